Source: an optimization exercise on an open RTL-to-GDS flow (aim: small area and a short achievable clock period). Production flows keep margins and buffers that such runs may drop.
RTL that was checked went through simulation tests only; none was proved equivalent to the original.
Runs are listed by start time; runs that overlapped did not see each other's results, and the first one shown may already differ from the original design.
Not every run is shown, and edits may drop behaviour that the tests do not exercise.
Only the layout flow was run in runs 2 to 9, 12 to 18, 32, 36, 40, 42 and 43; the RTL was not checked for function there.
Power is estimated from default activity; no workload was simulated.

**design/flow/design.v**
```verilog
`timescale 1ns / 1ps
module full_adder(
    input a,
    input b,
    input cin,
    output s,
    output cout
    );
	 wire ab;
	 wire bc;
	 wire ca;
	 wire axb;
	 xor T0(axb, a, b);
	 xor T1(s, axb, cin);
	 and T2(ab, a, b);
	 and T3(bc, b, cin);
	 and T4(ca, cin, a);
	 or T5(cout, ab, bc, ca);
endmodule
`timescale 1ns / 1ps
module multibit_adder(
    input [7:0] a,
    input [7:0] b,
    output [7:0] out
    );
	 wire [7:0] cin;
	 full_adder T1(a[0], b[0], 1'b0, out[0], cin[0]);
	 full_adder T2(a[1], b[1], cin[0], out[1], cin[1]);
	 full_adder T3(a[2], b[2], cin[1], out[2], cin[2]);
	 full_adder T4(a[3], b[3], cin[2], out[3], cin[3]);
	 full_adder T5(a[4], b[4], cin[3], out[4], cin[4]);
	 full_adder T6(a[5], b[5], cin[4], out[5], cin[5]);
	 full_adder T7(a[6], b[6], cin[5], out[6], cin[6]);
	 full_adder T8(a[7], b[7], cin[6], out[7], cin[7]);
endmodule
`timescale 1ns / 1ps
module ALU(
    input [7:0] a,
    input [7:0] b,
    input m,
    output [7:0] out
    );
	 wire [7:0] add;
	 multibit_adder T1(a, b, add);
	 assign out = add;
endmodule
`timescale 1ns / 1ps
module BCDto7(
    input [3:0] BCD,
    output reg[6:0] seg
    );
	always@(BCD) begin
		case(BCD)
			4'd0: seg = 7'b0111111;
			4'd1: seg = 7'b0000110;
			4'd2: seg = 7'b1011011;
			4'd3: seg = 7'b1001111;
			4'd4: seg = 7'b1100110;
			4'd5: seg = 7'b1101101;
			4'd6: seg = 7'b1111101;
			4'd7: seg = 7'b0000111;
			4'd8: seg = 7'b1111111;
			4'd9: seg = 7'b1101111;
			4'd10: seg = 7'b1110111;
			4'd11: seg = 7'b1011110;
			4'd12: seg = 7'b0111001;
			4'd13: seg = 7'b1001110;
			4'd14: seg = 7'b1111001;
			4'd15: seg = 7'b1110001;
			default: seg = 7'd0;
		endcase
	end
endmodule
`timescale 1ns / 1ps
module Control(
    input [1:0] op,
    output reg Branch,
    output reg MemtoReg,
    output reg MemRead,
    output reg MemWrite,
    output reg ALUOp,
    output reg ALUSrc,
    output reg RegWrite,
    output reg RegDst
    );
	 always @* begin
		if(op == 2'b00) begin
			RegDst = 1'b1;
			RegWrite = 1'b1;
			ALUSrc = 1'b0;
			Branch = 1'b0;
			MemRead = 1'b0;
			MemWrite = 1'b0;
			MemtoReg = 1'b0;
			ALUOp = 1'b1;
		end
		else if(op == 2'b01) begin
			RegDst = 1'b0;
			RegWrite = 1'b1;
			ALUSrc = 1'b1;
			Branch = 1'b0;
			MemRead = 1'b1;
			MemWrite = 1'b0;
			MemtoReg = 1'b1;
			ALUOp = 1'b0;
		end
		else if(op == 2'b10) begin
			RegDst = 1'b1;
			RegWrite = 1'b0;
			ALUSrc = 1'b1;
			Branch = 1'b0;
			MemRead = 1'b0;
			MemWrite = 1'b1;
			MemtoReg = 1'b0;
			ALUOp = 1'b0;
		end
		else begin
			RegDst = 1'b1;
			RegWrite = 1'b0;
			ALUSrc = 1'b0;
			Branch = 1'b1;
			MemRead = 1'b0;
			MemWrite = 1'b0;
			MemtoReg = 1'b0;
			ALUOp = 1'b0;
		end
	 end
endmodule
`timescale 1ns / 1ps
module DataMemory(
    input [7:0] Address,
    input [7:0] WriteData,
    input MemRead,
    input MemWrite,
	 input reset,
	 input clk,
    output [7:0] ReadData,
	 output led
    );
	 assign led = reset;
	 reg [7:0] data [31:0];
	always @(posedge reset or posedge clk) begin
		if(reset==1) begin
			data[0] = 8'd0;
			data[1] = 8'd1;
			data[2] = 8'd2;
			data[3] = 8'd3;
			data[4] = 8'd4;
			data[5] = 8'd5;
			data[6] = 8'd6;
			data[7] = 8'd7;
			data[8] = 8'd8;
			data[9] = 8'd9;
			data[10] = 8'd10;
			data[11] = 8'd11;
			data[12] = 8'd12;
			data[13] = 8'd13;
			data[14] = 8'd14;
			data[15] = 8'd15;
			data[16] = 8'd0;
			data[17] = 8'b11111111;
			data[18] = 8'b11111110;
			data[19] = 8'b11111101;
			data[20] = 8'b11111100;
			data[21] = 8'b11111011;
			data[22] = 8'b11111010;
			data[23] = 8'b11111001;
			data[24] = 8'b11111000;
			data[25] = 8'b11110111;
			data[26] = 8'b11110110;
			data[27] = 8'b11110101;
			data[28] = 8'b11110100;
			data[29] = 8'b11110011;
			data[30] = 8'b11110010;
			data[31] = 8'b11110001;
		end
		else if(MemWrite==1) begin
			data[Address[4:0]] = WriteData;
		end
	end
	assign ReadData = data[Address[4:0]];
endmodule
`timescale 1ns / 1ps
module Mux(
    input [7:0] a,
    input [7:0] b,
    input s,
    output [7:0] out
    );
	 assign out = (s==1'b0) ? a : b;
endmodule
`timescale 1ns / 1ps
module Mux2(
    input[1:0] a,
    input[1:0] b,
    input s,
    output[1:0] out
    );
	 assign out = (s==1'b0) ? a : b;
endmodule
`timescale 1ns / 1ps
module PC(
	 input[7:0] in,
    input clk,
	 input reset,
    output reg [7:0] out
    );
	 always @(posedge clk, posedge reset) begin
		if(reset) begin
			out <= 8'd0;
		end else begin
			out <= in;
		end
	 end
endmodule
`timescale 1ns / 1ps
module Register(
    input [1:0] ReadReg1,
    input [1:0] ReadReg2,
    input [1:0] WriteReg,
    input [7:0] WriteData,
	 input RegWrite,
	 input clk,
	 input reset,
    output [7:0] ReadData1,
    output [7:0] ReadData2,
    output [3:0] BCD_ten,
    output [3:0] BCD_one
    );
	 reg [7:0] register [3:0];
	 assign BCD_ten = WriteData[7:4];
	 assign BCD_one = WriteData[3:0];
	 assign ReadData1[7:0] = register[ReadReg1];
	 assign ReadData2[7:0] = register[ReadReg2];
	 always @(posedge clk, posedge reset) begin
	   if(reset) begin
			register[0] = 8'd0;
			register[1] = 8'd0;
			register[2] = 8'd0;
			register[3] = 8'd0;
		end else begin
		if(RegWrite==1'b1) begin
			register[WriteReg] = WriteData;
		end	
		end
	 end
endmodule
`timescale 1ns / 1ps
module SignExtend(
    input [1:0] in,
    output [7:0] extended
    );
	 assign extended = {in[1], in[1], in[1], in[1], in[1], in[1], in[1], in[0]};
endmodule
`timescale 1ns / 1ps
module Main(
    input clk,
    input [7:0] instruction,
	 input reset,
    output [7:0] ReadAddress,
	 output [6:0] seg_ten,
	 output [6:0] seg_one,
	 output led
    );
	 wire Branch;
	 wire MemtoReg;
	 wire MemRead;
	 wire MemWrite;
	 wire ALUOp;
	 wire ALUSrc;
	 wire RegWrite;
	 wire RegDst;
	 wire[7:0] extended;
	 wire[1:0] WriteReg;
	 wire[7:0] RegWriteData;
	 wire[7:0] ReadData1;
	 wire[7:0] ReadData2;
	 wire[3:0] BCD_ten;
	 wire[3:0] BCD_one;
	 wire[7:0] ALUin;
	 wire[7:0] Address;
	 wire[7:0] ReadDataMem;
	 wire[7:0] PC_in;
	 wire[7:0] PC_out;
	 wire[7:0] nextPC;
	 wire[7:0] AddtoMux;
	 assign ReadAddress = PC_out;
	 Control T1(instruction[7:6], Branch, MemtoReg, MemRead, MemWrite, ALUOp, ALUSrc, RegWrite, RegDst);
	 SignExtend T2(instruction[1:0], extended);
	 Mux2 T3(instruction[3:2], instruction[1:0], RegDst, WriteReg);
	 Register T4(instruction[5:4], instruction[3:2], WriteReg, RegWriteData, RegWrite, clk, reset, ReadData1, ReadData2, BCD_ten, BCD_one);
	 Mux T5(ReadData2, extended, ALUSrc, ALUin);
	 ALU T6(ReadData1, ALUin, ALUOp, Address);
	 DataMemory T7(Address, ReadData2, MemRead, MemWrite, reset, clk, ReadDataMem, led);
	 Mux T8(Address, ReadDataMem, MemtoReg, RegWriteData);
	 PC T9(PC_in, clk, reset, PC_out);
	 multibit_adder T10(PC_out, 8'd1, nextPC);
	 multibit_adder T11(nextPC, extended, AddtoMux);
	 Mux T12(nextPC, AddtoMux, Branch, PC_in);
	 BCDto7 T13(BCD_ten, seg_ten);
	 BCDto7 T14(BCD_one, seg_one);
endmodule
```
**design/flow/config.mk**
```make
export PLATFORM = sky130hd
export DESIGN_NAME = Main
export DESIGN_NICKNAME = Main
export VERILOG_FILES = /design/flow/design.v
export SDC_FILE = /design/flow/constraint.sdc
export NUM_CORES = 4
export LEC_CHECK = 0
export CAP_MARGIN = 20
export CORE_MARGIN = 2
export CORE_UTILIZATION = 40
export SLEW_MARGIN = 20
```
**design/flow/constraint.sdc**
```tcl
create_clock -name core_clock -period 9.0 [get_ports {clk}]
set_input_delay 1.8000 -clock core_clock [delete_from_list [all_inputs] [get_ports {clk}]]
set_output_delay 1.8000 -clock core_clock [all_outputs]
set_load 0.01 [all_outputs]
```
**design/flow/run.sh**
```bash
#!/bin/bash
# synth_recipe.tcl (not shown) runs the flow's synth.tcl, then flattens the netlist and writes it again
# the make line also repeats each setting of config.mk as NAME=value (left out here)
make -C /OpenROAD-flow-scripts/flow DESIGN_CONFIG=/design/flow/config.mk WORK_HOME=/design/flow/orfs CLKGATE_MAP_FILE= SYNTH_SCRIPT=/design/flow/synth_recipe.tcl finish
```
==> run notes, run 1 <==
- Pre-antenna DRT Iters: 6
- Hold Startpoint: T7.data[18][1]
- IO Count: 33
- Reg clk slew, reported paths: 0.05 ns
- Number of synthesized flops with an enable pin: 0
- Max-cap violations: 0
- Most common cell in the netlist: nand2_1
- Die X: 199 um
- Synth Area in XOR/XNOR: 0.344%
- CTS tree: done
- GR Overflow Total: 0
- Worst skew pair latency: 0.55 ns
- Drc violations: 0
- Post-route cell area: 0.0186 mm2
- Crit path time final: 8.77 ns
- Antenna violations before repair: 2
- Startpoint types: primary input
- First-pass GRT wire length: 79,300 um
- Initial DRC Count: 1,202
- Distinct cell type count after synthesis: 76
- Clk root buf: clkbuf_16
- Clock Tree Buf Depth: 3
- Worst EP required: 7.20 ns
- YS warnings: 7
- Compound-Gate Fraction of Synth Area: 13.5%
- Area contributors post-synth: dfrtp_1, dfstp_2, mux2_2
- Share of cells above drive strength 1: 38.2%
- Final setup viols: 0
- Initial core utilization: 40.6%
- Buffers on Ports: 32
- Post-synthesis simple-gate area fraction: 12.0%
- Mapped Cells: 1,407
- Post-synthesis adder-cell area fraction: 3.62%
- Slew margin rel.: 22.1%
- Number of cells on the worst reg-to-reg path: 23
- Fmax: 114 MHz
- Crit path max-delay family: adder cells
- Chip Height: 199 um
- Cell taking the most area after synthesis: dfrtp_1
- Vias in the first global route: 12,200
- H-tree depth: 2
- Largest net degree at the start of global routing: 175
- Period utilization: 97.4%
- Critical R2R Launch: T4.register[2][0]
- Min-Delay Path Depth: 2
- CP peak stage delay: 0.58 ns
- Least-Margin Pin Slew: 1.16 ns
- Nets: 1,611
- Critical path's slowest cell: fa_2
- Top FF cell, synth: dfrtp_1
- Die footprint: 0.0398 mm2
- GPL Wtd Cong: 0.974
- Syn Area/Cell: 10.9 um2
- CP Launch Point: instruction[6]
- Top-area cell type share of the netlist area: 28.2%
- Final ANT Viol Nets: 0
- HP Class: reg -> reg
- #FFs+latches synth: 296
- Mux contribution to synthesized area: 16.7%
- Number of CTS-inserted buffers: 34
- Critical-path maximum fanout: 10
- Total wire length: 52,600 um
- Top post-synthesis cells by count: nand2_1, dfrtp_1, mux2_2
- Via count: 12,200
- Cell mode on critical path: fa_2
- Diodes inserted: 0
- Async SR Flop Fraction: 100%
- Crit path buf inv count: 10
- CP Depth: 26
- Largest family of logic cells by synthesized area: multiplexers
- Mapped Nets: 1,454
- Final setup TNS: 0 ns
- Sequential area share after synthesis: 49.5%
- Core area: 0.0377 mm2
- Hold Vio Cnt, Final: 0
- Netlist Area Pre-Place: 0.0153 mm2
- Critical Path Sink Type: output pin
- Overall Global Routing Usage: 27.3%
- DP HPWL: 36,900 um
- Setup Skew: 0.0332 ns
- Final count of pins violating max slew: 0
- Avg WL per Cell: 25.1 um
- Area Growth Syn to Fin: 21.8%
- Status: no timing/DRC/antenna violations
- Placed Area: 0.0172 mm2
- Core Rows: 71
- WS Path Type: in -> out
- Clk sinks: 296
- RSZ-0062 raised after global routing: false
- Crit path arrival time: 6.97 ns
- Via-per-instance ratio: 5.83
## kinds of logic (layout without fill, tap and decap cells)
kind of cell,Yosys count,in the layout
xor gates and xnor gates,6,6
DFF,296,296
adders and majority gates,37,37
AOI/OAI and AO/OA,316,316
and+or+nand+nor,388,388
muxes,223,223
buffers and inverters,141,322
## repair_timing
action	4_1_cts	5_1_grt
buffers inserted	10	0
pin swaps	13	10
setup endpoints to repair	14	14
gates resized for setup	60	19
hold buffers	0	0
## tightest hold or removal path: stages (launching register included)
cell and delay (ns):
dfstp_2 0.36, nand2_1 0.04, o21ai_0 0.07
## registers in the layout, indices dropped and copies added, names as in the netlist
name	count
T7.data	256
T4.register	32
T9.out	8
## cells in the final DEF, fill, tap and decap left out, drive strengths merged, types with 8 or more instances in the layout
| master | instances |
|---|---|
| clkbuf | 54 |
| nand3b | 8 |
| buf | 196 |
| mux4 | 9 |
| nor2b | 10 |
| mux2 | 171 |
| nand4 | 11 |
| a22o | 8 |
| nor2 | 54 |
| nor3 | 16 |
| nor3b | 11 |
| inv | 35 |
| a31oi | 12 |
| o21ai | 156 |
| mux2i | 43 |
| nor4 | 8 |
| dlygate4sd2 | 9 |
| a22oi | 26 |
| o22ai | 8 |
| a21oi | 20 |
| dfrtp | 172 |
| clkdlybuf4s50 | 12 |
| dfstp | 124 |
| o21a | 12 |
| nand2 | 186 |
| nand3 | 35 |
| ha | 25 |
| a32oi | 16 |
| fa | 12 |
| and3 | 18 |
## routing by layer
layer  part of all wire, %  global-route usage, %  vias up
li1                      -                      -     5379
met1                    44                   38.1     6220
met2                    45                   41.5      522
met3                   7.4                   5.01      126
met4                   4.2                   11.6        0
met5                     0                      0        -
## stage by stage
stage / std cells / setup slack [ns] / utilization [%] / hold slack, ns
after floorplan: 1407 / 0.0401 / - / 0.442
after detailed placement: 2030 / -0.965 / 45.7 / 0.469
after global routing: 2099 / 0.00841 / 49.4 / 0.495
after global placement: 2029 / -0.974 / 45.6 / 0.458
after CTS: 2099 / 0.0176 / 49.3 / 0.481
final: 2099 / 0.233 / 49.4 / 0.480
## path summary, 6_finish.rpt
kind | end | slack [ns]
min reg2reg | T7.data[18][1] | 0.48
max reg2reg | T4.register[0][2] | 3.84
max | seg_one[6] | 0.23
min | T7.data[18][1] | 0.48
min in group asynchronous | T9.out[4] | 1.72
max in group asynchronous | T7.data[1][5] | 5.41
## layout make-up
| type | instances | area [um2] |
|---|---|---|
| inverter | 35 | 135 |
| clock inverter | 9 | 126 |
| fill | 3450 | 19100 |
| clock buffer | 51 | 997 |
| timing repair buffer | 227 | 1880 |
| multi-input combinational | 970 | 7270 |
| tap | 511 | 639 |
| sequential | 296 | 7560 |
Power of run 1 is not shown: the default activity estimate is doubtful for this run.
==> inputs of run 2 (changes only) <==
==> design/flow/design.v (replaced) <==
`timescale 1ns / 1ps
module Main(
    input clk,
    input [7:0] instruction,
    input reset,
    output [7:0] ReadAddress,
    output [6:0] seg_ten,
    output [6:0] seg_one,
    output led
    );
  wire [1:0] op = instruction[7:6];
  wire [1:0] rs = instruction[5:4];
  wire [1:0] rt = instruction[3:2];
  wire [1:0] x  = instruction[1:0];
  wire [7:0] imm = {{7{x[1]}}, x[0]};
  wire is_add  = (op == 2'b00);
  wire is_lw   = (op == 2'b01);
  wire is_sw   = (op == 2'b10);
  wire is_jump = (op == 2'b11);
  reg [7:0] R [0:3];
  wire [7:0] A = R[rs];
  wire [7:0] B = R[rt];
  wire [7:0] sum  = A + ((is_lw | is_sw) ? imm : B);
  wire [4:0] addr = sum[4:0];
  reg [7:0] M [0:31];
  wire [7:0] rd = M[addr];
  wire [7:0] W = is_lw ? rd : sum;
  integer i;
  always @(posedge clk or posedge reset) begin
    if (reset) begin
      for (i = 0; i < 4; i = i + 1) R[i] <= 8'd0;
    end else if (is_add) begin
      R[x] <= W;
    end else if (is_lw) begin
      R[rt] <= W;
    end
  end
  always @(posedge clk or posedge reset) begin
    if (reset) begin
      for (i = 0; i < 32; i = i + 1) M[i] <= (i <= 16) ? (i % 16) : (272 - i);
    end else if (is_sw) begin
      M[addr] <= B;
    end
  end
  reg [7:0] PC;
  always @(posedge clk or posedge reset) begin
    if (reset) PC <= 8'd0;
    else PC <= PC + 8'd1 + (is_jump ? imm : 8'd0);
  end
  assign ReadAddress = PC;
  assign led = reset;
  function [6:0] seg7(input [3:0] v);
    case (v)
      4'h0: seg7 = 7'b0111111;
      4'h1: seg7 = 7'b0000110;
      4'h2: seg7 = 7'b1011011;
      4'h3: seg7 = 7'b1001111;
      4'h4: seg7 = 7'b1100110;
      4'h5: seg7 = 7'b1101101;
      4'h6: seg7 = 7'b1111101;
      4'h7: seg7 = 7'b0000111;
      4'h8: seg7 = 7'b1111111;
      4'h9: seg7 = 7'b1101111;
      4'hA: seg7 = 7'b1110111;
      4'hB: seg7 = 7'b1011110;
      4'hC: seg7 = 7'b0111001;
      4'hD: seg7 = 7'b1001110;
      4'hE: seg7 = 7'b1111001;
      default: seg7 = 7'b1110001;
    endcase
  endfunction
  assign seg_ten = seg7(W[7:4]);
  assign seg_one = seg7(W[3:0]);
endmodule
==> run 2 against run 1 <==
  * Sequential share of layout area increased by 0.92 points
  * First-iteration DRC count is 14% lower
  * Clock-buffer cell count fell by 2
  * Critical endpoint unchanged
  * Largest cell class unchanged
  * Highest routed layer unchanged
==> run notes, run 2 <==
- Post-route cell area: 0.0182 mm2
- Via count: 12,000
- Crit path time final: 8.80 ns
- Area Growth Syn to Fin: 20.8%
- Clk root buf: clkbuf_16
- Core area: 0.0374 mm2
- Cts hold-fix bufs: 0
- Slew margin rel.: 19.9%
- IO Count: 33
- Max reg flops: 256
- DP HPWL: 34,800 um
- Status: no timing/DRC/antenna violations
- First-pass GRT wire length: 76,200 um
- Core Rows: 71
- Critical-path maximum fanout: 13
- HP Class: reg -> reg
- Async SR Flop Fraction: 100%
- Initial DRC Count: 1,038
- Max layer used: met4
- Setup Skew: 0.0149 ns
- M1 WL: 21,200 um
- Most common cell in the netlist: nand2_1
- Total wire length: 49,500 um
- Fmax: 114 MHz
- Final setup viols: 0
- #FFs+latches synth: 296
- Overall Global Routing Usage: 26.0%
- H-tree depth: 2
- CTS tree: done
- Max-cap violations: 0
- Cell taking the most area after synthesis: dfrtp_1
- Syn Area/Cell: 10.4 um2
- Clk sinks: 296
- Placed Area: 0.0168 mm2
- Chip Height: 198 um
- Met2 routed WL: 22,600 um
- Buffers on Ports: 32
- Most frequent cells in the layout: nand2_1, o21ai_0, dfrtp_1
- Worst EP required: 7.20 ns
- Number of CTS-inserted buffers: 35
- GR Overflow Total: 0
- Final ANT Viol Nets: 0
- Via-per-instance ratio: 5.73
- Mapped Nets: 1,486
- Antenna violations before repair: 1
- Least-Margin Pin Slew: 1.20 ns
- Period utilization: 97.8%
- Crit path arrival time: 7.00 ns
- Critical Path Sink Type: output pin
- YS warnings: 3
- Die X: 198 um
- RSZ-0062 raised after global routing: true
- Die footprint: 0.0392 mm2
- Hold Vio Cnt, Final: 0
- Startpoint types: primary input
- Worst skew pair latency: 0.53 ns
- Commonest non-fill, non-tap cell in the layout: nand2_1
- Avg WL per Cell: 23.7 um
- Number of synthesized flops with an enable pin: 0
- Share of cells above drive strength 1: 33.6%
- Top-area cell type share of the netlist area: 28.6%
- Final count of pins violating max slew: 0
- Top post-synthesis cells by count: nand2_1, o21ai_0, dfrtp_1
- GPL Wtd Cong: 0.934
- Initial core utilization: 40.3%
- Top FF cell, synth: dfrtp_1
- Hold Slack: 0.479 ns
- Area contributors post-synth: dfrtp_1, dfstp_2, mux2_2
- Netlist Area Pre-Place: 0.0151 mm2
- Vias in the first global route: 12,100
- Largest net degree at the start of global routing: 173
- Distinct cell type count after synthesis: 75
- Mapped Cells: 1,442
- Sequential area share after synthesis: 50.2%
- Drc violations: 0
- Pre-antenna DRT Iters: 7
- Clock Tree Buf Depth: 3
- Met3 wire len: 3610 um
- WS Path Type: in -> out
- Reg clk slew, reported paths: 0.06 ns
- Nets: 1,597
run 2: cell count changes after synthesis, sizes merged, moves of 15 or more:
cell	change
o21ai	+40
inv	-15
mux2	-19
nand2	+62
clkbuf	+15
a21oi	+18
run 2: area by class of cell:
class,instances,area [um2]
clock buffer,49,1030
inverter,21,86.3
antenna,1,2.50
sequential,296,7560
multi-input combinational,1017,7130
fill,3425,19200
tap,511,639
timing repair buffer,182,1570
clock inverter,14,180
run 2: kinds of logic after synthesis:
family,count (synthesis),share of synthesized area [%]
compound gates,362,14.8
xor+xnor,19,1.25
fa+ha+maj,34,2.92
buf+inv,129,3.54
flops,296,50.2
mux,215,16.4
simple gates,387,10.9
run 2: timing repair:
action                                  4_1_cts  5_1_grt
pin swaps                                     2        5
gates resized for setup                       0       34
hold endpoints to repair                      0        0
gates cloned                                  0        0
buffers inserted                              5        6
endpoints found under the setup margin        5       14
run 2: path summary, 6_finish.rpt:
kind | start | cells after the start | endpoint | slack [ns]
min | M[25][2] | 2 | M[25][2] | 0.48
max in group asynchronous | reset | 4 | M[12][5] | 5.73
max | instruction[2] | 22 | seg_one[6] | 0.20
min reg2reg | M[25][2] | 2 | M[25][2] | 0.48
min in group asynchronous | reset | 3 | M[11][2] | 1.87
max reg2reg | R[0][0] | 21 | R[2][4] | 4.61
run 2: through the flow:
step	instances	setup WS [ns]	TNS [ns]	util [%]
after floorplan	1442	0.546	0	-
after global placement	2016	-0.0311	-0.0311	44.9
after detailed placement	2016	-0.0564	-0.117	44.9
after CTS	2084	0.0000959	0	48.2
after global routing	2090	-0.0614	-0.125	48.7
final	2091	0.197	0	48.7
run 2: critical path, cell delays in order:
cell and delay [ns]:
clkdlybuf4s50_1 0.53, buf_4 0.17, buf_6 0.18, mux2_2 0.36, o21ai_1 0.17, o21ai_0 0.11, ha_2 0.41, nor2_1 0.09
a21oi_4 0.26, xnor2_4 0.19, buf_4 0.19, buf_12 0.14, nor2_1 0.07, a22o_1 0.22, a2111oi_1 0.38, a31oi_1 0.26
buf_4 0.23, ha_1 0.24, mux2_2 0.27, nand2_1 0.06, o31a_1 0.12, clkdlybuf4s50_1 0.53
run 2: metal layers:
metal	track usage, %	vias to the layer above
met5	0	-
met3	4.34	127
met4	11.1	0
li1	-	5349
met1	35.6	6014
met2	40.8	482
Power of run 2 is not shown: the default activity estimate is doubtful for this run.
==> inputs of run 3 (changes only) <==
--- a/design/flow/design.v
+++ b/design/flow/design.v
@@ -20,25 +20,62 @@
   reg [7:0] R [0:3];
-  wire [7:0] A = R[rs];
-  wire [7:0] B = R[rt];
-  wire [7:0] sum  = A + ((is_lw | is_sw) ? imm : B);
-  wire [4:0] addr = sum[4:0];
+  reg [3:0] RV;                  
+  wire [3:0] selA, selB;
+  genvar j;
+  generate
+    for (j = 0; j < 4; j = j + 1) begin : rsel
+      assign selA[j] = (rs == j) & RV[j];
+      assign selB[j] = (rt == j) & RV[j];
+    end
+  endgenerate
+  wire [7:0] A = ({8{selA[0]}} & R[0]) | ({8{selA[1]}} & R[1]) |
+                 ({8{selA[2]}} & R[2]) | ({8{selA[3]}} & R[3]);
+  wire [7:0] B = ({8{selB[0]}} & R[0]) | ({8{selB[1]}} & R[1]) |
+                 ({8{selB[2]}} & R[2]) | ({8{selB[3]}} & R[3]);
+  wire [7:0] sum_ab = A + B;      
+  wire [7:0] sum_ai = A + imm;    
+  wire [4:0] addr = sum_ai[4:0];
   reg [7:0] M [0:31];
-  wire [7:0] rd = M[addr];
-  wire [7:0] W = is_lw ? rd : sum;
-  integer i;
+  reg [31:0] MV;                 
+  wire [31:0] dec;
+  genvar i;
+  generate
+    for (i = 0; i < 32; i = i + 1) begin : mdec
+      assign dec[i] = (addr == i);
+    end
+  endgenerate
+  wire [31:0] msel = dec & MV;
+  reg [7:0] rdm;
+  integer k;
+  always @* begin
+    rdm = 8'd0;
+    for (k = 0; k < 32; k = k + 1)
+      rdm = rdm | ({8{msel[k]}} & M[k]);
+  end
+  wire written = |msel;
+  wire [7:0] init = {{4{addr[4] & (addr[3:0] != 4'd0)}},
+                     addr[4] ? (4'd0 - addr[3:0]) : addr[3:0]};
+  wire [7:0] rd = rdm | ({8{~written}} & init);
+  wire [7:0] W = is_lw ? rd : (is_sw ? sum_ai : sum_ab);
+  wire [3:0] rwe;
+  generate
+    for (j = 0; j < 4; j = j + 1) begin : rw
+      assign rwe[j] = (is_add & (x == j)) | (is_lw & (rt == j));
+      always @(posedge clk)
+        if (rwe[j]) R[j] <= W;
+    end
+  endgenerate
   always @(posedge clk or posedge reset) begin
-    if (reset) begin
-      for (i = 0; i < 4; i = i + 1) R[i] <= 8'd0;
-    end else if (is_add) begin
-      R[x] <= W;
-    end else if (is_lw) begin
-      R[rt] <= W;
+    if (reset) RV <= 4'd0;
+    else RV <= RV | rwe;
+  end
+  wire [31:0] mwe = {32{is_sw}} & dec;
+  generate
+    for (i = 0; i < 32; i = i + 1) begin : mw
+      always @(posedge clk)
+        if (mwe[i]) M[i] <= B;
     end
-  end
+  endgenerate
   always @(posedge clk or posedge reset) begin
-    if (reset) begin
-      for (i = 0; i < 32; i = i + 1) M[i] <= (i <= 16) ? (i % 16) : (272 - i);
-    end else if (is_sw) begin
-      M[addr] <= B;
-    end
+    if (reset) MV <= 32'd0;
+    else MV <= MV | mwe;
   end
==> run 3 against run 2 <==
  * Still clean
  * Global-route usage shrank 1.4 points
  * Worst setup slack gained 0.053 ns
  * Critical path depth shrank 1
  * Core utilization grew 0.79 points
  * Sequential share of layout area grew 11 points
  * Final cell count shrank 11%
  * Synthesized area grew 0.24%
  * Via count shrank 8.0%
  * Sequential cell count grew 36
  * Hold slack lost 0.024 ns
  * Cell area grew 1.6%
  * Die area grew 0.23%
  * Critical path type unchanged
  * Critical endpoint is now seg_one[3]
==> run notes, run 3 <==
- GPL Wtd Cong: 1.03
- DP HPWL: 33,000 um
- Post-route cell area: 0.0185 mm2
- Max-cap violations: 0
- Fmax: 114 MHz
- Largest net degree at the start of global routing: 45
- Critical Path Sink Type: output pin
- Setup slack after layout: 0.249 ns
- Final count of pins violating max slew: 0
- VDD IR-drop max: 112 uV
- Hold Startpoint: MV[14]
- Lkg Pwr: 6.72 nW
- Buffers on Ports: 32
- #FFs+latches synth: 332
- Nets: 1,367
- Hold Slack: 0.455 ns
- Clk root buf: clkbuf_16
- Worst EP required: 7.20 ns
- Commonest non-fill, non-tap cell in the layout: edfxtp_1
- # fillers: 3,216
- Worst r2r dst: R[2][3]
- Top-area cell type share of the netlist area: 57.3%
- Antenna violations before repair: 1
- Vias in the first global route: 10,800
- CTS tree: done
- RSZ-0062 raised after global routing: false
- Diodes inserted: 0
- Netlist Area Pre-Place: 0.0151 mm2
- YS warnings: 3
- Clock Tree Buf Depth: 3
- Distinct cell type count after synthesis: 83
- Clk sinks: 332
- Die footprint: 0.0393 mm2
- Syn Area/Cell: 13.3 um2
- Mapped Nets: 1,187
- Reg clk slew, reported paths: 0.05 ns
- GR Overflow Total: 0
- Number of CTS-inserted buffers: 36
- Mapped Cells: 1,139
- Core area: 0.0374 mm2
- Via count: 11,000
- Status: no timing/DRC/antenna violations
- Sequential area share after synthesis: 64.5%
- Avg WL per Cell: 25.8 um
- Drc violations: 0
- Pre-antenna DRT Iters: 6
- Top post-synthesis cells by count: edfxtp_1, nand2_1, nor2_1
- Cell taking the most area after synthesis: edfxtp_1
- Via-per-instance ratio: 5.93
- Crit path arrival time: 6.95 ns
- Top FF cell, synth: edfxtp_1
- Chip Height: 198 um
- Most common cell in the netlist: edfxtp_1
- Most frequent cells in the layout: edfxtp_1, buf_4, nand2_1
- Hold Path Sink: MV[14]
- Die X: 198 um
- Startpoint types: primary input
- Initial DRC Count: 1,399
- Total wire length: 47,900 um
- Initial core utilization: 40.4%
- Setup Skew: 0.0158 ns
- Period utilization: 97.2%
- Number of cells on the worst reg-to-reg path: 18
- Reg-to-reg slack, setup: 4.19 ns
- Area contributors post-synth: edfxtp_1, dfrtp_1, ha_1
- Critical R2R Launch: RV[1]
- WS Path Type: in -> out
- IO Count: 33
- Final setup TNS: 0 ns
- Least-Margin Pin Slew: 1.15 ns
- Placed Area: 0.0171 mm2
- Core Rows: 71
- DP Cell Count: 1,789
- First-pass GRT wire length: 70,400 um
- Critical-path maximum fanout: 7
- Hold Vio Cnt, Final: 0
- Async SR Flop Fraction: 13.3%
- Overall Global Routing Usage: 24.6%
- H-tree depth: 2
- Final setup viols: 0
- Share of cells above drive strength 1: 24.7%
- Slew margin rel.: 22.9%
- Min-Delay Path Depth: 1
- Area Growth Syn to Fin: 22.5%
- Setup WS pre-CTS: -0.463 ns
- Number of synthesized flops with an enable pin: 288
- Final ANT Viol Nets: 0
- Worst skew pair latency: 0.54 ns
- Pwr dens: 273 mW/mm2
- Finished Layout Cells: 1,857
- Max reg flops: 256
- Crit path time final: 8.75 ns
- HP Class: reg -> reg
-- run 3: logic make-up (layout without fill, tap and decap cells) --
kind of cell | Yosys count | count (layout) | share of synthesized area [%]
adders and majority gates | 38 | 38 | 3.30
buffers and inverters | 97 | 304 | 2.68
muxes | 10 | 10 | 0.779
DFF | 332 | 332 | 64.5
AOI/OAI and AO/OA | 298 | 298 | 15.5
and+or+nand+nor | 340 | 340 | 11.8
xor gates and xnor gates | 24 | 24 | 1.44
-- run 3: metrics by stage --
step | power, mW | utilization, %
floorplan | 2.78 | -
global placement | 3.54 | 45.7
detailed placement | 3.55 | 45.7
CTS | 5.01 | 49.1
global route | 5.25 | 49.5
finish | 5.05 | 49.5
-- run 3: routing by layer --
metal / track usage (%) / vias to the layer above / share of wire [%]
met5: 0 / - / 0.019
met4: 12.0 / 2 / 4.6
met3: 5.28 / 138 / 8.9
met2: 36.3 / 586 / 44
met1: 34.6 / 5478 / 42
li1: - / 4809 / -
-- run 3: worst max-delay path, cell delays in order --
cell             delay (ns)
clkdlybuf4s50_1        0.46
and3b_1                0.21
a22oi_1                0.17
o21ai_1                0.12
ha_2                   0.21
fa_2                   0.65
inv_1                  0.10
ha_2                   0.25
buf_4                  0.19
and2_1                 0.27
nor4_2                 0.35
o21ai_2                0.13
o311ai_1               0.15
and4_4                 0.34
and2_0                 0.17
a211o_1                0.22
inv_1                  0.11
ha_1                   0.28
inv_1                  0.05
mux4_2                 0.43
dlygate4sd2_1          0.30
-- run 3: worst max-delay path by stage --
stage / startpoint / to / slack, ns / cells past startpoint
after floorplan: instruction[5] / seg_one[3] / 0.68 / 22
after global placement: instruction[5] / seg_one[3] / -0.44 / 22
after detailed placement: instruction[5] / seg_one[5] / -0.46 / 23
after CTS: instruction[5] / seg_ten[6] / 0.009 / 22
after global routing: instruction[4] / seg_ten[3] / 0.007 / 23
final: instruction[4] / seg_one[3] / 0.25 / 21
-- run 3: layout make-up --
class / count / area (um2) / share of cell area, %
Inverter: 29 / 110 / 0.595
Clock buffer: 49 / 1020 / 5.51
Sequential cell: 332 / 9750 / 52.7
Clock inverter: 16 / 149 / 0.805
Timing Repair Buffer: 210 / 1690 / 9.12
Multi-Input combinational cell: 710 / 5140 / 27.8
Tap cell: 511 / 639 / 3.46
-- run 3: repair_timing --
item / 4_1_cts / 5_1_grt
hold buffers: 0 / 0
setup endpoints to repair: 14 / 14
resized for setup: 28 / 34
pin swaps: 12 / 12
buffers inserted: 0 / 3
-- run 3: power by group --
| group | switching, mW | internal [mW] | total (mW) |
|---|---|---|---|
| Clock | 0.600 | 0.855 | 1.46 |
| Sequential | 0.0740 | 1.84 | 1.92 |
| Combinational | 0.971 | 0.708 | 1.68 |
==> inputs of run 4 (changes only) <==
--- a/design/flow/config.mk
+++ b/design/flow/config.mk
@@ -10,2 +10,3 @@
 export CORE_UTILIZATION = 40
+export GPL_TIMING_DRIVEN = 0
 export SLEW_MARGIN = 20
==> run 4 against run 3 <==
  * Final cell count fell by 5.7%
  * Register-to-register slack improved by 0.03 ns
  * Clock power grew 8%
  * Sequential share of layout area is 0.84 points higher
  * Synthesized area did not move
  * Combinational power down 5%
  * Wire length fell by 3.1%
  * Critical path type unchanged
  * Critical endpoint unchanged
==> run notes, run 4 <==
- Most frequent cells in the layout: edfxtp_1, nand2_1, nor2_1
- YS warnings: 3
- Critical-path maximum fanout: 10
- DP HPWL: 31,200 um
- Nets: 1,259
- Drc violations: 0
- Cts hold-fix bufs: 0
- Seq. cell area: 0.00975 mm2
- Reg clk slew, reported paths: 0.06 ns
- Number of CTS-inserted buffers: 38
- Top-area cell type share of the netlist area: 57.3%
- GPL Wtd Cong: 0.939
- Pre-antenna DRT Iters: 6
- Critical Path Sink Type: output pin
- CP peak stage delay: 0.44 ns
- Final ANT Viol Nets: 0
- Hold Slack: 0.455 ns
- Worst skew pair latency: 0.53 ns
- Core Rows: 71
- Mapped Cells: 1,139
- Area contributors post-synth: edfxtp_1, dfrtp_1, ha_1
- Vias in the first global route: 10,200
- Fmax: 114 MHz
- Overall Power: 5.07 mW
- Share of cells above drive strength 1: 21.9%
- Multi-input logic area: 0.00549 mm2
- Top FF cell, synth: edfxtp_1
- Period utilization: 97.3%
- Die X: 198 um
- Core area: 0.0374 mm2
- Startpoint types: primary input
- Largest net degree at the start of global routing: 34
- Antenna violations before repair: 0
- DP Cell Count: 1,688
- Setup Skew: 0.0116 ns
- WS Path Type: in -> out
- IO Count: 33
- Cell mode on critical path: inv_1
- Setup slack after layout: 0.245 ns
- Syn Area/Cell: 13.3 um2
- # fillers: 3,234
- Final count of pins violating max slew: 0
- Clk root buf: clkbuf_16
- Commonest non-fill, non-tap cell in the layout: edfxtp_1
- Setup WS pre-CTS: -2.19 ns
- Netlist Area Pre-Place: 0.0151 mm2
- Most common cell in the netlist: edfxtp_1
- Hold Vio Cnt, Final: 0
- Initial DRC Count: 1,301
- Slew margin rel.: 15.3%
- Avg WL per Cell: 26.5 um
- Crit path cell chain: clkbuf_1 > and3_2 > a22o_1 > a221o_1 > ha_1 > o21ai_1 > or2_0 > clkbuf_2 > nand2_1 > clkbuf_4 > buf_4 > nand3_1 > a32oi_2 > a31oi_1 > a211o_4 > inv_1 > ha_2 > inv_1 > mux4_2 > dlygate4sd2_1
- Via count: 10,500
- Critical path's slowest cell: ha_1
- VDD IR-drop max: 113 uV
- Overall Global Routing Usage: 23.9%
- Via-per-instance ratio: 6.00
- Diodes inserted: 0
- Crit path max-delay family: compound AO/OA/AOI/OAI gates
- Total wire length: 46,400 um
- Cell taking the most area after synthesis: edfxtp_1
- Finished Layout Cells: 1,752
- Crit path buf inv count: 7
- Max-cap violations: 0
- Clock Tree Buf Depth: 3
- Crit path arrival time: 6.96 ns
- Area Growth Syn to Fin: 20.5%
- Initial core utilization: 40.4%
- Async SR Flop Fraction: 13.3%
- Lkg Pwr: 6.24 nW
- HP Class: reg -> reg
- Die footprint: 0.0393 mm2
- Crit path time final: 8.76 ns
- H-tree depth: 2
- #FFs+latches synth: 332
- Status: no timing/DRC/antenna violations
- Clk sinks: 332
- First-pass GRT wire length: 68,000 um
- Pwr dens: 279 mW/mm2
- CTS tree: done
- Sequential area share after synthesis: 64.5%
- Buffers on Ports: 31
- Mapped Nets: 1,187
- GR Overflow Total: 0
- Distinct cell type count after synthesis: 83
- Worst EP required: 7.20 ns
- Top post-synthesis cells by count: edfxtp_1, nand2_1, nor2_1
- Number of synthesized flops with an enable pin: 288
- Least-Margin Pin Slew: 1.27 ns
- Chip Height: 198 um
- Max reg flops: 256
- RSZ-0062 raised after global routing: false
- Final setup viols: 0
## run 4: cell types whose count changed in the layout (fill, tap and decap cells not counted), moves of 4 or more
| cell | change |
|---|---|
| a221oi_1 | -4 |
| and2_1 | -19 |
| and2_2 | +10 |
| and2_4 | +9 |
| buf_12 | +5 |
| buf_2 | +7 |
| buf_4 | -150 |
| clkbuf_1 | +14 |
| clkbuf_16 | +5 |
| clkbuf_2 | +5 |
| dlygate4sd2_1 | +6 |
| dlymetal6s2s_1 | -7 |
| nand2_1 | -8 |
| nand2_2 | +7 |
## run 4: power by group
part	total, mW	switching, mW	internal [mW]
sequential	1.90	0.0592	1.84
combinational	1.60	0.979	0.616
clock	1.57	0.622	0.950
total	5.07	1.66	3.41
## run 4: cells by family after synthesis
kind of cell / synth area share, %
and+or+nand+nor: 11.8
muxes: 0.779
xor gates and xnor gates: 1.44
AOI/OAI and AO/OA: 15.5
buffers and inverters: 2.68
adders and majority gates: 3.30
DFF: 64.5
## run 4: path summary, 6_finish.rpt
check                                from    endpoint  slack, ns  depth (start not counted)
min                                MV[14]      MV[14]       0.45                          1
max in group asynchronous           reset      MV[13]       6.86                          3
min reg2reg                        MV[14]      MV[14]       0.45                          1
min in group asynchronous           reset      MV[26]       1.63                          2
max reg2reg                         RV[0]      MV[23]       4.22                         15
max                        instruction[4]  seg_one[3]       0.24                         20
## run 4: cell type report
type / count / share of cell area, %
Buffer: 40 / 1.54
Clock inverter: 19 / 1.21
Timing Repair Buffer: 60 / 3.61
Clock buffer: 51 / 5.83
Tap cell: 511 / 3.51
Sequential cell: 332 / 53.6
Inverter: 29 / 0.619
Multi-Input combinational cell: 710 / 30.1
## run 4: metrics by stage
stage,TNS (ns),util (%),cell area [um2]
3_3_place_gp,-28.30,42.9,16100
6_report,0,48.7,18200
3_5_place_dp,-28.60,43.4,16200
4_1_cts,-0.0395,48.5,18100
2_1_floorplan,0,-,15100
5_1_grt,0,48.7,18200
## run 4: per-layer routing
layer  wire length, um  vias to the layer above  global-route usage (%)
met1             19500                     5301                    32.9
met5                 0                        -                       0
li1                  -                     4608                       -
met2             21400                      495                    37.6
met3              3890                      106                    4.79
met4              1620                        0                    8.33
## run 4: what timing repair did
action / CTS / global route
endpoints found under the setup margin: 14 / 14
pin swaps: 26 / 8
resized for setup: 146 / 20
hold endpoints to repair: 0 / 0
buffers inserted: 19 / 2
==> inputs of run 5 (changes only) <==
--- a/design/flow/config.mk
+++ b/design/flow/config.mk
@@ -10,3 +10,3 @@
 export CORE_UTILIZATION = 40
-export GPL_TIMING_DRIVEN = 0
+export SETUP_SLACK_MARGIN = 3.0
 export SLEW_MARGIN = 20
==> run 5 against run 4 <==
  * Synthesized cell count unchanged
  * Core utilization increased by 2.9 points
  * Critical path type unchanged
  * Total power increased by 5.4%
  * Worst setup slack improved by 0.72 ns
  * Clock-buffer cell count increased by 6
  * Global-route usage increased by 0.96 points
  * Critical path depth increased by 1
  * Non-clock buffer count increased by 114
  * Clock power decreased by 9.6%
  * Synthesized area unchanged
  * Sequential share of layout area decreased by 3.0 points
  * First-iteration DRC count increased by 2.6%
  * Still clean
==> run notes, run 5 <==
- Hold Vio Cnt, Final: 0
- GPL Wtd Cong: 0.929
- Number of CTS-inserted buffers: 37
- Worst skew pair latency: 0.55 ns
- Cell mode on critical path: buf_6
- GR Overflow Total: 0
- Setup Skew: 0.0281 ns
- Reg-to-reg slack, setup: 4.41 ns
- Netlist Area Pre-Place: 0.0151 mm2
- Clock Tree Buf Depth: 3
- Final setup viols: 0
- YS warnings: 3
- Area contributors post-synth: edfxtp_1, dfrtp_1, ha_1
- Max reg flops: 256
- IO Count: 33
- Crit path cell chain: buf_6 > and3b_2 > a22oi_2 > o21ai_2 > ha_2 > fa_2 > ha_4 > buf_6 > a222oi_1 > mux2_4 > a311oi_2 > buf_4 > o21ai_4 > and4_4 > and2_4 > a211o_1 > inv_2 > ha_4 > inv_1 > mux4_2 > buf_6
- Lkg Pwr: 6.86 nW
- CP Depth: 21
- Overall Power: 5.34 mW
- H-tree depth: 2
- Chip Height: 198 um
- Period utilization: 89.3%
- Buffers on Ports: 32
- CP Launch Point: instruction[4]
- Crit path time final: 8.04 ns
- Core Rows: 71
- Number of cells on the worst reg-to-reg path: 18
- Via count: 11,000
- Nets: 1,372
- Critical Path Sink Type: output pin
- Fmax: 124 MHz
- Clk root buf: clkbuf_16
- Sequential area share after synthesis: 64.5%
- First-pass GRT wire length: 71,200 um
- # fillers: 3,149
- Total wire length: 48,200 um
- Pre-antenna DRT Iters: 6
- Antenna violations before repair: 2
- CP peak stage delay: 0.71 ns
- Drc violations: 0
- Max-cap violations: 0
- Initial DRC Count: 1,335
- Distinct cell type count after synthesis: 83
- Cts hold-fix bufs: 0
- Largest net degree at the start of global routing: 45
- Area Growth Syn to Fin: 27.8%
- Hold Startpoint: MV[31]
- VDD IR-drop max: 133 uV
- Syn Area/Cell: 13.3 um2
- Via-per-instance ratio: 5.90
- Critical R2R Launch: RV[1]
- Final ANT Viol Nets: 0
- Top post-synthesis cells by count: edfxtp_1, nand2_1, nor2_1
- Reg clk slew, reported paths: 0.06 ns
- Die footprint: 0.0393 mm2
- CP endpoint: seg_one[3]
- Share of cells above drive strength 1: 32.8%
- Top-area cell type share of the netlist area: 57.3%
- Commonest non-fill, non-tap cell in the layout: edfxtp_1
- Crit path arrival time: 6.24 ns
- Core area: 0.0374 mm2
- Vias in the first global route: 10,900
- Avg WL per Cell: 25.9 um
- Critical path's slowest cell: fa_2
- Slew margin rel.: 22.7%
- Most common cell in the netlist: edfxtp_1
- Startpoint types: primary input
- Pwr dens: 277 mW/mm2
- Async SR Flop Fraction: 13.3%
- Crit path max-delay family: adder cells
- Crit path buf inv count: 6
- DP HPWL: 32,200 um
- RSZ-0062 raised after global routing: true
- WS Path Type: in -> out
- Die X: 198 um
- Final count of pins violating max slew: 0
- CTS tree: done
- Cell taking the most area after synthesis: edfxtp_1
- Diodes inserted: 0
- Overall Global Routing Usage: 24.8%
- Most frequent cells in the layout: edfxtp_1, buf_4, nand2_1
- Final Core Density: 51.6%
- Top FF cell, synth: edfxtp_1
- Status: no timing/DRC/antenna violations
- HP Class: reg -> reg
- Number of synthesized flops with an enable pin: 288
- Initial core utilization: 40.4%
- Mapped Nets: 1,187
- Least-Margin Pin Slew: 1.16 ns
- Critical-path maximum fanout: 5
- #FFs+latches synth: 332
- Worst EP required: 7.20 ns
- Mapped Cells: 1,139
- Clk sinks: 332
- Worst r2r dst: R[3][3]
==> run 5: cell counts after synthesis <==
No cell type changed its count.
==> run 5: metal layers <==
metal | track usage (%) | part of all wire [%] | routed length (um) | vias up
li1 | - | - | - | 4818
met3 | 5.23 | 9.2 | 4420 | 100
met1 | 34.2 | 41 | 19900 | 5542
met2 | 38.9 | 46 | 22200 | 526
met4 | 8.80 | 3.6 | 1750 | 0
met5 | 0 | 0 | 0 | -
==> run 5: area by class of cell <==
type / instances / area (um2) / area share [%]
clock buffers: 57 / 1040 / 5.40
clock inverters: 10 / 81.3 / 0.421
inverters: 29 / 119 / 0.616
multi-input cells: 710 / 5820 / 30.1
flip-flops and latches: 332 / 9750 / 50.5
well taps: 511 / 639 / 3.31
repair buffers: 214 / 1850 / 9.59
==> run 5: how the worst min path moves through the flow <==
| stage | endpoint | slack [ns] | cells after the start |
|---|---|---|---|
| after floorplan | MV[10] | 0.43 | 1 |
| after global placement | MV[0] | 0.44 | 1 |
| after detailed placement | MV[30] | 0.45 | 1 |
| after CTS | MV[30] | 0.46 | 1 |
| after global routing | MV[11] | 0.48 | 1 |
| final | MV[31] | 0.46 | 1 |
==> run 5: cells by family (layout without fill, tap and decap cells) <==
family,after synthesis,after routing,share of synthesized area [%]
AOI/OAI and AO/OA,298,298,15.5
muxes,10,10,0.779
and+or+nand+nor,340,340,11.8
buffers and inverters,97,310,2.68
xor gates and xnor gates,24,24,1.44
adders and majority gates,38,38,3.30
DFF,332,332,64.5
==> run 5: per-stage QoR <==
stage / hold slack (ns) / area [um2] / TNS (ns) / worst slack [ns] / instances
after floorplan: 0.430 / 15500 / 0 / 1.34 / 1139
after global placement: 0.441 / 17200 / -0.0539 / -0.0339 / 1758
after detailed placement: 0.445 / 17200 / -0.0702 / -0.0520 / 1758
after CTS: 0.460 / 18900 / 0 / 0.971 / 1853
after global routing: 0.476 / 19300 / 0 / 0.829 / 1863
final: 0.460 / 19300 / 0 / 0.960 / 1863
==> run 5: where the power goes <==
group / internal [mW] / switching, mW / leakage (nW)
clock network: 0.805 / 0.611 / 0.548
registers: 1.84 / 0.0665 / 3.14
logic: 0.904 / 1.11 / 3.17
==> run 5: timing repair <==
action / in CTS / in global routing
setup buffers: 28 / 10
hold endpoints to repair: 0 / 0
resized for setup: 173 / 59
pin swaps: 46 / 36
endpoints found under the setup margin: 30 / 14
==> inputs of run 6 (changes only) <==
--- a/design/flow/config.mk
+++ b/design/flow/config.mk
@@ -10,3 +10,4 @@
 export CORE_UTILIZATION = 40
-export SETUP_SLACK_MARGIN = 3.0
+export CTS_BUF_LIST = sky130_fd_sc_hd__clkbuf_4 sky130_fd_sc_hd__clkbuf_8
+export GPL_TIMING_DRIVEN = 0
 export SLEW_MARGIN = 20
==> run 6 against run 5 <==
  * Core utilization decreased by 3.3 points
  * Sequential power about the same
  * Final cell count decreased by 4.2%
  * Wire length decreased by 3.0%
  * Sequential cell count unchanged
  * Synthesized area unchanged
  * Non-clock buffer count decreased by 114
  * Cell area decreased by 6.3%
  * Global-route usage decreased by 0.64 points
  * Die area unchanged
  * Register-to-register slack got worse by 0.10 ns
==> run notes, run 6 <==
- Period utilization: 97.5%
- Max-cap violations: 0
- Crit path time final: 8.77 ns
- CTS tree: done
- Final setup viols: 0
- Status: no timing/DRC/antenna violations
- IO Count: 33
- Largest net degree at the start of global routing: 34
- Total wire length: 46,800 um
- Commonest non-fill, non-tap cell in the layout: edfxtp_1
- Clock network power share: 28.5%
- Critical Path Sink Type: output pin
- YS warnings: 3
- Final count of pins violating max slew: 0
- Cell taking the most area after synthesis: edfxtp_1
- Core area: 0.0374 mm2
- Initial DRC Count: 1,337
- Switching portion of total power: 34.0%
- Die footprint: 0.0393 mm2
- HP Class: reg -> reg
- DP HPWL: 31,200 um
- Final Core Density: 48.3%
- Max reg flops: 256
- Sequential area share after synthesis: 64.5%
- H-tree depth: 2
- Netlist Area Pre-Place: 0.0151 mm2
- RSZ-0062 raised after global routing: false
- Combinational Power Share: 32.7%
- #FFs+latches synth: 332
- Vias in the first global route: 10,300
- Die X: 198 um
- Fmax: 114 MHz
- Top FF cell, synth: edfxtp_1
- Via-per-instance ratio: 5.98
- Nets: 1,276
- Area Growth Syn to Fin: 19.7%
- Psw: 1.67 mW
- Mapped Cells: 1,139
- GPL Wtd Cong: 0.939
- VDD IR-drop max: 105 uV
- Startpoint types: primary input
- Via count: 10,700
- Slew margin rel.: 14.2%
- Top-area cell type share of the netlist area: 57.3%
- Final ANT Viol Nets: 0
- Mapped Nets: 1,187
- Setup Skew: 0.0322 ns
- Worst EP required: 7.20 ns
- Number of synthesized flops with an enable pin: 288
- Async SR Flop Fraction: 13.3%
- Syn Area/Cell: 13.3 um2
- WS Path Type: in -> out
- Initial core utilization: 40.4%
- First-pass GRT wire length: 68,600 um
- Top post-synthesis cells by count: edfxtp_1, nand2_1, nor2_1
- Most frequent cells in the layout: edfxtp_1, clkbuf_8, nand2_1
- Hold Slack: 0.455 ns
- DP Cell Count: 1,688
- Worst skew pair latency: 0.66 ns
- Overall Global Routing Usage: 24.2%
- Clk sinks: 332
- Avg WL per Cell: 26.2 um
- GR Overflow Total: 0
- Area contributors post-synth: edfxtp_1, dfrtp_1, ha_1
- Most common cell in the netlist: edfxtp_1
- Chip Height: 198 um
- Internal: 3.23 mW
- Drc violations: 0
- Hold Vio Cnt, Final: 0
- Reg clk slew, reported paths: 0.06 ns
- Least-Margin Pin Slew: 1.29 ns
- Cts hold-fix bufs: 0
- Finished Layout Cells: 1,785
- Crit path arrival time: 6.97 ns
- Share of cells above drive strength 1: 24.7%
- Number of CTS-inserted buffers: 55
- Critical-path maximum fanout: 10
- Flop pwr share: 38.8%
- Clk root buf: clkbuf_8
- Lkg Pwr: 6.25 nW
- Buffers on Ports: 31
- Distinct cell type count after synthesis: 83
- Pwr dens: 271 mW/mm2
- Pre-antenna DRT Iters: 6
- Clock Tree Buf Depth: 3
- Antenna violations before repair: 0
- Core Rows: 71
==> run 6: changes by cell type in the layout (fill, tap and decap cells not counted), sizes merged <==
cell / previous run / this run
bufinv: 0 / 1
clkdlybuf4s15: 0 / 1
clkinv: 9 / 12
buf: 198 / 47
dlymetal6s2s: 0 / 1
clkdlybuf4s50: 16 / 19
clkinvlp: 0 / 1
clkbuf: 57 / 109
diode: 0 / 1
dlygate4sd2: 0 / 10
==> run 6: final cells by class <==
type / instances / area, um2
plain buffers: 40 / 280
clock inverters: 15 / 120
fillers: 3258 / 19300
well taps: 511 / 639
flip-flops and latches: 332 / 9750
inverters: 29 / 113
repair buffers: 60 / 642
multi-input cells: 710 / 5500
clock buffers: 87 / 1040
diodes: 1 / 2.50
==> run 6: through the flow <==
stage / worst slack, ns / instance area [um2] / setup TNS [ns] / total power, mW
after detailed placement: -2.19 / 16200 / -28.60 / 3.35
after CTS: -0.0220 / 18000 / -0.0220 / 4.87
after floorplan: 0.676 / 15100 / 0 / 2.78
final: 0.228 / 18100 / 0 / 4.90
after global routing: 0.0310 / 18100 / 0 / 5.10
after global placement: -2.21 / 16100 / -28.30 / 3.32
==> run 6: logic make-up (layout without fill, tap and decap cells) <==
logic type	Yosys count	count (layout)	synth area share, %
AO/OA/AOI/OAI	298	298	15.5
XOR/XNOR	24	24	1.44
adder cells (fa/ha/maj)	38	38	3.30
buffers and inverters	97	231	2.68
flip-flops	332	332	64.5
multiplexers	10	10	0.779
other	0	1	0
AND/OR/NAND/NOR	340	340	11.8
==> run 6: repair_timing <==
item                       in CTS  in global routing
pin swaps                      28                  8
resized for setup             143                 21
setup buffers                  21                  1
setup endpoints to repair      14                 14
==> run 6: worst paths after layout <==
check	slack, ns	depth (start not counted)	startpoint	endpoint
worst min register to register	0.46	1	MV[14]	MV[14]
worst max-delay path	0.23	20	instruction[4]	seg_one[3]
worst min-delay path	0.46	1	MV[14]	MV[14]
min in group asynchronous	1.51	2	reset	MV[21]
worst max register to register	4.31	14	RV[0]	MV[23]
max in group asynchronous	6.97	3	reset	MV[13]
==> run 6: critical path, stage by stage <==
cell and delay, ns:
clkbuf_1 0.20, and3_2 0.37, a22o_1 0.26, a221o_1 0.33
ha_1 0.44, o21ai_1 0.19, or2_0 0.23, clkbuf_2 0.25
nand2_1 0.22, clkbuf_4 0.27, buf_4 0.27, nand3_1 0.20
a32oi_2 0.32, a31oi_1 0.14, a211o_4 0.36, inv_1 0.13
ha_2 0.21, inv_1 0.05, mux4_2 0.43, dlygate4sd2_1 0.29
==> run 6: metal layers <==
layer / vias up / part of all wire (%) / GRT usage [%]
met5: - / 0 / 0
met4: 0 / 3.6 / 9.91
met3: 95 / 8.8 / 5.23
li1: 4637 / - / -
met1: 5401 / 42 / 33.1
met2: 534 / 46 / 37.4
==> run 6: power groups by stage <==
stage	Clock (mW)	Combinational, mW	Sequential (mW)
3_3_place_gp	0	1.38	1.94
3_5_place_dp	0	1.42	1.93
6_report	1.39	1.60	1.90
4_1_cts	1.41	1.56	1.90
5_1_grt	1.48	1.70	1.92
2_1_floorplan	0	0.850	1.93
==> inputs of run 7 (changes only) <==
==> design/flow/design.v (replaced) <==
`timescale 1ns / 1ps
module Main(
    input clk,
    input [7:0] instruction,
    input reset,
    output [7:0] ReadAddress,
    output [6:0] seg_ten,
    output [6:0] seg_one,
    output led
    );
  wire [1:0] op = instruction[7:6];
  wire [1:0] rs = instruction[5:4];
  wire [1:0] rt = instruction[3:2];
  wire [1:0] x  = instruction[1:0];
  wire [7:0] imm = {{7{x[1]}}, x[0]};
  wire is_add  = (op == 2'b00);
  wire is_lw   = (op == 2'b01);
  wire is_sw   = (op == 2'b10);
  wire is_jump = (op == 2'b11);
  wire [3:0] rsd = {rs == 2'd3, rs == 2'd2, rs == 2'd1, rs == 2'd0};
  wire [3:0] rtd = {rt == 2'd3, rt == 2'd2, rt == 2'd1, rt == 2'd0};
  reg [7:0] R0, R1, R2, R3;
  wire [7:0] A, B, HA;
  wire [3:0] LA;
  genvar b;
  generate
    for (b = 0; b < 8; b = b + 1) begin : rdport
      cpu_ao4 ua (.s(rsd), .d({R3[b], R2[b], R1[b], R0[b]}), .y(A[b]));
      cpu_ao4 ub (.s(rtd), .d({R3[b], R2[b], R1[b], R0[b]}), .y(B[b]));
      cpu_ao4 uh (.s(rsd), .d({R3[4:2] == b, R2[4:2] == b, R1[4:2] == b, R0[4:2] == b}), .y(HA[b]));
    end
    for (b = 0; b < 4; b = b + 1) begin : rdlo
      cpu_ao4 ul (.s(rsd), .d({R3[1:0] == b, R2[1:0] == b, R1[1:0] == b, R0[1:0] == b}), .y(LA[b]));
    end
  endgenerate
  wire [7:0] sum_ab, sum_ai;
  cpu_add8 u_addab (.a(A), .b(B), .s(sum_ab));      
  cpu_add8 u_addai (.a(A), .b(imm), .s(sum_ai));    
  wire [3:0] lo;
  wire c2;
  cpu_lo u_lo (.la(LA), .x(x), .lo(lo), .c2(c2));
  wire [7:0] hi;
  cpu_hi u_hi (.ha(HA), .c2(c2), .x1(x[1]), .hi(hi));
  wire [31:0] dec;
  cpu_dec u_dec (.hi(hi), .lo(lo), .dec(dec));
  reg [7:0] M [0:31];
  reg [31:0] MV;                 
  wire [7:0] rdm;
  wire written;
  genvar i;
  generate
    for (b = 0; b < 8; b = b + 1) begin : rdmem
      wire [31:0] col;
      for (i = 0; i < 32; i = i + 1) begin : c
        assign col[i] = M[i][b];
      end
      cpu_ao32 u (.s(dec), .d(col), .y(rdm[b]));
    end
  endgenerate
  cpu_ao32 u_wr (.s(dec), .d(MV), .y(written));
  wire [4:0] addr = sum_ai[4:0];
  wire [7:0] init = {{4{addr[4] & (addr[3:0] != 4'd0)}},
                     addr[4] ? (4'd0 - addr[3:0]) : addr[3:0]};
  wire [7:0] W;
  cpu_wmux u_w (.rdm(rdm), .written(written), .init(init),
                .sum_ai(sum_ai), .sum_ab(sum_ab), .is_lw(is_lw), .is_sw(is_sw), .w(W));
  wire [3:0] rwe;
  assign rwe[0] = (is_add & (x == 2'd0)) | (is_lw & (rt == 2'd0));
  assign rwe[1] = (is_add & (x == 2'd1)) | (is_lw & (rt == 2'd1));
  assign rwe[2] = (is_add & (x == 2'd2)) | (is_lw & (rt == 2'd2));
  assign rwe[3] = (is_add & (x == 2'd3)) | (is_lw & (rt == 2'd3));
  always @(posedge clk or posedge reset) begin
    if (reset) begin
      R0 <= 8'd0; R1 <= 8'd0; R2 <= 8'd0; R3 <= 8'd0;
    end else begin
      if (rwe[0]) R0 <= W;
      if (rwe[1]) R1 <= W;
      if (rwe[2]) R2 <= W;
      if (rwe[3]) R3 <= W;
    end
  end
  wire [31:0] mwe = {32{is_sw}} & dec;
  generate
    for (i = 0; i < 32; i = i + 1) begin : mw
      always @(posedge clk)
        if (mwe[i]) M[i] <= B;
    end
  endgenerate
  always @(posedge clk or posedge reset) begin
    if (reset) MV <= 32'd0;
    else MV <= MV | mwe;
  end
  reg [7:0] PC;
  always @(posedge clk or posedge reset) begin
    if (reset) PC <= 8'd0;
    else PC <= PC + 8'd1 + (is_jump ? imm : 8'd0);
  end
  assign ReadAddress = PC;
  assign led = reset;
  cpu_seg7 u_ten (.v(W[7:4]), .seg(seg_ten));
  cpu_seg7 u_one (.v(W[3:0]), .seg(seg_one));
endmodule
module cpu_ao4(input [3:0] s, input [3:0] d, output y);
  assign y = |(s & d);
endmodule
module cpu_ao32(input [31:0] s, input [31:0] d, output y);
  assign y = |(s & d);
endmodule
module cpu_add8(input [7:0] a, input [7:0] b, output [7:0] s);
  assign s = a + b;
endmodule
module cpu_lo(input [3:0] la, input [1:0] x, output [3:0] lo, output c2);
  assign lo = (x == 2'd0) ? la :
              (x == 2'd1) ? {la[2:0], la[3]} :
              (x == 2'd2) ? {la[1:0], la[3:2]} :
                            {la[0], la[3:1]};
  assign c2 = (x == 2'd0) ? 1'b0 :
              (x == 2'd1) ? la[3] :
              (x == 2'd2) ? (la[2] | la[3]) :
                            (la[1] | la[2] | la[3]);
endmodule
module cpu_hi(input [7:0] ha, input c2, input x1, output [7:0] hi);
  wire [7:0] up   = {ha[6:0], ha[7]};
  wire [7:0] down = {ha[0], ha[7:1]};
  assign hi = x1 ? (c2 ? ha : down) : (c2 ? up : ha);
endmodule
module cpu_dec(input [7:0] hi, input [3:0] lo, output [31:0] dec);
  genvar i;
  generate
    for (i = 0; i < 32; i = i + 1) begin : d
      assign dec[i] = hi[i / 4] & lo[i % 4];
    end
  endgenerate
endmodule
module cpu_wmux(input [7:0] rdm, input written, input [7:0] init,
                input [7:0] sum_ai, input [7:0] sum_ab,
                input is_lw, input is_sw, output [7:0] w);
  wire [7:0] rd = written ? rdm : init;
  assign w = is_lw ? rd : (is_sw ? sum_ai : sum_ab);
endmodule
module cpu_seg7(input [3:0] v, output reg [6:0] seg);
  always @* begin
    case (v)
      4'h0: seg = 7'b0111111;
      4'h1: seg = 7'b0000110;
      4'h2: seg = 7'b1011011;
      4'h3: seg = 7'b1001111;
      4'h4: seg = 7'b1100110;
      4'h5: seg = 7'b1101101;
      4'h6: seg = 7'b1111101;
      4'h7: seg = 7'b0000111;
      4'h8: seg = 7'b1111111;
      4'h9: seg = 7'b1101111;
      4'hA: seg = 7'b1110111;
      4'hB: seg = 7'b1011110;
      4'hC: seg = 7'b0111001;
      4'hD: seg = 7'b1001110;
      4'hE: seg = 7'b1111001;
      default: seg = 7'b1110001;
    endcase
  end
endmodule
--- a/design/flow/config.mk
+++ b/design/flow/config.mk
@@ -12,2 +12,4 @@
 export GPL_TIMING_DRIVEN = 0
+export SETUP_SLACK_MARGIN = 2.5
 export SLEW_MARGIN = 20
+export SYNTH_HIERARCHICAL = 1
==> run 7 against run 6 <==
  * Still clean on timing, DRC and antenna
  * Sequential share of layout area is 3.1 points lower
  * Sequential cell count is 4 lower
  * Critical path depth is 1 higher
==> run notes, run 7 <==
- Avg WL per Cell: 21.7 um
- Final ANT Viol Nets: 0
- Syn Area/Cell: 13.9 um2
- Reg clk slew, reported paths: 0.06 ns
- Netlist Area Pre-Place: 0.0151 mm2
- Top post-synthesis cells by count: edfxtp_1, a22oi_1, dfrtp_1
- Antenna violations before repair: 1
- Number of cells on the worst reg-to-reg path: 17
- WS Path Type: in -> out
- Critical-path maximum fanout: 8
- Area contributors post-synth: edfxtp_1, dfrtp_1, a22oi_1
- Drc violations: 0
- Min-Delay Path Depth: 1
- Setup slack after layout: 1.24 ns
- Max reg flops: 256
- Clk root buf: clkbuf_8
- Critical R2R Launch: R0[4]
- Multi-input logic area: 0.00615 mm2
- Clk sinks: 328
- Top FF cell, synth: edfxtp_1
- Cell taking the most area after synthesis: edfxtp_1
- Core area: 0.0374 mm2
- Largest net degree at the start of global routing: 53
- Critical Path Sink Type: output pin
- Die X: 198 um
- Overall Global Routing Usage: 20.2%
- Via count: 10,000
- Startpoint types: primary input
- CTS tree: done
- Final setup viols: 0
- Most common cell in the netlist: edfxtp_1
- Most frequent cells in the layout: edfxtp_1, a22oi_1, dfrtp_1
- Worst skew pair latency: 0.61 ns
- CP Launch Point: instruction[5]
- Core Rows: 71
- Number of CTS-inserted buffers: 54
- Least-Margin Pin Slew: 0.801 ns
- Initial DRC Count: 830
- Setup Skew: 0.0455 ns
- Share of cells above drive strength 1: 34.2%
- Worst EP required: 7.20 ns
- Number of synthesized flops with an enable pin: 256
- IO Count: 33
- Seq. cell area: 0.00949 mm2
- GR Overflow Total: 0
- Crit path arrival time: 5.96 ns
- RSZ-0062 raised after global routing: true
- Hold Startpoint: PC[7]
- Commonest non-fill, non-tap cell in the layout: edfxtp_1
- #FFs+latches synth: 328
- Mapped Nets: 1,132
- Final count of pins violating max slew: 0
- Mapped Cells: 1,089
- Diodes inserted: 0
- Max-cap violations: 0
- YS warnings: 9
- Total wire length: 39,200 um
- Clock Tree Buf Depth: 3
- H-tree depth: 2
- Cts hold-fix bufs: 0
- Crit path time final: 7.76 ns
- Hold Vio Cnt, Final: 0
- HP Class: reg -> reg
- Period utilization: 86.2%
- # fillers: 3,193
- First-pass GRT wire length: 59,600 um
- Slew margin rel.: 46.4%
- Chip Height: 198 um
- Nets: 1,290
- Fmax: 129 MHz
- Distinct cell type count after synthesis: 61
- Setup WS pre-CTS: -0.681 ns
- Async SR Flop Fraction: 22.0%
- Buffers on Ports: 31
- Pre-antenna DRT Iters: 5
- Initial core utilization: 40.3%
- Die footprint: 0.0393 mm2
- Status: no timing/DRC/antenna violations
- GPL Wtd Cong: 0.868
- Top-area cell type share of the netlist area: 50.9%
- Vias in the first global route: 10,100
- Sequential area share after synthesis: 62.9%
- Via-per-instance ratio: 5.56
- DP HPWL: 24,400 um
- Area Growth Syn to Fin: 23.7%
run 7: changes by cell type after synthesis, sizes merged, moves of 17 or more:
cell	delta
a22o	-29
nor2	-33
nand3	-33
and2	+30
a31oi	-21
dfrtp	+28
nand4	+25
mux2	+28
clkbuf	-32
mux2i	+34
edfxtp	-32
a22oi	+147
nand2	-17
run 7: worst paths after layout:
check	endpoint	slack, ns
max	seg_one[6]	1.24
min	PC[7]	0.47
max reg2reg	R1[6]	4.57
min reg2reg	PC[7]	0.47
max in group asynchronous	PC[1]	6.77
min in group asynchronous	MV[17]	1.57
run 7: logic make-up after synthesis:
| kind of cell | Yosys count | synth area share [%] |
|---|---|---|
| compound gates | 273 | 13.6 |
| xor+xnor | 18 | 1.04 |
| fa+ha+maj | 33 | 2.84 |
| buf+inv | 54 | 1.88 |
| flops | 328 | 62.9 |
| mux | 75 | 5.72 |
| simple gates | 308 | 12.1 |
run 7: area by class of cell:
cell class | count | area share (%)
plain buffers | 27 | 1.03
well taps | 511 | 3.42
multi-input cells | 712 | 33.0
inverters | 27 | 0.623
flip-flops and latches | 328 | 50.8
clock buffers | 85 | 5.49
clock inverters | 16 | 0.911
repair buffers | 97 | 4.76
run 7: through the flow:
stage          hold WS (ns)  instances  TNS [ns]  utilization [%]  cell area (um2)
6_report              0.469       1803         0             49.9            18700
5_1_grt               0.487       1803         0             49.9            18700
4_1_cts               0.469       1785         0             49.0            18300
3_5_place_dp          0.451       1632     -7.87             43.4            16200
3_3_place_gp          0.448       1631     -7.03             43.3            16200
2_1_floorplan         0.434       1089         0                -            15200
run 7: per-module statistics from Yosys, one instance, submodules excluded:
| module | flops+latches | cells inside | copies in the design | cell area [um2] |
|---|---|---|---|---|
| Main | 328 | 567 | 1 | 11200 |
| cpu_add8 | 0 | 41 | 2 | 310 |
| cpu_ao32 | 0 | 21 | 9 | 158 |
| cpu_ao4 | 0 | 3 | 28 | 18.8 |
| cpu_dec | 0 | 32 | 1 | 200 |
| cpu_hi | 0 | 24 | 1 | 219 |
| cpu_lo | 0 | 8 | 1 | 124 |
| cpu_seg7 | 0 | 38 | 2 | 273 |
| cpu_wmux | 0 | 27 | 1 | 268 |
run 7: per-layer routing:
metal | global-route usage (%) | vias up | part of all wire [%]
met1 | 26.8 | 5077 | 43
met2 | 33.5 | 261 | 49
met3 | 3.51 | 67 | 5.7
li1 | - | 4624 | -
met4 | 7.07 | 0 | 3.2
met5 | 0 | - | 0
run 7: worst max-delay path, stage by stage:
cell and delay, ns:
buf_12 0.12, and2_4 0.18, a22oi_2 0.14, nand2_2 0.13
buf_6 0.13, mux4_2 0.59, and2_4 0.25, a22oi_2 0.22
nand4_1 0.26, or4_4 0.62, buf_12 0.17, buf_4 0.13
buf_6 0.11, mux2i_4 0.18, mux2i_4 0.17, buf_12 0.15
buf_8 0.11, nand2b_4 0.12, nand2_2 0.06, a22oi_2 0.14
buf_2 0.15
run 7: timing repair:
item,in CTS,in global routing
gates resized for setup,218,53
endpoints found under the setup margin,14,14
pin swaps,34,43
gates cloned,6,1
buffers inserted,46,17
Power of run 7 is not shown: the default activity estimate is doubtful for this run.
==> inputs of run 8 (changes only) <==
--- a/design/flow/design.v
+++ b/design/flow/design.v
@@ -37,25 +37,49 @@
   cpu_add8 u_addab (.a(A), .b(B), .s(sum_ab));      
-  cpu_add8 u_addai (.a(A), .b(imm), .s(sum_ai));    
+  cpu_addimm u_addai (.a(A), .x(x), .s(sum_ai));    
+  wire [3:0] xd = {x == 2'd3, x == 2'd2, x == 2'd1, x == 2'd0};
   wire [3:0] lo;
+  cpu_ao4 u_lo0 (.s(xd), .d({LA[1], LA[2], LA[3], LA[0]}), .y(lo[0]));
+  cpu_ao4 u_lo1 (.s(xd), .d({LA[2], LA[3], LA[0], LA[1]}), .y(lo[1]));
+  cpu_ao4 u_lo2 (.s(xd), .d({LA[3], LA[0], LA[1], LA[2]}), .y(lo[2]));
+  cpu_ao4 u_lo3 (.s(xd), .d({LA[0], LA[1], LA[2], LA[3]}), .y(lo[3]));
   wire c2;
-  cpu_lo u_lo (.la(LA), .x(x), .lo(lo), .c2(c2));
+  cpu_ao3 u_c2 (.s({x == 2'd3, x[1], x != 2'd0}), .d({LA[1], LA[2], LA[3]}), .y(c2));
+  wire [7:0] hc0 = x[1] ? {HA[0], HA[7:1]} : HA;
+  wire [7:0] hc1 = x[1] ? HA : {HA[6:0], HA[7]};
   wire [7:0] hi;
-  cpu_hi u_hi (.ha(HA), .c2(c2), .x1(x[1]), .hi(hi));
-  wire [31:0] dec;
-  cpu_dec u_dec (.hi(hi), .lo(lo), .dec(dec));
+  generate
+    for (b = 0; b < 8; b = b + 1) begin : hsel
+      cpu_mux2 u (.s(c2), .a(hc0[b]), .b(hc1[b]), .y(hi[b]));
+    end
+  endgenerate
+  wire [3:0] lo_sw = lo & {4{is_sw}};
+  wire [31:0] mwe;
+  genvar i, g;
+  generate
+    for (i = 0; i < 32; i = i + 1) begin : we
+      assign mwe[i] = hi[i / 4] & lo_sw[i % 4];
+    end
+  endgenerate
   reg [7:0] M [0:31];
   reg [31:0] MV;                 
+  wire [3:0] lo_lw = lo & {4{is_lw}};
   wire [7:0] rdm;
-  wire written;
-  genvar i;
+  wire written_lw;               
   generate
-    for (b = 0; b < 8; b = b + 1) begin : rdmem
-      wire [31:0] col;
-      for (i = 0; i < 32; i = i + 1) begin : c
-        assign col[i] = M[i][b];
+    for (b = 0; b < 9; b = b + 1) begin : rdmem
+      wire [7:0] grp;
+      for (g = 0; g < 8; g = g + 1) begin : gr
+        if (b < 8) begin : d
+          cpu_ao4 u (.s(lo), .d({M[4*g+3][b], M[4*g+2][b], M[4*g+1][b], M[4*g][b]}), .y(grp[g]));
+        end else begin : v
+          cpu_ao4 u (.s(lo_lw), .d(MV[4*g+3:4*g]), .y(grp[g]));
+        end
       end
-      cpu_ao32 u (.s(dec), .d(col), .y(rdm[b]));
+      if (b < 8) begin : o
+        cpu_ao8 u (.s(hi), .d(grp), .y(rdm[b]));
+      end else begin : ov
+        cpu_ao8 u (.s(hi), .d(grp), .y(written_lw));
+      end
     end
   endgenerate
-  cpu_ao32 u_wr (.s(dec), .d(MV), .y(written));
   wire [4:0] addr = sum_ai[4:0];
@@ -63,5 +87,5 @@
                      addr[4] ? (4'd0 - addr[3:0]) : addr[3:0]};
+  wire [7:0] other = is_lw ? init : (is_sw ? sum_ai : sum_ab);
   wire [7:0] W;
-  cpu_wmux u_w (.rdm(rdm), .written(written), .init(init),
-                .sum_ai(sum_ai), .sum_ab(sum_ab), .is_lw(is_lw), .is_sw(is_sw), .w(W));
+  cpu_wmux u_w (.rdm(rdm), .sel(written_lw), .other(other), .w(W));
   wire [3:0] rwe;
@@ -81,3 +105,2 @@
   end
-  wire [31:0] mwe = {32{is_sw}} & dec;
   generate
@@ -105,3 +128,3 @@
 endmodule
-module cpu_ao32(input [31:0] s, input [31:0] d, output y);
+module cpu_ao8(input [7:0] s, input [7:0] d, output y);
   assign y = |(s & d);
@@ -111,30 +134,13 @@
 endmodule
-module cpu_lo(input [3:0] la, input [1:0] x, output [3:0] lo, output c2);
-  assign lo = (x == 2'd0) ? la :
-              (x == 2'd1) ? {la[2:0], la[3]} :
-              (x == 2'd2) ? {la[1:0], la[3:2]} :
-                            {la[0], la[3:1]};
-  assign c2 = (x == 2'd0) ? 1'b0 :
-              (x == 2'd1) ? la[3] :
-              (x == 2'd2) ? (la[2] | la[3]) :
-                            (la[1] | la[2] | la[3]);
+module cpu_addimm(input [7:0] a, input [1:0] x, output [7:0] s);
+  assign s = a + {{7{x[1]}}, x[0]};
 endmodule
-module cpu_hi(input [7:0] ha, input c2, input x1, output [7:0] hi);
-  wire [7:0] up   = {ha[6:0], ha[7]};
-  wire [7:0] down = {ha[0], ha[7:1]};
-  assign hi = x1 ? (c2 ? ha : down) : (c2 ? up : ha);
+module cpu_ao3(input [2:0] s, input [2:0] d, output y);
+  assign y = |(s & d);
 endmodule
-module cpu_dec(input [7:0] hi, input [3:0] lo, output [31:0] dec);
-  genvar i;
-  generate
-    for (i = 0; i < 32; i = i + 1) begin : d
-      assign dec[i] = hi[i / 4] & lo[i % 4];
-    end
-  endgenerate
+module cpu_mux2(input s, input a, input b, output y);
+  assign y = s ? b : a;
 endmodule
-module cpu_wmux(input [7:0] rdm, input written, input [7:0] init,
-                input [7:0] sum_ai, input [7:0] sum_ab,
-                input is_lw, input is_sw, output [7:0] w);
-  wire [7:0] rd = written ? rdm : init;
-  assign w = is_lw ? rd : (is_sw ? sum_ai : sum_ab);
+module cpu_wmux(input [7:0] rdm, input sel, input [7:0] other, output [7:0] w);
+  assign w = sel ? rdm : other;
 endmodule
--- a/design/flow/config.mk
+++ b/design/flow/config.mk
@@ -10,5 +10,2 @@
 export CORE_UTILIZATION = 40
-export CTS_BUF_LIST = sky130_fd_sc_hd__clkbuf_4 sky130_fd_sc_hd__clkbuf_8
-export GPL_TIMING_DRIVEN = 0
-export SETUP_SLACK_MARGIN = 2.5
 export SLEW_MARGIN = 20
==> run 8 against run 7 <==
  * Wire length is 1.7% lower
  * Sequential cell count stayed put
  * Critical path depth shrank 5
  * Global-route usage is 0.58 points lower
==> run notes, run 8 <==
- Mapped Cells: 1,132
- WS Path Type: in -> out
- DP HPWL: 24,100 um
- Cell taking the most area after synthesis: edfxtp_1
- Diodes inserted: 0
- Largest net degree at the start of global routing: 73
- Async SR Flop Fraction: 22.0%
- Number of synthesized flops with an enable pin: 256
- Die footprint: 0.0400 mm2
- Total wire length: 38,500 um
- Clk root buf: clkbuf_16
- Number of CTS-inserted buffers: 35
- Top post-synthesis cells by count: edfxtp_1, a22oi_1, nand2_1
- Sequential area share after synthesis: 61.7%
- Final setup TNS: 0 ns
- Syn Area/Cell: 13.6 um2
- Pwr dens: 355 mW/mm2
- #FFs+latches synth: 328
- Placed Area: 0.0164 mm2
- Final count of pins violating max slew: 0
- Psw: 2.34 mW
- Core area: 0.0378 mm2
- Internal: 3.91 mW
- Fmax: 119 MHz
- Area Growth Syn to Fin: 14.5%
- Lkg Pwr: 6.73 nW
- Setup WS pre-CTS: 0.646 ns
- YS warnings: 9
- Period utilization: 93.7%
- Vias in the first global route: 9,627
- IO Count: 33
- Slew margin rel.: 45.0%
- Antenna violations before repair: 0
- Critical Path Sink Type: output pin
- Most common cell in the netlist: edfxtp_1
- Cts hold-fix bufs: 0
- Reg clk slew, reported paths: 0.06 ns
- Setup Skew: 0.0192 ns
- HP Class: reg -> reg
- VDD IR-drop max: 144 uV
- RSZ-0062 raised after global routing: false
- Avg WL per Cell: 22.0 um
- Die X: 200 um
- Top-area cell type share of the netlist area: 50.0%
- Critical-path maximum fanout: 20
- Via-per-instance ratio: 5.71
- Final ANT Viol Nets: 0
- Nets: 1,256
- Status: no timing/DRC/antenna violations
- Clock network power share: 23.7%
- Drc violations: 0
- Setup Fix Bufs, Post-CTS: 0
- Commonest non-fill, non-tap cell in the layout: edfxtp_1
- H-tree depth: 2
- Crit path arrival time: 6.64 ns
- Top FF cell, synth: edfxtp_1
- Startpoint types: primary input
- Chip Height: 200 um
- Buffers on Ports: 32
- Initial core utilization: 40.7%
- Post-CTS Resized: 0
- Clk sinks: 328
- Initial DRC Count: 930
- Min-Delay Path Depth: 1
- Most frequent cells in the layout: edfxtp_1, a22oi_1, nand2_1
- Max-cap violations: 0
- Crit path time final: 8.44 ns
- Max reg flops: 256
- Overall Global Routing Usage: 19.6%
- Setup slack after layout: 0.565 ns
- Post-route cell area: 0.0176 mm2
- Area contributors post-synth: edfxtp_1, a22oi_1, dfrtp_1
- Worst skew pair latency: 0.54 ns
- Share of cells above drive strength 1: 14.4%
- Via count: 9,989
- Netlist Area Pre-Place: 0.0154 mm2
- Combinational Power Share: 41.6%
- Mapped Nets: 1,175
- Final setup viols: 0
- CTS tree: done
- Core Rows: 71
- Number of cells on the worst reg-to-reg path: 10
- Worst EP required: 7.20 ns
- Overall Power: 6.25 mW
- Hold Vio Cnt, Final: 0
- Clock Tree Buf Depth: 3
- Distinct cell type count after synthesis: 62
- GPL Wtd Cong: 0.877
- Pre-antenna DRT Iters: 6
- Least-Margin Pin Slew: 0.824 ns
- Flop pwr share: 34.7%
- First-pass GRT wire length: 59,100 um
- Switching portion of total power: 37.4%
- GR Overflow Total: 0
run 8: final timing paths:
check                               start  slack (ns)         end
setup / recovery           instruction[4]        0.56  seg_ten[0]
hold / removal                     MV[13]        0.47      MV[13]
setup reg to reg                    R0[0]        5.07       R0[2]
hold reg to reg                    MV[13]        0.47      MV[13]
max in group asynchronous           reset        6.69       PC[7]
min in group asynchronous           reset        1.82       R3[2]
run 8: critical path, stage by stage:
cell and delay (ns):
clkdlybuf4s50_1 0.45, and2_1 0.44, a22oi_1 0.27, nand2_1 0.16, a222oi_1 0.49, inv_1 0.33
mux2_4 0.46, a22oi_1 0.37, nand4_1 0.27, mux2_4 0.39, inv_1 0.17, ha_1 0.26
nand2_1 0.10, a21oi_1 0.17, a21oi_2 0.04, clkdlybuf4s50_1 0.47
run 8: cell type report:
class                           instances  area, um2
Fill cell                            3319      20200
Sequential cell                       328       9490
Multi-Input combinational cell        763       5650
Clock buffer                           41        928
Tap cell                              511        639
Timing Repair Buffer                   59        539
Clock inverter                         22        256
Inverter                               26       98.8
run 8: kinds of logic (layout without fill, tap and decap cells):
logic type,Yosys count,after routing,synth area share [%]
buffers and inverters,41,148,1.61
DFF,328,328,61.7
adders and majority gates,33,33,2.78
and+or+nand+nor,326,326,11.5
xor gates and xnor gates,17,17,0.969
AOI/OAI and AO/OA,320,320,15.3
muxes,67,67,6.08
run 8: stage by stage:
step	cells	util (%)	hold slack (ns)
5_1_grt	1750	46.6	0.482
2_1_floorplan	1132	-	0.434
6_report	1750	46.6	0.469
3_3_place_gp	1687	43.5	0.448
4_1_cts	1750	46.6	0.471
3_5_place_dp	1687	43.5	0.454
run 8: power groups by stage:
stage	sequential [mW]	clock (mW)	combinational, mW
after global placement	2.19	0	2.54
final	2.17	1.48	2.60
after CTS	2.17	1.51	2.60
after detailed placement	2.20	0	2.58
after floorplan	2.14	0	1.70
after global routing	2.20	1.57	2.84
run 8: per-layer routing:
layer	part of all wire (%)	up-vias	GRT usage (%)
li1	-	4638	-
met1	46	4998	27.9
met2	46	295	31.2
met3	5.3	58	2.60
met4	2.8	0	6.42
met5	0	-	0
run 8: per-module statistics from Yosys, one instance, submodules excluded, excerpt:
module / cells inside / flops+latches / times used
Main: 598 / 328 / 1
cpu_add8: 41 / 0 / 1
cpu_addimm: 41 / 0 / 1
cpu_ao3: 2 / 0 / 1
cpu_ao4: 3 / 0 / 104
cpu_ao8: 5 / 0 / 9
cpu_mux2: 1 / 0 / 8
cpu_seg7: 38 / 0 / 2
==> inputs of run 9 (changes only) <==
--- a/design/flow/config.mk
+++ b/design/flow/config.mk
@@ -10,2 +10,3 @@
 export CORE_UTILIZATION = 40
+export SETUP_SLACK_MARGIN = 3.0
 export SLEW_MARGIN = 20
==> run 9 against run 8 <==
  * Via count increased by 11%
  * Critical endpoint is now seg_one[4]
  * Register-to-register slack got worse by 0.25 ns
  * Clock power decreased by 5%
  * Still clean
  * Cell area increased by 9.8%
  * Highest routed layer unchanged
  * Largest cell class unchanged
  * Core utilization increased by 4.6 points
==> run notes, run 9 <==
- Final setup TNS: 0 ns
- Crit path cell chain: buf_12 > and2_4 > a22oi_2 > nand2_2 > a222oi_1 > inv_2 > buf_8 > mux2_4 > buf_4 > a22oi_2 > nand4_1 > mux2_4 > buf_6 > ha_1 > a211oi_2 > a21oi_1 > buf_2
- Worst r2r dst: R0[7]
- Final count of pins violating max slew: 0
- Drc violations: 0
- Chip Height: 200 um
- Buffers on Ports: 32
- Top FF cell, synth: edfxtp_1
- Via-per-instance ratio: 5.92
- Avg WL per Cell: 25.3 um
- Pwr dens: 369 mW/mm2
- IO Count: 33
- Worst EP required: 7.20 ns
- YS warnings: 9
- Initial core utilization: 40.7%
- Area Growth Syn to Fin: 25.7%
- Startpoint types: primary input
- Vias in the first global route: 10,600
- Largest net degree at the start of global routing: 73
- Final ANT Viol Nets: 0
- Die X: 200 um
- Diodes inserted: 0
- Hold Slack: 0.467 ns
- Clk sinks: 328
- Sequential area share after synthesis: 61.7%
- CTS tree: done
- Share of cells above drive strength 1: 31.5%
- Commonest non-fill, non-tap cell in the layout: edfxtp_1
- Syn Area/Cell: 13.6 um2
- WS Path Type: in -> out
- Crit path buf inv count: 6
- Die footprint: 0.0400 mm2
- Initial DRC Count: 1,081
- Number of synthesized flops with an enable pin: 256
- Layer with the highest usage: met2
- Least-Margin Pin Slew: 0.583 ns
- Fmax: 141 MHz
- CP Launch Point: instruction[4]
- Setup Skew: 0.0237 ns
- Number of cells on the worst reg-to-reg path: 16
- Antenna violations before repair: 0
- Final setup viols: 0
- Status: no timing/DRC/antenna violations
- Slew margin rel.: 61.2%
- Most common cell in the netlist: edfxtp_1
- Lkg Pwr: 7.46 nW
- H-tree depth: 2
- Clk root buf: clkbuf_16
- Overall Global Routing Usage: 23.8%
- Nets: 1,375
- Top post-synthesis cells by count: edfxtp_1, a22oi_1, nand2_1
- Max reg flops: 256
- Mapped Nets: 1,175
- First-pass GRT wire length: 69,900 um
- HP Class: reg -> reg
- Max-cap violations: 0
- Critical-path maximum fanout: 8
- Total wire length: 47,300 um
- Hold Vio Cnt, Final: 0
- VDD IR-drop max: 139 uV
- Crit path arrival time: 5.29 ns
- Met2 Usage GRT: 38.4%
- Critical R2R Launch: R2[0]
- Reg-to-reg slack, setup: 4.82 ns
- Overall Power: 7.12 mW
- Worst skew pair latency: 0.53 ns
- Mapped Cells: 1,132
- Netlist Area Pre-Place: 0.0154 mm2
- Crit path max-delay family: compound AO/OA/AOI/OAI gates
- DP HPWL: 24,800 um
- Min-Delay Path Depth: 1
- #FFs+latches synth: 328
- Cell taking the most area after synthesis: edfxtp_1
- Period utilization: 78.8%
- Core Rows: 71
- M3 GR Usage: 4.40%
- Critical path's slowest cell: a222oi_1
- Hold Path Sink: MV[27]
- Hold Startpoint: MV[27]
- GR Overflow Total: 0
- Pre-antenna DRT Iters: 6
- Met1 Usage GRT: 32.3%
- Number of CTS-inserted buffers: 36
- Top-area cell type share of the netlist area: 50.0%
- Clock Tree Buf Depth: 3
- Crit path time final: 7.09 ns
- RSZ-0062 raised after global routing: true
- Area contributors post-synth: edfxtp_1, a22oi_1, dfrtp_1
- Via count: 11,100
- Reg clk slew, reported paths: 0.06 ns
- Cts hold-fix bufs: 0
- Final Core Density: 51.2%
- GPL Wtd Cong: 0.886
- Core area: 0.0378 mm2
- CP peak stage delay: 0.57 ns
- Async SR Flop Fraction: 22.0%
- Critical Path Sink Type: output pin
- Distinct cell type count after synthesis: 62
- Most frequent cells in the layout: edfxtp_1, a22oi_1, nand2_1
## run 9: cell counts after synthesis
No cell type changed its count.
## run 9: cell type report
cell class	count	area (um2)
Clock buffer	44	951
Clock inverter	19	168
Fill cell	3166	18400
Inverter	26	124
Multi-Input combinational cell	780	6530
Sequential cell	328	9490
Tap cell	511	639
Timing Repair Buffer	160	1430
## run 9: metrics by stage
step / cell area, um2 / setup WS [ns] / cells
6_report: 19300 / 1.91 / 1868
5_1_grt: 19300 / 1.81 / 1868
4_1_cts: 19100 / 2.07 / 1861
3_5_place_dp: 16700 / 0.746 / 1676
3_3_place_gp: 16700 / 0.774 / 1676
2_1_floorplan: 15700 / 2.52 / 1132
## run 9: worst max-delay path by stage
stage	slack, ns	endpoint	depth (start not counted)
floorplan	2.52	seg_ten[1]	15
global placement	0.77	seg_one[5]	16
detailed placement	0.75	seg_one[5]	16
CTS	2.07	seg_ten[3]	19
global route	1.81	seg_one[4]	19
finish	1.91	seg_one[4]	17
## run 9: logic make-up (layout without fill, tap and decap cells)
| kind of cell | Yosys count | count (layout) | share of synthesized area (%) |
|---|---|---|---|
| AO/OA/AOI/OAI | 320 | 320 | 15.3 |
| XOR/XNOR | 17 | 17 | 0.969 |
| adder cells (fa/ha/maj) | 33 | 33 | 2.78 |
| buffers and inverters | 41 | 249 | 1.61 |
| flip-flops | 328 | 328 | 61.7 |
| multiplexers | 67 | 70 | 6.08 |
| AND/OR/NAND/NOR | 326 | 340 | 11.5 |
## run 9: metal layers
layer / up-vias / part of all wire [%]
met5: - / 0
met4: 0 / 3.6
met3: 103 / 6.9
met2: 448 / 47
met1: 5621 / 43
li1: 4881 / -
## run 9: where the power goes
part	leakage, nW	switching, mW	internal [mW]	total, mW
sequential	3.23	0.216	1.96	2.18
combinational	3.68	2.03	1.50	3.54
clock	0.547	0.596	0.813	1.41
## run 9: modules after synthesis, one instance, submodules excluded
module	cells inside	copies in the design	flip-flops and latches
cpu_ao4	3	104	0
cpu_ao3	2	1	0
cpu_mux2	1	8	0
cpu_ao8	5	9	0
cpu_addimm	41	1	0
cpu_seg7	38	2	0
cpu_add8	41	1	0
cpu_wmux	9	1	0
Main	598	1	328
## run 9: what timing repair did
item                       in CTS  in global routing
pin swaps                      60                 32
cloned                         19                  0
buffers inserted              103                  6
resized for setup             173                 23
setup endpoints to repair      14                 14
==> inputs of run 10 (changes only) <==
--- a/design/flow/design.v
+++ b/design/flow/design.v
@@ -45,3 +45,6 @@
   wire c2;
-  cpu_ao3 u_c2 (.s({x == 2'd3, x[1], x != 2'd0}), .d({LA[1], LA[2], LA[3]}), .y(c2));
+  wire c2_a, c2_b;
+  cpu_aoi22 u_c2a (.a1(x == 2'd3), .a2(LA[1]), .b1(x[1]), .b2(LA[2]), .y(c2_a));
+  cpu_nand2 u_c2b (.a(x != 2'd0), .b(LA[3]), .y(c2_b));
+  cpu_nand2 u_c2 (.a(c2_a), .b(c2_b), .y(c2));
   wire [7:0] hc0 = x[1] ? {HA[0], HA[7:1]} : HA;
@@ -137,4 +140,7 @@
 endmodule
-module cpu_ao3(input [2:0] s, input [2:0] d, output y);
-  assign y = |(s & d);
+module cpu_aoi22(input a1, input a2, input b1, input b2, output y);
+  assign y = ~((a1 & a2) | (b1 & b2));
+endmodule
+module cpu_nand2(input a, input b, output y);
+  assign y = ~(a & b);
 endmodule
--- a/design/flow/config.mk
+++ b/design/flow/config.mk
@@ -9,4 +9,5 @@
 export CORE_MARGIN = 2
-export CORE_UTILIZATION = 40
-export SETUP_SLACK_MARGIN = 3.0
+export CORE_UTILIZATION = 55
+export CTS_CLUSTER_SIZE = 50
+export SETUP_SLACK_MARGIN = 2.5
 export SLEW_MARGIN = 20
==> run 10 against run 9 <==
  * Final cell count shrank 7.0%
  * Register-to-register slack gained 0.33 ns
  * Combinational power is essentially flat
  * Die area shrank 27%
  * Worst setup slack gained 0.18 ns
  * Still clean
  * Global-route usage grew 8.5 points
==> run notes, run 10 <==
- Final setup TNS: 0 ns
- # fillers: 1,943
- Slew margin rel.: 64.4%
- Overall Global Routing Usage: 32.3%
- HP Class: reg -> reg
- IO Count: 33
- Mux contribution to synthesized area: 6.08%
- Nets: 1,379
- YS warnings: 9
- Most common cell in the netlist: edfxtp_1
- RSZ-0062 raised after global routing: true
- Setup Skew: 0.0144 ns
- Mapped Cells: 1,133
- Compound-Gate Fraction of Synth Area: 15.3%
- Hold Path Sink: MV[2]
- Post-synthesis adder-cell area fraction: 2.78%
- Initial core utilization: 55.7%
- Initial DRC Count: 1,076
- Sequential area share after synthesis: 61.7%
- Final count of pins violating max slew: 0
- Distinct cell type count after synthesis: 61
- Max reg flops: 256
- Period utilization: 76.9%
- Post-synthesis simple-gate area fraction: 11.6%
- H-tree depth: 2
- Core Rows: 61
- Worst EP required: 7.20 ns
- Clock Tree Buf Depth: 3
- Final setup viols: 0
- Largest family of logic cells by synthesized area: compound AO/OA/AOI/OAI gates
- #FFs+latches synth: 328
- Top post-synthesis cells by count: edfxtp_1, a22oi_1, nand2_1
- Buffers on Ports: 32
- Core area: 0.0276 mm2
- Area contributors post-synth: edfxtp_1, a22oi_1, dfrtp_1
- Crit path time final: 6.92 ns
- Lkg Pwr: 7.44 nW
- Cts hold-fix bufs: 0
- Area Growth Syn to Fin: 25.5%
- Worst skew pair latency: 0.52 ns
- Clk sinks: 328
- Avg WL per Cell: 26.7 um
- Number of synthesized flops with an enable pin: 256
- Most frequent cells in the layout: edfxtp_1, a22oi_1, buf_4
- Pre-antenna DRT Iters: 5
- Netlist Area Pre-Place: 0.0154 mm2
- CTS tree: done
- Final ANT Viol Nets: 0
- Largest net degree at the start of global routing: 73
- First-pass GRT wire length: 69,200 um
- Crit path arrival time: 5.12 ns
- Mapped Nets: 1,176
- Min-Delay Path Depth: 1
- Total wire length: 46,300 um
- Clk root buf: clkbuf_16
- Top FF cell, synth: edfxtp_1
- DP Cell Count: 1,547
- DP HPWL: 24,400 um
- Worst r2r dst: R0[6]
- Max-cap violations: 0
- Least-Margin Pin Slew: 0.534 ns
- Reg-to-reg slack, setup: 5.15 ns
- Antenna violations before repair: 0
- Die footprint: 0.0293 mm2
- Startpoint types: primary input
- Hold Startpoint: MV[2]
- WS Path Type: in -> out
- Via count: 11,100
- Status: no timing/DRC/antenna violations
- Cell taking the most area after synthesis: edfxtp_1
- GPL Wtd Cong: 0.897
- Hold Slack: 0.468 ns
- Critical R2R Launch: R0[0]
- Reg clk slew, reported paths: 0.06 ns
- Top-area cell type share of the netlist area: 50.0%
- Via-per-instance ratio: 6.41
- Chip Height: 171 um
- Pwr dens: 369 mW/mm2
- VDD IR-drop max: 188 uV
- Critical Path Sink Type: output pin
- Critical-path maximum fanout: 8
- Commonest non-fill, non-tap cell in the layout: edfxtp_1
- Drc violations: 0
- Syn Area/Cell: 13.6 um2
- Share of cells above drive strength 1: 32.7%
- Number of cells on the worst reg-to-reg path: 15
- Synth Area in XOR/XNOR: 0.968%
- Vias in the first global route: 10,700
- Final Core Density: 69.8%
- Hold Vio Cnt, Final: 0
- Die X: 171 um
- Number of CTS-inserted buffers: 36
- Diodes inserted: 0
- Async SR Flop Fraction: 22.0%
- Fmax: 145 MHz
- GR Overflow Total: 0
- Finished Layout Cells: 1,738
## run 10: cell types whose count changed in the layout (fill, tap and decap cells not counted), sizes merged, moves of 2 or more
cell    before  now
buf        146  148
nand2      139  142
clkbuf      44   48
clkinv      14    9
## run 10: what timing repair did
action | 4_1_cts | 5_1_grt
gates resized for setup | 200 | 31
buffers inserted | 104 | 6
endpoints found under the setup margin | 14 | 14
gates cloned | 18 | 0
pin swaps | 68 | 27
## run 10: worst max-delay path by stage
stage	from	to	slack, ns	cells past startpoint
floorplan	instruction[4]	seg_one[1]	2.50	15
global placement	instruction[4]	seg_one[3]	0.88	17
detailed placement	instruction[5]	seg_one[0]	0.83	17
CTS	instruction[5]	seg_ten[6]	2.17	20
global route	instruction[5]	seg_ten[0]	1.93	21
finish	instruction[5]	seg_ten[0]	2.08	20
## run 10: per-layer routing
| metal | track usage, % | part of all wire (%) | wire (um) |
|---|---|---|---|
| met5 | 0 | 0 | 0 |
| met4 | 12.7 | 4.0 | 1870 |
| met1 | 46.3 | 42 | 19400 |
| met3 | 4.86 | 7.6 | 3500 |
| met2 | 50.2 | 47 | 21600 |
## run 10: where the power goes
group | switching (mW) | internal, mW
sequential | 0.222 | 1.96
combinational | 2.02 | 1.49
clock | 0.578 | 0.853
## run 10: per-module statistics from Yosys (local to each module, per instance)
module / times used / cells
cpu_add8: 1 / 41
cpu_ao4: 104 / 3
cpu_addimm: 1 / 41
cpu_mux2: 8 / 1
cpu_nand2: 2 / 1
cpu_ao8: 9 / 5
cpu_wmux: 1 / 9
cpu_seg7: 2 / 38
Main: 1 / 598
cpu_aoi22: 1 / 1
## run 10: critical path, stage by stage
cell     delay [ns]
buf_12         0.12
and2_4         0.19
a22oi_2        0.14
nand2_2        0.14
buf_6          0.14
a22oi_2        0.30
nand2_8        0.15
buf_12         0.17
buf_6          0.13
a22oi_1        0.17
nand2_1        0.12
a22oi_1        0.28
nand4_1        0.19
mux2_4         0.37
inv_6          0.11
ha_4           0.17
nand2_2        0.07
a21oi_2        0.15
a21oi_2        0.03
buf_2          0.13
## run 10: final cells by class
class                           instances  area [um2]  area share (%)
Clock inverter                         14         161           0.836
Timing Repair Buffer                  164        1410            7.31
Clock buffer                           48         977            5.06
Sequential cell                       328        9490            49.2
Inverter                               25         120           0.622
Tap cell                              378         473            2.45
Multi-Input combinational cell        781        6670            34.5
## run 10: kinds of logic (layout without fill, tap and decap cells)
group,after synthesis,count (layout)
fa+ha+maj,33,33
xor+xnor,17,17
flops,328,328
simple gates,328,342
mux,67,69
compound gates,320,320
buf+inv,40,251
## run 10: through the flow
stage	setup WS [ns]	total power [mW]	area [um2]
5_1_grt	1.93	7.44	19300
4_1_cts	2.17	6.93	19000
6_report	2.08	7.13	19300
3_3_place_gp	0.877	4.81	16400
2_1_floorplan	2.50	3.90	15600
3_5_place_dp	0.827	4.85	16400
==> inputs of run 11 (changes only) <==
--- a/design/flow/config.mk
+++ b/design/flow/config.mk
@@ -10,4 +10,3 @@
 export CORE_UTILIZATION = 55
-export CTS_CLUSTER_SIZE = 50
-export SETUP_SLACK_MARGIN = 2.5
+export SETUP_SLACK_MARGIN = 2.0
 export SLEW_MARGIN = 20
==> run 11 against run 10 <==
  * Highest routed layer unchanged
  * Sequential power about the same
  * Still clean
  * Cell area down 2.0%
  * Sequential cell count unchanged
  * Largest power group unchanged
  * Maximum frequency down 1.3%
==> run notes, run 11 <==
- Number of CTS-inserted buffers: 36
- Commonest non-fill, non-tap cell in the layout: edfxtp_1
- Clk sinks: 328
- Crit path time final: 7.01 ns
- IO Count: 33
- Initial DRC Count: 1,090
- Vias in the first global route: 10,200
- Reg clk slew, reported paths: 0.06 ns
- Final Core Density: 68.4%
- Via count: 10,700
- Top FF cell, synth: edfxtp_1
- YS warnings: 9
- Pre-antenna DRT Iters: 5
- GPL Wtd Cong: 0.894
- Die footprint: 0.0293 mm2
- Cts hold-fix bufs: 0
- RSZ-0062 raised after global routing: true
- Synth Area in XOR/XNOR: 0.968%
- Pwr dens: 366 mW/mm2
- Compound-Gate Fraction of Synth Area: 15.3%
- Final ANT Viol Nets: 0
- Status: no timing/DRC/antenna violations
- Max-cap violations: 0
- Final count of pins violating max slew: 0
- Largest family of logic cells by synthesized area: compound AO/OA/AOI/OAI gates
- Final setup viols: 0
- Area Growth Syn to Fin: 22.9%
- Mapped Nets: 1,176
- Syn Area/Cell: 13.6 um2
- Clock Tree Buf Depth: 3
- Largest net degree at the start of global routing: 73
- Cell taking the most area after synthesis: edfxtp_1
- Avg WL per Cell: 24.9 um
- Chip Height: 171 um
- Seq. cell area: 0.00949 mm2
- Worst EP required: 7.20 ns
- VDD IR-drop max: 171 uV
- Buffers on Ports: 32
- Critical Path Sink Type: output pin
- Setup Skew: 0.0132 ns
- Most frequent cells in the layout: edfxtp_1, a22oi_1, nand2_1
- Max reg flops: 256
- Fmax: 143 MHz
- #FFs+latches synth: 328
- Worst skew pair latency: 0.53 ns
- Diodes inserted: 0
- Initial core utilization: 55.7%
- Core area: 0.0276 mm2
- Die X: 171 um
- Netlist Area Pre-Place: 0.0154 mm2
- Drc violations: 0
- Post-synthesis adder-cell area fraction: 2.78%
- # fillers: 1,973
- Startpoint types: primary input
- HP Class: reg -> reg
- Nets: 1,351
- Critical path's slowest cell: mux2_4
- Crit path max-delay family: buffers and inverters
- Total wire length: 42,700 um
- Hold Slack: 0.468 ns
- Lkg Pwr: 7.28 nW
- Period utilization: 77.9%
- Crit path cell chain: clkdlybuf4s18_2 > or2_2 > inv_1 > a22oi_2 > nand2_4 > buf_12 > buf_12 > buf_4 > a22oi_1 > nand2_1 > a22oi_2 > nand4_1 > mux2_4 > inv_6 > buf_4 > ha_1 > a211oi_1 > a21oi_1 > buf_2
- Hold Vio Cnt, Final: 0
- Crit path buf inv count: 8
- WS Path Type: in -> out
- Slew margin rel.: 49.5%
- Crit path arrival time: 5.21 ns
- Clk root buf: clkbuf_16
- Critical-path maximum fanout: 8
- CP peak stage delay: 0.42 ns
- Overall Global Routing Usage: 29.3%
- Area contributors post-synth: edfxtp_1, a22oi_1, dfrtp_1
- Sequential area share after synthesis: 61.7%
- Distinct cell type count after synthesis: 61
- Core Rows: 61
- Share of cells above drive strength 1: 30.0%
- Top post-synthesis cells by count: edfxtp_1, a22oi_1, nand2_1
- Number of synthesized flops with an enable pin: 256
- Antenna violations before repair: 1
- DP HPWL: 25,000 um
- GR Overflow Total: 0
- Final setup TNS: 0 ns
- H-tree depth: 2
- Mapped Cells: 1,133
- Most common cell in the netlist: edfxtp_1
- Least-Margin Pin Slew: 0.758 ns
- Multi-input logic area: 0.00636 mm2
- Mux contribution to synthesized area: 6.08%
- First-pass GRT wire length: 63,700 um
- Post-synthesis simple-gate area fraction: 11.6%
- CTS tree: done
- Top-area cell type share of the netlist area: 50.0%
- Async SR Flop Fraction: 22.0%
- Via-per-instance ratio: 6.27
[run 11: cell counts after synthesis]
Identical to the previous run, type by type.
[run 11: metrics by stage]
step | instance area (um2) | instances | power, mW | setup slack, ns
after global routing | 18900 | 1714 | 7.23 | 1.90
after CTS | 18500 | 1693 | 6.66 | 2.00
after global placement | 16300 | 1562 | 4.78 | 0.805
after floorplan | 15400 | 1133 | 3.84 | 2.01
after detailed placement | 16300 | 1562 | 4.80 | 0.789
final | 18900 | 1714 | 6.91 | 1.99
[run 11: worst paths after layout]
check / slack [ns] / cells after the start / end / from
hold / removal: 0.47 / 1 / MV[21] / MV[21]
min in group asynchronous: 1.81 / 3 / MV[10] / reset
setup / recovery: 1.99 / 19 / seg_ten[4] / instruction[0]
hold reg to reg: 0.47 / 1 / MV[21] / MV[21]
setup reg to reg: 5.15 / 16 / R0[6] / R2[0]
max in group asynchronous: 6.65 / 3 / PC[1] / reset
[run 11: cell families after synthesis]
logic type / after synthesis
AND/OR/NAND/NOR: 328
flip-flops: 328
AO/OA/AOI/OAI: 320
multiplexers: 67
buffers and inverters: 40
adder cells (fa/ha/maj): 33
XOR/XNOR: 17
[run 11: power breakdown]
part	internal, mW	switching, mW	total [mW]
combinational	1.41	1.82	3.23
clock	0.877	0.607	1.48
sequential	1.96	0.235	2.20
[run 11: cell type report]
cell class | count | area share, %
clock inverters | 14 | 0.966
multi-input cells | 772 | 33.7
well taps | 378 | 2.50
repair buffers | 145 | 6.77
inverters | 25 | 0.556
flip-flops and latches | 328 | 50.2
clock buffers | 52 | 5.35
[run 11: per-module statistics from Yosys (local to each module, per instance), excerpt]
module | cell area [um2] | times used | cells inside
cpu_add8 | 310 | 1 | 41
cpu_ao8 | 36.3 | 9 | 5
Main | 11700 | 1 | 598
cpu_ao4 | 18.8 | 104 | 3
cpu_seg7 | 273 | 2 | 38
cpu_mux2 | 15.0 | 8 | 1
[run 11: repair_timing]
| item | 4_1_cts | 5_1_grt |
|---|---|---|
| setup endpoints to repair | 14 | 14 |
| cloned | 7 | 1 |
| pin swaps | 35 | 49 |
| setup buffers | 58 | 20 |
| gates resized for setup | 149 | 81 |
[run 11: metal layers]
layer | track usage (%) | vias up | part of all wire, %
met5 | 0 | - | 0
met4 | 8.00 | 0 | 2.6
met3 | 4.03 | 87 | 5.9
met2 | 45.9 | 411 | 46
met1 | 43.4 | 5412 | 45
li1 | - | 4836 | -
==> inputs of run 12 (changes only) <==
--- a/design/flow/design.v
+++ b/design/flow/design.v
@@ -68,4 +68,4 @@
   wire [3:0] lo_lw = lo & {4{is_lw}};
-  wire [7:0] rdm;
-  wire written_lw;               
+  wire [7:0] r0, r1;
+  wire w0, w1;                   
   generate
@@ -81,5 +81,7 @@
       if (b < 8) begin : o
-        cpu_ao8 u (.s(hi), .d(grp), .y(rdm[b]));
+        cpu_ao8 u0 (.s(hc0), .d(grp), .y(r0[b]));
+        cpu_ao8 u1 (.s(hc1), .d(grp), .y(r1[b]));
       end else begin : ov
-        cpu_ao8 u (.s(hi), .d(grp), .y(written_lw));
+        cpu_ao8 u0 (.s(hc0), .d(grp), .y(w0));
+        cpu_ao8 u1 (.s(hc1), .d(grp), .y(w1));
       end
@@ -92,3 +94,10 @@
   wire [7:0] W;
-  cpu_wmux u_w (.rdm(rdm), .sel(written_lw), .other(other), .w(W));
+  wire [7:0] y0, y1;
+  generate
+    for (b = 0; b < 8; b = b + 1) begin : wsel
+      cpu_mux2 u0 (.s(w0), .a(other[b]), .b(r0[b]), .y(y0[b]));
+      cpu_mux2 u1 (.s(w1), .a(other[b]), .b(r1[b]), .y(y1[b]));
+      cpu_mux2 u (.s(c2), .a(y0[b]), .b(y1[b]), .y(W[b]));
+    end
+  endgenerate
   wire [3:0] rwe;
@@ -149,5 +158,2 @@
 endmodule
-module cpu_wmux(input [7:0] rdm, input sel, input [7:0] other, output [7:0] w);
-  assign w = sel ? rdm : other;
-endmodule
 module cpu_seg7(input [3:0] v, output reg [6:0] seg);
==> run 12 against run 11 <==
  * Clock skew increased by 0.0053 ns
  * Die area increased by 3.5%
  * Still clean on timing, DRC and antenna
  * Highest routed layer unchanged
  * Largest cell class unchanged
  * Clock power down 5%
==> run notes, run 12 <==
- Distinct cell type count after synthesis: 61
- Setup Skew: 0.0185 ns
- # fillers: 2,072
- Crit path time final: 7.21 ns
- Worst skew pair latency: 0.53 ns
- Mapped Nets: 1,236
- Mapped Cells: 1,193
- GPL Wtd Cong: 0.918
- Initial core utilization: 55.7%
- Commonest non-fill, non-tap cell in the layout: edfxtp_1
- Area contributors post-synth: edfxtp_1, a22oi_1, dfrtp_1
- Psw: 2.96 mW
- Seq. cell area: 0.00949 mm2
- Share of cells above drive strength 1: 29.3%
- Syn Area/Cell: 13.4 um2
- Via-per-instance ratio: 6.54
- Buffers on Ports: 32
- Area Growth Syn to Fin: 21.0%
- Clock Tree Buf Depth: 3
- WS Path Type: in -> out
- Nets: 1,373
- Cell taking the most area after synthesis: edfxtp_1
- HP Class: reg -> reg
- IO Count: 33
- Vias in the first global route: 11,100
- Most common cell in the netlist: a22oi_1
- RSZ-0062 raised after global routing: true
- Lkg Pwr: 7.28 nW
- Final count of pins violating max slew: 0
- Top post-synthesis cells by count: a22oi_1, edfxtp_1, nand2_1
- Sequential area share after synthesis: 59.6%
- Diodes inserted: 0
- Status: no timing/DRC/antenna violations
- Largest net degree at the start of global routing: 73
- Pwr dens: 378 mW/mm2
- Top FF cell, synth: edfxtp_1
- Period utilization: 80.1%
- Netlist Area Pre-Place: 0.0159 mm2
- Reg clk slew, reported paths: 0.06 ns
- Hold Vio Cnt, Final: 0
- First-pass GRT wire length: 68,800 um
- CP peak stage delay: 0.37 ns
- Final setup TNS: 0 ns
- Internal: 4.34 mW
- Final Core Density: 67.4%
- Final setup viols: 0
- Core area: 0.0286 mm2
- Clock network power share: 19.3%
- Switching portion of total power: 40.6%
- Async SR Flop Fraction: 22.0%
- Total wire length: 45,400 um
- Multi-input logic area: 0.00709 mm2
- Combinational Power Share: 50.8%
- Drc violations: 0
- Crit path arrival time: 5.41 ns
- Clk sinks: 328
- Clk root buf: clkbuf_16
- Avg WL per Cell: 26.1 um
- Worst EP required: 7.20 ns
- Slew margin rel.: 33.5%
- Antenna violations before repair: 0
- Critical Path Sink Type: output pin
- Overall Global Routing Usage: 29.9%
- Flop pwr share: 29.9%
- Critical-path maximum fanout: 8
- Setup slack after layout: 1.79 ns
- Max-cap violations: 0
- Critical path's slowest cell: mux2_4
- Die footprint: 0.0303 mm2
- Number of synthesized flops with an enable pin: 256
- Cts hold-fix bufs: 0
- Pre-antenna DRT Iters: 5
- Top-area cell type share of the netlist area: 48.2%
- Max reg flops: 256
- Crit path cell chain: buf_12 > nor2b_4 > buf_6 > a22oi_2 > nand2_2 > a22oi_2 > nand2_8 > and2_4 > a22oi_2 > nand2_2 > a22oi_2 > nand4_1 > buf_6 > buf_4 > mux2_4 > mux2_4 > mux2i_1 > nor2_2 > a21oi_2 > buf_2
- DP HPWL: 27,100 um
- Most frequent cells in the layout: edfxtp_1, a22oi_1, nand2_1
- Least-Margin Pin Slew: 0.997 ns
- Die X: 174 um
- Fmax: 139 MHz
- GR Overflow Total: 0
- Initial DRC Count: 1,200
- #FFs+latches synth: 328
- Final ANT Viol Nets: 0
- Setup WS pre-CTS: 0.384 ns
- H-tree depth: 2
- Core Rows: 62
- Chip Height: 174 um
- VDD IR-drop max: 205 uV
- Number of CTS-inserted buffers: 35
- Overall Power: 7.30 mW
- CTS tree: done
- Cell mode on critical path: a22oi_2
- YS warnings: 9
- Startpoint types: primary input
- Via count: 11,400
-- run 12: final cells by class --
class	instances	share of cell area, %
Inverter	25	0.623
Multi-Input combinational cell	833	36.8
Clock inverter	17	0.915
Sequential cell	328	49.2
Timing Repair Buffer	107	4.98
Clock buffer	47	4.99
Tap cell	384	2.49
-- run 12: worst paths after layout --
| kind | slack, ns | start | cells after the start | end |
|---|---|---|---|---|
| min | 0.46 | MV[15] | 1 | MV[15] |
| max reg2reg | 4.90 | R0[1] | 17 | R0[6] |
| min in group asynchronous | 1.94 | reset | 3 | R3[2] |
| min reg2reg | 0.46 | MV[15] | 1 | MV[15] |
| max in group asynchronous | 6.41 | reset | 3 | MV[10] |
| max | 1.79 | instruction[5] | 20 | seg_ten[3] |
-- run 12: kinds of logic (layout without fill, tap and decap cells) --
logic type / Yosys count / in the layout / synth area share [%]
adders and majority gates: 33 / 33 / 2.69
xor gates and xnor gates: 17 / 17 / 0.934
AOI/OAI and AO/OA: 356 / 356 / 16.5
muxes: 83 / 84 / 7.37
DFF: 328 / 328 / 59.6
and+or+nand+nor: 337 / 343 / 11.5
buffers and inverters: 39 / 196 / 1.46
-- run 12: worst max-delay path: cells and delay by family --
family	cells	cell delay, ns
AO/OA/AOI/OAI	5	1.05
AND/OR/NAND/NOR	7	0.94
buffers and inverters	5	0.68
multiplexers	3	0.91
-- run 12: layer usage --
metal	up-vias	wire length, um	track usage, %
li1	5056	-	-
met2	432	21300	47.9
met3	123	2880	5.14
met5	-	0	0
met1	5777	19300	41.2
met4	0	1920	11.1
-- run 12: power by group through the flow --
stage               clock [mW]  sequential [mW]  combinational (mW)
finish                    1.41             2.18                3.70
global route              1.49             2.21                3.94
CTS                       1.42             2.17                3.51
detailed placement           0             2.20                3.15
global placement             0             2.19                3.11
floorplan                    0             2.13                2.11
-- run 12: timing repair --
action	CTS	global route
endpoints found under the setup margin	14	14
pin swaps	48	23
cloned	8	0
hold endpoints to repair	0	0
resized for setup	186	42
setup buffers	44	8
-- run 12: Yosys stat by module, one instance, submodules excluded --
| module | cells inside | flip-flops and latches |
|---|---|---|
| cpu_addimm | 41 | 0 |
| cpu_aoi22 | 1 | 0 |
| cpu_ao8 | 5 | 0 |
| cpu_ao4 | 3 | 0 |
| cpu_nand2 | 1 | 0 |
| cpu_mux2 | 1 | 0 |
| Main | 598 | 328 |
| cpu_seg7 | 38 | 0 |
| cpu_add8 | 41 | 0 |
-- run 12: per-stage QoR --
step                      cells  hold slack [ns]  instance area (um2)
after floorplan            1193            0.434                16200
after global placement     1617            0.448                17000
after detailed placement   1617            0.451                17000
after CTS                  1733            0.468                19000
after global routing       1741            0.481                19300
final                      1741            0.465                19300
==> inputs of run 13 (changes only) <==
--- a/design/flow/design.v
+++ b/design/flow/design.v
@@ -21,2 +21,5 @@
   wire [3:0] rtd = {rt == 2'd3, rt == 2'd2, rt == 2'd1, rt == 2'd0};
+  wire [3:0] xd  = {x == 2'd3, x == 2'd2, x == 2'd1, x == 2'd0};
+  wire [3:0] xd_lw = xd & {4{is_lw}};
+  wire [3:0] xd_sw = xd & {4{is_sw}};
   reg [7:0] R0, R1, R2, R3;
@@ -24,3 +27,3 @@
   wire [3:0] LA;
-  genvar b;
+  genvar b, i, g;
   generate
@@ -36,12 +39,12 @@
   wire [7:0] sum_ab, sum_ai;
-  cpu_add8 u_addab (.a(A), .b(B), .s(sum_ab));      
-  cpu_addimm u_addai (.a(A), .x(x), .s(sum_ai));    
-  wire [3:0] xd = {x == 2'd3, x == 2'd2, x == 2'd1, x == 2'd0};
-  wire [3:0] lo;
-  cpu_ao4 u_lo0 (.s(xd), .d({LA[1], LA[2], LA[3], LA[0]}), .y(lo[0]));
-  cpu_ao4 u_lo1 (.s(xd), .d({LA[2], LA[3], LA[0], LA[1]}), .y(lo[1]));
-  cpu_ao4 u_lo2 (.s(xd), .d({LA[3], LA[0], LA[1], LA[2]}), .y(lo[2]));
-  cpu_ao4 u_lo3 (.s(xd), .d({LA[0], LA[1], LA[2], LA[3]}), .y(lo[3]));
-  wire c2;
-  wire c2_a, c2_b;
+  cpu_add8 u_addab (.a(A), .b(B), .s(sum_ab));        
+  cpu_addimm u_addai (.a(A), .x(x), .s(sum_ai));      
+  wire [3:0] lo_rd, lo_wr;
+  generate
+    for (b = 0; b < 4; b = b + 1) begin : lsel
+      cpu_ao4 ur (.s(xd_lw), .d({LA[(b + 1) % 4], LA[(b + 2) % 4], LA[(b + 3) % 4], LA[b]}), .y(lo_rd[b]));
+      cpu_ao4 uw (.s(xd_sw), .d({LA[(b + 1) % 4], LA[(b + 2) % 4], LA[(b + 3) % 4], LA[b]}), .y(lo_wr[b]));
+    end
+  endgenerate
+  wire c2, c2_a, c2_b;
   cpu_aoi22 u_c2a (.a1(x == 2'd3), .a2(LA[1]), .b1(x[1]), .b2(LA[2]), .y(c2_a));
@@ -57,45 +60,13 @@
   endgenerate
-  wire [3:0] lo_sw = lo & {4{is_sw}};
-  wire [31:0] mwe;
-  genvar i, g;
+  reg [7:0] M [0:31];
+  wire [7:0] alu = is_sw ? sum_ai : sum_ab;
+  wire [7:0] alu_nlw = alu & {8{~is_lw}};
+  wire [7:0] W;
   generate
-    for (i = 0; i < 32; i = i + 1) begin : we
-      assign mwe[i] = hi[i / 4] & lo_sw[i % 4];
-    end
-  endgenerate
-  reg [7:0] M [0:31];
-  reg [31:0] MV;                 
-  wire [3:0] lo_lw = lo & {4{is_lw}};
-  wire [7:0] r0, r1;
-  wire w0, w1;                   
-  generate
-    for (b = 0; b < 9; b = b + 1) begin : rdmem
+    for (b = 0; b < 8; b = b + 1) begin : rdmem
       wire [7:0] grp;
       for (g = 0; g < 8; g = g + 1) begin : gr
-        if (b < 8) begin : d
-          cpu_ao4 u (.s(lo), .d({M[4*g+3][b], M[4*g+2][b], M[4*g+1][b], M[4*g][b]}), .y(grp[g]));
-        end else begin : v
-          cpu_ao4 u (.s(lo_lw), .d(MV[4*g+3:4*g]), .y(grp[g]));
-        end
+        cpu_ao4 u (.s(lo_rd), .d({M[4*g+3][b], M[4*g+2][b], M[4*g+1][b], M[4*g][b]}), .y(grp[g]));
       end
-      if (b < 8) begin : o
-        cpu_ao8 u0 (.s(hc0), .d(grp), .y(r0[b]));
-        cpu_ao8 u1 (.s(hc1), .d(grp), .y(r1[b]));
-      end else begin : ov
-        cpu_ao8 u0 (.s(hc0), .d(grp), .y(w0));
-        cpu_ao8 u1 (.s(hc1), .d(grp), .y(w1));
-      end
-    end
-  endgenerate
-  wire [4:0] addr = sum_ai[4:0];
-  wire [7:0] init = {{4{addr[4] & (addr[3:0] != 4'd0)}},
-                     addr[4] ? (4'd0 - addr[3:0]) : addr[3:0]};
-  wire [7:0] other = is_lw ? init : (is_sw ? sum_ai : sum_ab);
-  wire [7:0] W;
-  wire [7:0] y0, y1;
-  generate
-    for (b = 0; b < 8; b = b + 1) begin : wsel
-      cpu_mux2 u0 (.s(w0), .a(other[b]), .b(r0[b]), .y(y0[b]));
-      cpu_mux2 u1 (.s(w1), .a(other[b]), .b(r1[b]), .y(y1[b]));
-      cpu_mux2 u (.s(c2), .a(y0[b]), .b(y1[b]), .y(W[b]));
+      cpu_ao8p1 u (.s(hi), .d(grp), .e(alu_nlw[b]), .y(W[b]));
     end
@@ -119,10 +90,7 @@
     for (i = 0; i < 32; i = i + 1) begin : mw
-      always @(posedge clk)
-        if (mwe[i]) M[i] <= B;
+      always @(posedge clk or posedge reset)
+        if (reset) M[i] <= (i <= 16) ? (i % 16) : (272 - i);
+        else if (hi[i / 4] & lo_wr[i % 4]) M[i] <= B;
     end
   endgenerate
-  always @(posedge clk or posedge reset) begin
-    if (reset) MV <= 32'd0;
-    else MV <= MV | mwe;
-  end
   reg [7:0] PC;
@@ -140,4 +108,4 @@
 endmodule
-module cpu_ao8(input [7:0] s, input [7:0] d, output y);
-  assign y = |(s & d);
+module cpu_ao8p1(input [7:0] s, input [7:0] d, input e, output y);
+  assign y = |(s & d) | e;
 endmodule
==> run 13 against run 12 <==
  * Critical endpoint is now seg_ten[4]
  * Critical path depth fell by 1
  * Global-route usage fell by 0.92 points
  * Largest cell class is now multi-input combinational cells
  * Core utilization rose by 2.6 points
  * Hold slack improved by 0.0081 ns
  * Critical path type unchanged
  * First-iteration DRC count fell by 18%
  * Die area fell by 1.4%
  * Final cell count rose by 8.6%
  * Maximum frequency rose by 3.0%
  * Still clean on timing, DRC and antenna
==> run notes, run 13 <==
- Status: no timing/DRC/antenna violations
- Async SR Flop Fraction: 100%
- Setup Skew: 0.0134 ns
- Setup slack after layout: 2.00 ns
- CP peak stage delay: 0.53 ns
- Most frequent cells in the layout: mux2_2, dfrtp_1, a22oi_1
- Via-per-instance ratio: 6.26
- Worst skew pair latency: 0.57 ns
- Compound-Gate Fraction of Synth Area: 14.9%
- Nets: 1,529
- Die X: 173 um
- Largest net degree at the start of global routing: 184
- Distinct cell type count after synthesis: 58
- Critical Path Sink Type: output pin
- Clock Tree Buf Depth: 3
- Crit path time final: 7.00 ns
- Lkg Pwr: 8.81 nW
- DP HPWL: 27,000 um
- Startpoint types: primary input
- H-tree depth: 1
- Area Growth Syn to Fin: 24.5%
- Core area: 0.0279 mm2
- CP Launch Point: instruction[4]
- Via count: 11,800
- Critical-path maximum fanout: 7
- Least-Margin Pin Slew: 0.965 ns
- Cell mode on critical path: buf_6
- Pre-antenna DRT Iters: 6
- Worst r2r dst: R2[5]
- Number of cells on the worst reg-to-reg path: 16
- Hold Path Sink: PC[7]
- Hold Vio Cnt, Final: 0
- Vias in the first global route: 11,700
- First-pass GRT wire length: 68,900 um
- GR Overflow Total: 0
- Overall Global Routing Usage: 29.0%
- Drc violations: 0
- Top FF cell, synth: dfrtp_1
- Fmax: 143 MHz
- Clk sinks: 296
- Min-Delay Path Depth: 1
- Post-synthesis simple-gate area fraction: 8.72%
- Top post-synthesis cells by count: mux2_2, a22oi_1, dfrtp_1
- Number of synthesized flops with an enable pin: 0
- Reg clk slew, reported paths: 0.06 ns
- Pwr dens: 332 mW/mm2
- Diodes inserted: 0
- Post-synthesis adder-cell area fraction: 2.64%
- Mux contribution to synthesized area: 22.7%
- RSZ-0062 raised after global routing: true
- Clk root buf: clkbuf_16
- Slew margin rel.: 35.5%
- Crit path cell chain: buf_12 > nor2b_4 > buf_6 > a22oi_2 > nand2_2 > a22oi_2 > buf_6 > nand2_8 > buf_4 > a22oi_1 > nand2_1 > a222oi_1 > nand3_2 > buf_6 > buf_6 > ha_4 > a211oi_2 > a21oi_1 > buf_2
- Buffers on Ports: 32
- Core Rows: 61
- Synth Area in XOR/XNOR: 0.781%
- Hold Startpoint: PC[7]
- YS warnings: 9
- Setup WS pre-CTS: 0.465 ns
- Initial DRC Count: 987
- Critical path's slowest cell: a222oi_1
- CTS tree: done
- Antenna violations before repair: 0
- Cts hold-fix bufs: 0
- WS Path Type: in -> out
- Chip Height: 173 um
- Largest family of logic cells by synthesized area: multiplexers
- Critical R2R Launch: R2[1]
- Cell taking the most area after synthesis: dfrtp_1
- Final count of pins violating max slew: 0
- Die footprint: 0.0299 mm2
- Total wire length: 44,800 um
- Sequential area share after synthesis: 48.2%
- Top-area cell type share of the netlist area: 27.4%
- Max-cap violations: 0
- Max reg flops: 256
- Crit path buf inv count: 7
- Period utilization: 77.8%
- Mapped Nets: 1,365
- DP Cell Count: 1,730
- Finished Layout Cells: 1,890
- Mapped Cells: 1,323
- GPL Wtd Cong: 0.863
- Final setup TNS: 0 ns
- VDD IR-drop max: 195 uV
- IO Count: 33
- Worst EP required: 7.20 ns
- Final setup viols: 0
- Initial core utilization: 56.2%
- Most common cell in the netlist: mux2_2
- Crit path max-delay family: compound AO/OA/AOI/OAI gates
- Area contributors post-synth: dfrtp_1, mux2_2, dfstp_2
- Share of cells above drive strength 1: 54.2%
- Final ANT Viol Nets: 0
- Netlist Area Pre-Place: 0.0157 mm2
- HP Class: reg -> reg
- Number of CTS-inserted buffers: 31
- Avg WL per Cell: 23.7 um
- Commonest non-fill, non-tap cell in the layout: mux2_2
- Crit path arrival time: 5.20 ns
- Syn Area/Cell: 11.9 um2
- Reg-to-reg slack, setup: 5.17 ns
- #FFs+latches synth: 296
run 13: changes by cell type after synthesis, moves of 48 or more:
cell,delta
dfstp_2,+124
dfrtp_1,+100
mux2_2,+289
mux2_4,-48
edfxtp_1,-256
a22oi_1,-83
run 13: where the power goes:
part	total, mW	internal [mW]	leakage, nW	switching (mW)
logic	2.92	1.43	4.71	1.49
clock network	1.27	0.735	0.507	0.534
registers	2.30	1.94	3.59	0.364
run 13: worst max-delay path by stage:
stage	to	cells past startpoint
2_1_floorplan	seg_ten[1]	16
3_3_place_gp	seg_one[5]	15
4_1_cts	seg_one[5]	18
3_5_place_dp	seg_one[3]	15
5_1_grt	seg_ten[3]	17
6_report	seg_ten[4]	19
run 13: per-layer routing:
| metal | wire, um | track usage (%) | up-vias | share of wire [%] |
|---|---|---|---|---|
| met3 | 2660 | 4.20 | 75 | 5.9 |
| met2 | 21000 | 46.6 | 365 | 47 |
| li1 | - | - | 5313 | - |
| met4 | 990 | 6.11 | 0 | 2.2 |
| met5 | 0 | 0 | - | 0 |
| met1 | 20200 | 42.0 | 6080 | 45 |
run 13: worst reg2reg max path, stage by stage (launching register included):
cell	delay, ns
dfrtp_1	0.45
and2_1	0.19
a22oi_1	0.26
nand2_4	0.13
a22oi_2	0.24
nand2_4	0.17
buf_12	0.18
buf_4	0.15
a22oi_2	0.18
nand2_1	0.08
a222oi_1	0.58
nand3_2	0.26
buf_6	0.19
buf_6	0.12
buf_4	0.13
buf_4	0.12
mux2_1	0.29
run 13: per-module statistics from Yosys, one instance, submodules excluded:
module	flops+latches	times used	cell area [um2]	cells inside
Main	296	1	12200	814
cpu_add8	0	1	310	41
cpu_addimm	0	1	310	41
cpu_ao4	0	100	18.8	3
cpu_ao8p1	0	8	43.8	5
cpu_aoi22	0	1	12.5	1
cpu_mux2	0	8	15.0	1
cpu_nand2	0	2	3.75	1
cpu_seg7	0	2	273	38
run 13: per-stage QoR:
stage                     utilization, %  area (um2)  total power, mW  hold slack [ns]
after global routing                70.0       19500             6.85            0.509
after floorplan                        -       15700             3.79            0.480
after CTS                           66.8       18700             6.15            0.480
after global placement              59.6       16600             4.49            0.461
final                               70.0       19500             6.50            0.473
after detailed placement            59.6       16600             4.55            0.466
run 13: logic make-up (layout without fill, tap and decap cells):
family,after synthesis,in the layout
AOI/OAI and AO/OA,307,307
and+or+nand+nor,285,289
adders and majority gates,32,32
muxes,314,314
xor gates and xnor gates,14,14
DFF,296,296
buffers and inverters,75,260
run 13: final cells by class:
class / instances / area, um2
sequential: 296 / 7560
fill: 2060 / 8390
multi-input combinational: 956 / 8720
tap: 378 / 473
clock inverter: 10 / 80.1
inverter: 23 / 97.6
clock buffer: 48 / 930
timing repair buffer: 179 / 1680
run 13: repair_timing:
item / 4_1_cts / 5_1_grt
pin swaps: 26 / 75
setup buffers: 59 / 33
setup endpoints to repair: 14 / 14
resized for setup: 159 / 143
cloned: 5 / 4
endpoints found under the hold margin: 0 / 0
==> inputs of run 14 (changes only) <==
--- a/design/flow/config.mk
+++ b/design/flow/config.mk
@@ -10,2 +10,5 @@
 export CORE_UTILIZATION = 55
+export CTS_BUF_LIST = sky130_fd_sc_hd__clkbuf_8
+export CTS_CLUSTER_DIAMETER = 100
+export CTS_CLUSTER_SIZE = 16
 export SETUP_SLACK_MARGIN = 2.0
==> run 14 against run 13 <==
  * Maximum frequency decreased by 0.15%
  * Final cell count fell by 0.79%
  * Sequential cell count did not move
  * Largest power group unchanged
  * Synthesized area is the same
  * Critical path depth down 2
  * Still clean
  * Largest cell class unchanged
  * Highest routed layer unchanged
  * Sequential power about the same
==> run notes, run 14 <==
- GR Overflow Total: 0
- Core Rows: 61
- Top post-synthesis cells by count: mux2_2, a22oi_1, dfrtp_1
- Crit path arrival time: 5.21 ns
- Period utilization: 77.9%
- Largest net degree at the start of global routing: 184
- H-tree depth: 1
- Chip Height: 173 um
- Crit path time final: 7.01 ns
- Via count: 11,800
- Worst EP required: 7.20 ns
- Antenna violations before repair: 0
- Mapped Cells: 1,323
- Die X: 173 um
- GPL Wtd Cong: 0.863
- Number of synthesized flops with an enable pin: 0
- CTS tree: done
- Clock Tree Buf Depth: 3
- Cell taking the most area after synthesis: dfrtp_1
- Status: no timing/DRC/antenna violations
- WS Path Type: in -> out
- Initial core utilization: 56.2%
- Startpoint types: primary input
- Mapped Nets: 1,365
- Clk root buf: clkbuf_8
- Fmax: 143 MHz
- Hold Slack: 0.480 ns
- Final ANT Viol Nets: 0
- RSZ-0062 raised after global routing: true
- Via-per-instance ratio: 6.28
- Least-Margin Pin Slew: 1.01 ns
- Initial DRC Count: 1,151
- Setup Skew: 0.0249 ns
- Syn Area/Cell: 11.9 um2
- Buffers on Ports: 32
- VDD IR-drop max: 187 uV
- Pwr dens: 312 mW/mm2
- Async SR Flop Fraction: 100%
- Top FF cell, synth: dfrtp_1
- Top-area cell type share of the netlist area: 27.4%
- Vias in the first global route: 11,600
- Netlist Area Pre-Place: 0.0157 mm2
- Clk sinks: 296
- Diodes inserted: 0
- Drc violations: 0
- Area contributors post-synth: dfrtp_1, mux2_2, dfstp_2
- Area Growth Syn to Fin: 20.9%
- #FFs+latches synth: 296
- Worst skew pair latency: 0.59 ns
- Setup WS pre-CTS: 0.465 ns
- Most frequent cells in the layout: mux2_2, dfrtp_1, a22oi_1
- Total wire length: 44,600 um
- DP HPWL: 27,000 um
- HP Class: reg -> reg
- IO Count: 33
- Lkg Pwr: 8.57 nW
- Die footprint: 0.0299 mm2
- Hold Vio Cnt, Final: 0
- Number of CTS-inserted buffers: 22
- Post-route cell area: 0.0190 mm2
- Max reg flops: 256
- Commonest non-fill, non-tap cell in the layout: mux2_2
- Overall Global Routing Usage: 28.9%
- Distinct cell type count after synthesis: 58
- Avg WL per Cell: 23.8 um
- Share of cells above drive strength 1: 53.6%
- Most common cell in the netlist: mux2_2
- Nets: 1,523
- Reg-to-reg slack, setup: 5.18 ns
- Max-cap violations: 0
- Cts hold-fix bufs: 0
- First-pass GRT wire length: 68,500 um
- # fillers: 2,112
- YS warnings: 9
- Sequential area share after synthesis: 48.2%
- Final count of pins violating max slew: 0
- Critical Path Sink Type: output pin
- Placed Area: 0.0166 mm2
- Slew margin rel.: 32.6%
- Critical-path maximum fanout: 7
- Reg clk slew, reported paths: 0.11 ns
- Core area: 0.0279 mm2
- Pre-antenna DRT Iters: 6
- Final setup viols: 0
- Setup slack after layout: 1.99 ns
- Final setup TNS: 0 ns
==> run 14: cell count changes in the layout (fill, tap and decap cells not counted), moves of 4 or more <==
| cell | before | now |
|---|---|---|
| clkbuf_16 | 34 | 3 |
| a21oi_2 | 15 | 10 |
| clkbuf_1 | 8 | 0 |
| buf_4 | 104 | 110 |
| a21oi_1 | 16 | 20 |
| clkinv_2 | 7 | 0 |
| a22oi_1 | 163 | 157 |
| inv_1 | 15 | 32 |
| a22oi_2 | 41 | 47 |
| clkbuf_8 | 9 | 22 |
==> run 14: final timing paths <==
path / start / to / cells past startpoint
worst max register to register: R0[0] / R2[5] / 16
max in group asynchronous: reset / M[2][0] / 5
worst min register to register: PC[7] / PC[7] / 1
worst min-delay path: PC[7] / PC[7] / 1
min in group asynchronous: reset / M[10][4] / 2
worst max-delay path: instruction[4] / seg_one[4] / 17
==> run 14: logic make-up after synthesis <==
group | after synthesis | synth area share, %
adders and majority gates | 32 | 2.65
DFF | 296 | 48.2
AOI/OAI and AO/OA | 307 | 14.9
buffers and inverters | 75 | 2.13
muxes | 314 | 22.7
and+or+nand+nor | 285 | 8.72
xor gates and xnor gates | 14 | 0.781
==> run 14: worst max-delay path, cell delays in order <==
cell,delay [ns]
buf_6,0.11
nor2b_4,0.15
buf_8,0.14
buf_4,0.13
buf_4,0.15
a22oi_2,0.14
nand2_2,0.09
mux2_4,0.30
mux2_4,0.33
a222oi_1,0.75
nand3_4,0.24
buf_6,0.19
buf_6,0.12
ha_4,0.15
a211oi_2,0.20
a21oi_1,0.06
buf_2,0.14
==> run 14: stage by stage <==
step / std cells / power (mW) / util, %
after floorplan: 1323 / 3.79 / -
after global placement: 1730 / 4.49 / 59.6
after detailed placement: 1730 / 4.55 / 59.6
after CTS: 1834 / 5.58 / 64.9
after global routing: 1875 / 6.27 / 68.0
final: 1875 / 5.92 / 68.0
==> run 14: power breakdown <==
part / total, mW / internal, mW / leakage (nW) / switching (mW)
Combinational: 2.94 / 1.45 / 4.72 / 1.50
Sequential: 2.30 / 1.93 / 3.59 / 0.362
Clock: 0.681 / 0.235 / 0.255 / 0.446
Total: 5.92 / 3.61 / 8.57 / 2.31
==> run 14: modules after synthesis (local to each module, per instance), excerpt <==
module	flip-flops and latches	cell area [um2]	cells
cpu_seg7	0	273	38
cpu_mux2	0	15.0	1
Main	296	12200	814
cpu_ao8p1	0	43.8	5
cpu_aoi22	0	12.5	1
cpu_addimm	0	310	41
cpu_add8	0	310	41
cpu_nand2	0	3.75	1
==> run 14: what timing repair did <==
action | CTS | global route
cloned | 4 | 3
endpoints found under the setup margin | 14 | 14
setup buffers | 60 | 37
resized for setup | 164 | 143
pin swaps | 29 | 63
==> run 14: per-layer routing <==
metal / global-route usage (%) / share of wire [%]
met1: 41.6 / 45
met5: 0 / 0
met4: 7.77 / 2.6
met2: 46.2 / 47
met3: 4.05 / 5.4
==> run 14: cell type report <==
cell class              count  area, um2  share of cell area [%]
repair buffers            183       1700                    8.93
inverters                  23        103                   0.540
flip-flops and latches    296       7560                    39.8
clock inverters            18       85.1                   0.448
well taps                 378        473                    2.49
clock buffers              22        303                    1.59
multi-input cells         955       8770                    46.2
==> inputs of run 15 (changes only) <==
--- a/design/flow/design.v
+++ b/design/flow/design.v
@@ -21,2 +21,3 @@
   wire [3:0] rtd = {rt == 2'd3, rt == 2'd2, rt == 2'd1, rt == 2'd0};
+  wire [3:0] rtd_nsw = rtd & {4{~is_sw}};
   wire [3:0] xd  = {x == 2'd3, x == 2'd2, x == 2'd1, x == 2'd0};
@@ -25,3 +26,3 @@
   reg [7:0] R0, R1, R2, R3;
-  wire [7:0] A, B, HA;
+  wire [7:0] A, B, BI, HA;
   wire [3:0] LA;
@@ -32,2 +33,3 @@
       cpu_ao4 ub (.s(rtd), .d({R3[b], R2[b], R1[b], R0[b]}), .y(B[b]));
+      cpu_ao4p1 ubi (.s(rtd_nsw), .d({R3[b], R2[b], R1[b], R0[b]}), .e(is_sw & imm[b]), .y(BI[b]));
       cpu_ao4 uh (.s(rsd), .d({R3[4:2] == b, R2[4:2] == b, R1[4:2] == b, R0[4:2] == b}), .y(HA[b]));
@@ -38,5 +40,4 @@
   endgenerate
-  wire [7:0] sum_ab, sum_ai;
-  cpu_add8 u_addab (.a(A), .b(B), .s(sum_ab));        
-  cpu_addimm u_addai (.a(A), .x(x), .s(sum_ai));      
+  wire [7:0] sum;
+  cpu_add8 u_add (.a(A), .b(BI), .s(sum));
   wire [3:0] lo_rd, lo_wr;
@@ -61,5 +62,4 @@
   reg [7:0] M [0:31];
-  wire [7:0] alu = is_sw ? sum_ai : sum_ab;
-  wire [7:0] alu_nlw = alu & {8{~is_lw}};
-  wire [7:0] W;
+  wire [7:0] alu_nlw = sum & {8{~is_lw}};
+  wire [7:0] W, Wr;
   generate
@@ -70,3 +70,9 @@
       end
-      cpu_ao8p1 u (.s(hi), .d(grp), .e(alu_nlw[b]), .y(W[b]));
+      wire [3:0] t;
+      cpu_aoi22 u0 (.a1(hi[0]), .a2(grp[0]), .b1(hi[1]), .b2(grp[1]), .y(t[0]));
+      cpu_aoi22 u1 (.a1(hi[2]), .a2(grp[2]), .b1(hi[3]), .b2(grp[3]), .y(t[1]));
+      cpu_aoi22 u2 (.a1(hi[4]), .a2(grp[4]), .b1(hi[5]), .b2(grp[5]), .y(t[2]));
+      cpu_aoi221 u3 (.a1(hi[6]), .a2(grp[6]), .b1(hi[7]), .b2(grp[7]), .c(alu_nlw[b]), .y(t[3]));
+      cpu_nand4 us (.a(t[0]), .b(t[1]), .c(t[2]), .d(t[3]), .y(W[b]));
+      cpu_nand4r ur (.a(t[0]), .b(t[1]), .c(t[2]), .d(t[3]), .y(Wr[b]));
     end
@@ -82,6 +88,6 @@
     end else begin
-      if (rwe[0]) R0 <= W;
-      if (rwe[1]) R1 <= W;
-      if (rwe[2]) R2 <= W;
-      if (rwe[3]) R3 <= W;
+      if (rwe[0]) R0 <= Wr;
+      if (rwe[1]) R1 <= Wr;
+      if (rwe[2]) R2 <= Wr;
+      if (rwe[3]) R3 <= Wr;
     end
@@ -108,4 +114,7 @@
 endmodule
-module cpu_ao8p1(input [7:0] s, input [7:0] d, input e, output y);
-  assign y = |(s & d) | e;
+module cpu_ao4p1(input [3:0] s, input [3:0] d, input e, output y);
+  wire t0, t1;
+  cpu_aoi22 u0 (.a1(s[0]), .a2(d[0]), .b1(s[1]), .b2(d[1]), .y(t0));
+  cpu_aoi221 u1 (.a1(s[2]), .a2(d[2]), .b1(s[3]), .b2(d[3]), .c(e), .y(t1));
+  cpu_nand2 u2 (.a(t0), .b(t1), .y(y));
 endmodule
@@ -114,4 +123,10 @@
 endmodule
-module cpu_addimm(input [7:0] a, input [1:0] x, output [7:0] s);
-  assign s = a + {{7{x[1]}}, x[0]};
+module cpu_aoi221(input a1, input a2, input b1, input b2, input c, output y);
+  assign y = ~((a1 & a2) | (b1 & b2) | c);
+endmodule
+module cpu_nand4(input a, input b, input c, input d, output y);
+  assign y = ~(a & b & c & d);
+endmodule
+module cpu_nand4r(input a, input b, input c, input d, output y);
+  assign y = ~(a & b & c & d);
 endmodule
==> design/flow/flow/run.sh (new file) <==
#!/bin/bash
# The standard layout, with two changes made through ORFS's own variables:
# the input and output ports get buf_4 buffers (the standard port buffering
# picks a delay cell), and after global routing the gates with slack to spare
# are downsized (ORFS's power recovery step).
set -uo pipefail
export BUFFER_PORTS_ARGS="-buffer_cell sky130_fd_sc_hd__buf_4"
export RECOVER_POWER=100
bash standard.sh finish > standard.log 2>&1
==> design/flow/standard.sh (new file) <==
#!/bin/bash
# synth_recipe.tcl (not shown) runs the flow's synth.tcl, then flattens the netlist and writes it again
# the make line also repeats each setting of config.mk as NAME=value (left out here)
make -C /OpenROAD-flow-scripts/flow DESIGN_CONFIG=/design/flow/config.mk WORK_HOME=/design/flow/orfs CLKGATE_MAP_FILE= SYNTH_SCRIPT=/design/flow/synth_recipe.tcl "${@:-finish}"
--- a/design/flow/config.mk
+++ b/design/flow/config.mk
@@ -10,5 +10,2 @@
 export CORE_UTILIZATION = 55
-export CTS_BUF_LIST = sky130_fd_sc_hd__clkbuf_8
-export CTS_CLUSTER_DIAMETER = 100
-export CTS_CLUSTER_SIZE = 16
 export SETUP_SLACK_MARGIN = 2.0
removed: design/flow/run.sh
==> run 15 against run 14 <==
  * The layout now fails its checks (capacitance limit, slew limit)
  * Clock power rose by 100%
  * Synthesized cell count fell by 2.1%
  * Non-clock buffer count fell by 68
  * Total power rose by 0.36%
  * Hold slack got worse by 0.0073 ns
  * Final cell count fell by 3.3%
  * Via count fell by 2.3%
  * Sequential cell count did not move
  * Largest cell class unchanged
  * Highest routed layer unchanged
==> run notes, run 15 <==
- Most frequent cells in the layout: mux2_2, a22oi_1, dfrtp_1
- Clock Tree Buf Depth: 3
- Overall Global Routing Usage: 29.0%
- Netlist Area Pre-Place: 0.0157 mm2
- Most common cell in the netlist: mux2_2
- Mapped Nets: 1,329
- Die footprint: 0.0298 mm2
- Final count of pins violating max slew: 137
- Async SR Flop Fraction: 100%
- Final setup TNS: 0 ns
- Least-Margin Pin Slew: 3.24 ns
- Met2 Usage GRT: 45.4%
- Overall Power: 5.94 mW
- Layer with the highest usage: met2
- Final ANT Viol Nets: 0
- Slew margin rel.: -116%
- M3 GR Usage: 4.18%
- Initial DRC Count: 1,023
- Largest net degree at the start of global routing: 163
- Top-area cell type share of the netlist area: 27.5%
- HP Class: reg -> reg
- DP HPWL: 26,700 um
- YS warnings: 9
- Via-per-instance ratio: 6.34
- Antenna violations before repair: 0
- Worst EP required: 7.20 ns
- IO Count: 33
- Via count: 11,500
- Reg clk slew, reported paths: 0.05 ns
- #FFs+latches synth: 296
- Cell taking the most area after synthesis: dfrtp_1
- Share of cells above drive strength 1: 47.8%
- Sequential area share after synthesis: 48.3%
- Crit path arrival time: 6.00 ns
- Die X: 173 um
- Commonest non-fill, non-tap cell in the layout: mux2_2
- WS Path Type: in -> out
- Cell mode on critical path: buf_4
- Pwr dens: 327 mW/mm2
- VDD IR-drop max: 236 uV
- Startpoint types: primary input
- First-pass GRT wire length: 67,800 um
- Number of CTS-inserted buffers: 34
- Area contributors post-synth: dfrtp_1, mux2_2, dfstp_2
- RSZ-0062 raised after global routing: false
- Mapped Cells: 1,295
- Area Growth Syn to Fin: 16.2%
- Number of synthesized flops with an enable pin: 0
- Syn Area/Cell: 12.1 um2
- Setup Skew: 0.0147 ns
- Nets: 1,444
- Crit path buf inv count: 6
- Lkg Pwr: 8.18 nW
- Max reg flops: 256
- Vias in the first global route: 11,300
- SO Faults: capacitance limit, slew limit
- Critical path's slowest cell: a221oi_1
- Distinct cell type count after synthesis: 54
- Initial core utilization: 56.1%
- Drc violations: 0
- Final setup viols: 0
- Diodes inserted: 0
- Status: finished with violations
- Period utilization: 86.7%
- Crit path cell chain: clkbuf_1 > and2_1 > buf_4 > a22oi_1 > nand2_1 > clkbuf_4 > a22oi_1 > nand2_1 > mux2_1 > a221oi_1 > nand4_1 > buf_4 > buf_4 > ha_1 > mux2i_1 > nor2_1 > a21oi_1 > clkbuf_1
- Fmax: 128 MHz
- Critical Path Sink Type: output pin
- H-tree depth: 2
- GPL Wtd Cong: 0.920
- Avg WL per Cell: 24.3 um
- Clk root buf: clkbuf_16
- Cts hold-fix bufs: 0
- Crit path max-delay family: buffers and inverters
- Pre-antenna DRT Iters: 5
- Clk sinks: 296
- Core area: 0.0279 mm2
- GR Overflow Total: 0
- Chip Height: 173 um
- Total wire length: 44,100 um
- Max-cap violations: 2
- Core Rows: 61
- Critical-path maximum fanout: 20
- Top post-synthesis cells by count: mux2_2, a22oi_1, dfrtp_1
- Met1 Usage GRT: 41.4%
- Hold Vio Cnt, Final: 0
- CP peak stage delay: 0.74 ns
- Worst skew pair latency: 0.52 ns
- Buffers on Ports: 32
- CTS tree: done
- Top FF cell, synth: dfrtp_1
- Crit path time final: 7.80 ns
[run 15: cell types whose count changed in the layout (fill, tap and decap cells not counted), moves of 11 or more]
cell	before	now
mux2_4	12	0
ha_1	7	19
buf_2	11	0
ha_4	20	3
a22oi_1	157	179
clkbuf_1	0	35
nand2_1	135	150
a22o_1	14	0
buf_6	25	6
clkbuf_16	3	35
clkbuf_8	22	6
nand4_1	1	17
buf_4	110	77
inv_1	32	14
[run 15: metrics by stage]
step / hold slack (ns) / instance area [um2] / worst slack, ns / std cells / util, %
6_report: 0.472 / 18200 / 1.20 / 1814 / 65.1
5_1_grt: 0.487 / 18200 / 1.02 / 1814 / 65.1
4_1_cts: 0.482 / 17800 / 2.01 / 1777 / 63.9
3_5_place_dp: 0.472 / 16400 / 1.23 / 1683 / 58.5
3_3_place_gp: 0.462 / 16400 / 1.32 / 1683 / 58.5
2_1_floorplan: 0.480 / 15700 / 2.18 / 1295 / -
[run 15: per-module statistics from Yosys, one instance, submodules excluded, excerpt]
module	flops+latches	cell area (um2)	cells	times used
cpu_aoi221	0	15.0	1	16
Main	296	12000	795	1
cpu_nand4r	0	6.26	1	8
cpu_ao4	0	18.8	3	100
cpu_nand4	0	6.26	1	8
cpu_aoi22	0	12.5	1	33
[run 15: path summary, 6_finish.rpt]
| path | to | slack, ns | start | cells after the start |
|---|---|---|---|---|
| min reg2reg | PC[7] | 0.47 | PC[7] | 1 |
| min | PC[7] | 0.47 | PC[7] | 1 |
| max in group asynchronous | M[1][5] | 3.30 | reset | 4 |
| max reg2reg | R3[2] | 4.95 | R2[1] | 11 |
| max | seg_one[3] | 1.20 | instruction[4] | 18 |
| min in group asynchronous | M[10][0] | 2.56 | reset | 3 |
[run 15: area by class of cell]
| type | instances | area [um2] |
|---|---|---|
| clock inverters | 10 | 97.6 |
| flip-flops and latches | 296 | 7560 |
| fillers | 2238 | 9740 |
| inverters | 18 | 71.3 |
| well taps | 378 | 473 |
| clock buffers | 52 | 1000 |
| multi-input cells | 945 | 8140 |
| repair buffers | 115 | 851 |
[run 15: what timing repair did]
action,in CTS,in global routing
setup endpoints to repair,14,14
cloned,3,2
buffers inserted,29,35
resized for setup,40,60
pin swaps,16,31
[run 15: logic make-up after synthesis]
group | after synthesis | share of synthesized area [%]
mux | 306 | 22.2
simple gates | 300 | 9.29
flops | 296 | 48.3
xor+xnor | 11 | 0.615
buf+inv | 59 | 1.69
compound gates | 299 | 16.0
fa+ha+maj | 24 | 1.97
[run 15: metal layers]
metal / part of all wire [%] / vias up / routed length [um]
met1: 44 / 5876 / 19500
met2: 46 / 395 / 20300
li1: - / 5152 / -
met5: 0 / - / 0
met4: 3.2 / 0 / 1390
met3: 6.5 / 83 / 2870
[run 15: power breakdown]
group / leakage, nW / internal [mW] / total [mW] / switching (mW)
Clock: 0.543 / 0.802 / 1.36 / 0.554
Combinational: 4.05 / 0.998 / 2.26 / 1.27
Sequential: 3.59 / 1.93 / 2.32 / 0.388
Total: 8.18 / 3.73 / 5.94 / 2.21
==> inputs of run 16 (changes only) <==
==> design/flow/run.sh (new file) <==
#!/bin/bash
# synth_recipe.tcl (not shown) runs the flow's synth.tcl, then flattens the netlist and writes it again
# the make line also repeats each setting of config.mk as NAME=value (left out here)
make -C /OpenROAD-flow-scripts/flow DESIGN_CONFIG=/design/flow/config.mk WORK_HOME=/design/flow/orfs CLKGATE_MAP_FILE= SYNTH_SCRIPT=/design/flow/synth_recipe.tcl finish
removed: design/flow/flow/run.sh
removed: design/flow/standard.sh
==> run 16 against run 15 <==
  * Now clean on timing, DRC and antenna
  * Final cell count is 2.1% higher
  * Sequential share of layout area is 1.8 points lower
  * Register-to-register slack better by 0.55 ns
  * First-iteration DRC count is 6.0% higher
  * Maximum frequency is 12% higher
  * Critical path depth is 3 higher
  * Synthesized cell count stayed put
  * Non-clock buffer count is 44 higher
  * Sequential power hardly changed
  * Largest cell class unchanged
  * Largest power group is now combinational cells
  * Highest routed layer unchanged
==> run notes, run 16 <==
- Clock network power share: 21.4%
- Syn Area/Cell: 12.1 um2
- Top FF cell, synth: dfrtp_1
- Final setup TNS: 0 ns
- Worst skew pair latency: 0.53 ns
- H-tree depth: 2
- Mapped Nets: 1,329
- Number of CTS-inserted buffers: 34
- Setup WS pre-CTS: 0.625 ns
- Final setup viols: 0
- Min-Delay Path Depth: 1
- Nets: 1,484
- #FFs+latches synth: 296
- Top-area cell type share of the netlist area: 27.5%
- Crit path time final: 6.98 ns
- Number of synthesized flops with an enable pin: 0
- Largest net degree at the start of global routing: 123
- Overall Power: 6.27 mW
- Final Core Density: 68.1%
- Drc violations: 0
- Async SR Flop Fraction: 100%
- Area Growth Syn to Fin: 21.5%
- Die footprint: 0.0298 mm2
- Period utilization: 77.6%
- Die X: 173 um
- Top post-synthesis cells by count: mux2_2, a22oi_1, dfrtp_1
- IO Count: 33
- Number of cells on the worst reg-to-reg path: 13
- Fmax: 143 MHz
- Least-Margin Pin Slew: 1.03 ns
- Diodes inserted: 0
- Setup Skew: 0.0373 ns
- YS warnings: 9
- Netlist Area Pre-Place: 0.0157 mm2
- Status: no timing/DRC/antenna violations
- Cts hold-fix bufs: 0
- Final ANT Viol Nets: 0
- Chip Height: 173 um
- Core Rows: 61
- Distinct cell type count after synthesis: 54
- Pwr dens: 329 mW/mm2
- Clk sinks: 296
- Reg clk slew, reported paths: 0.05 ns
- Initial DRC Count: 1,084
- Worst EP required: 7.20 ns
- Most common cell in the netlist: mux2_2
- Commonest non-fill, non-tap cell in the layout: mux2_2
- Most frequent cells in the layout: mux2_2, a22oi_1, dfrtp_1
- Area contributors post-synth: dfrtp_1, mux2_2, dfstp_2
- Combinational Power Share: 41.6%
- Cell taking the most area after synthesis: dfrtp_1
- Pre-antenna DRT Iters: 6
- Critical-path maximum fanout: 9
- First-pass GRT wire length: 68,600 um
- Sequential area share after synthesis: 48.3%
- Startpoint types: primary input
- Total wire length: 44,900 um
- Flop pwr share: 37.0%
- Hold Vio Cnt, Final: 0
- Switching portion of total power: 37.0%
- CTS tree: done
- Critical Path Sink Type: output pin
- Mapped Cells: 1,295
- Share of cells above drive strength 1: 53.2%
- GR Overflow Total: 0
- Max-cap violations: 0
- Buffers on Ports: 32
- Avg WL per Cell: 24.2 um
- RSZ-0062 raised after global routing: true
- Lkg Pwr: 8.51 nW
- Internal: 3.95 mW
- Vias in the first global route: 11,600
- Overall Global Routing Usage: 29.3%
- Psw: 2.32 mW
- GPL Wtd Cong: 0.953
- VDD IR-drop max: 200 uV
- Initial core utilization: 56.1%
- Final count of pins violating max slew: 0
- HP Class: reg -> reg
- Via-per-instance ratio: 6.33
- Setup slack after layout: 2.02 ns
- Clock Tree Buf Depth: 3
- Max reg flops: 256
- Via count: 11,700
- DP HPWL: 27,400 um
- Crit path arrival time: 5.18 ns
- WS Path Type: in -> out
- Antenna violations before repair: 0
- Clk root buf: clkbuf_16
- Slew margin rel.: 31.4%
- Core area: 0.0279 mm2
==> run 16: changes by cell type in the layout (fill, tap and decap cells not counted), sizes merged, moves of 4 or more <==
cell,change
buf,+53
clkbuf,-14
clkdlybuf4s50,+10
clkinv,-6
nand2,-4
==> run 16: logic make-up (layout without fill, tap and decap cells) <==
| logic type | count (synthesis) | count (layout) | synth area share (%) |
|---|---|---|---|
| compound gates | 299 | 299 | 16.0 |
| xor+xnor | 11 | 11 | 0.615 |
| fa+ha+maj | 24 | 24 | 1.97 |
| buf+inv | 59 | 238 | 1.69 |
| flops | 296 | 296 | 48.3 |
| mux | 306 | 306 | 22.2 |
| simple gates | 300 | 301 | 9.29 |
==> run 16: stage by stage <==
step,hold slack [ns],cell area [um2],std cells
4_1_cts,0.469,18500,1827
6_report,0.468,19000,1853
3_3_place_gp,0.457,16600,1706
3_5_place_dp,0.458,16600,1706
2_1_floorplan,0.480,15700,1295
5_1_grt,0.483,19000,1853
==> run 16: layer usage <==
| metal | vias to the layer above | GRT usage (%) | part of all wire, % |
|---|---|---|---|
| met5 | - | 0 | 0 |
| met4 | 0 | 10.2 | 3.6 |
| met3 | 102 | 4.57 | 5.9 |
| met2 | 367 | 46.1 | 46 |
| met1 | 6037 | 41.6 | 44 |
| li1 | 5231 | - | - |
==> run 16: cell type report <==
| class | count | area [um2] |
|---|---|---|
| inverter | 18 | 75.1 |
| fill | 2086 | 8900 |
| multi-input combinational | 941 | 8400 |
| clock inverter | 3 | 47.5 |
| clock buffer | 58 | 1040 |
| sequential | 296 | 7560 |
| timing repair buffer | 159 | 1430 |
| tap | 378 | 473 |
==> run 16: path summary, 6_finish.rpt <==
check                          startpoint    endpoint  slack (ns)
setup reg to reg                    R2[1]       R2[3]        5.50
min in group asynchronous           reset     M[9][7]        1.76
hold reg to reg                     PC[7]       PC[7]        0.47
setup / recovery           instruction[7]  seg_ten[4]        2.02
max in group asynchronous           reset    M[16][6]        5.88
hold / removal                      PC[7]       PC[7]        0.47
==> run 16: timing repair <==
item,4_1_cts,5_1_grt
setup buffers,58,25
pin swaps,34,43
setup endpoints to repair,14,14
endpoints found under the hold margin,0,0
gates resized for setup,146,89
gates cloned,2,1
==> run 16: power by group through the flow <==
| stage | Combinational, mW | Clock (mW) | Sequential [mW] |
|---|---|---|---|
| final | 2.61 | 1.34 | 2.32 |
| after global routing | 2.80 | 1.42 | 2.39 |
| after CTS | 2.44 | 1.36 | 2.31 |
| after detailed placement | 2.21 | 0 | 2.32 |
| after global placement | 2.18 | 0 | 2.31 |
| after floorplan | 1.54 | 0 | 2.21 |
==> run 16: modules after synthesis (local to each module, per instance), excerpt <==
module	cell area [um2]	flops+latches
Main	12000	296
cpu_add8	310	0
cpu_ao4	18.8	0
cpu_aoi22	12.5	0
cpu_aoi221	15.0	0
cpu_mux2	15.0	0
cpu_nand2	3.75	0
cpu_nand4	6.26	0
cpu_nand4r	6.26	0
cpu_seg7	273	0
==> run 16: worst max-delay path, cell delays in order <==
cell        delay, ns
buf_6            0.12
nor2b_4          0.14
nor3_4           0.30
buf_6            0.15
a22oi_2          0.07
nand2_2          0.12
buf_4            0.12
inv_1            0.05
fa_2             0.39
nor2b_4          0.13
o31a_1           0.17
a21oi_1          0.06
and2_1           0.18
a221oi_4         0.26
nand4_1          0.13
buf_4            0.20
clkinvlp_4       0.15
ha_1             0.21
a211oi_1         0.08
a21oi_1          0.15
clkbuf_2         0.16
==> inputs of run 17 (changes only) <==
--- a/design/flow/config.mk
+++ b/design/flow/config.mk
@@ -10,3 +10,3 @@
 export CORE_UTILIZATION = 55
-export SETUP_SLACK_MARGIN = 2.0
+export SETUP_SLACK_MARGIN = 3.0
 export SLEW_MARGIN = 20
==> run 17 against run 16 <==
  * Still clean
  * Synthesized area did not move
  * Cell area rose by 1.5%
  * Clock power barely moved
  * Sequential share of layout area fell by 0.58 points
  * Non-clock buffer count rose by 12
  * Sequential cell count did not move
  * Highest routed layer unchanged
==> run notes, run 17 <==
- Chip Height: 173 um
- Commonest non-fill, non-tap cell in the layout: mux2_2
- Max-cap violations: 0
- H-tree depth: 2
- Setup slack after layout: 2.03 ns
- IO Count: 33
- #FFs+latches synth: 296
- Flop pwr share: 35.8%
- Most frequent cells in the layout: mux2_2, a22oi_1, dfrtp_1
- Initial DRC Count: 1,030
- Slew margin rel.: 30.0%
- Crit path time final: 6.97 ns
- Pre-antenna DRT Iters: 6
- Buffers on Ports: 32
- Max reg flops: 256
- Clock Tree Buf Depth: 3
- Crit path arrival time: 5.17 ns
- Worst EP required: 7.20 ns
- Final setup TNS: 0 ns
- Async SR Flop Fraction: 100%
- Pwr dens: 334 mW/mm2
- Hold Path Sink: PC[7]
- Switching portion of total power: 37.3%
- Most common cell in the netlist: mux2_2
- Worst r2r dst: R3[2]
- Number of cells on the worst reg-to-reg path: 14
- Fmax: 143 MHz
- Area Growth Syn to Fin: 23.3%
- Placed Area: 0.0168 mm2
- Status: no timing/DRC/antenna violations
- Overall Global Routing Usage: 31.1%
- Critical R2R Launch: R2[0]
- Period utilization: 77.4%
- Reg-to-reg slack, setup: 5.34 ns
- Critical-path maximum fanout: 6
- Final setup viols: 0
- Psw: 2.40 mW
- Least-Margin Pin Slew: 1.05 ns
- Largest net degree at the start of global routing: 188
- Syn Area/Cell: 12.1 um2
- Final count of pins violating max slew: 0
- DP HPWL: 26,900 um
- VDD IR-drop max: 201 uV
- Distinct cell type count after synthesis: 54
- Avg WL per Cell: 25.3 um
- Seq. cell area: 0.00756 mm2
- Die footprint: 0.0298 mm2
- Diodes inserted: 0
- Top post-synthesis cells by count: mux2_2, a22oi_1, dfrtp_1
- CTS tree: done
- Post-route cell area: 0.0193 mm2
- First-pass GRT wire length: 71,400 um
- Share of cells above drive strength 1: 54.8%
- Mapped Cells: 1,295
- Startpoint types: primary input
- Mapped Nets: 1,329
- Nets: 1,503
- # fillers: 2,030
- Reg clk slew, reported paths: 0.05 ns
- Core area: 0.0279 mm2
- WS Path Type: in -> out
- Die X: 173 um
- Lkg Pwr: 8.68 nW
- Critical Path Sink Type: output pin
- Hold Slack: 0.463 ns
- Antenna violations before repair: 0
- Hold Startpoint: PC[7]
- GR Overflow Total: 0
- Sequential area share after synthesis: 48.3%
- RSZ-0062 raised after global routing: true
- Core Rows: 61
- Internal: 4.04 mW
- Via-per-instance ratio: 6.41
- Area contributors post-synth: dfrtp_1, mux2_2, dfstp_2
- Clk root buf: clkbuf_16
- Hold Vio Cnt, Final: 0
- YS warnings: 9
- Multi-input logic area: 0.00857 mm2
- Combinational Power Share: 43.2%
- Top-area cell type share of the netlist area: 27.5%
- Final ANT Viol Nets: 0
- Number of CTS-inserted buffers: 34
- CP Launch Point: instruction[6]
- Netlist Area Pre-Place: 0.0157 mm2
- Clk sinks: 296
- GPL Wtd Cong: 0.875
- Setup WS pre-CTS: 0.692 ns
- Initial core utilization: 56.1%
- HP Class: reg -> reg
- Cell taking the most area after synthesis: dfrtp_1
- Worst skew pair latency: 0.53 ns
- Drc violations: 0
- Setup Skew: 0.0148 ns
- Number of synthesized flops with an enable pin: 0
- Clock network power share: 21.0%
- Via count: 12,000
- Min-Delay Path Depth: 1
- Total wire length: 47,400 um
- Top FF cell, synth: dfrtp_1
- Vias in the first global route: 11,700
[run 17: metal layers]
metal / GRT usage (%) / routed length (um) / vias to the layer above
met5: 0 / 0 / -
met4: 10.9 / 1620 / 0
met3: 6.40 / 3530 / 100
met2: 49.6 / 22300 / 431
met1: 42.5 / 20000 / 6193
li1: - / - / 5284
[run 17: layout make-up]
cell class                 instances  share of cell area [%]
clock buffer                      51                    5.15
clock inverter                    10                   0.564
sequential                       296                    39.2
timing repair buffer             171                    7.83
tap                              378                    2.45
inverter                          18                   0.460
multi-input combinational        948                    44.4
[run 17: timing repair]
action / in CTS / in global routing
endpoints found under the setup margin: 14 / 14
hold buffers: 0 / 0
setup buffers: 82 / 28
cloned: 8 / 2
resized for setup: 168 / 33
pin swaps: 58 / 31
[run 17: power groups by stage]
stage                     Clock [mW]  Combinational [mW]  Sequential [mW]
after floorplan                    0                1.65             2.21
after global placement             0                2.29             2.30
after detailed placement           0                2.32             2.32
after CTS                       1.38                2.59             2.30
after global routing            1.43                2.96             2.38
final                           1.36                2.78             2.31
[run 17: stage by stage]
| step | instances | power, mW | util (%) |
|---|---|---|---|
| 2_1_floorplan | 1295 | 3.86 | - |
| 3_3_place_gp | 1691 | 4.59 | 60.1 |
| 3_5_place_dp | 1691 | 4.64 | 60.1 |
| 4_1_cts | 1842 | 6.26 | 67.7 |
| 5_1_grt | 1872 | 6.77 | 69.1 |
| 6_report | 1872 | 6.45 | 69.1 |
[run 17: kinds of logic (layout without fill, tap and decap cells)]
| kind of cell | count (synthesis) | count (layout) | synth area share [%] |
|---|---|---|---|
| muxes | 306 | 307 | 22.2 |
| xor gates and xnor gates | 11 | 11 | 0.615 |
| and+or+nand+nor | 300 | 307 | 9.29 |
| buffers and inverters | 59 | 250 | 1.69 |
| AOI/OAI and AO/OA | 299 | 299 | 16.0 |
| DFF | 296 | 296 | 48.3 |
| adders and majority gates | 24 | 24 | 1.97 |
[run 17: worst max-delay path by stage]
stage,to,slack (ns),cells after the start
CTS,seg_ten[5],2.02,21
floorplan,seg_ten[1],2.53,17
finish,seg_ten[0],2.03,21
detailed placement,seg_ten[4],0.69,19
global placement,seg_ten[4],0.70,19
global route,seg_ten[4],1.84,20
[run 17: Yosys stat by module, one instance, submodules excluded, a selection]
module / cell area [um2] / flops+latches / cells
cpu_nand4r: 6.26 / 0 / 1
cpu_add8: 310 / 0 / 41
cpu_ao4: 18.8 / 0 / 3
cpu_mux2: 15.0 / 0 / 1
cpu_aoi221: 15.0 / 0 / 1
cpu_aoi22: 12.5 / 0 / 1
Main: 12000 / 296 / 795
cpu_seg7: 273 / 0 / 38
cpu_nand2: 3.75 / 0 / 1
cpu_nand4: 6.26 / 0 / 1
[run 17: worst max-delay path: stages]
cell      delay (ns)
buf_6           0.09
buf_6           0.11
nand2b_4        0.15
and2_4          0.20
a221oi_2        0.29
nand2_1         0.15
ha_4            0.24
a211oi_2        0.22
o21bai_1        0.11
a21oi_1         0.17
xnor2_1         0.08
and2_1          0.17
a221oi_2        0.27
nand4_1         0.23
buf_4           0.21
ha_4            0.16
buf_6           0.11
nand2_4         0.08
o21ai_2         0.06
a21oi_2         0.11
buf_2           0.13
==> inputs of run 18 (changes only) <==
--- a/design/flow/config.mk
+++ b/design/flow/config.mk
@@ -10,3 +10,6 @@
 export CORE_UTILIZATION = 55
-export SETUP_SLACK_MARGIN = 3.0
+export CTS_BUF_LIST = sky130_fd_sc_hd__clkbuf_8
+export CTS_CLUSTER_DIAMETER = 100
+export CTS_CLUSTER_SIZE = 12
+export SETUP_SLACK_MARGIN = 3.6
 export SLEW_MARGIN = 20
==> run 18 against run 17 <==
  * First-iteration DRC count rose by 6.6%
  * Sequential cell count unchanged
  * Maximum frequency increased by 2.1%
  * Core utilization up 0.96 points
  * Critical path type unchanged
  * Critical endpoint is now seg_ten[3]
  * Largest cell class unchanged
==> run notes, run 18 <==
- Initial core utilization: 56.1%
- Core area: 0.0279 mm2
- Async SR Flop Fraction: 100%
- Max layer used: met4
- Buffers on Ports: 32
- Final ANT Viol Nets: 0
- RSZ-0062 raised after global routing: true
- Via count: 12,300
- Mapped Nets: 1,329
- Overall Power: 6.08 mW
- CP peak stage delay: 0.30 ns
- Critical Path Sink Type: output pin
- GPL Wtd Cong: 0.877
- Pre-antenna DRT Iters: 5
- Crit path max-delay family: compound AO/OA/AOI/OAI gates
- Drc violations: 0
- Mapped Cells: 1,295
- First-pass GRT wire length: 72,400 um
- Netlist Area Pre-Place: 0.0157 mm2
- Initial DRC Count: 1,098
- #FFs+latches synth: 296
- Met3 wire len: 3720 um
- Worst skew pair latency: 0.62 ns
- Area Growth Syn to Fin: 25.1%
- Vias in the first global route: 11,800
- Top-area cell type share of the netlist area: 27.5%
- Setup Skew: 0.0328 ns
- Period utilization: 75.8%
- Least-Margin Pin Slew: 1.13 ns
- Clock Tree Buf Depth: 3
- Status: no timing/DRC/antenna violations
- Max-cap violations: 0
- Crit path arrival time: 5.03 ns
- Lkg Pwr: 8.84 nW
- DP HPWL: 27,100 um
- # fillers: 2,063
- Antenna violations before repair: 0
- Largest net degree at the start of global routing: 180
- Worst EP required: 7.20 ns
- Sequential area share after synthesis: 48.3%
- Final setup TNS: 0 ns
- Top FF cell, synth: dfrtp_1
- Clk sinks: 296
- HP Class: reg -> reg
- WS Path Type: in -> out
- Via-per-instance ratio: 6.40
- Total wire length: 49,100 um
- Hold Vio Cnt, Final: 0
- Met2 routed WL: 23,000 um
- Crit path buf inv count: 5
- Top post-synthesis cells by count: mux2_2, a22oi_1, dfrtp_1
- YS warnings: 9
- Crit path cell chain: buf_8 > buf_6 > nand2b_4 > and2_4 > buf_4 > a221oi_2 > nand2_1 > ha_4 > a21oi_1 > o21ai_1 > a41oi_2 > xnor2_1 > and2_4 > a221oi_4 > nand4_1 > buf_6 > mux2i_1 > nor2_2 > a21oi_2 > buf_2
- Cell taking the most area after synthesis: dfrtp_1
- Overall Global Routing Usage: 31.3%
- Critical-path maximum fanout: 8
- Final setup viols: 0
- Max reg flops: 256
- Share of cells above drive strength 1: 57.2%
- Reg clk slew, reported paths: 0.08 ns
- Most common cell in the netlist: mux2_2
- Crit path time final: 6.83 ns
- Die X: 173 um
- Avg WL per Cell: 25.6 um
- Area contributors post-synth: dfrtp_1, mux2_2, dfstp_2
- Critical path's slowest cell: a221oi_4
- Syn Area/Cell: 12.1 um2
- Chip Height: 173 um
- Diodes inserted: 0
- GR Overflow Total: 0
- Pwr dens: 311 mW/mm2
- Fmax: 147 MHz
- Final count of pins violating max slew: 0
- Distinct cell type count after synthesis: 54
- VDD IR-drop max: 204 uV
- M1 WL: 20,600 um
- IO Count: 33
- Nets: 1,552
- Core Rows: 61
- Slew margin rel.: 24.7%
- Startpoint types: primary input
- CTS tree: done
- Commonest non-fill, non-tap cell in the layout: mux2_2
- Die footprint: 0.0298 mm2
- Multi-input logic area: 0.00889 mm2
- Clk root buf: clkbuf_8
- Number of CTS-inserted buffers: 28
- Most frequent cells in the layout: mux2_2, dfrtp_1, a22oi_1
- Number of synthesized flops with an enable pin: 0
- H-tree depth: 1
- Seq. cell area: 0.00756 mm2
-- run 18: cell counts after synthesis --
No cell type changed its count.
-- run 18: cell families after synthesis --
family,after synthesis,synth area share (%)
adder cells (fa/ha/maj),24,1.97
AO/OA/AOI/OAI,299,16.0
AND/OR/NAND/NOR,300,9.29
multiplexers,306,22.2
buffers and inverters,59,1.69
flip-flops,296,48.3
XOR/XNOR,11,0.615
-- run 18: area by class of cell --
class | instances | area share, %
flip-flops and latches | 296 | 38.6
inverters | 18 | 0.518
repair buffers | 221 | 10.5
well taps | 378 | 2.42
clock inverters | 24 | 0.530
multi-input cells | 953 | 45.4
clock buffers | 28 | 1.97
-- run 18: worst paths after layout --
check / end / cells past startpoint / startpoint / slack (ns)
worst max register to register: R3[4] / 15 / R2[0] / 5.26
worst min register to register: PC[7] / 1 / PC[7] / 0.47
min in group asynchronous: M[8][0] / 3 / reset / 1.77
worst max-delay path: seg_ten[3] / 20 / instruction[6] / 2.17
worst min-delay path: PC[7] / 1 / PC[7] / 0.47
max in group asynchronous: M[30][3] / 4 / reset / 5.81
-- run 18: worst reg2reg max path: stages, from the launching register on --
cell and delay (ns):
dfrtp_1 0.50, and2_1 0.23, a22oi_2 0.22, nand2_2 0.15, buf_6 0.15, a22oi_2 0.19, buf_6 0.20, nand2_8 0.13
buf_4 0.17, a22oi_1 0.26, nand2_2 0.11, a221oi_4 0.35, buf_4 0.17, buf_4 0.10, nand4_1 0.30, mux2_2 0.40
-- run 18: what timing repair did --
| item | in CTS | in global routing |
|---|---|---|
| pin swaps | 75 | 63 |
| hold buffers | 0 | 0 |
| endpoints found under the setup margin | 14 | 14 |
| gates resized for setup | 216 | 73 |
| gates cloned | 11 | 6 |
| buffers inserted | 106 | 52 |
-- run 18: metrics by stage --
step	instance area [um2]	setup slack (ns)	utilization [%]	std cells	hold WS [ns]
floorplan	16000	2.52	-	1295	0.480
global placement	16800	0.718	60.0	1691	0.457
detailed placement	16800	0.607	60.0	1691	0.460
CTS	18700	2.23	67.0	1860	0.476
global route	19600	2.05	70.1	1918	0.497
finish	19600	2.17	70.1	1918	0.471
-- run 18: where the power goes --
part | internal [mW] | switching (mW) | total [mW]
clock network | 0.293 | 0.466 | 0.759
registers | 1.93 | 0.393 | 2.32
logic | 1.44 | 1.56 | 3.00
-- run 18: routing by layer --
| layer | GRT usage [%] | vias to the layer above |
|---|---|---|
| met5 | 0 | - |
| met4 | 10.7 | 0 |
| met3 | 5.01 | 118 |
| met2 | 50.3 | 532 |
| met1 | 43.7 | 6267 |
| li1 | - | 5363 |
-- run 18: per-module statistics from Yosys (local to each module, per instance), a selection --
module	copies in the design	area, um2
cpu_nand4r	8	6.26
cpu_nand2	10	3.75
cpu_ao4	100	18.8
cpu_aoi22	33	12.5
cpu_seg7	2	273
cpu_aoi221	16	15.0
==> inputs of run 19 (changes only) <==
--- a/design/flow/design.v
+++ b/design/flow/design.v
@@ -21,3 +21,4 @@
   wire [3:0] rtd = {rt == 2'd3, rt == 2'd2, rt == 2'd1, rt == 2'd0};
-  wire [3:0] rtd_nsw = rtd & {4{~is_sw}};
+  wire [3:0] rsd_alu = rsd & {4{~is_lw}};
+  wire [3:0] rtd_alu = rtd & {4{is_add | is_jump}};
   wire [3:0] xd  = {x == 2'd3, x == 2'd2, x == 2'd1, x == 2'd0};
@@ -31,5 +32,5 @@
     for (b = 0; b < 8; b = b + 1) begin : rdport
-      cpu_ao4 ua (.s(rsd), .d({R3[b], R2[b], R1[b], R0[b]}), .y(A[b]));
+      cpu_ao4 ua (.s(rsd_alu), .d({R3[b], R2[b], R1[b], R0[b]}), .y(A[b]));
       cpu_ao4 ub (.s(rtd), .d({R3[b], R2[b], R1[b], R0[b]}), .y(B[b]));
-      cpu_ao4p1 ubi (.s(rtd_nsw), .d({R3[b], R2[b], R1[b], R0[b]}), .e(is_sw & imm[b]), .y(BI[b]));
+      cpu_ao4p1 ubi (.s(rtd_alu), .d({R3[b], R2[b], R1[b], R0[b]}), .e(is_sw & imm[b]), .y(BI[b]));
       cpu_ao4 uh (.s(rsd), .d({R3[4:2] == b, R2[4:2] == b, R1[4:2] == b, R0[4:2] == b}), .y(HA[b]));
@@ -62,3 +63,3 @@
   reg [7:0] M [0:31];
-  wire [7:0] alu_nlw = sum & {8{~is_lw}};
+  wire [7:0] alu_nlw = sum;
   wire [7:0] W, Wr;
--- a/design/flow/config.mk
+++ b/design/flow/config.mk
@@ -7,3 +7,3 @@
 export LEC_CHECK = 0
-export CAP_MARGIN = 20
+export CAP_MARGIN = 10
 export CORE_MARGIN = 2
@@ -13,4 +13,6 @@
 export CTS_CLUSTER_SIZE = 12
-export SETUP_SLACK_MARGIN = 3.6
-export SLEW_MARGIN = 20
+export GPL_TIMING_DRIVEN = 0
+export SETUP_SLACK_MARGIN = 3.0
+export SLEW_MARGIN = 10
 export SYNTH_HIERARCHICAL = 1
+export TNS_END_PERCENT = 0
==> run 19 against run 18 <==
  * Critical path depth fell by 2
  * Worst setup slack lost 0.16 ns
  * Still clean
  * Global-route usage decreased by 0.12 points
==> run notes, run 19 <==
- Core Rows: 61
- Status: no timing/DRC/antenna violations
- Max reg flops: 256
- Top FF cell, synth: dfrtp_1
- Period utilization: 77.7%
- Switching portion of total power: 40.0%
- Buffers on Ports: 32
- H-tree depth: 1
- Cell taking the most area after synthesis: dfrtp_1
- Top-area cell type share of the netlist area: 27.4%
- GR Overflow Total: 0
- Avg WL per Cell: 25.5 um
- Share of cells above drive strength 1: 50.1%
- Hold Path Sink: PC[7]
- Combinational Power Share: 46.3%
- First-pass GRT wire length: 72,100 um
- Pwr dens: 311 mW/mm2
- Max-cap violations: 0
- Area Growth Syn to Fin: 19.1%
- Clk root buf: clkbuf_8
- Chip Height: 173 um
- RSZ-0062 raised after global routing: true
- Min-Delay Path Depth: 1
- Mapped Nets: 1,327
- Most frequent cells in the layout: mux2_2, a22oi_1, dfrtp_1
- Sequential area share after synthesis: 48.1%
- Fmax: 143 MHz
- Lkg Pwr: 8.47 nW
- Drc violations: 0
- Final count of pins violating max slew: 0
- Core area: 0.0279 mm2
- Critical R2R Launch: R2[1]
- Total wire length: 47,700 um
- Syn Area/Cell: 12.2 um2
- Final Core Density: 67.0%
- CTS tree: done
- HP Class: reg -> reg
- Setup Skew: 0.0187 ns
- Reg-to-reg slack, setup: 5.40 ns
- Number of CTS-inserted buffers: 28
- Hold Vio Cnt, Final: 0
- Layer with the highest usage: met2
- Met1 Usage GRT: 45.6%
- Startpoint types: primary input
- Hold Slack: 0.471 ns
- Worst skew pair latency: 0.61 ns
- Distinct cell type count after synthesis: 55
- Hold Startpoint: PC[7]
- Vias in the first global route: 11,700
- Clk sinks: 296
- Finished Layout Cells: 1,868
- Number of synthesized flops with an enable pin: 0
- Crit path arrival time: 5.19 ns
- Via count: 11,900
- Initial DRC Count: 1,094
- Via-per-instance ratio: 6.39
- Crit path cell chain: clkbuf_4 > and2_4 > a22oi_2 > nand2_2 > buf_4 > a22oi_2 > nand2_4 > buf_12 > a22oi_2 > nand2_2 > a221oi_4 > nand4_1 > inv_2 > buf_4 > ha_1 > o21ai_2 > a21oi_1 > clkdlybuf4s15_2
- M3 GR Usage: 4.09%
- GPL Wtd Cong: 0.892
- Async SR Flop Fraction: 100%
- Worst r2r dst: R1[6]
- Psw: 2.32 mW
- Largest net degree at the start of global routing: 41
- Least-Margin Pin Slew: 1.01 ns
- Overall Global Routing Usage: 31.2%
- Initial core utilization: 56.3%
- Nets: 1,507
- Critical-path maximum fanout: 36
- Cts hold-fix bufs: 0
- Slew margin rel.: 32.9%
- Netlist Area Pre-Place: 0.0157 mm2
- DP Cell Count: 1,712
- Clock network power share: 13.4%
- #FFs+latches synth: 296
- Worst EP required: 7.20 ns
- IO Count: 33
- Die X: 173 um
- Number of cells on the worst reg-to-reg path: 14
- Reg clk slew, reported paths: 0.08 ns
- Flop pwr share: 40.3%
- DP HPWL: 29,300 um
- Clock Tree Buf Depth: 3
- Mapped Cells: 1,289
- Final setup viols: 0
- Final ANT Viol Nets: 0
- Antenna violations before repair: 0
- Critical Path Sink Type: output pin
- Top post-synthesis cells by count: mux2_2, a22oi_1, dfrtp_1
- VDD IR-drop max: 156 uV
- Die footprint: 0.0299 mm2
- Crit path time final: 6.99 ns
- Met2 Usage GRT: 49.4%
- Area contributors post-synth: dfrtp_1, dfstp_2, mux2_2
- Pre-antenna DRT Iters: 5
- Commonest non-fill, non-tap cell in the layout: mux2_2
- WS Path Type: in -> out
- Most common cell in the netlist: mux2_2
- YS warnings: 9
- Cell mode on critical path: a22oi_2
- Diodes inserted: 0
- Critical path's slowest cell: a221oi_4
- CP peak stage delay: 0.41 ns
- Internal: 3.49 mW
==> run 19: cell count changes after synthesis, sizes merged, moves of 4 or more <==
| cell | previous run | this run |
|---|---|---|
| and2 | 19 | 12 |
| nor2 | 30 | 26 |
| a21oi | 19 | 15 |
| ha | 23 | 27 |
| nand2b | 8 | 4 |
| nand2 | 161 | 165 |
| inv | 18 | 22 |
==> run 19: cell type report <==
type	instances	area, um2
flip-flops and latches	296	7560
multi-input cells	933	8400
inverters	22	103
plain buffers	42	240
well taps	378	473
fillers	2170	9230
clock buffers	30	413
clock inverters	21	83.8
repair buffers	146	1430
==> run 19: per-layer routing <==
metal	vias to the layer above	share of wire, %
met4	0	2.8
li1	5270	-
met2	491	46
met5	-	0
met1	6072	44
met3	96	7.1
==> run 19: power groups by stage <==
stage	sequential [mW]	clock, mW	combinational (mW)
floorplan	2.25	0	1.58
global placement	2.33	0	2.31
finish	2.34	0.777	2.69
CTS	2.33	0.796	2.60
detailed placement	2.35	0	2.38
global route	2.41	0.848	2.87
==> run 19: timing repair <==
action	CTS	global route
gates cloned	8	1
buffers inserted	85	11
pin swaps	49	29
endpoints found under the setup margin	22	14
resized for setup	176	36
==> run 19: kinds of logic (layout without fill, tap and decap cells) <==
kind of cell             after synthesis  after routing  share of synthesized area (%)
adder cells (fa/ha/maj)               28             28                           2.28
multiplexers                         308            308                           22.6
buffers and inverters                 64            261                           1.92
AND/OR/NAND/NOR                      286            290                           8.62
XOR/XNOR                              11             11                          0.613
AO/OA/AOI/OAI                        296            296                           15.8
flip-flops                           296            296                           48.1
==> run 19: how the worst max path moves through the flow <==
stage                        start    endpoint
floorplan           instruction[6]  seg_ten[1]
global placement    instruction[5]  seg_one[3]
detailed placement  instruction[3]  seg_ten[1]
CTS                 instruction[6]  seg_ten[4]
global route        instruction[4]  seg_one[3]
finish              instruction[4]  seg_one[3]
==> run 19: metrics by stage <==
stage               setup slack, ns  instance area [um2]  power [mW]  TNS, ns
finish                         2.01                18700        5.81        0
global route                   1.90                18700        6.13        0
CTS                            2.09                18500        5.73        0
detailed placement           -0.158                16800        4.73   -0.693
global placement             -0.887                16500        4.65   -11.21
floorplan                      1.94                15700        3.83        0
==> run 19: modules after synthesis, one instance, submodules excluded, a selection <==
module | flops+latches | cell area, um2
cpu_nand4 | 0 | 6.26
Main | 296 | 12100
cpu_seg7 | 0 | 273
cpu_ao4 | 0 | 18.8
cpu_nand2 | 0 | 3.75
cpu_aoi22 | 0 | 12.5
cpu_mux2 | 0 | 15.0
cpu_add8 | 0 | 310
cpu_aoi221 | 0 | 15.0
cpu_nand4r | 0 | 6.26
==> run 19: worst max-delay path, delay by kind of cell <==
kind	cells	cell delay, ns
and+or+nand+nor	5	0.83
AOI/OAI and AO/OA	6	1.22
adders and majority gates	1	0.25
buffers and inverters	6	1.03
==> inputs of run 20 (changes only) <==
--- a/design/flow/config.mk
+++ b/design/flow/config.mk
@@ -7,3 +7,3 @@
 export LEC_CHECK = 0
-export CAP_MARGIN = 10
+export CAP_MARGIN = 20
 export CORE_MARGIN = 2
@@ -13,6 +13,4 @@
 export CTS_CLUSTER_SIZE = 12
-export GPL_TIMING_DRIVEN = 0
-export SETUP_SLACK_MARGIN = 3.0
-export SLEW_MARGIN = 10
+export SETUP_SLACK_MARGIN = 2.5
+export SLEW_MARGIN = 20
 export SYNTH_HIERARCHICAL = 1
-export TNS_END_PERCENT = 0
==> run 20 against run 19 <==
  * Register-to-register slack worse by 0.09 ns
  * Hold slack gained 0.0040 ns
  * Sequential power grew 2%
  * Critical path type unchanged
  * Critical endpoint is now seg_ten[3]
  * Largest cell class unchanged
==> run notes, run 20 <==
- Clock Tree Buf Depth: 3
- Area contributors post-synth: dfrtp_1, dfstp_2, mux2_2
- Initial core utilization: 56.3%
- Slew margin rel.: 31.2%
- Least-Margin Pin Slew: 1.03 ns
- Largest net degree at the start of global routing: 179
- Core area: 0.0279 mm2
- Period utilization: 75.4%
- Buffers on Ports: 32
- CP peak stage delay: 0.37 ns
- Critical path's slowest cell: fa_2
- Mapped Cells: 1,289
- YS warnings: 9
- Number of CTS-inserted buffers: 28
- Met1 Usage GRT: 44.7%
- Status: no timing/DRC/antenna violations
- Critical Path Sink Type: output pin
- Initial DRC Count: 1,374
- Final setup TNS: 0 ns
- M3 GR Usage: 7.12%
- Final count of pins violating max slew: 0
- Via count: 12,100
- Met2 Usage GRT: 46.7%
- Placed Area: 0.0167 mm2
- Hold Vio Cnt, Final: 0
- Max reg flops: 256
- Fmax: 147 MHz
- HP Class: reg -> reg
- Startpoint types: primary input
- Total wire length: 48,900 um
- Layer with the highest usage: met2
- Cell taking the most area after synthesis: dfrtp_1
- GR Overflow Total: 0
- Setup slack after layout: 2.21 ns
- First-pass GRT wire length: 71,800 um
- Worst EP required: 7.20 ns
- Syn Area/Cell: 12.2 um2
- Mapped Nets: 1,327
- GPL Wtd Cong: 0.874
- Clk sinks: 296
- Die footprint: 0.0299 mm2
- RSZ-0062 raised after global routing: true
- Nets: 1,504
- Setup WS pre-CTS: 0.416 ns
- H-tree depth: 1
- DP Cell Count: 1,686
- Top post-synthesis cells by count: mux2_2, a22oi_1, dfrtp_1
- Final ANT Viol Nets: 0
- Most common cell in the netlist: mux2_2
- IO Count: 33
- Setup Skew: 0.0230 ns
- Post-route cell area: 0.0191 mm2
- WS Path Type: in -> out
- Core Rows: 61
- Top-area cell type share of the netlist area: 27.4%
- Die X: 173 um
- Share of cells above drive strength 1: 55.7%
- Crit path time final: 6.79 ns
- Drc violations: 0
- Diodes inserted: 0
- Number of synthesized flops with an enable pin: 0
- #FFs+latches synth: 296
- Avg WL per Cell: 26.2 um
- Overall Global Routing Usage: 31.0%
- Reg clk slew, reported paths: 0.08 ns
- Area Growth Syn to Fin: 21.7%
- Max-cap violations: 0
- Pwr dens: 314 mW/mm2
- Critical-path maximum fanout: 5
- Via-per-instance ratio: 6.49
- Crit path arrival time: 4.99 ns
- Antenna violations before repair: 0
- Async SR Flop Fraction: 100%
- Final setup viols: 0
- Distinct cell type count after synthesis: 55
- Lkg Pwr: 8.61 nW
- DP HPWL: 27,200 um
- Finished Layout Cells: 1,864
- Clk root buf: clkbuf_8
- Vias in the first global route: 11,600
- Sequential area share after synthesis: 48.1%
- # fillers: 2,079
- Top FF cell, synth: dfrtp_1
- CTS tree: done
- Pre-antenna DRT Iters: 6
- Most frequent cells in the layout: mux2_2, dfrtp_1, a22oi_1
- Worst skew pair latency: 0.61 ns
- Commonest non-fill, non-tap cell in the layout: mux2_2
- VDD IR-drop max: 151 uV
- Crit path cell chain: buf_8 > inv_6 > ha_4 > buf_12 > nor3_4 > buf_6 > a22oi_2 > nand2_1 > ha_2 > inv_2 > fa_2 > nor2b_4 > o31a_1 > a21oi_2 > a221oi_2 > nand4_1 > buf_6 > ha_4 > mux2i_1 > nor2_1 > a21oi_1 > buf_2
- Chip Height: 173 um
- Netlist Area Pre-Place: 0.0157 mm2
-- run 20: metal layers --
layer / wire length [um] / vias to the layer above / part of all wire [%]
li1: - / 5245 / -
met1: 21300 / 6132 / 44
met2: 21400 / 571 / 44
met3: 4190 / 155 / 8.6
met4: 1990 / 0 / 4.1
met5: 0 / - / 0
-- run 20: area by class of cell --
| type | count | area (um2) | area share (%) |
|---|---|---|---|
| multi-input cells | 937 | 8830 | 46.2 |
| flip-flops and latches | 296 | 7560 | 39.5 |
| repair buffers | 181 | 1630 | 8.53 |
| well taps | 378 | 473 | 2.47 |
| clock buffers | 28 | 385 | 2.02 |
| inverters | 22 | 125 | 0.654 |
| clock inverters | 22 | 114 | 0.595 |
-- run 20: timing repair --
item                                    4_1_cts  5_1_grt
gates cloned                                  8        3
gates resized for setup                     191      124
endpoints found under the hold margin         0        0
buffers inserted                             86       31
hold buffers                                  0        0
endpoints found under the setup margin       14       14
pin swaps                                    64       72
-- run 20: metrics by stage --
step           power [mW]  utilization, %  hold slack (ns)
2_1_floorplan        3.83               -            0.480
3_3_place_gp         4.59            59.6            0.452
3_5_place_dp         4.64            59.6            0.463
4_1_cts              5.73            65.9            0.477
5_1_grt              6.32            68.5            0.515
6_report             6.01            68.5            0.475
-- run 20: worst paths after layout --
path,from,slack (ns),cells after the start,end
hold reg to reg,PC[7],0.47,1,PC[7]
setup reg to reg,R0[0],5.31,13,R1[2]
max in group asynchronous,reset,5.81,3,PC[7]
hold / removal,PC[7],0.47,1,PC[7]
min in group asynchronous,reset,1.74,2,R3[3]
setup / recovery,instruction[7],2.21,22,seg_ten[3]
-- run 20: report_power, final --
group | switching (mW) | internal [mW] | total, mW | leakage [nW]
Sequential | 0.425 | 1.96 | 2.39 | 3.57
Clock | 0.462 | 0.319 | 0.782 | 0.327
Combinational | 1.54 | 1.31 | 2.85 | 4.71
Total | 2.42 | 3.59 | 6.01 | 8.61
-- run 20: Yosys stat by module (local to each module, per instance), a selection --
module,cells inside,flip-flops and latches,cell area (um2)
Main,789,296,12100
cpu_add8,41,0,310
cpu_ao4,3,0,18.8
cpu_mux2,1,0,15.0
cpu_nand2,1,0,3.75
cpu_seg7,38,0,273
-- run 20: logic make-up (layout without fill, tap and decap cells) --
| family | count (synthesis) | count (layout) | synth area share (%) |
|---|---|---|---|
| compound gates | 296 | 296 | 15.8 |
| simple gates | 286 | 294 | 8.62 |
| mux | 308 | 308 | 22.6 |
| buf+inv | 64 | 253 | 1.92 |
| xor+xnor | 11 | 11 | 0.613 |
| flops | 296 | 296 | 48.1 |
| fa+ha+maj | 28 | 28 | 2.28 |
-- run 20: worst max-delay path, delay by kind of cell --
kind            cells  cell delay (ns)
simple gates        5             0.61
compound gates      5             0.74
mux                 1             0.14
fa+ha+maj           4             0.89
buf+inv             7             0.80
==> inputs of run 21 (changes only) <==
--- a/design/flow/config.mk
+++ b/design/flow/config.mk
@@ -9,3 +9,3 @@
 export CORE_MARGIN = 2
-export CORE_UTILIZATION = 55
+export CORE_UTILIZATION = 70
 export CTS_BUF_LIST = sky130_fd_sc_hd__clkbuf_8
==> run 21 against run 20 <==
  * Clock power increased by 3.8%
  * Maximum frequency decreased by 4.4%
  * Via count increased by 11%
  * Synthesized area unchanged
  * Synthesized cell count unchanged
  * Critical path type unchanged
  * Highest routed layer unchanged
==> run notes, run 21 <==
- Status: no timing/DRC/antenna violations
- CP peak stage delay: 0.35 ns
- GR Overflow Total: 0
- Placed Area: 0.0164 mm2
- Crit path time final: 7.10 ns
- Syn Area/Cell: 12.2 um2
- Number of synthesized flops with an enable pin: 0
- Cell taking the most area after synthesis: dfrtp_1
- Die X: 154 um
- #FFs+latches synth: 296
- Lkg Pwr: 8.73 nW
- Overall Global Routing Usage: 44.1%
- H-tree depth: 1
- RSZ-0062 raised after global routing: true
- Mapped Nets: 1,327
- Mapped Cells: 1,289
- Worst skew pair latency: 0.64 ns
- Max reg flops: 256
- Core area: 0.0220 mm2
- Crit path arrival time: 5.30 ns
- Share of cells above drive strength 1: 56.4%
- Post-route cell area: 0.0192 mm2
- CP Launch Point: instruction[7]
- Number of cells on the worst reg-to-reg path: 33
- Die footprint: 0.0237 mm2
- Drc violations: 0
- Via-per-instance ratio: 7.57
- Hold Slack: 0.470 ns
- Period utilization: 78.9%
- Buffers on Ports: 32
- Crit path buf inv count: 8
- Fmax: 141 MHz
- First-pass GRT wire length: 78,900 um
- Worst r2r dst: R1[4]
- Final count of pins violating max slew: 0
- Clk root buf: clkbuf_8
- Total wire length: 56,400 um
- Critical Path Sink Type: output pin
- Netlist Area Pre-Place: 0.0157 mm2
- GPL Wtd Cong: 0.913
- Core Rows: 54
- Largest net degree at the start of global routing: 173
- Crit path cell chain: buf_8 > inv_6 > ha_4 > nor3_4 > buf_4 > buf_4 > a22oi_1 > nand2_1 > ha_4 > o21a_1 > o31a_1 > or4_4 > nand3_2 > a221oi_2 > nand4_1 > buf_6 > buf_6 > inv_4 > a211oi_2 > a21oi_1 > buf_2
- Critical path's slowest cell: ha_4
- Setup Skew: 0.0300 ns
- Pwr dens: 334 mW/mm2
- Reg clk slew, reported paths: 0.09 ns
- Pre-antenna DRT Iters: 7
- CP endpoint: seg_ten[4]
- Cts hold-fix bufs: 0
- Max-cap violations: 0
- Crit path max-delay family: compound AO/OA/AOI/OAI gates
- CP Depth: 21
- Top post-synthesis cells by count: mux2_2, a22oi_1, dfrtp_1
- Final setup viols: 0
- Initial core utilization: 71.6%
- Most common cell in the netlist: mux2_2
- IO Count: 33
- Top FF cell, synth: dfrtp_1
- Diodes inserted: 0
- Clk sinks: 296
- Clock Tree Buf Depth: 3
- WS Path Type: in -> out
- YS warnings: 9
- Most frequent cells in the layout: mux2_2, dfrtp_1, a22oi_1
- Nets: 1,516
- Area Growth Syn to Fin: 22.1%
- Antenna violations before repair: 0
- Reg-to-reg slack, setup: 2.98 ns
- Final setup TNS: 0 ns
- DP HPWL: 26,400 um
- Hold Vio Cnt, Final: 0
- HP Class: reg -> reg
- CTS tree: done
- Least-Margin Pin Slew: 1.08 ns
- Slew margin rel.: 28.0%
- Async SR Flop Fraction: 100%
- Final Core Density: 87.4%
- Final ANT Viol Nets: 0
- Chip Height: 154 um
- Number of CTS-inserted buffers: 28
- Distinct cell type count after synthesis: 55
- Initial DRC Count: 1,842
- Avg WL per Cell: 31.7 um
- Finished Layout Cells: 1,780
- Vias in the first global route: 13,300
- Worst EP required: 7.20 ns
- Sequential area share after synthesis: 48.1%
- Startpoint types: primary input
- Area contributors post-synth: dfrtp_1, dfstp_2, mux2_2
- Commonest non-fill, non-tap cell in the layout: mux2_2
- Via count: 13,500
- DP Cell Count: 1,576
- Critical-path maximum fanout: 6
- Critical R2R Launch: R3[1]
- Top-area cell type share of the netlist area: 27.4%
- VDD IR-drop max: 249 uV
-- run 21: cell counts after synthesis --
No cell type changed its count.
-- run 21: routing by layer --
metal / wire length, um / GRT usage, % / share of wire [%]
met5: 0 / 0 / 0
met2: 24800 / 68.4 / 44
met3: 7470 / 11.5 / 13
met1: 18800 / 55.6 / 33
met4: 5290 / 27.9 / 9.4
-- run 21: layout make-up --
cell class,instances,area (um2)
clock buffers,28,385
clock inverters,24,121
fillers,1017,2770
inverters,22,115
multi-input cells,941,8920
flip-flops and latches,296,7560
well taps,280,350
repair buffers,189,1730
-- run 21: how the worst min path moves through the flow --
stage | startpoint | to | slack [ns] | depth (start not counted)
2_1_floorplan | M[0][0] | M[0][0] | 0.48 | 1
3_3_place_gp | PC[7] | PC[7] | 0.46 | 1
3_5_place_dp | PC[7] | PC[7] | 0.46 | 1
4_1_cts | PC[7] | PC[7] | 0.48 | 1
5_1_grt | PC[7] | PC[7] | 0.49 | 1
6_report | PC[7] | PC[7] | 0.47 | 1
-- run 21: Yosys stat by module (local to each module, per instance), a selection --
| module | flops+latches | cells inside |
|---|---|---|
| cpu_mux2 | 0 | 1 |
| cpu_seg7 | 0 | 38 |
| cpu_add8 | 0 | 41 |
| cpu_nand2 | 0 | 1 |
| cpu_aoi22 | 0 | 1 |
| cpu_aoi221 | 0 | 1 |
| Main | 296 | 789 |
| cpu_nand4 | 0 | 1 |
| cpu_nand4r | 0 | 1 |
| cpu_ao4 | 0 | 3 |
-- run 21: cell families after synthesis --
family | synth area share, %
flops | 48.1
compound gates | 15.8
mux | 22.6
fa+ha+maj | 2.28
xor+xnor | 0.613
buf+inv | 1.92
simple gates | 8.62
-- run 21: timing repair --
action	4_1_cts	5_1_grt
buffers inserted	121	18
gates cloned	13	0
setup endpoints to repair	14	14
gates resized for setup	239	73
pin swaps	72	74
-- run 21: where the power goes --
| part | switching (mW) | leakage (nW) | internal, mW |
|---|---|---|---|
| registers | 0.479 | 3.57 | 1.96 |
| logic | 1.72 | 4.82 | 1.43 |
| clock network | 0.491 | 0.337 | 0.321 |
-- run 21: through the flow --
step | power (mW) | setup WS (ns)
2_1_floorplan | 3.83 | 2.50
3_3_place_gp | 4.49 | 0.739
3_5_place_dp | 4.59 | 0.694
4_1_cts | 5.82 | 2.33
5_1_grt | 6.59 | 1.87
6_report | 6.41 | 1.90
==> inputs of run 22 (changes only) <==
--- a/design/flow/design.v
+++ b/design/flow/design.v
@@ -22,3 +22,3 @@
   wire [3:0] rsd_alu = rsd & {4{~is_lw}};
-  wire [3:0] rtd_alu = rtd & {4{is_add | is_jump}};
+  wire b_en = is_add | is_jump;
   wire [3:0] xd  = {x == 2'd3, x == 2'd2, x == 2'd1, x == 2'd0};
@@ -27,3 +27,3 @@
   reg [7:0] R0, R1, R2, R3;
-  wire [7:0] A, B, BI, HA;
+  wire [7:0] A, B, B2, BI, HA;
   wire [3:0] LA;
@@ -34,3 +34,4 @@
       cpu_ao4 ub (.s(rtd), .d({R3[b], R2[b], R1[b], R0[b]}), .y(B[b]));
-      cpu_ao4p1 ubi (.s(rtd_alu), .d({R3[b], R2[b], R1[b], R0[b]}), .e(is_sw & imm[b]), .y(BI[b]));
+      cpu_ao4 ub2 (.s(rtd), .d({R3[b], R2[b], R1[b], R0[b]}), .y(B2[b]));
+      cpu_a21o ubi (.a1(B2[b]), .a2(b_en), .b1(is_sw & imm[b]), .x(BI[b]));
       cpu_ao4 uh (.s(rsd), .d({R3[4:2] == b, R2[4:2] == b, R1[4:2] == b, R0[4:2] == b}), .y(HA[b]));
@@ -43,6 +44,9 @@
   cpu_add8 u_add (.a(A), .b(BI), .s(sum));
-  wire [3:0] lo_rd, lo_wr;
+  wire [3:0] lo_rd [0:3];
+  wire [3:0] lo_wr;
   generate
     for (b = 0; b < 4; b = b + 1) begin : lsel
-      cpu_ao4 ur (.s(xd_lw), .d({LA[(b + 1) % 4], LA[(b + 2) % 4], LA[(b + 3) % 4], LA[b]}), .y(lo_rd[b]));
+      for (g = 0; g < 4; g = g + 1) begin : cp
+        cpu_ao4 ur (.s(xd_lw), .d({LA[(b + 1) % 4], LA[(b + 2) % 4], LA[(b + 3) % 4], LA[b]}), .y(lo_rd[g][b]));
+      end
       cpu_ao4 uw (.s(xd_sw), .d({LA[(b + 1) % 4], LA[(b + 2) % 4], LA[(b + 3) % 4], LA[b]}), .y(lo_wr[b]));
@@ -69,3 +73,3 @@
       for (g = 0; g < 8; g = g + 1) begin : gr
-        cpu_ao4 u (.s(lo_rd), .d({M[4*g+3][b], M[4*g+2][b], M[4*g+1][b], M[4*g][b]}), .y(grp[g]));
+        cpu_ao4 u (.s(lo_rd[b / 2]), .d({M[4*g+3][b], M[4*g+2][b], M[4*g+1][b], M[4*g][b]}), .y(grp[g]));
       end
@@ -124,2 +128,5 @@
 endmodule
+module cpu_a21o(input a1, input a2, input b1, output x);
+  assign x = (a1 & a2) | b1;
+endmodule
 module cpu_aoi221(input a1, input a2, input b1, input b2, input c, output y);
--- a/design/flow/config.mk
+++ b/design/flow/config.mk
@@ -9,3 +9,3 @@
 export CORE_MARGIN = 2
-export CORE_UTILIZATION = 70
+export CORE_UTILIZATION = 55
 export CTS_BUF_LIST = sky130_fd_sc_hd__clkbuf_8
==> run 22 against run 21 <==
  * Maximum frequency rose by 5.3%
  * Critical path type unchanged
  * Combinational power fell by 6%
  * Wire length fell by 14%
  * Via count fell by 7.8%
  * Critical endpoint is now seg_ten[5]
  * First-iteration DRC count fell by 41%
  * Hold slack barely moved
  * Cell area rose by 2.0%
  * Synthesized area rose by 1.1%
  * Clock-buffer cell count did not move
  * Non-clock buffer count rose by 10
  * Sequential cell count did not move
==> run notes, run 22 <==
- Status: no timing/DRC/antenna violations
- Via count: 12,400
- Crit path time final: 6.74 ns
- Cell mode on critical path: buf_4
- #FFs+latches synth: 296
- Top FF cell, synth: dfrtp_1
- Die X: 174 um
- Switching portion of total power: 39.7%
- CP peak stage delay: 0.28 ns
- Crit path arrival time: 4.94 ns
- Critical path's slowest cell: and3b_2
- Final count of pins violating max slew: 0
- Vias in the first global route: 12,400
- Setup Skew: 0.0511 ns
- Hold Slack: 0.470 ns
- Distinct cell type count after synthesis: 52
- Min-Delay Path Depth: 1
- Reg clk slew, reported paths: 0.08 ns
- Area contributors post-synth: dfrtp_1, dfstp_2, mux2_2
- Drc violations: 0
- Mapped Nets: 1,374
- Final setup TNS: 0 ns
- Flop pwr share: 38.4%
- Initial core utilization: 55.6%
- Final ANT Viol Nets: 0
- Clk sinks: 296
- Critical-path maximum fanout: 6
- Sequential area share after synthesis: 47.6%
- Combinational Power Share: 48.5%
- Number of CTS-inserted buffers: 28
- HP Class: reg -> reg
- First-pass GRT wire length: 75,200 um
- Worst EP required: 7.20 ns
- Overall Global Routing Usage: 32.2%
- Top-area cell type share of the netlist area: 27.1%
- Crit path cell chain: buf_8 > clkinv_4 > ha_4 > and3b_2 > a22oi_1 > nand2_1 > ha_4 > buf_4 > a211oi_4 > nor2_2 > a41oi_2 > xnor2_2 > a221oi_4 > nand4_1 > buf_4 > buf_4 > nand2b_4 > nand3_1 > o21ai_1 > buf_2
- Hold Startpoint: PC[7]
- RSZ-0062 raised after global routing: true
- Hold Path Sink: PC[7]
- Final setup viols: 0
- Syn Area/Cell: 11.9 um2
- Area Growth Syn to Fin: 23.2%
- Startpoint types: primary input
- Largest family of logic cells by synthesized area: multiplexers
- Worst skew pair latency: 0.64 ns
- Most common cell in the netlist: mux2_2
- Number of synthesized flops with an enable pin: 0
- Reg-to-reg slack, setup: 5.48 ns
- Most frequent cells in the layout: mux2_2, a22oi_1, dfrtp_1
- Netlist Area Pre-Place: 0.0159 mm2
- Post-synthesis adder-cell area fraction: 2.25%
- Hold Vio Cnt, Final: 0
- H-tree depth: 1
- Async SR Flop Fraction: 100%
- IO Count: 33
- Core area: 0.0285 mm2
- Chip Height: 174 um
- Core Rows: 62
- Via-per-instance ratio: 6.43
- Share of cells above drive strength 1: 55.5%
- GPL Wtd Cong: 0.898
- Compound-Gate Fraction of Synth Area: 16.6%
- Clock network power share: 13.0%
- Commonest non-fill, non-tap cell in the layout: mux2_2
- Least-Margin Pin Slew: 0.890 ns
- DP HPWL: 30,700 um
- Avg WL per Cell: 25.2 um
- Largest net degree at the start of global routing: 161
- WS Path Type: in -> out
- Fmax: 148 MHz
- Synth Area in XOR/XNOR: 0.606%
- Critical R2R Launch: R2[0]
- Lkg Pwr: 8.79 nW
- Mapped Cells: 1,336
- Mux contribution to synthesized area: 22.1%
- Initial DRC Count: 1,079
- Max-cap violations: 0
- Max reg flops: 256
- Cell taking the most area after synthesis: dfrtp_1
- Psw: 2.43 mW
- CTS tree: done
- Clk root buf: clkbuf_8
- GR Overflow Total: 0
- Die footprint: 0.0303 mm2
- Total wire length: 48,700 um
- Top post-synthesis cells by count: mux2_2, a22oi_1, nand2_1
- Pre-antenna DRT Iters: 6
- Number of cells on the worst reg-to-reg path: 14
- Antenna violations before repair: 0
- Slew margin rel.: 40.7%
- Internal: 3.68 mW
- Worst r2r dst: R1[7]
- Buffers on Ports: 32
- Period utilization: 74.9%
- Clock Tree Buf Depth: 3
- Post-synthesis simple-gate area fraction: 8.94%
- Diodes inserted: 0
- VDD IR-drop max: 205 uV
- Critical Path Sink Type: output pin
- YS warnings: 10
- Pwr dens: 312 mW/mm2
- Nets: 1,564
-- run 22: worst max-delay path by stage --
stage	start	end	slack (ns)	depth (start not counted)
detailed placement	instruction[5]	seg_ten[5]	0.60	15
global placement	instruction[7]	seg_ten[1]	0.65	17
floorplan	instruction[7]	seg_ten[1]	2.50	16
global route	instruction[7]	seg_ten[2]	2.09	21
finish	instruction[7]	seg_ten[5]	2.26	20
CTS	instruction[7]	seg_ten[2]	2.27	21
-- run 22: critical path: cells and delay by family --
| kind | cells | cell delay (ns) |
|---|---|---|
| fa+ha+maj | 2 | 0.39 |
| xor+xnor | 1 | 0.14 |
| compound gates | 5 | 0.98 |
| buf+inv | 6 | 0.77 |
| simple gates | 6 | 0.86 |
-- run 22: layout make-up --
cell class              count  area (um2)
clock buffers              28         385
clock inverters            23         125
fillers                  2152        8980
inverters                  21         103
multi-input cells         980        9010
flip-flops and latches    296        7560
well taps                 384         480
repair buffers            199        1910
-- run 22: cells by family after synthesis --
logic type / Yosys count
flip-flops: 296
adder cells (fa/ha/maj): 28
buffers and inverters: 65
XOR/XNOR: 11
AND/OR/NAND/NOR: 299
AO/OA/AOI/OAI: 330
multiplexers: 307
-- run 22: modules after synthesis, one instance, submodules excluded, a selection --
| module | copies in the design | area, um2 | flops+latches | cells |
|---|---|---|---|---|
| Main | 1 | 12100 | 296 | 792 |
| cpu_add8 | 1 | 310 | 0 | 41 |
| cpu_seg7 | 2 | 273 | 0 | 38 |
| cpu_ao4 | 120 | 18.8 | 0 | 3 |
| cpu_mux2 | 8 | 15.0 | 0 | 1 |
| cpu_aoi221 | 8 | 15.0 | 0 | 1 |
| cpu_aoi22 | 25 | 12.5 | 0 | 1 |
| cpu_a21o | 8 | 7.51 | 0 | 1 |
| cpu_nand4r | 8 | 6.26 | 0 | 1 |
| cpu_nand2 | 2 | 3.75 | 0 | 1 |
-- run 22: stage by stage --
step	instance area [um2]	utilization (%)	cells	power (mW)	setup WS [ns]
after global placement	16800	58.9	1746	4.55	0.654
final	19600	68.5	1931	6.11	2.26
after detailed placement	16800	58.9	1746	4.61	0.596
after floorplan	15900	-	1336	3.81	2.50
after CTS	19100	66.9	1911	5.90	2.27
after global routing	19600	68.5	1931	6.45	2.09
-- run 22: layer usage --
layer  part of all wire [%]  vias to the layer above  global-route usage [%]
met5                      0                        -                       0
met4                    5.2                        0                    13.9
met3                    5.4                      128                    4.55
met2                     46                      462                    51.2
met1                     43                     6360                    44.3
li1                       -                     5467                       -
-- run 22: what timing repair did --
action / 4_1_cts / 5_1_grt
buffers inserted: 104 / 20
hold buffers: 0 / 0
resized for setup: 297 / 67
pin swaps: 98 / 65
gates cloned: 10 / 0
setup endpoints to repair: 14 / 14
-- run 22: power by group through the flow --
stage	combinational [mW]	sequential (mW)	clock (mW)
4_1_cts	2.75	2.33	0.817
2_1_floorplan	1.59	2.22	0
5_1_grt	3.16	2.42	0.868
6_report	2.97	2.35	0.797
3_5_place_dp	2.26	2.35	0
3_3_place_gp	2.22	2.33	0
==> inputs of run 23 (changes only) <==
--- a/design/flow/design.v
+++ b/design/flow/design.v
@@ -22,3 +22,3 @@
   wire [3:0] rsd_alu = rsd & {4{~is_lw}};
-  wire b_en = is_add | is_jump;
+  wire [3:0] rtd_alu = rtd & {4{is_add | is_jump}};
   wire [3:0] xd  = {x == 2'd3, x == 2'd2, x == 2'd1, x == 2'd0};
@@ -27,3 +27,3 @@
   reg [7:0] R0, R1, R2, R3;
-  wire [7:0] A, B, B2, BI, HA;
+  wire [7:0] A, B, BI, HA;
   wire [3:0] LA;
@@ -34,4 +34,3 @@
       cpu_ao4 ub (.s(rtd), .d({R3[b], R2[b], R1[b], R0[b]}), .y(B[b]));
-      cpu_ao4 ub2 (.s(rtd), .d({R3[b], R2[b], R1[b], R0[b]}), .y(B2[b]));
-      cpu_a21o ubi (.a1(B2[b]), .a2(b_en), .b1(is_sw & imm[b]), .x(BI[b]));
+      cpu_ao4p1 ubi (.s(rtd_alu), .d({R3[b], R2[b], R1[b], R0[b]}), .e(is_sw & imm[b]), .y(BI[b]));
       cpu_ao4 uh (.s(rsd), .d({R3[4:2] == b, R2[4:2] == b, R1[4:2] == b, R0[4:2] == b}), .y(HA[b]));
@@ -44,9 +43,6 @@
   cpu_add8 u_add (.a(A), .b(BI), .s(sum));
-  wire [3:0] lo_rd [0:3];
-  wire [3:0] lo_wr;
+  wire [3:0] lo_rd, lo_wr;
   generate
     for (b = 0; b < 4; b = b + 1) begin : lsel
-      for (g = 0; g < 4; g = g + 1) begin : cp
-        cpu_ao4 ur (.s(xd_lw), .d({LA[(b + 1) % 4], LA[(b + 2) % 4], LA[(b + 3) % 4], LA[b]}), .y(lo_rd[g][b]));
-      end
+      cpu_ao4 ur (.s(xd_lw), .d({LA[(b + 1) % 4], LA[(b + 2) % 4], LA[(b + 3) % 4], LA[b]}), .y(lo_rd[b]));
       cpu_ao4 uw (.s(xd_sw), .d({LA[(b + 1) % 4], LA[(b + 2) % 4], LA[(b + 3) % 4], LA[b]}), .y(lo_wr[b]));
@@ -73,3 +69,3 @@
       for (g = 0; g < 8; g = g + 1) begin : gr
-        cpu_ao4 u (.s(lo_rd[b / 2]), .d({M[4*g+3][b], M[4*g+2][b], M[4*g+1][b], M[4*g][b]}), .y(grp[g]));
+        cpu_ao4 u (.s(lo_rd), .d({M[4*g+3][b], M[4*g+2][b], M[4*g+1][b], M[4*g][b]}), .y(grp[g]));
       end
@@ -128,5 +124,2 @@
 endmodule
-module cpu_a21o(input a1, input a2, input b1, output x);
-  assign x = (a1 & a2) | b1;
-endmodule
 module cpu_aoi221(input a1, input a2, input b1, input b2, input c, output y);
--- a/design/flow/config.mk
+++ b/design/flow/config.mk
@@ -13,2 +13,3 @@
 export CTS_CLUSTER_SIZE = 12
+export GPL_TIMING_DRIVEN = 0
 export SETUP_SLACK_MARGIN = 2.5
==> run 23 against run 22 <==
  * Sequential power about the same
  * Final cell count down 0.10%
  * First-iteration DRC count up 6.7%
  * Worst setup slack worse by 0.16 ns
  * Via count up 2.0%
  * Clock power about the same
  * Register-to-register slack worse by 0.15 ns
  * Cell area up 1.2%
  * Clock-buffer cell count up 2
  * Largest cell class unchanged
  * Highest routed layer unchanged
==> run notes, run 23 <==
- Status: no timing/DRC/antenna violations
- Clk sinks: 296
- Core area: 0.0279 mm2
- Vias in the first global route: 12,700
- Least-Margin Pin Slew: 0.884 ns
- Mapped Nets: 1,327
- Largest net degree at the start of global routing: 35
- Mapped Cells: 1,289
- Setup Skew: 0.0270 ns
- Critical-path maximum fanout: 6
- DP HPWL: 28,900 um
- First-pass GRT wire length: 80,000 um
- Diodes inserted: 0
- Syn Area/Cell: 12.2 um2
- Via count: 12,700
- #FFs+latches synth: 296
- Netlist Area Pre-Place: 0.0157 mm2
- Final count of pins violating max slew: 0
- H-tree depth: 1
- Share of cells above drive strength 1: 56.0%
- HP Class: reg -> reg
- IO Count: 33
- Most frequent cells in the layout: mux2_2, dfrtp_1, a22oi_1
- Via-per-instance ratio: 6.57
- Initial core utilization: 56.3%
- Startpoint types: primary input
- Overall Global Routing Usage: 35.4%
- Worst skew pair latency: 0.63 ns
- WS Path Type: in -> out
- Final setup viols: 0
- Pwr dens: 317 mW/mm2
- Hold Slack: 0.475 ns
- Pre-antenna DRT Iters: 5
- Period utilization: 76.7%
- Area contributors post-synth: dfrtp_1, dfstp_2, mux2_2
- Reg clk slew, reported paths: 0.08 ns
- GR Overflow Total: 0
- Clk root buf: clkbuf_8
- Core Rows: 61
- Multi-input logic area: 0.00908 mm2
- Hold Vio Cnt, Final: 0
- Distinct cell type count after synthesis: 55
- Total wire length: 54,400 um
- GPL Wtd Cong: 0.842
- Crit path time final: 6.91 ns
- Worst EP required: 7.20 ns
- Lkg Pwr: 8.92 nW
- Crit path arrival time: 5.11 ns
- Number of synthesized flops with an enable pin: 0
- Final ANT Viol Nets: 0
- YS warnings: 9
- Avg WL per Cell: 28.2 um
- Area Growth Syn to Fin: 26.0%
- CTS tree: done
- Async SR Flop Fraction: 100%
- Critical Path Sink Type: output pin
- Max-cap violations: 0
- Cell taking the most area after synthesis: dfrtp_1
- Max reg flops: 256
- Top-area cell type share of the netlist area: 27.4%
- Drc violations: 0
- Top FF cell, synth: dfrtp_1
- Buffers on Ports: 32
- # fillers: 2,015
- Final setup TNS: 0 ns
- Initial DRC Count: 1,151
- Chip Height: 173 um
- Post-route cell area: 0.0198 mm2
- Commonest non-fill, non-tap cell in the layout: mux2_2
- Slew margin rel.: 41.0%
- Number of CTS-inserted buffers: 28
- Placed Area: 0.0168 mm2
- Antenna violations before repair: 0
- Nets: 1,567
- Die footprint: 0.0299 mm2
- Fmax: 145 MHz
- Seq. cell area: 0.00756 mm2
- RSZ-0062 raised after global routing: true
- Top post-synthesis cells by count: mux2_2, a22oi_1, dfrtp_1
- Die X: 173 um
- Clock Tree Buf Depth: 3
- Sequential area share after synthesis: 48.1%
- Most common cell in the netlist: mux2_2
- VDD IR-drop max: 147 uV
run 23: cell families after synthesis:
family,synth area share [%]
compound gates,15.8
buf+inv,1.92
fa+ha+maj,2.28
xor+xnor,0.613
mux,22.6
flops,48.1
simple gates,8.62
run 23: per-stage QoR:
stage | setup slack (ns) | cells | utilization [%] | power [mW]
after floorplan | 2.50 | 1289 | - | 3.83
after global placement | 0.409 | 1699 | 59.5 | 4.65
after detailed placement | 0.320 | 1708 | 60.2 | 4.72
after CTS | 2.15 | 1902 | 68.6 | 5.90
after global routing | 1.99 | 1929 | 70.9 | 6.57
final | 2.09 | 1929 | 70.9 | 6.27
run 23: repair_timing:
action | in CTS | in global routing
gates cloned | 16 | 3
setup buffers | 126 | 24
hold buffers | 0 | 0
setup endpoints to repair | 14 | 14
pin swaps | 75 | 68
resized for setup | 249 | 95
run 23: layout make-up:
class                           instances  area share (%)
Buffer                                 42            1.30
Clock buffer                           30            2.09
Clock inverter                         22           0.442
Inverter                               22           0.645
Multi-Input combinational cell        947            45.9
Sequential cell                       296            38.2
Tap cell                              378            2.39
Timing Repair Buffer                  192            9.08
run 23: final timing paths:
check                                     from    endpoint  slack, ns  cells past startpoint
min in group asynchronous                reset    M[30][0]       1.55                      2
worst min register to register           PC[7]       PC[7]       0.47                      1
max in group asynchronous                reset    M[18][3]       6.14                      6
worst max-delay path            instruction[7]  seg_ten[3]       2.09                     21
worst min-delay path                     PC[7]       PC[7]       0.47                      1
worst max register to register           R2[1]       R1[6]       5.33                     15
run 23: modules after synthesis, one instance, submodules excluded, a selection:
module	copies in the design	cells inside	cell area, um2	flip-flops and latches
cpu_add8	1	41	310	0
cpu_nand4	8	1	6.26	0
cpu_aoi221	16	1	15.0	0
cpu_aoi22	33	1	12.5	0
cpu_nand4r	8	1	6.26	0
cpu_mux2	8	1	15.0	0
Main	1	789	12100	296
cpu_ao4	100	3	18.8	0
cpu_seg7	2	38	273	0
cpu_nand2	10	1	3.75	0
run 23: worst max-delay path, stage by stage:
cell and delay (ns):
buf_8 0.09, inv_6 0.04, ha_4 0.17, clkbuf_16 0.16, nor3b_4 0.28, buf_6 0.16
a22oi_2 0.05, nand2_2 0.13, inv_2 0.06, fa_2 0.42, nor2b_4 0.12, o31a_1 0.18
or4_1 0.15, nand3_2 0.09, a221oi_4 0.31, nand4_1 0.27, buf_6 0.24, buf_6 0.14
nor2_4 0.08, a21oi_2 0.04, buf_2 0.14
run 23: power by group:
| part | total (mW) | internal (mW) | switching (mW) |
|---|---|---|---|
| clock network | 0.797 | 0.309 | 0.488 |
| registers | 2.36 | 1.96 | 0.403 |
| logic | 3.11 | 1.40 | 1.71 |
run 23: routing by layer:
metal	vias up	track usage [%]	share of wire, %
met5	-	0	0
met2	609	54.2	45
li1	5395	-	-
met4	0	16.1	5.0
met3	153	6.90	8.7
met1	6509	48.9	42
==> inputs of run 24 (changes only) <==
--- a/design/flow/config.mk
+++ b/design/flow/config.mk
@@ -13,3 +13,2 @@
 export CTS_CLUSTER_SIZE = 12
-export GPL_TIMING_DRIVEN = 0
 export SETUP_SLACK_MARGIN = 2.5
@@ -17 +16,2 @@
 export SYNTH_HIERARCHICAL = 1
+export TNS_END_PERCENT = 0
==> run 24 against run 23 <==
  * Die area unchanged
  * Critical path depth fell by 2
  * Global-route usage shrank 5.6 points
  * Sequential share of layout area rose by 3.4 points
  * Clock power decreased by 3.0%
  * Critical path type unchanged
  * Sequential power is essentially flat
  * Largest power group unchanged
  * Clock skew is 0.0033 ns lower
  * Total power is 9.1% lower
  * Register-to-register slack better by 0.11 ns
  * First-iteration DRC count fell by 31%
==> run notes, run 24 <==
- Status: no timing/DRC/antenna violations
- Most common cell in the netlist: mux2_2
- Overall Global Routing Usage: 29.8%
- Final count of pins violating max slew: 0
- YS warnings: 9
- Number of cells on the worst reg-to-reg path: 12
- Reg-to-reg slack, setup: 5.44 ns
- RSZ-0062 raised after global routing: true
- Vias in the first global route: 11,600
- Top post-synthesis cells by count: mux2_2, a22oi_1, dfrtp_1
- CTS tree: done
- Number of CTS-inserted buffers: 28
- Sequential area share after synthesis: 48.1%
- Area contributors post-synth: dfrtp_1, dfstp_2, mux2_2
- Diodes inserted: 0
- Via-per-instance ratio: 6.33
- Critical path's slowest cell: a221oi_2
- CP endpoint: seg_ten[3]
- Clock Tree Buf Depth: 3
- Die footprint: 0.0299 mm2
- Clk sinks: 296
- GR Overflow Total: 0
- Most frequent cells in the layout: mux2_2, a22oi_1, dfrtp_1
- Mapped Cells: 1,289
- Least-Margin Pin Slew: 1.05 ns
- Antenna violations before repair: 0
- Crit path cell chain: buf_2 > nor2_4 > a22oi_1 > nand2_2 > buf_4 > a22oi_2 > nand2_4 > buf_4 > buf_4 > a22oi_1 > nand2_1 > a221oi_2 > nand4_1 > buf_4 > ha_1 > mux2i_1 > nor2_1 > a21oi_2 > buf_2
- Overall Power: 5.70 mW
- VDD IR-drop max: 146 uV
- Avg WL per Cell: 24.5 um
- Top FF cell, synth: dfrtp_1
- Clk root buf: clkbuf_8
- Drc violations: 0
- Max layer used: met4
- Critical Path Sink Type: output pin
- Initial DRC Count: 789
- Cell mode on critical path: buf_4
- Compound-Gate Fraction of Synth Area: 15.8%
- Worst skew pair latency: 0.60 ns
- Max reg flops: 256
- Met2 routed WL: 20,300 um
- Share of cells above drive strength 1: 50.0%
- Final setup TNS: 0 ns
- Commonest non-fill, non-tap cell in the layout: mux2_2
- CP Launch Point: instruction[4]
- Pwr dens: 314 mW/mm2
- Mux contribution to synthesized area: 22.6%
- Netlist Area Pre-Place: 0.0157 mm2
- #FFs+latches synth: 296
- Critical-path maximum fanout: 12
- Buffers on Ports: 32
- CP peak stage delay: 0.30 ns
- IO Count: 33
- Worst r2r dst: R1[3]
- GPL Wtd Cong: 0.903
- H-tree depth: 1
- Slew margin rel.: 29.8%
- Setup Skew: 0.0237 ns
- Synth Area in XOR/XNOR: 0.613%
- Hold Vio Cnt, Final: 0
- HP Class: reg -> reg
- Area Growth Syn to Fin: 15.7%
- Nets: 1,465
- Lkg Pwr: 8.28 nW
- DP HPWL: 28,000 um
- Max-cap violations: 0
- Crit path time final: 6.93 ns
- Cell taking the most area after synthesis: dfrtp_1
- Largest family of logic cells by synthesized area: multiplexers
- Chip Height: 173 um
- WS Path Type: in -> out
- Initial core utilization: 56.3%
- Crit path arrival time: 5.13 ns
- Distinct cell type count after synthesis: 55
- Syn Area/Cell: 12.2 um2
- First-pass GRT wire length: 69,400 um
- Die X: 173 um
- Startpoint types: primary input
- Total wire length: 44,700 um
- Final setup viols: 0
- Worst EP required: 7.20 ns
- Met3 wire len: 3090 um
- Post-synthesis adder-cell area fraction: 2.28%
- Critical R2R Launch: R2[1]
- Fmax: 144 MHz
- Core area: 0.0279 mm2
- Number of synthesized flops with an enable pin: 0
- Final ANT Viol Nets: 0
- M1 WL: 19,800 um
- Reg clk slew, reported paths: 0.08 ns
- Top-area cell type share of the netlist area: 27.4%
- Period utilization: 76.9%
- Core Rows: 61
- Pre-antenna DRT Iters: 7
- Largest net degree at the start of global routing: 155
- Async SR Flop Fraction: 100%
- Post-synthesis simple-gate area fraction: 8.62%
- Via count: 11,600
- Mapped Nets: 1,327
- # fillers: 2,264
## run 24: power breakdown
group | switching (mW) | total, mW | internal (mW)
combinational | 1.37 | 2.56 | 1.20
clock | 0.454 | 0.773 | 0.319
sequential | 0.402 | 2.36 | 1.96
## run 24: cells by family after synthesis
kind of cell | count (synthesis)
compound gates | 296
xor+xnor | 11
fa+ha+maj | 28
buf+inv | 64
flops | 296
mux | 308
simple gates | 286
## run 24: worst max-delay path: cells and delay by family
kind,cells,cell delay (ns)
compound gates,5,1.00
fa+ha+maj,1,0.18
buf+inv,6,1.09
mux,1,0.14
simple gates,6,0.90
## run 24: cell type report
type | count | area, um2 | area share (%)
Multi-Input combinational cell | 933 | 8290 | 45.6
Sequential cell | 296 | 7560 | 41.6
Timing Repair Buffer | 146 | 1250 | 6.88
Tap cell | 378 | 473 | 2.60
Clock buffer | 28 | 385 | 2.12
Clock inverter | 22 | 114 | 0.626
Inverter | 22 | 103 | 0.565
## run 24: how the worst min path moves through the flow
stage,startpoint,to,slack (ns),depth (start not counted)
floorplan,M[0][0],M[0][0],0.48,1
finish,PC[7],PC[7],0.47,1
detailed placement,PC[7],PC[7],0.46,1
global placement,PC[7],PC[7],0.45,1
CTS,PC[7],PC[7],0.47,1
global route,PC[7],PC[7],0.51,1
## run 24: what timing repair did
action                                 CTS  global route
hold buffers                             0             0
pin swaps                               49             9
gates cloned                             5             0
buffers inserted                        71             5
endpoints found under the hold margin    0             0
setup endpoints to repair               14            14
resized for setup                      175             9
## run 24: per-stage QoR
step | setup WS [ns] | area (um2) | hold slack [ns] | instances | utilization (%)
2_1_floorplan | 1.94 | 15700 | 0.480 | 1289 | -
3_3_place_gp | 0.613 | 16600 | 0.454 | 1694 | 59.6
6_report | 2.07 | 18200 | 0.470 | 1825 | 65.1
3_5_place_dp | 0.550 | 16600 | 0.460 | 1694 | 59.6
4_1_cts | 2.19 | 18100 | 0.474 | 1820 | 64.8
5_1_grt | 1.95 | 18200 | 0.506 | 1825 | 65.1
## run 24: Yosys stat by module (local to each module, per instance), excerpt
module      cell area (um2)  flops+latches  times used
cpu_nand2              3.75              0          10
Main                  12100            296           1
cpu_mux2               15.0              0           8
cpu_ao4                18.8              0         100
cpu_nand4r             6.26              0           8
cpu_aoi221             15.0              0          16
cpu_nand4              6.26              0           8
cpu_aoi22              12.5              0          33
cpu_add8                310              0           1
cpu_seg7                273              0           2
## run 24: metal layers
metal  global-route usage, %  vias to the layer above
met2                    46.8                      397
met3                    5.83                       93
met4                    9.43                        0
li1                        -                     5160
met1                    41.7                     5903
met5                       0                        -
==> inputs of run 25 (changes only) <==
--- a/design/flow/config.mk
+++ b/design/flow/config.mk
@@ -13,3 +13,3 @@
 export CTS_CLUSTER_SIZE = 12
-export SETUP_SLACK_MARGIN = 2.5
+export SETUP_SLACK_MARGIN = 3.0
 export SLEW_MARGIN = 20
==> run 25 against run 24 <==
  * Sequential power is essentially flat
  * Wire length unchanged
  * Hold slack unchanged
  * Critical endpoint unchanged
  * Die area unchanged
  * Combinational power barely moved
  * Highest routed layer unchanged
  * Sequential share of layout area did not move
  * Total power did not move
  * First-iteration DRC count unchanged
  * Critical path depth is the same
  * Largest cell class unchanged
  * Worst setup slack is the same
  * Maximum frequency is the same
  * Critical path type unchanged
==> run notes, run 25 <==
- Status: no timing/DRC/antenna violations
- Crit path time final: 6.93 ns
- Area Growth Syn to Fin: 15.7%
- Setup Skew: 0.0237 ns
- Startpoint types: primary input
- Mapped Nets: 1,327
- Placed Area: 0.0166 mm2
- Final setup viols: 0
- Top FF cell, synth: dfrtp_1
- Diodes inserted: 0
- Nets: 1,465
- Most frequent cells in the layout: mux2_2, a22oi_1, dfrtp_1
- Via count: 11,600
- Overall Power: 5.70 mW
- #FFs+latches synth: 296
- Sequential area share after synthesis: 48.1%
- Share of cells above drive strength 1: 50.0%
- Fmax: 144 MHz
- VDD IR-drop max: 146 uV
- Initial DRC Count: 789
- Number of CTS-inserted buffers: 28
- Vias in the first global route: 11,600
- Reg clk slew, reported paths: 0.08 ns
- Max reg flops: 256
- Clk sinks: 296
- Worst r2r dst: R1[3]
- Period utilization: 76.9%
- H-tree depth: 1
- Slew margin rel.: 29.8%
- Async SR Flop Fraction: 100%
- IO Count: 33
- Clk root buf: clkbuf_8
- Commonest non-fill, non-tap cell in the layout: mux2_2
- Core area: 0.0279 mm2
- HP Class: reg -> reg
- Pwr dens: 314 mW/mm2
- Pre-antenna DRT Iters: 7
- Chip Height: 173 um
- Hold Startpoint: PC[7]
- RSZ-0062 raised after global routing: true
- Buffers on Ports: 32
- Die footprint: 0.0299 mm2
- GPL Wtd Cong: 0.903
- DP HPWL: 28,000 um
- Worst EP required: 7.20 ns
- Cell taking the most area after synthesis: dfrtp_1
- Top post-synthesis cells by count: mux2_2, a22oi_1, dfrtp_1
- # fillers: 2,264
- Core Rows: 61
- Crit path arrival time: 5.13 ns
- Clock Tree Buf Depth: 3
- Area contributors post-synth: dfrtp_1, dfstp_2, mux2_2
- Antenna violations before repair: 0
- Final Core Density: 65.1%
- Mapped Cells: 1,289
- Final setup TNS: 0 ns
- Setup slack after layout: 2.07 ns
- Final ANT Viol Nets: 0
- Worst skew pair latency: 0.60 ns
- First-pass GRT wire length: 69,400 um
- Critical R2R Launch: R2[1]
- Critical-path maximum fanout: 12
- Final count of pins violating max slew: 0
- Largest net degree at the start of global routing: 155
- Hold Path Sink: PC[7]
- Reg-to-reg slack, setup: 5.44 ns
- Setup WS pre-CTS: 0.550 ns
- Top-area cell type share of the netlist area: 27.4%
- Overall Global Routing Usage: 29.8%
- Initial core utilization: 56.3%
- Max-cap violations: 0
- Syn Area/Cell: 12.2 um2
- YS warnings: 9
- Die X: 173 um
- Number of cells on the worst reg-to-reg path: 12
- Number of synthesized flops with an enable pin: 0
- Avg WL per Cell: 24.5 um
- Post-route cell area: 0.0182 mm2
- Lkg Pwr: 8.28 nW
- Hold Vio Cnt, Final: 0
- Total wire length: 44,700 um
- Critical Path Sink Type: output pin
- GR Overflow Total: 0
- CTS tree: done
- Most common cell in the netlist: mux2_2
- Least-Margin Pin Slew: 1.05 ns
- Min-Delay Path Depth: 1
- Via-per-instance ratio: 6.33
- Distinct cell type count after synthesis: 55
- Drc violations: 0
- WS Path Type: in -> out
- Netlist Area Pre-Place: 0.0157 mm2
-- run 25: logic make-up (layout without fill, tap and decap cells) --
logic type / Yosys count / after routing / share of synthesized area, %
and+or+nand+nor: 286 / 290 / 8.62
DFF: 296 / 296 / 48.1
adders and majority gates: 28 / 28 / 2.28
xor gates and xnor gates: 11 / 11 / 0.613
AOI/OAI and AO/OA: 296 / 296 / 15.8
buffers and inverters: 64 / 218 / 1.92
muxes: 308 / 308 / 22.6
-- run 25: cell type report --
type	count	area [um2]	area share (%)
Multi-Input combinational cell	933	8290	45.6
Sequential cell	296	7560	41.6
Timing Repair Buffer	146	1250	6.88
Tap cell	378	473	2.60
Clock buffer	28	385	2.12
Clock inverter	22	114	0.626
Inverter	22	103	0.565
-- run 25: critical path: stages --
cell      delay, ns
buf_2          0.18
nor2_4         0.10
a22oi_1        0.23
nand2_2        0.17
buf_4          0.17
a22oi_2        0.20
nand2_4        0.15
buf_4          0.21
buf_4          0.15
a22oi_1        0.16
nand2_1        0.12
a221oi_2       0.30
nand4_1        0.28
buf_4          0.23
ha_1           0.18
mux2i_1        0.14
nor2_1         0.08
a21oi_2        0.11
buf_2          0.15
-- run 25: metrics by stage --
stage,instances,hold WS [ns]
after global routing,1825,0.506
after floorplan,1289,0.480
after global placement,1694,0.454
after detailed placement,1694,0.460
final,1825,0.470
after CTS,1820,0.474
-- run 25: worst max-delay path by stage --
stage | startpoint | end | slack (ns) | cells past startpoint
after global placement | instruction[5] | seg_one[5] | 0.61 | 13
after global routing | instruction[4] | seg_one[3] | 1.95 | 18
after CTS | instruction[7] | seg_ten[3] | 2.19 | 22
final | instruction[4] | seg_ten[3] | 2.07 | 19
after detailed placement | instruction[5] | seg_one[3] | 0.55 | 13
after floorplan | instruction[6] | seg_ten[1] | 1.94 | 16
-- run 25: metal layers --
metal / routed length (um) / up-vias / track usage (%)
li1: - / 5160 / -
met5: 0 / - / 0
met1: 19800 / 5903 / 41.7
met3: 3090 / 93 / 5.83
met4: 1530 / 0 / 9.43
met2: 20300 / 397 / 46.8
-- run 25: modules after synthesis, one instance, submodules excluded, a selection --
module / cells / cell area [um2] / flops+latches / times used
Main: 789 / 12100 / 296 / 1
cpu_add8: 41 / 310 / 0 / 1
cpu_seg7: 38 / 273 / 0 / 2
cpu_ao4: 3 / 18.8 / 0 / 100
cpu_aoi221: 1 / 15.0 / 0 / 16
cpu_mux2: 1 / 15.0 / 0 / 8
cpu_aoi22: 1 / 12.5 / 0 / 33
cpu_nand4: 1 / 6.26 / 0 / 8
cpu_nand4r: 1 / 6.26 / 0 / 8
cpu_nand2: 1 / 3.75 / 0 / 10
-- run 25: what timing repair did --
action                                  4_1_cts  5_1_grt
gates cloned                                  5        0
endpoints found under the setup margin       14       14
hold buffers                                  0        0
gates resized for setup                     175        9
pin swaps                                    49        9
setup buffers                                71        5
-- run 25: power by group --
group | total (mW) | internal, mW | switching [mW]
Clock | 0.773 | 0.319 | 0.454
Sequential | 2.36 | 1.96 | 0.402
Combinational | 2.56 | 1.20 | 1.37
Total | 5.70 | 3.47 | 2.22
==> inputs of run 26 (changes only) <==
--- a/design/flow/config.mk
+++ b/design/flow/config.mk
@@ -13,3 +13,3 @@
 export CTS_CLUSTER_SIZE = 12
-export SETUP_SLACK_MARGIN = 3.0
+export SETUP_SLACK_MARGIN = 2.3
 export SLEW_MARGIN = 20
==> run 26 against run 25 <==
  * Still clean on timing, DRC and antenna
  * Combinational power is essentially flat
  * Cell area is the same
  * Clock-buffer cell count is the same
  * Non-clock buffer count is the same
  * Critical path depth is the same
  * Sequential cell count is the same
  * Clock skew is the same
  * Critical endpoint unchanged
  * Highest routed layer unchanged
==> run notes, run 26 <==
- Diodes inserted: 0
- Die X: 173 um
- Avg WL per Cell: 24.5 um
- Pwr dens: 314 mW/mm2
- Clk sinks: 296
- Antenna violations before repair: 0
- Slew margin rel.: 29.8%
- Startpoint types: primary input
- Max reg flops: 256
- Distinct cell type count after synthesis: 55
- Chip Height: 173 um
- Hold Startpoint: PC[7]
- Top FF cell, synth: dfrtp_1
- Initial core utilization: 56.3%
- Cts hold-fix bufs: 0
- Number of CTS-inserted buffers: 28
- Switching portion of total power: 39.0%
- Die footprint: 0.0299 mm2
- Most frequent cells in the layout: mux2_2, a22oi_1, dfrtp_1
- Largest net degree at the start of global routing: 155
- Period utilization: 76.9%
- Max layer used: met4
- HP Class: reg -> reg
- Core area: 0.0279 mm2
- Worst skew pair latency: 0.60 ns
- Core Rows: 61
- Nets: 1,465
- Lkg Pwr: 8.28 nW
- Least-Margin Pin Slew: 1.05 ns
- Critical Path Sink Type: output pin
- Top post-synthesis cells by count: mux2_2, a22oi_1, dfrtp_1
- Netlist Area Pre-Place: 0.0157 mm2
- Finished Layout Cells: 1,825
- # fillers: 2,264
- Crit path time final: 6.93 ns
- Final setup TNS: 0 ns
- IO Count: 33
- Final setup viols: 0
- Flop pwr share: 41.4%
- Total wire length: 44,700 um
- First-pass GRT wire length: 69,400 um
- DP HPWL: 28,000 um
- Max-cap violations: 0
- YS warnings: 9
- Async SR Flop Fraction: 100%
- Vias in the first global route: 11,600
- Overall Power: 5.70 mW
- Placed Area: 0.0166 mm2
- Final ANT Viol Nets: 0
- Reg-to-reg slack, setup: 5.44 ns
- Crit path arrival time: 5.13 ns
- Critical-path maximum fanout: 12
- Met3 wire len: 3090 um
- Met2 routed WL: 20,300 um
- Via-per-instance ratio: 6.33
- VDD IR-drop max: 146 uV
- Overall Global Routing Usage: 29.8%
- Drc violations: 0
- Clock network power share: 13.6%
- DP Cell Count: 1,694
- Mapped Cells: 1,289
- Sequential area share after synthesis: 48.1%
- Final count of pins violating max slew: 0
- #FFs+latches synth: 296
- Internal: 3.47 mW
- Clock Tree Buf Depth: 3
- Top-area cell type share of the netlist area: 27.4%
- CP Launch Point: instruction[4]
- Initial DRC Count: 789
- Hold Vio Cnt, Final: 0
- RSZ-0062 raised after global routing: true
- Share of cells above drive strength 1: 50.0%
- H-tree depth: 1
- CTS tree: done
- Reg clk slew, reported paths: 0.08 ns
- Post-route cell area: 0.0182 mm2
- M1 WL: 19,800 um
- GPL Wtd Cong: 0.903
- Number of synthesized flops with an enable pin: 0
- Clk root buf: clkbuf_8
- Cell taking the most area after synthesis: dfrtp_1
- WS Path Type: in -> out
- Buffers on Ports: 32
- Pre-antenna DRT Iters: 7
- Worst EP required: 7.20 ns
- Setup Skew: 0.0237 ns
- Commonest non-fill, non-tap cell in the layout: mux2_2
- GR Overflow Total: 0
- Critical R2R Launch: R2[1]
- Via count: 11,600
- Area contributors post-synth: dfrtp_1, dfstp_2, mux2_2
- Status: no timing/DRC/antenna violations
- Most common cell in the netlist: mux2_2
- Psw: 2.22 mW
- Mapped Nets: 1,327
- Combinational Power Share: 45.0%
- Syn Area/Cell: 12.2 um2
- Fmax: 144 MHz
- Area Growth Syn to Fin: 15.7%
## run 26: logic make-up (layout without fill, tap and decap cells)
| group | count (synthesis) | in the layout | synth area share (%) |
|---|---|---|---|
| mux | 308 | 308 | 22.6 |
| compound gates | 296 | 296 | 15.8 |
| flops | 296 | 296 | 48.1 |
| simple gates | 286 | 290 | 8.62 |
| buf+inv | 64 | 218 | 1.92 |
| fa+ha+maj | 28 | 28 | 2.28 |
| xor+xnor | 11 | 11 | 0.613 |
## run 26: timing repair
action	CTS	global route
pin swaps	49	9
setup buffers	71	5
cloned	5	0
gates resized for setup	175	9
endpoints found under the setup margin	14	14
## run 26: cell type report
class	instances	area (um2)	share of cell area [%]
well taps	378	473	2.60
repair buffers	146	1250	6.88
flip-flops and latches	296	7560	41.6
clock buffers	28	385	2.12
multi-input cells	933	8290	45.6
clock inverters	22	114	0.626
inverters	22	103	0.565
## run 26: power groups by stage
stage	clock network (mW)	registers, mW	logic [mW]
CTS	0.799	2.35	2.48
global placement	0	2.36	2.23
detailed placement	0	2.38	2.26
finish	0.773	2.36	2.56
global route	0.853	2.43	2.75
floorplan	0	2.25	1.58
## run 26: path summary, 6_finish.rpt
| check | cells after the start | end |
|---|---|---|
| setup / recovery | 19 | seg_ten[3] |
| hold / removal | 1 | PC[7] |
| setup reg to reg | 12 | R1[3] |
| hold reg to reg | 1 | PC[7] |
| max in group asynchronous | 4 | M[28][0] |
| min in group asynchronous | 3 | M[7][7] |
## run 26: per-module statistics from Yosys (local to each module, per instance), a selection
module,area (um2),cells inside,copies in the design,flops+latches
cpu_nand4,6.26,1,8,0
Main,12100,789,1,296
cpu_ao4,18.8,3,100,0
cpu_seg7,273,38,2,0
cpu_nand2,3.75,1,10,0
cpu_aoi22,12.5,1,33,0
cpu_mux2,15.0,1,8,0
cpu_nand4r,6.26,1,8,0
cpu_add8,310,41,1,0
## run 26: worst max-delay path, cell delays in order
cell,delay (ns)
buf_2,0.18
nor2_4,0.10
a22oi_1,0.23
nand2_2,0.17
buf_4,0.17
a22oi_2,0.20
nand2_4,0.15
buf_4,0.21
buf_4,0.15
a22oi_1,0.16
nand2_1,0.12
a221oi_2,0.30
nand4_1,0.28
buf_4,0.23
ha_1,0.18
mux2i_1,0.14
nor2_1,0.08
a21oi_2,0.11
buf_2,0.15
## run 26: through the flow
| stage | setup WS (ns) | hold slack [ns] | utilization [%] |
|---|---|---|---|
| after floorplan | 1.94 | 0.480 | - |
| after global placement | 0.613 | 0.454 | 59.6 |
| after detailed placement | 0.550 | 0.460 | 59.6 |
| after CTS | 2.19 | 0.474 | 64.8 |
| after global routing | 1.95 | 0.506 | 65.1 |
| final | 2.07 | 0.470 | 65.1 |
## run 26: per-layer routing
layer | GRT usage, % | up-vias
met5 | 0 | -
met4 | 9.43 | 0
met3 | 5.83 | 93
met2 | 46.8 | 397
met1 | 41.7 | 5903
li1 | - | 5160
==> inputs of run 27 (changes only) <==
--- a/design/flow/config.mk
+++ b/design/flow/config.mk
@@ -13,5 +13,5 @@
 export CTS_CLUSTER_SIZE = 12
-export SETUP_SLACK_MARGIN = 2.3
+export SETUP_SLACK_MARGIN = 2.5
 export SLEW_MARGIN = 20
 export SYNTH_HIERARCHICAL = 1
-export TNS_END_PERCENT = 0
+export TNS_END_PERCENT = 20
==> run 27 against run 26 <==
  * Combinational power about the same
  * Largest power group unchanged
  * Largest cell class unchanged
  * Sequential cell count unchanged
  * Clock skew increased by 0.0039 ns
  * Sequential power about the same
  * Still clean on timing, DRC and antenna
  * Critical endpoint unchanged
==> run notes, run 27 <==
- Status: no timing/DRC/antenna violations
- Min-Delay Path Depth: 1
- GR Overflow Total: 0
- Number of CTS-inserted buffers: 28
- Number of cells on the worst reg-to-reg path: 12
- Least-Margin Pin Slew: 1.00 ns
- Hold Slack: 0.470 ns
- Antenna violations before repair: 0
- Worst r2r dst: R1[3]
- Syn Area/Cell: 12.2 um2
- Buffers on Ports: 32
- Commonest non-fill, non-tap cell in the layout: mux2_2
- Top FF cell, synth: dfrtp_1
- Overall Global Routing Usage: 29.8%
- Distinct cell type count after synthesis: 55
- Most frequent cells in the layout: mux2_2, a22oi_1, dfrtp_1
- DP HPWL: 28,000 um
- Crit path arrival time: 5.15 ns
- Reg-to-reg slack, setup: 5.43 ns
- Final setup viols: 0
- # fillers: 2,250
- Finished Layout Cells: 1,826
- Core Rows: 61
- Number of synthesized flops with an enable pin: 0
- Top-area cell type share of the netlist area: 27.4%
- #FFs+latches synth: 296
- Final ANT Viol Nets: 0
- Final setup TNS: 0 ns
- RSZ-0062 raised after global routing: true
- Setup WS pre-CTS: 0.550 ns
- Max reg flops: 256
- Nets: 1,466
- Setup Skew: 0.0276 ns
- CTS tree: done
- Die footprint: 0.0299 mm2
- Mapped Cells: 1,289
- Mapped Nets: 1,327
- Vias in the first global route: 11,700
- IO Count: 33
- HP Class: reg -> reg
- VDD IR-drop max: 152 uV
- Critical-path maximum fanout: 6
- Clk sinks: 296
- Sequential area share after synthesis: 48.1%
- GPL Wtd Cong: 0.903
- Lkg Pwr: 8.30 nW
- Period utilization: 77.2%
- Hold Vio Cnt, Final: 0
- Clock Tree Buf Depth: 3
- Top post-synthesis cells by count: mux2_2, a22oi_1, dfrtp_1
- First-pass GRT wire length: 70,200 um
- Diodes inserted: 0
- Cell taking the most area after synthesis: dfrtp_1
- Via count: 11,600
- Critical Path Sink Type: output pin
- Via-per-instance ratio: 6.38
- Total wire length: 44,700 um
- Initial core utilization: 56.3%
- Largest net degree at the start of global routing: 155
- Hold Path Sink: PC[7]
- Worst skew pair latency: 0.60 ns
- Area contributors post-synth: dfrtp_1, dfstp_2, mux2_2
- Crit path time final: 6.95 ns
- WS Path Type: in -> out
- Netlist Area Pre-Place: 0.0157 mm2
- Chip Height: 173 um
- Async SR Flop Fraction: 100%
- Hold Startpoint: PC[7]
- Critical R2R Launch: R2[1]
- Fmax: 144 MHz
- Core area: 0.0279 mm2
- Share of cells above drive strength 1: 50.6%
- Pwr dens: 314 mW/mm2
- Max-cap violations: 0
- Die X: 173 um
- DP Cell Count: 1,694
- Slew margin rel.: 32.8%
- Avg WL per Cell: 24.5 um
- Most common cell in the netlist: mux2_2
- Worst EP required: 7.20 ns
- Final count of pins violating max slew: 0
- Setup slack after layout: 2.05 ns
- Area Growth Syn to Fin: 16.1%
- Clk root buf: clkbuf_8
- Drc violations: 0
- Pre-antenna DRT Iters: 6
- Startpoint types: primary input
- Initial DRC Count: 766
- YS warnings: 9
- Reg clk slew, reported paths: 0.08 ns
- H-tree depth: 1
run 27: cell counts after synthesis:
Identical to the previous run, type by type.
run 27: cell families (layout without fill, tap and decap cells):
kind of cell	Yosys count	in the layout	synth area share (%)
flip-flops	296	296	48.1
XOR/XNOR	11	11	0.613
buffers and inverters	64	219	1.92
AO/OA/AOI/OAI	296	296	15.8
AND/OR/NAND/NOR	286	290	8.62
adder cells (fa/ha/maj)	28	28	2.28
multiplexers	308	308	22.6
run 27: final cells by class:
class / instances / area (um2) / area share [%]
timing repair buffer: 147 / 1280 / 7.04
clock inverter: 22 / 114 / 0.624
sequential: 296 / 7560 / 41.5
tap: 378 / 473 / 2.59
clock buffer: 28 / 385 / 2.11
multi-input combinational: 933 / 8320 / 45.6
inverter: 22 / 108 / 0.590
run 27: layer usage:
metal,global-route usage (%),wire (um),up-vias
met3,4.20,2930,83
met1,42.9,19900,6000
met4,8.12,1280,0
li1,-,-,5161
met5,0,0,-
met2,47.6,20600,399
run 27: worst max-delay path by stage:
| stage | from | to | cells past startpoint |
|---|---|---|---|
| global route | instruction[4] | seg_ten[6] | 20 |
| finish | instruction[4] | seg_ten[3] | 21 |
| CTS | instruction[7] | seg_ten[3] | 22 |
| detailed placement | instruction[5] | seg_one[3] | 13 |
| global placement | instruction[5] | seg_one[5] | 13 |
| floorplan | instruction[6] | seg_ten[1] | 16 |
run 27: worst max-delay path, cell delays in order:
cell	delay, ns
buf_2	0.16
nor2b_4	0.22
nor2b_1	0.20
buf_4	0.16
a22oi_1	0.09
nand2_1	0.14
ha_4	0.18
inv_2	0.04
fa_2	0.36
nor2b_4	0.13
o31a_1	0.17
a21oi_2	0.06
a221oi_2	0.30
nand4_1	0.22
buf_4	0.20
ha_4	0.17
buf_6	0.11
mux2i_1	0.12
nor2_1	0.08
a21oi_2	0.10
buf_2	0.15
run 27: metrics by stage:
step,utilization (%),instance area [um2],power (mW)
after floorplan,-,15700,3.83
after global placement,59.6,16600,4.59
after detailed placement,59.6,16600,4.64
after CTS,64.9,18100,5.64
after global routing,65.3,18200,6.06
final,65.3,18200,5.72
run 27: where the power goes:
| part | switching [mW] | total, mW | internal, mW | leakage, nW |
|---|---|---|---|---|
| sequential | 0.403 | 2.36 | 1.96 | 3.57 |
| clock | 0.453 | 0.772 | 0.319 | 0.327 |
| combinational | 1.38 | 2.59 | 1.21 | 4.40 |
| total | 2.24 | 5.72 | 3.49 | 8.30 |
run 27: Yosys stat by module (local to each module, per instance), a selection:
module,copies in the design,flops+latches
Main,1,296
cpu_add8,1,0
cpu_ao4,100,0
cpu_aoi22,33,0
cpu_aoi221,16,0
cpu_mux2,8,0
cpu_nand2,10,0
cpu_nand4,8,0
cpu_nand4r,8,0
cpu_seg7,2,0
run 27: what timing repair did:
| item | CTS | global route |
|---|---|---|
| buffers inserted | 72 | 5 |
| pin swaps | 53 | 14 |
| hold endpoints to repair | 0 | 0 |
| resized for setup | 187 | 20 |
| gates cloned | 5 | 0 |
| hold buffers | 0 | 0 |
| endpoints found under the setup margin | 14 | 14 |
==> inputs of run 28 (changes only) <==
--- a/design/flow/design.v
+++ b/design/flow/design.v
@@ -22,3 +22,3 @@
   wire [3:0] rsd_alu = rsd & {4{~is_lw}};
-  wire [3:0] rtd_alu = rtd & {4{is_add | is_jump}};
+  wire b_en = is_add | is_jump;
   wire [3:0] xd  = {x == 2'd3, x == 2'd2, x == 2'd1, x == 2'd0};
@@ -27,3 +27,3 @@
   reg [7:0] R0, R1, R2, R3;
-  wire [7:0] A, B, BI, HA;
+  wire [7:0] A, B, B2, BI, HA;
   wire [3:0] LA;
@@ -34,3 +34,4 @@
       cpu_ao4 ub (.s(rtd), .d({R3[b], R2[b], R1[b], R0[b]}), .y(B[b]));
-      cpu_ao4p1 ubi (.s(rtd_alu), .d({R3[b], R2[b], R1[b], R0[b]}), .e(is_sw & imm[b]), .y(BI[b]));
+      cpu_ao4 ub2 (.s(rtd), .d({R3[b], R2[b], R1[b], R0[b]}), .y(B2[b]));
+      cpu_a21o ubi (.a1(B2[b]), .a2(b_en), .b1(is_sw & imm[b]), .x(BI[b]));
       cpu_ao4 uh (.s(rsd), .d({R3[4:2] == b, R2[4:2] == b, R1[4:2] == b, R0[4:2] == b}), .y(HA[b]));
@@ -43,6 +44,9 @@
   cpu_add8 u_add (.a(A), .b(BI), .s(sum));
-  wire [3:0] lo_rd, lo_wr;
+  wire [3:0] lo_rd [0:3];
+  wire [3:0] lo_wr;
   generate
     for (b = 0; b < 4; b = b + 1) begin : lsel
-      cpu_ao4 ur (.s(xd_lw), .d({LA[(b + 1) % 4], LA[(b + 2) % 4], LA[(b + 3) % 4], LA[b]}), .y(lo_rd[b]));
+      for (g = 0; g < 4; g = g + 1) begin : cp
+        cpu_ao4 ur (.s(xd_lw), .d({LA[(b + 1) % 4], LA[(b + 2) % 4], LA[(b + 3) % 4], LA[b]}), .y(lo_rd[g][b]));
+      end
       cpu_ao4 uw (.s(xd_sw), .d({LA[(b + 1) % 4], LA[(b + 2) % 4], LA[(b + 3) % 4], LA[b]}), .y(lo_wr[b]));
@@ -69,3 +73,3 @@
       for (g = 0; g < 8; g = g + 1) begin : gr
-        cpu_ao4 u (.s(lo_rd), .d({M[4*g+3][b], M[4*g+2][b], M[4*g+1][b], M[4*g][b]}), .y(grp[g]));
+        cpu_ao4 u (.s(lo_rd[b / 2]), .d({M[4*g+3][b], M[4*g+2][b], M[4*g+1][b], M[4*g][b]}), .y(grp[g]));
       end
@@ -124,2 +128,5 @@
 endmodule
+module cpu_a21o(input a1, input a2, input b1, output x);
+  assign x = (a1 & a2) | b1;
+endmodule
 module cpu_aoi221(input a1, input a2, input b1, input b2, input c, output y);
--- a/design/flow/config.mk
+++ b/design/flow/config.mk
@@ -8,2 +8,4 @@
 export CAP_MARGIN = 20
+export CELL_PAD_IN_SITES_DETAIL_PLACEMENT = 0
+export CELL_PAD_IN_SITES_GLOBAL_PLACEMENT = 0
 export CORE_MARGIN = 2
@@ -13,5 +15,5 @@
 export CTS_CLUSTER_SIZE = 12
-export SETUP_SLACK_MARGIN = 2.5
+export SETUP_SLACK_MARGIN = 2.3
 export SLEW_MARGIN = 20
 export SYNTH_HIERARCHICAL = 1
-export TNS_END_PERCENT = 20
+export TNS_END_PERCENT = 0
==> run 28 against run 27 <==
  * Combinational power up 2%
  * Maximum frequency is 2.7% higher
  * Clock-buffer cell count is the same
  * Synthesized cell count increased by 3.6%
  * Clock power shrank 2%
  * Critical endpoint is now seg_ten[5]
  * Largest cell class unchanged
  * Largest power group unchanged
==> run notes, run 28 <==
- Status: no timing/DRC/antenna violations
- Nets: 1,502
- YS warnings: 10
- Clk sinks: 296
- Most frequent cells in the layout: mux2_2, a22oi_1, dfrtp_1
- Cell taking the most area after synthesis: dfrtp_1
- Netlist Area Pre-Place: 0.0159 mm2
- Area Growth Syn to Fin: 16.5%
- Worst EP required: 7.20 ns
- Final count of pins violating max slew: 0
- Initial core utilization: 55.6%
- CTS tree: done
- Commonest non-fill, non-tap cell in the layout: mux2_2
- HP Class: reg -> reg
- Period utilization: 75.1%
- Mapped Nets: 1,374
- DP HPWL: 29,700 um
- Sequential area share after synthesis: 47.6%
- Top-area cell type share of the netlist area: 27.1%
- Most common cell in the netlist: mux2_2
- Max-cap violations: 0
- Distinct cell type count after synthesis: 52
- Core Rows: 62
- Buffers on Ports: 32
- Final ANT Viol Nets: 0
- Crit path time final: 6.76 ns
- Final setup TNS: 0 ns
- Setup Skew: 0.0589 ns
- Area contributors post-synth: dfrtp_1, dfstp_2, mux2_2
- H-tree depth: 1
- Overall Power: 5.74 mW
- Async SR Flop Fraction: 100%
- Antenna violations before repair: 0
- Fmax: 148 MHz
- #FFs+latches synth: 296
- Initial DRC Count: 915
- Worst skew pair latency: 0.63 ns
- Critical Path Sink Type: output pin
- WS Path Type: in -> out
- Number of CTS-inserted buffers: 28
- Drc violations: 0
- Least-Margin Pin Slew: 0.999 ns
- # fillers: 2,304
- Max reg flops: 256
- Pwr dens: 310 mW/mm2
- GR Overflow Total: 0
- Vias in the first global route: 11,600
- Hold Vio Cnt, Final: 0
- RSZ-0062 raised after global routing: true
- Total wire length: 46,100 um
- Avg WL per Cell: 24.6 um
- Number of synthesized flops with an enable pin: 0
- Mapped Cells: 1,336
- Clock Tree Buf Depth: 3
- Clk root buf: clkbuf_8
- Pre-antenna DRT Iters: 5
- Finished Layout Cells: 1,870
- Core area: 0.0285 mm2
- Share of cells above drive strength 1: 50.0%
- Startpoint types: primary input
- VDD IR-drop max: 181 uV
- DP Cell Count: 1,746
- Largest net degree at the start of global routing: 79
- Top post-synthesis cells by count: mux2_2, a22oi_1, nand2_1
- Critical-path maximum fanout: 12
- Die X: 174 um
- Lkg Pwr: 8.37 nW
- Reg clk slew, reported paths: 0.08 ns
- Overall Global Routing Usage: 30.2%
- Top FF cell, synth: dfrtp_1
- Crit path arrival time: 4.96 ns
- Die footprint: 0.0303 mm2
- IO Count: 33
- Syn Area/Cell: 11.9 um2
- GPL Wtd Cong: 0.885
- Via count: 12,000
- Via-per-instance ratio: 6.39
- Slew margin rel.: 33.4%
- Diodes inserted: 0
- First-pass GRT wire length: 70,100 um
- Final setup viols: 0
- Chip Height: 174 um
-- run 28: cell types whose count changed after synthesis, moves of 9 or more --
cell	delta
nand2_1	+12
a22oi_1	+40
a22oi_2	-9
mux2_2	+16
-- run 28: layout make-up --
| type | instances | area [um2] | share of cell area (%) |
|---|---|---|---|
| Timing Repair Buffer | 137 | 1160 | 6.26 |
| Tap cell | 384 | 480 | 2.60 |
| Multi-Input combinational cell | 980 | 8710 | 47.1 |
| Sequential cell | 296 | 7560 | 40.9 |
| Clock inverter | 24 | 96.3 | 0.521 |
| Inverter | 21 | 105 | 0.568 |
| Clock buffer | 28 | 385 | 2.08 |
-- run 28: routing by layer --
| metal | routed length (um) | global-route usage, % |
|---|---|---|
| met3 | 3490 | 5.69 |
| met5 | 0 | 0 |
| met1 | 20200 | 43.5 |
| met4 | 1840 | 10.3 |
| met2 | 20500 | 46.0 |
-- run 28: where the power goes --
group / internal [mW] / total (mW) / switching, mW
logic: 1.21 / 2.65 / 1.44
clock network: 0.291 / 0.754 / 0.462
registers: 1.96 / 2.34 / 0.381
total: 3.46 / 5.74 / 2.28
-- run 28: logic make-up after synthesis --
kind of cell | synth area share (%)
DFF | 47.6
muxes | 22.1
and+or+nand+nor | 8.94
adders and majority gates | 2.25
buffers and inverters | 1.91
xor gates and xnor gates | 0.606
AOI/OAI and AO/OA | 16.6
-- run 28: modules after synthesis, one instance, submodules excluded --
module      flip-flops and latches  cell area, um2  times used  cells inside
cpu_aoi22                        0            12.5          25             1
cpu_ao4                          0            18.8         120             3
cpu_nand4r                       0            6.26           8             1
cpu_add8                         0             310           1            41
cpu_aoi221                       0            15.0           8             1
cpu_a21o                         0            7.51           8             1
cpu_nand4                        0            6.26           8             1
cpu_mux2                         0            15.0           8             1
Main                           296           12100           1           792
cpu_nand2                        0            3.75           2             1
cpu_seg7                         0             273           2            38
-- run 28: final timing paths --
kind | from | end | slack, ns | cells after the start
min in group asynchronous | reset | M[23][2] | 1.70 | 2
worst max-delay path | instruction[4] | seg_ten[5] | 2.24 | 18
max in group asynchronous | reset | M[7][3] | 5.92 | 3
worst max register to register | R0[0] | R1[6] | 5.51 | 12
worst min-delay path | M[15][5] | M[15][5] | 0.51 | 1
worst min register to register | M[15][5] | M[15][5] | 0.51 | 1
-- run 28: timing repair --
| item | 4_1_cts | 5_1_grt |
|---|---|---|
| pin swaps | 42 | 52 |
| setup buffers | 46 | 19 |
| gates cloned | 5 | 2 |
| hold buffers | 0 | 0 |
| hold endpoints to repair | 0 | 0 |
| gates resized for setup | 189 | 61 |
| endpoints found under the setup margin | 14 | 14 |
-- run 28: critical path, stage by stage --
cell       delay [ns]
buf_4            0.16
and2_4           0.20
a22oi_2          0.19
nand2_2          0.14
clkbuf_16        0.19
a22oi_1          0.27
nand2_4          0.25
buf_4            0.22
a22oi_1          0.15
nand2_1          0.15
a22oi_2          0.30
nand4_1          0.18
buf_6            0.18
buf_6            0.14
nand2b_4         0.14
nand3_1          0.09
o21ai_2          0.05
buf_2            0.13
-- run 28: stage by stage --
stage	hold slack, ns	setup WS [ns]	utilization (%)	area (um2)
after floorplan	0.480	2.18	-	15900
after global placement	0.466	0.584	58.7	16800
after detailed placement	0.493	0.535	58.7	16800
after CTS	0.512	2.29	63.4	18100
after global routing	0.522	2.15	64.8	18500
final	0.510	2.24	64.8	18500
==> inputs of run 29 (changes only) <==
==> design/flow/flow/run.sh (new file) <==
#!/bin/bash
set -uo pipefail
export CTS_ARGS="-sink_clustering_enable -repair_clock_nets -sink_clustering_size 12 -sink_clustering_max_diameter 100 -buf_list sky130_fd_sc_hd__clkbuf_8 -dont_use_dummy_load"
export BUFFER_PORTS_ARGS="-buffer_cell sky130_fd_sc_hd__buf_2"
bash standard.sh finish > standard.log 2>&1
==> design/flow/standard.sh (new file) <==
#!/bin/bash
# synth_recipe.tcl (not shown) runs the flow's synth.tcl, then flattens the netlist and writes it again
# the make line also repeats each setting of config.mk as NAME=value (left out here)
make -C /OpenROAD-flow-scripts/flow DESIGN_CONFIG=/design/flow/config.mk WORK_HOME=/design/flow/orfs CLKGATE_MAP_FILE= SYNTH_SCRIPT=/design/flow/synth_recipe.tcl "${@:-finish}"
--- a/design/flow/config.mk
+++ b/design/flow/config.mk
@@ -8,4 +8,2 @@
 export CAP_MARGIN = 20
-export CELL_PAD_IN_SITES_DETAIL_PLACEMENT = 0
-export CELL_PAD_IN_SITES_GLOBAL_PLACEMENT = 0
 export CORE_MARGIN = 2
removed: design/flow/run.sh
==> run 29 against run 28 <==
  * Still clean
  * Final cell count down 1.3%
  * Maximum frequency down 0.10%
  * Worst setup slack worse by 0.0069 ns
  * Die area unchanged
  * Critical path type unchanged
  * Highest routed layer unchanged
==> run notes, run 29 <==
- Area Growth Syn to Fin: 16.6%
- M3 GR Usage: 4.68%
- Final setup TNS: 0 ns
- DP HPWL: 29,300 um
- Number of synthesized flops with an enable pin: 0
- RSZ-0062 raised after global routing: true
- Max-cap violations: 0
- # fillers: 2,242
- Antenna violations before repair: 0
- Overall Global Routing Usage: 31.1%
- Period utilization: 75.2%
- Final ANT Viol Nets: 0
- Critical-path maximum fanout: 13
- Die footprint: 0.0303 mm2
- Critical path's slowest cell: a221oi_4
- Vias in the first global route: 11,600
- GR Overflow Total: 0
- VDD IR-drop max: 142 uV
- Via count: 12,000
- Buffers on Ports: 32
- Total wire length: 47,000 um
- HP Class: reg -> reg
- Async SR Flop Fraction: 100%
- Pwr dens: 310 mW/mm2
- Cts hold-fix bufs: 0
- Top-area cell type share of the netlist area: 27.1%
- Cell taking the most area after synthesis: dfrtp_1
- Top post-synthesis cells by count: mux2_2, a22oi_1, nand2_1
- Status: no timing/DRC/antenna violations
- Setup Skew: 0.120 ns
- IO Count: 33
- Critical Path Sink Type: output pin
- Mapped Nets: 1,374
- Top FF cell, synth: dfrtp_1
- Startpoint types: primary input
- CTS tree: done
- YS warnings: 10
- Cell mode on critical path: buf_4
- Clk root buf: clkbuf_8
- WS Path Type: in -> out
- Crit path cell chain: buf_4 > nor2b_4 > a22oi_2 > buf_4 > nand2_4 > a22oi_1 > nand2_2 > buf_4 > a22oi_1 > nand2_2 > a221oi_4 > nand4_1 > buf_6 > nand2b_1 > a21oi_1 > a21oi_2 > buf_2
- Drc violations: 0
- Worst EP required: 7.20 ns
- Fmax: 148 MHz
- Hold Vio Cnt, Final: 0
- Post-route cell area: 0.0185 mm2
- Clock Tree Buf Depth: 3
- Die X: 174 um
- Via-per-instance ratio: 6.48
- Slew margin rel.: 34.9%
- Most frequent cells in the layout: mux2_2, a22oi_1, dfrtp_1
- First-pass GRT wire length: 72,400 um
- Worst skew pair latency: 0.64 ns
- Nets: 1,501
- Seq. cell area: 0.00756 mm2
- Crit path time final: 6.77 ns
- Met1 Usage GRT: 45.2%
- Max reg flops: 256
- Least-Margin Pin Slew: 0.977 ns
- Setup WS pre-CTS: 1.03 ns
- Netlist Area Pre-Place: 0.0159 mm2
- Commonest non-fill, non-tap cell in the layout: mux2_2
- Mapped Cells: 1,336
- Final setup viols: 0
- Initial DRC Count: 1,149
- Diodes inserted: 0
- Pre-antenna DRT Iters: 6
- Reg clk slew, reported paths: 0.09 ns
- Final count of pins violating max slew: 0
- Area contributors post-synth: dfrtp_1, dfstp_2, mux2_2
- CP peak stage delay: 0.36 ns
- Number of CTS-inserted buffers: 28
- Layer with the highest usage: met2
- Met2 Usage GRT: 48.8%
- Chip Height: 174 um
- #FFs+latches synth: 296
- Clk sinks: 296
- H-tree depth: 1
- Multi-input logic area: 0.00886 mm2
- Largest net degree at the start of global routing: 170
- Crit path arrival time: 4.97 ns
- Core Rows: 62
- Sequential area share after synthesis: 47.6%
- Syn Area/Cell: 11.9 um2
- Placed Area: 0.0165 mm2
- GPL Wtd Cong: 0.855
- Core area: 0.0285 mm2
- Lkg Pwr: 8.28 nW
- Initial core utilization: 55.6%
- Setup slack after layout: 2.23 ns
- Distinct cell type count after synthesis: 52
- Avg WL per Cell: 25.5 um
- Most common cell in the netlist: mux2_2
- Share of cells above drive strength 1: 52.5%
run 29: cell counts after synthesis:
No cell type changed its count.
run 29: final cells by class:
cell class	count	share of cell area, %
clock buffer	28	2.08
tap	384	2.59
inverter	21	0.554
multi-input combinational	980	47.8
sequential	296	40.8
timing repair buffer	136	6.16
run 29: worst max-delay path: cells and delay by family:
| family | cells | cell delay, ns |
|---|---|---|
| AO/OA/AOI/OAI | 6 | 1.24 |
| AND/OR/NAND/NOR | 6 | 0.95 |
| buffers and inverters | 5 | 0.94 |
run 29: logic make-up after synthesis:
logic type | count (synthesis) | share of synthesized area, %
and+or+nand+nor | 299 | 8.94
xor gates and xnor gates | 11 | 0.606
adders and majority gates | 28 | 2.25
AOI/OAI and AO/OA | 330 | 16.6
muxes | 307 | 22.1
DFF | 296 | 47.6
buffers and inverters | 65 | 1.91
run 29: path summary, 6_finish.rpt:
check | from | endpoint | slack, ns | depth (start not counted)
max in group asynchronous | reset | M[16][4] | 5.85 | 4
hold / removal | PC[7] | PC[7] | 0.48 | 1
hold reg to reg | PC[7] | PC[7] | 0.48 | 1
setup reg to reg | R0[1] | R1[2] | 5.54 | 11
setup / recovery | instruction[4] | seg_one[0] | 2.23 | 17
min in group asynchronous | reset | M[24][1] | 1.27 | 2
run 29: timing repair:
action / CTS / global route
pin swaps: 51 / 51
cloned: 5 / 1
endpoints found under the setup margin: 14 / 14
buffers inserted: 59 / 18
resized for setup: 128 / 83
run 29: power breakdown:
group          internal [mW]  switching [mW]
Sequential              1.96           0.376
Clock                  0.276           0.435
Combinational           1.22            1.47
Total                   3.45            2.28
run 29: per-module statistics from Yosys, one instance, submodules excluded:
module / cell area (um2) / cells / flops+latches
Main: 12100 / 792 / 296
cpu_add8: 310 / 41 / 0
cpu_seg7: 273 / 38 / 0
cpu_ao4: 18.8 / 3 / 0
cpu_aoi221: 15.0 / 1 / 0
cpu_mux2: 15.0 / 1 / 0
cpu_aoi22: 12.5 / 1 / 0
cpu_a21o: 7.51 / 1 / 0
cpu_nand4: 6.26 / 1 / 0
cpu_nand4r: 6.26 / 1 / 0
cpu_nand2: 3.75 / 1 / 0
run 29: per-layer routing:
metal  up-vias  share of wire [%]
met5         -                  0
met4         0                2.9
met3        84                5.7
met2       392                 46
met1      6168                 45
li1       5317                  -
run 29: stage by stage:
stage | hold WS (ns) | cells | util (%) | power (mW)
after floorplan | 0.480 | 1336 | - | 3.81
after global placement | 0.458 | 1734 | 57.8 | 4.44
after detailed placement | 0.467 | 1734 | 57.8 | 4.49
after CTS | 0.484 | 1826 | 63.0 | 5.48
after global routing | 0.509 | 1845 | 64.9 | 6.07
final | 0.476 | 1845 | 64.9 | 5.74
==> inputs of run 30 (changes only) <==
==> design/flow/run.sh (new file) <==
#!/bin/bash
# synth_recipe.tcl (not shown) runs the flow's synth.tcl, then flattens the netlist and writes it again
# the make line also repeats each setting of config.mk as NAME=value (left out here)
make -C /OpenROAD-flow-scripts/flow DESIGN_CONFIG=/design/flow/config.mk WORK_HOME=/design/flow/orfs CLKGATE_MAP_FILE= SYNTH_SCRIPT=/design/flow/synth_recipe.tcl finish
removed: design/flow/flow/run.sh
removed: design/flow/standard.sh
==> run 30 against run 29 <==
  * Still clean on timing, DRC and antenna
  * Core utilization down 0.092 points
  * Total power about the same
  * Maximum frequency grew 0.10%
  * Die area unchanged
  * Register-to-register slack got worse by 0.03 ns
  * Critical path depth is 1 higher
  * Wire length shrank 1.9%
  * Via count about the same
  * Largest power group unchanged
==> run notes, run 30 <==
- Initial DRC Count: 915
- Total wire length: 46,100 um
- Least-Margin Pin Slew: 0.999 ns
- Area contributors post-synth: dfrtp_1, dfstp_2, mux2_2
- Vias in the first global route: 11,600
- RSZ-0062 raised after global routing: true
- Via-per-instance ratio: 6.39
- Via count: 12,000
- Post-route cell area: 0.0185 mm2
- Cell taking the most area after synthesis: dfrtp_1
- Most frequent cells in the layout: mux2_2, a22oi_1, dfrtp_1
- Largest net degree at the start of global routing: 79
- Most common cell in the netlist: mux2_2
- Startpoint types: primary input
- DP HPWL: 29,700 um
- Netlist Area Pre-Place: 0.0159 mm2
- Number of CTS-inserted buffers: 28
- Syn Area/Cell: 11.9 um2
- Final ANT Viol Nets: 0
- Hold Vio Cnt, Final: 0
- H-tree depth: 1
- Clk sinks: 296
- Initial core utilization: 55.6%
- Worst EP required: 7.20 ns
- Crit path max-delay family: simple AND/OR/NAND/NOR gates
- Avg WL per Cell: 24.6 um
- First-pass GRT wire length: 70,100 um
- GR Overflow Total: 0
- Slew margin rel.: 33.4%
- Top post-synthesis cells by count: mux2_2, a22oi_1, nand2_1
- Mapped Nets: 1,374
- YS warnings: 10
- Die footprint: 0.0303 mm2
- GPL Wtd Cong: 0.885
- Min-Delay Path Depth: 1
- Chip Height: 174 um
- Hold Slack: 0.510 ns
- Cts hold-fix bufs: 0
- Number of synthesized flops with an enable pin: 0
- Status: no timing/DRC/antenna violations
- Pre-antenna DRT Iters: 5
- Setup Skew: 0.0589 ns
- WS Path Type: in -> out
- Critical path's slowest cell: a22oi_2
- DP Cell Count: 1,746
- Fmax: 148 MHz
- Diodes inserted: 0
- VDD IR-drop max: 181 uV
- Buffers on Ports: 32
- Crit path buf inv count: 6
- Number of cells on the worst reg-to-reg path: 12
- Finished Layout Cells: 1,870
- Crit path cell chain: buf_4 > and2_4 > a22oi_2 > nand2_2 > clkbuf_16 > a22oi_1 > nand2_4 > buf_4 > a22oi_1 > nand2_1 > a22oi_2 > nand4_1 > buf_6 > buf_6 > nand2b_4 > nand3_1 > o21ai_2 > buf_2
- Async SR Flop Fraction: 100%
- Top FF cell, synth: dfrtp_1
- Overall Global Routing Usage: 30.2%
- Top-area cell type share of the netlist area: 27.1%
- Max-cap violations: 0
- Area Growth Syn to Fin: 16.5%
- Crit path time final: 6.76 ns
- Critical Path Sink Type: output pin
- HP Class: reg -> reg
- Critical-path maximum fanout: 12
- Nets: 1,502
- Reg-to-reg slack, setup: 5.51 ns
- Distinct cell type count after synthesis: 52
- Drc violations: 0
- Core area: 0.0285 mm2
- Sequential area share after synthesis: 47.6%
- Pwr dens: 310 mW/mm2
- Core Rows: 62
- Clk root buf: clkbuf_8
- IO Count: 33
- CP Depth: 18
- Final setup viols: 0
- Antenna violations before repair: 0
- Commonest non-fill, non-tap cell in the layout: mux2_2
- Lkg Pwr: 8.37 nW
- Final count of pins violating max slew: 0
- Clock Tree Buf Depth: 3
- CP peak stage delay: 0.30 ns
- Share of cells above drive strength 1: 50.0%
- Crit path arrival time: 4.96 ns
- Reg clk slew, reported paths: 0.08 ns
- CTS tree: done
- Placed Area: 0.0168 mm2
- Die X: 174 um
- Max reg flops: 256
- Final setup TNS: 0 ns
- #FFs+latches synth: 296
- Mapped Cells: 1,336
- Period utilization: 75.1%
- Worst skew pair latency: 0.63 ns
## run 30: cell counts after synthesis
Identical to the previous run, type by type.
## run 30: final cells by class
| type | instances | area, um2 |
|---|---|---|
| clock buffer | 28 | 385 |
| clock inverter | 24 | 96.3 |
| fill | 2304 | 10000 |
| inverter | 21 | 105 |
| multi-input combinational | 980 | 8710 |
| sequential | 296 | 7560 |
| tap | 384 | 480 |
| timing repair buffer | 137 | 1160 |
## run 30: per-module statistics from Yosys, one instance, submodules excluded, a selection
module / cell area [um2] / copies in the design
cpu_aoi221: 15.0 / 8
cpu_seg7: 273 / 2
cpu_aoi22: 12.5 / 25
cpu_ao4: 18.8 / 120
cpu_a21o: 7.51 / 8
cpu_nand2: 3.75 / 2
cpu_nand4r: 6.26 / 8
cpu_nand4: 6.26 / 8
cpu_mux2: 15.0 / 8
## run 30: layer usage
layer  GRT usage [%]  wire length, um  vias up
li1                -                -     5327
met1            43.5            20200     6096
met2            46.0            20500      431
met3            5.69             3490      104
met4            10.3             1840        0
met5               0                0        -
## run 30: path summary, 6_finish.rpt
check,to,from
worst min-delay path,M[15][5],M[15][5]
worst max register to register,R1[6],R0[0]
worst min register to register,M[15][5],M[15][5]
max in group asynchronous,M[7][3],reset
min in group asynchronous,M[23][2],reset
worst max-delay path,seg_ten[5],instruction[4]
## run 30: repair_timing
action	CTS	global route
setup buffers	46	19
pin swaps	42	52
gates resized for setup	189	61
cloned	5	2
setup endpoints to repair	14	14
## run 30: power by group
part           switching (mW)  total [mW]  internal [mW]
registers               0.381        2.34           1.96
clock network           0.462       0.754          0.291
logic                    1.44        2.65           1.21
## run 30: cells by family after synthesis
family / Yosys count / share of synthesized area, %
adders and majority gates: 28 / 2.25
and+or+nand+nor: 299 / 8.94
xor gates and xnor gates: 11 / 0.606
muxes: 307 / 22.1
buffers and inverters: 65 / 1.91
DFF: 296 / 47.6
AOI/OAI and AO/OA: 330 / 16.6
## run 30: metrics by stage
| stage | total power, mW | util, % | setup slack [ns] |
|---|---|---|---|
| after floorplan | 3.81 | - | 2.18 |
| after global placement | 4.56 | 58.7 | 0.584 |
| after detailed placement | 4.61 | 58.7 | 0.535 |
| after CTS | 5.58 | 63.4 | 2.29 |
| after global routing | 6.08 | 64.8 | 2.15 |
| final | 5.74 | 64.8 | 2.24 |
==> inputs of run 31 (changes only) <==
--- a/design/flow/config.mk
+++ b/design/flow/config.mk
@@ -13,2 +13,3 @@
 export CTS_CLUSTER_SIZE = 12
+export PLACE_DENSITY = 0.75
 export SETUP_SLACK_MARGIN = 2.3
==> run 31 against run 30 <==
  * Still clean on timing, DRC and antenna
  * Synthesized cell count unchanged
  * Clock-buffer cell count unchanged
  * Total power increased by 2.1%
  * Combinational power grew 4%
  * Clock power increased by 0.5%
  * Wire length is 1.3% higher
  * Hold slack got worse by 0.022 ns
  * Sequential share of layout area fell by 0.20 points
  * Maximum frequency is 1.1% lower
  * Final cell count is 1.3% higher
  * Sequential power barely moved
  * Core utilization rose by 0.32 points
  * Largest cell class unchanged
  * Highest routed layer unchanged
==> run notes, run 31 <==
- #FFs+latches synth: 296
- Top-area cell type share of the netlist area: 27.1%
- Diodes inserted: 0
- Cts hold-fix bufs: 0
- CTS tree: done
- DP Cell Count: 1,736
- Nets: 1,527
- Worst r2r dst: R2[7]
- Netlist Area Pre-Place: 0.0159 mm2
- Via count: 12,500
- Clk root buf: clkbuf_8
- Setup WS pre-CTS: 0.463 ns
- Final setup viols: 0
- Drc violations: 0
- GR Overflow Total: 0
- Post-route cell area: 0.0186 mm2
- Slew margin rel.: 33.3%
- Die footprint: 0.0303 mm2
- Initial DRC Count: 1,327
- Most frequent cells in the layout: mux2_2, a22oi_1, dfrtp_1
- Vias in the first global route: 12,400
- Finished Layout Cells: 1,894
- Clock Tree Buf Depth: 3
- Buffers on Ports: 32
- IO Count: 33
- Syn Area/Cell: 11.9 um2
- Number of CTS-inserted buffers: 28
- # fillers: 2,174
- Reg clk slew, reported paths: 0.09 ns
- Pwr dens: 315 mW/mm2
- H-tree depth: 1
- Initial core utilization: 55.6%
- Cell taking the most area after synthesis: dfrtp_1
- Final ANT Viol Nets: 0
- Fmax: 146 MHz
- Clk sinks: 296
- Antenna violations before repair: 0
- Number of cells on the worst reg-to-reg path: 27
- First-pass GRT wire length: 71,900 um
- RSZ-0062 raised after global routing: true
- Mapped Cells: 1,336
- Largest net degree at the start of global routing: 189
- Sequential area share after synthesis: 47.6%
- Setup slack after layout: 2.16 ns
- Placed Area: 0.0167 mm2
- CP Launch Point: instruction[7]
- Chip Height: 174 um
- Top post-synthesis cells by count: mux2_2, a22oi_1, nand2_1
- Crit path time final: 6.84 ns
- Worst skew pair latency: 0.64 ns
- Distinct cell type count after synthesis: 52
- Core Rows: 62
- Pre-antenna DRT Iters: 6
- Number of synthesized flops with an enable pin: 0
- Startpoint types: primary input
- Critical R2R Launch: R0[1]
- DP HPWL: 28,900 um
- Mapped Nets: 1,374
- Final setup TNS: 0 ns
- Avg WL per Cell: 24.6 um
- Commonest non-fill, non-tap cell in the layout: mux2_2
- Async SR Flop Fraction: 100%
- Worst EP required: 7.20 ns
- Final count of pins violating max slew: 0
- Area Growth Syn to Fin: 17.1%
- Crit path arrival time: 5.04 ns
- Share of cells above drive strength 1: 50.3%
- Hold Startpoint: PC[7]
- Max-cap violations: 0
- Seq. cell area: 0.00756 mm2
- Overall Global Routing Usage: 30.2%
- CP endpoint: seg_ten[3]
- Critical-path maximum fanout: 8
- Die X: 174 um
- VDD IR-drop max: 144 uV
- Period utilization: 76.0%
- Multi-input logic area: 0.00861 mm2
- Core area: 0.0285 mm2
- Critical Path Sink Type: output pin
- Setup Skew: 0.0532 ns
- HP Class: reg -> reg
- GPL Wtd Cong: 0.945
- YS warnings: 10
- WS Path Type: in -> out
- Reg-to-reg slack, setup: 4.14 ns
- Area contributors post-synth: dfrtp_1, dfstp_2, mux2_2
- Top FF cell, synth: dfrtp_1
- Status: no timing/DRC/antenna violations
- Via-per-instance ratio: 6.60
- Max reg flops: 256
- Lkg Pwr: 8.47 nW
- Total wire length: 46,700 um
- Most common cell in the netlist: mux2_2
- Hold Vio Cnt, Final: 0
- Overall Power: 5.86 mW
- Least-Margin Pin Slew: 1.00 ns
-- run 31: cell count changes in the layout (fill, tap and decap cells not counted), moves of 4 or more --
cell | previous run | this run
a22oi_1 | 212 | 216
buf_2 | 12 | 8
buf_6 | 14 | 8
ha_4 | 14 | 8
inv_2 | 3 | 8
ha_2 | 1 | 5
nand2_2 | 20 | 14
nand2_4 | 10 | 19
buf_4 | 88 | 116
a22oi_2 | 55 | 51
-- run 31: Yosys stat by module, one instance, submodules excluded, a selection --
module,cells,times used
cpu_seg7,38,2
cpu_nand4r,1,8
cpu_nand2,1,2
cpu_nand4,1,8
cpu_ao4,3,120
cpu_add8,41,1
cpu_aoi221,1,8
Main,792,1
cpu_aoi22,1,25
cpu_a21o,1,8
-- run 31: through the flow --
step / utilization (%) / hold WS (ns)
floorplan: - / 0.480
global placement: 58.5 / 0.471
detailed placement: 58.5 / 0.478
CTS: 64.3 / 0.496
global route: 65.1 / 0.516
finish: 65.1 / 0.488
-- run 31: cell families after synthesis --
kind of cell | after synthesis | share of synthesized area [%]
AOI/OAI and AO/OA | 330 | 16.6
muxes | 307 | 22.1
and+or+nand+nor | 299 | 8.94
DFF | 296 | 47.6
buffers and inverters | 65 | 1.91
adders and majority gates | 28 | 2.25
xor gates and xnor gates | 11 | 0.606
-- run 31: critical path: stages --
cell	delay, ns
buf_6	0.09
inv_4	0.04
buf_4	0.12
ha_1	0.28
inv_2	0.14
a21o_1	0.20
ha_4	0.22
a211oi_4	0.27
o21bai_1	0.13
a21oi_2	0.19
xnor2_2	0.14
a221oi_2	0.24
nand4_1	0.30
buf_4	0.25
ha_2	0.17
mux2i_1	0.14
nor2_1	0.06
a21oi_1	0.10
buf_2	0.14
-- run 31: worst min path at each step --
stage / end / depth (start not counted)
6_report: PC[7] / 1
5_1_grt: PC[7] / 1
4_1_cts: PC[7] / 1
3_5_place_dp: PC[7] / 1
3_3_place_gp: PC[7] / 1
2_1_floorplan: M[0][0] / 1
-- run 31: final cells by class --
type / count / share of cell area, %
clock buffer: 28 / 2.07
clock inverter: 23 / 0.538
inverter: 21 / 0.458
multi-input combinational: 980 / 46.3
sequential: 296 / 40.7
tap: 384 / 2.58
timing repair buffer: 162 / 7.35
-- run 31: report_power, final --
group          internal, mW  total [mW]  switching (mW)
sequential             1.96        2.35           0.391
clock                 0.293       0.758           0.464
combinational          1.30        2.75            1.45
total                  3.55        5.86            2.30
-- run 31: routing by layer --
layer | wire length (um) | vias up | global-route usage (%)
li1 | - | 5364 | -
met1 | 19000 | 6277 | 41.6
met2 | 20700 | 672 | 46.0
met3 | 4340 | 183 | 6.34
met4 | 2700 | 0 | 14.4
met5 | 0 | - | 0
-- run 31: what timing repair did --
| action | 4_1_cts | 5_1_grt |
|---|---|---|
| resized for setup | 202 | 15 |
| pin swaps | 56 | 23 |
| setup buffers | 84 | 18 |
| setup endpoints to repair | 14 | 14 |
| endpoints found under the hold margin | 0 | 0 |
| gates cloned | 3 | 2 |
==> inputs of run 32 (changes only) <==
--- a/design/flow/design.v
+++ b/design/flow/design.v
@@ -28,3 +28,3 @@
   wire [7:0] A, B, B2, BI, HA;
-  wire [3:0] LA;
+  wire [3:0] LA, LB;             
   genvar b, i, g;
@@ -40,2 +40,3 @@
       cpu_ao4 ul (.s(rsd), .d({R3[1:0] == b, R2[1:0] == b, R1[1:0] == b, R0[1:0] == b}), .y(LA[b]));
+      cpu_ao4 ul2 (.s(rsd), .d({R3[1:0] == b, R2[1:0] == b, R1[1:0] == b, R0[1:0] == b}), .y(LB[b]));
     end
@@ -49,5 +50,9 @@
       for (g = 0; g < 4; g = g + 1) begin : cp
-        cpu_ao4 ur (.s(xd_lw), .d({LA[(b + 1) % 4], LA[(b + 2) % 4], LA[(b + 3) % 4], LA[b]}), .y(lo_rd[g][b]));
+        if (g < 2) begin : ca
+          cpu_ao4 ur (.s(xd_lw), .d({LA[(b + 1) % 4], LA[(b + 2) % 4], LA[(b + 3) % 4], LA[b]}), .y(lo_rd[g][b]));
+        end else begin : cb
+          cpu_ao4 ur (.s(xd_lw), .d({LB[(b + 1) % 4], LB[(b + 2) % 4], LB[(b + 3) % 4], LB[b]}), .y(lo_rd[g][b]));
+        end
       end
-      cpu_ao4 uw (.s(xd_sw), .d({LA[(b + 1) % 4], LA[(b + 2) % 4], LA[(b + 3) % 4], LA[b]}), .y(lo_wr[b]));
+      cpu_ao4 uw (.s(xd_sw), .d({LB[(b + 1) % 4], LB[(b + 2) % 4], LB[(b + 3) % 4], LB[b]}), .y(lo_wr[b]));
     end
@@ -68,3 +73,3 @@
   wire [7:0] alu_nlw = sum;
-  wire [7:0] W, Wr;
+  wire [7:0] W, W2, Wr;          
   generate
@@ -81,2 +86,3 @@
       cpu_nand4 us (.a(t[0]), .b(t[1]), .c(t[2]), .d(t[3]), .y(W[b]));
+      cpu_nand4 us2 (.a(t[0]), .b(t[1]), .c(t[2]), .d(t[3]), .y(W2[b]));
       cpu_nand4r ur (.a(t[0]), .b(t[1]), .c(t[2]), .d(t[3]), .y(Wr[b]));
@@ -113,4 +119,6 @@
   assign led = reset;
-  cpu_seg7 u_ten (.v(W[7:4]), .seg(seg_ten));
-  cpu_seg7 u_one (.v(W[3:0]), .seg(seg_one));
+  cpu_seg7a u_ten_a (.v(W[7:4]), .seg(seg_ten[3:0]));
+  cpu_seg7b u_ten_b (.v(W2[7:4]), .seg(seg_ten[6:4]));
+  cpu_seg7a u_one_a (.v(W[3:0]), .seg(seg_one[3:0]));
+  cpu_seg7b u_one_b (.v(W2[3:0]), .seg(seg_one[6:4]));
 endmodule
@@ -149,23 +157,49 @@
 endmodule
-module cpu_seg7(input [3:0] v, output reg [6:0] seg);
+module cpu_seg7a(input [3:0] v, output [3:0] seg);
+  reg [6:0] p;
   always @* begin
     case (v)
-      4'h0: seg = 7'b0111111;
-      4'h1: seg = 7'b0000110;
-      4'h2: seg = 7'b1011011;
-      4'h3: seg = 7'b1001111;
-      4'h4: seg = 7'b1100110;
-      4'h5: seg = 7'b1101101;
-      4'h6: seg = 7'b1111101;
-      4'h7: seg = 7'b0000111;
-      4'h8: seg = 7'b1111111;
-      4'h9: seg = 7'b1101111;
-      4'hA: seg = 7'b1110111;
-      4'hB: seg = 7'b1011110;
-      4'hC: seg = 7'b0111001;
-      4'hD: seg = 7'b1001110;
-      4'hE: seg = 7'b1111001;
-      default: seg = 7'b1110001;
+      4'h0: p = 7'b0111111;
+      4'h1: p = 7'b0000110;
+      4'h2: p = 7'b1011011;
+      4'h3: p = 7'b1001111;
+      4'h4: p = 7'b1100110;
+      4'h5: p = 7'b1101101;
+      4'h6: p = 7'b1111101;
+      4'h7: p = 7'b0000111;
+      4'h8: p = 7'b1111111;
+      4'h9: p = 7'b1101111;
+      4'hA: p = 7'b1110111;
+      4'hB: p = 7'b1011110;
+      4'hC: p = 7'b0111001;
+      4'hD: p = 7'b1001110;
+      4'hE: p = 7'b1111001;
+      default: p = 7'b1110001;
     endcase
   end
-endmodule
+  assign seg = p[3:0];
+endmodule
+module cpu_seg7b(input [3:0] v, output [2:0] seg);
+  reg [6:0] p;
+  always @* begin
+    case (v)
+      4'h0: p = 7'b0111111;
+      4'h1: p = 7'b0000110;
+      4'h2: p = 7'b1011011;
+      4'h3: p = 7'b1001111;
+      4'h4: p = 7'b1100110;
+      4'h5: p = 7'b1101101;
+      4'h6: p = 7'b1111101;
+      4'h7: p = 7'b0000111;
+      4'h8: p = 7'b1111111;
+      4'h9: p = 7'b1101111;
+      4'hA: p = 7'b1110111;
+      4'hB: p = 7'b1011110;
+      4'hC: p = 7'b0111001;
+      4'hD: p = 7'b1001110;
+      4'hE: p = 7'b1111001;
+      default: p = 7'b1110001;
+    endcase
+  end
+  assign seg = p[6:4];
+endmodule
--- a/design/flow/config.mk
+++ b/design/flow/config.mk
@@ -13,3 +13,2 @@
 export CTS_CLUSTER_SIZE = 12
-export PLACE_DENSITY = 0.75
 export SETUP_SLACK_MARGIN = 2.3
==> run 32 against run 31 <==
  * Total power decreased by 1.1%
  * Cell area increased by 1.9%
  * Clock-buffer cell count rose by 1
  * First-iteration DRC count rose by 3.3%
  * Global-route usage increased by 1.4 points
  * Final cell count up 1.3%
  * Sequential power fell by 2%
  * Register-to-register slack better by 1.3 ns
  * Synthesized cell count is 0.82% higher
  * Critical path depth shrank 2
  * Hold slack worse by 0.012 ns
  * Wire length grew 3.1%
  * Largest cell class unchanged
==> run notes, run 32 <==
- Top-area cell type share of the netlist area: 27.0%
- CTS tree: done
- Met1 Usage GRT: 46.1%
- First-pass GRT wire length: 74,000 um
- Least-Margin Pin Slew: 0.896 ns
- Vias in the first global route: 11,900
- GR Overflow Total: 0
- Die footprint: 0.0304 mm2
- Final setup TNS: 0 ns
- Layer with the highest usage: met2
- Avg WL per Cell: 25.1 um
- YS warnings: 11
- Clk sinks: 296
- Max-cap violations: 0
- Max reg flops: 256
- Antenna violations before repair: 0
- Share of cells above drive strength 1: 49.8%
- Setup WS pre-CTS: 0.429 ns
- Nets: 1,547
- #FFs+latches synth: 296
- Core area: 0.0286 mm2
- Buffers on Ports: 32
- Final ANT Viol Nets: 0
- Final count of pins violating max slew: 0
- Syn Area/Cell: 11.8 um2
- Worst EP required: 7.20 ns
- Most common cell in the netlist: mux2_2
- Setup slack after layout: 2.05 ns
- WS Path Type: in -> out
- Top FF cell, synth: dfrtp_1
- Number of CTS-inserted buffers: 29
- Initial DRC Count: 1,371
- Area Growth Syn to Fin: 18.8%
- Hold Startpoint: PC[7]
- # fillers: 2,222
- Via-per-instance ratio: 6.44
- M3 GR Usage: 5.10%
- Met2 Usage GRT: 48.9%
- Top post-synthesis cells by count: mux2_2, a22oi_1, nand2_1
- Mapped Cells: 1,347
- GPL Wtd Cong: 0.873
- H-tree depth: 1
- Crit path time final: 6.95 ns
- Lkg Pwr: 8.65 nW
- Largest net degree at the start of global routing: 108
- Slew margin rel.: 40.2%
- Most frequent cells in the layout: mux2_2, a22oi_1, dfrtp_1
- Critical Path Sink Type: output pin
- Pre-antenna DRT Iters: 6
- Clk root buf: clkbuf_8
- Commonest non-fill, non-tap cell in the layout: mux2_2
- Period utilization: 77.2%
- Area contributors post-synth: dfrtp_1, mux2_2, dfstp_2
- RSZ-0062 raised after global routing: true
- Critical R2R Launch: R2[0]
- Pwr dens: 306 mW/mm2
- CP Launch Point: instruction[7]
- HP Class: reg -> reg
- Mapped Nets: 1,381
- IO Count: 33
- Diodes inserted: 0
- Reg clk slew, reported paths: 0.09 ns
- Netlist Area Pre-Place: 0.0159 mm2
- Number of synthesized flops with an enable pin: 0
- DP HPWL: 31,200 um
- Initial core utilization: 55.7%
- Final setup viols: 0
- Setup Skew: 0.0347 ns
- Via count: 12,400
- Hold Vio Cnt, Final: 0
- Clock Tree Buf Depth: 3
- Overall Global Routing Usage: 31.6%
- Total wire length: 48,100 um
- VDD IR-drop max: 194 uV
- Async SR Flop Fraction: 100%
- Sequential area share after synthesis: 47.4%
- Worst skew pair latency: 0.64 ns
- Fmax: 144 MHz
- Distinct cell type count after synthesis: 56
- Status: no timing/DRC/antenna violations
- Startpoint types: primary input
- Drc violations: 0
- Chip Height: 174 um
- Cts hold-fix bufs: 0
- Critical-path maximum fanout: 7
- Core Rows: 62
- Die X: 174 um
- Crit path arrival time: 5.15 ns
- Cell taking the most area after synthesis: dfrtp_1
[run 32: cell types whose count changed after synthesis, moves of 4 or more]
cell      previous run  this run
a21oi_1             16         9
nand4_1             16        26
buf_6                7         2
xor2_1               1         7
mux2_2             288       295
mux2_4              16         8
a22oi_1            240       250
clkbuf_1            34        39
o21ai_1              4         0
xnor2_1             10         5
ha_1                27        23
[run 32: cells by family after synthesis]
logic type	Yosys count	share of synthesized area, %
AO/OA/AOI/OAI	329	16.5
buffers and inverters	67	1.74
XOR/XNOR	12	0.659
flip-flops	296	47.4
multiplexers	312	22.3
adder cells (fa/ha/maj)	24	1.93
AND/OR/NAND/NOR	307	9.35
[run 32: worst paths after layout]
check                                  end  slack (ns)  depth (start not counted)
min in group asynchronous          M[1][1]        1.58                          2
worst min-delay path                 PC[7]        0.48                          1
worst max-delay path            seg_ten[3]        2.05                         17
worst max register to register       R2[3]        5.43                         11
max in group asynchronous         M[14][7]        5.67                          4
worst min register to register       PC[7]        0.48                          1
[run 32: area by class of cell]
| type | count | area, um2 | share of cell area (%) |
|---|---|---|---|
| clock buffer | 29 | 399 | 2.11 |
| clock inverter | 23 | 151 | 0.799 |
| inverter | 21 | 87.6 | 0.462 |
| multi-input combinational | 992 | 8700 | 45.9 |
| sequential | 296 | 7560 | 39.9 |
| tap | 384 | 480 | 2.54 |
| timing repair buffer | 173 | 1560 | 8.25 |
[run 32: metal layers]
metal / part of all wire, % / vias to the layer above
li1: - / 5489
met2: 45 / 495
met5: 0 / -
met4: 3.0 / 0
met3: 7.4 / 100
met1: 44 / 6273
[run 32: power by group]
| part | internal (mW) | switching, mW | leakage, nW |
|---|---|---|---|
| combinational | 1.26 | 1.39 | 4.72 |
| clock | 0.361 | 0.482 | 0.349 |
| sequential | 1.93 | 0.370 | 3.58 |
| total | 3.55 | 2.24 | 8.65 |
[run 32: per-stage QoR]
step                cell area, um2  power (mW)  util [%]  std cells  hold WS (ns)
floorplan                    15900        3.75         -       1347         0.480
global route                 18900        6.12      66.2       1918         0.506
finish                       18900        5.79      66.2       1918         0.475
detailed placement           16800        4.52      58.8       1753         0.461
CTS                          18600        5.65      65.0       1897         0.475
global placement             16800        4.47      58.8       1753         0.456
[run 32: repair_timing]
| item | 4_1_cts | 5_1_grt |
|---|---|---|
| setup endpoints to repair | 14 | 14 |
| pin swaps | 60 | 32 |
| gates resized for setup | 167 | 39 |
| gates cloned | 7 | 3 |
| buffers inserted | 85 | 18 |
[run 32: modules after synthesis (local to each module, per instance), a selection]
module,cells inside,area (um2)
Main,796,12000
cpu_add8,38,309
cpu_seg7a,20,174
cpu_seg7b,13,88.8
cpu_mux2,1,15.0
cpu_aoi221,1,15.0
cpu_a21o,1,7.51
cpu_nand4,1,6.26
cpu_nand4r,1,6.26
cpu_nand2,1,3.75
[run 32: worst max-delay path, stage by stage]
cell	delay, ns
buf_8	0.10
inv_6	0.05
ha_4	0.16
and3b_2	0.28
a22oi_2	0.19
nand2_2	0.10
ha_4	0.18
fa_2	0.35
a21o_2	0.20
a21oi_2	0.17
xnor2_2	0.09
a221oi_2	0.25
nand4_1	0.23
inv_2	0.17
ha_4	0.22
mux4_2	0.47
buf_6	0.14
==> inputs of run 33 (changes only) <==
==> design/flow/design.v: back to that of run 22 <==
--- a/design/flow/config.mk
+++ b/design/flow/config.mk
@@ -13,3 +13,3 @@
 export CTS_CLUSTER_SIZE = 12
-export SETUP_SLACK_MARGIN = 2.3
+export SETUP_SLACK_MARGIN = 1.6
 export SLEW_MARGIN = 20
==> run 33 against run 32 <==
  * Total power decreased by 6.5%
  * Non-clock buffer count is 85 lower
  * Core utilization down 4.7 points
  * Largest power group is now sequential cells
  * Critical endpoint is now seg_one[4]
==> run notes, run 33 <==
- Via count: 11,600
- Overall Global Routing Usage: 29.3%
- Die X: 174 um
- Area Growth Syn to Fin: 10.4%
- Largest net degree at the start of global routing: 79
- Most common cell in the netlist: mux2_2
- Cell mode on critical path: buf_4
- Crit path cell chain: dlygate4sd2_1 > inv_2 > ha_4 > buf_4 > and3b_2 > a22oi_1 > nand2_2 > buf_4 > a22oi_1 > nand2_1 > a221oi_2 > nand4_1 > buf_4 > inv_2 > a211oi_1 > a21oi_1 > clkdlybuf4s50_1
- First-pass GRT wire length: 68,200 um
- Die footprint: 0.0303 mm2
- Mapped Cells: 1,336
- Async SR Flop Fraction: 100%
- H-tree depth: 1
- Crit path buf inv count: 7
- Total wire length: 44,200 um
- Overall Power: 5.42 mW
- Chip Height: 174 um
- Drc violations: 0
- Number of synthesized flops with an enable pin: 0
- Sequential area share after synthesis: 47.6%
- Clk sinks: 296
- Reg clk slew, reported paths: 0.08 ns
- VDD IR-drop max: 180 uV
- Netlist Area Pre-Place: 0.0159 mm2
- Crit path arrival time: 5.62 ns
- Max reg flops: 256
- Clock network power share: 13.9%
- Psw: 2.11 mW
- Final setup viols: 0
- Nets: 1,448
- Hold Slack: 0.511 ns
- Syn Area/Cell: 11.9 um2
- Final count of pins violating max slew: 0
- IO Count: 33
- Critical path's slowest cell: clkdlybuf4s50_1
- Core Rows: 62
- Top post-synthesis cells by count: mux2_2, a22oi_1, nand2_1
- Internal: 3.30 mW
- Least-Margin Pin Slew: 0.992 ns
- Buffers on Ports: 32
- HP Class: reg -> reg
- Final setup TNS: 0 ns
- Pre-antenna DRT Iters: 6
- Setup WS pre-CTS: 0.535 ns
- YS warnings: 10
- Fmax: 135 MHz
- Setup Skew: 0.0498 ns
- Startpoint types: primary input
- Post-route cell area: 0.0175 mm2
- Period utilization: 82.4%
- Area contributors post-synth: dfrtp_1, dfstp_2, mux2_2
- Share of cells above drive strength 1: 42.2%
- Worst EP required: 7.20 ns
- Top FF cell, synth: dfrtp_1
- Max-cap violations: 0
- Cell taking the most area after synthesis: dfrtp_1
- GPL Wtd Cong: 0.885
- Clock Tree Buf Depth: 3
- Initial DRC Count: 911
- Setup slack after layout: 1.58 ns
- DP HPWL: 29,700 um
- Antenna violations before repair: 0
- GR Overflow Total: 0
- Placed Area: 0.0168 mm2
- Commonest non-fill, non-tap cell in the layout: mux2_2
- Top-area cell type share of the netlist area: 27.1%
- CP peak stage delay: 0.55 ns
- Critical-path maximum fanout: 16
- Most frequent cells in the layout: mux2_2, a22oi_1, dfrtp_1
- Multi-input logic area: 0.00820 mm2
- Via-per-instance ratio: 6.37
- CTS tree: done
- Worst skew pair latency: 0.62 ns
- Pwr dens: 309 mW/mm2
- Core area: 0.0285 mm2
- Hold Vio Cnt, Final: 0
- Diodes inserted: 0
- #FFs+latches synth: 296
- Crit path time final: 7.42 ns
- Final ANT Viol Nets: 0
- Combinational Power Share: 43.1%
- Lkg Pwr: 8.04 nW
- Slew margin rel.: 33.9%
- Number of CTS-inserted buffers: 28
- RSZ-0062 raised after global routing: true
- Status: no timing/DRC/antenna violations
- Flop pwr share: 43.0%
- Vias in the first global route: 11,200
- # fillers: 2,426
- WS Path Type: in -> out
- Mapped Nets: 1,374
- Crit path max-delay family: buffers and inverters
- Initial core utilization: 55.6%
- Switching portion of total power: 39.0%
- Avg WL per Cell: 24.3 um
- Distinct cell type count after synthesis: 52
- Critical Path Sink Type: output pin
- Seq. cell area: 0.00756 mm2
- Clk root buf: clkbuf_8
-- run 33: cell types whose count changed in the layout (fill, tap and decap cells not counted), moves of 10 or more --
| cell | before | now |
|---|---|---|
| buf_4 | 118 | 55 |
| a22oi_2 | 60 | 31 |
| a22oi_1 | 215 | 236 |
| ha_1 | 12 | 25 |
| buf_6 | 11 | 0 |
| clkdlybuf4s50_1 | 10 | 21 |
| nand2_2 | 19 | 8 |
| a21oi_1 | 6 | 16 |
| nand4_1 | 26 | 16 |
-- run 33: power groups by stage --
stage | clock [mW] | sequential [mW] | combinational [mW]
5_1_grt | 0.819 | 2.41 | 2.53
3_5_place_dp | 0 | 2.35 | 2.26
4_1_cts | 0.772 | 2.32 | 2.32
3_3_place_gp | 0 | 2.33 | 2.23
2_1_floorplan | 0 | 2.22 | 1.58
6_report | 0.750 | 2.33 | 2.33
-- run 33: final timing paths --
kind	endpoint	start	depth (start not counted)	slack, ns
max in group asynchronous	M[0][5]	reset	3	5.95
worst max-delay path	seg_one[4]	instruction[7]	17	1.58
worst min-delay path	M[15][5]	M[15][5]	1	0.51
min in group asynchronous	M[23][2]	reset	2	1.70
worst min register to register	M[15][5]	M[15][5]	1	0.51
worst max register to register	R1[6]	R0[1]	11	5.38
-- run 33: cell type report --
type | count | share of cell area, %
Clock buffer | 28 | 2.20
Timing Repair Buffer | 88 | 4.21
Tap cell | 384 | 2.74
Multi-Input combinational cell | 975 | 46.7
Inverter | 21 | 0.471
Sequential cell | 296 | 43.1
Clock inverter | 24 | 0.549
-- run 33: what timing repair did --
item	CTS	global route
buffers inserted	18	0
pin swaps	6	2
cloned	0	0
hold buffers	0	0
resized for setup	53	15
endpoints found under the setup margin	14	13
-- run 33: cells by family after synthesis --
| kind of cell | count (synthesis) | synth area share (%) |
|---|---|---|
| buffers and inverters | 65 | 1.91 |
| xor gates and xnor gates | 11 | 0.606 |
| AOI/OAI and AO/OA | 330 | 16.6 |
| and+or+nand+nor | 299 | 8.94 |
| DFF | 296 | 47.6 |
| muxes | 307 | 22.1 |
| adders and majority gates | 28 | 2.25 |
-- run 33: per-module statistics from Yosys, one instance, submodules excluded, excerpt --
module | flip-flops and latches | cells inside | cell area [um2]
cpu_ao4 | 0 | 3 | 18.8
cpu_aoi221 | 0 | 1 | 15.0
cpu_nand4r | 0 | 1 | 6.26
cpu_nand2 | 0 | 1 | 3.75
cpu_mux2 | 0 | 1 | 15.0
cpu_seg7 | 0 | 38 | 273
-- run 33: through the flow --
step           std cells  utilization [%]
6_report            1816             61.5
5_1_grt             1816             61.5
4_1_cts             1816             61.3
3_5_place_dp        1746             58.7
3_3_place_gp        1746             58.7
2_1_floorplan       1336                -
-- run 33: routing by layer --
layer	GRT usage (%)	part of all wire [%]	routed length, um
met3	4.51	6.9	3060
met1	43.4	45	20100
met2	44.8	44	19600
met5	0	0	0
met4	8.75	3.2	1410
==> inputs of run 34 (changes only) <==
--- a/design/flow/config.mk
+++ b/design/flow/config.mk
@@ -13,3 +13,4 @@
 export CTS_CLUSTER_SIZE = 12
-export SETUP_SLACK_MARGIN = 1.6
+export GPL_ROUTABILITY_DRIVEN = 0
+export SETUP_SLACK_MARGIN = 2.3
 export SLEW_MARGIN = 20
==> run 34 against run 33 <==
  * Still clean on timing, DRC and antenna
  * Total power grew 5.9%
  * Clock skew increased by 0.0091 ns
  * Non-clock buffer count increased by 49
  * Cell area is 5.5% higher
  * Register-to-register slack better by 0.13 ns
  * Core utilization rose by 3.4 points
  * Hold slack worse by 0.00092 ns
  * Critical endpoint is now seg_ten[5]
  * Highest routed layer unchanged
==> run notes, run 34 <==
- Total wire length: 46,100 um
- Most common cell in the netlist: mux2_2
- Via count: 12,000
- Pre-antenna DRT Iters: 5
- #FFs+latches synth: 296
- Clk root buf: clkbuf_8
- RSZ-0062 raised after global routing: true
- Mapped Cells: 1,336
- Distinct cell type count after synthesis: 52
- Crit path arrival time: 4.96 ns
- VDD IR-drop max: 181 uV
- Setup Skew: 0.0589 ns
- Slew margin rel.: 33.4%
- Async SR Flop Fraction: 100%
- Largest net degree at the start of global routing: 79
- Placed Area: 0.0168 mm2
- DP Cell Count: 1,746
- Top-area cell type share of the netlist area: 27.1%
- Status: no timing/DRC/antenna violations
- Vias in the first global route: 11,600
- Least-Margin Pin Slew: 0.999 ns
- Number of synthesized flops with an enable pin: 0
- Chip Height: 174 um
- Internal: 3.46 mW
- Core area: 0.0285 mm2
- Final count of pins violating max slew: 0
- Buffers on Ports: 32
- Drc violations: 0
- Commonest non-fill, non-tap cell in the layout: mux2_2
- Area Growth Syn to Fin: 16.5%
- Die X: 174 um
- Clock Tree Buf Depth: 3
- Netlist Area Pre-Place: 0.0159 mm2
- Max-cap violations: 0
- YS warnings: 10
- Antenna violations before repair: 0
- Critical Path Sink Type: output pin
- CP Launch Point: instruction[4]
- Final ANT Viol Nets: 0
- Reg clk slew, reported paths: 0.08 ns
- Startpoint types: primary input
- Hold Vio Cnt, Final: 0
- Combinational Power Share: 46.2%
- Critical-path maximum fanout: 12
- Diodes inserted: 0
- Initial DRC Count: 915
- WS Path Type: in -> out
- Period utilization: 75.1%
- Flop pwr share: 40.7%
- Critical R2R Launch: R0[0]
- Max reg flops: 256
- Psw: 2.28 mW
- Area contributors post-synth: dfrtp_1, dfstp_2, mux2_2
- Most frequent cells in the layout: mux2_2, a22oi_1, dfrtp_1
- First-pass GRT wire length: 70,100 um
- Lkg Pwr: 8.37 nW
- Nets: 1,502
- Via-per-instance ratio: 6.39
- IO Count: 33
- Cell taking the most area after synthesis: dfrtp_1
- CTS tree: done
- Avg WL per Cell: 24.6 um
- Worst skew pair latency: 0.63 ns
- Clock network power share: 13.1%
- Overall Global Routing Usage: 30.2%
- Finished Layout Cells: 1,870
- Top post-synthesis cells by count: mux2_2, a22oi_1, nand2_1
- Switching portion of total power: 39.7%
- Mapped Nets: 1,374
- Sequential area share after synthesis: 47.6%
- HP Class: reg -> reg
- Clk sinks: 296
- Initial core utilization: 55.6%
- Pwr dens: 310 mW/mm2
- Core Rows: 62
- Final setup TNS: 0 ns
- DP HPWL: 29,700 um
- H-tree depth: 1
- Fmax: 148 MHz
- Final setup viols: 0
- Number of CTS-inserted buffers: 28
- Syn Area/Cell: 11.9 um2
- Hold Startpoint: M[15][5]
- Top FF cell, synth: dfrtp_1
- Share of cells above drive strength 1: 50.0%
- Die footprint: 0.0303 mm2
- GR Overflow Total: 0
- Crit path time final: 6.76 ns
- Post-route cell area: 0.0185 mm2
- Worst EP required: 7.20 ns
run 34: cell count changes in the layout (fill, tap and decap cells not counted), moves of 5 or more:
cell             delta
clkdlybuf4s50_1    -11
inv_1               -5
ha_1               -13
nand2_1            -12
ha_4               +13
nand2_2            +12
a22oi_1            -24
buf_6              +14
buf_4              +33
buf_2              +12
a22oi_2            +24
run 34: power by group through the flow:
stage / Combinational, mW / Sequential, mW / Clock [mW]
final: 2.65 / 2.34 / 0.754
after global routing: 2.85 / 2.41 / 0.819
after CTS: 2.49 / 2.33 / 0.772
after detailed placement: 2.26 / 2.35 / 0
after global placement: 2.23 / 2.33 / 0
after floorplan: 1.58 / 2.22 / 0
run 34: metrics by stage:
stage	hold WS, ns	worst slack, ns	total power, mW	util [%]
final	0.510	2.24	5.74	64.8
after global routing	0.522	2.15	6.08	64.8
after CTS	0.512	2.29	5.58	63.4
after detailed placement	0.493	0.535	4.61	58.7
after global placement	0.466	0.584	4.56	58.7
after floorplan	0.480	2.18	3.81	-
run 34: layer usage:
metal / up-vias / GRT usage [%] / part of all wire, %
met5: - / 0 / 0
met4: 0 / 10.3 / 4.0
met3: 104 / 5.69 / 7.6
met2: 431 / 46.0 / 44
met1: 6096 / 43.5 / 44
li1: 5327 / - / -
run 34: worst paths after layout:
kind | end | slack [ns] | cells after the start
max | seg_ten[5] | 2.24 | 18
min | M[15][5] | 0.51 | 1
max in group asynchronous | M[7][3] | 5.92 | 3
min reg2reg | M[15][5] | 0.51 | 1
max reg2reg | R1[6] | 5.51 | 12
min in group asynchronous | M[23][2] | 1.70 | 2
run 34: critical path: stages:
cell and delay (ns):
buf_4 0.16, and2_4 0.20, a22oi_2 0.19, nand2_2 0.14
clkbuf_16 0.19, a22oi_1 0.27, nand2_4 0.25, buf_4 0.22
a22oi_1 0.15, nand2_1 0.15, a22oi_2 0.30, nand4_1 0.18
buf_6 0.18, buf_6 0.14, nand2b_4 0.14, nand3_1 0.09
o21ai_2 0.05, buf_2 0.13
run 34: timing repair:
action                                  in CTS  in global routing
pin swaps                                   42                 52
endpoints found under the setup margin      14                 14
gates resized for setup                    189                 61
cloned                                       5                  2
buffers inserted                            46                 19
hold buffers                                 0                  0
run 34: logic make-up (layout without fill, tap and decap cells):
kind of cell	after synthesis	count (layout)	share of synthesized area, %
buf+inv	65	210	1.91
simple gates	299	303	8.94
xor+xnor	11	11	0.606
fa+ha+maj	28	28	2.25
mux	307	308	22.1
compound gates	330	330	16.6
flops	296	296	47.6
run 34: layout make-up:
class                           count  area, um2
Clock buffer                       28        385
Clock inverter                     24       96.3
Fill cell                        2304      10000
Inverter                           21        105
Multi-Input combinational cell    980       8710
Sequential cell                   296       7560
Tap cell                          384        480
Timing Repair Buffer              137       1160
run 34: Yosys stat by module, one instance, submodules excluded, excerpt:
module,cells,area (um2)
cpu_add8,41,310
cpu_seg7,38,273
cpu_ao4,3,18.8
cpu_aoi221,1,15.0
cpu_mux2,1,15.0
cpu_aoi22,1,12.5
cpu_a21o,1,7.51
cpu_nand2,1,3.75
==> inputs of run 35 (changes only) <==
--- a/design/flow/config.mk
+++ b/design/flow/config.mk
@@ -7,3 +7,3 @@
 export LEC_CHECK = 0
-export CAP_MARGIN = 20
+export CAP_MARGIN = 0
 export CORE_MARGIN = 2
@@ -13,5 +13,4 @@
 export CTS_CLUSTER_SIZE = 12
-export GPL_ROUTABILITY_DRIVEN = 0
 export SETUP_SLACK_MARGIN = 2.3
-export SLEW_MARGIN = 20
+export SLEW_MARGIN = 0
 export SYNTH_HIERARCHICAL = 1
==> run 35 against run 34 <==
  * Synthesized area unchanged
  * Total power down 1.3%
  * Sequential share of layout area up 0.10 points
  * Sequential power about the same
  * Clock power down 0.8%
  * Clock skew down 0.0079 ns
  * Synthesized cell count unchanged
  * Core utilization down 0.16 points
  * Final cell count about the same
  * Wire length down 0.22%
==> run notes, run 35 <==
- Status: no timing/DRC/antenna violations
- Top post-synthesis cells by count: mux2_2, a22oi_1, nand2_1
- Buffers on Ports: 32
- Most common cell in the netlist: mux2_2
- Psw: 2.25 mW
- Total wire length: 46,000 um
- Combinational Power Share: 45.6%
- Startpoint types: primary input
- Critical-path maximum fanout: 8
- Worst skew pair latency: 0.62 ns
- Sequential area share after synthesis: 47.6%
- Final count of pins violating max slew: 0
- Reg clk slew, reported paths: 0.08 ns
- Number of CTS-inserted buffers: 28
- Mapped Cells: 1,336
- Cell mode on critical path: buf_4
- Compound-Gate Fraction of Synth Area: 16.6%
- Final Core Density: 64.6%
- Crit path arrival time: 4.90 ns
- Switching portion of total power: 39.8%
- Critical Path Sink Type: output pin
- YS warnings: 10
- Fmax: 149 MHz
- #FFs+latches synth: 296
- Crit path cell chain: buf_4 > nor2b_4 > a22oi_2 > buf_4 > nand2_4 > a22oi_2 > nand2_1 > buf_6 > mux2_4 > buf_4 > a221oi_2 > buf_4 > nand4_1 > buf_6 > inv_6 > ha_4 > o21ai_2 > a21oi_1 > buf_2
- Nets: 1,501
- Post-synthesis adder-cell area fraction: 2.25%
- Antenna violations before repair: 0
- Least-Margin Pin Slew: 1.22 ns
- Largest net degree at the start of global routing: 79
- Max reg flops: 256
- Die footprint: 0.0303 mm2
- Seq. cell area: 0.00756 mm2
- Distinct cell type count after synthesis: 52
- Post-synthesis simple-gate area fraction: 8.94%
- Worst EP required: 7.20 ns
- RSZ-0062 raised after global routing: true
- Most frequent cells in the layout: mux2_2, a22oi_1, dfrtp_1
- Core Rows: 62
- Cts hold-fix bufs: 0
- Initial core utilization: 55.6%
- Pwr dens: 307 mW/mm2
- Critical path's slowest cell: mux2_4
- Drc violations: 0
- Area contributors post-synth: dfrtp_1, dfstp_2, mux2_2
- IO Count: 33
- Vias in the first global route: 11,500
- Multi-input logic area: 0.00871 mm2
- Commonest non-fill, non-tap cell in the layout: mux2_2
- Internal: 3.41 mW
- Flop pwr share: 41.2%
- Lkg Pwr: 8.36 nW
- HP Class: reg -> reg
- Syn Area/Cell: 11.9 um2
- CP peak stage delay: 0.36 ns
- Final ANT Viol Nets: 0
- Chip Height: 174 um
- Pre-antenna DRT Iters: 6
- Area Growth Syn to Fin: 16.2%
- Core area: 0.0285 mm2
- Die X: 174 um
- H-tree depth: 1
- DP Cell Count: 1,746
- Via count: 11,900
- Period utilization: 74.5%
- Async SR Flop Fraction: 100%
- Mapped Nets: 1,374
- Number of synthesized flops with an enable pin: 0
- # fillers: 2,306
- VDD IR-drop max: 172 uV
- Clock network power share: 13.2%
- Clk sinks: 296
- GR Overflow Total: 0
- Setup Skew: 0.0510 ns
- GPL Wtd Cong: 0.885
- Avg WL per Cell: 24.6 um
- Top-area cell type share of the netlist area: 27.1%
- WS Path Type: in -> out
- Cell taking the most area after synthesis: dfrtp_1
- Crit path max-delay family: buffers and inverters
- Initial DRC Count: 1,045
- Final setup viols: 0
- Top FF cell, synth: dfrtp_1
- Clock Tree Buf Depth: 3
- Crit path buf inv count: 8
- Largest family of logic cells by synthesized area: multiplexers
- CTS tree: done
- Diodes inserted: 0
- Clk root buf: clkbuf_8
- First-pass GRT wire length: 70,400 um
- Slew margin rel.: 18.2%
- Netlist Area Pre-Place: 0.0159 mm2
- Crit path time final: 6.70 ns
- Mux contribution to synthesized area: 22.1%
- DP HPWL: 29,700 um
- Max-cap violations: 0
- Synth Area in XOR/XNOR: 0.606%
- Final setup TNS: 0 ns
- Overall Global Routing Usage: 30.2%
- Via-per-instance ratio: 6.38
- Finished Layout Cells: 1,869
- Share of cells above drive strength 1: 49.2%
- Hold Vio Cnt, Final: 0
[run 35: worst paths after layout]
kind,start,to,slack (ns),cells past startpoint
worst min-delay path,M[24][1],M[24][1],0.51,1
max in group asynchronous,reset,M[8][4],5.95,3
worst max-delay path,instruction[4],seg_ten[3],2.30,19
min in group asynchronous,reset,M[23][2],1.68,2
worst max register to register,R0[1],R1[6],5.53,12
worst min register to register,M[24][1],M[24][1],0.51,1
[run 35: logic make-up after synthesis]
kind of cell               count (synthesis)
AOI/OAI and AO/OA                        330
xor gates and xnor gates                  11
adders and majority gates                 28
buffers and inverters                     65
DFF                                      296
muxes                                    307
and+or+nand+nor                          299
[run 35: layout make-up]
| class | count | area share, % |
|---|---|---|
| Inverter | 21 | 0.556 |
| Clock buffer | 28 | 2.09 |
| Tap cell | 384 | 2.60 |
| Sequential cell | 296 | 41.0 |
| Clock inverter | 24 | 0.522 |
| Multi-Input combinational cell | 984 | 47.2 |
| Timing Repair Buffer | 132 | 6.07 |
[run 35: metrics by stage]
stage | total power [mW] | cell area (um2) | setup WS, ns | hold WS [ns]
3_5_place_dp | 4.61 | 16800 | 0.539 | 0.493
3_3_place_gp | 4.56 | 16800 | 0.584 | 0.466
5_1_grt | 6.00 | 18500 | 2.16 | 0.523
2_1_floorplan | 3.81 | 15900 | 2.18 | 0.480
4_1_cts | 5.56 | 18100 | 2.29 | 0.512
6_report | 5.66 | 18500 | 2.30 | 0.511
[run 35: worst reg2reg max path, delay by kind of cell (launching register included)]
| family | cells | cell delay, ns |
|---|---|---|
| buffers and inverters | 2 | 0.41 |
| AOI/OAI and AO/OA | 4 | 0.98 |
| DFF | 1 | 0.49 |
| and+or+nand+nor | 5 | 1.06 |
| muxes | 1 | 0.39 |
[run 35: power groups by stage]
stage          Sequential (mW)  Combinational, mW  Clock [mW]
3_5_place_dp              2.35               2.26           0
3_3_place_gp              2.33               2.23           0
6_report                  2.33               2.58       0.748
2_1_floorplan             2.22               1.58           0
4_1_cts                   2.32               2.47       0.770
5_1_grt                   2.41               2.77       0.817
[run 35: layer usage]
layer,wire (um),up-vias,track usage (%)
met5,0,-,0
met4,1700,0,9.70
met3,3290,106,5.42
met2,20500,423,46.3
met1,20400,6049,43.8
li1,-,5347,-
[run 35: per-module statistics from Yosys, one instance, submodules excluded, excerpt]
module	times used	area, um2
Main	1	12100
cpu_a21o	8	7.51
cpu_ao4	120	18.8
cpu_mux2	8	15.0
cpu_nand2	2	3.75
cpu_nand4	8	6.26
cpu_nand4r	8	6.26
[run 35: repair_timing]
action | in CTS | in global routing
cloned | 8 | 2
setup buffers | 42 | 19
resized for setup | 200 | 49
pin swaps | 43 | 42
endpoints found under the setup margin | 14 | 14
==> inputs of run 36 (changes only) <==
==> design/flow/design.v: back to that of run 32 <==
--- a/design/flow/config.mk
+++ b/design/flow/config.mk
@@ -7,3 +7,3 @@
 export LEC_CHECK = 0
-export CAP_MARGIN = 0
+export CAP_MARGIN = 5
 export CORE_MARGIN = 2
@@ -14,3 +14,3 @@
 export SETUP_SLACK_MARGIN = 2.3
-export SLEW_MARGIN = 0
+export SLEW_MARGIN = 5
 export SYNTH_HIERARCHICAL = 1
==> run 36 against run 35 <==
  * Clock power grew 6.4%
  * Via count up 3.7%
  * Wire length grew 3.6%
  * Sequential power about the same
  * Critical path type unchanged
==> run notes, run 36 <==
- DP Cell Count: 1,753
- Nets: 1,548
- WS Path Type: in -> out
- Critical Path Sink Type: output pin
- Cts hold-fix bufs: 0
- Via-per-instance ratio: 6.44
- Mapped Nets: 1,381
- Share of cells above drive strength 1: 50.6%
- Clock Tree Buf Depth: 3
- Startpoint types: primary input
- Most common cell in the netlist: mux2_2
- # fillers: 2,208
- Hold Path Sink: PC[7]
- Final Core Density: 65.9%
- Hold Startpoint: PC[7]
- Final count of pins violating max slew: 0
- Buffers on Ports: 32
- CTS tree: done
- Via count: 12,400
- Crit path arrival time: 5.14 ns
- Clk root buf: clkbuf_8
- Combinational Power Share: 46.3%
- Final setup TNS: 0 ns
- Critical R2R Launch: R0[1]
- Initial core utilization: 55.7%
- Flop pwr share: 39.9%
- Distinct cell type count after synthesis: 56
- Worst r2r dst: R2[2]
- Number of CTS-inserted buffers: 28
- Drc violations: 0
- Total wire length: 47,600 um
- DP HPWL: 31,200 um
- Multi-input logic area: 0.00875 mm2
- Area contributors post-synth: dfrtp_1, mux2_2, dfstp_2
- Sequential area share after synthesis: 47.4%
- Async SR Flop Fraction: 100%
- Setup Skew: 0.0428 ns
- Internal: 3.52 mW
- Pwr dens: 305 mW/mm2
- Period utilization: 77.2%
- Placed Area: 0.0168 mm2
- Clk sinks: 296
- Top-area cell type share of the netlist area: 27.0%
- Clock network power share: 13.8%
- Core Rows: 62
- Chip Height: 174 um
- Worst skew pair latency: 0.63 ns
- Max-cap violations: 0
- Seq. cell area: 0.00756 mm2
- GR Overflow Total: 0
- Avg WL per Cell: 24.8 um
- YS warnings: 11
- Lkg Pwr: 8.62 nW
- Mapped Cells: 1,347
- Status: no timing/DRC/antenna violations
- IO Count: 33
- Initial DRC Count: 1,027
- Number of synthesized flops with an enable pin: 0
- Critical-path maximum fanout: 10
- Hold Vio Cnt, Final: 0
- Crit path time final: 6.94 ns
- Switching portion of total power: 38.9%
- Slew margin rel.: 22.7%
- Die X: 174 um
- Max reg flops: 256
- Psw: 2.24 mW
- Final setup viols: 0
- Overall Global Routing Usage: 31.1%
- Netlist Area Pre-Place: 0.0159 mm2
- Syn Area/Cell: 11.8 um2
- Die footprint: 0.0304 mm2
- Reg clk slew, reported paths: 0.09 ns
- Antenna violations before repair: 0
- Area Growth Syn to Fin: 18.4%
- Diodes inserted: 0
- Number of cells on the worst reg-to-reg path: 13
- Vias in the first global route: 11,800
- First-pass GRT wire length: 73,200 um
- Worst EP required: 7.20 ns
- Reg-to-reg slack, setup: 5.44 ns
- GPL Wtd Cong: 0.873
- Pre-antenna DRT Iters: 5
- Top post-synthesis cells by count: mux2_2, a22oi_1, nand2_1
- Final ANT Viol Nets: 0
- Fmax: 144 MHz
- HP Class: reg -> reg
- Cell taking the most area after synthesis: dfrtp_1
- Largest net degree at the start of global routing: 108
- H-tree depth: 1
- Top FF cell, synth: dfrtp_1
- Min-Delay Path Depth: 1
- VDD IR-drop max: 194 uV
- Finished Layout Cells: 1,919
- RSZ-0062 raised after global routing: true
- Core area: 0.0286 mm2
- Most frequent cells in the layout: mux2_2, a22oi_1, dfrtp_1
- Hold Slack: 0.474 ns
- Post-route cell area: 0.0189 mm2
- Least-Margin Pin Slew: 1.16 ns
- #FFs+latches synth: 296
- Commonest non-fill, non-tap cell in the layout: mux2_2
## run 36: power groups by stage
stage / clock [mW] / sequential (mW) / combinational, mW
after floorplan: 0 / 2.18 / 1.57
after global placement: 0 / 2.29 / 2.17
after detailed placement: 0 / 2.31 / 2.21
after CTS: 0.810 / 2.29 / 2.47
after global routing: 0.864 / 2.37 / 2.86
final: 0.796 / 2.30 / 2.67
## run 36: per-layer routing
metal,wire (um),up-vias,track usage (%),part of all wire [%]
met5,0,-,0,0
met4,1490,0,8.58,3.1
met3,3040,89,4.42,6.4
met2,21300,462,47.4,45
met1,21800,6323,46.8,46
li1,-,5493,-,-
## run 36: through the flow
stage                     setup slack [ns]  total power, mW
after floorplan                       2.01             3.75
after global placement               0.575             4.47
after detailed placement             0.457             4.52
after CTS                             2.18             5.56
after global routing                  1.99             6.09
final                                 2.06             5.77
## run 36: how the worst max path moves through the flow
stage	start	endpoint	slack, ns	depth (start not counted)
6_report	instruction[5]	seg_one[3]	2.06	16
5_1_grt	instruction[5]	seg_one[3]	1.99	17
4_1_cts	instruction[5]	seg_ten[3]	2.18	17
3_5_place_dp	instruction[5]	seg_one[3]	0.46	13
3_3_place_gp	instruction[5]	seg_one[3]	0.57	13
2_1_floorplan	instruction[7]	seg_ten[3]	2.01	15
## run 36: kinds of logic (layout without fill, tap and decap cells)
| kind of cell | after synthesis | in the layout | share of synthesized area, % |
|---|---|---|---|
| xor gates and xnor gates | 12 | 12 | 0.659 |
| DFF | 296 | 296 | 47.4 |
| muxes | 312 | 312 | 22.3 |
| and+or+nand+nor | 307 | 314 | 9.35 |
| AOI/OAI and AO/OA | 329 | 329 | 16.5 |
| buffers and inverters | 67 | 248 | 1.74 |
| adders and majority gates | 24 | 24 | 1.93 |
## run 36: per-module statistics from Yosys, one instance, submodules excluded, excerpt
module | cell area, um2 | copies in the design
cpu_add8 | 309 | 1
cpu_mux2 | 15.0 | 8
cpu_a21o | 7.51 | 8
cpu_aoi22 | 12.5 | 25
Main | 12000 | 1
cpu_ao4 | 18.8 | 124
## run 36: timing repair
action / CTS / global route
setup buffers: 88 / 20
gates cloned: 3 / 4
resized for setup: 161 / 70
setup endpoints to repair: 14 / 14
pin swaps: 51 / 50
## run 36: layout make-up
type	instances	area share (%)
Inverter	21	0.464
Tap cell	384	2.55
Multi-Input combinational cell	991	46.3
Timing Repair Buffer	176	7.88
Clock inverter	23	0.663
Sequential cell	296	40.1
Clock buffer	28	2.04
## run 36: critical path: stages
cell and delay [ns]:
buf_4 0.15, nor2b_4 0.16, buf_4 0.16, a22oi_2 0.23
nand2_2 0.18, a22oi_2 0.21, nand2_2 0.13, buf_6 0.18
a22oi_1 0.21, nand2_1 0.13, a221oi_4 0.36, nand4_1 0.21
inv_2 0.11, ha_1 0.24, mux4_2 0.50, buf_6 0.14
==> inputs of run 37 (changes only) <==
==> design/flow/design.v: back to that of run 22 <==
==> run 37 against run 36 <==
  * Non-clock buffer count fell by 44
  * Wire length decreased by 3.5%
  * Global-route usage is 0.91 points lower
  * Sequential share of layout area increased by 0.91 points
  * Cell area shrank 2.2%
  * Combinational power fell by 3%
  * Synthesized area fell by 0.35%
  * Synthesized cell count shrank 0.82%
  * Clock power shrank 6.0%
==> run notes, run 37 <==
- Max reg flops: 256
- Critical Path Sink Type: output pin
- Final setup TNS: 0 ns
- Met2 Usage GRT: 46.3%
- Period utilization: 74.5%
- Share of cells above drive strength 1: 49.2%
- Antenna violations before repair: 0
- DP HPWL: 29,700 um
- GPL Wtd Cong: 0.885
- Cts hold-fix bufs: 0
- Clk sinks: 296
- Most frequent cells in the layout: mux2_2, a22oi_1, dfrtp_1
- Core Rows: 62
- Nets: 1,501
- Worst EP required: 7.20 ns
- Number of synthesized flops with an enable pin: 0
- Area Growth Syn to Fin: 16.2%
- Area contributors post-synth: dfrtp_1, dfstp_2, mux2_2
- #FFs+latches synth: 296
- Drc violations: 0
- Final ANT Viol Nets: 0
- Die X: 174 um
- M3 GR Usage: 5.42%
- Least-Margin Pin Slew: 1.22 ns
- Syn Area/Cell: 11.9 um2
- Sequential area share after synthesis: 47.6%
- Via count: 11,900
- RSZ-0062 raised after global routing: true
- Async SR Flop Fraction: 100%
- YS warnings: 10
- Mapped Nets: 1,374
- Critical-path maximum fanout: 8
- Most common cell in the netlist: mux2_2
- Post-route cell area: 0.0185 mm2
- Fmax: 149 MHz
- Commonest non-fill, non-tap cell in the layout: mux2_2
- First-pass GRT wire length: 70,400 um
- Overall Global Routing Usage: 30.2%
- Worst skew pair latency: 0.62 ns
- HP Class: reg -> reg
- Setup Skew: 0.0510 ns
- H-tree depth: 1
- Initial DRC Count: 1,045
- Largest net degree at the start of global routing: 79
- Pre-antenna DRT Iters: 6
- Total wire length: 46,000 um
- Met1 Usage GRT: 43.8%
- Final setup viols: 0
- VDD IR-drop max: 172 uV
- Die footprint: 0.0303 mm2
- Pwr dens: 307 mW/mm2
- Top-area cell type share of the netlist area: 27.1%
- GR Overflow Total: 0
- IO Count: 33
- # fillers: 2,306
- Top post-synthesis cells by count: mux2_2, a22oi_1, nand2_1
- Crit path arrival time: 4.90 ns
- Crit path time final: 6.70 ns
- Final Core Density: 64.6%
- Top FF cell, synth: dfrtp_1
- Reg clk slew, reported paths: 0.08 ns
- Lkg Pwr: 8.36 nW
- Clk root buf: clkbuf_8
- Buffers on Ports: 32
- Max-cap violations: 0
- WS Path Type: in -> out
- Vias in the first global route: 11,500
- Startpoint types: primary input
- CTS tree: done
- Distinct cell type count after synthesis: 52
- Diodes inserted: 0
- Placed Area: 0.0168 mm2
- Final count of pins violating max slew: 0
- Avg WL per Cell: 24.6 um
- Mapped Cells: 1,336
- Via-per-instance ratio: 6.38
- Netlist Area Pre-Place: 0.0159 mm2
- Initial core utilization: 55.6%
- Hold Vio Cnt, Final: 0
- Clock Tree Buf Depth: 3
- Cell taking the most area after synthesis: dfrtp_1
- Layer with the highest usage: met2
- Slew margin rel.: 18.2%
- Chip Height: 174 um
- Core area: 0.0285 mm2
- Number of CTS-inserted buffers: 28
- Status: no timing/DRC/antenna violations
[run 37: cell types whose count changed in the layout (fill, tap and decap cells not counted), moves of 5 or more]
cell,before,now
buf_4,123,79
a22oi_2,68,53
nand2_2,24,13
nand4_1,26,16
nand2_4,4,12
a22oi_1,207,214
buf_2,4,11
mux2_4,9,16
a21oi_1,6,12
dlygate4sd2_1,9,3
xor2_1,6,1
[run 37: routing by layer]
layer  routed length (um)  share of wire, %
met1                20400                44
met2                20500                45
met3                 3290               7.2
met4                 1700               3.7
met5                    0                 0
[run 37: worst max-delay path: stages]
cell and delay (ns):
buf_4 0.16, nor2b_4 0.16, a22oi_2 0.27, buf_4 0.18
nand2_4 0.09, a22oi_2 0.13, nand2_1 0.11, buf_6 0.15
mux2_4 0.36, buf_4 0.15, a221oi_2 0.26, buf_4 0.17
nand4_1 0.10, buf_6 0.17, inv_6 0.09, ha_4 0.21
o21ai_2 0.12, a21oi_1 0.07, buf_2 0.13
[run 37: area by class of cell]
type,count,area (um2),share of cell area [%]
clock inverter,24,96.3,0.522
multi-input combinational,984,8710,47.2
sequential,296,7560,41.0
timing repair buffer,132,1120,6.07
tap,384,480,2.60
inverter,21,103,0.556
clock buffer,28,385,2.09
[run 37: through the flow]
step	instances	power (mW)	hold WS, ns	setup WS [ns]
3_3_place_gp	1746	4.56	0.466	0.584
3_5_place_dp	1746	4.61	0.493	0.539
6_report	1869	5.66	0.511	2.30
4_1_cts	1848	5.56	0.512	2.29
5_1_grt	1869	6.00	0.523	2.16
2_1_floorplan	1336	3.81	0.480	2.18
[run 37: cell families after synthesis]
kind of cell	Yosys count	share of synthesized area, %
simple gates	299	8.94
buf+inv	65	1.91
xor+xnor	11	0.606
compound gates	330	16.6
fa+ha+maj	28	2.25
flops	296	47.6
mux	307	22.1
[run 37: path summary, 6_finish.rpt]
| check | startpoint | cells after the start | slack (ns) | endpoint |
|---|---|---|---|---|
| worst min-delay path | M[24][1] | 1 | 0.51 | M[24][1] |
| worst min register to register | M[24][1] | 1 | 0.51 | M[24][1] |
| worst max-delay path | instruction[4] | 19 | 2.30 | seg_ten[3] |
| max in group asynchronous | reset | 3 | 5.95 | M[8][4] |
| worst max register to register | R0[1] | 12 | 5.53 | R1[6] |
| min in group asynchronous | reset | 2 | 1.68 | M[23][2] |
[run 37: power breakdown]
part           internal (mW)  total, mW  leakage (nW)  switching (mW)
Clock                  0.292      0.748         0.327           0.457
Sequential              1.96       2.33          3.58           0.379
Combinational           1.16       2.58          4.46            1.42
Total                   3.41       5.66          8.36            2.25
[run 37: repair_timing]
action	in CTS	in global routing
endpoints found under the hold margin	0	0
cloned	8	2
gates resized for setup	200	49
endpoints found under the setup margin	14	14
pin swaps	43	42
buffers inserted	42	19
[run 37: Yosys stat by module (local to each module, per instance)]
module,cell area (um2),flip-flops and latches,times used,cells inside
cpu_nand2,3.75,0,2,1
cpu_add8,310,0,1,41
cpu_a21o,7.51,0,8,1
cpu_nand4r,6.26,0,8,1
Main,12100,296,1,792
cpu_seg7,273,0,2,38
cpu_aoi221,15.0,0,8,1
cpu_mux2,15.0,0,8,1
cpu_aoi22,12.5,0,25,1
cpu_nand4,6.26,0,8,1
cpu_ao4,18.8,0,120,3
==> inputs of run 38 (changes only) <==
--- a/design/flow/config.mk
+++ b/design/flow/config.mk
@@ -9,3 +9,3 @@
 export CORE_MARGIN = 2
-export CORE_UTILIZATION = 55
+export CORE_UTILIZATION = 60
 export CTS_BUF_LIST = sky130_fd_sc_hd__clkbuf_8
==> run 38 against run 37 <==
  * Combinational power increased by 5%
  * Largest cell class unchanged
  * Clock power increased by 3.5%
  * First-iteration DRC count increased by 26%
  * Critical path type unchanged
==> run notes, run 38 <==
- Least-Margin Pin Slew: 1.21 ns
- Commonest non-fill, non-tap cell in the layout: mux2_2
- Worst EP required: 7.20 ns
- Die X: 167 um
- Worst skew pair latency: 0.61 ns
- Slew margin rel.: 18.8%
- Max-cap violations: 0
- Most common cell in the netlist: mux2_2
- Clk sinks: 296
- Via-per-instance ratio: 6.58
- Area Growth Syn to Fin: 17.6%
- Critical Path Sink Type: output pin
- Crit path arrival time: 4.98 ns
- DP HPWL: 28,500 um
- Reg clk slew, reported paths: 0.08 ns
- Top post-synthesis cells by count: mux2_2, a22oi_1, nand2_1
- Number of synthesized flops with an enable pin: 0
- Clk root buf: clkbuf_8
- HP Class: reg -> reg
- CTS tree: done
- Nets: 1,514
- Setup slack after layout: 2.22 ns
- Core area: 0.0261 mm2
- Max reg flops: 256
- Antenna violations before repair: 0
- GR Overflow Total: 0
- Vias in the first global route: 12,100
- Mapped Nets: 1,374
- Pwr dens: 312 mW/mm2
- YS warnings: 10
- Post-route cell area: 0.0187 mm2
- Startpoint types: primary input
- Period utilization: 75.3%
- Top FF cell, synth: dfrtp_1
- RSZ-0062 raised after global routing: true
- Fmax: 148 MHz
- Mapped Cells: 1,336
- Pre-antenna DRT Iters: 6
- Distinct cell type count after synthesis: 52
- IO Count: 33
- WS Path Type: in -> out
- Area contributors post-synth: dfrtp_1, dfstp_2, mux2_2
- Overall Global Routing Usage: 32.1%
- Netlist Area Pre-Place: 0.0159 mm2
- Total wire length: 45,800 um
- Cell taking the most area after synthesis: dfrtp_1
- Placed Area: 0.0166 mm2
- H-tree depth: 1
- Lkg Pwr: 8.47 nW
- Die footprint: 0.0278 mm2
- Sequential area share after synthesis: 47.6%
- Final ANT Viol Nets: 0
- Largest net degree at the start of global routing: 182
- Cts hold-fix bufs: 0
- Buffers on Ports: 32
- Critical-path maximum fanout: 10
- Final setup TNS: 0 ns
- Critical path's slowest cell: bufbuf_16
- Drc violations: 0
- Initial DRC Count: 1,321
- Crit path time final: 6.78 ns
- Final count of pins violating max slew: 0
- CP peak stage delay: 0.31 ns
- Top-area cell type share of the netlist area: 27.1%
- Most frequent cells in the layout: mux2_2, a22oi_1, dfrtp_1
- Final setup viols: 0
- Chip Height: 167 um
- Async SR Flop Fraction: 100%
- Status: no timing/DRC/antenna violations
- VDD IR-drop max: 256 uV
- First-pass GRT wire length: 70,300 um
- Setup Skew: 0.0464 ns
- Hold Vio Cnt, Final: 0
- Clock Tree Buf Depth: 3
- Number of CTS-inserted buffers: 28
- Diodes inserted: 0
- #FFs+latches synth: 296
- Via count: 12,100
- Crit path cell chain: buf_4 > and2_4 > a22oi_2 > nand2_2 > bufbuf_16 > a22oi_1 > nand2_4 > buf_12 > a22oi_1 > nand2_1 > a22oi_2 > nand4_1 > buf_6 > inv_4 > ha_4 > o21ai_2 > a21oi_1 > buf_2
- Setup WS pre-CTS: 0.620 ns
- Share of cells above drive strength 1: 51.3%
- Initial core utilization: 61.0%
- GPL Wtd Cong: 0.897
- Avg WL per Cell: 25.0 um
- Syn Area/Cell: 11.9 um2
- Core Rows: 59
## run 38: cell counts after synthesis
Identical to the previous run, type by type.
## run 38: per-stage QoR
stage | power, mW | std cells | hold WS (ns) | utilization, %
floorplan | 3.81 | 1336 | 0.480 | -
global placement | 4.52 | 1688 | 0.460 | 63.8
detailed placement | 4.59 | 1688 | 0.467 | 63.8
CTS | 5.63 | 1807 | 0.479 | 69.9
global route | 6.15 | 1833 | 0.504 | 71.7
finish | 5.84 | 1833 | 0.474 | 71.7
## run 38: modules after synthesis, one instance, submodules excluded
module,flip-flops and latches,copies in the design
cpu_ao4,0,120
Main,296,1
cpu_nand4r,0,8
cpu_aoi221,0,8
cpu_add8,0,1
cpu_seg7,0,2
cpu_mux2,0,8
cpu_nand2,0,2
cpu_aoi22,0,25
cpu_a21o,0,8
cpu_nand4,0,8
## run 38: area by class of cell
| type | count | area, um2 |
|---|---|---|
| clock inverters | 24 | 121 |
| inverters | 21 | 100 |
| well taps | 335 | 419 |
| flip-flops and latches | 296 | 7560 |
| repair buffers | 150 | 1360 |
| clock buffers | 28 | 385 |
| fillers | 1839 | 7370 |
| multi-input cells | 979 | 8740 |
## run 38: final timing paths
check	slack [ns]	endpoint	startpoint	cells after the start
max in group asynchronous	5.86	M[3][4]	reset	3
setup reg to reg	5.28	R0[6]	R2[0]	13
setup / recovery	2.22	seg_ten[3]	instruction[5]	18
hold / removal	0.47	PC[7]	PC[7]	1
min in group asynchronous	1.72	M[2][6]	reset	2
hold reg to reg	0.47	PC[7]	PC[7]	1
## run 38: timing repair
item,in CTS,in global routing
gates cloned,7,3
setup endpoints to repair,14,14
setup buffers,60,23
pin swaps,57,49
resized for setup,215,63
endpoints found under the hold margin,0,0
## run 38: routing by layer
layer  GRT usage [%]  share of wire, %
met2            50.6                46
met1            44.6                44
met4            13.2               4.4
met5               0                 0
met3            5.13               5.9
## run 38: kinds of logic (layout without fill, tap and decap cells)
logic type | after synthesis | after routing | share of synthesized area [%]
buf+inv | 65 | 223 | 1.91
mux | 307 | 307 | 22.1
xor+xnor | 11 | 11 | 0.606
simple gates | 299 | 303 | 8.94
compound gates | 330 | 330 | 16.6
fa+ha+maj | 28 | 28 | 2.25
flops | 296 | 296 | 47.6
## run 38: worst max-delay path, delay by kind of cell
family | cells | cell delay, ns
and+or+nand+nor | 5 | 0.75
adders and majority gates | 1 | 0.22
AOI/OAI and AO/OA | 6 | 1.10
buffers and inverters | 6 | 1.06
## run 38: power by group
| group | total [mW] | switching [mW] | internal (mW) |
|---|---|---|---|
| clock | 0.774 | 0.454 | 0.320 |
| combinational | 2.72 | 1.46 | 1.26 |
| sequential | 2.34 | 0.388 | 1.96 |
==> inputs of run 39 (changes only) <==
--- a/design/flow/config.mk
+++ b/design/flow/config.mk
@@ -9,3 +9,3 @@
 export CORE_MARGIN = 2
-export CORE_UTILIZATION = 60
+export CORE_UTILIZATION = 50
 export CTS_BUF_LIST = sky130_fd_sc_hd__clkbuf_8
==> run 39 against run 38 <==
  * Sequential cell count is the same
  * Synthesized cell count is the same
  * Clock skew down 0.013 ns
  * Core utilization fell by 11 points
  * Synthesized area is the same
  * Maximum frequency shrank 0.85%
  * Global-route usage down 3.6 points
  * Combinational power rose by 6%
  * Critical path depth increased by 2
  * Cell area rose by 2.0%
  * Via count rose by 1.8%
==> run notes, run 39 <==
- Status: no timing/DRC/antenna violations
- Clock Tree Buf Depth: 3
- Pre-antenna DRT Iters: 5
- CP Depth: 20
- WS Path Type: in -> out
- Period utilization: 76.0%
- Chip Height: 182 um
- Commonest non-fill, non-tap cell in the layout: mux2_2
- Final ANT Viol Nets: 0
- Reg-to-reg slack, setup: 4.49 ns
- Syn Area/Cell: 11.9 um2
- CP endpoint: seg_ten[0]
- Distinct cell type count after synthesis: 52
- IO Count: 33
- Final setup viols: 0
- Vias in the first global route: 12,100
- RSZ-0062 raised after global routing: true
- Crit path time final: 6.84 ns
- Clk sinks: 296
- Critical path's slowest cell: a221oi_2
- Cell mode on critical path: buf_4
- Max-cap violations: 0
- Die footprint: 0.0332 mm2
- CTS tree: done
- Final Core Density: 60.7%
- Max reg flops: 256
- Nets: 1,571
- #FFs+latches synth: 296
- Crit path buf inv count: 7
- # fillers: 2,542
- Reg clk slew, reported paths: 0.08 ns
- H-tree depth: 1
- YS warnings: 10
- Number of synthesized flops with an enable pin: 0
- Overall Global Routing Usage: 28.5%
- Crit path max-delay family: compound AO/OA/AOI/OAI gates
- Number of CTS-inserted buffers: 28
- Via-per-instance ratio: 6.28
- Number of cells on the worst reg-to-reg path: 22
- Drc violations: 0
- Psw: 2.36 mW
- Cell taking the most area after synthesis: dfrtp_1
- Worst r2r dst: R2[6]
- Top-area cell type share of the netlist area: 27.1%
- Internal: 3.63 mW
- Setup Skew: 0.0329 ns
- Lkg Pwr: 8.72 nW
- Total wire length: 47,900 um
- Hold Vio Cnt, Final: 0
- Initial core utilization: 50.6%
- Async SR Flop Fraction: 100%
- Initial DRC Count: 930
- Critical-path maximum fanout: 8
- Share of cells above drive strength 1: 53.4%
- Sequential area share after synthesis: 47.6%
- Mapped Cells: 1,336
- Final count of pins violating max slew: 0
- CP Launch Point: instruction[5]
- Antenna violations before repair: 0
- Netlist Area Pre-Place: 0.0159 mm2
- Combinational Power Share: 48.0%
- Diodes inserted: 0
- Crit path arrival time: 5.04 ns
- Critical Path Sink Type: output pin
- Top FF cell, synth: dfrtp_1
- Largest net degree at the start of global routing: 171
- Most common cell in the netlist: mux2_2
- DP HPWL: 30,200 um
- Via count: 12,300
- Area contributors post-synth: dfrtp_1, dfstp_2, mux2_2
- Core area: 0.0314 mm2
- Buffers on Ports: 32
- First-pass GRT wire length: 73,200 um
- GPL Wtd Cong: 0.892
- VDD IR-drop max: 154 uV
- Core Rows: 65
- Pwr dens: 314 mW/mm2
- Least-Margin Pin Slew: 0.978 ns
- Final setup TNS: 0 ns
- Most frequent cells in the layout: mux2_2, a22oi_1, dfrtp_1
- Top post-synthesis cells by count: mux2_2, a22oi_1, nand2_1
- Critical R2R Launch: R0[0]
- Flop pwr share: 39.2%
- Fmax: 146 MHz
- Die X: 182 um
- GR Overflow Total: 0
- Startpoint types: primary input
- Clk root buf: clkbuf_8
- Mapped Nets: 1,374
- Worst skew pair latency: 0.63 ns
- Avg WL per Cell: 24.5 um
- Clock network power share: 12.8%
- Crit path cell chain: buf_4 > nor2b_4 > a22oi_2 > nand2_2 > buf_4 > buf_4 > a22oi_2 > nand2_4 > buf_4 > a22oi_1 > nand2_1 > a221oi_2 > nand4_1 > buf_4 > inv_2 > ha_2 > nand2_1 > a21oi_2 > a21oi_2 > buf_2
- HP Class: reg -> reg
- CP peak stage delay: 0.33 ns
- Min-Delay Path Depth: 1
- Area Growth Syn to Fin: 20.0%
- Worst EP required: 7.20 ns
- Switching portion of total power: 39.4%
- Slew margin rel.: 34.8%
## run 39: cell count changes in the layout (fill, tap and decap cells not counted), moves of 4 or more
cell      change
a22oi_1       -5
a22oi_2       +5
buf_4        +60
clkbuf_2      -4
ha_4          -6
nand2_2       +4
## run 39: worst min path at each step
stage / start / to / slack, ns
3_5_place_dp: PC[7] / PC[7] / 0.47
3_3_place_gp: PC[7] / PC[7] / 0.47
5_1_grt: M[1][7] / M[1][7] / 0.52
2_1_floorplan: M[0][0] / M[0][0] / 0.48
6_report: PC[7] / PC[7] / 0.47
4_1_cts: PC[7] / PC[7] / 0.48
## run 39: logic make-up (layout without fill, tap and decap cells)
| logic type | Yosys count | after routing | share of synthesized area (%) |
|---|---|---|---|
| DFF | 296 | 296 | 47.6 |
| and+or+nand+nor | 299 | 304 | 8.94 |
| xor gates and xnor gates | 11 | 11 | 0.606 |
| adders and majority gates | 28 | 28 | 2.25 |
| buffers and inverters | 65 | 279 | 1.91 |
| muxes | 307 | 307 | 22.1 |
| AOI/OAI and AO/OA | 330 | 330 | 16.6 |
## run 39: metal layers
metal / GRT usage (%) / vias up / wire length, um
met5: 0 / - / 0
met4: 10.8 / 0 / 2100
met3: 4.17 / 116 / 3130
met2: 44.0 / 474 / 21200
met1: 40.9 / 6242 / 21400
li1: - / 5459 / -
## run 39: modules after synthesis (local to each module, per instance)
module	copies in the design	cells	area, um2
Main	1	792	12100
cpu_add8	1	41	310
cpu_seg7	2	38	273
cpu_ao4	120	3	18.8
cpu_aoi221	8	1	15.0
cpu_mux2	8	1	15.0
cpu_aoi22	25	1	12.5
cpu_a21o	8	1	7.51
cpu_nand4	8	1	6.26
cpu_nand4r	8	1	6.26
cpu_nand2	2	1	3.75
## run 39: final cells by class
type,count,area [um2],area share [%]
Tap cell,402,503,2.64
Sequential cell,296,7560,39.7
Clock inverter,24,104,0.545
Inverter,21,87.6,0.459
Multi-Input combinational cell,980,8730,45.8
Timing Repair Buffer,206,1700,8.91
Clock buffer,28,385,2.02
## run 39: timing repair
item	4_1_cts	5_1_grt
setup endpoints to repair	14	14
gates cloned	6	2
hold buffers	0	0
pin swaps	68	39
buffers inserted	117	20
resized for setup	220	43
## run 39: through the flow
step                std cells  hold WS, ns  area, um2  total power, mW  worst slack (ns)
floorplan                1336        0.480      15900             3.81              2.18
global placement         1760        0.467      16800             4.56             0.582
detailed placement       1760        0.466      16800             4.61             0.488
CTS                      1935        0.479      18800             5.82              2.21
global route             1957        0.517      19100             6.33              2.05
finish                   1957        0.472      19100             5.99              2.16
## run 39: power groups by stage
stage	Combinational [mW]	Clock [mW]	Sequential, mW
after floorplan	1.58	0	2.22
after global placement	2.22	0	2.34
after detailed placement	2.26	0	2.35
after CTS	2.69	0.791	2.34
after global routing	3.07	0.843	2.42
final	2.87	0.768	2.35
==> inputs of run 40 (changes only) <==
--- a/design/flow/design.v
+++ b/design/flow/design.v
@@ -34,8 +34,8 @@
       cpu_ao4 ub (.s(rtd), .d({R3[b], R2[b], R1[b], R0[b]}), .y(B[b]));
-      cpu_ao4 ub2 (.s(rtd), .d({R3[b], R2[b], R1[b], R0[b]}), .y(B2[b]));
+      cpu_mux4 ub2 (.s(rt), .d({R3[b], R2[b], R1[b], R0[b]}), .y(B2[b]));
       cpu_a21o ubi (.a1(B2[b]), .a2(b_en), .b1(is_sw & imm[b]), .x(BI[b]));
-      cpu_ao4 uh (.s(rsd), .d({R3[4:2] == b, R2[4:2] == b, R1[4:2] == b, R0[4:2] == b}), .y(HA[b]));
+      cpu_mux4 uh (.s(rs), .d({R3[4:2] == b, R2[4:2] == b, R1[4:2] == b, R0[4:2] == b}), .y(HA[b]));
     end
     for (b = 0; b < 4; b = b + 1) begin : rdlo
-      cpu_ao4 ul (.s(rsd), .d({R3[1:0] == b, R2[1:0] == b, R1[1:0] == b, R0[1:0] == b}), .y(LA[b]));
+      cpu_mux4 ul (.s(rs), .d({R3[1:0] == b, R2[1:0] == b, R1[1:0] == b, R0[1:0] == b}), .y(LA[b]));
     end
@@ -116,2 +116,5 @@
 endmodule
+module cpu_mux4(input [1:0] s, input [3:0] d, output y);
+  assign y = d[s];
+endmodule
 module cpu_ao4(input [3:0] s, input [3:0] d, output y);
--- a/design/flow/config.mk
+++ b/design/flow/config.mk
@@ -9,3 +9,3 @@
 export CORE_MARGIN = 2
-export CORE_UTILIZATION = 50
+export CORE_UTILIZATION = 55
 export CTS_BUF_LIST = sky130_fd_sc_hd__clkbuf_8
==> run 40 against run 39 <==
  * Cell area fell by 3.3%
  * Global-route usage increased by 2.6 points
  * Critical path type unchanged
  * Critical endpoint is now seg_ten[4]
  * Synthesized area hardly changed
  * Still clean
  * Via count shrank 3.0%
  * Largest power group unchanged
  * Sequential share of layout area increased by 1.4 points
  * Hold slack better by 0.0044 ns
==> run notes, run 40 <==
- Syn Area/Cell: 12.4 um2
- Initial DRC Count: 1,277
- Vias in the first global route: 11,700
- WS Path Type: in -> out
- IO Count: 33
- Least-Margin Pin Slew: 1.20 ns
- Worst skew pair latency: 0.64 ns
- Final ANT Viol Nets: 0
- Critical Path Sink Type: output pin
- DP Cell Count: 1,696
- Core area: 0.0285 mm2
- Period utilization: 76.7%
- Fmax: 145 MHz
- DP HPWL: 29,600 um
- Final setup viols: 0
- Hold Vio Cnt, Final: 0
- Buffers on Ports: 32
- GPL Wtd Cong: 0.876
- Reg-to-reg slack, setup: 5.09 ns
- H-tree depth: 1
- Largest family of logic cells by synthesized area: multiplexers
- Worst EP required: 7.20 ns
- Startpoint types: primary input
- Lkg Pwr: 8.28 nW
- Max reg flops: 256
- Via-per-instance ratio: 6.57
- Reg clk slew, reported paths: 0.09 ns
- Core Rows: 62
- Compound-Gate Fraction of Synth Area: 14.8%
- Async SR Flop Fraction: 100%
- Pre-antenna DRT Iters: 9
- Drc violations: 0
- Share of cells above drive strength 1: 50.0%
- HP Class: reg -> reg
- CTS tree: done
- Die footprint: 0.0303 mm2
- Hold Slack: 0.476 ns
- Commonest non-fill, non-tap cell in the layout: mux2_2
- Largest net degree at the start of global routing: 158
- Finished Layout Cells: 1,815
- Via count: 11,900
- Overall Global Routing Usage: 31.1%
- Worst r2r dst: R1[6]
- Hold Path Sink: PC[7]
- Initial core utilization: 55.6%
- Top-area cell type share of the netlist area: 27.1%
- Mapped Nets: 1,322
- Critical R2R Launch: R3[1]
- Min-Delay Path Depth: 1
- Number of CTS-inserted buffers: 28
- Avg WL per Cell: 26.0 um
- Number of cells on the worst reg-to-reg path: 9
- Post-synthesis adder-cell area fraction: 2.25%
- Hold Startpoint: PC[7]
- Top FF cell, synth: dfrtp_1
- Final setup TNS: 0 ns
- Nets: 1,448
- Synth Area in XOR/XNOR: 0.662%
- Mux contribution to synthesized area: 24.7%
- Sequential area share after synthesis: 47.6%
- Total wire length: 47,200 um
- Die X: 174 um
- Most frequent cells in the layout: mux2_2, a22oi_1, dfrtp_1
- Final count of pins violating max slew: 0
- Most common cell in the netlist: mux2_2
- Area contributors post-synth: dfrtp_1, dfstp_2, mux2_2
- Status: no timing/DRC/antenna violations
- Antenna violations before repair: 0
- # fillers: 2,286
- Final Core Density: 64.6%
- Slew margin rel.: 19.9%
- #FFs+latches synth: 296
- Top post-synthesis cells by count: mux2_2, a22oi_1, dfrtp_1
- Chip Height: 174 um
- YS warnings: 10
- Cell taking the most area after synthesis: dfrtp_1
- Clk sinks: 296
- Netlist Area Pre-Place: 0.0159 mm2
- Clock Tree Buf Depth: 3
- Mapped Cells: 1,284
- GR Overflow Total: 0
- Number of synthesized flops with an enable pin: 0
- Clk root buf: clkbuf_8
- Post-synthesis simple-gate area fraction: 8.40%
- Cts hold-fix bufs: 0
- VDD IR-drop max: 175 uV
- RSZ-0062 raised after global routing: true
- Area Growth Syn to Fin: 16.0%
- First-pass GRT wire length: 72,500 um
- Distinct cell type count after synthesis: 57
- Crit path time final: 6.91 ns
- Max-cap violations: 0
- Diodes inserted: 0
- Critical-path maximum fanout: 6
- Crit path arrival time: 5.11 ns
- Setup Skew: 0.0509 ns
- Pwr dens: 309 mW/mm2
run 40: cell count changes after synthesis, sizes merged, moves of 4 or more:
cell | previous run | this run
mux4 | 0 | 20
a22oi | 267 | 227
xnor2 | 10 | 5
nor2 | 25 | 18
nand2 | 178 | 158
nor2b | 16 | 12
xor2 | 1 | 7
run 40: cells by family (layout without fill, tap and decap cells):
kind of cell / count (synthesis) / in the layout
mux: 326 / 332
flops: 296 / 296
compound gates: 290 / 290
simple gates: 274 / 276
buf+inv: 58 / 197
fa+ha+maj: 28 / 28
xor+xnor: 12 / 12
run 40: power by group:
part,internal (mW),switching (mW)
combinational,1.19,1.48
clock,0.322,0.468
sequential,1.86,0.368
run 40: Yosys stat by module (local to each module, per instance), a selection:
module / cells inside / times used / flops+latches / cell area, um2
cpu_nand4r: 1 / 8 / 0 / 6.26
cpu_aoi221: 1 / 8 / 0 / 15.0
cpu_nand4: 1 / 8 / 0 / 6.26
cpu_ao4: 3 / 100 / 0 / 18.8
cpu_mux2: 1 / 8 / 0 / 15.0
cpu_seg7: 38 / 2 / 0 / 273
cpu_aoi22: 1 / 25 / 0 / 12.5
cpu_a21o: 1 / 8 / 0 / 7.51
cpu_mux4: 1 / 20 / 0 / 22.5
run 40: area by class of cell:
class,count,area (um2),area share [%]
Timing Repair Buffer,127,1160,6.28
Sequential cell,296,7560,41.0
Tap cell,384,480,2.61
Multi-Input combinational cell,938,8640,46.9
Inverter,19,85.1,0.462
Clock inverter,23,125,0.679
Clock buffer,28,385,2.09
run 40: per-layer routing:
metal | wire [um] | global-route usage (%) | share of wire [%] | up-vias
met5 | 0 | 0 | 0 | -
li1 | - | - | - | 5176
met4 | 1930 | 10.3 | 4.1 | 0
met3 | 3470 | 5.64 | 7.4 | 115
met2 | 21200 | 48.1 | 45 | 494
met1 | 20700 | 44.7 | 44 | 6136
run 40: what timing repair did:
action | in CTS | in global routing
pin swaps | 35 | 33
gates resized for setup | 135 | 64
gates cloned | 7 | 3
setup buffers | 33 | 25
endpoints found under the hold margin | 0 | 0
setup endpoints to repair | 14 | 14
run 40: critical path: stages:
cell and delay (ns):
buf_8 0.11, inv_6 0.05, ha_4 0.18, nor3b_4 0.07, buf_4 0.16, a22oi_2 0.18
nand2_2 0.09, ha_4 0.17, fa_2 0.36, a211oi_2 0.27, nor3_1 0.10, or3b_4 0.39
a221oi_4 0.33, nand4_1 0.23, buf_6 0.20, inv_4 0.07, a211oi_2 0.05, a21oi_1 0.13
buf_2 0.15
run 40: how the worst max path moves through the flow:
| stage | start | end | slack (ns) | cells past startpoint |
|---|---|---|---|---|
| 3_3_place_gp | instruction[7] | seg_ten[1] | 0.72 | 17 |
| 3_5_place_dp | instruction[7] | seg_ten[0] | 0.56 | 19 |
| 5_1_grt | instruction[7] | seg_ten[4] | 1.94 | 19 |
| 4_1_cts | instruction[6] | seg_ten[4] | 2.08 | 17 |
| 2_1_floorplan | instruction[7] | seg_ten[1] | 2.19 | 15 |
| 6_report | instruction[7] | seg_ten[4] | 2.09 | 19 |
run 40: per-stage QoR:
| stage | total power [mW] | setup WS [ns] | instance area [um2] |
|---|---|---|---|
| after floorplan | 3.73 | 2.19 | 15900 |
| after global placement | 4.55 | 0.721 | 16800 |
| after detailed placement | 4.60 | 0.559 | 16800 |
| after CTS | 5.52 | 2.08 | 17900 |
| after global routing | 6.02 | 1.94 | 18400 |
| final | 5.69 | 2.09 | 18400 |
==> inputs of run 41 (changes only) <==
--- a/design/flow/design.v
+++ b/design/flow/design.v
@@ -34,8 +34,8 @@
       cpu_ao4 ub (.s(rtd), .d({R3[b], R2[b], R1[b], R0[b]}), .y(B[b]));
-      cpu_mux4 ub2 (.s(rt), .d({R3[b], R2[b], R1[b], R0[b]}), .y(B2[b]));
+      cpu_ao4 ub2 (.s(rtd), .d({R3[b], R2[b], R1[b], R0[b]}), .y(B2[b]));
       cpu_a21o ubi (.a1(B2[b]), .a2(b_en), .b1(is_sw & imm[b]), .x(BI[b]));
-      cpu_mux4 uh (.s(rs), .d({R3[4:2] == b, R2[4:2] == b, R1[4:2] == b, R0[4:2] == b}), .y(HA[b]));
+      cpu_ao4 uh (.s(rsd), .d({R3[4:2] == b, R2[4:2] == b, R1[4:2] == b, R0[4:2] == b}), .y(HA[b]));
     end
     for (b = 0; b < 4; b = b + 1) begin : rdlo
-      cpu_mux4 ul (.s(rs), .d({R3[1:0] == b, R2[1:0] == b, R1[1:0] == b, R0[1:0] == b}), .y(LA[b]));
+      cpu_ao4 ul (.s(rsd), .d({R3[1:0] == b, R2[1:0] == b, R1[1:0] == b, R0[1:0] == b}), .y(LA[b]));
     end
@@ -116,5 +116,2 @@
 endmodule
-module cpu_mux4(input [1:0] s, input [3:0] d, output y);
-  assign y = d[s];
-endmodule
 module cpu_ao4(input [3:0] s, input [3:0] d, output y);
==> design/flow/flow/run.sh (new file) <==
#!/bin/bash
# The standard layout (standard.sh), with one step added between the
# standard synthesis and the floorplan: every combinational cell of the
# synthesized netlist is set to drive strength 1 (flow/downsize.py), so that
# the layout's timing repair sizes up only the cells on the critical paths.
# Registers and their cell types are those of the standard synthesis.
# Each step's full output goes to a log file in this folder.
set -euo pipefail
RES=$PWD/orfs/results/$FLOW_PLATFORM/Main/base
bash standard.sh "$RES/1_2_yosys.v" > synth.log 2>&1
python3 flow/downsize.py "$FLOW_HOME/platforms/sky130hd/lib/sky130_fd_sc_hd__tt_025C_1v80.lib" "$RES/1_2_yosys.v" > downsize.log 2>&1
bash standard.sh finish > standard.log 2>&1
==> design/flow/flow/downsize.py (new file) <==
"""Set every combinational cell of a synthesized netlist to drive strength 1
(when the library has that size), so that the layout's timing repair sizes up
only the cells that need it. Flip-flops and the function of every cell are
left as they are. Usage: downsize.py LIBERTY NETLIST"""
import re
import sys

lib, net = sys.argv[1], sys.argv[2]
cells = set(re.findall(r'cell\s*\(\s*"?(sky130_fd_sc_hd__\w+)"?\s*\)', open(lib).read()))
text = open(net).read()


def smaller(m):
    name = m.group(1)
    base, size = m.group(2), m.group(3)
    if re.match(r'(e|s|se)?df|dl|conb|tap|fill|decap', base):
        return m.group(0)
    one = 'sky130_fd_sc_hd__%s_1' % base
    if int(size) > 1 and one in cells:
        return m.group(0).replace(name, one, 1)
    return m.group(0)


text, n = re.subn(r'^\s*((?:sky130_fd_sc_hd__)(\w+?)_(\d+))\s', smaller, text, flags=re.M)
open(net, 'w').write(text)
==> design/flow/standard.sh (new file) <==
#!/bin/bash
# synth_recipe.tcl (not shown) runs the flow's synth.tcl, then flattens the netlist and writes it again
# the make line also repeats each setting of config.mk as NAME=value (left out here)
make -C /OpenROAD-flow-scripts/flow DESIGN_CONFIG=/design/flow/config.mk WORK_HOME=/design/flow/orfs CLKGATE_MAP_FILE= SYNTH_SCRIPT=/design/flow/synth_recipe.tcl "${@:-finish}"
removed: design/flow/run.sh
==> run 41 against run 40 <==
  * Critical path depth rose by 1
  * Via count is 0.50% higher
  * Global-route usage increased by 0.16 points
  * Die area decreased by 2.2%
  * Core utilization increased by 1.5 points
  * Clock power increased by 0.9%
  * Synthesized area is 2.2% lower
  * Register-to-register slack improved by 0.37 ns
  * Sequential power up 5%
  * Critical path type unchanged
  * Largest power group unchanged
==> run notes, run 41 <==
- Psw: 2.25 mW
- Internal: 3.34 mW
- Vias in the first global route: 11,400
- Area Growth Syn to Fin: 18.3%
- HP Class: reg -> reg
- Clock Tree Buf Depth: 3
- Max-cap violations: 0
- Min-Delay Path Depth: 1
- Final setup viols: 0
- Diodes inserted: 0
- Commonest non-fill, non-tap cell in the layout: mux2_1
- Clk root buf: clkbuf_8
- Chip Height: 172 um
- Seq. cell area: 0.00756 mm2
- Mapped Cells: 1,336
- Clk sinks: 296
- CP peak stage delay: 0.50 ns
- Number of cells on the worst reg-to-reg path: 13
- Worst r2r dst: R1[7]
- Combinational Power Share: 43.6%
- Clock network power share: 14.3%
- Via-per-instance ratio: 6.49
- DP HPWL: 29,800 um
- # fillers: 2,206
- Critical Path Sink Type: output pin
- Drc violations: 0
- Total wire length: 46,100 um
- Mapped Nets: 1,374
- Core Rows: 61
- Final setup TNS: 0 ns
- Switching portion of total power: 40.3%
- Hold Startpoint: PC[7]
- Share of cells above drive strength 1: 28.8%
- Period utilization: 74.8%
- Crit path time final: 6.73 ns
- Slew margin rel.: 15.4%
- GR Overflow Total: 0
- Nets: 1,487
- Reg clk slew, reported paths: 0.09 ns
- Initial core utilization: 55.9%
- Crit path max-delay family: simple AND/OR/NAND/NOR gates
- Critical R2R Launch: R2[1]
- Buffers on Ports: 32
- Syn Area/Cell: 11.6 um2
- Pre-antenna DRT Iters: 6
- IO Count: 33
- Hold Path Sink: PC[7]
- Startpoint types: primary input
- Largest net degree at the start of global routing: 119
- VDD IR-drop max: 166 uV
- Overall Global Routing Usage: 31.3%
- Lkg Pwr: 8.44 nW
- Via count: 12,000
- Least-Margin Pin Slew: 1.27 ns
- Crit path arrival time: 4.93 ns
- Multi-input logic area: 0.00860 mm2
- CTS tree: done
- Netlist Area Pre-Place: 0.0155 mm2
- Crit path cell chain: buf_6 > inv_4 > ha_4 > and3b_2 > a22oi_2 > nand2_2 > ha_4 > inv_2 > fa_2 > nor2b_2 > o31a_1 > or4_4 > nand3_4 > a221oi_4 > nand4_1 > buf_6 > inv_2 > a211oi_2 > a21oi_1 > buf_2
- Most frequent cells in the layout: mux2_1, a22oi_1, dfrtp_1
- Worst skew pair latency: 0.64 ns
- Initial DRC Count: 1,173
- Final ANT Viol Nets: 0
- Die X: 172 um
- GPL Wtd Cong: 0.876
- Status: no timing/DRC/antenna violations
- Setup Skew: 0.0445 ns
- Critical-path maximum fanout: 6
- Hold Vio Cnt, Final: 0
- RSZ-0062 raised after global routing: true
- Avg WL per Cell: 24.9 um
- Max reg flops: 256
- H-tree depth: 1
- First-pass GRT wire length: 70,500 um
- Antenna violations before repair: 0
- Worst EP required: 7.20 ns
- Final Core Density: 66.1%
- Number of CTS-inserted buffers: 28
- Crit path buf inv count: 6
- Flop pwr share: 42.1%
- Core area: 0.0278 mm2
- Die footprint: 0.0296 mm2
- Critical path's slowest cell: or4_4
- Final count of pins violating max slew: 0
- Cts hold-fix bufs: 0
- Pwr dens: 304 mW/mm2
- Reg-to-reg slack, setup: 5.46 ns
- YS warnings: 10
- Fmax: 149 MHz
- WS Path Type: in -> out
## run 41: cell types whose count changed in the layout (fill, tap and decap cells not counted), moves of 8 or more
cell	delta
nand2_1	+15
mux4_2	-24
ha_4	+8
a21oi_1	+8
buf_4	-15
buf_6	+12
mux2_1	+288
a22oi_2	+10
mux2_2	-282
a22oi_1	+30
## run 41: area by class of cell
type,instances,area share (%)
clock buffer,28,2.10
timing repair buffer,124,6.18
inverter,21,0.518
multi-input combinational,978,46.8
clock inverter,22,0.661
tap,378,2.57
sequential,296,41.2
## run 41: what timing repair did
| item | in CTS | in global routing |
|---|---|---|
| setup buffers | 43 | 5 |
| gates cloned | 2 | 4 |
| pin swaps | 51 | 52 |
| endpoints found under the setup margin | 14 | 14 |
| resized for setup | 227 | 92 |
## run 41: power by group through the flow
| stage | logic (mW) | registers (mW) | clock network (mW) |
|---|---|---|---|
| after global routing | 2.63 | 2.42 | 0.863 |
| after global placement | 1.99 | 2.34 | 0 |
| after floorplan | 1.31 | 2.23 | 0 |
| after CTS | 2.26 | 2.34 | 0.813 |
| after detailed placement | 2.02 | 2.36 | 0 |
| final | 2.44 | 2.35 | 0.797 |
## run 41: worst max path at each step
| stage | startpoint | to | slack (ns) | cells past startpoint |
|---|---|---|---|---|
| after global routing | instruction[5] | seg_one[1] | 2.15 | 17 |
| after floorplan | instruction[7] | seg_ten[1] | 2.10 | 17 |
| after global placement | instruction[7] | seg_ten[4] | 0.60 | 19 |
| after detailed placement | instruction[7] | seg_ten[4] | 0.50 | 19 |
| after CTS | instruction[7] | seg_ten[3] | 2.26 | 19 |
| final | instruction[7] | seg_ten[4] | 2.27 | 20 |
## run 41: through the flow
stage	instances	worst slack [ns]	hold WS [ns]	total power [mW]	area, um2
2_1_floorplan	1336	2.10	0.465	3.54	15500
6_report	1847	2.27	0.471	5.59	18400
3_3_place_gp	1743	0.602	0.461	4.33	16500
4_1_cts	1838	2.26	0.480	5.41	18000
3_5_place_dp	1743	0.503	0.465	4.38	16500
5_1_grt	1847	2.15	0.489	5.91	18400
## run 41: layer usage
metal | GRT usage [%] | part of all wire, %
met2 | 48.6 | 45
met5 | 0 | 0
met4 | 11.4 | 3.9
met1 | 45.1 | 45
met3 | 4.12 | 5.9
==> inputs of run 42 (changes only) <==
--- a/design/flow/design.v
+++ b/design/flow/design.v
@@ -126,3 +126,39 @@
 module cpu_add8(input [7:0] a, input [7:0] b, output [7:0] s);
-  assign s = a + b;
+  wire [7:0] p, g;
+  wire [7:1] c;
+  genvar i;
+  generate
+    for (i = 0; i < 8; i = i + 1) begin : pg
+      cpu_xor2 up (.a(a[i]), .b(b[i]), .y(p[i]));
+      cpu_and2 ug (.a(a[i]), .b(b[i]), .y(g[i]));
+    end
+  endgenerate
+  cpu_carry uc (.g(g[6:0]), .p(p[6:0]), .c(c));
+  assign s[0] = p[0];
+  generate
+    for (i = 1; i < 8; i = i + 1) begin : sm
+      cpu_xor2 us (.a(p[i]), .b(c[i]), .y(s[i]));
+    end
+  endgenerate
+endmodule
+module cpu_xor2(input a, input b, output y);
+  assign y = a ^ b;
+endmodule
+module cpu_and2(input a, input b, output y);
+  assign y = a & b;
+endmodule
+module cpu_carry(input [6:0] g, input [6:0] p, output [7:1] c);
+  wire g10 = g[1] | (p[1] & g[0]);
+  wire g32 = g[3] | (p[3] & g[2]);
+  wire p32 = p[3] & p[2];
+  wire g54 = g[5] | (p[5] & g[4]);
+  wire p54 = p[5] & p[4];
+  wire g20 = g[2] | (p[2] & g10);
+  wire g30 = g32 | (p32 & g10);
+  wire g64 = g[6] | (p[6] & g54);
+  wire p64 = p[6] & p54;
+  wire g40 = g[4] | (p[4] & g30);
+  wire g50 = g54 | (p54 & g30);
+  wire g60 = g64 | (p64 & g30);
+  assign c = {g60, g50, g40, g30, g20, g10, g[0]};
 endmodule
==> design/flow/run.sh (new file) <==
#!/bin/bash
# synth_recipe.tcl (not shown) runs the flow's synth.tcl, then flattens the netlist and writes it again
# the make line also repeats each setting of config.mk as NAME=value (left out here)
make -C /OpenROAD-flow-scripts/flow DESIGN_CONFIG=/design/flow/config.mk WORK_HOME=/design/flow/orfs CLKGATE_MAP_FILE= SYNTH_SCRIPT=/design/flow/synth_recipe.tcl finish
removed: design/flow/flow/run.sh
removed: design/flow/flow/downsize.py
removed: design/flow/standard.sh
==> run 42 against run 41 <==
  * Clock power fell by 5.5%
  * Clock-buffer cell count is 1 higher
  * Critical path type unchanged
  * Clock skew decreased by 0.028 ns
  * Worst setup slack got worse by 0.058 ns
==> run notes, run 42 <==
- Diodes inserted: 0
- Clk root buf: clkbuf_8
- Hold Startpoint: PC[7]
- Core area: 0.0286 mm2
- Die footprint: 0.0304 mm2
- Chip Height: 174 um
- Area contributors post-synth: dfrtp_1, dfstp_2, mux2_2
- H-tree depth: 1
- YS warnings: 10
- Setup Skew: 0.0161 ns
- Mapped Cells: 1,343
- Reg clk slew, reported paths: 0.08 ns
- Pre-antenna DRT Iters: 6
- Number of synthesized flops with an enable pin: 0
- Share of cells above drive strength 1: 49.3%
- Status: no timing/DRC/antenna violations
- Syn Area/Cell: 11.9 um2
- Internal: 3.35 mW
- Cell taking the most area after synthesis: dfrtp_1
- Critical-path maximum fanout: 6
- Number of CTS-inserted buffers: 28
- Antenna violations before repair: 0
- Post-route cell area: 0.0183 mm2
- Via-per-instance ratio: 6.40
- Sequential area share after synthesis: 47.4%
- #FFs+latches synth: 296
- Flop pwr share: 41.3%
- Crit path time final: 6.79 ns
- Initial core utilization: 55.7%
- Psw: 2.22 mW
- HP Class: reg -> reg
- Slew margin rel.: 15.5%
- Top-area cell type share of the netlist area: 27.0%
- Final Core Density: 64.1%
- GR Overflow Total: 0
- Placed Area: 0.0167 mm2
- Final ANT Viol Nets: 0
- Largest net degree at the start of global routing: 150
- Netlist Area Pre-Place: 0.0160 mm2
- Buffers on Ports: 32
- Core Rows: 62
- Critical Path Sink Type: output pin
- Hold Slack: 0.470 ns
- Period utilization: 75.5%
- WS Path Type: in -> out
- Hold Vio Cnt, Final: 0
- Vias in the first global route: 11,500
- Clock network power share: 13.5%
- Most common cell in the netlist: mux2_2
- Die X: 174 um
- # fillers: 2,247
- Via count: 11,900
- Critical R2R Launch: R0[1]
- Seq. cell area: 0.00756 mm2
- Final setup viols: 0
- Multi-input logic area: 0.00858 mm2
- DP HPWL: 29,800 um
- Overall Global Routing Usage: 30.1%
- Top FF cell, synth: dfrtp_1
- VDD IR-drop max: 259 uV
- Worst skew pair latency: 0.59 ns
- Total wire length: 46,200 um
- Fmax: 147 MHz
- Top post-synthesis cells by count: mux2_2, a22oi_1, nand2_1
- Clk sinks: 296
- GPL Wtd Cong: 0.868
- CTS tree: done
- Area Growth Syn to Fin: 14.9%
- Pwr dens: 304 mW/mm2
- CP Launch Point: instruction[7]
- Mapped Nets: 1,373
- Commonest non-fill, non-tap cell in the layout: mux2_2
- Avg WL per Cell: 24.8 um
- Async SR Flop Fraction: 100%
- Worst EP required: 7.20 ns
- Final count of pins violating max slew: 0
- Initial DRC Count: 1,068
- RSZ-0062 raised after global routing: true
- Combinational Power Share: 45.2%
- Startpoint types: primary input
- Nets: 1,482
- Drc violations: 0
- Crit path arrival time: 4.99 ns
- Final setup TNS: 0 ns
- Clock Tree Buf Depth: 3
- Most frequent cells in the layout: mux2_2, a22oi_1, dfrtp_1
- IO Count: 33
- Least-Margin Pin Slew: 1.26 ns
- First-pass GRT wire length: 70,500 um
- Switching portion of total power: 39.8%
- Lkg Pwr: 8.41 nW
- Overall Power: 5.57 mW
- Distinct cell type count after synthesis: 52
- Max reg flops: 256
- Max-cap violations: 0
run 42: repair_timing:
item | in CTS | in global routing
cloned | 4 | 3
hold buffers | 0 | 0
endpoints found under the hold margin | 0 | 0
pin swaps | 36 | 37
setup endpoints to repair | 14 | 14
resized for setup | 191 | 65
setup buffers | 38 | 22
run 42: cells by family after synthesis:
logic type | after synthesis | synth area share [%]
fa+ha+maj | 20 | 1.57
flops | 296 | 47.4
buf+inv | 75 | 2.36
mux | 306 | 22.1
simple gates | 302 | 8.99
compound gates | 322 | 16.3
xor+xnor | 22 | 1.21
run 42: final timing paths:
kind	to	slack, ns	cells past startpoint
max	seg_ten[0]	2.21	20
min	PC[7]	0.47	1
max reg2reg	R0[6]	5.55	12
min reg2reg	PC[7]	0.47	1
max in group asynchronous	M[16][1]	5.87	3
min in group asynchronous	R3[2]	1.73	2
run 42: critical path, cell delays in order:
cell,delay (ns)
buf_8,0.10
inv_4,0.06
ha_4,0.19
nor3_2,0.06
buf_4,0.17
a22oi_2,0.17
nand2_2,0.10
xor2_2,0.18
a21o_1,0.21
nand4_1,0.11
nand3_2,0.10
a31o_1,0.25
xor2_2,0.20
a221oi_4,0.27
nand4_1,0.28
buf_4,0.25
buf_4,0.14
o21ai_2,0.14
a21oi_2,0.06
buf_2,0.13
run 42: power by group through the flow:
stage / sequential, mW / clock, mW / combinational, mW
after floorplan: 2.18 / 0 / 1.58
after global placement: 2.30 / 0 / 2.18
final: 2.30 / 0.753 / 2.52
after global routing: 2.38 / 0.838 / 2.70
after CTS: 2.29 / 0.778 / 2.37
after detailed placement: 2.32 / 0 / 2.22
run 42: metal layers:
metal  global-route usage (%)  share of wire (%)
met5                        0                  0
met4                     9.66                3.3
met3                     6.67                7.8
met2                     45.5                 44
met1                     43.3                 45
run 42: cell type report:
cell class	count	area share, %
multi-input combinational	976	46.8
sequential	296	41.2
timing repair buffer	131	6.21
tap	384	2.62
clock buffer	29	2.18
clock inverter	23	0.478
inverter	19	0.471
run 42: per-stage QoR:
step,instances,setup slack [ns]
finish,1858,2.21
global route,1858,2.13
CTS,1833,2.26
detailed placement,1739,0.519
global placement,1739,0.652
floorplan,1343,2.24
run 42: modules after synthesis, one instance, submodules excluded, a selection:
| module | flops+latches | cells inside |
|---|---|---|
| Main | 296 | 800 |
| cpu_xor2 | 0 | 1 |
| cpu_carry | 0 | 17 |
| cpu_mux2 | 0 | 1 |
| cpu_nand4r | 0 | 1 |
| cpu_nand4 | 0 | 1 |
| cpu_ao4 | 0 | 3 |
| cpu_add8 | 0 | 1 |
| cpu_and2 | 0 | 1 |
| cpu_seg7 | 0 | 38 |
| cpu_aoi22 | 0 | 1 |
| cpu_aoi221 | 0 | 1 |
==> inputs of run 43 (changes only) <==
--- a/design/flow/design.v
+++ b/design/flow/design.v
@@ -60,3 +60,3 @@
   wire [7:0] hc1 = x[1] ? HA : {HA[6:0], HA[7]};
-  wire [7:0] hi;
+  wire [7:0] hi, hi_wr;
   generate
@@ -64,2 +64,3 @@
       cpu_mux2 u (.s(c2), .a(hc0[b]), .b(hc1[b]), .y(hi[b]));
+      cpu_mux2 uw (.s(c2), .a(hc0[b]), .b(hc1[b]), .y(hi_wr[b]));    
     end
@@ -68,3 +69,3 @@
   wire [7:0] alu_nlw = sum;
-  wire [7:0] W, Wr;
+  wire [7:0] W;
   generate
@@ -81,3 +82,2 @@
       cpu_nand4 us (.a(t[0]), .b(t[1]), .c(t[2]), .d(t[3]), .y(W[b]));
-      cpu_nand4r ur (.a(t[0]), .b(t[1]), .c(t[2]), .d(t[3]), .y(Wr[b]));
     end
@@ -93,6 +93,6 @@
     end else begin
-      if (rwe[0]) R0 <= Wr;
-      if (rwe[1]) R1 <= Wr;
-      if (rwe[2]) R2 <= Wr;
-      if (rwe[3]) R3 <= Wr;
+      if (rwe[0]) R0 <= W;
+      if (rwe[1]) R1 <= W;
+      if (rwe[2]) R2 <= W;
+      if (rwe[3]) R3 <= W;
     end
@@ -103,3 +103,3 @@
         if (reset) M[i] <= (i <= 16) ? (i % 16) : (272 - i);
-        else if (hi[i / 4] & lo_wr[i % 4]) M[i] <= B;
+        else if (hi_wr[i / 4] & lo_wr[i % 4]) M[i] <= B;
     end
@@ -126,39 +126,3 @@
 module cpu_add8(input [7:0] a, input [7:0] b, output [7:0] s);
-  wire [7:0] p, g;
-  wire [7:1] c;
-  genvar i;
-  generate
-    for (i = 0; i < 8; i = i + 1) begin : pg
-      cpu_xor2 up (.a(a[i]), .b(b[i]), .y(p[i]));
-      cpu_and2 ug (.a(a[i]), .b(b[i]), .y(g[i]));
-    end
-  endgenerate
-  cpu_carry uc (.g(g[6:0]), .p(p[6:0]), .c(c));
-  assign s[0] = p[0];
-  generate
-    for (i = 1; i < 8; i = i + 1) begin : sm
-      cpu_xor2 us (.a(p[i]), .b(c[i]), .y(s[i]));
-    end
-  endgenerate
-endmodule
-module cpu_xor2(input a, input b, output y);
-  assign y = a ^ b;
-endmodule
-module cpu_and2(input a, input b, output y);
-  assign y = a & b;
-endmodule
-module cpu_carry(input [6:0] g, input [6:0] p, output [7:1] c);
-  wire g10 = g[1] | (p[1] & g[0]);
-  wire g32 = g[3] | (p[3] & g[2]);
-  wire p32 = p[3] & p[2];
-  wire g54 = g[5] | (p[5] & g[4]);
-  wire p54 = p[5] & p[4];
-  wire g20 = g[2] | (p[2] & g10);
-  wire g30 = g32 | (p32 & g10);
-  wire g64 = g[6] | (p[6] & g54);
-  wire p64 = p[6] & p54;
-  wire g40 = g[4] | (p[4] & g30);
-  wire g50 = g54 | (p54 & g30);
-  wire g60 = g64 | (p64 & g30);
-  assign c = {g60, g50, g40, g30, g20, g10, g[0]};
+  assign s = a + b;
 endmodule
@@ -171,5 +135,2 @@
 module cpu_nand4(input a, input b, input c, input d, output y);
-  assign y = ~(a & b & c & d);
-endmodule
-module cpu_nand4r(input a, input b, input c, input d, output y);
   assign y = ~(a & b & c & d);
==> run 43 against run 42 <==
  * Via count shrank 1.6%
  * Critical path depth shrank 1
  * Core utilization shrank 0.50 points
  * First-iteration DRC count shrank 30%
  * Non-clock buffer count shrank 4
  * Synthesized cell count shrank 0.89%
  * Critical endpoint is now seg_one[0]
  * Highest routed layer unchanged
==> run notes, run 43 <==
- Status: no timing/DRC/antenna violations
- Core Rows: 62
- Total wire length: 44,800 um
- Avg WL per Cell: 24.2 um
- Worst skew pair latency: 0.64 ns
- Mapped Nets: 1,369
- Largest family of logic cells by synthesized area: multiplexers
- Pwr dens: 307 mW/mm2
- Diodes inserted: 0
- Chip Height: 174 um
- Psw: 2.15 mW
- Share of cells above drive strength 1: 47.3%
- CTS tree: done
- Mux contribution to synthesized area: 23.0%
- Most frequent cells in the layout: mux2_2, a22oi_1, dfrtp_1
- Top-area cell type share of the netlist area: 27.0%
- Setup Skew: 0.0460 ns
- Cell taking the most area after synthesis: dfrtp_1
- Buffers on Ports: 32
- Commonest non-fill, non-tap cell in the layout: mux2_2
- Flop pwr share: 41.9%
- DP HPWL: 29,300 um
- Via-per-instance ratio: 6.31
- Placed Area: 0.0169 mm2
- Netlist Area Pre-Place: 0.0160 mm2
- Largest net degree at the start of global routing: 104
- Most common cell in the netlist: mux2_2
- Number of CTS-inserted buffers: 28
- Syn Area/Cell: 12.0 um2
- Clk sinks: 296
- Combinational Power Share: 43.8%
- Post-route cell area: 0.0182 mm2
- #FFs+latches synth: 296
- Core area: 0.0286 mm2
- Crit path time final: 6.83 ns
- YS warnings: 10
- Clock network power share: 14.3%
- VDD IR-drop max: 205 uV
- RSZ-0062 raised after global routing: true
- H-tree depth: 1
- Overall Global Routing Usage: 29.8%
- Lkg Pwr: 8.37 nW
- Cts hold-fix bufs: 0
- Hold Vio Cnt, Final: 0
- Top FF cell, synth: dfrtp_1
- Initial core utilization: 55.7%
- HP Class: reg -> reg
- Post-synthesis simple-gate area fraction: 8.27%
- Clock Tree Buf Depth: 3
- Area Growth Syn to Fin: 14.0%
- Period utilization: 75.8%
- Final ANT Viol Nets: 0
- Final setup viols: 0
- Number of synthesized flops with an enable pin: 0
- Final setup TNS: 0 ns
- Die X: 174 um
- GR Overflow Total: 0
- Critical Path Sink Type: output pin
- Worst EP required: 7.20 ns
- Drc violations: 0
- GPL Wtd Cong: 0.872
- Async SR Flop Fraction: 100%
- Clk root buf: clkbuf_8
- Least-Margin Pin Slew: 1.09 ns
- Final count of pins violating max slew: 0
- Compound-Gate Fraction of Synth Area: 16.6%
- Max-cap violations: 0
- Internal: 3.43 mW
- Sequential area share after synthesis: 47.4%
- IO Count: 33
- Vias in the first global route: 11,800
- Initial DRC Count: 747
- Synth Area in XOR/XNOR: 0.604%
- Slew margin rel.: 27.1%
- Critical path's slowest cell: a22oi_2
- Mapped Cells: 1,331
- Max reg flops: 256
- CP peak stage delay: 0.30 ns
- Antenna violations before repair: 0
- Crit path arrival time: 5.02 ns
- Startpoint types: primary input
- Crit path cell chain: buf_4 > and2_4 > a22oi_2 > nand2_2 > buf_4 > a22oi_1 > nand2_2 > buf_6 > a22oi_1 > nand2_1 > a22oi_2 > nand4_1 > buf_4 > buf_4 > ha_1 > nand2_2 > o21ai_2 > a21oi_2 > dlygate4sd2_1
- Cell mode on critical path: buf_4
- Pre-antenna DRT Iters: 6
- Critical-path maximum fanout: 10
- Nets: 1,485
- Switching portion of total power: 38.6%
- First-pass GRT wire length: 69,900 um
- Distinct cell type count after synthesis: 52
- Area contributors post-synth: dfrtp_1, dfstp_2, mux2_2
- Top post-synthesis cells by count: mux2_2, a22oi_1, nand2_1
- Die footprint: 0.0304 mm2
- Fmax: 147 MHz
- WS Path Type: in -> out
- Post-synthesis adder-cell area fraction: 2.24%
- Via count: 11,700
- Reg clk slew, reported paths: 0.09 ns
run 43: changes by cell type after synthesis, moves of 3 or more:
cell	change
ha_1	+7
buf_4	-5
buf_2	-5
nand4_1	-11
xor2_1	-16
a21oi_1	+5
mux2_4	+8
and2_1	-8
inv_1	+3
nor2_1	+3
a21o_1	-3
nand3_1	-3
xnor2_1	+5
run 43: layout make-up:
| class | instances | area (um2) |
|---|---|---|
| fill | 2335 | 10400 |
| multi-input combinational | 971 | 8450 |
| sequential | 296 | 7560 |
| timing repair buffer | 127 | 1080 |
| tap | 384 | 480 |
| clock buffer | 28 | 385 |
| clock inverter | 24 | 129 |
| inverter | 23 | 104 |
run 43: cells by family after synthesis:
family,after synthesis
mux,315
fa+ha+maj,28
compound gates,331
xor+xnor,11
flops,296
simple gates,285
buf+inv,65
run 43: critical path, delay by kind of cell:
family | cells | cell delay (ns)
AND/OR/NAND/NOR | 6 | 0.80
buffers and inverters | 6 | 1.13
AO/OA/AOI/OAI | 6 | 1.07
adder cells (fa/ha/maj) | 1 | 0.22
run 43: power by group through the flow:
| stage | clock [mW] | combinational (mW) | sequential [mW] |
|---|---|---|---|
| after global placement | 0 | 2.24 | 2.34 |
| after floorplan | 0 | 1.61 | 2.23 |
| final | 0.800 | 2.45 | 2.34 |
| after detailed placement | 0 | 2.29 | 2.35 |
| after CTS | 0.824 | 2.43 | 2.33 |
| after global routing | 0.875 | 2.66 | 2.41 |
run 43: timing repair:
action                                  4_1_cts  5_1_grt
resized for setup                           169       20
endpoints found under the hold margin         0        0
buffers inserted                             39        7
endpoints found under the setup margin       14       14
cloned                                        2        0
pin swaps                                    34       14
run 43: worst paths after layout:
path	depth (start not counted)	start	endpoint	slack, ns
worst min register to register	1	PC[7]	PC[7]	0.48
worst min-delay path	1	PC[7]	PC[7]	0.48
worst max-delay path	19	instruction[4]	seg_one[0]	2.18
max in group asynchronous	3	reset	M[16][6]	6.00
min in group asynchronous	2	reset	M[4][1]	1.63
worst max register to register	16	R0[0]	R0[6]	5.44
run 43: modules after synthesis, one instance, submodules excluded:
module      cells  cell area [um2]  flops+latches
cpu_mux2        1             15.0              0
cpu_add8       41              310              0
cpu_ao4         3             18.8              0
cpu_seg7       38              273              0
Main          787            12100            296
cpu_aoi221      1             15.0              0
cpu_a21o        1             7.51              0
cpu_nand4       1             6.26              0
cpu_nand2       1             3.75              0
cpu_aoi22       1             12.5              0
run 43: stage by stage:
stage	util (%)	total power, mW	setup WS, ns	std cells	hold WS (ns)
6_report	63.6	5.59	2.18	1853	0.483
5_1_grt	63.6	5.95	1.96	1853	0.498
4_1_cts	63.2	5.59	2.19	1846	0.485
3_5_place_dp	59.1	4.64	0.426	1753	0.465
3_3_place_gp	59.1	4.58	0.486	1753	0.462
2_1_floorplan	-	3.84	1.93	1331	0.480
run 43: routing by layer:
layer  global-route usage (%)  vias to the layer above  part of all wire (%)
li1                         -                     5262                     -
met1                     41.6                     5930                    45
met2                     46.5                      393                    45
met3                     4.40                      112                   5.3
met4                     13.3                        0                   5.0
met5                        0                        -                     0
==> inputs of run 44 (changes only) <==
--- a/design/flow/design.v
+++ b/design/flow/design.v
@@ -126,3 +126,39 @@
 module cpu_add8(input [7:0] a, input [7:0] b, output [7:0] s);
-  assign s = a + b;
+  wire [7:0] p, g;
+  wire [7:1] c;
+  genvar i;
+  generate
+    for (i = 0; i < 8; i = i + 1) begin : pg
+      cpu_xor2 up (.a(a[i]), .b(b[i]), .y(p[i]));
+      cpu_and2 ug (.a(a[i]), .b(b[i]), .y(g[i]));
+    end
+  endgenerate
+  cpu_carry uc (.g(g[6:0]), .p(p[6:0]), .c(c));
+  assign s[0] = p[0];
+  generate
+    for (i = 1; i < 8; i = i + 1) begin : sm
+      cpu_xor2 us (.a(p[i]), .b(c[i]), .y(s[i]));
+    end
+  endgenerate
+endmodule
+module cpu_xor2(input a, input b, output y);
+  assign y = a ^ b;
+endmodule
+module cpu_and2(input a, input b, output y);
+  assign y = a & b;
+endmodule
+module cpu_carry(input [6:0] g, input [6:0] p, output [7:1] c);
+  wire g10 = g[1] | (p[1] & g[0]);
+  wire g32 = g[3] | (p[3] & g[2]);
+  wire p32 = p[3] & p[2];
+  wire g54 = g[5] | (p[5] & g[4]);
+  wire p54 = p[5] & p[4];
+  wire g20 = g[2] | (p[2] & g10);
+  wire g30 = g32 | (p32 & g10);
+  wire g64 = g[6] | (p[6] & g54);
+  wire p64 = p[6] & p54;
+  wire g40 = g[4] | (p[4] & g30);
+  wire g50 = g54 | (p54 & g30);
+  wire g60 = g64 | (p64 & g30);
+  assign c = {g60, g50, g40, g30, g20, g10, g[0]};
 endmodule
==> run 44 against run 43 <==
  * Global-route usage is 0.48 points higher
  * Hold slack worse by 0.0080 ns
  * Critical path type unchanged
  * Final cell count is 1.1% higher
  * Synthesized cell count is 0.90% higher
  * Sequential share of layout area is 0.36 points lower
  * Largest cell class unchanged
  * Still clean
==> run notes, run 44 <==
- Period utilization: 74.7%
- Initial core utilization: 55.8%
- HP Class: reg -> reg
- Status: no timing/DRC/antenna violations
- Cts hold-fix bufs: 0
- DP Cell Count: 1,742
- Mapped Cells: 1,343
- Flop pwr share: 41.9%
- Top-area cell type share of the netlist area: 26.9%
- Crit path arrival time: 4.92 ns
- Area Growth Syn to Fin: 14.5%
- Reg clk slew, reported paths: 0.09 ns
- Final Core Density: 63.9%
- GR Overflow Total: 0
- Largest net degree at the start of global routing: 140
- Switching portion of total power: 39.3%
- Psw: 2.18 mW
- Cell taking the most area after synthesis: dfrtp_1
- Crit path time final: 6.72 ns
- Combinational Power Share: 44.4%
- Clk sinks: 296
- Clock network power share: 13.8%
- Setup slack after layout: 2.28 ns
- Avg WL per Cell: 24.7 um
- Critical Path Sink Type: output pin
- Initial DRC Count: 946
- Most common cell in the netlist: mux2_2
- Mapped Nets: 1,373
- First-pass GRT wire length: 71,400 um
- Least-Margin Pin Slew: 1.06 ns
- Startpoint types: primary input
- YS warnings: 10
- Clock Tree Buf Depth: 3
- Critical-path maximum fanout: 9
- CTS tree: done
- Final count of pins violating max slew: 0
- H-tree depth: 1
- Share of cells above drive strength 1: 49.1%
- Top FF cell, synth: dfrtp_1
- WS Path Type: in -> out
- Sequential area share after synthesis: 47.2%
- Number of synthesized flops with an enable pin: 0
- Drc violations: 0
- Nets: 1,499
- Reg-to-reg slack, setup: 5.47 ns
- Hold Vio Cnt, Final: 0
- Most frequent cells in the layout: mux2_2, a22oi_1, dfrtp_1
- Die X: 175 um
- Total wire length: 46,200 um
- Core area: 0.0287 mm2
- Syn Area/Cell: 11.9 um2
- Via-per-instance ratio: 6.31
- Setup Skew: 0.0159 ns
- Final setup viols: 0
- Chip Height: 175 um
- Core Rows: 62
- Via count: 11,800
- Slew margin rel.: 29.0%
- Area contributors post-synth: dfrtp_1, dfstp_2, mux2_2
- IO Count: 33
- Top post-synthesis cells by count: mux2_2, a22oi_1, nand2_1
- Distinct cell type count after synthesis: 52
- Buffers on Ports: 32
- DP HPWL: 29,000 um
- Clk root buf: clkbuf_8
- Lkg Pwr: 8.51 nW
- Netlist Area Pre-Place: 0.0160 mm2
- Worst skew pair latency: 0.59 ns
- Commonest non-fill, non-tap cell in the layout: mux2_2
- Max-cap violations: 0
- VDD IR-drop max: 217 uV
- Worst EP required: 7.20 ns
- Diodes inserted: 0
- Pre-antenna DRT Iters: 5
- Pwr dens: 302 mW/mm2
- GPL Wtd Cong: 0.887
- Vias in the first global route: 11,700
- Number of CTS-inserted buffers: 28
- Final ANT Viol Nets: 0
- Internal: 3.36 mW
- Antenna violations before repair: 0
- Overall Global Routing Usage: 30.3%
- Die footprint: 0.0305 mm2
- Finished Layout Cells: 1,874
- RSZ-0062 raised after global routing: true
- Setup WS pre-CTS: 0.411 ns
- #FFs+latches synth: 296
- Fmax: 149 MHz
- Max reg flops: 256
- Async SR Flop Fraction: 100%
- Final setup TNS: 0 ns
-- run 44: cell count changes in the layout (fill, tap and decap cells not counted), moves of 4 or more --
cell / before / now
and2_1: 7 / 13
a22oi_2: 37 / 54
buf_4: 81 / 101
ha_4: 7 / 2
a22oi_1: 230 / 213
xnor2_1: 9 / 4
a21oi_1: 12 / 8
nand3_1: 2 / 6
xor2_1: 2 / 15
-- run 44: final timing paths --
check | depth (start not counted) | startpoint | endpoint
min | 1 | PC[7] | PC[7]
min reg2reg | 1 | PC[7] | PC[7]
max | 20 | instruction[5] | seg_ten[3]
min in group asynchronous | 2 | reset | M[8][2]
max reg2reg | 15 | R0[1] | R3[7]
max in group asynchronous | 4 | reset | R1[7]
-- run 44: cell type report --
cell class                 instances  area (um2)
fill                            2283       10400
multi-input combinational        976        8500
sequential                       296        7560
timing repair buffer             148        1240
tap                              384         480
clock buffer                      29         399
clock inverter                    22        83.8
inverter                          19        77.6
-- run 44: per-layer routing --
metal	GRT usage [%]	wire [um]
met5	0	0
met4	11.5	1860
met3	5.85	3090
met2	46.6	20900
met1	42.8	20400
-- run 44: what timing repair did --
item | 4_1_cts | 5_1_grt
endpoints found under the setup margin | 14 | 14
buffers inserted | 64 | 11
resized for setup | 150 | 52
cloned | 5 | 1
pin swaps | 36 | 24
endpoints found under the hold margin | 0 | 0
-- run 44: stage by stage --
stage	area, um2	power, mW	hold slack, ns
finish	18400	5.54	0.475
global placement	16800	4.51	0.456
floorplan	16000	3.79	0.480
CTS	18100	5.49	0.477
global route	18400	5.88	0.511
detailed placement	16800	4.57	0.459
-- run 44: cell families (layout without fill, tap and decap cells) --
group,Yosys count,after routing,synth area share [%]
mux,314,314,22.8
fa+ha+maj,20,20,1.56
buf+inv,75,218,2.35
simple gates,294,298,8.64
xor+xnor,22,22,1.20
compound gates,322,322,16.3
flops,296,296,47.2
-- run 44: power by group through the flow --
stage,Sequential [mW],Combinational (mW),Clock [mW]
final,2.32,2.46,0.763
after global routing,2.39,2.65,0.843
after CTS,2.31,2.39,0.789
after detailed placement,2.33,2.24,0
after global placement,2.31,2.20,0
after floorplan,2.18,1.60,0
-- run 44: modules after synthesis (local to each module, per instance), excerpt --
module | flip-flops and latches | cells inside
cpu_ao4 | 0 | 3
cpu_nand2 | 0 | 1
cpu_nand4 | 0 | 1
cpu_aoi22 | 0 | 1
cpu_carry | 0 | 17
cpu_a21o | 0 | 1
cpu_aoi221 | 0 | 1
cpu_add8 | 0 | 1
cpu_seg7 | 0 | 38
-- run 44: critical path, cell delays in order --
cell and delay (ns):
buf_12 0.11, and2_4 0.18, buf_6 0.14, nor2b_4 0.15, a22oi_1 0.17, nand2_1 0.11
and2_4 0.17, a21o_1 0.19, nand4_1 0.11, nand3_2 0.13, a31o_1 0.26, xor2_2 0.18
a221oi_2 0.25, nand4_1 0.17, buf_6 0.17, buf_8 0.13, mux2i_2 0.17, nor2_1 0.06
a21oi_1 0.11, buf_2 0.14

-- separate check: timing with driven ports --
In the flow no input, the clock included, has a driving cell. The finished layouts below were timed again as built, in two steps. Step 1 assumes that a clkbuf_16 drives the clock port and a buf_2 every other input. Step 2, shift: input delay + t, output delay - t, t = (earliest + latest rising clock arrival at the registers) / 2. This alone moves slack from input paths to output paths. Three values: ideal ports, drivers, drivers and shift; two values: the first two.
run | shift t [ns] | setup slack, ns | worst hold slack (ns) | cell pins on the clock port's net
run 1 | 0.587 | 0.233 / 0.214 / 0.214 | 0.480 / 0.480 / 0.480 | 1
run 2 | 0.573 | 0.197 / 0.174 / 0.174 | 0.479 / 0.479 / 0.479 | 1
run 3 | 0.584 | 0.249 / 0.227 / 0.227 | 0.455 / 0.455 / 0.455 | 1
run 4 | 0.578 | 0.245 / 0.223 / 0.223 | 0.455 / 0.455 / 0.455 | 1
run 5 | 0.585 | 0.960 / 0.927 / 0.927 | 0.460 / 0.460 / 0.460 | 1
run 6 | 0.698 | 0.228 / 0.207 / 0.207 | 0.455 / 0.455 / 0.455 | 1
run 7 | 0.639 | 1.244 / 1.199 / 1.199 | 0.469 / 0.469 / 0.469 | 1
run 8 | 0.579 | 0.565 / 0.542 / 0.542 | 0.469 / 0.469 / 0.469 | 1
run 9 | 0.572 | 1.906 / 1.855 / 1.855 | 0.467 / 0.467 / 0.467 | 1
run 10 | 0.561 | 2.083 / 2.036 / 2.036 | 0.468 / 0.468 / 0.468 | 1
run 11 | 0.577 | 1.992 / 1.945 / 1.945 | 0.468 / 0.468 / 0.468 | 1
run 12 | 0.570 | 1.790 / 1.734 / 1.734 | 0.465 / 0.465 / 0.465 | 1
run 13 | 0.617 | 1.998 / 1.947 / 1.947 | 0.473 / 0.473 / 0.473 | 1
run 14 | 0.625 | 1.987 / 1.952 / 1.952 | 0.480 / 0.480 / 0.480 | 1
run 15 | 0.565 | 1.195 / 1.170 / 1.170 | 0.472 / 0.472 / 0.472 | 1
run 16 | 0.562 | 2.015 / 1.974 / 1.974 | 0.468 / 0.468 / 0.468 | 1
run 17 | 0.569 | 2.031 / 1.998 / 1.998 | 0.463 / 0.463 / 0.463 | 1
run 18 | 0.651 | 2.174 / 2.131 / 2.131 | 0.471 / 0.471 / 0.471 | 1
run 19 | 0.647 | 2.009 / 1.980 / 1.980 | 0.471 / 0.471 / 0.471 | 1
run 20 | 0.641 | 2.213 / 2.160 / 2.160 | 0.475 / 0.475 / 0.475 | 1
run 21 | 0.668 | 1.902 / 1.853 / 1.616 | 0.470 / 0.470 / 0.470 | 1
run 22 | 0.662 | 2.257 / 2.217 / 2.217 | 0.470 / 0.470 / 0.470 | 1
run 23 | 0.669 | 2.094 / 2.043 / 2.043 | 0.475 / 0.475 / 0.475 | 1
run 24 | 0.640 | 2.075 / 2.046 / 2.046 | 0.470 / 0.470 / 0.470 | 1
run 25 | 0.640 | 2.075 / 2.046 / 2.046 | 0.470 / 0.470 / 0.470 | 1
run 26 | 0.640 | 2.075 / 2.046 / 2.046 | 0.470 / 0.470 / 0.470 | 1
run 27 | 0.639 | 2.053 / 1.982 / 1.982 | 0.470 / 0.470 / 0.470 | 1
run 28 | 0.643 | 2.239 / 2.209 / 2.209 | 0.510 / 0.510 / 0.510 | 1
run 29 | 0.630 | 2.232 / 2.200 / 2.200 | 0.476 / 0.476 / 0.476 | 1
run 30 | 0.643 | 2.239 / 2.209 / 2.209 | 0.510 / 0.510 / 0.510 | 1
run 31 | 0.656 | 2.161 / 2.116 / 2.116 | 0.488 / 0.488 / 0.488 | 1
run 32 | 0.667 | 2.055 / 2.016 / 2.016 | 0.475 / 0.475 / 0.475 | 1
run 33 | 0.637 | 1.581 / 1.562 / 1.562 | 0.511 / 0.511 / 0.511 | 1
run 34 | 0.643 | 2.239 / 2.209 / 2.209 | 0.510 / 0.510 / 0.510 | 1
run 35 | 0.640 | 2.297 / 2.266 / 2.266 | 0.511 / 0.511 / 0.511 | 1
run 36 | 0.658 | 2.056 / 2.034 / 2.034 | 0.474 / 0.474 / 0.474 | 1
run 37 | 0.640 | 2.297 / 2.266 / 2.266 | 0.511 / 0.511 / 0.511 | 1
run 38 | 0.639 | 2.222 / 2.192 / 2.192 | 0.474 / 0.474 / 0.474 | 1
run 39 | 0.665 | 2.164 / 2.139 / 2.139 | 0.472 / 0.472 / 0.472 | 1
run 40 | 0.663 | 2.095 / 2.047 / 2.047 | 0.476 / 0.476 / 0.476 | 1
run 41 | 0.668 | 2.267 / 2.233 / 2.233 | 0.471 / 0.471 / 0.471 | 1
run 42 | 0.630 | 2.209 / 2.164 / 2.164 | 0.470 / 0.470 / 0.470 | 1
run 43 | 0.671 | 2.175 / 2.132 / 2.132 | 0.483 / 0.483 / 0.483 | 1
run 44 | 0.634 | 2.281 / 2.223 / 2.223 | 0.475 / 0.475 / 0.475 | 1
For run 21, which loses most, drivers alone change the setup slack by -0.049 ns; drivers and shift together by -0.286 ns.
